What follows belongs to an exercise in optimizing a design on an open flow for small area and a short achievable clock period; a production flow would make more cautious choices.
Where RTL was checked, it was by simulation tests only, not by an equivalence proof against the original.
Runs are listed by start time; runs that overlapped did not see each other's results, and the first one shown may already differ from the original design.
The series may have gaps, and a smaller design here may also do less where the tests do not look.
Only the layout flow was run in runs 2 to 7, 13, 14 and 21; the RTL was not checked for function there.
Power and IR drop assume default switching activity.

**flow/run.sh**
```bash
#!/bin/bash
# synth_recipe.tcl (not shown) runs the flow's synth.tcl, then flattens the netlist and writes it again
# the make line also repeats each setting of config.mk as NAME=value (left out here)
make -C /OpenROAD-flow-scripts/flow DESIGN_CONFIG=/design/flow/config.mk WORK_HOME=/design/flow/orfs CLKGATE_MAP_FILE= SYNTH_SCRIPT=/design/flow/synth_recipe.tcl finish
```
**flow/config.mk**
```make
export PLATFORM = sky130hd
export DESIGN_NAME = Multiplier
export DESIGN_NICKNAME = Multiplier
export VERILOG_FILES = /design/flow/design.v
export SDC_FILE = /design/flow/constraint.sdc
export NUM_CORES = 4
export LEC_CHECK = 0
export CAP_MARGIN = 20
export CORE_MARGIN = 2
export CORE_UTILIZATION = 40
export SLEW_MARGIN = 20
```
**flow/constraint.sdc**
```tcl
create_clock -name core_clock -period 5.6 [get_ports {clock}]
set_input_delay 1.1200 -clock core_clock [delete_from_list [all_inputs] [get_ports {clock}]]
set_output_delay 1.1200 -clock core_clock [all_outputs]
set_load 0.01 [all_outputs]
```
**flow/design.v**
```verilog
module C22(	 
  input  [1:0] io_in,	 
  output [1:0] io_out	 
);
  assign io_out = {1'h0, io_in[0]} + {1'h0, io_in[1]};	 
endmodule
module C32(	 
  input  [2:0] io_in,	 
  output [1:0] io_out	 
);
  assign io_out = {1'h0, io_in[0]} + {1'h0, io_in[1]} + {1'h0, io_in[2]};	 
endmodule
module MulCore(	 
  input         clock,	 
  input  [32:0] io_a,	 
                io_b,	 
  input         io_regEnables_0,	 
                io_regEnables_1,	 
  output [65:0] io_res	 
);
  wire [1:0]  _c22_168_io_out;	 
  wire [1:0]  _c22_167_io_out;	 
  wire [1:0]  _c22_166_io_out;	 
  wire [1:0]  _c22_165_io_out;	 
  wire [1:0]  _c22_164_io_out;	 
  wire [1:0]  _c22_163_io_out;	 
  wire [1:0]  _c22_162_io_out;	 
  wire [1:0]  _c22_161_io_out;	 
  wire [1:0]  _c22_160_io_out;	 
  wire [1:0]  _c22_159_io_out;	 
  wire [1:0]  _c22_158_io_out;	 
  wire [1:0]  _c22_157_io_out;	 
  wire [1:0]  _c22_156_io_out;	 
  wire [1:0]  _c22_155_io_out;	 
  wire [1:0]  _c22_154_io_out;	 
  wire [1:0]  _c22_153_io_out;	 
  wire [1:0]  _c22_152_io_out;	 
  wire [1:0]  _c22_151_io_out;	 
  wire [1:0]  _c22_150_io_out;	 
  wire [1:0]  _c22_149_io_out;	 
  wire [1:0]  _c22_148_io_out;	 
  wire [1:0]  _c22_147_io_out;	 
  wire [1:0]  _c32_510_io_out;	 
  wire [1:0]  _c32_509_io_out;	 
  wire [1:0]  _c32_508_io_out;	 
  wire [1:0]  _c32_507_io_out;	 
  wire [1:0]  _c32_506_io_out;	 
  wire [1:0]  _c32_505_io_out;	 
  wire [1:0]  _c32_504_io_out;	 
  wire [1:0]  _c32_503_io_out;	 
  wire [1:0]  _c32_502_io_out;	 
  wire [1:0]  _c32_501_io_out;	 
  wire [1:0]  _c32_500_io_out;	 
  wire [1:0]  _c32_499_io_out;	 
  wire [1:0]  _c32_498_io_out;	 
  wire [1:0]  _c32_497_io_out;	 
  wire [1:0]  _c32_496_io_out;	 
  wire [1:0]  _c32_495_io_out;	 
  wire [1:0]  _c32_494_io_out;	 
  wire [1:0]  _c32_493_io_out;	 
  wire [1:0]  _c22_146_io_out;	 
  wire [1:0]  _c22_145_io_out;	 
  wire [1:0]  _c22_144_io_out;	 
  wire [1:0]  _c22_143_io_out;	 
  wire [1:0]  _c22_142_io_out;	 
  wire [1:0]  _c22_141_io_out;	 
  wire [1:0]  _c22_140_io_out;	 
  wire [1:0]  _c22_139_io_out;	 
  wire [1:0]  _c22_138_io_out;	 
  wire [1:0]  _c22_137_io_out;	 
  wire [1:0]  _c22_136_io_out;	 
  wire [1:0]  _c22_135_io_out;	 
  wire [1:0]  _c22_134_io_out;	 
  wire [1:0]  _c22_133_io_out;	 
  wire [1:0]  _c22_132_io_out;	 
  wire [1:0]  _c22_131_io_out;	 
  wire [1:0]  _c22_130_io_out;	 
  wire [1:0]  _c22_129_io_out;	 
  wire [1:0]  _c22_128_io_out;	 
  wire [1:0]  _c22_127_io_out;	 
  wire [1:0]  _c22_126_io_out;	 
  wire [1:0]  _c22_125_io_out;	 
  wire [1:0]  _c22_124_io_out;	 
  wire [1:0]  _c22_123_io_out;	 
  wire [1:0]  _c22_122_io_out;	 
  wire [1:0]  _c22_121_io_out;	 
  wire [1:0]  _c22_120_io_out;	 
  wire [1:0]  _c22_119_io_out;	 
  wire [1:0]  _c22_118_io_out;	 
  wire [1:0]  _c22_117_io_out;	 
  wire [1:0]  _c22_116_io_out;	 
  wire [1:0]  _c22_115_io_out;	 
  wire [1:0]  _c22_114_io_out;	 
  wire [1:0]  _c22_113_io_out;	 
  wire [1:0]  _c22_112_io_out;	 
  wire [1:0]  _c22_111_io_out;	 
  wire [1:0]  _c32_492_io_out;	 
  wire [1:0]  _c32_491_io_out;	 
  wire [1:0]  _c32_490_io_out;	 
  wire [1:0]  _c32_489_io_out;	 
  wire [1:0]  _c32_488_io_out;	 
  wire [1:0]  _c32_487_io_out;	 
  wire [1:0]  _c32_486_io_out;	 
  wire [1:0]  _c32_485_io_out;	 
  wire [1:0]  _c32_484_io_out;	 
  wire [1:0]  _c32_483_io_out;	 
  wire [1:0]  _c32_482_io_out;	 
  wire [1:0]  _c32_481_io_out;	 
  wire [1:0]  _c32_480_io_out;	 
  wire [1:0]  _c32_479_io_out;	 
  wire [1:0]  _c32_478_io_out;	 
  wire [1:0]  _c32_477_io_out;	 
  wire [1:0]  _c32_476_io_out;	 
  wire [1:0]  _c32_475_io_out;	 
  wire [1:0]  _c32_474_io_out;	 
  wire [1:0]  _c32_473_io_out;	 
  wire [1:0]  _c32_472_io_out;	 
  wire [1:0]  _c32_471_io_out;	 
  wire [1:0]  _c32_470_io_out;	 
  wire [1:0]  _c32_469_io_out;	 
  wire [1:0]  _c32_468_io_out;	 
  wire [1:0]  _c32_467_io_out;	 
  wire [1:0]  _c32_466_io_out;	 
  wire [1:0]  _c32_465_io_out;	 
  wire [1:0]  _c32_464_io_out;	 
  wire [1:0]  _c32_463_io_out;	 
  wire [1:0]  _c32_462_io_out;	 
  wire [1:0]  _c32_461_io_out;	 
  wire [1:0]  _c32_460_io_out;	 
  wire [1:0]  _c32_459_io_out;	 
  wire [1:0]  _c22_110_io_out;	 
  wire [1:0]  _c22_109_io_out;	 
  wire [1:0]  _c22_108_io_out;	 
  wire [1:0]  _c22_107_io_out;	 
  wire [1:0]  _c22_106_io_out;	 
  wire [1:0]  _c22_105_io_out;	 
  wire [1:0]  _c22_104_io_out;	 
  wire [1:0]  _c22_103_io_out;	 
  wire [1:0]  _c22_102_io_out;	 
  wire [1:0]  _c22_101_io_out;	 
  wire [1:0]  _c22_100_io_out;	 
  wire [1:0]  _c22_99_io_out;	 
  wire [1:0]  _c22_98_io_out;	 
  wire [1:0]  _c22_97_io_out;	 
  wire [1:0]  _c22_96_io_out;	 
  wire [1:0]  _c22_95_io_out;	 
  wire [1:0]  _c22_94_io_out;	 
  wire [1:0]  _c22_93_io_out;	 
  wire [1:0]  _c22_92_io_out;	 
  wire [1:0]  _c22_91_io_out;	 
  wire [1:0]  _c22_90_io_out;	 
  wire [1:0]  _c22_89_io_out;	 
  wire [1:0]  _c32_458_io_out;	 
  wire [1:0]  _c32_457_io_out;	 
  wire [1:0]  _c32_456_io_out;	 
  wire [1:0]  _c32_455_io_out;	 
  wire [1:0]  _c32_454_io_out;	 
  wire [1:0]  _c32_453_io_out;	 
  wire [1:0]  _c32_452_io_out;	 
  wire [1:0]  _c32_451_io_out;	 
  wire [1:0]  _c32_450_io_out;	 
  wire [1:0]  _c32_449_io_out;	 
  wire [1:0]  _c32_448_io_out;	 
  wire [1:0]  _c32_447_io_out;	 
  wire [1:0]  _c32_446_io_out;	 
  wire [1:0]  _c32_445_io_out;	 
  wire [1:0]  _c22_88_io_out;	 
  wire [1:0]  _c32_444_io_out;	 
  wire [1:0]  _c22_87_io_out;	 
  wire [1:0]  _c32_443_io_out;	 
  wire [1:0]  _c22_86_io_out;	 
  wire [1:0]  _c32_442_io_out;	 
  wire [1:0]  _c32_441_io_out;	 
  wire [1:0]  _c32_440_io_out;	 
  wire [1:0]  _c32_439_io_out;	 
  wire [1:0]  _c32_438_io_out;	 
  wire [1:0]  _c32_437_io_out;	 
  wire [1:0]  _c32_436_io_out;	 
  wire [1:0]  _c32_435_io_out;	 
  wire [1:0]  _c32_434_io_out;	 
  wire [1:0]  _c32_433_io_out;	 
  wire [1:0]  _c32_432_io_out;	 
  wire [1:0]  _c32_431_io_out;	 
  wire [1:0]  _c32_430_io_out;	 
  wire [1:0]  _c32_429_io_out;	 
  wire [1:0]  _c32_428_io_out;	 
  wire [1:0]  _c32_427_io_out;	 
  wire [1:0]  _c32_426_io_out;	 
  wire [1:0]  _c32_425_io_out;	 
  wire [1:0]  _c32_424_io_out;	 
  wire [1:0]  _c32_423_io_out;	 
  wire [1:0]  _c32_422_io_out;	 
  wire [1:0]  _c22_85_io_out;	 
  wire [1:0]  _c32_421_io_out;	 
  wire [1:0]  _c22_84_io_out;	 
  wire [1:0]  _c32_420_io_out;	 
  wire [1:0]  _c22_83_io_out;	 
  wire [1:0]  _c32_419_io_out;	 
  wire [1:0]  _c22_82_io_out;	 
  wire [1:0]  _c32_418_io_out;	 
  wire [1:0]  _c22_81_io_out;	 
  wire [1:0]  _c32_417_io_out;	 
  wire [1:0]  _c32_416_io_out;	 
  wire [1:0]  _c32_415_io_out;	 
  wire [1:0]  _c32_414_io_out;	 
  wire [1:0]  _c32_413_io_out;	 
  wire [1:0]  _c32_412_io_out;	 
  wire [1:0]  _c32_411_io_out;	 
  wire [1:0]  _c32_410_io_out;	 
  wire [1:0]  _c32_409_io_out;	 
  wire [1:0]  _c32_408_io_out;	 
  wire [1:0]  _c32_407_io_out;	 
  wire [1:0]  _c32_406_io_out;	 
  wire [1:0]  _c32_405_io_out;	 
  wire [1:0]  _c32_404_io_out;	 
  wire [1:0]  _c32_403_io_out;	 
  wire [1:0]  _c22_80_io_out;	 
  wire [1:0]  _c22_79_io_out;	 
  wire [1:0]  _c22_78_io_out;	 
  wire [1:0]  _c22_77_io_out;	 
  wire [1:0]  _c22_76_io_out;	 
  wire [1:0]  _c22_75_io_out;	 
  wire [1:0]  _c22_74_io_out;	 
  wire [1:0]  _c22_73_io_out;	 
  wire [1:0]  _c22_72_io_out;	 
  wire [1:0]  _c22_71_io_out;	 
  wire [1:0]  _c22_70_io_out;	 
  wire [1:0]  _c22_69_io_out;	 
  wire [1:0]  _c22_68_io_out;	 
  wire [1:0]  _c32_402_io_out;	 
  wire [1:0]  _c32_401_io_out;	 
  wire [1:0]  _c32_400_io_out;	 
  wire [1:0]  _c32_399_io_out;	 
  wire [1:0]  _c32_398_io_out;	 
  wire [1:0]  _c32_397_io_out;	 
  wire [1:0]  _c32_396_io_out;	 
  wire [1:0]  _c32_395_io_out;	 
  wire [1:0]  _c32_394_io_out;	 
  wire [1:0]  _c32_393_io_out;	 
  wire [1:0]  _c32_392_io_out;	 
  wire [1:0]  _c32_391_io_out;	 
  wire [1:0]  _c32_390_io_out;	 
  wire [1:0]  _c32_389_io_out;	 
  wire [1:0]  _c32_388_io_out;	 
  wire [1:0]  _c32_387_io_out;	 
  wire [1:0]  _c32_386_io_out;	 
  wire [1:0]  _c32_385_io_out;	 
  wire [1:0]  _c32_384_io_out;	 
  wire [1:0]  _c32_383_io_out;	 
  wire [1:0]  _c32_382_io_out;	 
  wire [1:0]  _c32_381_io_out;	 
  wire [1:0]  _c32_380_io_out;	 
  wire [1:0]  _c32_379_io_out;	 
  wire [1:0]  _c32_378_io_out;	 
  wire [1:0]  _c32_377_io_out;	 
  wire [1:0]  _c32_376_io_out;	 
  wire [1:0]  _c32_375_io_out;	 
  wire [1:0]  _c32_374_io_out;	 
  wire [1:0]  _c32_373_io_out;	 
  wire [1:0]  _c32_372_io_out;	 
  wire [1:0]  _c32_371_io_out;	 
  wire [1:0]  _c32_370_io_out;	 
  wire [1:0]  _c22_67_io_out;	 
  wire [1:0]  _c32_369_io_out;	 
  wire [1:0]  _c32_368_io_out;	 
  wire [1:0]  _c22_66_io_out;	 
  wire [1:0]  _c32_367_io_out;	 
  wire [1:0]  _c32_366_io_out;	 
  wire [1:0]  _c22_65_io_out;	 
  wire [1:0]  _c32_365_io_out;	 
  wire [1:0]  _c32_364_io_out;	 
  wire [1:0]  _c22_64_io_out;	 
  wire [1:0]  _c32_363_io_out;	 
  wire [1:0]  _c32_362_io_out;	 
  wire [1:0]  _c22_63_io_out;	 
  wire [1:0]  _c32_361_io_out;	 
  wire [1:0]  _c32_360_io_out;	 
  wire [1:0]  _c22_62_io_out;	 
  wire [1:0]  _c32_359_io_out;	 
  wire [1:0]  _c32_358_io_out;	 
  wire [1:0]  _c22_61_io_out;	 
  wire [1:0]  _c32_357_io_out;	 
  wire [1:0]  _c32_356_io_out;	 
  wire [1:0]  _c22_60_io_out;	 
  wire [1:0]  _c32_355_io_out;	 
  wire [1:0]  _c32_354_io_out;	 
  wire [1:0]  _c22_59_io_out;	 
  wire [1:0]  _c32_353_io_out;	 
  wire [1:0]  _c32_352_io_out;	 
  wire [1:0]  _c22_58_io_out;	 
  wire [1:0]  _c32_351_io_out;	 
  wire [1:0]  _c32_350_io_out;	 
  wire [1:0]  _c32_349_io_out;	 
  wire [1:0]  _c32_348_io_out;	 
  wire [1:0]  _c32_347_io_out;	 
  wire [1:0]  _c32_346_io_out;	 
  wire [1:0]  _c32_345_io_out;	 
  wire [1:0]  _c32_344_io_out;	 
  wire [1:0]  _c32_343_io_out;	 
  wire [1:0]  _c32_342_io_out;	 
  wire [1:0]  _c32_341_io_out;	 
  wire [1:0]  _c32_340_io_out;	 
  wire [1:0]  _c32_339_io_out;	 
  wire [1:0]  _c32_338_io_out;	 
  wire [1:0]  _c32_337_io_out;	 
  wire [1:0]  _c32_336_io_out;	 
  wire [1:0]  _c32_335_io_out;	 
  wire [1:0]  _c32_334_io_out;	 
  wire [1:0]  _c32_333_io_out;	 
  wire [1:0]  _c32_332_io_out;	 
  wire [1:0]  _c22_57_io_out;	 
  wire [1:0]  _c32_331_io_out;	 
  wire [1:0]  _c22_56_io_out;	 
  wire [1:0]  _c32_330_io_out;	 
  wire [1:0]  _c22_55_io_out;	 
  wire [1:0]  _c32_329_io_out;	 
  wire [1:0]  _c22_54_io_out;	 
  wire [1:0]  _c32_328_io_out;	 
  wire [1:0]  _c32_327_io_out;	 
  wire [1:0]  _c32_326_io_out;	 
  wire [1:0]  _c32_325_io_out;	 
  wire [1:0]  _c32_324_io_out;	 
  wire [1:0]  _c32_323_io_out;	 
  wire [1:0]  _c32_322_io_out;	 
  wire [1:0]  _c32_321_io_out;	 
  wire [1:0]  _c32_320_io_out;	 
  wire [1:0]  _c32_319_io_out;	 
  wire [1:0]  _c22_53_io_out;	 
  wire [1:0]  _c22_52_io_out;	 
  wire [1:0]  _c22_51_io_out;	 
  wire [1:0]  _c22_50_io_out;	 
  wire [1:0]  _c22_49_io_out;	 
  wire [1:0]  _c22_48_io_out;	 
  wire [1:0]  _c22_47_io_out;	 
  wire [1:0]  _c22_46_io_out;	 
  wire [1:0]  _c22_45_io_out;	 
  wire [1:0]  _c32_318_io_out;	 
  wire [1:0]  _c32_317_io_out;	 
  wire [1:0]  _c32_316_io_out;	 
  wire [1:0]  _c32_315_io_out;	 
  wire [1:0]  _c32_314_io_out;	 
  wire [1:0]  _c32_313_io_out;	 
  wire [1:0]  _c22_44_io_out;	 
  wire [1:0]  _c32_312_io_out;	 
  wire [1:0]  _c32_311_io_out;	 
  wire [1:0]  _c32_310_io_out;	 
  wire [1:0]  _c32_309_io_out;	 
  wire [1:0]  _c32_308_io_out;	 
  wire [1:0]  _c32_307_io_out;	 
  wire [1:0]  _c32_306_io_out;	 
  wire [1:0]  _c32_305_io_out;	 
  wire [1:0]  _c32_304_io_out;	 
  wire [1:0]  _c32_303_io_out;	 
  wire [1:0]  _c32_302_io_out;	 
  wire [1:0]  _c32_301_io_out;	 
  wire [1:0]  _c32_300_io_out;	 
  wire [1:0]  _c22_43_io_out;	 
  wire [1:0]  _c32_299_io_out;	 
  wire [1:0]  _c32_298_io_out;	 
  wire [1:0]  _c22_42_io_out;	 
  wire [1:0]  _c32_297_io_out;	 
  wire [1:0]  _c32_296_io_out;	 
  wire [1:0]  _c22_41_io_out;	 
  wire [1:0]  _c32_295_io_out;	 
  wire [1:0]  _c32_294_io_out;	 
  wire [1:0]  _c22_40_io_out;	 
  wire [1:0]  _c32_293_io_out;	 
  wire [1:0]  _c32_292_io_out;	 
  wire [1:0]  _c22_39_io_out;	 
  wire [1:0]  _c32_291_io_out;	 
  wire [1:0]  _c32_290_io_out;	 
  wire [1:0]  _c32_289_io_out;	 
  wire [1:0]  _c32_288_io_out;	 
  wire [1:0]  _c32_287_io_out;	 
  wire [1:0]  _c32_286_io_out;	 
  wire [1:0]  _c32_285_io_out;	 
  wire [1:0]  _c32_284_io_out;	 
  wire [1:0]  _c32_283_io_out;	 
  wire [1:0]  _c32_282_io_out;	 
  wire [1:0]  _c32_281_io_out;	 
  wire [1:0]  _c32_280_io_out;	 
  wire [1:0]  _c32_279_io_out;	 
  wire [1:0]  _c32_278_io_out;	 
  wire [1:0]  _c32_277_io_out;	 
  wire [1:0]  _c32_276_io_out;	 
  wire [1:0]  _c32_275_io_out;	 
  wire [1:0]  _c32_274_io_out;	 
  wire [1:0]  _c32_273_io_out;	 
  wire [1:0]  _c32_272_io_out;	 
  wire [1:0]  _c32_271_io_out;	 
  wire [1:0]  _c32_270_io_out;	 
  wire [1:0]  _c32_269_io_out;	 
  wire [1:0]  _c32_268_io_out;	 
  wire [1:0]  _c32_267_io_out;	 
  wire [1:0]  _c32_266_io_out;	 
  wire [1:0]  _c32_265_io_out;	 
  wire [1:0]  _c32_264_io_out;	 
  wire [1:0]  _c32_263_io_out;	 
  wire [1:0]  _c32_262_io_out;	 
  wire [1:0]  _c32_261_io_out;	 
  wire [1:0]  _c32_260_io_out;	 
  wire [1:0]  _c32_259_io_out;	 
  wire [1:0]  _c32_258_io_out;	 
  wire [1:0]  _c32_257_io_out;	 
  wire [1:0]  _c32_256_io_out;	 
  wire [1:0]  _c32_255_io_out;	 
  wire [1:0]  _c32_254_io_out;	 
  wire [1:0]  _c32_253_io_out;	 
  wire [1:0]  _c32_252_io_out;	 
  wire [1:0]  _c32_251_io_out;	 
  wire [1:0]  _c32_250_io_out;	 
  wire [1:0]  _c32_249_io_out;	 
  wire [1:0]  _c32_248_io_out;	 
  wire [1:0]  _c32_247_io_out;	 
  wire [1:0]  _c32_246_io_out;	 
  wire [1:0]  _c32_245_io_out;	 
  wire [1:0]  _c32_244_io_out;	 
  wire [1:0]  _c22_38_io_out;	 
  wire [1:0]  _c32_243_io_out;	 
  wire [1:0]  _c32_242_io_out;	 
  wire [1:0]  _c32_241_io_out;	 
  wire [1:0]  _c22_37_io_out;	 
  wire [1:0]  _c32_240_io_out;	 
  wire [1:0]  _c32_239_io_out;	 
  wire [1:0]  _c32_238_io_out;	 
  wire [1:0]  _c22_36_io_out;	 
  wire [1:0]  _c32_237_io_out;	 
  wire [1:0]  _c32_236_io_out;	 
  wire [1:0]  _c32_235_io_out;	 
  wire [1:0]  _c32_234_io_out;	 
  wire [1:0]  _c32_233_io_out;	 
  wire [1:0]  _c32_232_io_out;	 
  wire [1:0]  _c32_231_io_out;	 
  wire [1:0]  _c32_230_io_out;	 
  wire [1:0]  _c32_229_io_out;	 
  wire [1:0]  _c32_228_io_out;	 
  wire [1:0]  _c32_227_io_out;	 
  wire [1:0]  _c32_226_io_out;	 
  wire [1:0]  _c32_225_io_out;	 
  wire [1:0]  _c32_224_io_out;	 
  wire [1:0]  _c32_223_io_out;	 
  wire [1:0]  _c32_222_io_out;	 
  wire [1:0]  _c32_221_io_out;	 
  wire [1:0]  _c32_220_io_out;	 
  wire [1:0]  _c32_219_io_out;	 
  wire [1:0]  _c32_218_io_out;	 
  wire [1:0]  _c32_217_io_out;	 
  wire [1:0]  _c22_35_io_out;	 
  wire [1:0]  _c32_216_io_out;	 
  wire [1:0]  _c32_215_io_out;	 
  wire [1:0]  _c22_34_io_out;	 
  wire [1:0]  _c32_214_io_out;	 
  wire [1:0]  _c32_213_io_out;	 
  wire [1:0]  _c22_33_io_out;	 
  wire [1:0]  _c32_212_io_out;	 
  wire [1:0]  _c32_211_io_out;	 
  wire [1:0]  _c32_210_io_out;	 
  wire [1:0]  _c32_209_io_out;	 
  wire [1:0]  _c32_208_io_out;	 
  wire [1:0]  _c32_207_io_out;	 
  wire [1:0]  _c32_206_io_out;	 
  wire [1:0]  _c32_205_io_out;	 
  wire [1:0]  _c32_204_io_out;	 
  wire [1:0]  _c32_203_io_out;	 
  wire [1:0]  _c32_202_io_out;	 
  wire [1:0]  _c32_201_io_out;	 
  wire [1:0]  _c32_200_io_out;	 
  wire [1:0]  _c32_199_io_out;	 
  wire [1:0]  _c22_32_io_out;	 
  wire [1:0]  _c32_198_io_out;	 
  wire [1:0]  _c22_31_io_out;	 
  wire [1:0]  _c32_197_io_out;	 
  wire [1:0]  _c22_30_io_out;	 
  wire [1:0]  _c32_196_io_out;	 
  wire [1:0]  _c32_195_io_out;	 
  wire [1:0]  _c32_194_io_out;	 
  wire [1:0]  _c32_193_io_out;	 
  wire [1:0]  _c32_192_io_out;	 
  wire [1:0]  _c32_191_io_out;	 
  wire [1:0]  _c32_190_io_out;	 
  wire [1:0]  _c22_29_io_out;	 
  wire [1:0]  _c22_28_io_out;	 
  wire [1:0]  _c22_27_io_out;	 
  wire [1:0]  _c22_26_io_out;	 
  wire [1:0]  _c22_25_io_out;	 
  wire [1:0]  _c32_189_io_out;	 
  wire [1:0]  _c32_188_io_out;	 
  wire [1:0]  _c32_187_io_out;	 
  wire [1:0]  _c32_186_io_out;	 
  wire [1:0]  _c22_24_io_out;	 
  wire [1:0]  _c32_185_io_out;	 
  wire [1:0]  _c22_23_io_out;	 
  wire [1:0]  _c32_184_io_out;	 
  wire [1:0]  _c32_183_io_out;	 
  wire [1:0]  _c32_182_io_out;	 
  wire [1:0]  _c32_181_io_out;	 
  wire [1:0]  _c32_180_io_out;	 
  wire [1:0]  _c32_179_io_out;	 
  wire [1:0]  _c32_178_io_out;	 
  wire [1:0]  _c32_177_io_out;	 
  wire [1:0]  _c32_176_io_out;	 
  wire [1:0]  _c22_22_io_out;	 
  wire [1:0]  _c32_175_io_out;	 
  wire [1:0]  _c32_174_io_out;	 
  wire [1:0]  _c22_21_io_out;	 
  wire [1:0]  _c32_173_io_out;	 
  wire [1:0]  _c32_172_io_out;	 
  wire [1:0]  _c32_171_io_out;	 
  wire [1:0]  _c32_170_io_out;	 
  wire [1:0]  _c32_169_io_out;	 
  wire [1:0]  _c32_168_io_out;	 
  wire [1:0]  _c32_167_io_out;	 
  wire [1:0]  _c32_166_io_out;	 
  wire [1:0]  _c32_165_io_out;	 
  wire [1:0]  _c32_164_io_out;	 
  wire [1:0]  _c32_163_io_out;	 
  wire [1:0]  _c32_162_io_out;	 
  wire [1:0]  _c32_161_io_out;	 
  wire [1:0]  _c32_160_io_out;	 
  wire [1:0]  _c22_20_io_out;	 
  wire [1:0]  _c32_159_io_out;	 
  wire [1:0]  _c32_158_io_out;	 
  wire [1:0]  _c32_157_io_out;	 
  wire [1:0]  _c22_19_io_out;	 
  wire [1:0]  _c32_156_io_out;	 
  wire [1:0]  _c32_155_io_out;	 
  wire [1:0]  _c32_154_io_out;	 
  wire [1:0]  _c32_153_io_out;	 
  wire [1:0]  _c32_152_io_out;	 
  wire [1:0]  _c32_151_io_out;	 
  wire [1:0]  _c32_150_io_out;	 
  wire [1:0]  _c32_149_io_out;	 
  wire [1:0]  _c32_148_io_out;	 
  wire [1:0]  _c32_147_io_out;	 
  wire [1:0]  _c32_146_io_out;	 
  wire [1:0]  _c32_145_io_out;	 
  wire [1:0]  _c32_144_io_out;	 
  wire [1:0]  _c32_143_io_out;	 
  wire [1:0]  _c32_142_io_out;	 
  wire [1:0]  _c32_141_io_out;	 
  wire [1:0]  _c32_140_io_out;	 
  wire [1:0]  _c32_139_io_out;	 
  wire [1:0]  _c32_138_io_out;	 
  wire [1:0]  _c22_18_io_out;	 
  wire [1:0]  _c32_137_io_out;	 
  wire [1:0]  _c32_136_io_out;	 
  wire [1:0]  _c32_135_io_out;	 
  wire [1:0]  _c32_134_io_out;	 
  wire [1:0]  _c22_17_io_out;	 
  wire [1:0]  _c32_133_io_out;	 
  wire [1:0]  _c32_132_io_out;	 
  wire [1:0]  _c32_131_io_out;	 
  wire [1:0]  _c32_130_io_out;	 
  wire [1:0]  _c32_129_io_out;	 
  wire [1:0]  _c32_128_io_out;	 
  wire [1:0]  _c32_127_io_out;	 
  wire [1:0]  _c32_126_io_out;	 
  wire [1:0]  _c32_125_io_out;	 
  wire [1:0]  _c32_124_io_out;	 
  wire [1:0]  _c32_123_io_out;	 
  wire [1:0]  _c32_122_io_out;	 
  wire [1:0]  _c32_121_io_out;	 
  wire [1:0]  _c32_120_io_out;	 
  wire [1:0]  _c32_119_io_out;	 
  wire [1:0]  _c32_118_io_out;	 
  wire [1:0]  _c32_117_io_out;	 
  wire [1:0]  _c32_116_io_out;	 
  wire [1:0]  _c32_115_io_out;	 
  wire [1:0]  _c22_16_io_out;	 
  wire [1:0]  _c32_114_io_out;	 
  wire [1:0]  _c32_113_io_out;	 
  wire [1:0]  _c32_112_io_out;	 
  wire [1:0]  _c32_111_io_out;	 
  wire [1:0]  _c32_110_io_out;	 
  wire [1:0]  _c22_15_io_out;	 
  wire [1:0]  _c32_109_io_out;	 
  wire [1:0]  _c32_108_io_out;	 
  wire [1:0]  _c32_107_io_out;	 
  wire [1:0]  _c32_106_io_out;	 
  wire [1:0]  _c32_105_io_out;	 
  wire [1:0]  _c22_14_io_out;	 
  wire [1:0]  _c32_104_io_out;	 
  wire [1:0]  _c32_103_io_out;	 
  wire [1:0]  _c32_102_io_out;	 
  wire [1:0]  _c32_101_io_out;	 
  wire [1:0]  _c32_100_io_out;	 
  wire [1:0]  _c22_13_io_out;	 
  wire [1:0]  _c32_99_io_out;	 
  wire [1:0]  _c32_98_io_out;	 
  wire [1:0]  _c32_97_io_out;	 
  wire [1:0]  _c32_96_io_out;	 
  wire [1:0]  _c32_95_io_out;	 
  wire [1:0]  _c22_12_io_out;	 
  wire [1:0]  _c32_94_io_out;	 
  wire [1:0]  _c32_93_io_out;	 
  wire [1:0]  _c32_92_io_out;	 
  wire [1:0]  _c32_91_io_out;	 
  wire [1:0]  _c32_90_io_out;	 
  wire [1:0]  _c22_11_io_out;	 
  wire [1:0]  _c32_89_io_out;	 
  wire [1:0]  _c32_88_io_out;	 
  wire [1:0]  _c32_87_io_out;	 
  wire [1:0]  _c32_86_io_out;	 
  wire [1:0]  _c32_85_io_out;	 
  wire [1:0]  _c22_10_io_out;	 
  wire [1:0]  _c32_84_io_out;	 
  wire [1:0]  _c32_83_io_out;	 
  wire [1:0]  _c32_82_io_out;	 
  wire [1:0]  _c32_81_io_out;	 
  wire [1:0]  _c32_80_io_out;	 
  wire [1:0]  _c32_79_io_out;	 
  wire [1:0]  _c32_78_io_out;	 
  wire [1:0]  _c32_77_io_out;	 
  wire [1:0]  _c32_76_io_out;	 
  wire [1:0]  _c32_75_io_out;	 
  wire [1:0]  _c32_74_io_out;	 
  wire [1:0]  _c32_73_io_out;	 
  wire [1:0]  _c32_72_io_out;	 
  wire [1:0]  _c32_71_io_out;	 
  wire [1:0]  _c32_70_io_out;	 
  wire [1:0]  _c32_69_io_out;	 
  wire [1:0]  _c32_68_io_out;	 
  wire [1:0]  _c32_67_io_out;	 
  wire [1:0]  _c32_66_io_out;	 
  wire [1:0]  _c32_65_io_out;	 
  wire [1:0]  _c32_64_io_out;	 
  wire [1:0]  _c32_63_io_out;	 
  wire [1:0]  _c32_62_io_out;	 
  wire [1:0]  _c32_61_io_out;	 
  wire [1:0]  _c32_60_io_out;	 
  wire [1:0]  _c22_9_io_out;	 
  wire [1:0]  _c32_59_io_out;	 
  wire [1:0]  _c32_58_io_out;	 
  wire [1:0]  _c32_57_io_out;	 
  wire [1:0]  _c32_56_io_out;	 
  wire [1:0]  _c22_8_io_out;	 
  wire [1:0]  _c32_55_io_out;	 
  wire [1:0]  _c32_54_io_out;	 
  wire [1:0]  _c32_53_io_out;	 
  wire [1:0]  _c32_52_io_out;	 
  wire [1:0]  _c32_51_io_out;	 
  wire [1:0]  _c32_50_io_out;	 
  wire [1:0]  _c32_49_io_out;	 
  wire [1:0]  _c32_48_io_out;	 
  wire [1:0]  _c32_47_io_out;	 
  wire [1:0]  _c32_46_io_out;	 
  wire [1:0]  _c32_45_io_out;	 
  wire [1:0]  _c32_44_io_out;	 
  wire [1:0]  _c32_43_io_out;	 
  wire [1:0]  _c32_42_io_out;	 
  wire [1:0]  _c32_41_io_out;	 
  wire [1:0]  _c32_40_io_out;	 
  wire [1:0]  _c32_39_io_out;	 
  wire [1:0]  _c32_38_io_out;	 
  wire [1:0]  _c32_37_io_out;	 
  wire [1:0]  _c32_36_io_out;	 
  wire [1:0]  _c22_7_io_out;	 
  wire [1:0]  _c32_35_io_out;	 
  wire [1:0]  _c32_34_io_out;	 
  wire [1:0]  _c32_33_io_out;	 
  wire [1:0]  _c22_6_io_out;	 
  wire [1:0]  _c32_32_io_out;	 
  wire [1:0]  _c32_31_io_out;	 
  wire [1:0]  _c32_30_io_out;	 
  wire [1:0]  _c32_29_io_out;	 
  wire [1:0]  _c32_28_io_out;	 
  wire [1:0]  _c32_27_io_out;	 
  wire [1:0]  _c32_26_io_out;	 
  wire [1:0]  _c32_25_io_out;	 
  wire [1:0]  _c32_24_io_out;	 
  wire [1:0]  _c32_23_io_out;	 
  wire [1:0]  _c32_22_io_out;	 
  wire [1:0]  _c32_21_io_out;	 
  wire [1:0]  _c32_20_io_out;	 
  wire [1:0]  _c32_19_io_out;	 
  wire [1:0]  _c32_18_io_out;	 
  wire [1:0]  _c22_5_io_out;	 
  wire [1:0]  _c32_17_io_out;	 
  wire [1:0]  _c32_16_io_out;	 
  wire [1:0]  _c22_4_io_out;	 
  wire [1:0]  _c32_15_io_out;	 
  wire [1:0]  _c32_14_io_out;	 
  wire [1:0]  _c32_13_io_out;	 
  wire [1:0]  _c32_12_io_out;	 
  wire [1:0]  _c32_11_io_out;	 
  wire [1:0]  _c32_10_io_out;	 
  wire [1:0]  _c32_9_io_out;	 
  wire [1:0]  _c32_8_io_out;	 
  wire [1:0]  _c32_7_io_out;	 
  wire [1:0]  _c32_6_io_out;	 
  wire [1:0]  _c22_3_io_out;	 
  wire [1:0]  _c32_5_io_out;	 
  wire [1:0]  _c22_2_io_out;	 
  wire [1:0]  _c32_4_io_out;	 
  wire [1:0]  _c32_3_io_out;	 
  wire [1:0]  _c32_2_io_out;	 
  wire [1:0]  _c32_1_io_out;	 
  wire [1:0]  _c32_io_out;	 
  wire [1:0]  _c22_1_io_out;	 
  wire [1:0]  _c22_io_out;	 
  wire [33:0] b_sext = {io_b[32], io_b};	 
  wire [33:0] neg_b = ~b_sext;	 
  wire [33:0] neg_bx2 = {neg_b[32:0], 1'h0};	 
  reg  [33:0] casez_tmp;	 
  always_comb begin	 
    casez (io_a[1:0])	 
      2'b00:
        casez_tmp = 34'h0;	 
      2'b01:
        casez_tmp = b_sext;	 
      2'b10:
        casez_tmp = neg_bx2;	 
      default:
        casez_tmp = neg_b;	 
    endcase	 
  end  
  reg         r;	 
  reg         r_1;	 
  reg         r_2;	 
  reg         r_3;	 
  reg         r_4;	 
  reg         r_5;	 
  reg         r_6;	 
  reg         r_7;	 
  reg         r_8;	 
  reg         r_9;	 
  reg         r_10;	 
  reg         r_11;	 
  reg         r_12;	 
  reg         r_13;	 
  reg         r_14;	 
  reg         r_15;	 
  reg         r_16;	 
  reg         r_17;	 
  reg         r_18;	 
  reg         r_19;	 
  reg         r_20;	 
  reg         r_21;	 
  reg         r_22;	 
  reg         r_23;	 
  reg         r_24;	 
  reg         r_25;	 
  reg         r_26;	 
  reg         r_27;	 
  reg         r_28;	 
  reg         r_29;	 
  reg         r_30;	 
  reg         r_31;	 
  reg         r_32;	 
  reg         r_33;	 
  reg         r_34;	 
  reg         r_35;	 
  reg         r_36;	 
  reg         r_37;	 
  reg         r_38;	 
  reg         r_39;	 
  reg         r_40;	 
  reg         r_41;	 
  reg         r_42;	 
  reg         r_43;	 
  reg         r_44;	 
  reg         r_45;	 
  reg         r_46;	 
  reg         r_47;	 
  reg         r_48;	 
  reg         r_49;	 
  reg         r_50;	 
  reg         r_51;	 
  reg         r_52;	 
  reg         r_53;	 
  reg         r_54;	 
  reg         r_55;	 
  reg         r_56;	 
  reg         r_57;	 
  reg         r_58;	 
  reg         r_59;	 
  reg         r_60;	 
  reg         r_61;	 
  reg         r_62;	 
  reg         r_63;	 
  reg         r_64;	 
  reg         r_65;	 
  reg         r_66;	 
  reg         r_67;	 
  reg         r_68;	 
  reg         r_69;	 
  reg         r_70;	 
  reg         r_71;	 
  reg         r_72;	 
  reg         r_73;	 
  reg         r_74;	 
  reg         r_75;	 
  reg         r_76;	 
  reg         r_77;	 
  reg         r_78;	 
  reg         r_79;	 
  reg         r_80;	 
  reg         r_81;	 
  reg         r_82;	 
  reg         r_83;	 
  reg         r_84;	 
  reg         r_85;	 
  reg         r_86;	 
  reg         r_87;	 
  reg         r_88;	 
  reg         r_89;	 
  reg         r_90;	 
  reg         r_91;	 
  reg         r_92;	 
  reg         r_93;	 
  reg         r_94;	 
  reg         r_95;	 
  reg         r_96;	 
  reg         r_97;	 
  reg         r_98;	 
  reg         r_99;	 
  reg         r_100;	 
  reg         r_101;	 
  reg         r_102;	 
  reg         r_103;	 
  reg         r_104;	 
  reg         r_105;	 
  reg         r_106;	 
  reg         r_107;	 
  reg         r_108;	 
  reg         r_109;	 
  reg         r_110;	 
  reg         r_111;	 
  reg         r_112;	 
  reg         r_113;	 
  reg         r_114;	 
  reg         r_115;	 
  reg         r_116;	 
  reg         r_117;	 
  reg         r_118;	 
  reg         r_119;	 
  reg         r_120;	 
  reg         r_121;	 
  reg         r_122;	 
  reg         r_123;	 
  reg         r_124;	 
  reg         r_125;	 
  reg         r_126;	 
  reg         r_127;	 
  reg         r_128;	 
  reg         r_129;	 
  reg         r_130;	 
  reg         r_131;	 
  reg         r_132;	 
  reg         r_133;	 
  reg         r_134;	 
  reg         r_135;	 
  reg         r_136;	 
  reg         r_137;	 
  reg         r_138;	 
  reg         r_139;	 
  reg         r_140;	 
  reg         r_141;	 
  reg         r_142;	 
  reg         r_143;	 
  reg         r_144;	 
  reg         r_145;	 
  reg         r_146;	 
  reg         r_147;	 
  reg         r_148;	 
  reg         r_149;	 
  reg         r_150;	 
  reg         r_151;	 
  reg         r_152;	 
  reg         r_153;	 
  reg         r_154;	 
  reg         r_155;	 
  reg         r_156;	 
  reg         r_157;	 
  reg         r_158;	 
  reg         r_159;	 
  reg         r_160;	 
  reg         r_161;	 
  reg         r_162;	 
  reg         r_163;	 
  reg         r_164;	 
  reg         r_165;	 
  reg         r_166;	 
  reg         r_167;	 
  reg         r_168;	 
  reg         r_169;	 
  reg         r_170;	 
  reg         r_171;	 
  reg         r_172;	 
  reg         r_173;	 
  reg         r_174;	 
  reg         r_175;	 
  reg         r_176;	 
  reg         r_177;	 
  reg         r_178;	 
  reg         r_179;	 
  reg         r_180;	 
  reg         r_181;	 
  reg         r_182;	 
  reg         r_183;	 
  reg         r_184;	 
  reg         r_185;	 
  reg         r_186;	 
  reg         r_187;	 
  reg         r_188;	 
  reg         r_189;	 
  reg         r_190;	 
  reg         r_191;	 
  reg         r_192;	 
  reg         r_193;	 
  reg         r_194;	 
  reg         r_195;	 
  reg         r_196;	 
  reg         r_197;	 
  reg         r_198;	 
  reg         r_199;	 
  reg         r_200;	 
  reg         r_201;	 
  reg         r_202;	 
  reg         r_203;	 
  reg         r_204;	 
  reg         r_205;	 
  reg         r_206;	 
  reg         r_207;	 
  reg         r_208;	 
  reg         r_209;	 
  reg         r_210;	 
  reg         r_211;	 
  reg         r_212;	 
  reg         r_213;	 
  reg         r_214;	 
  reg         r_215;	 
  reg         r_216;	 
  reg         r_217;	 
  reg         r_218;	 
  reg         r_219;	 
  reg         r_220;	 
  reg         r_221;	 
  reg         r_222;	 
  reg         r_223;	 
  reg         r_224;	 
  reg         r_225;	 
  reg         r_226;	 
  reg         r_227;	 
  reg         r_228;	 
  reg         r_229;	 
  reg         r_230;	 
  reg         r_231;	 
  reg         r_232;	 
  reg         r_233;	 
  reg         r_234;	 
  reg         r_235;	 
  reg         r_236;	 
  reg         r_237;	 
  reg         r_238;	 
  reg         r_239;	 
  reg         r_240;	 
  reg         r_241;	 
  reg         r_242;	 
  reg         r_243;	 
  reg         r_244;	 
  reg         r_245;	 
  reg         r_246;	 
  reg         r_247;	 
  reg         r_248;	 
  reg         r_249;	 
  reg         r_250;	 
  reg         r_251;	 
  reg         r_252;	 
  reg         r_253;	 
  reg         r_254;	 
  reg         r_255;	 
  reg         r_256;	 
  reg         r_257;	 
  reg         r_258;	 
  reg         r_259;	 
  reg         r_260;	 
  reg         r_261;	 
  reg         r_262;	 
  reg         r_263;	 
  reg         r_264;	 
  reg         r_265;	 
  reg         r_266;	 
  reg         r_267;	 
  reg         r_268;	 
  reg         r_269;	 
  reg         r_270;	 
  reg         r_271;	 
  reg         r_272;	 
  reg         r_273;	 
  reg         r_274;	 
  reg         r_275;	 
  reg         r_276;	 
  reg         r_277;	 
  reg         r_278;	 
  reg         r_279;	 
  reg         r_280;	 
  reg         r_281;	 
  reg         r_282;	 
  reg         r_283;	 
  reg         r_284;	 
  reg         r_285;	 
  reg         r_286;	 
  reg         r_287;	 
  reg         r_288;	 
  reg         r_289;	 
  reg         r_290;	 
  reg         r_291;	 
  reg         r_292;	 
  reg         r_293;	 
  reg         r_294;	 
  reg         r_295;	 
  reg         r_296;	 
  reg         r_297;	 
  reg         r_298;	 
  reg         r_299;	 
  reg         r_300;	 
  reg         r_301;	 
  reg         r_302;	 
  reg         r_303;	 
  reg         r_304;	 
  reg         r_305;	 
  reg         r_306;	 
  reg         r_307;	 
  reg         r_308;	 
  reg         r_309;	 
  reg         r_310;	 
  reg         r_311;	 
  reg         r_312;	 
  reg         r_313;	 
  reg         r_314;	 
  reg         r_315;	 
  reg         r_316;	 
  reg         r_317;	 
  reg         r_318;	 
  reg         r_319;	 
  reg         r_320;	 
  reg         r_321;	 
  reg         r_322;	 
  reg         r_323;	 
  reg         r_324;	 
  reg         r_325;	 
  reg         r_326;	 
  reg         r_327;	 
  reg         r_328;	 
  reg         r_329;	 
  reg         r_330;	 
  reg         r_331;	 
  reg         r_332;	 
  reg         r_333;	 
  reg         r_334;	 
  reg         r_335;	 
  reg         r_336;	 
  reg         r_337;	 
  reg         r_338;	 
  reg         r_339;	 
  reg         r_340;	 
  reg         r_341;	 
  reg         r_342;	 
  reg         r_343;	 
  reg         r_344;	 
  reg         r_345;	 
  reg         r_346;	 
  reg         r_347;	 
  reg         r_348;	 
  reg         r_349;	 
  reg         r_350;	 
  reg         r_351;	 
  reg         r_352;	 
  reg         r_353;	 
  reg         r_354;	 
  reg         r_355;	 
  reg         r_356;	 
  reg         r_357;	 
  reg         r_358;	 
  reg         r_359;	 
  reg         r_360;	 
  reg         r_361;	 
  reg         r_362;	 
  reg         r_363;	 
  reg         r_364;	 
  reg         r_365;	 
  reg         r_366;	 
  reg         r_367;	 
  reg         r_368;	 
  reg         r_369;	 
  reg         r_370;	 
  reg         r_371;	 
  reg         r_372;	 
  reg         r_373;	 
  reg         r_374;	 
  reg         r_375;	 
  reg         r_376;	 
  reg         r_377;	 
  reg         r_378;	 
  reg         r_379;	 
  reg         r_380;	 
  reg         r_381;	 
  reg         r_382;	 
  reg         r_383;	 
  reg         r_384;	 
  reg         r_385;	 
  reg         r_386;	 
  reg         r_387;	 
  reg         r_388;	 
  reg         r_389;	 
  reg         r_390;	 
  reg         r_391;	 
  reg         r_392;	 
  reg         r_393;	 
  reg         r_394;	 
  reg         r_395;	 
  reg         r_396;	 
  reg         r_397;	 
  reg         r_398;	 
  reg         r_399;	 
  reg         r_400;	 
  reg         r_401;	 
  reg         r_402;	 
  reg         r_403;	 
  reg         r_404;	 
  reg         r_405;	 
  reg         r_406;	 
  reg         r_407;	 
  reg         r_408;	 
  reg         r_409;	 
  reg         r_410;	 
  reg         r_411;	 
  reg         r_412;	 
  reg         r_413;	 
  reg         r_414;	 
  reg         r_415;	 
  reg         r_416;	 
  reg         r_417;	 
  reg         r_418;	 
  reg         r_419;	 
  reg         r_420;	 
  reg         r_421;	 
  reg         r_422;	 
  reg         r_423;	 
  reg         r_424;	 
  reg         r_425;	 
  reg         r_426;	 
  reg         r_427;	 
  reg         r_428;	 
  reg         r_429;	 
  reg         r_430;	 
  reg         r_431;	 
  reg         r_432;	 
  reg         r_433;	 
  reg         r_434;	 
  reg         r_435;	 
  reg         r_436;	 
  reg         r_437;	 
  reg         r_438;	 
  reg         r_439;	 
  reg         r_440;	 
  reg         r_441;	 
  reg         r_442;	 
  reg         r_443;	 
  reg         r_444;	 
  reg         r_445;	 
  reg         r_446;	 
  reg         r_447;	 
  reg         r_448;	 
  reg         r_449;	 
  reg         r_450;	 
  reg         r_451;	 
  reg         r_452;	 
  reg         r_453;	 
  reg         r_454;	 
  reg         r_455;	 
  reg         r_456;	 
  reg         r_457;	 
  reg         r_458;	 
  reg         r_459;	 
  reg         r_460;	 
  reg         r_461;	 
  reg         r_462;	 
  reg         r_463;	 
  reg         r_464;	 
  reg         r_465;	 
  reg         r_466;	 
  reg         r_467;	 
  reg         r_468;	 
  reg         r_469;	 
  reg         r_470;	 
  reg         r_471;	 
  reg         r_472;	 
  reg         r_473;	 
  reg         r_474;	 
  reg         r_475;	 
  reg         r_476;	 
  reg         r_477;	 
  reg         r_478;	 
  reg         r_479;	 
  reg         r_480;	 
  reg         r_481;	 
  reg         r_482;	 
  reg         r_483;	 
  reg         r_484;	 
  reg         r_485;	 
  reg         r_486;	 
  reg         r_487;	 
  reg         r_488;	 
  reg         r_489;	 
  reg         r_490;	 
  reg         r_491;	 
  reg         r_492;	 
  reg         r_493;	 
  reg         r_494;	 
  reg         r_495;	 
  reg         r_496;	 
  reg         r_497;	 
  reg         r_498;	 
  reg         r_499;	 
  reg         r_500;	 
  reg         r_501;	 
  reg         r_502;	 
  reg         r_503;	 
  reg         r_504;	 
  reg         r_505;	 
  reg         r_506;	 
  reg         r_507;	 
  reg         r_508;	 
  reg         r_509;	 
  reg         r_510;	 
  reg         r_511;	 
  reg         r_512;	 
  reg         r_513;	 
  reg         r_514;	 
  reg         r_515;	 
  reg         r_516;	 
  reg         r_517;	 
  reg         r_518;	 
  reg         r_519;	 
  reg         r_520;	 
  reg         r_521;	 
  reg         r_522;	 
  reg         r_523;	 
  reg         r_524;	 
  reg         r_525;	 
  reg         r_526;	 
  reg         r_527;	 
  reg         r_528;	 
  reg         r_529;	 
  reg         r_530;	 
  reg         r_531;	 
  reg         r_532;	 
  reg         r_533;	 
  reg         r_534;	 
  reg         r_535;	 
  reg         r_536;	 
  reg         r_537;	 
  reg         r_538;	 
  reg         r_539;	 
  reg         r_540;	 
  reg         r_541;	 
  reg         r_542;	 
  reg         r_543;	 
  reg         r_544;	 
  reg         r_545;	 
  reg         r_546;	 
  reg         r_547;	 
  reg         r_548;	 
  reg         r_549;	 
  reg         r_550;	 
  reg         r_551;	 
  reg         r_552;	 
  reg         r_553;	 
  reg         r_554;	 
  reg         r_555;	 
  reg         r_556;	 
  reg         r_557;	 
  reg         r_558;	 
  reg         r_559;	 
  reg         r_560;	 
  reg         r_561;	 
  reg         r_562;	 
  reg         r_563;	 
  reg         r_564;	 
  reg         r_565;	 
  reg         r_566;	 
  reg         r_567;	 
  reg         r_568;	 
  reg         r_569;	 
  reg         r_570;	 
  reg         r_571;	 
  reg         r_572;	 
  reg         r_573;	 
  reg         r_574;	 
  reg         r_575;	 
  reg         r_576;	 
  reg         r_577;	 
  reg         r_578;	 
  reg         r_579;	 
  reg         r_580;	 
  reg         r_581;	 
  reg         r_582;	 
  reg         r_583;	 
  reg         r_584;	 
  reg         r_585;	 
  reg         r_586;	 
  reg         r_587;	 
  reg         r_588;	 
  reg         r_589;	 
  reg         r_590;	 
  reg         r_591;	 
  reg         r_592;	 
  reg         r_593;	 
  reg         r_594;	 
  reg         r_595;	 
  reg         r_596;	 
  reg         r_597;	 
  reg         r_598;	 
  reg         r_599;	 
  reg         r_600;	 
  reg         r_601;	 
  reg         r_602;	 
  reg         r_603;	 
  reg         r_604;	 
  reg         r_605;	 
  reg         r_606;	 
  reg         r_607;	 
  reg         r_608;	 
  reg         r_609;	 
  reg         r_610;	 
  reg         r_611;	 
  reg         r_612;	 
  reg         r_613;	 
  reg         r_614;	 
  reg         r_615;	 
  reg         r_616;	 
  reg         r_617;	 
  reg         r_618;	 
  reg         r_619;	 
  reg         r_620;	 
  reg         r_621;	 
  reg         r_622;	 
  reg         r_623;	 
  reg         r_624;	 
  reg         r_625;	 
  reg         r_626;	 
  reg         r_627;	 
  reg         r_628;	 
  reg         r_629;	 
  reg         r_630;	 
  reg         r_631;	 
  reg         r_632;	 
  reg         r_633;	 
  reg         r_634;	 
  reg         r_635;	 
  reg         r_636;	 
  reg         r_637;	 
  reg         r_638;	 
  reg         r_639;	 
  reg         r_640;	 
  reg         r_641;	 
  reg         r_642;	 
  reg         r_643;	 
  reg         r_644;	 
  reg         r_645;	 
  reg         r_646;	 
  reg         r_647;	 
  reg         r_648;	 
  reg         r_649;	 
  reg         r_650;	 
  reg         r_651;	 
  reg         r_652;	 
  reg         r_653;	 
  reg         r_654;	 
  reg         r_655;	 
  reg         r_656;	 
  reg         r_657;	 
  reg         r_658;	 
  reg         r_659;	 
  reg         r_660;	 
  reg         r_661;	 
  reg         r_662;	 
  reg         r_663;	 
  reg         r_664;	 
  reg         r_665;	 
  reg         r_666;	 
  reg         r_667;	 
  reg         r_668;	 
  reg         r_669;	 
  reg         r_670;	 
  reg         r_671;	 
  reg         r_672;	 
  reg         r_673;	 
  reg         r_674;	 
  reg         r_675;	 
  reg         r_676;	 
  reg         r_677;	 
  reg         r_678;	 
  reg         r_679;	 
  reg         r_680;	 
  reg         r_681;	 
  reg         r_682;	 
  reg         r_683;	 
  reg         r_684;	 
  reg         r_685;	 
  reg         r_686;	 
  reg         r_687;	 
  reg         r_688;	 
  reg         r_689;	 
  reg         r_690;	 
  reg         r_691;	 
  reg         r_692;	 
  reg         r_693;	 
  reg         r_694;	 
  reg         r_695;	 
  reg         r_696;	 
  reg         r_697;	 
  reg         r_698;	 
  reg         r_699;	 
  reg         r_700;	 
  reg         r_701;	 
  reg         r_702;	 
  reg         r_703;	 
  reg         r_704;	 
  reg         r_705;	 
  reg         r_706;	 
  reg         r_707;	 
  reg         r_708;	 
  reg         r_709;	 
  reg         r_710;	 
  reg         r_711;	 
  reg         r_712;	 
  reg         r_713;	 
  reg         r_714;	 
  reg         r_715;	 
  reg         r_716;	 
  reg         r_717;	 
  reg         r_718;	 
  reg         r_719;	 
  reg         r_720;	 
  reg         r_721;	 
  reg         r_722;	 
  reg         r_723;	 
  reg         r_724;	 
  reg         r_725;	 
  reg         r_726;	 
  reg         r_727;	 
  reg         r_728;	 
  reg         r_729;	 
  reg         r_730;	 
  reg         r_731;	 
  reg         r_732;	 
  reg         r_733;	 
  reg         r_734;	 
  reg         r_735;	 
  reg         r_736;	 
  reg         r_737;	 
  reg         r_738;	 
  reg         r_739;	 
  reg         r_740;	 
  reg         r_741;	 
  reg         r_742;	 
  reg         r_743;	 
  reg         r_744;	 
  reg         r_745;	 
  reg         r_746;	 
  reg         r_747;	 
  reg         r_748;	 
  reg         r_749;	 
  reg         r_750;	 
  reg         r_751;	 
  reg         r_752;	 
  reg         r_753;	 
  reg         r_754;	 
  reg         r_755;	 
  reg         r_756;	 
  reg         r_757;	 
  reg         r_758;	 
  reg         r_759;	 
  reg         r_760;	 
  reg         r_761;	 
  reg         r_762;	 
  reg         r_763;	 
  reg         r_764;	 
  reg         r_765;	 
  reg         r_766;	 
  reg         r_767;	 
  reg         r_768;	 
  reg         r_769;	 
  reg         r_770;	 
  reg         r_771;	 
  reg         r_772;	 
  reg         r_773;	 
  reg         r_774;	 
  reg         r_775;	 
  reg         r_776;	 
  reg         r_777;	 
  reg         r_778;	 
  reg         r_779;	 
  reg         r_780;	 
  reg         r_781;	 
  reg         r_782;	 
  reg         r_783;	 
  reg         r_784;	 
  reg         r_785;	 
  reg         r_786;	 
  reg         r_787;	 
  wire [33:0] bx2 = {io_b, 1'h0};	 
  wire        _t_T_10 = io_a[3:1] == 3'h4;	 
  wire        _GEN = io_a[3:1] == 3'h6 | io_a[3:1] == 3'h5;	 
  wire [33:0] pp_tmp_1 =
    _GEN
      ? neg_b
      : _t_T_10
          ? neg_bx2
          : io_a[3:1] == 3'h3
              ? bx2
              : io_a[3:1] == 3'h2 | io_a[3:1] == 3'h1 ? b_sext : 34'h0;	 
  wire [1:0]  t_1 = (&(io_a[1:0])) ? 2'h1 : {io_a[1:0] == 2'h2, 1'h0};	 
  wire        _t_T_15 = io_a[5:3] == 3'h4;	 
  wire        _GEN_0 = io_a[5:3] == 3'h6 | io_a[5:3] == 3'h5;	 
  wire [33:0] pp_tmp_2 =
    _GEN_0
      ? neg_b
      : _t_T_15
          ? neg_bx2
          : io_a[5:3] == 3'h3
              ? bx2
              : io_a[5:3] == 3'h2 | io_a[5:3] == 3'h1 ? b_sext : 34'h0;	 
  wire [1:0]  t_2 = _GEN ? 2'h1 : {_t_T_10, 1'h0};	 
  wire        _t_T_20 = io_a[7:5] == 3'h4;	 
  wire        _GEN_1 = io_a[7:5] == 3'h6 | io_a[7:5] == 3'h5;	 
  wire [33:0] pp_tmp_3 =
    _GEN_1
      ? neg_b
      : _t_T_20
          ? neg_bx2
          : io_a[7:5] == 3'h3
              ? bx2
              : io_a[7:5] == 3'h2 | io_a[7:5] == 3'h1 ? b_sext : 34'h0;	 
  wire [1:0]  t_3 = _GEN_0 ? 2'h1 : {_t_T_15, 1'h0};	 
  wire        _t_T_25 = io_a[9:7] == 3'h4;	 
  wire        _GEN_2 = io_a[9:7] == 3'h6 | io_a[9:7] == 3'h5;	 
  wire [33:0] pp_tmp_4 =
    _GEN_2
      ? neg_b
      : _t_T_25
          ? neg_bx2
          : io_a[9:7] == 3'h3
              ? bx2
              : io_a[9:7] == 3'h2 | io_a[9:7] == 3'h1 ? b_sext : 34'h0;	 
  wire [1:0]  t_4 = _GEN_1 ? 2'h1 : {_t_T_20, 1'h0};	 
  wire        _t_T_30 = io_a[11:9] == 3'h4;	 
  wire        _GEN_3 = io_a[11:9] == 3'h6 | io_a[11:9] == 3'h5;	 
  wire [33:0] pp_tmp_5 =
    _GEN_3
      ? neg_b
      : _t_T_30
          ? neg_bx2
          : io_a[11:9] == 3'h3
              ? bx2
              : io_a[11:9] == 3'h2 | io_a[11:9] == 3'h1 ? b_sext : 34'h0;	 
  wire [1:0]  t_5 = _GEN_2 ? 2'h1 : {_t_T_25, 1'h0};	 
  wire        _t_T_35 = io_a[13:11] == 3'h4;	 
  wire        _GEN_4 = io_a[13:11] == 3'h6 | io_a[13:11] == 3'h5;	 
  wire [33:0] pp_tmp_6 =
    _GEN_4
      ? neg_b
      : _t_T_35
          ? neg_bx2
          : io_a[13:11] == 3'h3
              ? bx2
              : io_a[13:11] == 3'h2 | io_a[13:11] == 3'h1 ? b_sext : 34'h0;	 
  wire [1:0]  t_6 = _GEN_3 ? 2'h1 : {_t_T_30, 1'h0};	 
  wire        _t_T_40 = io_a[15:13] == 3'h4;	 
  wire        _GEN_5 = io_a[15:13] == 3'h6 | io_a[15:13] == 3'h5;	 
  wire [33:0] pp_tmp_7 =
    _GEN_5
      ? neg_b
      : _t_T_40
          ? neg_bx2
          : io_a[15:13] == 3'h3
              ? bx2
              : io_a[15:13] == 3'h2 | io_a[15:13] == 3'h1 ? b_sext : 34'h0;	 
  wire [1:0]  t_7 = _GEN_4 ? 2'h1 : {_t_T_35, 1'h0};	 
  wire        _t_T_45 = io_a[17:15] == 3'h4;	 
  wire        _GEN_6 = io_a[17:15] == 3'h6 | io_a[17:15] == 3'h5;	 
  wire [33:0] pp_tmp_8 =
    _GEN_6
      ? neg_b
      : _t_T_45
          ? neg_bx2
          : io_a[17:15] == 3'h3
              ? bx2
              : io_a[17:15] == 3'h2 | io_a[17:15] == 3'h1 ? b_sext : 34'h0;	 
  wire [1:0]  t_8 = _GEN_5 ? 2'h1 : {_t_T_40, 1'h0};	 
  wire        _t_T_50 = io_a[19:17] == 3'h4;	 
  wire        _GEN_7 = io_a[19:17] == 3'h6 | io_a[19:17] == 3'h5;	 
  wire [33:0] pp_tmp_9 =
    _GEN_7
      ? neg_b
      : _t_T_50
          ? neg_bx2
          : io_a[19:17] == 3'h3
              ? bx2
              : io_a[19:17] == 3'h2 | io_a[19:17] == 3'h1 ? b_sext : 34'h0;	 
  wire [1:0]  t_9 = _GEN_6 ? 2'h1 : {_t_T_45, 1'h0};	 
  wire        _t_T_55 = io_a[21:19] == 3'h4;	 
  wire        _GEN_8 = io_a[21:19] == 3'h6 | io_a[21:19] == 3'h5;	 
  wire [33:0] pp_tmp_10 =
    _GEN_8
      ? neg_b
      : _t_T_55
          ? neg_bx2
          : io_a[21:19] == 3'h3
              ? bx2
              : io_a[21:19] == 3'h2 | io_a[21:19] == 3'h1 ? b_sext : 34'h0;	 
  wire [1:0]  t_10 = _GEN_7 ? 2'h1 : {_t_T_50, 1'h0};	 
  wire        _t_T_60 = io_a[23:21] == 3'h4;	 
  wire        _GEN_9 = io_a[23:21] == 3'h6 | io_a[23:21] == 3'h5;	 
  wire [33:0] pp_tmp_11 =
    _GEN_9
      ? neg_b
      : _t_T_60
          ? neg_bx2
          : io_a[23:21] == 3'h3
              ? bx2
              : io_a[23:21] == 3'h2 | io_a[23:21] == 3'h1 ? b_sext : 34'h0;	 
  wire [1:0]  t_11 = _GEN_8 ? 2'h1 : {_t_T_55, 1'h0};	 
  wire        _t_T_65 = io_a[25:23] == 3'h4;	 
  wire        _GEN_10 = io_a[25:23] == 3'h6 | io_a[25:23] == 3'h5;	 
  wire [33:0] pp_tmp_12 =
    _GEN_10
      ? neg_b
      : _t_T_65
          ? neg_bx2
          : io_a[25:23] == 3'h3
              ? bx2
              : io_a[25:23] == 3'h2 | io_a[25:23] == 3'h1 ? b_sext : 34'h0;	 
  wire [1:0]  t_12 = _GEN_9 ? 2'h1 : {_t_T_60, 1'h0};	 
  wire        _t_T_70 = io_a[27:25] == 3'h4;	 
  wire        _GEN_11 = io_a[27:25] == 3'h6 | io_a[27:25] == 3'h5;	 
  wire [33:0] pp_tmp_13 =
    _GEN_11
      ? neg_b
      : _t_T_70
          ? neg_bx2
          : io_a[27:25] == 3'h3
              ? bx2
              : io_a[27:25] == 3'h2 | io_a[27:25] == 3'h1 ? b_sext : 34'h0;	 
  wire [1:0]  t_13 = _GEN_10 ? 2'h1 : {_t_T_65, 1'h0};	 
  wire        _t_T_75 = io_a[29:27] == 3'h4;	 
  wire        _GEN_12 = io_a[29:27] == 3'h6 | io_a[29:27] == 3'h5;	 
  wire [33:0] pp_tmp_14 =
    _GEN_12
      ? neg_b
      : _t_T_75
          ? neg_bx2
          : io_a[29:27] == 3'h3
              ? bx2
              : io_a[29:27] == 3'h2 | io_a[29:27] == 3'h1 ? b_sext : 34'h0;	 
  wire [1:0]  t_14 = _GEN_11 ? 2'h1 : {_t_T_70, 1'h0};	 
  wire        _t_T_80 = io_a[31:29] == 3'h4;	 
  wire        _GEN_13 = io_a[31:29] == 3'h6 | io_a[31:29] == 3'h5;	 
  wire [33:0] pp_tmp_15 =
    _GEN_13
      ? neg_b
      : _t_T_80
          ? neg_bx2
          : io_a[31:29] == 3'h3
              ? bx2
              : io_a[31:29] == 3'h2 | io_a[31:29] == 3'h1 ? b_sext : 34'h0;	 
  wire [1:0]  t_15 = _GEN_12 ? 2'h1 : {_t_T_75, 1'h0};	 
  wire [2:0]  x_16 = {io_a[32], io_a[32:31]};	 
  wire [33:0] pp_tmp_16 =
    x_16 == 3'h6 | x_16 == 3'h5
      ? neg_b
      : x_16 == 3'h4
          ? neg_bx2
          : x_16 == 3'h3 ? bx2 : x_16 == 3'h2 | x_16 == 3'h1 ? b_sext : 34'h0;	 
  wire [1:0]  t_16 = _GEN_13 ? 2'h1 : {_t_T_80, 1'h0};	 
  always @(posedge clock) begin	 
    if (io_regEnables_0) begin	 
      r <= casez_tmp[0];	 
      r_1 <= t_1[0];	 
      r_2 <= casez_tmp[1];	 
      r_3 <= t_1[1];	 
      r_4 <= casez_tmp[2];	 
      r_5 <= pp_tmp_1[0];	 
      r_6 <= t_2[0];	 
      r_7 <= casez_tmp[3];	 
      r_8 <= pp_tmp_1[1];	 
      r_9 <= t_2[1];	 
      r_10 <= casez_tmp[4];	 
      r_11 <= pp_tmp_1[2];	 
      r_12 <= pp_tmp_2[0];	 
      r_13 <= t_3[0];	 
      r_14 <= casez_tmp[5];	 
      r_15 <= pp_tmp_1[3];	 
      r_16 <= pp_tmp_2[1];	 
      r_17 <= t_3[1];	 
      r_18 <= casez_tmp[6];	 
      r_19 <= pp_tmp_1[4];	 
      r_20 <= pp_tmp_2[2];	 
      r_21 <= pp_tmp_3[0];	 
      r_22 <= t_4[0];	 
      r_23 <= casez_tmp[7];	 
      r_24 <= pp_tmp_1[5];	 
      r_25 <= pp_tmp_2[3];	 
      r_26 <= pp_tmp_3[1];	 
      r_27 <= t_4[1];	 
      r_28 <= casez_tmp[8];	 
      r_29 <= pp_tmp_1[6];	 
      r_30 <= pp_tmp_2[4];	 
      r_31 <= pp_tmp_3[2];	 
      r_32 <= pp_tmp_4[0];	 
      r_33 <= t_5[0];	 
      r_34 <= casez_tmp[9];	 
      r_35 <= pp_tmp_1[7];	 
      r_36 <= pp_tmp_2[5];	 
      r_37 <= pp_tmp_3[3];	 
      r_38 <= pp_tmp_4[1];	 
      r_39 <= t_5[1];	 
      r_40 <= casez_tmp[10];	 
      r_41 <= pp_tmp_1[8];	 
      r_42 <= pp_tmp_2[6];	 
      r_43 <= pp_tmp_3[4];	 
      r_44 <= pp_tmp_4[2];	 
      r_45 <= pp_tmp_5[0];	 
      r_46 <= t_6[0];	 
      r_47 <= casez_tmp[11];	 
      r_48 <= pp_tmp_1[9];	 
      r_49 <= pp_tmp_2[7];	 
      r_50 <= pp_tmp_3[5];	 
      r_51 <= pp_tmp_4[3];	 
      r_52 <= pp_tmp_5[1];	 
      r_53 <= t_6[1];	 
      r_54 <= casez_tmp[12];	 
      r_55 <= pp_tmp_1[10];	 
      r_56 <= pp_tmp_2[8];	 
      r_57 <= pp_tmp_3[6];	 
      r_58 <= pp_tmp_4[4];	 
      r_59 <= pp_tmp_5[2];	 
      r_60 <= pp_tmp_6[0];	 
      r_61 <= t_7[0];	 
      r_62 <= casez_tmp[13];	 
      r_63 <= pp_tmp_1[11];	 
      r_64 <= pp_tmp_2[9];	 
      r_65 <= pp_tmp_3[7];	 
      r_66 <= pp_tmp_4[5];	 
      r_67 <= pp_tmp_5[3];	 
      r_68 <= pp_tmp_6[1];	 
      r_69 <= t_7[1];	 
      r_70 <= casez_tmp[14];	 
      r_71 <= pp_tmp_1[12];	 
      r_72 <= pp_tmp_2[10];	 
      r_73 <= pp_tmp_3[8];	 
      r_74 <= pp_tmp_4[6];	 
      r_75 <= pp_tmp_5[4];	 
      r_76 <= pp_tmp_6[2];	 
      r_77 <= pp_tmp_7[0];	 
      r_78 <= t_8[0];	 
      r_79 <= casez_tmp[15];	 
      r_80 <= pp_tmp_1[13];	 
      r_81 <= pp_tmp_2[11];	 
      r_82 <= pp_tmp_3[9];	 
      r_83 <= pp_tmp_4[7];	 
      r_84 <= pp_tmp_5[5];	 
      r_85 <= pp_tmp_6[3];	 
      r_86 <= pp_tmp_7[1];	 
      r_87 <= t_8[1];	 
      r_88 <= casez_tmp[16];	 
      r_89 <= pp_tmp_1[14];	 
      r_90 <= pp_tmp_2[12];	 
      r_91 <= pp_tmp_3[10];	 
      r_92 <= pp_tmp_4[8];	 
      r_93 <= pp_tmp_5[6];	 
      r_94 <= pp_tmp_6[4];	 
      r_95 <= pp_tmp_7[2];	 
      r_96 <= pp_tmp_8[0];	 
      r_97 <= t_9[0];	 
      r_98 <= casez_tmp[17];	 
      r_99 <= pp_tmp_1[15];	 
      r_100 <= pp_tmp_2[13];	 
      r_101 <= pp_tmp_3[11];	 
      r_102 <= pp_tmp_4[9];	 
      r_103 <= pp_tmp_5[7];	 
      r_104 <= pp_tmp_6[5];	 
      r_105 <= pp_tmp_7[3];	 
      r_106 <= pp_tmp_8[1];	 
      r_107 <= t_9[1];	 
      r_108 <= casez_tmp[18];	 
      r_109 <= pp_tmp_1[16];	 
      r_110 <= pp_tmp_2[14];	 
      r_111 <= pp_tmp_3[12];	 
      r_112 <= pp_tmp_4[10];	 
      r_113 <= pp_tmp_5[8];	 
      r_114 <= pp_tmp_6[6];	 
      r_115 <= pp_tmp_7[4];	 
      r_116 <= pp_tmp_8[2];	 
      r_117 <= pp_tmp_9[0];	 
      r_118 <= t_10[0];	 
      r_119 <= casez_tmp[19];	 
      r_120 <= pp_tmp_1[17];	 
      r_121 <= pp_tmp_2[15];	 
      r_122 <= pp_tmp_3[13];	 
      r_123 <= pp_tmp_4[11];	 
      r_124 <= pp_tmp_5[9];	 
      r_125 <= pp_tmp_6[7];	 
      r_126 <= pp_tmp_7[5];	 
      r_127 <= pp_tmp_8[3];	 
      r_128 <= pp_tmp_9[1];	 
      r_129 <= t_10[1];	 
      r_130 <= casez_tmp[20];	 
      r_131 <= pp_tmp_1[18];	 
      r_132 <= pp_tmp_2[16];	 
      r_133 <= pp_tmp_3[14];	 
      r_134 <= pp_tmp_4[12];	 
      r_135 <= pp_tmp_5[10];	 
      r_136 <= pp_tmp_6[8];	 
      r_137 <= pp_tmp_7[6];	 
      r_138 <= pp_tmp_8[4];	 
      r_139 <= pp_tmp_9[2];	 
      r_140 <= pp_tmp_10[0];	 
      r_141 <= t_11[0];	 
      r_142 <= casez_tmp[21];	 
      r_143 <= pp_tmp_1[19];	 
      r_144 <= pp_tmp_2[17];	 
      r_145 <= pp_tmp_3[15];	 
      r_146 <= pp_tmp_4[13];	 
      r_147 <= pp_tmp_5[11];	 
      r_148 <= pp_tmp_6[9];	 
      r_149 <= pp_tmp_7[7];	 
      r_150 <= pp_tmp_8[5];	 
      r_151 <= pp_tmp_9[3];	 
      r_152 <= pp_tmp_10[1];	 
      r_153 <= t_11[1];	 
      r_154 <= casez_tmp[22];	 
      r_155 <= pp_tmp_1[20];	 
      r_156 <= pp_tmp_2[18];	 
      r_157 <= pp_tmp_3[16];	 
      r_158 <= pp_tmp_4[14];	 
      r_159 <= pp_tmp_5[12];	 
      r_160 <= pp_tmp_6[10];	 
      r_161 <= pp_tmp_7[8];	 
      r_162 <= pp_tmp_8[6];	 
      r_163 <= pp_tmp_9[4];	 
      r_164 <= pp_tmp_10[2];	 
      r_165 <= pp_tmp_11[0];	 
      r_166 <= t_12[0];	 
      r_167 <= casez_tmp[23];	 
      r_168 <= pp_tmp_1[21];	 
      r_169 <= pp_tmp_2[19];	 
      r_170 <= pp_tmp_3[17];	 
      r_171 <= pp_tmp_4[15];	 
      r_172 <= pp_tmp_5[13];	 
      r_173 <= pp_tmp_6[11];	 
      r_174 <= pp_tmp_7[9];	 
      r_175 <= pp_tmp_8[7];	 
      r_176 <= pp_tmp_9[5];	 
      r_177 <= pp_tmp_10[3];	 
      r_178 <= pp_tmp_11[1];	 
      r_179 <= t_12[1];	 
      r_180 <= casez_tmp[24];	 
      r_181 <= pp_tmp_1[22];	 
      r_182 <= pp_tmp_2[20];	 
      r_183 <= pp_tmp_3[18];	 
      r_184 <= pp_tmp_4[16];	 
      r_185 <= pp_tmp_5[14];	 
      r_186 <= pp_tmp_6[12];	 
      r_187 <= pp_tmp_7[10];	 
      r_188 <= pp_tmp_8[8];	 
      r_189 <= pp_tmp_9[6];	 
      r_190 <= pp_tmp_10[4];	 
      r_191 <= pp_tmp_11[2];	 
      r_192 <= pp_tmp_12[0];	 
      r_193 <= t_13[0];	 
      r_194 <= casez_tmp[25];	 
      r_195 <= pp_tmp_1[23];	 
      r_196 <= pp_tmp_2[21];	 
      r_197 <= pp_tmp_3[19];	 
      r_198 <= pp_tmp_4[17];	 
      r_199 <= pp_tmp_5[15];	 
      r_200 <= pp_tmp_6[13];	 
      r_201 <= pp_tmp_7[11];	 
      r_202 <= pp_tmp_8[9];	 
      r_203 <= pp_tmp_9[7];	 
      r_204 <= pp_tmp_10[5];	 
      r_205 <= pp_tmp_11[3];	 
      r_206 <= pp_tmp_12[1];	 
      r_207 <= t_13[1];	 
      r_208 <= casez_tmp[26];	 
      r_209 <= pp_tmp_1[24];	 
      r_210 <= pp_tmp_2[22];	 
      r_211 <= pp_tmp_3[20];	 
      r_212 <= pp_tmp_4[18];	 
      r_213 <= pp_tmp_5[16];	 
      r_214 <= pp_tmp_6[14];	 
      r_215 <= pp_tmp_7[12];	 
      r_216 <= pp_tmp_8[10];	 
      r_217 <= pp_tmp_9[8];	 
      r_218 <= pp_tmp_10[6];	 
      r_219 <= pp_tmp_11[4];	 
      r_220 <= pp_tmp_12[2];	 
      r_221 <= pp_tmp_13[0];	 
      r_222 <= t_14[0];	 
      r_223 <= casez_tmp[27];	 
      r_224 <= pp_tmp_1[25];	 
      r_225 <= pp_tmp_2[23];	 
      r_226 <= pp_tmp_3[21];	 
      r_227 <= pp_tmp_4[19];	 
      r_228 <= pp_tmp_5[17];	 
      r_229 <= pp_tmp_6[15];	 
      r_230 <= pp_tmp_7[13];	 
      r_231 <= pp_tmp_8[11];	 
      r_232 <= pp_tmp_9[9];	 
      r_233 <= pp_tmp_10[7];	 
      r_234 <= pp_tmp_11[5];	 
      r_235 <= pp_tmp_12[3];	 
      r_236 <= pp_tmp_13[1];	 
      r_237 <= t_14[1];	 
      r_238 <= casez_tmp[28];	 
      r_239 <= pp_tmp_1[26];	 
      r_240 <= pp_tmp_2[24];	 
      r_241 <= pp_tmp_3[22];	 
      r_242 <= pp_tmp_4[20];	 
      r_243 <= pp_tmp_5[18];	 
      r_244 <= pp_tmp_6[16];	 
      r_245 <= pp_tmp_7[14];	 
      r_246 <= pp_tmp_8[12];	 
      r_247 <= pp_tmp_9[10];	 
      r_248 <= pp_tmp_10[8];	 
      r_249 <= pp_tmp_11[6];	 
      r_250 <= pp_tmp_12[4];	 
      r_251 <= pp_tmp_13[2];	 
      r_252 <= pp_tmp_14[0];	 
      r_253 <= t_15[0];	 
      r_254 <= casez_tmp[29];	 
      r_255 <= pp_tmp_1[27];	 
      r_256 <= pp_tmp_2[25];	 
      r_257 <= pp_tmp_3[23];	 
      r_258 <= pp_tmp_4[21];	 
      r_259 <= pp_tmp_5[19];	 
      r_260 <= pp_tmp_6[17];	 
      r_261 <= pp_tmp_7[15];	 
      r_262 <= pp_tmp_8[13];	 
      r_263 <= pp_tmp_9[11];	 
      r_264 <= pp_tmp_10[9];	 
      r_265 <= pp_tmp_11[7];	 
      r_266 <= pp_tmp_12[5];	 
      r_267 <= pp_tmp_13[3];	 
      r_268 <= pp_tmp_14[1];	 
      r_269 <= t_15[1];	 
      r_270 <= casez_tmp[30];	 
      r_271 <= pp_tmp_1[28];	 
      r_272 <= pp_tmp_2[26];	 
      r_273 <= pp_tmp_3[24];	 
      r_274 <= pp_tmp_4[22];	 
      r_275 <= pp_tmp_5[20];	 
      r_276 <= pp_tmp_6[18];	 
      r_277 <= pp_tmp_7[16];	 
      r_278 <= pp_tmp_8[14];	 
      r_279 <= pp_tmp_9[12];	 
      r_280 <= pp_tmp_10[10];	 
      r_281 <= pp_tmp_11[8];	 
      r_282 <= pp_tmp_12[6];	 
      r_283 <= pp_tmp_13[4];	 
      r_284 <= pp_tmp_14[2];	 
      r_285 <= pp_tmp_15[0];	 
      r_286 <= t_16[0];	 
      r_287 <= casez_tmp[31];	 
      r_288 <= pp_tmp_1[29];	 
      r_289 <= pp_tmp_2[27];	 
      r_290 <= pp_tmp_3[25];	 
      r_291 <= pp_tmp_4[23];	 
      r_292 <= pp_tmp_5[21];	 
      r_293 <= pp_tmp_6[19];	 
      r_294 <= pp_tmp_7[17];	 
      r_295 <= pp_tmp_8[15];	 
      r_296 <= pp_tmp_9[13];	 
      r_297 <= pp_tmp_10[11];	 
      r_298 <= pp_tmp_11[9];	 
      r_299 <= pp_tmp_12[7];	 
      r_300 <= pp_tmp_13[5];	 
      r_301 <= pp_tmp_14[3];	 
      r_302 <= pp_tmp_15[1];	 
      r_303 <= t_16[1];	 
      r_304 <= casez_tmp[32];	 
      r_305 <= pp_tmp_1[30];	 
      r_306 <= pp_tmp_2[28];	 
      r_307 <= pp_tmp_3[26];	 
      r_308 <= pp_tmp_4[24];	 
      r_309 <= pp_tmp_5[22];	 
      r_310 <= pp_tmp_6[20];	 
      r_311 <= pp_tmp_7[18];	 
      r_312 <= pp_tmp_8[16];	 
      r_313 <= pp_tmp_9[14];	 
      r_314 <= pp_tmp_10[12];	 
      r_315 <= pp_tmp_11[10];	 
      r_316 <= pp_tmp_12[8];	 
      r_317 <= pp_tmp_13[6];	 
      r_318 <= pp_tmp_14[4];	 
      r_319 <= pp_tmp_15[2];	 
      r_320 <= pp_tmp_16[0];	 
      r_321 <= casez_tmp[33];	 
      r_322 <= pp_tmp_1[31];	 
      r_323 <= pp_tmp_2[29];	 
      r_324 <= pp_tmp_3[27];	 
      r_325 <= pp_tmp_4[25];	 
      r_326 <= pp_tmp_5[23];	 
      r_327 <= pp_tmp_6[21];	 
      r_328 <= pp_tmp_7[19];	 
      r_329 <= pp_tmp_8[17];	 
      r_330 <= pp_tmp_9[15];	 
      r_331 <= pp_tmp_10[13];	 
      r_332 <= pp_tmp_11[11];	 
      r_333 <= pp_tmp_12[9];	 
      r_334 <= pp_tmp_13[7];	 
      r_335 <= pp_tmp_14[5];	 
      r_336 <= pp_tmp_15[3];	 
      r_337 <= pp_tmp_16[1];	 
      r_338 <= casez_tmp[33];	 
      r_339 <= pp_tmp_1[32];	 
      r_340 <= pp_tmp_2[30];	 
      r_341 <= pp_tmp_3[28];	 
      r_342 <= pp_tmp_4[26];	 
      r_343 <= pp_tmp_5[24];	 
      r_344 <= pp_tmp_6[22];	 
      r_345 <= pp_tmp_7[20];	 
      r_346 <= pp_tmp_8[18];	 
      r_347 <= pp_tmp_9[16];	 
      r_348 <= pp_tmp_10[14];	 
      r_349 <= pp_tmp_11[12];	 
      r_350 <= pp_tmp_12[10];	 
      r_351 <= pp_tmp_13[8];	 
      r_352 <= pp_tmp_14[6];	 
      r_353 <= pp_tmp_15[4];	 
      r_354 <= pp_tmp_16[2];	 
      r_355 <= casez_tmp[33];	 
      r_356 <= pp_tmp_1[33];	 
      r_357 <= pp_tmp_2[31];	 
      r_358 <= pp_tmp_3[29];	 
      r_359 <= pp_tmp_4[27];	 
      r_360 <= pp_tmp_5[25];	 
      r_361 <= pp_tmp_6[23];	 
      r_362 <= pp_tmp_7[21];	 
      r_363 <= pp_tmp_8[19];	 
      r_364 <= pp_tmp_9[17];	 
      r_365 <= pp_tmp_10[15];	 
      r_366 <= pp_tmp_11[13];	 
      r_367 <= pp_tmp_12[11];	 
      r_368 <= pp_tmp_13[9];	 
      r_369 <= pp_tmp_14[7];	 
      r_370 <= pp_tmp_15[5];	 
      r_371 <= pp_tmp_16[3];	 
      r_372 <= ~(casez_tmp[33]);	 
      r_373 <= ~(pp_tmp_1[33]);	 
      r_374 <= pp_tmp_2[32];	 
      r_375 <= pp_tmp_3[30];	 
      r_376 <= pp_tmp_4[28];	 
      r_377 <= pp_tmp_5[26];	 
      r_378 <= pp_tmp_6[24];	 
      r_379 <= pp_tmp_7[22];	 
      r_380 <= pp_tmp_8[20];	 
      r_381 <= pp_tmp_9[18];	 
      r_382 <= pp_tmp_10[16];	 
      r_383 <= pp_tmp_11[14];	 
      r_384 <= pp_tmp_12[12];	 
      r_385 <= pp_tmp_13[10];	 
      r_386 <= pp_tmp_14[8];	 
      r_387 <= pp_tmp_15[6];	 
      r_388 <= pp_tmp_16[4];	 
      r_390 <= pp_tmp_2[33];	 
      r_391 <= pp_tmp_3[31];	 
      r_392 <= pp_tmp_4[29];	 
      r_393 <= pp_tmp_5[27];	 
      r_394 <= pp_tmp_6[25];	 
      r_395 <= pp_tmp_7[23];	 
      r_396 <= pp_tmp_8[21];	 
      r_397 <= pp_tmp_9[19];	 
      r_398 <= pp_tmp_10[17];	 
      r_399 <= pp_tmp_11[15];	 
      r_400 <= pp_tmp_12[13];	 
      r_401 <= pp_tmp_13[11];	 
      r_402 <= pp_tmp_14[9];	 
      r_403 <= pp_tmp_15[7];	 
      r_404 <= pp_tmp_16[5];	 
      r_405 <= ~(pp_tmp_2[33]);	 
      r_406 <= pp_tmp_3[32];	 
      r_407 <= pp_tmp_4[30];	 
      r_408 <= pp_tmp_5[28];	 
      r_409 <= pp_tmp_6[26];	 
      r_410 <= pp_tmp_7[24];	 
      r_411 <= pp_tmp_8[22];	 
      r_412 <= pp_tmp_9[20];	 
      r_413 <= pp_tmp_10[18];	 
      r_414 <= pp_tmp_11[16];	 
      r_415 <= pp_tmp_12[14];	 
      r_416 <= pp_tmp_13[12];	 
      r_417 <= pp_tmp_14[10];	 
      r_418 <= pp_tmp_15[8];	 
      r_419 <= pp_tmp_16[6];	 
      r_421 <= pp_tmp_3[33];	 
      r_422 <= pp_tmp_4[31];	 
      r_423 <= pp_tmp_5[29];	 
      r_424 <= pp_tmp_6[27];	 
      r_425 <= pp_tmp_7[25];	 
      r_426 <= pp_tmp_8[23];	 
      r_427 <= pp_tmp_9[21];	 
      r_428 <= pp_tmp_10[19];	 
      r_429 <= pp_tmp_11[17];	 
      r_430 <= pp_tmp_12[15];	 
      r_431 <= pp_tmp_13[13];	 
      r_432 <= pp_tmp_14[11];	 
      r_433 <= pp_tmp_15[9];	 
      r_434 <= pp_tmp_16[7];	 
      r_435 <= ~(pp_tmp_3[33]);	 
      r_436 <= pp_tmp_4[32];	 
      r_437 <= pp_tmp_5[30];	 
      r_438 <= pp_tmp_6[28];	 
      r_439 <= pp_tmp_7[26];	 
      r_440 <= pp_tmp_8[24];	 
      r_441 <= pp_tmp_9[22];	 
      r_442 <= pp_tmp_10[20];	 
      r_443 <= pp_tmp_11[18];	 
      r_444 <= pp_tmp_12[16];	 
      r_445 <= pp_tmp_13[14];	 
      r_446 <= pp_tmp_14[12];	 
      r_447 <= pp_tmp_15[10];	 
      r_448 <= pp_tmp_16[8];	 
      r_450 <= pp_tmp_4[33];	 
      r_451 <= pp_tmp_5[31];	 
      r_452 <= pp_tmp_6[29];	 
      r_453 <= pp_tmp_7[27];	 
      r_454 <= pp_tmp_8[25];	 
      r_455 <= pp_tmp_9[23];	 
      r_456 <= pp_tmp_10[21];	 
      r_457 <= pp_tmp_11[19];	 
      r_458 <= pp_tmp_12[17];	 
      r_459 <= pp_tmp_13[15];	 
      r_460 <= pp_tmp_14[13];	 
      r_461 <= pp_tmp_15[11];	 
      r_462 <= pp_tmp_16[9];	 
      r_463 <= ~(pp_tmp_4[33]);	 
      r_464 <= pp_tmp_5[32];	 
      r_465 <= pp_tmp_6[30];	 
      r_466 <= pp_tmp_7[28];	 
      r_467 <= pp_tmp_8[26];	 
      r_468 <= pp_tmp_9[24];	 
      r_469 <= pp_tmp_10[22];	 
      r_470 <= pp_tmp_11[20];	 
      r_471 <= pp_tmp_12[18];	 
      r_472 <= pp_tmp_13[16];	 
      r_473 <= pp_tmp_14[14];	 
      r_474 <= pp_tmp_15[12];	 
      r_475 <= pp_tmp_16[10];	 
      r_477 <= pp_tmp_5[33];	 
      r_478 <= pp_tmp_6[31];	 
      r_479 <= pp_tmp_7[29];	 
      r_480 <= pp_tmp_8[27];	 
      r_481 <= pp_tmp_9[25];	 
      r_482 <= pp_tmp_10[23];	 
      r_483 <= pp_tmp_11[21];	 
      r_484 <= pp_tmp_12[19];	 
      r_485 <= pp_tmp_13[17];	 
      r_486 <= pp_tmp_14[15];	 
      r_487 <= pp_tmp_15[13];	 
      r_488 <= pp_tmp_16[11];	 
      r_489 <= ~(pp_tmp_5[33]);	 
      r_490 <= pp_tmp_6[32];	 
      r_491 <= pp_tmp_7[30];	 
      r_492 <= pp_tmp_8[28];	 
      r_493 <= pp_tmp_9[26];	 
      r_494 <= pp_tmp_10[24];	 
      r_495 <= pp_tmp_11[22];	 
      r_496 <= pp_tmp_12[20];	 
      r_497 <= pp_tmp_13[18];	 
      r_498 <= pp_tmp_14[16];	 
      r_499 <= pp_tmp_15[14];	 
      r_500 <= pp_tmp_16[12];	 
      r_502 <= pp_tmp_6[33];	 
      r_503 <= pp_tmp_7[31];	 
      r_504 <= pp_tmp_8[29];	 
      r_505 <= pp_tmp_9[27];	 
      r_506 <= pp_tmp_10[25];	 
      r_507 <= pp_tmp_11[23];	 
      r_508 <= pp_tmp_12[21];	 
      r_509 <= pp_tmp_13[19];	 
      r_510 <= pp_tmp_14[17];	 
      r_511 <= pp_tmp_15[15];	 
      r_512 <= pp_tmp_16[13];	 
      r_513 <= ~(pp_tmp_6[33]);	 
      r_514 <= pp_tmp_7[32];	 
      r_515 <= pp_tmp_8[30];	 
      r_516 <= pp_tmp_9[28];	 
      r_517 <= pp_tmp_10[26];	 
      r_518 <= pp_tmp_11[24];	 
      r_519 <= pp_tmp_12[22];	 
      r_520 <= pp_tmp_13[20];	 
      r_521 <= pp_tmp_14[18];	 
      r_522 <= pp_tmp_15[16];	 
      r_523 <= pp_tmp_16[14];	 
      r_525 <= pp_tmp_7[33];	 
      r_526 <= pp_tmp_8[31];	 
      r_527 <= pp_tmp_9[29];	 
      r_528 <= pp_tmp_10[27];	 
      r_529 <= pp_tmp_11[25];	 
      r_530 <= pp_tmp_12[23];	 
      r_531 <= pp_tmp_13[21];	 
      r_532 <= pp_tmp_14[19];	 
      r_533 <= pp_tmp_15[17];	 
      r_534 <= pp_tmp_16[15];	 
      r_535 <= ~(pp_tmp_7[33]);	 
      r_536 <= pp_tmp_8[32];	 
      r_537 <= pp_tmp_9[30];	 
      r_538 <= pp_tmp_10[28];	 
      r_539 <= pp_tmp_11[26];	 
      r_540 <= pp_tmp_12[24];	 
      r_541 <= pp_tmp_13[22];	 
      r_542 <= pp_tmp_14[20];	 
      r_543 <= pp_tmp_15[18];	 
      r_544 <= pp_tmp_16[16];	 
      r_546 <= pp_tmp_8[33];	 
      r_547 <= pp_tmp_9[31];	 
      r_548 <= pp_tmp_10[29];	 
      r_549 <= pp_tmp_11[27];	 
      r_550 <= pp_tmp_12[25];	 
      r_551 <= pp_tmp_13[23];	 
      r_552 <= pp_tmp_14[21];	 
      r_553 <= pp_tmp_15[19];	 
      r_554 <= pp_tmp_16[17];	 
      r_555 <= ~(pp_tmp_8[33]);	 
      r_556 <= pp_tmp_9[32];	 
      r_557 <= pp_tmp_10[30];	 
      r_558 <= pp_tmp_11[28];	 
      r_559 <= pp_tmp_12[26];	 
      r_560 <= pp_tmp_13[24];	 
      r_561 <= pp_tmp_14[22];	 
      r_562 <= pp_tmp_15[20];	 
      r_563 <= pp_tmp_16[18];	 
      r_565 <= pp_tmp_9[33];	 
      r_566 <= pp_tmp_10[31];	 
      r_567 <= pp_tmp_11[29];	 
      r_568 <= pp_tmp_12[27];	 
      r_569 <= pp_tmp_13[25];	 
      r_570 <= pp_tmp_14[23];	 
      r_571 <= pp_tmp_15[21];	 
      r_572 <= pp_tmp_16[19];	 
      r_573 <= ~(pp_tmp_9[33]);	 
      r_574 <= pp_tmp_10[32];	 
      r_575 <= pp_tmp_11[30];	 
      r_576 <= pp_tmp_12[28];	 
      r_577 <= pp_tmp_13[26];	 
      r_578 <= pp_tmp_14[24];	 
      r_579 <= pp_tmp_15[22];	 
      r_580 <= pp_tmp_16[20];	 
      r_582 <= pp_tmp_10[33];	 
      r_583 <= pp_tmp_11[31];	 
      r_584 <= pp_tmp_12[29];	 
      r_585 <= pp_tmp_13[27];	 
      r_586 <= pp_tmp_14[25];	 
      r_587 <= pp_tmp_15[23];	 
      r_588 <= pp_tmp_16[21];	 
      r_589 <= ~(pp_tmp_10[33]);	 
      r_590 <= pp_tmp_11[32];	 
      r_591 <= pp_tmp_12[30];	 
      r_592 <= pp_tmp_13[28];	 
      r_593 <= pp_tmp_14[26];	 
      r_594 <= pp_tmp_15[24];	 
      r_595 <= pp_tmp_16[22];	 
      r_597 <= pp_tmp_11[33];	 
      r_598 <= pp_tmp_12[31];	 
      r_599 <= pp_tmp_13[29];	 
      r_600 <= pp_tmp_14[27];	 
      r_601 <= pp_tmp_15[25];	 
      r_602 <= pp_tmp_16[23];	 
      r_603 <= ~(pp_tmp_11[33]);	 
      r_604 <= pp_tmp_12[32];	 
      r_605 <= pp_tmp_13[30];	 
      r_606 <= pp_tmp_14[28];	 
      r_607 <= pp_tmp_15[26];	 
      r_608 <= pp_tmp_16[24];	 
      r_610 <= pp_tmp_12[33];	 
      r_611 <= pp_tmp_13[31];	 
      r_612 <= pp_tmp_14[29];	 
      r_613 <= pp_tmp_15[27];	 
      r_614 <= pp_tmp_16[25];	 
      r_615 <= ~(pp_tmp_12[33]);	 
      r_616 <= pp_tmp_13[32];	 
      r_617 <= pp_tmp_14[30];	 
      r_618 <= pp_tmp_15[28];	 
      r_619 <= pp_tmp_16[26];	 
      r_621 <= pp_tmp_13[33];	 
      r_622 <= pp_tmp_14[31];	 
      r_623 <= pp_tmp_15[29];	 
      r_624 <= pp_tmp_16[27];	 
      r_625 <= ~(pp_tmp_13[33]);	 
      r_626 <= pp_tmp_14[32];	 
      r_627 <= pp_tmp_15[30];	 
      r_628 <= pp_tmp_16[28];	 
      r_630 <= pp_tmp_14[33];	 
      r_631 <= pp_tmp_15[31];	 
      r_632 <= pp_tmp_16[29];	 
      r_633 <= ~(pp_tmp_14[33]);	 
      r_634 <= pp_tmp_15[32];	 
      r_635 <= pp_tmp_16[30];	 
      r_637 <= pp_tmp_15[33];	 
      r_638 <= pp_tmp_16[31];	 
      r_639 <= ~(pp_tmp_15[33]);	 
      r_640 <= pp_tmp_16[32];	 
      r_642 <= pp_tmp_16[33];	 
    end
    r_389 <= io_regEnables_0 | r_389;	 
    r_420 <= io_regEnables_0 | r_420;	 
    r_449 <= io_regEnables_0 | r_449;	 
    r_476 <= io_regEnables_0 | r_476;	 
    r_501 <= io_regEnables_0 | r_501;	 
    r_524 <= io_regEnables_0 | r_524;	 
    r_545 <= io_regEnables_0 | r_545;	 
    r_564 <= io_regEnables_0 | r_564;	 
    r_581 <= io_regEnables_0 | r_581;	 
    r_596 <= io_regEnables_0 | r_596;	 
    r_609 <= io_regEnables_0 | r_609;	 
    r_620 <= io_regEnables_0 | r_620;	 
    r_629 <= io_regEnables_0 | r_629;	 
    r_636 <= io_regEnables_0 | r_636;	 
    r_641 <= io_regEnables_0 | r_641;	 
    if (io_regEnables_1) begin	 
      r_643 <= _c22_io_out[0];	 
      r_644 <= _c22_27_io_out[0];	 
      r_645 <= _c22_49_io_out[0];	 
      r_646 <= _c22_73_io_out[0];	 
      r_647 <= _c22_98_io_out[0];	 
      r_648 <= _c22_99_io_out[0];	 
      r_649 <= _c22_98_io_out[1];	 
      r_650 <= _c22_100_io_out[0];	 
      r_651 <= _c22_99_io_out[1];	 
      r_652 <= _c22_101_io_out[0];	 
      r_653 <= _c22_100_io_out[1];	 
      r_654 <= _c22_102_io_out[0];	 
      r_655 <= _c22_101_io_out[1];	 
      r_656 <= _c22_103_io_out[0];	 
      r_657 <= _c22_102_io_out[1];	 
      r_658 <= _c22_104_io_out[0];	 
      r_659 <= _c22_103_io_out[1];	 
      r_660 <= _c22_105_io_out[0];	 
      r_661 <= _c22_104_io_out[1];	 
      r_662 <= _c22_106_io_out[0];	 
      r_663 <= _c22_105_io_out[1];	 
      r_664 <= _c22_107_io_out[0];	 
      r_665 <= _c22_106_io_out[1];	 
      r_666 <= _c22_108_io_out[0];	 
      r_667 <= _c22_107_io_out[1];	 
      r_668 <= _c22_109_io_out[0];	 
      r_669 <= _c22_108_io_out[1];	 
      r_670 <= _c22_110_io_out[0];	 
      r_671 <= _c22_109_io_out[1];	 
      r_672 <= _c32_459_io_out[0];	 
      r_673 <= _c22_110_io_out[1];	 
      r_674 <= _c32_460_io_out[0];	 
      r_675 <= _c32_459_io_out[1];	 
      r_676 <= _c32_461_io_out[0];	 
      r_677 <= _c32_460_io_out[1];	 
      r_678 <= _c32_462_io_out[0];	 
      r_679 <= _c32_461_io_out[1];	 
      r_680 <= _c32_463_io_out[0];	 
      r_681 <= _c32_462_io_out[1];	 
      r_682 <= _c32_464_io_out[0];	 
      r_683 <= _c32_463_io_out[1];	 
      r_684 <= _c32_465_io_out[0];	 
      r_685 <= _c32_464_io_out[1];	 
      r_686 <= _c32_466_io_out[0];	 
      r_687 <= _c32_465_io_out[1];	 
      r_688 <= _c32_467_io_out[0];	 
      r_689 <= _c32_466_io_out[1];	 
      r_690 <= _c32_468_io_out[0];	 
      r_691 <= _c32_467_io_out[1];	 
      r_692 <= _c22_81_io_out[1];	 
      r_693 <= _c32_469_io_out[0];	 
      r_694 <= _c32_468_io_out[1];	 
      r_695 <= _c22_82_io_out[1];	 
      r_696 <= _c32_470_io_out[0];	 
      r_697 <= _c32_469_io_out[1];	 
      r_698 <= _c22_83_io_out[1];	 
      r_699 <= _c32_471_io_out[0];	 
      r_700 <= _c32_470_io_out[1];	 
      r_701 <= _c22_84_io_out[1];	 
      r_702 <= _c32_472_io_out[0];	 
      r_703 <= _c32_471_io_out[1];	 
      r_704 <= _c22_85_io_out[1];	 
      r_705 <= _c32_473_io_out[0];	 
      r_706 <= _c32_472_io_out[1];	 
      r_707 <= _c32_423_io_out[1];	 
      r_708 <= _c32_474_io_out[0];	 
      r_709 <= _c32_473_io_out[1];	 
      r_710 <= _c32_425_io_out[1];	 
      r_711 <= _c32_475_io_out[0];	 
      r_712 <= _c32_474_io_out[1];	 
      r_713 <= _c32_427_io_out[1];	 
      r_714 <= _c32_476_io_out[0];	 
      r_715 <= _c32_475_io_out[1];	 
      r_716 <= _c32_429_io_out[1];	 
      r_717 <= _c32_477_io_out[0];	 
      r_718 <= _c32_476_io_out[1];	 
      r_719 <= _c32_431_io_out[1];	 
      r_720 <= _c32_478_io_out[0];	 
      r_721 <= _c32_477_io_out[1];	 
      r_722 <= _c32_433_io_out[1];	 
      r_723 <= _c32_479_io_out[0];	 
      r_724 <= _c32_478_io_out[1];	 
      r_725 <= _c32_435_io_out[1];	 
      r_726 <= _c32_480_io_out[0];	 
      r_727 <= _c32_479_io_out[1];	 
      r_728 <= _c32_437_io_out[1];	 
      r_729 <= _c32_481_io_out[0];	 
      r_730 <= _c32_480_io_out[1];	 
      r_731 <= _c32_439_io_out[1];	 
      r_732 <= _c32_482_io_out[0];	 
      r_733 <= _c32_481_io_out[1];	 
      r_734 <= _c32_441_io_out[1];	 
      r_735 <= _c32_483_io_out[0];	 
      r_736 <= _c32_482_io_out[1];	 
      r_737 <= _c22_86_io_out[1];	 
      r_738 <= _c32_484_io_out[0];	 
      r_739 <= _c32_483_io_out[1];	 
      r_740 <= _c22_87_io_out[1];	 
      r_741 <= _c32_485_io_out[0];	 
      r_742 <= _c32_484_io_out[1];	 
      r_743 <= _c22_88_io_out[1];	 
      r_744 <= _c32_486_io_out[0];	 
      r_745 <= _c32_485_io_out[1];	 
      r_746 <= _c32_487_io_out[0];	 
      r_747 <= _c32_486_io_out[1];	 
      r_748 <= _c32_488_io_out[0];	 
      r_749 <= _c32_487_io_out[1];	 
      r_750 <= _c32_489_io_out[0];	 
      r_751 <= _c32_488_io_out[1];	 
      r_752 <= _c32_490_io_out[0];	 
      r_753 <= _c32_489_io_out[1];	 
      r_754 <= _c32_491_io_out[0];	 
      r_755 <= _c32_490_io_out[1];	 
      r_756 <= _c32_492_io_out[0];	 
      r_757 <= _c32_491_io_out[1];	 
      r_758 <= _c22_111_io_out[0];	 
      r_759 <= _c32_492_io_out[1];	 
      r_760 <= _c22_112_io_out[0];	 
      r_761 <= _c22_111_io_out[1];	 
      r_762 <= _c22_113_io_out[0];	 
      r_763 <= _c22_112_io_out[1];	 
      r_764 <= _c22_114_io_out[0];	 
      r_765 <= _c22_113_io_out[1];	 
      r_766 <= _c22_115_io_out[0];	 
      r_767 <= _c22_114_io_out[1];	 
      r_768 <= _c22_116_io_out[0];	 
      r_769 <= _c22_115_io_out[1];	 
      r_770 <= _c22_117_io_out[0];	 
      r_771 <= _c22_116_io_out[1];	 
      r_772 <= _c22_118_io_out[0];	 
      r_773 <= _c22_117_io_out[1];	 
      r_774 <= _c22_119_io_out[0];	 
      r_775 <= _c22_118_io_out[1];	 
      r_776 <= _c22_120_io_out[0];	 
      r_777 <= _c22_119_io_out[1];	 
      r_778 <= _c22_121_io_out[0];	 
      r_779 <= _c22_120_io_out[1];	 
      r_780 <= _c22_122_io_out[0];	 
      r_781 <= _c22_121_io_out[1];	 
      r_782 <= _c22_123_io_out[0];	 
      r_783 <= _c22_122_io_out[1];	 
      r_784 <= _c22_124_io_out[0];	 
      r_785 <= _c22_123_io_out[1];	 
      r_786 <= _c22_125_io_out[0];	 
      r_787 <= _c22_124_io_out[1];	 
    end
  end  
  C22 c22 (	 
    .io_in  ({r_1, r}),	 
    .io_out (_c22_io_out)
  );	 
  C22 c22_1 (	 
    .io_in  ({r_3, r_2}),	 
    .io_out (_c22_1_io_out)
  );	 
  C32 c32 (	 
    .io_in  ({r_6, r_5, r_4}),	 
    .io_out (_c32_io_out)
  );	 
  C32 c32_1 (	 
    .io_in  ({r_9, r_8, r_7}),	 
    .io_out (_c32_1_io_out)
  );	 
  C32 c32_2 (	 
    .io_in  ({r_12, r_11, r_10}),	 
    .io_out (_c32_2_io_out)
  );	 
  C32 c32_3 (	 
    .io_in  ({r_16, r_15, r_14}),	 
    .io_out (_c32_3_io_out)
  );	 
  C32 c32_4 (	 
    .io_in  ({r_20, r_19, r_18}),	 
    .io_out (_c32_4_io_out)
  );	 
  C22 c22_2 (	 
    .io_in  ({r_22, r_21}),	 
    .io_out (_c22_2_io_out)
  );	 
  C32 c32_5 (	 
    .io_in  ({r_25, r_24, r_23}),	 
    .io_out (_c32_5_io_out)
  );	 
  C22 c22_3 (	 
    .io_in  ({r_27, r_26}),	 
    .io_out (_c22_3_io_out)
  );	 
  C32 c32_6 (	 
    .io_in  ({r_30, r_29, r_28}),	 
    .io_out (_c32_6_io_out)
  );	 
  C32 c32_7 (	 
    .io_in  ({r_33, r_32, r_31}),	 
    .io_out (_c32_7_io_out)
  );	 
  C32 c32_8 (	 
    .io_in  ({r_36, r_35, r_34}),	 
    .io_out (_c32_8_io_out)
  );	 
  C32 c32_9 (	 
    .io_in  ({r_39, r_38, r_37}),	 
    .io_out (_c32_9_io_out)
  );	 
  C32 c32_10 (	 
    .io_in  ({r_42, r_41, r_40}),	 
    .io_out (_c32_10_io_out)
  );	 
  C32 c32_11 (	 
    .io_in  ({r_45, r_44, r_43}),	 
    .io_out (_c32_11_io_out)
  );	 
  C32 c32_12 (	 
    .io_in  ({r_49, r_48, r_47}),	 
    .io_out (_c32_12_io_out)
  );	 
  C32 c32_13 (	 
    .io_in  ({r_52, r_51, r_50}),	 
    .io_out (_c32_13_io_out)
  );	 
  C32 c32_14 (	 
    .io_in  ({r_56, r_55, r_54}),	 
    .io_out (_c32_14_io_out)
  );	 
  C32 c32_15 (	 
    .io_in  ({r_59, r_58, r_57}),	 
    .io_out (_c32_15_io_out)
  );	 
  C22 c22_4 (	 
    .io_in  ({r_61, r_60}),	 
    .io_out (_c22_4_io_out)
  );	 
  C32 c32_16 (	 
    .io_in  ({r_64, r_63, r_62}),	 
    .io_out (_c32_16_io_out)
  );	 
  C32 c32_17 (	 
    .io_in  ({r_67, r_66, r_65}),	 
    .io_out (_c32_17_io_out)
  );	 
  C22 c22_5 (	 
    .io_in  ({r_69, r_68}),	 
    .io_out (_c22_5_io_out)
  );	 
  C32 c32_18 (	 
    .io_in  ({r_72, r_71, r_70}),	 
    .io_out (_c32_18_io_out)
  );	 
  C32 c32_19 (	 
    .io_in  ({r_75, r_74, r_73}),	 
    .io_out (_c32_19_io_out)
  );	 
  C32 c32_20 (	 
    .io_in  ({r_78, r_77, r_76}),	 
    .io_out (_c32_20_io_out)
  );	 
  C32 c32_21 (	 
    .io_in  ({r_81, r_80, r_79}),	 
    .io_out (_c32_21_io_out)
  );	 
  C32 c32_22 (	 
    .io_in  ({r_84, r_83, r_82}),	 
    .io_out (_c32_22_io_out)
  );	 
  C32 c32_23 (	 
    .io_in  ({r_87, r_86, r_85}),	 
    .io_out (_c32_23_io_out)
  );	 
  C32 c32_24 (	 
    .io_in  ({r_90, r_89, r_88}),	 
    .io_out (_c32_24_io_out)
  );	 
  C32 c32_25 (	 
    .io_in  ({r_93, r_92, r_91}),	 
    .io_out (_c32_25_io_out)
  );	 
  C32 c32_26 (	 
    .io_in  ({r_96, r_95, r_94}),	 
    .io_out (_c32_26_io_out)
  );	 
  C32 c32_27 (	 
    .io_in  ({r_100, r_99, r_98}),	 
    .io_out (_c32_27_io_out)
  );	 
  C32 c32_28 (	 
    .io_in  ({r_103, r_102, r_101}),	 
    .io_out (_c32_28_io_out)
  );	 
  C32 c32_29 (	 
    .io_in  ({r_106, r_105, r_104}),	 
    .io_out (_c32_29_io_out)
  );	 
  C32 c32_30 (	 
    .io_in  ({r_110, r_109, r_108}),	 
    .io_out (_c32_30_io_out)
  );	 
  C32 c32_31 (	 
    .io_in  ({r_113, r_112, r_111}),	 
    .io_out (_c32_31_io_out)
  );	 
  C32 c32_32 (	 
    .io_in  ({r_116, r_115, r_114}),	 
    .io_out (_c32_32_io_out)
  );	 
  C22 c22_6 (	 
    .io_in  ({r_118, r_117}),	 
    .io_out (_c22_6_io_out)
  );	 
  C32 c32_33 (	 
    .io_in  ({r_121, r_120, r_119}),	 
    .io_out (_c32_33_io_out)
  );	 
  C32 c32_34 (	 
    .io_in  ({r_124, r_123, r_122}),	 
    .io_out (_c32_34_io_out)
  );	 
  C32 c32_35 (	 
    .io_in  ({r_127, r_126, r_125}),	 
    .io_out (_c32_35_io_out)
  );	 
  C22 c22_7 (	 
    .io_in  ({r_129, r_128}),	 
    .io_out (_c22_7_io_out)
  );	 
  C32 c32_36 (	 
    .io_in  ({r_132, r_131, r_130}),	 
    .io_out (_c32_36_io_out)
  );	 
  C32 c32_37 (	 
    .io_in  ({r_135, r_134, r_133}),	 
    .io_out (_c32_37_io_out)
  );	 
  C32 c32_38 (	 
    .io_in  ({r_138, r_137, r_136}),	 
    .io_out (_c32_38_io_out)
  );	 
  C32 c32_39 (	 
    .io_in  ({r_141, r_140, r_139}),	 
    .io_out (_c32_39_io_out)
  );	 
  C32 c32_40 (	 
    .io_in  ({r_144, r_143, r_142}),	 
    .io_out (_c32_40_io_out)
  );	 
  C32 c32_41 (	 
    .io_in  ({r_147, r_146, r_145}),	 
    .io_out (_c32_41_io_out)
  );	 
  C32 c32_42 (	 
    .io_in  ({r_150, r_149, r_148}),	 
    .io_out (_c32_42_io_out)
  );	 
  C32 c32_43 (	 
    .io_in  ({r_153, r_152, r_151}),	 
    .io_out (_c32_43_io_out)
  );	 
  C32 c32_44 (	 
    .io_in  ({r_156, r_155, r_154}),	 
    .io_out (_c32_44_io_out)
  );	 
  C32 c32_45 (	 
    .io_in  ({r_159, r_158, r_157}),	 
    .io_out (_c32_45_io_out)
  );	 
  C32 c32_46 (	 
    .io_in  ({r_162, r_161, r_160}),	 
    .io_out (_c32_46_io_out)
  );	 
  C32 c32_47 (	 
    .io_in  ({r_165, r_164, r_163}),	 
    .io_out (_c32_47_io_out)
  );	 
  C32 c32_48 (	 
    .io_in  ({r_169, r_168, r_167}),	 
    .io_out (_c32_48_io_out)
  );	 
  C32 c32_49 (	 
    .io_in  ({r_172, r_171, r_170}),	 
    .io_out (_c32_49_io_out)
  );	 
  C32 c32_50 (	 
    .io_in  ({r_175, r_174, r_173}),	 
    .io_out (_c32_50_io_out)
  );	 
  C32 c32_51 (	 
    .io_in  ({r_178, r_177, r_176}),	 
    .io_out (_c32_51_io_out)
  );	 
  C32 c32_52 (	 
    .io_in  ({r_182, r_181, r_180}),	 
    .io_out (_c32_52_io_out)
  );	 
  C32 c32_53 (	 
    .io_in  ({r_185, r_184, r_183}),	 
    .io_out (_c32_53_io_out)
  );	 
  C32 c32_54 (	 
    .io_in  ({r_188, r_187, r_186}),	 
    .io_out (_c32_54_io_out)
  );	 
  C32 c32_55 (	 
    .io_in  ({r_191, r_190, r_189}),	 
    .io_out (_c32_55_io_out)
  );	 
  C22 c22_8 (	 
    .io_in  ({r_193, r_192}),	 
    .io_out (_c22_8_io_out)
  );	 
  C32 c32_56 (	 
    .io_in  ({r_196, r_195, r_194}),	 
    .io_out (_c32_56_io_out)
  );	 
  C32 c32_57 (	 
    .io_in  ({r_199, r_198, r_197}),	 
    .io_out (_c32_57_io_out)
  );	 
  C32 c32_58 (	 
    .io_in  ({r_202, r_201, r_200}),	 
    .io_out (_c32_58_io_out)
  );	 
  C32 c32_59 (	 
    .io_in  ({r_205, r_204, r_203}),	 
    .io_out (_c32_59_io_out)
  );	 
  C22 c22_9 (	 
    .io_in  ({r_207, r_206}),	 
    .io_out (_c22_9_io_out)
  );	 
  C32 c32_60 (	 
    .io_in  ({r_210, r_209, r_208}),	 
    .io_out (_c32_60_io_out)
  );	 
  C32 c32_61 (	 
    .io_in  ({r_213, r_212, r_211}),	 
    .io_out (_c32_61_io_out)
  );	 
  C32 c32_62 (	 
    .io_in  ({r_216, r_215, r_214}),	 
    .io_out (_c32_62_io_out)
  );	 
  C32 c32_63 (	 
    .io_in  ({r_219, r_218, r_217}),	 
    .io_out (_c32_63_io_out)
  );	 
  C32 c32_64 (	 
    .io_in  ({r_222, r_221, r_220}),	 
    .io_out (_c32_64_io_out)
  );	 
  C32 c32_65 (	 
    .io_in  ({r_225, r_224, r_223}),	 
    .io_out (_c32_65_io_out)
  );	 
  C32 c32_66 (	 
    .io_in  ({r_228, r_227, r_226}),	 
    .io_out (_c32_66_io_out)
  );	 
  C32 c32_67 (	 
    .io_in  ({r_231, r_230, r_229}),	 
    .io_out (_c32_67_io_out)
  );	 
  C32 c32_68 (	 
    .io_in  ({r_234, r_233, r_232}),	 
    .io_out (_c32_68_io_out)
  );	 
  C32 c32_69 (	 
    .io_in  ({r_237, r_236, r_235}),	 
    .io_out (_c32_69_io_out)
  );	 
  C32 c32_70 (	 
    .io_in  ({r_240, r_239, r_238}),	 
    .io_out (_c32_70_io_out)
  );	 
  C32 c32_71 (	 
    .io_in  ({r_243, r_242, r_241}),	 
    .io_out (_c32_71_io_out)
  );	 
  C32 c32_72 (	 
    .io_in  ({r_246, r_245, r_244}),	 
    .io_out (_c32_72_io_out)
  );	 
  C32 c32_73 (	 
    .io_in  ({r_249, r_248, r_247}),	 
    .io_out (_c32_73_io_out)
  );	 
  C32 c32_74 (	 
    .io_in  ({r_252, r_251, r_250}),	 
    .io_out (_c32_74_io_out)
  );	 
  C32 c32_75 (	 
    .io_in  ({r_256, r_255, r_254}),	 
    .io_out (_c32_75_io_out)
  );	 
  C32 c32_76 (	 
    .io_in  ({r_259, r_258, r_257}),	 
    .io_out (_c32_76_io_out)
  );	 
  C32 c32_77 (	 
    .io_in  ({r_262, r_261, r_260}),	 
    .io_out (_c32_77_io_out)
  );	 
  C32 c32_78 (	 
    .io_in  ({r_265, r_264, r_263}),	 
    .io_out (_c32_78_io_out)
  );	 
  C32 c32_79 (	 
    .io_in  ({r_268, r_267, r_266}),	 
    .io_out (_c32_79_io_out)
  );	 
  C32 c32_80 (	 
    .io_in  ({r_272, r_271, r_270}),	 
    .io_out (_c32_80_io_out)
  );	 
  C32 c32_81 (	 
    .io_in  ({r_275, r_274, r_273}),	 
    .io_out (_c32_81_io_out)
  );	 
  C32 c32_82 (	 
    .io_in  ({r_278, r_277, r_276}),	 
    .io_out (_c32_82_io_out)
  );	 
  C32 c32_83 (	 
    .io_in  ({r_281, r_280, r_279}),	 
    .io_out (_c32_83_io_out)
  );	 
  C32 c32_84 (	 
    .io_in  ({r_284, r_283, r_282}),	 
    .io_out (_c32_84_io_out)
  );	 
  C22 c22_10 (	 
    .io_in  ({r_286, r_285}),	 
    .io_out (_c22_10_io_out)
  );	 
  C32 c32_85 (	 
    .io_in  ({r_289, r_288, r_287}),	 
    .io_out (_c32_85_io_out)
  );	 
  C32 c32_86 (	 
    .io_in  ({r_292, r_291, r_290}),	 
    .io_out (_c32_86_io_out)
  );	 
  C32 c32_87 (	 
    .io_in  ({r_295, r_294, r_293}),	 
    .io_out (_c32_87_io_out)
  );	 
  C32 c32_88 (	 
    .io_in  ({r_298, r_297, r_296}),	 
    .io_out (_c32_88_io_out)
  );	 
  C32 c32_89 (	 
    .io_in  ({r_301, r_300, r_299}),	 
    .io_out (_c32_89_io_out)
  );	 
  C22 c22_11 (	 
    .io_in  ({r_303, r_302}),	 
    .io_out (_c22_11_io_out)
  );	 
  C32 c32_90 (	 
    .io_in  ({r_306, r_305, r_304}),	 
    .io_out (_c32_90_io_out)
  );	 
  C32 c32_91 (	 
    .io_in  ({r_309, r_308, r_307}),	 
    .io_out (_c32_91_io_out)
  );	 
  C32 c32_92 (	 
    .io_in  ({r_312, r_311, r_310}),	 
    .io_out (_c32_92_io_out)
  );	 
  C32 c32_93 (	 
    .io_in  ({r_315, r_314, r_313}),	 
    .io_out (_c32_93_io_out)
  );	 
  C32 c32_94 (	 
    .io_in  ({r_318, r_317, r_316}),	 
    .io_out (_c32_94_io_out)
  );	 
  C22 c22_12 (	 
    .io_in  ({r_320, r_319}),	 
    .io_out (_c22_12_io_out)
  );	 
  C32 c32_95 (	 
    .io_in  ({r_323, r_322, r_321}),	 
    .io_out (_c32_95_io_out)
  );	 
  C32 c32_96 (	 
    .io_in  ({r_326, r_325, r_324}),	 
    .io_out (_c32_96_io_out)
  );	 
  C32 c32_97 (	 
    .io_in  ({r_329, r_328, r_327}),	 
    .io_out (_c32_97_io_out)
  );	 
  C32 c32_98 (	 
    .io_in  ({r_332, r_331, r_330}),	 
    .io_out (_c32_98_io_out)
  );	 
  C32 c32_99 (	 
    .io_in  ({r_335, r_334, r_333}),	 
    .io_out (_c32_99_io_out)
  );	 
  C22 c22_13 (	 
    .io_in  ({r_337, r_336}),	 
    .io_out (_c22_13_io_out)
  );	 
  C32 c32_100 (	 
    .io_in  ({r_340, r_339, r_338}),	 
    .io_out (_c32_100_io_out)
  );	 
  C32 c32_101 (	 
    .io_in  ({r_343, r_342, r_341}),	 
    .io_out (_c32_101_io_out)
  );	 
  C32 c32_102 (	 
    .io_in  ({r_346, r_345, r_344}),	 
    .io_out (_c32_102_io_out)
  );	 
  C32 c32_103 (	 
    .io_in  ({r_349, r_348, r_347}),	 
    .io_out (_c32_103_io_out)
  );	 
  C32 c32_104 (	 
    .io_in  ({r_352, r_351, r_350}),	 
    .io_out (_c32_104_io_out)
  );	 
  C22 c22_14 (	 
    .io_in  ({r_354, r_353}),	 
    .io_out (_c22_14_io_out)
  );	 
  C32 c32_105 (	 
    .io_in  ({r_357, r_356, r_355}),	 
    .io_out (_c32_105_io_out)
  );	 
  C32 c32_106 (	 
    .io_in  ({r_360, r_359, r_358}),	 
    .io_out (_c32_106_io_out)
  );	 
  C32 c32_107 (	 
    .io_in  ({r_363, r_362, r_361}),	 
    .io_out (_c32_107_io_out)
  );	 
  C32 c32_108 (	 
    .io_in  ({r_366, r_365, r_364}),	 
    .io_out (_c32_108_io_out)
  );	 
  C32 c32_109 (	 
    .io_in  ({r_369, r_368, r_367}),	 
    .io_out (_c32_109_io_out)
  );	 
  C22 c22_15 (	 
    .io_in  ({r_371, r_370}),	 
    .io_out (_c22_15_io_out)
  );	 
  C32 c32_110 (	 
    .io_in  ({r_374, r_373, r_372}),	 
    .io_out (_c32_110_io_out)
  );	 
  C32 c32_111 (	 
    .io_in  ({r_377, r_376, r_375}),	 
    .io_out (_c32_111_io_out)
  );	 
  C32 c32_112 (	 
    .io_in  ({r_380, r_379, r_378}),	 
    .io_out (_c32_112_io_out)
  );	 
  C32 c32_113 (	 
    .io_in  ({r_383, r_382, r_381}),	 
    .io_out (_c32_113_io_out)
  );	 
  C32 c32_114 (	 
    .io_in  ({r_386, r_385, r_384}),	 
    .io_out (_c32_114_io_out)
  );	 
  C22 c22_16 (	 
    .io_in  ({r_388, r_387}),	 
    .io_out (_c22_16_io_out)
  );	 
  C32 c32_115 (	 
    .io_in  ({r_391, r_390, r_389}),	 
    .io_out (_c32_115_io_out)
  );	 
  C32 c32_116 (	 
    .io_in  ({r_394, r_393, r_392}),	 
    .io_out (_c32_116_io_out)
  );	 
  C32 c32_117 (	 
    .io_in  ({r_397, r_396, r_395}),	 
    .io_out (_c32_117_io_out)
  );	 
  C32 c32_118 (	 
    .io_in  ({r_400, r_399, r_398}),	 
    .io_out (_c32_118_io_out)
  );	 
  C32 c32_119 (	 
    .io_in  ({r_403, r_402, r_401}),	 
    .io_out (_c32_119_io_out)
  );	 
  C32 c32_120 (	 
    .io_in  ({r_407, r_406, r_405}),	 
    .io_out (_c32_120_io_out)
  );	 
  C32 c32_121 (	 
    .io_in  ({r_410, r_409, r_408}),	 
    .io_out (_c32_121_io_out)
  );	 
  C32 c32_122 (	 
    .io_in  ({r_413, r_412, r_411}),	 
    .io_out (_c32_122_io_out)
  );	 
  C32 c32_123 (	 
    .io_in  ({r_416, r_415, r_414}),	 
    .io_out (_c32_123_io_out)
  );	 
  C32 c32_124 (	 
    .io_in  ({r_419, r_418, r_417}),	 
    .io_out (_c32_124_io_out)
  );	 
  C32 c32_125 (	 
    .io_in  ({r_422, r_421, r_420}),	 
    .io_out (_c32_125_io_out)
  );	 
  C32 c32_126 (	 
    .io_in  ({r_425, r_424, r_423}),	 
    .io_out (_c32_126_io_out)
  );	 
  C32 c32_127 (	 
    .io_in  ({r_428, r_427, r_426}),	 
    .io_out (_c32_127_io_out)
  );	 
  C32 c32_128 (	 
    .io_in  ({r_431, r_430, r_429}),	 
    .io_out (_c32_128_io_out)
  );	 
  C32 c32_129 (	 
    .io_in  ({r_434, r_433, r_432}),	 
    .io_out (_c32_129_io_out)
  );	 
  C32 c32_130 (	 
    .io_in  ({r_437, r_436, r_435}),	 
    .io_out (_c32_130_io_out)
  );	 
  C32 c32_131 (	 
    .io_in  ({r_440, r_439, r_438}),	 
    .io_out (_c32_131_io_out)
  );	 
  C32 c32_132 (	 
    .io_in  ({r_443, r_442, r_441}),	 
    .io_out (_c32_132_io_out)
  );	 
  C32 c32_133 (	 
    .io_in  ({r_446, r_445, r_444}),	 
    .io_out (_c32_133_io_out)
  );	 
  C22 c22_17 (	 
    .io_in  ({r_448, r_447}),	 
    .io_out (_c22_17_io_out)
  );	 
  C32 c32_134 (	 
    .io_in  ({r_451, r_450, r_449}),	 
    .io_out (_c32_134_io_out)
  );	 
  C32 c32_135 (	 
    .io_in  ({r_454, r_453, r_452}),	 
    .io_out (_c32_135_io_out)
  );	 
  C32 c32_136 (	 
    .io_in  ({r_457, r_456, r_455}),	 
    .io_out (_c32_136_io_out)
  );	 
  C32 c32_137 (	 
    .io_in  ({r_460, r_459, r_458}),	 
    .io_out (_c32_137_io_out)
  );	 
  C22 c22_18 (	 
    .io_in  ({r_462, r_461}),	 
    .io_out (_c22_18_io_out)
  );	 
  C32 c32_138 (	 
    .io_in  ({r_465, r_464, r_463}),	 
    .io_out (_c32_138_io_out)
  );	 
  C32 c32_139 (	 
    .io_in  ({r_468, r_467, r_466}),	 
    .io_out (_c32_139_io_out)
  );	 
  C32 c32_140 (	 
    .io_in  ({r_471, r_470, r_469}),	 
    .io_out (_c32_140_io_out)
  );	 
  C32 c32_141 (	 
    .io_in  ({r_474, r_473, r_472}),	 
    .io_out (_c32_141_io_out)
  );	 
  C32 c32_142 (	 
    .io_in  ({r_478, r_477, r_476}),	 
    .io_out (_c32_142_io_out)
  );	 
  C32 c32_143 (	 
    .io_in  ({r_481, r_480, r_479}),	 
    .io_out (_c32_143_io_out)
  );	 
  C32 c32_144 (	 
    .io_in  ({r_484, r_483, r_482}),	 
    .io_out (_c32_144_io_out)
  );	 
  C32 c32_145 (	 
    .io_in  ({r_487, r_486, r_485}),	 
    .io_out (_c32_145_io_out)
  );	 
  C32 c32_146 (	 
    .io_in  ({r_491, r_490, r_489}),	 
    .io_out (_c32_146_io_out)
  );	 
  C32 c32_147 (	 
    .io_in  ({r_494, r_493, r_492}),	 
    .io_out (_c32_147_io_out)
  );	 
  C32 c32_148 (	 
    .io_in  ({r_497, r_496, r_495}),	 
    .io_out (_c32_148_io_out)
  );	 
  C32 c32_149 (	 
    .io_in  ({r_500, r_499, r_498}),	 
    .io_out (_c32_149_io_out)
  );	 
  C32 c32_150 (	 
    .io_in  ({r_503, r_502, r_501}),	 
    .io_out (_c32_150_io_out)
  );	 
  C32 c32_151 (	 
    .io_in  ({r_506, r_505, r_504}),	 
    .io_out (_c32_151_io_out)
  );	 
  C32 c32_152 (	 
    .io_in  ({r_509, r_508, r_507}),	 
    .io_out (_c32_152_io_out)
  );	 
  C32 c32_153 (	 
    .io_in  ({r_512, r_511, r_510}),	 
    .io_out (_c32_153_io_out)
  );	 
  C32 c32_154 (	 
    .io_in  ({r_515, r_514, r_513}),	 
    .io_out (_c32_154_io_out)
  );	 
  C32 c32_155 (	 
    .io_in  ({r_518, r_517, r_516}),	 
    .io_out (_c32_155_io_out)
  );	 
  C32 c32_156 (	 
    .io_in  ({r_521, r_520, r_519}),	 
    .io_out (_c32_156_io_out)
  );	 
  C22 c22_19 (	 
    .io_in  ({r_523, r_522}),	 
    .io_out (_c22_19_io_out)
  );	 
  C32 c32_157 (	 
    .io_in  ({r_526, r_525, r_524}),	 
    .io_out (_c32_157_io_out)
  );	 
  C32 c32_158 (	 
    .io_in  ({r_529, r_528, r_527}),	 
    .io_out (_c32_158_io_out)
  );	 
  C32 c32_159 (	 
    .io_in  ({r_532, r_531, r_530}),	 
    .io_out (_c32_159_io_out)
  );	 
  C22 c22_20 (	 
    .io_in  ({r_534, r_533}),	 
    .io_out (_c22_20_io_out)
  );	 
  C32 c32_160 (	 
    .io_in  ({r_537, r_536, r_535}),	 
    .io_out (_c32_160_io_out)
  );	 
  C32 c32_161 (	 
    .io_in  ({r_540, r_539, r_538}),	 
    .io_out (_c32_161_io_out)
  );	 
  C32 c32_162 (	 
    .io_in  ({r_543, r_542, r_541}),	 
    .io_out (_c32_162_io_out)
  );	 
  C32 c32_163 (	 
    .io_in  ({r_547, r_546, r_545}),	 
    .io_out (_c32_163_io_out)
  );	 
  C32 c32_164 (	 
    .io_in  ({r_550, r_549, r_548}),	 
    .io_out (_c32_164_io_out)
  );	 
  C32 c32_165 (	 
    .io_in  ({r_553, r_552, r_551}),	 
    .io_out (_c32_165_io_out)
  );	 
  C32 c32_166 (	 
    .io_in  ({r_557, r_556, r_555}),	 
    .io_out (_c32_166_io_out)
  );	 
  C32 c32_167 (	 
    .io_in  ({r_560, r_559, r_558}),	 
    .io_out (_c32_167_io_out)
  );	 
  C32 c32_168 (	 
    .io_in  ({r_563, r_562, r_561}),	 
    .io_out (_c32_168_io_out)
  );	 
  C32 c32_169 (	 
    .io_in  ({r_566, r_565, r_564}),	 
    .io_out (_c32_169_io_out)
  );	 
  C32 c32_170 (	 
    .io_in  ({r_569, r_568, r_567}),	 
    .io_out (_c32_170_io_out)
  );	 
  C32 c32_171 (	 
    .io_in  ({r_572, r_571, r_570}),	 
    .io_out (_c32_171_io_out)
  );	 
  C32 c32_172 (	 
    .io_in  ({r_575, r_574, r_573}),	 
    .io_out (_c32_172_io_out)
  );	 
  C32 c32_173 (	 
    .io_in  ({r_578, r_577, r_576}),	 
    .io_out (_c32_173_io_out)
  );	 
  C22 c22_21 (	 
    .io_in  ({r_580, r_579}),	 
    .io_out (_c22_21_io_out)
  );	 
  C32 c32_174 (	 
    .io_in  ({r_583, r_582, r_581}),	 
    .io_out (_c32_174_io_out)
  );	 
  C32 c32_175 (	 
    .io_in  ({r_586, r_585, r_584}),	 
    .io_out (_c32_175_io_out)
  );	 
  C22 c22_22 (	 
    .io_in  ({r_588, r_587}),	 
    .io_out (_c22_22_io_out)
  );	 
  C32 c32_176 (	 
    .io_in  ({r_591, r_590, r_589}),	 
    .io_out (_c32_176_io_out)
  );	 
  C32 c32_177 (	 
    .io_in  ({r_594, r_593, r_592}),	 
    .io_out (_c32_177_io_out)
  );	 
  C32 c32_178 (	 
    .io_in  ({r_598, r_597, r_596}),	 
    .io_out (_c32_178_io_out)
  );	 
  C32 c32_179 (	 
    .io_in  ({r_601, r_600, r_599}),	 
    .io_out (_c32_179_io_out)
  );	 
  C32 c32_180 (	 
    .io_in  ({r_605, r_604, r_603}),	 
    .io_out (_c32_180_io_out)
  );	 
  C32 c32_181 (	 
    .io_in  ({r_608, r_607, r_606}),	 
    .io_out (_c32_181_io_out)
  );	 
  C32 c32_182 (	 
    .io_in  ({r_611, r_610, r_609}),	 
    .io_out (_c32_182_io_out)
  );	 
  C32 c32_183 (	 
    .io_in  ({r_614, r_613, r_612}),	 
    .io_out (_c32_183_io_out)
  );	 
  C32 c32_184 (	 
    .io_in  ({r_617, r_616, r_615}),	 
    .io_out (_c32_184_io_out)
  );	 
  C22 c22_23 (	 
    .io_in  ({r_619, r_618}),	 
    .io_out (_c22_23_io_out)
  );	 
  C32 c32_185 (	 
    .io_in  ({r_622, r_621, r_620}),	 
    .io_out (_c32_185_io_out)
  );	 
  C22 c22_24 (	 
    .io_in  ({r_624, r_623}),	 
    .io_out (_c22_24_io_out)
  );	 
  C32 c32_186 (	 
    .io_in  ({r_627, r_626, r_625}),	 
    .io_out (_c32_186_io_out)
  );	 
  C32 c32_187 (	 
    .io_in  ({r_631, r_630, r_629}),	 
    .io_out (_c32_187_io_out)
  );	 
  C32 c32_188 (	 
    .io_in  ({r_635, r_634, r_633}),	 
    .io_out (_c32_188_io_out)
  );	 
  C32 c32_189 (	 
    .io_in  ({r_638, r_637, r_636}),	 
    .io_out (_c32_189_io_out)
  );	 
  C22 c22_25 (	 
    .io_in  ({r_640, r_639}),	 
    .io_out (_c22_25_io_out)
  );	 
  C22 c22_26 (	 
    .io_in  ({r_642, r_641}),	 
    .io_out (_c22_26_io_out)
  );	 
  C22 c22_27 (	 
    .io_in  ({_c22_io_out[1], _c22_1_io_out[0]}),	 
    .io_out (_c22_27_io_out)
  );	 
  C22 c22_28 (	 
    .io_in  ({_c22_1_io_out[1], _c32_io_out[0]}),	 
    .io_out (_c22_28_io_out)
  );	 
  C22 c22_29 (	 
    .io_in  ({_c32_io_out[1], _c32_1_io_out[0]}),	 
    .io_out (_c22_29_io_out)
  );	 
  C32 c32_190 (	 
    .io_in  ({r_13, _c32_1_io_out[1], _c32_2_io_out[0]}),	 
    .io_out (_c32_190_io_out)
  );	 
  C32 c32_191 (	 
    .io_in  ({r_17, _c32_2_io_out[1], _c32_3_io_out[0]}),	 
    .io_out (_c32_191_io_out)
  );	 
  C32 c32_192 (	 
    .io_in  ({_c22_2_io_out[0], _c32_3_io_out[1], _c32_4_io_out[0]}),	 
    .io_out (_c32_192_io_out)
  );	 
  C32 c32_193 (	 
    .io_in  ({_c22_3_io_out[0], _c32_4_io_out[1], _c32_5_io_out[0]}),	 
    .io_out (_c32_193_io_out)
  );	 
  C32 c32_194 (	 
    .io_in  ({_c32_7_io_out[0], _c32_5_io_out[1], _c32_6_io_out[0]}),	 
    .io_out (_c32_194_io_out)
  );	 
  C32 c32_195 (	 
    .io_in  ({_c32_9_io_out[0], _c32_6_io_out[1], _c32_8_io_out[0]}),	 
    .io_out (_c32_195_io_out)
  );	 
  C32 c32_196 (	 
    .io_in  ({_c32_11_io_out[0], _c32_8_io_out[1], _c32_10_io_out[0]}),	 
    .io_out (_c32_196_io_out)
  );	 
  C22 c22_30 (	 
    .io_in  ({r_46, _c32_9_io_out[1]}),	 
    .io_out (_c22_30_io_out)
  );	 
  C32 c32_197 (	 
    .io_in  ({_c32_13_io_out[0], _c32_10_io_out[1], _c32_12_io_out[0]}),	 
    .io_out (_c32_197_io_out)
  );	 
  C22 c22_31 (	 
    .io_in  ({r_53, _c32_11_io_out[1]}),	 
    .io_out (_c22_31_io_out)
  );	 
  C32 c32_198 (	 
    .io_in  ({_c32_15_io_out[0], _c32_12_io_out[1], _c32_14_io_out[0]}),	 
    .io_out (_c32_198_io_out)
  );	 
  C22 c22_32 (	 
    .io_in  ({_c22_4_io_out[0], _c32_13_io_out[1]}),	 
    .io_out (_c22_32_io_out)
  );	 
  C32 c32_199 (	 
    .io_in  ({_c32_17_io_out[0], _c32_14_io_out[1], _c32_16_io_out[0]}),	 
    .io_out (_c32_199_io_out)
  );	 
  C32 c32_200 (	 
    .io_in  ({_c22_4_io_out[1], _c22_5_io_out[0], _c32_15_io_out[1]}),	 
    .io_out (_c32_200_io_out)
  );	 
  C32 c32_201 (	 
    .io_in  ({_c32_19_io_out[0], _c32_16_io_out[1], _c32_18_io_out[0]}),	 
    .io_out (_c32_201_io_out)
  );	 
  C32 c32_202 (	 
    .io_in  ({_c22_5_io_out[1], _c32_20_io_out[0], _c32_17_io_out[1]}),	 
    .io_out (_c32_202_io_out)
  );	 
  C32 c32_203 (	 
    .io_in  ({_c32_22_io_out[0], _c32_18_io_out[1], _c32_21_io_out[0]}),	 
    .io_out (_c32_203_io_out)
  );	 
  C32 c32_204 (	 
    .io_in  ({_c32_20_io_out[1], _c32_23_io_out[0], _c32_19_io_out[1]}),	 
    .io_out (_c32_204_io_out)
  );	 
  C32 c32_205 (	 
    .io_in  ({_c32_25_io_out[0], _c32_21_io_out[1], _c32_24_io_out[0]}),	 
    .io_out (_c32_205_io_out)
  );	 
  C32 c32_206 (	 
    .io_in  ({_c32_23_io_out[1], _c32_26_io_out[0], _c32_22_io_out[1]}),	 
    .io_out (_c32_206_io_out)
  );	 
  C32 c32_207 (	 
    .io_in  ({_c32_28_io_out[0], _c32_24_io_out[1], _c32_27_io_out[0]}),	 
    .io_out (_c32_207_io_out)
  );	 
  C32 c32_208 (	 
    .io_in  ({_c32_26_io_out[1], _c32_29_io_out[0], _c32_25_io_out[1]}),	 
    .io_out (_c32_208_io_out)
  );	 
  C32 c32_209 (	 
    .io_in  ({_c32_31_io_out[0], _c32_27_io_out[1], _c32_30_io_out[0]}),	 
    .io_out (_c32_209_io_out)
  );	 
  C32 c32_210 (	 
    .io_in  ({_c32_29_io_out[1], _c32_32_io_out[0], _c32_28_io_out[1]}),	 
    .io_out (_c32_210_io_out)
  );	 
  C32 c32_211 (	 
    .io_in  ({_c32_34_io_out[0], _c32_30_io_out[1], _c32_33_io_out[0]}),	 
    .io_out (_c32_211_io_out)
  );	 
  C32 c32_212 (	 
    .io_in  ({_c32_32_io_out[1], _c32_35_io_out[0], _c32_31_io_out[1]}),	 
    .io_out (_c32_212_io_out)
  );	 
  C22 c22_33 (	 
    .io_in  ({_c22_6_io_out[1], _c22_7_io_out[0]}),	 
    .io_out (_c22_33_io_out)
  );	 
  C32 c32_213 (	 
    .io_in  ({_c32_37_io_out[0], _c32_33_io_out[1], _c32_36_io_out[0]}),	 
    .io_out (_c32_213_io_out)
  );	 
  C32 c32_214 (	 
    .io_in  ({_c32_35_io_out[1], _c32_38_io_out[0], _c32_34_io_out[1]}),	 
    .io_out (_c32_214_io_out)
  );	 
  C22 c22_34 (	 
    .io_in  ({_c22_7_io_out[1], _c32_39_io_out[0]}),	 
    .io_out (_c22_34_io_out)
  );	 
  C32 c32_215 (	 
    .io_in  ({_c32_41_io_out[0], _c32_36_io_out[1], _c32_40_io_out[0]}),	 
    .io_out (_c32_215_io_out)
  );	 
  C32 c32_216 (	 
    .io_in  ({_c32_38_io_out[1], _c32_42_io_out[0], _c32_37_io_out[1]}),	 
    .io_out (_c32_216_io_out)
  );	 
  C22 c22_35 (	 
    .io_in  ({_c32_39_io_out[1], _c32_43_io_out[0]}),	 
    .io_out (_c22_35_io_out)
  );	 
  C32 c32_217 (	 
    .io_in  ({_c32_45_io_out[0], _c32_40_io_out[1], _c32_44_io_out[0]}),	 
    .io_out (_c32_217_io_out)
  );	 
  C32 c32_218 (	 
    .io_in  ({_c32_42_io_out[1], _c32_46_io_out[0], _c32_41_io_out[1]}),	 
    .io_out (_c32_218_io_out)
  );	 
  C32 c32_219 (	 
    .io_in  ({r_166, _c32_43_io_out[1], _c32_47_io_out[0]}),	 
    .io_out (_c32_219_io_out)
  );	 
  C32 c32_220 (	 
    .io_in  ({_c32_49_io_out[0], _c32_44_io_out[1], _c32_48_io_out[0]}),	 
    .io_out (_c32_220_io_out)
  );	 
  C32 c32_221 (	 
    .io_in  ({_c32_46_io_out[1], _c32_50_io_out[0], _c32_45_io_out[1]}),	 
    .io_out (_c32_221_io_out)
  );	 
  C32 c32_222 (	 
    .io_in  ({r_179, _c32_47_io_out[1], _c32_51_io_out[0]}),	 
    .io_out (_c32_222_io_out)
  );	 
  C32 c32_223 (	 
    .io_in  ({_c32_53_io_out[0], _c32_48_io_out[1], _c32_52_io_out[0]}),	 
    .io_out (_c32_223_io_out)
  );	 
  C32 c32_224 (	 
    .io_in  ({_c32_50_io_out[1], _c32_54_io_out[0], _c32_49_io_out[1]}),	 
    .io_out (_c32_224_io_out)
  );	 
  C32 c32_225 (	 
    .io_in  ({_c22_8_io_out[0], _c32_51_io_out[1], _c32_55_io_out[0]}),	 
    .io_out (_c32_225_io_out)
  );	 
  C32 c32_226 (	 
    .io_in  ({_c32_57_io_out[0], _c32_52_io_out[1], _c32_56_io_out[0]}),	 
    .io_out (_c32_226_io_out)
  );	 
  C32 c32_227 (	 
    .io_in  ({_c32_54_io_out[1], _c32_58_io_out[0], _c32_53_io_out[1]}),	 
    .io_out (_c32_227_io_out)
  );	 
  C32 c32_228 (	 
    .io_in  ({_c22_9_io_out[0], _c32_55_io_out[1], _c32_59_io_out[0]}),	 
    .io_out (_c32_228_io_out)
  );	 
  C32 c32_229 (	 
    .io_in  ({_c32_61_io_out[0], _c32_56_io_out[1], _c32_60_io_out[0]}),	 
    .io_out (_c32_229_io_out)
  );	 
  C32 c32_230 (	 
    .io_in  ({_c32_58_io_out[1], _c32_62_io_out[0], _c32_57_io_out[1]}),	 
    .io_out (_c32_230_io_out)
  );	 
  C32 c32_231 (	 
    .io_in  ({_c32_64_io_out[0], _c32_59_io_out[1], _c32_63_io_out[0]}),	 
    .io_out (_c32_231_io_out)
  );	 
  C32 c32_232 (	 
    .io_in  ({_c32_66_io_out[0], _c32_60_io_out[1], _c32_65_io_out[0]}),	 
    .io_out (_c32_232_io_out)
  );	 
  C32 c32_233 (	 
    .io_in  ({_c32_62_io_out[1], _c32_67_io_out[0], _c32_61_io_out[1]}),	 
    .io_out (_c32_233_io_out)
  );	 
  C32 c32_234 (	 
    .io_in  ({_c32_69_io_out[0], _c32_63_io_out[1], _c32_68_io_out[0]}),	 
    .io_out (_c32_234_io_out)
  );	 
  C32 c32_235 (	 
    .io_in  ({_c32_71_io_out[0], _c32_65_io_out[1], _c32_70_io_out[0]}),	 
    .io_out (_c32_235_io_out)
  );	 
  C32 c32_236 (	 
    .io_in  ({_c32_67_io_out[1], _c32_72_io_out[0], _c32_66_io_out[1]}),	 
    .io_out (_c32_236_io_out)
  );	 
  C32 c32_237 (	 
    .io_in  ({_c32_74_io_out[0], _c32_68_io_out[1], _c32_73_io_out[0]}),	 
    .io_out (_c32_237_io_out)
  );	 
  C22 c22_36 (	 
    .io_in  ({r_253, _c32_69_io_out[1]}),	 
    .io_out (_c22_36_io_out)
  );	 
  C32 c32_238 (	 
    .io_in  ({_c32_76_io_out[0], _c32_70_io_out[1], _c32_75_io_out[0]}),	 
    .io_out (_c32_238_io_out)
  );	 
  C32 c32_239 (	 
    .io_in  ({_c32_72_io_out[1], _c32_77_io_out[0], _c32_71_io_out[1]}),	 
    .io_out (_c32_239_io_out)
  );	 
  C32 c32_240 (	 
    .io_in  ({_c32_79_io_out[0], _c32_73_io_out[1], _c32_78_io_out[0]}),	 
    .io_out (_c32_240_io_out)
  );	 
  C22 c22_37 (	 
    .io_in  ({r_269, _c32_74_io_out[1]}),	 
    .io_out (_c22_37_io_out)
  );	 
  C32 c32_241 (	 
    .io_in  ({_c32_81_io_out[0], _c32_75_io_out[1], _c32_80_io_out[0]}),	 
    .io_out (_c32_241_io_out)
  );	 
  C32 c32_242 (	 
    .io_in  ({_c32_77_io_out[1], _c32_82_io_out[0], _c32_76_io_out[1]}),	 
    .io_out (_c32_242_io_out)
  );	 
  C32 c32_243 (	 
    .io_in  ({_c32_84_io_out[0], _c32_78_io_out[1], _c32_83_io_out[0]}),	 
    .io_out (_c32_243_io_out)
  );	 
  C22 c22_38 (	 
    .io_in  ({_c22_10_io_out[0], _c32_79_io_out[1]}),	 
    .io_out (_c22_38_io_out)
  );	 
  C32 c32_244 (	 
    .io_in  ({_c32_86_io_out[0], _c32_80_io_out[1], _c32_85_io_out[0]}),	 
    .io_out (_c32_244_io_out)
  );	 
  C32 c32_245 (	 
    .io_in  ({_c32_82_io_out[1], _c32_87_io_out[0], _c32_81_io_out[1]}),	 
    .io_out (_c32_245_io_out)
  );	 
  C32 c32_246 (	 
    .io_in  ({_c32_89_io_out[0], _c32_83_io_out[1], _c32_88_io_out[0]}),	 
    .io_out (_c32_246_io_out)
  );	 
  C32 c32_247 (	 
    .io_in  ({_c22_10_io_out[1], _c22_11_io_out[0], _c32_84_io_out[1]}),	 
    .io_out (_c32_247_io_out)
  );	 
  C32 c32_248 (	 
    .io_in  ({_c32_91_io_out[0], _c32_85_io_out[1], _c32_90_io_out[0]}),	 
    .io_out (_c32_248_io_out)
  );	 
  C32 c32_249 (	 
    .io_in  ({_c32_87_io_out[1], _c32_92_io_out[0], _c32_86_io_out[1]}),	 
    .io_out (_c32_249_io_out)
  );	 
  C32 c32_250 (	 
    .io_in  ({_c32_94_io_out[0], _c32_88_io_out[1], _c32_93_io_out[0]}),	 
    .io_out (_c32_250_io_out)
  );	 
  C32 c32_251 (	 
    .io_in  ({_c22_11_io_out[1], _c22_12_io_out[0], _c32_89_io_out[1]}),	 
    .io_out (_c32_251_io_out)
  );	 
  C32 c32_252 (	 
    .io_in  ({_c32_96_io_out[0], _c32_90_io_out[1], _c32_95_io_out[0]}),	 
    .io_out (_c32_252_io_out)
  );	 
  C32 c32_253 (	 
    .io_in  ({_c32_92_io_out[1], _c32_97_io_out[0], _c32_91_io_out[1]}),	 
    .io_out (_c32_253_io_out)
  );	 
  C32 c32_254 (	 
    .io_in  ({_c32_99_io_out[0], _c32_93_io_out[1], _c32_98_io_out[0]}),	 
    .io_out (_c32_254_io_out)
  );	 
  C32 c32_255 (	 
    .io_in  ({_c22_12_io_out[1], _c22_13_io_out[0], _c32_94_io_out[1]}),	 
    .io_out (_c32_255_io_out)
  );	 
  C32 c32_256 (	 
    .io_in  ({_c32_101_io_out[0], _c32_95_io_out[1], _c32_100_io_out[0]}),	 
    .io_out (_c32_256_io_out)
  );	 
  C32 c32_257 (	 
    .io_in  ({_c32_97_io_out[1], _c32_102_io_out[0], _c32_96_io_out[1]}),	 
    .io_out (_c32_257_io_out)
  );	 
  C32 c32_258 (	 
    .io_in  ({_c32_104_io_out[0], _c32_98_io_out[1], _c32_103_io_out[0]}),	 
    .io_out (_c32_258_io_out)
  );	 
  C32 c32_259 (	 
    .io_in  ({_c22_13_io_out[1], _c22_14_io_out[0], _c32_99_io_out[1]}),	 
    .io_out (_c32_259_io_out)
  );	 
  C32 c32_260 (	 
    .io_in  ({_c32_106_io_out[0], _c32_100_io_out[1], _c32_105_io_out[0]}),	 
    .io_out (_c32_260_io_out)
  );	 
  C32 c32_261 (	 
    .io_in  ({_c32_102_io_out[1], _c32_107_io_out[0], _c32_101_io_out[1]}),	 
    .io_out (_c32_261_io_out)
  );	 
  C32 c32_262 (	 
    .io_in  ({_c32_109_io_out[0], _c32_103_io_out[1], _c32_108_io_out[0]}),	 
    .io_out (_c32_262_io_out)
  );	 
  C32 c32_263 (	 
    .io_in  ({_c22_14_io_out[1], _c22_15_io_out[0], _c32_104_io_out[1]}),	 
    .io_out (_c32_263_io_out)
  );	 
  C32 c32_264 (	 
    .io_in  ({_c32_111_io_out[0], _c32_105_io_out[1], _c32_110_io_out[0]}),	 
    .io_out (_c32_264_io_out)
  );	 
  C32 c32_265 (	 
    .io_in  ({_c32_107_io_out[1], _c32_112_io_out[0], _c32_106_io_out[1]}),	 
    .io_out (_c32_265_io_out)
  );	 
  C32 c32_266 (	 
    .io_in  ({_c32_114_io_out[0], _c32_108_io_out[1], _c32_113_io_out[0]}),	 
    .io_out (_c32_266_io_out)
  );	 
  C32 c32_267 (	 
    .io_in  ({_c22_15_io_out[1], _c22_16_io_out[0], _c32_109_io_out[1]}),	 
    .io_out (_c32_267_io_out)
  );	 
  C32 c32_268 (	 
    .io_in  ({_c32_116_io_out[0], _c32_110_io_out[1], _c32_115_io_out[0]}),	 
    .io_out (_c32_268_io_out)
  );	 
  C32 c32_269 (	 
    .io_in  ({_c32_112_io_out[1], _c32_117_io_out[0], _c32_111_io_out[1]}),	 
    .io_out (_c32_269_io_out)
  );	 
  C32 c32_270 (	 
    .io_in  ({_c32_119_io_out[0], _c32_113_io_out[1], _c32_118_io_out[0]}),	 
    .io_out (_c32_270_io_out)
  );	 
  C32 c32_271 (	 
    .io_in  ({_c22_16_io_out[1], r_404, _c32_114_io_out[1]}),	 
    .io_out (_c32_271_io_out)
  );	 
  C32 c32_272 (	 
    .io_in  ({_c32_121_io_out[0], _c32_115_io_out[1], _c32_120_io_out[0]}),	 
    .io_out (_c32_272_io_out)
  );	 
  C32 c32_273 (	 
    .io_in  ({_c32_117_io_out[1], _c32_122_io_out[0], _c32_116_io_out[1]}),	 
    .io_out (_c32_273_io_out)
  );	 
  C32 c32_274 (	 
    .io_in  ({_c32_124_io_out[0], _c32_118_io_out[1], _c32_123_io_out[0]}),	 
    .io_out (_c32_274_io_out)
  );	 
  C32 c32_275 (	 
    .io_in  ({_c32_126_io_out[0], _c32_120_io_out[1], _c32_125_io_out[0]}),	 
    .io_out (_c32_275_io_out)
  );	 
  C32 c32_276 (	 
    .io_in  ({_c32_122_io_out[1], _c32_127_io_out[0], _c32_121_io_out[1]}),	 
    .io_out (_c32_276_io_out)
  );	 
  C32 c32_277 (	 
    .io_in  ({_c32_129_io_out[0], _c32_123_io_out[1], _c32_128_io_out[0]}),	 
    .io_out (_c32_277_io_out)
  );	 
  C32 c32_278 (	 
    .io_in  ({_c32_131_io_out[0], _c32_125_io_out[1], _c32_130_io_out[0]}),	 
    .io_out (_c32_278_io_out)
  );	 
  C32 c32_279 (	 
    .io_in  ({_c32_127_io_out[1], _c32_132_io_out[0], _c32_126_io_out[1]}),	 
    .io_out (_c32_279_io_out)
  );	 
  C32 c32_280 (	 
    .io_in  ({_c22_17_io_out[0], _c32_128_io_out[1], _c32_133_io_out[0]}),	 
    .io_out (_c32_280_io_out)
  );	 
  C32 c32_281 (	 
    .io_in  ({_c32_135_io_out[0], _c32_130_io_out[1], _c32_134_io_out[0]}),	 
    .io_out (_c32_281_io_out)
  );	 
  C32 c32_282 (	 
    .io_in  ({_c32_132_io_out[1], _c32_136_io_out[0], _c32_131_io_out[1]}),	 
    .io_out (_c32_282_io_out)
  );	 
  C32 c32_283 (	 
    .io_in  ({_c22_18_io_out[0], _c32_133_io_out[1], _c32_137_io_out[0]}),	 
    .io_out (_c32_283_io_out)
  );	 
  C32 c32_284 (	 
    .io_in  ({_c32_139_io_out[0], _c32_134_io_out[1], _c32_138_io_out[0]}),	 
    .io_out (_c32_284_io_out)
  );	 
  C32 c32_285 (	 
    .io_in  ({_c32_136_io_out[1], _c32_140_io_out[0], _c32_135_io_out[1]}),	 
    .io_out (_c32_285_io_out)
  );	 
  C32 c32_286 (	 
    .io_in  ({r_475, _c32_137_io_out[1], _c32_141_io_out[0]}),	 
    .io_out (_c32_286_io_out)
  );	 
  C32 c32_287 (	 
    .io_in  ({_c32_143_io_out[0], _c32_138_io_out[1], _c32_142_io_out[0]}),	 
    .io_out (_c32_287_io_out)
  );	 
  C32 c32_288 (	 
    .io_in  ({_c32_140_io_out[1], _c32_144_io_out[0], _c32_139_io_out[1]}),	 
    .io_out (_c32_288_io_out)
  );	 
  C32 c32_289 (	 
    .io_in  ({r_488, _c32_141_io_out[1], _c32_145_io_out[0]}),	 
    .io_out (_c32_289_io_out)
  );	 
  C32 c32_290 (	 
    .io_in  ({_c32_147_io_out[0], _c32_142_io_out[1], _c32_146_io_out[0]}),	 
    .io_out (_c32_290_io_out)
  );	 
  C32 c32_291 (	 
    .io_in  ({_c32_144_io_out[1], _c32_148_io_out[0], _c32_143_io_out[1]}),	 
    .io_out (_c32_291_io_out)
  );	 
  C22 c22_39 (	 
    .io_in  ({_c32_145_io_out[1], _c32_149_io_out[0]}),	 
    .io_out (_c22_39_io_out)
  );	 
  C32 c32_292 (	 
    .io_in  ({_c32_151_io_out[0], _c32_146_io_out[1], _c32_150_io_out[0]}),	 
    .io_out (_c32_292_io_out)
  );	 
  C32 c32_293 (	 
    .io_in  ({_c32_148_io_out[1], _c32_152_io_out[0], _c32_147_io_out[1]}),	 
    .io_out (_c32_293_io_out)
  );	 
  C22 c22_40 (	 
    .io_in  ({_c32_149_io_out[1], _c32_153_io_out[0]}),	 
    .io_out (_c22_40_io_out)
  );	 
  C32 c32_294 (	 
    .io_in  ({_c32_155_io_out[0], _c32_150_io_out[1], _c32_154_io_out[0]}),	 
    .io_out (_c32_294_io_out)
  );	 
  C32 c32_295 (	 
    .io_in  ({_c32_152_io_out[1], _c32_156_io_out[0], _c32_151_io_out[1]}),	 
    .io_out (_c32_295_io_out)
  );	 
  C22 c22_41 (	 
    .io_in  ({_c32_153_io_out[1], _c22_19_io_out[0]}),	 
    .io_out (_c22_41_io_out)
  );	 
  C32 c32_296 (	 
    .io_in  ({_c32_158_io_out[0], _c32_154_io_out[1], _c32_157_io_out[0]}),	 
    .io_out (_c32_296_io_out)
  );	 
  C32 c32_297 (	 
    .io_in  ({_c32_156_io_out[1], _c32_159_io_out[0], _c32_155_io_out[1]}),	 
    .io_out (_c32_297_io_out)
  );	 
  C22 c22_42 (	 
    .io_in  ({_c22_19_io_out[1], _c22_20_io_out[0]}),	 
    .io_out (_c22_42_io_out)
  );	 
  C32 c32_298 (	 
    .io_in  ({_c32_161_io_out[0], _c32_157_io_out[1], _c32_160_io_out[0]}),	 
    .io_out (_c32_298_io_out)
  );	 
  C32 c32_299 (	 
    .io_in  ({_c32_159_io_out[1], _c32_162_io_out[0], _c32_158_io_out[1]}),	 
    .io_out (_c32_299_io_out)
  );	 
  C22 c22_43 (	 
    .io_in  ({_c22_20_io_out[1], r_544}),	 
    .io_out (_c22_43_io_out)
  );	 
  C32 c32_300 (	 
    .io_in  ({_c32_164_io_out[0], _c32_160_io_out[1], _c32_163_io_out[0]}),	 
    .io_out (_c32_300_io_out)
  );	 
  C32 c32_301 (	 
    .io_in  ({_c32_162_io_out[1], _c32_165_io_out[0], _c32_161_io_out[1]}),	 
    .io_out (_c32_301_io_out)
  );	 
  C32 c32_302 (	 
    .io_in  ({_c32_167_io_out[0], _c32_163_io_out[1], _c32_166_io_out[0]}),	 
    .io_out (_c32_302_io_out)
  );	 
  C32 c32_303 (	 
    .io_in  ({_c32_165_io_out[1], _c32_168_io_out[0], _c32_164_io_out[1]}),	 
    .io_out (_c32_303_io_out)
  );	 
  C32 c32_304 (	 
    .io_in  ({_c32_170_io_out[0], _c32_166_io_out[1], _c32_169_io_out[0]}),	 
    .io_out (_c32_304_io_out)
  );	 
  C32 c32_305 (	 
    .io_in  ({_c32_168_io_out[1], _c32_171_io_out[0], _c32_167_io_out[1]}),	 
    .io_out (_c32_305_io_out)
  );	 
  C32 c32_306 (	 
    .io_in  ({_c32_173_io_out[0], _c32_169_io_out[1], _c32_172_io_out[0]}),	 
    .io_out (_c32_306_io_out)
  );	 
  C32 c32_307 (	 
    .io_in  ({_c32_171_io_out[1], _c22_21_io_out[0], _c32_170_io_out[1]}),	 
    .io_out (_c32_307_io_out)
  );	 
  C32 c32_308 (	 
    .io_in  ({_c32_175_io_out[0], _c32_172_io_out[1], _c32_174_io_out[0]}),	 
    .io_out (_c32_308_io_out)
  );	 
  C32 c32_309 (	 
    .io_in  ({_c22_21_io_out[1], _c22_22_io_out[0], _c32_173_io_out[1]}),	 
    .io_out (_c32_309_io_out)
  );	 
  C32 c32_310 (	 
    .io_in  ({_c32_177_io_out[0], _c32_174_io_out[1], _c32_176_io_out[0]}),	 
    .io_out (_c32_310_io_out)
  );	 
  C32 c32_311 (	 
    .io_in  ({_c22_22_io_out[1], r_595, _c32_175_io_out[1]}),	 
    .io_out (_c32_311_io_out)
  );	 
  C32 c32_312 (	 
    .io_in  ({_c32_179_io_out[0], _c32_176_io_out[1], _c32_178_io_out[0]}),	 
    .io_out (_c32_312_io_out)
  );	 
  C22 c22_44 (	 
    .io_in  ({r_602, _c32_177_io_out[1]}),	 
    .io_out (_c22_44_io_out)
  );	 
  C32 c32_313 (	 
    .io_in  ({_c32_181_io_out[0], _c32_178_io_out[1], _c32_180_io_out[0]}),	 
    .io_out (_c32_313_io_out)
  );	 
  C32 c32_314 (	 
    .io_in  ({_c32_183_io_out[0], _c32_180_io_out[1], _c32_182_io_out[0]}),	 
    .io_out (_c32_314_io_out)
  );	 
  C32 c32_315 (	 
    .io_in  ({_c22_23_io_out[0], _c32_182_io_out[1], _c32_184_io_out[0]}),	 
    .io_out (_c32_315_io_out)
  );	 
  C32 c32_316 (	 
    .io_in  ({_c22_24_io_out[0], _c32_184_io_out[1], _c32_185_io_out[0]}),	 
    .io_out (_c32_316_io_out)
  );	 
  C32 c32_317 (	 
    .io_in  ({r_628, _c32_185_io_out[1], _c32_186_io_out[0]}),	 
    .io_out (_c32_317_io_out)
  );	 
  C32 c32_318 (	 
    .io_in  ({r_632, _c32_186_io_out[1], _c32_187_io_out[0]}),	 
    .io_out (_c32_318_io_out)
  );	 
  C22 c22_45 (	 
    .io_in  ({_c32_187_io_out[1], _c32_188_io_out[0]}),	 
    .io_out (_c22_45_io_out)
  );	 
  C22 c22_46 (	 
    .io_in  ({_c32_188_io_out[1], _c32_189_io_out[0]}),	 
    .io_out (_c22_46_io_out)
  );	 
  C22 c22_47 (	 
    .io_in  ({_c32_189_io_out[1], _c22_25_io_out[0]}),	 
    .io_out (_c22_47_io_out)
  );	 
  C22 c22_48 (	 
    .io_in  ({_c22_25_io_out[1], _c22_26_io_out[0]}),	 
    .io_out (_c22_48_io_out)
  );	 
  C22 c22_49 (	 
    .io_in  ({_c22_27_io_out[1], _c22_28_io_out[0]}),	 
    .io_out (_c22_49_io_out)
  );	 
  C22 c22_50 (	 
    .io_in  ({_c22_28_io_out[1], _c22_29_io_out[0]}),	 
    .io_out (_c22_50_io_out)
  );	 
  C22 c22_51 (	 
    .io_in  ({_c22_29_io_out[1], _c32_190_io_out[0]}),	 
    .io_out (_c22_51_io_out)
  );	 
  C22 c22_52 (	 
    .io_in  ({_c32_190_io_out[1], _c32_191_io_out[0]}),	 
    .io_out (_c22_52_io_out)
  );	 
  C22 c22_53 (	 
    .io_in  ({_c32_191_io_out[1], _c32_192_io_out[0]}),	 
    .io_out (_c22_53_io_out)
  );	 
  C32 c32_319 (	 
    .io_in  ({_c22_2_io_out[1], _c32_192_io_out[1], _c32_193_io_out[0]}),	 
    .io_out (_c32_319_io_out)
  );	 
  C32 c32_320 (	 
    .io_in  ({_c22_3_io_out[1], _c32_193_io_out[1], _c32_194_io_out[0]}),	 
    .io_out (_c32_320_io_out)
  );	 
  C32 c32_321 (	 
    .io_in  ({_c32_7_io_out[1], _c32_194_io_out[1], _c32_195_io_out[0]}),	 
    .io_out (_c32_321_io_out)
  );	 
  C32 c32_322 (	 
    .io_in  ({_c22_30_io_out[0], _c32_195_io_out[1], _c32_196_io_out[0]}),	 
    .io_out (_c32_322_io_out)
  );	 
  C32 c32_323 (	 
    .io_in  ({_c22_31_io_out[0], _c32_196_io_out[1], _c32_197_io_out[0]}),	 
    .io_out (_c32_323_io_out)
  );	 
  C32 c32_324 (	 
    .io_in  ({_c22_32_io_out[0], _c32_197_io_out[1], _c32_198_io_out[0]}),	 
    .io_out (_c32_324_io_out)
  );	 
  C32 c32_325 (	 
    .io_in  ({_c32_200_io_out[0], _c32_198_io_out[1], _c32_199_io_out[0]}),	 
    .io_out (_c32_325_io_out)
  );	 
  C32 c32_326 (	 
    .io_in  ({_c32_202_io_out[0], _c32_199_io_out[1], _c32_201_io_out[0]}),	 
    .io_out (_c32_326_io_out)
  );	 
  C32 c32_327 (	 
    .io_in  ({_c32_204_io_out[0], _c32_201_io_out[1], _c32_203_io_out[0]}),	 
    .io_out (_c32_327_io_out)
  );	 
  C32 c32_328 (	 
    .io_in  ({_c32_206_io_out[0], _c32_203_io_out[1], _c32_205_io_out[0]}),	 
    .io_out (_c32_328_io_out)
  );	 
  C22 c22_54 (	 
    .io_in  ({r_97, _c32_204_io_out[1]}),	 
    .io_out (_c22_54_io_out)
  );	 
  C32 c32_329 (	 
    .io_in  ({_c32_208_io_out[0], _c32_205_io_out[1], _c32_207_io_out[0]}),	 
    .io_out (_c32_329_io_out)
  );	 
  C22 c22_55 (	 
    .io_in  ({r_107, _c32_206_io_out[1]}),	 
    .io_out (_c22_55_io_out)
  );	 
  C32 c32_330 (	 
    .io_in  ({_c32_210_io_out[0], _c32_207_io_out[1], _c32_209_io_out[0]}),	 
    .io_out (_c32_330_io_out)
  );	 
  C22 c22_56 (	 
    .io_in  ({_c22_6_io_out[0], _c32_208_io_out[1]}),	 
    .io_out (_c22_56_io_out)
  );	 
  C32 c32_331 (	 
    .io_in  ({_c32_212_io_out[0], _c32_209_io_out[1], _c32_211_io_out[0]}),	 
    .io_out (_c32_331_io_out)
  );	 
  C22 c22_57 (	 
    .io_in  ({_c22_33_io_out[0], _c32_210_io_out[1]}),	 
    .io_out (_c22_57_io_out)
  );	 
  C32 c32_332 (	 
    .io_in  ({_c32_214_io_out[0], _c32_211_io_out[1], _c32_213_io_out[0]}),	 
    .io_out (_c32_332_io_out)
  );	 
  C32 c32_333 (	 
    .io_in  ({_c22_33_io_out[1], _c22_34_io_out[0], _c32_212_io_out[1]}),	 
    .io_out (_c32_333_io_out)
  );	 
  C32 c32_334 (	 
    .io_in  ({_c32_216_io_out[0], _c32_213_io_out[1], _c32_215_io_out[0]}),	 
    .io_out (_c32_334_io_out)
  );	 
  C32 c32_335 (	 
    .io_in  ({_c22_34_io_out[1], _c22_35_io_out[0], _c32_214_io_out[1]}),	 
    .io_out (_c32_335_io_out)
  );	 
  C32 c32_336 (	 
    .io_in  ({_c32_218_io_out[0], _c32_215_io_out[1], _c32_217_io_out[0]}),	 
    .io_out (_c32_336_io_out)
  );	 
  C32 c32_337 (	 
    .io_in  ({_c22_35_io_out[1], _c32_219_io_out[0], _c32_216_io_out[1]}),	 
    .io_out (_c32_337_io_out)
  );	 
  C32 c32_338 (	 
    .io_in  ({_c32_221_io_out[0], _c32_217_io_out[1], _c32_220_io_out[0]}),	 
    .io_out (_c32_338_io_out)
  );	 
  C32 c32_339 (	 
    .io_in  ({_c32_219_io_out[1], _c32_222_io_out[0], _c32_218_io_out[1]}),	 
    .io_out (_c32_339_io_out)
  );	 
  C32 c32_340 (	 
    .io_in  ({_c32_224_io_out[0], _c32_220_io_out[1], _c32_223_io_out[0]}),	 
    .io_out (_c32_340_io_out)
  );	 
  C32 c32_341 (	 
    .io_in  ({_c32_222_io_out[1], _c32_225_io_out[0], _c32_221_io_out[1]}),	 
    .io_out (_c32_341_io_out)
  );	 
  C32 c32_342 (	 
    .io_in  ({_c32_227_io_out[0], _c32_223_io_out[1], _c32_226_io_out[0]}),	 
    .io_out (_c32_342_io_out)
  );	 
  C32 c32_343 (	 
    .io_in  ({_c32_225_io_out[1], _c32_228_io_out[0], _c32_224_io_out[1]}),	 
    .io_out (_c32_343_io_out)
  );	 
  C32 c32_344 (	 
    .io_in  ({_c32_230_io_out[0], _c32_226_io_out[1], _c32_229_io_out[0]}),	 
    .io_out (_c32_344_io_out)
  );	 
  C32 c32_345 (	 
    .io_in  ({_c32_228_io_out[1], _c32_231_io_out[0], _c32_227_io_out[1]}),	 
    .io_out (_c32_345_io_out)
  );	 
  C32 c32_346 (	 
    .io_in  ({_c32_233_io_out[0], _c32_229_io_out[1], _c32_232_io_out[0]}),	 
    .io_out (_c32_346_io_out)
  );	 
  C32 c32_347 (	 
    .io_in  ({_c32_231_io_out[1], _c32_234_io_out[0], _c32_230_io_out[1]}),	 
    .io_out (_c32_347_io_out)
  );	 
  C32 c32_348 (	 
    .io_in  ({_c32_236_io_out[0], _c32_232_io_out[1], _c32_235_io_out[0]}),	 
    .io_out (_c32_348_io_out)
  );	 
  C32 c32_349 (	 
    .io_in  ({_c32_234_io_out[1], _c32_237_io_out[0], _c32_233_io_out[1]}),	 
    .io_out (_c32_349_io_out)
  );	 
  C32 c32_350 (	 
    .io_in  ({_c32_239_io_out[0], _c32_235_io_out[1], _c32_238_io_out[0]}),	 
    .io_out (_c32_350_io_out)
  );	 
  C32 c32_351 (	 
    .io_in  ({_c32_237_io_out[1], _c32_240_io_out[0], _c32_236_io_out[1]}),	 
    .io_out (_c32_351_io_out)
  );	 
  C22 c22_58 (	 
    .io_in  ({_c22_36_io_out[1], _c22_37_io_out[0]}),	 
    .io_out (_c22_58_io_out)
  );	 
  C32 c32_352 (	 
    .io_in  ({_c32_242_io_out[0], _c32_238_io_out[1], _c32_241_io_out[0]}),	 
    .io_out (_c32_352_io_out)
  );	 
  C32 c32_353 (	 
    .io_in  ({_c32_240_io_out[1], _c32_243_io_out[0], _c32_239_io_out[1]}),	 
    .io_out (_c32_353_io_out)
  );	 
  C22 c22_59 (	 
    .io_in  ({_c22_37_io_out[1], _c22_38_io_out[0]}),	 
    .io_out (_c22_59_io_out)
  );	 
  C32 c32_354 (	 
    .io_in  ({_c32_245_io_out[0], _c32_241_io_out[1], _c32_244_io_out[0]}),	 
    .io_out (_c32_354_io_out)
  );	 
  C32 c32_355 (	 
    .io_in  ({_c32_243_io_out[1], _c32_246_io_out[0], _c32_242_io_out[1]}),	 
    .io_out (_c32_355_io_out)
  );	 
  C22 c22_60 (	 
    .io_in  ({_c22_38_io_out[1], _c32_247_io_out[0]}),	 
    .io_out (_c22_60_io_out)
  );	 
  C32 c32_356 (	 
    .io_in  ({_c32_249_io_out[0], _c32_244_io_out[1], _c32_248_io_out[0]}),	 
    .io_out (_c32_356_io_out)
  );	 
  C32 c32_357 (	 
    .io_in  ({_c32_246_io_out[1], _c32_250_io_out[0], _c32_245_io_out[1]}),	 
    .io_out (_c32_357_io_out)
  );	 
  C22 c22_61 (	 
    .io_in  ({_c32_247_io_out[1], _c32_251_io_out[0]}),	 
    .io_out (_c22_61_io_out)
  );	 
  C32 c32_358 (	 
    .io_in  ({_c32_253_io_out[0], _c32_248_io_out[1], _c32_252_io_out[0]}),	 
    .io_out (_c32_358_io_out)
  );	 
  C32 c32_359 (	 
    .io_in  ({_c32_250_io_out[1], _c32_254_io_out[0], _c32_249_io_out[1]}),	 
    .io_out (_c32_359_io_out)
  );	 
  C22 c22_62 (	 
    .io_in  ({_c32_251_io_out[1], _c32_255_io_out[0]}),	 
    .io_out (_c22_62_io_out)
  );	 
  C32 c32_360 (	 
    .io_in  ({_c32_257_io_out[0], _c32_252_io_out[1], _c32_256_io_out[0]}),	 
    .io_out (_c32_360_io_out)
  );	 
  C32 c32_361 (	 
    .io_in  ({_c32_254_io_out[1], _c32_258_io_out[0], _c32_253_io_out[1]}),	 
    .io_out (_c32_361_io_out)
  );	 
  C22 c22_63 (	 
    .io_in  ({_c32_255_io_out[1], _c32_259_io_out[0]}),	 
    .io_out (_c22_63_io_out)
  );	 
  C32 c32_362 (	 
    .io_in  ({_c32_261_io_out[0], _c32_256_io_out[1], _c32_260_io_out[0]}),	 
    .io_out (_c32_362_io_out)
  );	 
  C32 c32_363 (	 
    .io_in  ({_c32_258_io_out[1], _c32_262_io_out[0], _c32_257_io_out[1]}),	 
    .io_out (_c32_363_io_out)
  );	 
  C22 c22_64 (	 
    .io_in  ({_c32_259_io_out[1], _c32_263_io_out[0]}),	 
    .io_out (_c22_64_io_out)
  );	 
  C32 c32_364 (	 
    .io_in  ({_c32_265_io_out[0], _c32_260_io_out[1], _c32_264_io_out[0]}),	 
    .io_out (_c32_364_io_out)
  );	 
  C32 c32_365 (	 
    .io_in  ({_c32_262_io_out[1], _c32_266_io_out[0], _c32_261_io_out[1]}),	 
    .io_out (_c32_365_io_out)
  );	 
  C22 c22_65 (	 
    .io_in  ({_c32_263_io_out[1], _c32_267_io_out[0]}),	 
    .io_out (_c22_65_io_out)
  );	 
  C32 c32_366 (	 
    .io_in  ({_c32_269_io_out[0], _c32_264_io_out[1], _c32_268_io_out[0]}),	 
    .io_out (_c32_366_io_out)
  );	 
  C32 c32_367 (	 
    .io_in  ({_c32_266_io_out[1], _c32_270_io_out[0], _c32_265_io_out[1]}),	 
    .io_out (_c32_367_io_out)
  );	 
  C22 c22_66 (	 
    .io_in  ({_c32_267_io_out[1], _c32_271_io_out[0]}),	 
    .io_out (_c22_66_io_out)
  );	 
  C32 c32_368 (	 
    .io_in  ({_c32_273_io_out[0], _c32_268_io_out[1], _c32_272_io_out[0]}),	 
    .io_out (_c32_368_io_out)
  );	 
  C32 c32_369 (	 
    .io_in  ({_c32_270_io_out[1], _c32_274_io_out[0], _c32_269_io_out[1]}),	 
    .io_out (_c32_369_io_out)
  );	 
  C22 c22_67 (	 
    .io_in  ({_c32_271_io_out[1], _c32_119_io_out[1]}),	 
    .io_out (_c22_67_io_out)
  );	 
  C32 c32_370 (	 
    .io_in  ({_c32_276_io_out[0], _c32_272_io_out[1], _c32_275_io_out[0]}),	 
    .io_out (_c32_370_io_out)
  );	 
  C32 c32_371 (	 
    .io_in  ({_c32_274_io_out[1], _c32_277_io_out[0], _c32_273_io_out[1]}),	 
    .io_out (_c32_371_io_out)
  );	 
  C32 c32_372 (	 
    .io_in  ({_c32_279_io_out[0], _c32_275_io_out[1], _c32_278_io_out[0]}),	 
    .io_out (_c32_372_io_out)
  );	 
  C32 c32_373 (	 
    .io_in  ({_c32_277_io_out[1], _c32_280_io_out[0], _c32_276_io_out[1]}),	 
    .io_out (_c32_373_io_out)
  );	 
  C32 c32_374 (	 
    .io_in  ({_c32_282_io_out[0], _c32_278_io_out[1], _c32_281_io_out[0]}),	 
    .io_out (_c32_374_io_out)
  );	 
  C32 c32_375 (	 
    .io_in  ({_c32_280_io_out[1], _c32_283_io_out[0], _c32_279_io_out[1]}),	 
    .io_out (_c32_375_io_out)
  );	 
  C32 c32_376 (	 
    .io_in  ({_c32_285_io_out[0], _c32_281_io_out[1], _c32_284_io_out[0]}),	 
    .io_out (_c32_376_io_out)
  );	 
  C32 c32_377 (	 
    .io_in  ({_c32_283_io_out[1], _c32_286_io_out[0], _c32_282_io_out[1]}),	 
    .io_out (_c32_377_io_out)
  );	 
  C32 c32_378 (	 
    .io_in  ({_c32_288_io_out[0], _c32_284_io_out[1], _c32_287_io_out[0]}),	 
    .io_out (_c32_378_io_out)
  );	 
  C32 c32_379 (	 
    .io_in  ({_c32_286_io_out[1], _c32_289_io_out[0], _c32_285_io_out[1]}),	 
    .io_out (_c32_379_io_out)
  );	 
  C32 c32_380 (	 
    .io_in  ({_c32_291_io_out[0], _c32_287_io_out[1], _c32_290_io_out[0]}),	 
    .io_out (_c32_380_io_out)
  );	 
  C32 c32_381 (	 
    .io_in  ({_c32_289_io_out[1], _c22_39_io_out[0], _c32_288_io_out[1]}),	 
    .io_out (_c32_381_io_out)
  );	 
  C32 c32_382 (	 
    .io_in  ({_c32_293_io_out[0], _c32_290_io_out[1], _c32_292_io_out[0]}),	 
    .io_out (_c32_382_io_out)
  );	 
  C32 c32_383 (	 
    .io_in  ({_c22_39_io_out[1], _c22_40_io_out[0], _c32_291_io_out[1]}),	 
    .io_out (_c32_383_io_out)
  );	 
  C32 c32_384 (	 
    .io_in  ({_c32_295_io_out[0], _c32_292_io_out[1], _c32_294_io_out[0]}),	 
    .io_out (_c32_384_io_out)
  );	 
  C32 c32_385 (	 
    .io_in  ({_c22_40_io_out[1], _c22_41_io_out[0], _c32_293_io_out[1]}),	 
    .io_out (_c32_385_io_out)
  );	 
  C32 c32_386 (	 
    .io_in  ({_c32_297_io_out[0], _c32_294_io_out[1], _c32_296_io_out[0]}),	 
    .io_out (_c32_386_io_out)
  );	 
  C32 c32_387 (	 
    .io_in  ({_c22_41_io_out[1], _c22_42_io_out[0], _c32_295_io_out[1]}),	 
    .io_out (_c32_387_io_out)
  );	 
  C32 c32_388 (	 
    .io_in  ({_c32_299_io_out[0], _c32_296_io_out[1], _c32_298_io_out[0]}),	 
    .io_out (_c32_388_io_out)
  );	 
  C32 c32_389 (	 
    .io_in  ({_c22_42_io_out[1], _c22_43_io_out[0], _c32_297_io_out[1]}),	 
    .io_out (_c32_389_io_out)
  );	 
  C32 c32_390 (	 
    .io_in  ({_c32_301_io_out[0], _c32_298_io_out[1], _c32_300_io_out[0]}),	 
    .io_out (_c32_390_io_out)
  );	 
  C32 c32_391 (	 
    .io_in  ({_c22_43_io_out[1], r_554, _c32_299_io_out[1]}),	 
    .io_out (_c32_391_io_out)
  );	 
  C32 c32_392 (	 
    .io_in  ({_c32_303_io_out[0], _c32_300_io_out[1], _c32_302_io_out[0]}),	 
    .io_out (_c32_392_io_out)
  );	 
  C32 c32_393 (	 
    .io_in  ({_c32_305_io_out[0], _c32_302_io_out[1], _c32_304_io_out[0]}),	 
    .io_out (_c32_393_io_out)
  );	 
  C32 c32_394 (	 
    .io_in  ({_c32_307_io_out[0], _c32_304_io_out[1], _c32_306_io_out[0]}),	 
    .io_out (_c32_394_io_out)
  );	 
  C32 c32_395 (	 
    .io_in  ({_c32_309_io_out[0], _c32_306_io_out[1], _c32_308_io_out[0]}),	 
    .io_out (_c32_395_io_out)
  );	 
  C32 c32_396 (	 
    .io_in  ({_c32_311_io_out[0], _c32_308_io_out[1], _c32_310_io_out[0]}),	 
    .io_out (_c32_396_io_out)
  );	 
  C32 c32_397 (	 
    .io_in  ({_c22_44_io_out[0], _c32_310_io_out[1], _c32_312_io_out[0]}),	 
    .io_out (_c32_397_io_out)
  );	 
  C32 c32_398 (	 
    .io_in  ({_c32_179_io_out[1], _c32_312_io_out[1], _c32_313_io_out[0]}),	 
    .io_out (_c32_398_io_out)
  );	 
  C32 c32_399 (	 
    .io_in  ({_c32_181_io_out[1], _c32_313_io_out[1], _c32_314_io_out[0]}),	 
    .io_out (_c32_399_io_out)
  );	 
  C32 c32_400 (	 
    .io_in  ({_c32_183_io_out[1], _c32_314_io_out[1], _c32_315_io_out[0]}),	 
    .io_out (_c32_400_io_out)
  );	 
  C32 c32_401 (	 
    .io_in  ({_c22_23_io_out[1], _c32_315_io_out[1], _c32_316_io_out[0]}),	 
    .io_out (_c32_401_io_out)
  );	 
  C32 c32_402 (	 
    .io_in  ({_c22_24_io_out[1], _c32_316_io_out[1], _c32_317_io_out[0]}),	 
    .io_out (_c32_402_io_out)
  );	 
  C22 c22_68 (	 
    .io_in  ({_c32_317_io_out[1], _c32_318_io_out[0]}),	 
    .io_out (_c22_68_io_out)
  );	 
  C22 c22_69 (	 
    .io_in  ({_c32_318_io_out[1], _c22_45_io_out[0]}),	 
    .io_out (_c22_69_io_out)
  );	 
  C22 c22_70 (	 
    .io_in  ({_c22_45_io_out[1], _c22_46_io_out[0]}),	 
    .io_out (_c22_70_io_out)
  );	 
  C22 c22_71 (	 
    .io_in  ({_c22_46_io_out[1], _c22_47_io_out[0]}),	 
    .io_out (_c22_71_io_out)
  );	 
  C22 c22_72 (	 
    .io_in  ({_c22_47_io_out[1], _c22_48_io_out[0]}),	 
    .io_out (_c22_72_io_out)
  );	 
  C22 c22_73 (	 
    .io_in  ({_c22_49_io_out[1], _c22_50_io_out[0]}),	 
    .io_out (_c22_73_io_out)
  );	 
  C22 c22_74 (	 
    .io_in  ({_c22_50_io_out[1], _c22_51_io_out[0]}),	 
    .io_out (_c22_74_io_out)
  );	 
  C22 c22_75 (	 
    .io_in  ({_c22_51_io_out[1], _c22_52_io_out[0]}),	 
    .io_out (_c22_75_io_out)
  );	 
  C22 c22_76 (	 
    .io_in  ({_c22_52_io_out[1], _c22_53_io_out[0]}),	 
    .io_out (_c22_76_io_out)
  );	 
  C22 c22_77 (	 
    .io_in  ({_c22_53_io_out[1], _c32_319_io_out[0]}),	 
    .io_out (_c22_77_io_out)
  );	 
  C22 c22_78 (	 
    .io_in  ({_c32_319_io_out[1], _c32_320_io_out[0]}),	 
    .io_out (_c22_78_io_out)
  );	 
  C22 c22_79 (	 
    .io_in  ({_c32_320_io_out[1], _c32_321_io_out[0]}),	 
    .io_out (_c22_79_io_out)
  );	 
  C22 c22_80 (	 
    .io_in  ({_c32_321_io_out[1], _c32_322_io_out[0]}),	 
    .io_out (_c22_80_io_out)
  );	 
  C32 c32_403 (	 
    .io_in  ({_c22_30_io_out[1], _c32_322_io_out[1], _c32_323_io_out[0]}),	 
    .io_out (_c32_403_io_out)
  );	 
  C32 c32_404 (	 
    .io_in  ({_c22_31_io_out[1], _c32_323_io_out[1], _c32_324_io_out[0]}),	 
    .io_out (_c32_404_io_out)
  );	 
  C32 c32_405 (	 
    .io_in  ({_c22_32_io_out[1], _c32_324_io_out[1], _c32_325_io_out[0]}),	 
    .io_out (_c32_405_io_out)
  );	 
  C32 c32_406 (	 
    .io_in  ({_c32_200_io_out[1], _c32_325_io_out[1], _c32_326_io_out[0]}),	 
    .io_out (_c32_406_io_out)
  );	 
  C32 c32_407 (	 
    .io_in  ({_c32_202_io_out[1], _c32_326_io_out[1], _c32_327_io_out[0]}),	 
    .io_out (_c32_407_io_out)
  );	 
  C32 c32_408 (	 
    .io_in  ({_c22_54_io_out[0], _c32_327_io_out[1], _c32_328_io_out[0]}),	 
    .io_out (_c32_408_io_out)
  );	 
  C32 c32_409 (	 
    .io_in  ({_c22_55_io_out[0], _c32_328_io_out[1], _c32_329_io_out[0]}),	 
    .io_out (_c32_409_io_out)
  );	 
  C32 c32_410 (	 
    .io_in  ({_c22_56_io_out[0], _c32_329_io_out[1], _c32_330_io_out[0]}),	 
    .io_out (_c32_410_io_out)
  );	 
  C32 c32_411 (	 
    .io_in  ({_c22_57_io_out[0], _c32_330_io_out[1], _c32_331_io_out[0]}),	 
    .io_out (_c32_411_io_out)
  );	 
  C32 c32_412 (	 
    .io_in  ({_c32_333_io_out[0], _c32_331_io_out[1], _c32_332_io_out[0]}),	 
    .io_out (_c32_412_io_out)
  );	 
  C32 c32_413 (	 
    .io_in  ({_c32_335_io_out[0], _c32_332_io_out[1], _c32_334_io_out[0]}),	 
    .io_out (_c32_413_io_out)
  );	 
  C32 c32_414 (	 
    .io_in  ({_c32_337_io_out[0], _c32_334_io_out[1], _c32_336_io_out[0]}),	 
    .io_out (_c32_414_io_out)
  );	 
  C32 c32_415 (	 
    .io_in  ({_c32_339_io_out[0], _c32_336_io_out[1], _c32_338_io_out[0]}),	 
    .io_out (_c32_415_io_out)
  );	 
  C32 c32_416 (	 
    .io_in  ({_c32_341_io_out[0], _c32_338_io_out[1], _c32_340_io_out[0]}),	 
    .io_out (_c32_416_io_out)
  );	 
  C32 c32_417 (	 
    .io_in  ({_c32_343_io_out[0], _c32_340_io_out[1], _c32_342_io_out[0]}),	 
    .io_out (_c32_417_io_out)
  );	 
  C22 c22_81 (	 
    .io_in  ({_c22_8_io_out[1], _c32_341_io_out[1]}),	 
    .io_out (_c22_81_io_out)
  );	 
  C32 c32_418 (	 
    .io_in  ({_c32_345_io_out[0], _c32_342_io_out[1], _c32_344_io_out[0]}),	 
    .io_out (_c32_418_io_out)
  );	 
  C22 c22_82 (	 
    .io_in  ({_c22_9_io_out[1], _c32_343_io_out[1]}),	 
    .io_out (_c22_82_io_out)
  );	 
  C32 c32_419 (	 
    .io_in  ({_c32_347_io_out[0], _c32_344_io_out[1], _c32_346_io_out[0]}),	 
    .io_out (_c32_419_io_out)
  );	 
  C22 c22_83 (	 
    .io_in  ({_c32_64_io_out[1], _c32_345_io_out[1]}),	 
    .io_out (_c22_83_io_out)
  );	 
  C32 c32_420 (	 
    .io_in  ({_c32_349_io_out[0], _c32_346_io_out[1], _c32_348_io_out[0]}),	 
    .io_out (_c32_420_io_out)
  );	 
  C22 c22_84 (	 
    .io_in  ({_c22_36_io_out[0], _c32_347_io_out[1]}),	 
    .io_out (_c22_84_io_out)
  );	 
  C32 c32_421 (	 
    .io_in  ({_c32_351_io_out[0], _c32_348_io_out[1], _c32_350_io_out[0]}),	 
    .io_out (_c32_421_io_out)
  );	 
  C22 c22_85 (	 
    .io_in  ({_c22_58_io_out[0], _c32_349_io_out[1]}),	 
    .io_out (_c22_85_io_out)
  );	 
  C32 c32_422 (	 
    .io_in  ({_c32_353_io_out[0], _c32_350_io_out[1], _c32_352_io_out[0]}),	 
    .io_out (_c32_422_io_out)
  );	 
  C32 c32_423 (	 
    .io_in  ({_c22_58_io_out[1], _c22_59_io_out[0], _c32_351_io_out[1]}),	 
    .io_out (_c32_423_io_out)
  );	 
  C32 c32_424 (	 
    .io_in  ({_c32_355_io_out[0], _c32_352_io_out[1], _c32_354_io_out[0]}),	 
    .io_out (_c32_424_io_out)
  );	 
  C32 c32_425 (	 
    .io_in  ({_c22_59_io_out[1], _c22_60_io_out[0], _c32_353_io_out[1]}),	 
    .io_out (_c32_425_io_out)
  );	 
  C32 c32_426 (	 
    .io_in  ({_c32_357_io_out[0], _c32_354_io_out[1], _c32_356_io_out[0]}),	 
    .io_out (_c32_426_io_out)
  );	 
  C32 c32_427 (	 
    .io_in  ({_c22_60_io_out[1], _c22_61_io_out[0], _c32_355_io_out[1]}),	 
    .io_out (_c32_427_io_out)
  );	 
  C32 c32_428 (	 
    .io_in  ({_c32_359_io_out[0], _c32_356_io_out[1], _c32_358_io_out[0]}),	 
    .io_out (_c32_428_io_out)
  );	 
  C32 c32_429 (	 
    .io_in  ({_c22_61_io_out[1], _c22_62_io_out[0], _c32_357_io_out[1]}),	 
    .io_out (_c32_429_io_out)
  );	 
  C32 c32_430 (	 
    .io_in  ({_c32_361_io_out[0], _c32_358_io_out[1], _c32_360_io_out[0]}),	 
    .io_out (_c32_430_io_out)
  );	 
  C32 c32_431 (	 
    .io_in  ({_c22_62_io_out[1], _c22_63_io_out[0], _c32_359_io_out[1]}),	 
    .io_out (_c32_431_io_out)
  );	 
  C32 c32_432 (	 
    .io_in  ({_c32_363_io_out[0], _c32_360_io_out[1], _c32_362_io_out[0]}),	 
    .io_out (_c32_432_io_out)
  );	 
  C32 c32_433 (	 
    .io_in  ({_c22_63_io_out[1], _c22_64_io_out[0], _c32_361_io_out[1]}),	 
    .io_out (_c32_433_io_out)
  );	 
  C32 c32_434 (	 
    .io_in  ({_c32_365_io_out[0], _c32_362_io_out[1], _c32_364_io_out[0]}),	 
    .io_out (_c32_434_io_out)
  );	 
  C32 c32_435 (	 
    .io_in  ({_c22_64_io_out[1], _c22_65_io_out[0], _c32_363_io_out[1]}),	 
    .io_out (_c32_435_io_out)
  );	 
  C32 c32_436 (	 
    .io_in  ({_c32_367_io_out[0], _c32_364_io_out[1], _c32_366_io_out[0]}),	 
    .io_out (_c32_436_io_out)
  );	 
  C32 c32_437 (	 
    .io_in  ({_c22_65_io_out[1], _c22_66_io_out[0], _c32_365_io_out[1]}),	 
    .io_out (_c32_437_io_out)
  );	 
  C32 c32_438 (	 
    .io_in  ({_c32_369_io_out[0], _c32_366_io_out[1], _c32_368_io_out[0]}),	 
    .io_out (_c32_438_io_out)
  );	 
  C32 c32_439 (	 
    .io_in  ({_c22_66_io_out[1], _c22_67_io_out[0], _c32_367_io_out[1]}),	 
    .io_out (_c32_439_io_out)
  );	 
  C32 c32_440 (	 
    .io_in  ({_c32_371_io_out[0], _c32_368_io_out[1], _c32_370_io_out[0]}),	 
    .io_out (_c32_440_io_out)
  );	 
  C32 c32_441 (	 
    .io_in  ({_c22_67_io_out[1], _c32_124_io_out[1], _c32_369_io_out[1]}),	 
    .io_out (_c32_441_io_out)
  );	 
  C32 c32_442 (	 
    .io_in  ({_c32_373_io_out[0], _c32_370_io_out[1], _c32_372_io_out[0]}),	 
    .io_out (_c32_442_io_out)
  );	 
  C22 c22_86 (	 
    .io_in  ({_c32_129_io_out[1], _c32_371_io_out[1]}),	 
    .io_out (_c22_86_io_out)
  );	 
  C32 c32_443 (	 
    .io_in  ({_c32_375_io_out[0], _c32_372_io_out[1], _c32_374_io_out[0]}),	 
    .io_out (_c32_443_io_out)
  );	 
  C22 c22_87 (	 
    .io_in  ({_c22_17_io_out[1], _c32_373_io_out[1]}),	 
    .io_out (_c22_87_io_out)
  );	 
  C32 c32_444 (	 
    .io_in  ({_c32_377_io_out[0], _c32_374_io_out[1], _c32_376_io_out[0]}),	 
    .io_out (_c32_444_io_out)
  );	 
  C22 c22_88 (	 
    .io_in  ({_c22_18_io_out[1], _c32_375_io_out[1]}),	 
    .io_out (_c22_88_io_out)
  );	 
  C32 c32_445 (	 
    .io_in  ({_c32_379_io_out[0], _c32_376_io_out[1], _c32_378_io_out[0]}),	 
    .io_out (_c32_445_io_out)
  );	 
  C32 c32_446 (	 
    .io_in  ({_c32_381_io_out[0], _c32_378_io_out[1], _c32_380_io_out[0]}),	 
    .io_out (_c32_446_io_out)
  );	 
  C32 c32_447 (	 
    .io_in  ({_c32_383_io_out[0], _c32_380_io_out[1], _c32_382_io_out[0]}),	 
    .io_out (_c32_447_io_out)
  );	 
  C32 c32_448 (	 
    .io_in  ({_c32_385_io_out[0], _c32_382_io_out[1], _c32_384_io_out[0]}),	 
    .io_out (_c32_448_io_out)
  );	 
  C32 c32_449 (	 
    .io_in  ({_c32_387_io_out[0], _c32_384_io_out[1], _c32_386_io_out[0]}),	 
    .io_out (_c32_449_io_out)
  );	 
  C32 c32_450 (	 
    .io_in  ({_c32_389_io_out[0], _c32_386_io_out[1], _c32_388_io_out[0]}),	 
    .io_out (_c32_450_io_out)
  );	 
  C32 c32_451 (	 
    .io_in  ({_c32_391_io_out[0], _c32_388_io_out[1], _c32_390_io_out[0]}),	 
    .io_out (_c32_451_io_out)
  );	 
  C32 c32_452 (	 
    .io_in  ({_c32_301_io_out[1], _c32_390_io_out[1], _c32_392_io_out[0]}),	 
    .io_out (_c32_452_io_out)
  );	 
  C32 c32_453 (	 
    .io_in  ({_c32_303_io_out[1], _c32_392_io_out[1], _c32_393_io_out[0]}),	 
    .io_out (_c32_453_io_out)
  );	 
  C32 c32_454 (	 
    .io_in  ({_c32_305_io_out[1], _c32_393_io_out[1], _c32_394_io_out[0]}),	 
    .io_out (_c32_454_io_out)
  );	 
  C32 c32_455 (	 
    .io_in  ({_c32_307_io_out[1], _c32_394_io_out[1], _c32_395_io_out[0]}),	 
    .io_out (_c32_455_io_out)
  );	 
  C32 c32_456 (	 
    .io_in  ({_c32_309_io_out[1], _c32_395_io_out[1], _c32_396_io_out[0]}),	 
    .io_out (_c32_456_io_out)
  );	 
  C32 c32_457 (	 
    .io_in  ({_c32_311_io_out[1], _c32_396_io_out[1], _c32_397_io_out[0]}),	 
    .io_out (_c32_457_io_out)
  );	 
  C32 c32_458 (	 
    .io_in  ({_c22_44_io_out[1], _c32_397_io_out[1], _c32_398_io_out[0]}),	 
    .io_out (_c32_458_io_out)
  );	 
  C22 c22_89 (	 
    .io_in  ({_c32_398_io_out[1], _c32_399_io_out[0]}),	 
    .io_out (_c22_89_io_out)
  );	 
  C22 c22_90 (	 
    .io_in  ({_c32_399_io_out[1], _c32_400_io_out[0]}),	 
    .io_out (_c22_90_io_out)
  );	 
  C22 c22_91 (	 
    .io_in  ({_c32_400_io_out[1], _c32_401_io_out[0]}),	 
    .io_out (_c22_91_io_out)
  );	 
  C22 c22_92 (	 
    .io_in  ({_c32_401_io_out[1], _c32_402_io_out[0]}),	 
    .io_out (_c22_92_io_out)
  );	 
  C22 c22_93 (	 
    .io_in  ({_c32_402_io_out[1], _c22_68_io_out[0]}),	 
    .io_out (_c22_93_io_out)
  );	 
  C22 c22_94 (	 
    .io_in  ({_c22_68_io_out[1], _c22_69_io_out[0]}),	 
    .io_out (_c22_94_io_out)
  );	 
  C22 c22_95 (	 
    .io_in  ({_c22_69_io_out[1], _c22_70_io_out[0]}),	 
    .io_out (_c22_95_io_out)
  );	 
  C22 c22_96 (	 
    .io_in  ({_c22_70_io_out[1], _c22_71_io_out[0]}),	 
    .io_out (_c22_96_io_out)
  );	 
  C22 c22_97 (	 
    .io_in  ({_c22_71_io_out[1], _c22_72_io_out[0]}),	 
    .io_out (_c22_97_io_out)
  );	 
  C22 c22_98 (	 
    .io_in  ({_c22_73_io_out[1], _c22_74_io_out[0]}),	 
    .io_out (_c22_98_io_out)
  );	 
  C22 c22_99 (	 
    .io_in  ({_c22_74_io_out[1], _c22_75_io_out[0]}),	 
    .io_out (_c22_99_io_out)
  );	 
  C22 c22_100 (	 
    .io_in  ({_c22_75_io_out[1], _c22_76_io_out[0]}),	 
    .io_out (_c22_100_io_out)
  );	 
  C22 c22_101 (	 
    .io_in  ({_c22_76_io_out[1], _c22_77_io_out[0]}),	 
    .io_out (_c22_101_io_out)
  );	 
  C22 c22_102 (	 
    .io_in  ({_c22_77_io_out[1], _c22_78_io_out[0]}),	 
    .io_out (_c22_102_io_out)
  );	 
  C22 c22_103 (	 
    .io_in  ({_c22_78_io_out[1], _c22_79_io_out[0]}),	 
    .io_out (_c22_103_io_out)
  );	 
  C22 c22_104 (	 
    .io_in  ({_c22_79_io_out[1], _c22_80_io_out[0]}),	 
    .io_out (_c22_104_io_out)
  );	 
  C22 c22_105 (	 
    .io_in  ({_c22_80_io_out[1], _c32_403_io_out[0]}),	 
    .io_out (_c22_105_io_out)
  );	 
  C22 c22_106 (	 
    .io_in  ({_c32_403_io_out[1], _c32_404_io_out[0]}),	 
    .io_out (_c22_106_io_out)
  );	 
  C22 c22_107 (	 
    .io_in  ({_c32_404_io_out[1], _c32_405_io_out[0]}),	 
    .io_out (_c22_107_io_out)
  );	 
  C22 c22_108 (	 
    .io_in  ({_c32_405_io_out[1], _c32_406_io_out[0]}),	 
    .io_out (_c22_108_io_out)
  );	 
  C22 c22_109 (	 
    .io_in  ({_c32_406_io_out[1], _c32_407_io_out[0]}),	 
    .io_out (_c22_109_io_out)
  );	 
  C22 c22_110 (	 
    .io_in  ({_c32_407_io_out[1], _c32_408_io_out[0]}),	 
    .io_out (_c22_110_io_out)
  );	 
  C32 c32_459 (	 
    .io_in  ({_c22_54_io_out[1], _c32_408_io_out[1], _c32_409_io_out[0]}),	 
    .io_out (_c32_459_io_out)
  );	 
  C32 c32_460 (	 
    .io_in  ({_c22_55_io_out[1], _c32_409_io_out[1], _c32_410_io_out[0]}),	 
    .io_out (_c32_460_io_out)
  );	 
  C32 c32_461 (	 
    .io_in  ({_c22_56_io_out[1], _c32_410_io_out[1], _c32_411_io_out[0]}),	 
    .io_out (_c32_461_io_out)
  );	 
  C32 c32_462 (	 
    .io_in  ({_c22_57_io_out[1], _c32_411_io_out[1], _c32_412_io_out[0]}),	 
    .io_out (_c32_462_io_out)
  );	 
  C32 c32_463 (	 
    .io_in  ({_c32_333_io_out[1], _c32_412_io_out[1], _c32_413_io_out[0]}),	 
    .io_out (_c32_463_io_out)
  );	 
  C32 c32_464 (	 
    .io_in  ({_c32_335_io_out[1], _c32_413_io_out[1], _c32_414_io_out[0]}),	 
    .io_out (_c32_464_io_out)
  );	 
  C32 c32_465 (	 
    .io_in  ({_c32_337_io_out[1], _c32_414_io_out[1], _c32_415_io_out[0]}),	 
    .io_out (_c32_465_io_out)
  );	 
  C32 c32_466 (	 
    .io_in  ({_c32_339_io_out[1], _c32_415_io_out[1], _c32_416_io_out[0]}),	 
    .io_out (_c32_466_io_out)
  );	 
  C32 c32_467 (	 
    .io_in  ({_c22_81_io_out[0], _c32_416_io_out[1], _c32_417_io_out[0]}),	 
    .io_out (_c32_467_io_out)
  );	 
  C32 c32_468 (	 
    .io_in  ({_c22_82_io_out[0], _c32_417_io_out[1], _c32_418_io_out[0]}),	 
    .io_out (_c32_468_io_out)
  );	 
  C32 c32_469 (	 
    .io_in  ({_c22_83_io_out[0], _c32_418_io_out[1], _c32_419_io_out[0]}),	 
    .io_out (_c32_469_io_out)
  );	 
  C32 c32_470 (	 
    .io_in  ({_c22_84_io_out[0], _c32_419_io_out[1], _c32_420_io_out[0]}),	 
    .io_out (_c32_470_io_out)
  );	 
  C32 c32_471 (	 
    .io_in  ({_c22_85_io_out[0], _c32_420_io_out[1], _c32_421_io_out[0]}),	 
    .io_out (_c32_471_io_out)
  );	 
  C32 c32_472 (	 
    .io_in  ({_c32_423_io_out[0], _c32_421_io_out[1], _c32_422_io_out[0]}),	 
    .io_out (_c32_472_io_out)
  );	 
  C32 c32_473 (	 
    .io_in  ({_c32_425_io_out[0], _c32_422_io_out[1], _c32_424_io_out[0]}),	 
    .io_out (_c32_473_io_out)
  );	 
  C32 c32_474 (	 
    .io_in  ({_c32_427_io_out[0], _c32_424_io_out[1], _c32_426_io_out[0]}),	 
    .io_out (_c32_474_io_out)
  );	 
  C32 c32_475 (	 
    .io_in  ({_c32_429_io_out[0], _c32_426_io_out[1], _c32_428_io_out[0]}),	 
    .io_out (_c32_475_io_out)
  );	 
  C32 c32_476 (	 
    .io_in  ({_c32_431_io_out[0], _c32_428_io_out[1], _c32_430_io_out[0]}),	 
    .io_out (_c32_476_io_out)
  );	 
  C32 c32_477 (	 
    .io_in  ({_c32_433_io_out[0], _c32_430_io_out[1], _c32_432_io_out[0]}),	 
    .io_out (_c32_477_io_out)
  );	 
  C32 c32_478 (	 
    .io_in  ({_c32_435_io_out[0], _c32_432_io_out[1], _c32_434_io_out[0]}),	 
    .io_out (_c32_478_io_out)
  );	 
  C32 c32_479 (	 
    .io_in  ({_c32_437_io_out[0], _c32_434_io_out[1], _c32_436_io_out[0]}),	 
    .io_out (_c32_479_io_out)
  );	 
  C32 c32_480 (	 
    .io_in  ({_c32_439_io_out[0], _c32_436_io_out[1], _c32_438_io_out[0]}),	 
    .io_out (_c32_480_io_out)
  );	 
  C32 c32_481 (	 
    .io_in  ({_c32_441_io_out[0], _c32_438_io_out[1], _c32_440_io_out[0]}),	 
    .io_out (_c32_481_io_out)
  );	 
  C32 c32_482 (	 
    .io_in  ({_c22_86_io_out[0], _c32_440_io_out[1], _c32_442_io_out[0]}),	 
    .io_out (_c32_482_io_out)
  );	 
  C32 c32_483 (	 
    .io_in  ({_c22_87_io_out[0], _c32_442_io_out[1], _c32_443_io_out[0]}),	 
    .io_out (_c32_483_io_out)
  );	 
  C32 c32_484 (	 
    .io_in  ({_c22_88_io_out[0], _c32_443_io_out[1], _c32_444_io_out[0]}),	 
    .io_out (_c32_484_io_out)
  );	 
  C32 c32_485 (	 
    .io_in  ({_c32_377_io_out[1], _c32_444_io_out[1], _c32_445_io_out[0]}),	 
    .io_out (_c32_485_io_out)
  );	 
  C32 c32_486 (	 
    .io_in  ({_c32_379_io_out[1], _c32_445_io_out[1], _c32_446_io_out[0]}),	 
    .io_out (_c32_486_io_out)
  );	 
  C32 c32_487 (	 
    .io_in  ({_c32_381_io_out[1], _c32_446_io_out[1], _c32_447_io_out[0]}),	 
    .io_out (_c32_487_io_out)
  );	 
  C32 c32_488 (	 
    .io_in  ({_c32_383_io_out[1], _c32_447_io_out[1], _c32_448_io_out[0]}),	 
    .io_out (_c32_488_io_out)
  );	 
  C32 c32_489 (	 
    .io_in  ({_c32_385_io_out[1], _c32_448_io_out[1], _c32_449_io_out[0]}),	 
    .io_out (_c32_489_io_out)
  );	 
  C32 c32_490 (	 
    .io_in  ({_c32_387_io_out[1], _c32_449_io_out[1], _c32_450_io_out[0]}),	 
    .io_out (_c32_490_io_out)
  );	 
  C32 c32_491 (	 
    .io_in  ({_c32_389_io_out[1], _c32_450_io_out[1], _c32_451_io_out[0]}),	 
    .io_out (_c32_491_io_out)
  );	 
  C32 c32_492 (	 
    .io_in  ({_c32_391_io_out[1], _c32_451_io_out[1], _c32_452_io_out[0]}),	 
    .io_out (_c32_492_io_out)
  );	 
  C22 c22_111 (	 
    .io_in  ({_c32_452_io_out[1], _c32_453_io_out[0]}),	 
    .io_out (_c22_111_io_out)
  );	 
  C22 c22_112 (	 
    .io_in  ({_c32_453_io_out[1], _c32_454_io_out[0]}),	 
    .io_out (_c22_112_io_out)
  );	 
  C22 c22_113 (	 
    .io_in  ({_c32_454_io_out[1], _c32_455_io_out[0]}),	 
    .io_out (_c22_113_io_out)
  );	 
  C22 c22_114 (	 
    .io_in  ({_c32_455_io_out[1], _c32_456_io_out[0]}),	 
    .io_out (_c22_114_io_out)
  );	 
  C22 c22_115 (	 
    .io_in  ({_c32_456_io_out[1], _c32_457_io_out[0]}),	 
    .io_out (_c22_115_io_out)
  );	 
  C22 c22_116 (	 
    .io_in  ({_c32_457_io_out[1], _c32_458_io_out[0]}),	 
    .io_out (_c22_116_io_out)
  );	 
  C22 c22_117 (	 
    .io_in  ({_c32_458_io_out[1], _c22_89_io_out[0]}),	 
    .io_out (_c22_117_io_out)
  );	 
  C22 c22_118 (	 
    .io_in  ({_c22_89_io_out[1], _c22_90_io_out[0]}),	 
    .io_out (_c22_118_io_out)
  );	 
  C22 c22_119 (	 
    .io_in  ({_c22_90_io_out[1], _c22_91_io_out[0]}),	 
    .io_out (_c22_119_io_out)
  );	 
  C22 c22_120 (	 
    .io_in  ({_c22_91_io_out[1], _c22_92_io_out[0]}),	 
    .io_out (_c22_120_io_out)
  );	 
  C22 c22_121 (	 
    .io_in  ({_c22_92_io_out[1], _c22_93_io_out[0]}),	 
    .io_out (_c22_121_io_out)
  );	 
  C22 c22_122 (	 
    .io_in  ({_c22_93_io_out[1], _c22_94_io_out[0]}),	 
    .io_out (_c22_122_io_out)
  );	 
  C22 c22_123 (	 
    .io_in  ({_c22_94_io_out[1], _c22_95_io_out[0]}),	 
    .io_out (_c22_123_io_out)
  );	 
  C22 c22_124 (	 
    .io_in  ({_c22_95_io_out[1], _c22_96_io_out[0]}),	 
    .io_out (_c22_124_io_out)
  );	 
  C22 c22_125 (	 
    .io_in  ({_c22_96_io_out[1], _c22_97_io_out[0]}),	 
    .io_out (_c22_125_io_out)
  );	 
  C22 c22_126 (	 
    .io_in  ({r_649, r_648}),	 
    .io_out (_c22_126_io_out)
  );	 
  C22 c22_127 (	 
    .io_in  ({r_651, r_650}),	 
    .io_out (_c22_127_io_out)
  );	 
  C22 c22_128 (	 
    .io_in  ({r_653, r_652}),	 
    .io_out (_c22_128_io_out)
  );	 
  C22 c22_129 (	 
    .io_in  ({r_655, r_654}),	 
    .io_out (_c22_129_io_out)
  );	 
  C22 c22_130 (	 
    .io_in  ({r_657, r_656}),	 
    .io_out (_c22_130_io_out)
  );	 
  C22 c22_131 (	 
    .io_in  ({r_659, r_658}),	 
    .io_out (_c22_131_io_out)
  );	 
  C22 c22_132 (	 
    .io_in  ({r_661, r_660}),	 
    .io_out (_c22_132_io_out)
  );	 
  C22 c22_133 (	 
    .io_in  ({r_663, r_662}),	 
    .io_out (_c22_133_io_out)
  );	 
  C22 c22_134 (	 
    .io_in  ({r_665, r_664}),	 
    .io_out (_c22_134_io_out)
  );	 
  C22 c22_135 (	 
    .io_in  ({r_667, r_666}),	 
    .io_out (_c22_135_io_out)
  );	 
  C22 c22_136 (	 
    .io_in  ({r_669, r_668}),	 
    .io_out (_c22_136_io_out)
  );	 
  C22 c22_137 (	 
    .io_in  ({r_671, r_670}),	 
    .io_out (_c22_137_io_out)
  );	 
  C22 c22_138 (	 
    .io_in  ({r_673, r_672}),	 
    .io_out (_c22_138_io_out)
  );	 
  C22 c22_139 (	 
    .io_in  ({r_675, r_674}),	 
    .io_out (_c22_139_io_out)
  );	 
  C22 c22_140 (	 
    .io_in  ({r_677, r_676}),	 
    .io_out (_c22_140_io_out)
  );	 
  C22 c22_141 (	 
    .io_in  ({r_679, r_678}),	 
    .io_out (_c22_141_io_out)
  );	 
  C22 c22_142 (	 
    .io_in  ({r_681, r_680}),	 
    .io_out (_c22_142_io_out)
  );	 
  C22 c22_143 (	 
    .io_in  ({r_683, r_682}),	 
    .io_out (_c22_143_io_out)
  );	 
  C22 c22_144 (	 
    .io_in  ({r_685, r_684}),	 
    .io_out (_c22_144_io_out)
  );	 
  C22 c22_145 (	 
    .io_in  ({r_687, r_686}),	 
    .io_out (_c22_145_io_out)
  );	 
  C22 c22_146 (	 
    .io_in  ({r_689, r_688}),	 
    .io_out (_c22_146_io_out)
  );	 
  C32 c32_493 (	 
    .io_in  ({r_692, r_691, r_690}),	 
    .io_out (_c32_493_io_out)
  );	 
  C32 c32_494 (	 
    .io_in  ({r_695, r_694, r_693}),	 
    .io_out (_c32_494_io_out)
  );	 
  C32 c32_495 (	 
    .io_in  ({r_698, r_697, r_696}),	 
    .io_out (_c32_495_io_out)
  );	 
  C32 c32_496 (	 
    .io_in  ({r_701, r_700, r_699}),	 
    .io_out (_c32_496_io_out)
  );	 
  C32 c32_497 (	 
    .io_in  ({r_704, r_703, r_702}),	 
    .io_out (_c32_497_io_out)
  );	 
  C32 c32_498 (	 
    .io_in  ({r_707, r_706, r_705}),	 
    .io_out (_c32_498_io_out)
  );	 
  C32 c32_499 (	 
    .io_in  ({r_710, r_709, r_708}),	 
    .io_out (_c32_499_io_out)
  );	 
  C32 c32_500 (	 
    .io_in  ({r_713, r_712, r_711}),	 
    .io_out (_c32_500_io_out)
  );	 
  C32 c32_501 (	 
    .io_in  ({r_716, r_715, r_714}),	 
    .io_out (_c32_501_io_out)
  );	 
  C32 c32_502 (	 
    .io_in  ({r_719, r_718, r_717}),	 
    .io_out (_c32_502_io_out)
  );	 
  C32 c32_503 (	 
    .io_in  ({r_722, r_721, r_720}),	 
    .io_out (_c32_503_io_out)
  );	 
  C32 c32_504 (	 
    .io_in  ({r_725, r_724, r_723}),	 
    .io_out (_c32_504_io_out)
  );	 
  C32 c32_505 (	 
    .io_in  ({r_728, r_727, r_726}),	 
    .io_out (_c32_505_io_out)
  );	 
  C32 c32_506 (	 
    .io_in  ({r_731, r_730, r_729}),	 
    .io_out (_c32_506_io_out)
  );	 
  C32 c32_507 (	 
    .io_in  ({r_734, r_733, r_732}),	 
    .io_out (_c32_507_io_out)
  );	 
  C32 c32_508 (	 
    .io_in  ({r_737, r_736, r_735}),	 
    .io_out (_c32_508_io_out)
  );	 
  C32 c32_509 (	 
    .io_in  ({r_740, r_739, r_738}),	 
    .io_out (_c32_509_io_out)
  );	 
  C32 c32_510 (	 
    .io_in  ({r_743, r_742, r_741}),	 
    .io_out (_c32_510_io_out)
  );	 
  C22 c22_147 (	 
    .io_in  ({r_745, r_744}),	 
    .io_out (_c22_147_io_out)
  );	 
  C22 c22_148 (	 
    .io_in  ({r_747, r_746}),	 
    .io_out (_c22_148_io_out)
  );	 
  C22 c22_149 (	 
    .io_in  ({r_749, r_748}),	 
    .io_out (_c22_149_io_out)
  );	 
  C22 c22_150 (	 
    .io_in  ({r_751, r_750}),	 
    .io_out (_c22_150_io_out)
  );	 
  C22 c22_151 (	 
    .io_in  ({r_753, r_752}),	 
    .io_out (_c22_151_io_out)
  );	 
  C22 c22_152 (	 
    .io_in  ({r_755, r_754}),	 
    .io_out (_c22_152_io_out)
  );	 
  C22 c22_153 (	 
    .io_in  ({r_757, r_756}),	 
    .io_out (_c22_153_io_out)
  );	 
  C22 c22_154 (	 
    .io_in  ({r_759, r_758}),	 
    .io_out (_c22_154_io_out)
  );	 
  C22 c22_155 (	 
    .io_in  ({r_761, r_760}),	 
    .io_out (_c22_155_io_out)
  );	 
  C22 c22_156 (	 
    .io_in  ({r_763, r_762}),	 
    .io_out (_c22_156_io_out)
  );	 
  C22 c22_157 (	 
    .io_in  ({r_765, r_764}),	 
    .io_out (_c22_157_io_out)
  );	 
  C22 c22_158 (	 
    .io_in  ({r_767, r_766}),	 
    .io_out (_c22_158_io_out)
  );	 
  C22 c22_159 (	 
    .io_in  ({r_769, r_768}),	 
    .io_out (_c22_159_io_out)
  );	 
  C22 c22_160 (	 
    .io_in  ({r_771, r_770}),	 
    .io_out (_c22_160_io_out)
  );	 
  C22 c22_161 (	 
    .io_in  ({r_773, r_772}),	 
    .io_out (_c22_161_io_out)
  );	 
  C22 c22_162 (	 
    .io_in  ({r_775, r_774}),	 
    .io_out (_c22_162_io_out)
  );	 
  C22 c22_163 (	 
    .io_in  ({r_777, r_776}),	 
    .io_out (_c22_163_io_out)
  );	 
  C22 c22_164 (	 
    .io_in  ({r_779, r_778}),	 
    .io_out (_c22_164_io_out)
  );	 
  C22 c22_165 (	 
    .io_in  ({r_781, r_780}),	 
    .io_out (_c22_165_io_out)
  );	 
  C22 c22_166 (	 
    .io_in  ({r_783, r_782}),	 
    .io_out (_c22_166_io_out)
  );	 
  C22 c22_167 (	 
    .io_in  ({r_785, r_784}),	 
    .io_out (_c22_167_io_out)
  );	 
  C22 c22_168 (	 
    .io_in  ({r_787, r_786}),	 
    .io_out (_c22_168_io_out)
  );	 
  assign io_res =
    {_c22_168_io_out[0],
     _c22_167_io_out[0],
     _c22_166_io_out[0],
     _c22_165_io_out[0],
     _c22_164_io_out[0],
     _c22_163_io_out[0],
     _c22_162_io_out[0],
     _c22_161_io_out[0],
     _c22_160_io_out[0],
     _c22_159_io_out[0],
     _c22_158_io_out[0],
     _c22_157_io_out[0],
     _c22_156_io_out[0],
     _c22_155_io_out[0],
     _c22_154_io_out[0],
     _c22_153_io_out[0],
     _c22_152_io_out[0],
     _c22_151_io_out[0],
     _c22_150_io_out[0],
     _c22_149_io_out[0],
     _c22_148_io_out[0],
     _c22_147_io_out[0],
     _c32_510_io_out[0],
     _c32_509_io_out[0],
     _c32_508_io_out[0],
     _c32_507_io_out[0],
     _c32_506_io_out[0],
     _c32_505_io_out[0],
     _c32_504_io_out[0],
     _c32_503_io_out[0],
     _c32_502_io_out[0],
     _c32_501_io_out[0],
     _c32_500_io_out[0],
     _c32_499_io_out[0],
     _c32_498_io_out[0],
     _c32_497_io_out[0],
     _c32_496_io_out[0],
     _c32_495_io_out[0],
     _c32_494_io_out[0],
     _c32_493_io_out[0],
     _c22_146_io_out[0],
     _c22_145_io_out[0],
     _c22_144_io_out[0],
     _c22_143_io_out[0],
     _c22_142_io_out[0],
     _c22_141_io_out[0],
     _c22_140_io_out[0],
     _c22_139_io_out[0],
     _c22_138_io_out[0],
     _c22_137_io_out[0],
     _c22_136_io_out[0],
     _c22_135_io_out[0],
     _c22_134_io_out[0],
     _c22_133_io_out[0],
     _c22_132_io_out[0],
     _c22_131_io_out[0],
     _c22_130_io_out[0],
     _c22_129_io_out[0],
     _c22_128_io_out[0],
     _c22_127_io_out[0],
     _c22_126_io_out[0],
     r_647,
     r_646,
     r_645,
     r_644,
     r_643}
    + {_c22_167_io_out[1],
       _c22_166_io_out[1],
       _c22_165_io_out[1],
       _c22_164_io_out[1],
       _c22_163_io_out[1],
       _c22_162_io_out[1],
       _c22_161_io_out[1],
       _c22_160_io_out[1],
       _c22_159_io_out[1],
       _c22_158_io_out[1],
       _c22_157_io_out[1],
       _c22_156_io_out[1],
       _c22_155_io_out[1],
       _c22_154_io_out[1],
       _c22_153_io_out[1],
       _c22_152_io_out[1],
       _c22_151_io_out[1],
       _c22_150_io_out[1],
       _c22_149_io_out[1],
       _c22_148_io_out[1],
       _c22_147_io_out[1],
       _c32_510_io_out[1],
       _c32_509_io_out[1],
       _c32_508_io_out[1],
       _c32_507_io_out[1],
       _c32_506_io_out[1],
       _c32_505_io_out[1],
       _c32_504_io_out[1],
       _c32_503_io_out[1],
       _c32_502_io_out[1],
       _c32_501_io_out[1],
       _c32_500_io_out[1],
       _c32_499_io_out[1],
       _c32_498_io_out[1],
       _c32_497_io_out[1],
       _c32_496_io_out[1],
       _c32_495_io_out[1],
       _c32_494_io_out[1],
       _c32_493_io_out[1],
       _c22_146_io_out[1],
       _c22_145_io_out[1],
       _c22_144_io_out[1],
       _c22_143_io_out[1],
       _c22_142_io_out[1],
       _c22_141_io_out[1],
       _c22_140_io_out[1],
       _c22_139_io_out[1],
       _c22_138_io_out[1],
       _c22_137_io_out[1],
       _c22_136_io_out[1],
       _c22_135_io_out[1],
       _c22_134_io_out[1],
       _c22_133_io_out[1],
       _c22_132_io_out[1],
       _c22_131_io_out[1],
       _c22_130_io_out[1],
       _c22_129_io_out[1],
       _c22_128_io_out[1],
       _c22_127_io_out[1],
       _c22_126_io_out[1],
       6'h0};	 
endmodule
module Multiplier(
  input         clock,
                reset,
                io_in_valid,
  input  [31:0] io_a,
                io_b,
  input  [1:0]  io_op,
  output [31:0] io_res,
  output        io_res_valid
);
  wire [65:0] _mulcore_inst_io_res;
  reg         valid_1;
  reg         valid_2;
  reg  [1:0]  op_1;
  reg  [1:0]  op_2;
  always @(posedge clock) begin
    if (reset) begin
      valid_1 <= 1'h0;
      valid_2 <= 1'h0;
    end
    else begin
      valid_1 <= io_in_valid;
      valid_2 <= valid_1;
    end
    if (io_in_valid)
      op_1 <= io_op;
    if (valid_1)
      op_2 <= op_1;
  end
  MulCore mulcore_inst (
    .clock           (clock),
    .io_a            ({io_op != 2'h3 & io_a[31], io_a}),
    .io_b            ({~(io_op[1]) & io_b[31], io_b}),
    .io_regEnables_0 (io_in_valid),
    .io_regEnables_1 (valid_1),
    .io_res          (_mulcore_inst_io_res)
  );
  assign io_res = (|op_2) ? _mulcore_inst_io_res[63:32] : _mulcore_inst_io_res[31:0];
  assign io_res_valid = valid_2;
endmodule
```
==> results of run 1 <==
[cells by family (layout without fill, tap and decap cells)]
group           Yosys count  in the layout
compound gates          982            982
simple gates            694            694
xor+xnor                583            583
flops                   784            784
fa+ha+maj               720            720
mux                       3              3
other cells               0              2
buf+inv                1027            972
[worst max-delay path, delay by kind of cell, from the launching register on]
family	cells	cell delay, ps
DFF	1	410
adders and majority gates	3	810
buffers and inverters	3	550
AOI/OAI and AO/OA	8	1840
and+or+nand+nor	1	100
[worst min path at each step]
| stage | startpoint | endpoint | slack, ps |
|---|---|---|---|
| global route | op_1[1]$_DFFE_PP_ | op_2[1]$_DFFE_PP_ | 440 |
| CTS | op_1[1]$_DFFE_PP_ | op_2[1]$_DFFE_PP_ | 420 |
| detailed placement | op_1[1]$_DFFE_PP_ | op_2[1]$_DFFE_PP_ | 410 |
| floorplan | op_1[0]$_DFFE_PP_ | op_2[0]$_DFFE_PP_ | 400 |
| finish | op_1[1]$_DFFE_PP_ | op_2[1]$_DFFE_PP_ | 420 |
| global placement | op_1[1]$_DFFE_PP_ | op_2[1]$_DFFE_PP_ | 410 |
[metal layers]
layer | global-route usage (%) | up-vias | share of wire [%]
met2 | 36.6 | 1920 | 44
met4 | 7.81 | 8 | 3.1
met3 | 3.83 | 263 | 9.4
met5 | 0 | - | 0.025
li1 | - | 16200 | -
met1 | 34.9 | 19100 | 43
[area by class of cell]
type	count	area (um2)
Antenna cell	2	5.00
Clock buffer	104	2270
Clock inverter	48	363
Fill cell	12500	76300
Inverter	599	2250
Multi-Input combinational cell	2982	29000
Sequential cell	784	23400
Tap cell	1794	2240
Timing Repair Buffer	221	1790
[cell usage after synthesis (16+ instances only)]
| master | number | area share (%) |
|---|---|---|
| edfxtp_1 | 768 | 42 |
| inv_1 | 599 | 4.0 |
| xor2_1 | 554 | 8.7 |
| fa_1 | 511 | 18 |
| nor2_1 | 366 | 2.5 |
| clkbuf_1 | 357 | 2.4 |
| a221o_1 | 287 | 5.2 |
| o21ai_0 | 235 | 2.1 |
| ha_1 | 209 | 4.7 |
| a22oi_1 | 180 | 2.4 |
| nand2_1 | 138 | 0.93 |
| a21oi_1 | 110 | 0.99 |
| and2_1 | 69 | 0.78 |
| buf_1 | 56 | 0.38 |
| a21o_1 | 43 | 0.58 |
| nand3_1 | 30 | 0.27 |
| xnor2_1 | 29 | 0.46 |
| and3_1 | 23 | 0.26 |
| o21ai_1 | 21 | 0.19 |
| dfxtp_1 | 16 | 0.58 |
| nand4_1 | 16 | 0.18 |
| or2_2 | 16 | 0.18 |
[timing repair]
item / in CTS / in global routing
pin swaps: 9 / 15
setup buffers: 4 / 4
endpoints found under the setup margin: 22 / 17
resized for setup: 41 / 57
[layout by cell type (no fill, tap or decap), types with 43 or more instances in the layout]
cell type / instances
nand2_1: 125
edfxtp_1: 768
o21ai_0: 234
a21o_1: 43
xor2_1: 539
a22oi_1: 180
a221o_1: 287
buf_4: 111
a21oi_1: 103
clkbuf_16: 87
inv_1: 599
nor2_1: 349
buf_2: 50
ha_1: 188
and2_1: 69
fa_1: 510
[through the flow]
stage / hold slack, ps / std cells / utilization (%) / area [um2] / setup slack [ps]
after global placement: 410 / 6367 / 42.2 / 58000 / 210
after detailed placement: 412 / 6370 / 42.2 / 58100 / 224
after CTS: 423 / 6526 / 44.3 / 60900 / -37.1
after global routing: 436 / 6533 / 44.5 / 61300 / -35.2
after floorplan: 400 / 4793 / - / 55500 / 1290
final: 421 / 6534 / 44.5 / 61300 / 99.1
==> flow_metrics.py, run 1 <==
metrics = {
    "outcome": {
        "status": "complete, no violations",
    },
    "timing": {
        "tightest_slew_ps": 1190,
        "drv_slew": 0,
        "setup_tns_ps": 0,
        "rsz0062_at_grt": "yes",
        "clock_skew_ps": 28.3,
        "finalSetupViolations": 0,
        "maxSlewHeadroom_pct": 20.4,
        "finalHoldViolations": 0,
        "period_share_pct": 98.2,
        "fmax_mhz": 182,
        "min_period_ps": 5500,
    },
    "finish": {
        "reg.largest.list": "op_1: 2 flops, op_2: 2 flops",
        "syn_to_final_growth_pct": 10.4,
        "drive_gt1_share_pct": 8.82,
        "nets": 5461,
    },
    "critical_path": {
        "cp_cell_sequence": "ha_4 > ha_4 > fa_2 > a21o_1 > a221o_1 > a221oi_4 > a211oi_4 > a221oi_2 > buf_4 > o31ai_1 > buf_4 > o21bai_4 > nand3_1 > a31o_1 > clkdlybuf4s15_1",
        "crit_fanout": 3,
        "critPathMaxStageDelay_ps": 410,
        "arrival_ps": 4380,
        "startpoint": "mulcore_inst.r_651$_DFFE_PP_",
        "worst_r2r_endpoint": "mulcore_inst.r_678$_DFFE_PP_",
        "worstSetupPathType": "reg2out",
        "crit_path_end_kind": "primary output",
        "cp.required_ps": 4480,
        "crit_path_start_kind": "flop",
        "reg2reg_from": "mulcore_inst.r_135$_DFFE_PP_",
        "r2r_cells": 9,
        "rrSetupSlack_ps": 1860,
        "cp_slowest_cell": "edfxtp_1",
        "endpoint": "io_res[24]",
    },
    "synthesis": {
        "synthCells": 4793,
        "synth_edf_count": 768,
        "yosys.area_share.simple_pct": 5.48,
        "synth_xor_area_share_pct": 9.19,
        "synth_nets": 5582,
        "synth_top_family_by_area": "adder cells",
        "synthAdderAreaFrac_pct": 23.1,
        "yosysSeqAreaShare_pct": 42.1,
        "synth.distinct_cells": 69,
        "ys.warnings.count": 2,
        "yosys_register_bits": 784,
        "synth_compound_area_share_pct": 13.1,
        "async_flop_share_pct": 0,
        "ys.flop_type": "edfxtp_1",
        "avgSynthCellArea_um2": 11.6,
        "netlist_area_mm2": 0.0555,
        "synth.area.mux_share_pct": 0.0563,
    },
    "route": {
        "drcViolationCount": 0,
        "via_per_inst": 5.74,
        "finalWirelength_um": 171000,
        "drtIter0Drc": 4277,
        "wl_per_cell_um": 26.2,
        "first_pass_iters": 6,
        "via_count": 37500,
        "antenna_left": 0,
    },
    "clock_tree": {
        "clock_path_buffers": 3,
        "h-tree-depth": 3,
        "cts_tree": "yes",
        "path_clk_slew_ps": 60,
        "cts_root_buffer": "clkbuf_16",
        "holdBufCountCts": 0,
        "cts_sinks": 784,
        "cts_buffers": 84,
        "clock_latency_ps": 660,
    },
    "die": {
        "die_area_mm2": 0.142,
        "core_mm2": 0.138,
        "die_h_um": 377,
        "num_io_pins": 102,
        "core.rowCount": 136,
        "die_w_um": 377,
        "initial_core_util_pct": 40.4,
    },
    "global_route": {
        "antenna_found_initial": 12,
        "grt_pass1_vias": 37300,
        "track_usage_pct": 24.0,
        "grt_max_degree": 104,
        "overflow": 0,
        "grt_pass1_wl_um": 252000,
    },
    "placement": {
        "place_hpwl_um": 116000,
        "numPortBuffers": 101,
        "place.gp.congestion": 0.877,
    },
    "hold_path": {
        "min_delay_path_depth": 0,
        "min_path_type": "reg2reg",
    },
    "flow_run": {
        "cap_violations": 0,
    },
}
Power of run 1 is not shown: the default activity estimate is doubtful for this run.
## Run 2: large edit since run 1, in outline
flow/design.v: 5361 -> 2756 lines; modules unchanged: 0
  MulCore: edited, 5309 -> 2725 lines, shown in part
  Multiplier: edited, 40 -> 31 lines
  removed: C22, C32
==> module MulCore, changes in run 2, first 56 of 8033 lines <==
@@ -1,5309 +1,2725 @@
-module MulCore(	 
-  input         clock,	 
-  input  [32:0] io_a,	 
-                io_b,	 
-  input         io_regEnables_0,	 
-                io_regEnables_1,	 
-  output [65:0] io_res	 
+module MulCore(
+  input         clock,
+  input  [31:0] io_a,
+  input  [31:0] io_b,
+  input  [1:0]  io_op,
+  output [31:0] io_res
 );
-  wire [1:0]  _c22_168_io_out;	 
-  wire [1:0]  _c22_167_io_out;	 
-  wire [1:0]  _c22_166_io_out;	 
-  wire [1:0]  _c22_165_io_out;	 
-  wire [1:0]  _c22_164_io_out;	 
-  wire [1:0]  _c22_163_io_out;	 
-  wire [1:0]  _c22_162_io_out;	 
-  wire [1:0]  _c22_161_io_out;	 
-  wire [1:0]  _c22_160_io_out;	 
-  wire [1:0]  _c22_159_io_out;	 
-  wire [1:0]  _c22_158_io_out;	 
-  wire [1:0]  _c22_157_io_out;	 
-  wire [1:0]  _c22_156_io_out;	 
-  wire [1:0]  _c22_155_io_out;	 
-  wire [1:0]  _c22_154_io_out;	 
-  wire [1:0]  _c22_153_io_out;	 
-  wire [1:0]  _c22_152_io_out;	 
-  wire [1:0]  _c22_151_io_out;	 
-  wire [1:0]  _c22_150_io_out;	 
-  wire [1:0]  _c22_149_io_out;	 
-  wire [1:0]  _c22_148_io_out;	 
-  wire [1:0]  _c22_147_io_out;	 
-  wire [1:0]  _c32_510_io_out;	 
-  wire [1:0]  _c32_509_io_out;	 
-  wire [1:0]  _c32_508_io_out;	 
-  wire [1:0]  _c32_507_io_out;	 
-  wire [1:0]  _c32_506_io_out;	 
-  wire [1:0]  _c32_505_io_out;	 
-  wire [1:0]  _c32_504_io_out;	 
-  wire [1:0]  _c32_503_io_out;	 
-  wire [1:0]  _c32_502_io_out;	 
-  wire [1:0]  _c32_501_io_out;	 
-  wire [1:0]  _c32_500_io_out;	 
-  wire [1:0]  _c32_499_io_out;	 
-  wire [1:0]  _c32_498_io_out;	 
-  wire [1:0]  _c32_497_io_out;	 
-  wire [1:0]  _c32_496_io_out;	 
-  wire [1:0]  _c32_495_io_out;	 
-  wire [1:0]  _c32_494_io_out;	 
-  wire [1:0]  _c32_493_io_out;	 
-  wire [1:0]  _c22_146_io_out;	 
==> module Multiplier as of run 2 <==
module Multiplier(
  input         clock,
                reset,
                io_in_valid,
  input  [31:0] io_a,
                io_b,
  input  [1:0]  io_op,
  output [31:0] io_res,
  output        io_res_valid
);
  reg valid_1;
  reg valid_2;
  always @(posedge clock) begin
    if (reset) begin
      valid_1 <= 1'h0;
      valid_2 <= 1'h0;
    end
    else begin
      valid_1 <= io_in_valid;
      valid_2 <= valid_1;
    end
  end
  MulCore mulcore_inst (
    .clock  (clock),
    .io_a   (io_a),
    .io_b   (io_b),
    .io_op  (io_op),
    .io_res (io_res)
  );
  assign io_res_valid = valid_2;
endmodule
==> run 2 against run 1 <==
  * Setup slack better by 290 ps
  * Routed wire length is 2.9% lower
  * Global-route usage is 7.5 points higher
  * Register-to-register slack lost 390 ps
  * Largest cell class unchanged
  * Maximum frequency grew 5.7%
  * Core utilization shrank 1.1 points
  * Synthesized cell count up 11%
  * Non-clock buffer count rose by 93
  * Cell area shrank 29%
  * Area after synthesis shrank 27%
  * Via count increased by 4.6%
  * First-iteration DRC count is 42% higher
==> flow_metrics.py, run 2 <==
metrics = {
    "outcome": {
        "status": "complete, no violations",
    },
    "synthesis": {
        "yosys.cell_count.top_type": "inv_1",
        "yosys_register_bits": 317,
        "synth.distinct_cells": 81,
        "avgSynthCellArea_um2": 7.65,
        "synth_nets": 5927,
        "async_flop_share_pct": 0,
        "synth_common_cells": "584 x inv_1, 530 x clkbuf_1, 493 x fa_1",
        "yosysTopAreaCell": "fa_1",
        "netlist_area_mm2": 0.0406,
        "synth_edf_count": 0,
        "yosys.area.top_type_share_pct": 24.3,
        "synth_area_leaders": "fa_1 24%, dfxtp_1 16%, a22oi_1 6.1%",
        "yosysSeqAreaShare_pct": 15.6,
        "ys.flop_type": "dfxtp_1",
        "synthCells": 5299,
        "ys.warnings.count": 2,
    },
    "global_route": {
        "antenna_found_initial": 11,
        "overflow": 0,
        "grt_max_degree": 121,
        "track_usage_pct": 31.5,
        "grt_pass1_wl_um": 245000,
        "grt_pass1_vias": 35800,
    },
    "finish": {
        "fin_util_pct": 43.4,
        "mostFrequentLayoutCell": "inv_1",
        "seqCellArea_mm2": 0.00635,
        "drive_gt1_share_pct": 7.42,
        "fillCellCount": 10100,
        "final_cell_mix": "584 x inv_1, 493 x fa_1, 458 x nand2_1",
        "final_cells": 6369,
        "syn_to_final_growth_pct": 7.34,
        "multiInputGateArea_mm2": 0.0295,
        "nets": 5613,
        "reg.largest.list": "mulcore_inst.rl: 32 flops, mulcore_inst.rxh: 32 flops, mulcore_inst.ryh: 22 flops",
    },
    "timing": {
        "drv_slew": 0,
        "holdWs_ps": 322,
        "rsz0062_at_grt": "no",
        "clock_skew_ps": 32.9,
        "period_share_pct": 93.0,
        "finalHoldViolations": 0,
        "finalSetupViolations": 0,
        "setup_tns_ps": 0,
        "maxSlewHeadroom_pct": 25.3,
        "min_period_ps": 5210,
        "tightest_slew_ps": 1120,
        "fmax_mhz": 192,
    },
    "die": {
        "num_io_pins": 102,
        "die_h_um": 322,
        "initial_core_util_pct": 40.4,
        "die_area_mm2": 0.104,
        "core.rowCount": 116,
        "die_w_um": 322,
        "core_mm2": 0.100,
    },
    "clock_tree": {
        "clock_path_buffers": 3,
        "holdBufCountCts": 0,
        "path_clk_slew_ps": 60,
        "cts_tree": "yes",
        "clock_latency_ps": 590,
        "cts_sinks": 317,
        "cts_root_buffer": "clkbuf_16",
        "post_cts_buffers": 0,
        "post_cts_resized": 0,
        "h-tree-depth": 2,
        "cts_buffers": 36,
    },
    "route": {
        "antenna_left": 0,
        "via_count": 39200,
        "via_per_inst": 6.16,
        "wl_per_cell_um": 26.1,
        "drtIter0Drc": 6082,
        "drcViolationCount": 0,
        "first_pass_iters": 7,
        "finalWirelength_um": 166000,
    },
    "placement": {
        "place.gp.congestion": 0.965,
        "numPlacedInstances": 6304,
        "numPortBuffers": 101,
        "place_hpwl_um": 123000,
    },
    "critical_path": {
        "rrSetupSlack_ps": 1470,
        "arrival_ps": 4090,
        "r2r_cells": 12,
        "critPathMaxStageDelay_ps": 530,
        "path_buf_inv": 4,
        "cp_cell_sequence": "inv_1 > fa_1 > inv_1 > fa_1 > a21oi_1 > o2111ai_1 > a21oi_1 > buf_4 > o41ai_1 > xor2_1 > mux2_2 > clkdlybuf4s50_1",
        "startpoint": "mulcore_inst.ryh[0]$_DFF_P_",
        "crit_fanout": 5,
        "crit_path_start_kind": "flop",
        "worst_r2r_endpoint": "mulcore_inst.rl[31]$_DFF_P_",
        "path_depth": 12,
        "reg2reg_from": "mulcore_inst.q840$_DFF_P_",
        "crit_path_end_kind": "primary output",
        "cpLargestDelayFamily": "compound AO/OA/AOI/OAI gates",
        "cp.required_ps": 4480,
        "cp_slowest_cell": "clkdlybuf4s50_1",
        "endpoint": "io_res[24]",
        "worstSetupPathType": "reg2out",
    },
    "hold_path": {
        "min_path_type": "reg2reg",
        "hp-start": "mulcore_inst.q984$_DFF_P_",
    },
    "pwr": {
        "ir_worst_vdd_v": 0.000881,
        "power.leakage_nw": 17.6,
        "power_mw": 26.8,
        "pwr_density_cell_mw_per_mm2": 616,
    },
    "flow_run": {
        "cap_violations": 0,
    },
}
[run 2: final cells by class]
class | count | share of cell area (%)
Clock buffer | 51 | 2.34
Sequential cell | 317 | 14.6
Inverter | 589 | 5.08
Antenna cell | 1 | 0.00575
Timing Repair Buffer | 314 | 5.99
Tap cell | 1357 | 3.90
Clock inverter | 13 | 0.241
Multi-Input combinational cell | 3727 | 67.9
[run 2: layer usage]
metal / share of wire (%) / GRT usage [%] / vias up
li1: - / - / 17500
met4: 4.6 / 12.7 / 10
met1: 40 / 43.8 / 18800
met5: 0.042 / 0 / -
met3: 14 / 9.53 / 389
met2: 41 / 45.3 / 2585
[run 2: kinds of logic (layout without fill, tap and decap cells)]
family	Yosys count	count (layout)	share of synthesized area [%]
compound gates	1845	1845	29.1
xor+xnor	106	106	2.29
fa+ha+maj	659	659	28.8
buf+inv	1255	967	11.7
flops	317	317	15.6
mux	28	28	0.731
other cells	0	1	0
simple gates	1089	1089	11.7
[run 2: worst register-to-register path, cell delays in order (launching register included)]
cell and delay (ps):
dfxtp_1 320, fa_1 600, inv_1 80, fa_1 410, fa_1 550, inv_1 60, fa_1 430, ha_1 400
nand2_1 140, o21bai_1 300, nor4b_1 90, a2111oi_0 450, o211ai_1 150
[run 2: worst min path at each step]
stage | end | cells after the start | slack [ps]
after floorplan | mulcore_inst.rhi$_DFF_P_ | 0 | 310
after global placement | mulcore_inst.rxh[31]$_DFF_P_ | 0 | 310
after detailed placement | mulcore_inst.rxh[31]$_DFF_P_ | 0 | 310
after CTS | mulcore_inst.rxh[29]$_DFF_P_ | 0 | 320
after global routing | mulcore_inst.rxh[31]$_DFF_P_ | 0 | 330
final | mulcore_inst.rxh[29]$_DFF_P_ | 0 | 320
[run 2: power breakdown]
group	internal, mW	leakage (nW)	switching, mW	total (mW)
Clock	1.28	0.555	1.04	2.32
Combinational	7.92	14.4	12.2	20.1
Sequential	3.72	2.67	0.679	4.39
[run 2: per-stage QoR]
stage / setup WS, ps / cell area (um2)
global route: 213 / 43500
detailed placement: 773 / 42400
global placement: 799 / 42400
floorplan: 1370 / 40600
CTS: 404 / 43500
finish: 394 / 43500
--- run 3: outline of the changes from run 2 ---
flow/design.v: 2756 -> 2916 lines; modules unchanged: 1
  MulCore: edited, 2725 -> 2885 lines, shown in part
==> module MulCore as of run 3, first 40 of 2885 lines <==
module MulCore(
  input         clock,
  input  [31:0] io_a,
  input  [31:0] io_b,
  input  [1:0]  io_op,
  output [31:0] io_res
);
  wire sa = (io_op != 2'h3);
  wire sb = ~io_op[1];
  wire hi = (io_op != 2'h0);
  wire bx = sb & io_b[31];
  wire [33:0] B = {bx, bx, io_b};
  wire [32:0] A = {io_a, 1'b0};
  wire corr = io_a[31] & ~sa;
  wire one0 = A[1] ^ A[0];
  wire two0 = (A[2] & ~A[1] & ~A[0]) | (~A[2] & A[1] & A[0]);
  wire neg0 = A[2];
  wire [33:0] pp0;
  assign pp0[0] = (one0 & B[0]) ^ neg0;
  assign pp0[1] = ((one0 & B[1]) | (two0 & B[0])) ^ neg0;
  assign pp0[2] = ((one0 & B[2]) | (two0 & B[1])) ^ neg0;
  assign pp0[3] = ((one0 & B[3]) | (two0 & B[2])) ^ neg0;
  assign pp0[4] = ((one0 & B[4]) | (two0 & B[3])) ^ neg0;
  assign pp0[5] = ((one0 & B[5]) | (two0 & B[4])) ^ neg0;
  assign pp0[6] = ((one0 & B[6]) | (two0 & B[5])) ^ neg0;
  assign pp0[7] = ((one0 & B[7]) | (two0 & B[6])) ^ neg0;
  assign pp0[8] = ((one0 & B[8]) | (two0 & B[7])) ^ neg0;
  assign pp0[9] = ((one0 & B[9]) | (two0 & B[8])) ^ neg0;
  assign pp0[10] = ((one0 & B[10]) | (two0 & B[9])) ^ neg0;
  assign pp0[11] = ((one0 & B[11]) | (two0 & B[10])) ^ neg0;
  assign pp0[12] = ((one0 & B[12]) | (two0 & B[11])) ^ neg0;
  assign pp0[13] = ((one0 & B[13]) | (two0 & B[12])) ^ neg0;
  assign pp0[14] = ((one0 & B[14]) | (two0 & B[13])) ^ neg0;
  assign pp0[15] = ((one0 & B[15]) | (two0 & B[14])) ^ neg0;
  assign pp0[16] = ((one0 & B[16]) | (two0 & B[15])) ^ neg0;
  assign pp0[17] = ((one0 & B[17]) | (two0 & B[16])) ^ neg0;
  assign pp0[18] = ((one0 & B[18]) | (two0 & B[17])) ^ neg0;
  assign pp0[19] = ((one0 & B[19]) | (two0 & B[18])) ^ neg0;
  assign pp0[20] = ((one0 & B[20]) | (two0 & B[19])) ^ neg0;
  assign pp0[21] = ((one0 & B[21]) | (two0 & B[20])) ^ neg0;
==> run 3 against run 2 <==
  * Clock-buffer cell count grew 11
  * Routed wire length grew 0.63%
  * Worst hold slack gained 16 ps
  * Core utilization shrank 0.15 points
  * Largest cell class unchanged
  * Sequential share of layout area grew 3.2 points
  * Maximum frequency grew 5.8%
  * Cell count grew 1.7%
  * Register-to-register slack lost 240 ps
  * Highest routed layer unchanged
  * Synthesized cell count grew 1.9%
  * Still clean on timing, DRC and antenna
==> flow_metrics.py, run 3 <==
metrics = {
    "timing": {
        "drv_slew": 0,
        "tightest_slew_ps": 1240,
        "period_share_pct": 87.9,
        "fmax_mhz": 203,
        "maxSlewHeadroom_pct": 17.2,
        "clock_skew_ps": 19.7,
        "finalSetupViolations": 0,
        "finalHoldViolations": 0,
        "setup_tns_ps": 0,
        "finalWorstSetupSlack_ps": 680,
        "rsz0062_at_grt": "no",
        "min_period_ps": 4920,
    },
    "placement": {
        "place.gp.congestion": 0.949,
        "numPortBuffers": 101,
        "post-place-ws_ps": 874,
        "dpl-instance-area_mm2": 0.0433,
        "place_hpwl_um": 121000,
    },
    "clock_tree": {
        "post_cts_resized": 0,
        "cts_buffers": 46,
        "h-tree-depth": 2,
        "clock_latency_ps": 620,
        "holdBufCountCts": 0,
        "path_clk_slew_ps": 60,
        "cts_root_buffer": "clkbuf_16",
        "clock_path_buffers": 3,
        "cts_tree": "yes",
        "cts_sinks": 397,
        "post_cts_buffers": 0,
    },
    "route": {
        "via_count": 39800,
        "drcViolationCount": 0,
        "drtIter0Drc": 6111,
        "antenna_left": 0,
        "first_pass_iters": 7,
        "via_per_inst": 6.14,
        "finalWirelength_um": 167000,
        "wl_per_cell_um": 25.9,
    },
    "die": {
        "die_h_um": 327,
        "num_io_pins": 102,
        "core_mm2": 0.104,
        "core.rowCount": 118,
        "initial_core_util_pct": 40.3,
        "die_area_mm2": 0.107,
        "die_w_um": 327,
    },
    "critical_path": {
        "rrSetupSlack_ps": 1230,
        "reg2reg_from": "mulcore_inst.q631$_DFF_P_",
        "crit_path_end_kind": "primary output",
        "arrival_ps": 3800,
        "cp_cell_sequence": "inv_1 > fa_1 > inv_1 > fa_1 > a21oi_1 > nor2_2 > o2111ai_2 > nand2_1 > o31ai_1 > nand2_1 > xnor2_1 > a21oi_1 > clkdlybuf4s50_1",
        "cp_slowest_cell": "clkdlybuf4s50_1",
        "crit_path_start_kind": "flop",
        "critPathMaxStageDelay_ps": 620,
        "crit_fanout": 4,
        "cp.required_ps": 4480,
        "path_buf_inv": 3,
        "worst_r2r_endpoint": "mulcore_inst.rl[25]$_DFF_P_",
        "worstSetupPathType": "reg2out",
        "cpLargestDelayFamily": "compound AO/OA/AOI/OAI gates",
        "r2r_cells": 18,
    },
    "global_route": {
        "track_usage_pct": 30.5,
        "grt_max_degree": 70,
        "grt_pass1_wl_um": 245000,
        "antenna_found_initial": 6,
        "grt_pass1_vias": 35700,
        "overflow": 0,
    },
    "finish": {
        "seqCellArea_mm2": 0.00795,
        "fillCellCount": 10300,
        "final_area_mm2": 0.0448,
        "reg.largest.list": "mulcore_inst.rl: 32 flops, mulcore_inst.rxh: 32 flops, mulcore_inst.ryh: 22 flops",
        "fin_util_pct": 43.2,
        "syn_to_final_growth_pct": 7.24,
        "mostFrequentLayoutCell": "inv_1",
        "drive_gt1_share_pct": 7.48,
        "final_cell_mix": "600 x inv_1, 554 x a21oi_1, 499 x nor2_1",
        "nets": 5687,
        "multiInputGateArea_mm2": 0.0291,
    },
    "hold_path": {
        "min_path_type": "reg2reg",
        "worstHoldEndpoint": "mulcore_inst.rxh[31]$_DFF_P_",
        "min_delay_path_depth": 0,
        "hp-start": "mulcore_inst.q908$_DFF_P_",
    },
    "synthesis": {
        "yosys.area.top_type_share_pct": 23.6,
        "yosys.cell_count.top_type": "inv_1",
        "synth_common_cells": "601 x inv_1, 554 x a21oi_1, 531 x clkbuf_1",
        "synth_nets": 6026,
        "netlist_area_mm2": 0.0418,
        "synth_edf_count": 0,
        "yosysSeqAreaShare_pct": 19.0,
        "async_flop_share_pct": 0,
        "ys.flop_type": "dfxtp_1",
        "ys.warnings.count": 2,
        "yosys_register_bits": 397,
        "avgSynthCellArea_um2": 7.74,
        "yosysTopAreaCell": "fa_1",
        "synth_area_leaders": "fa_1 24%, dfxtp_1 19%, a21oi_1 6.6%",
        "synth.distinct_cells": 73,
        "synthCells": 5398,
    },
    "flow_run": {
        "cap_violations": 0,
    },
    "outcome": {
        "status": "complete, no violations",
    },
}
==> run 3: changes by cell type after synthesis, sizes merged, moves of 21 or more <==
cell and delta:
a211oi -136, a21oi +158, a221oi +147, a22oi -101
dfxtp +80, nor2 +130, nor2b -40, o211ai -21
o21ai -162, o22ai +92, o311a -32
==> run 3: worst max-delay path by stage <==
| stage | from | endpoint | slack (ps) | cells past startpoint |
|---|---|---|---|---|
| final | mulcore_inst.ryh[0]$_DFF_P_ | io_res[16] | 680 | 13 |
| after global placement | io_a[6] | mulcore_inst.q631$_DFF_P_ | 860 | 11 |
| after floorplan | mulcore_inst.q683$_DFF_P_ | mulcore_inst.rl[31]$_DFF_P_ | 1760 | 18 |
| after CTS | mulcore_inst.ryh[0]$_DFF_P_ | io_res[16] | 610 | 13 |
| after detailed placement | io_a[6] | mulcore_inst.q725$_DFF_P_ | 870 | 9 |
| after global routing | mulcore_inst.ryh[0]$_DFF_P_ | io_res[30] | 460 | 13 |
==> run 3: cell type report <==
| class | instances | area share (%) |
|---|---|---|
| multi-input combinational | 3722 | 64.9 |
| timing repair buffer | 286 | 5.05 |
| clock inverter | 22 | 0.458 |
| sequential | 397 | 17.7 |
| inverter | 606 | 5.07 |
| clock buffer | 62 | 2.90 |
| antenna | 2 | 0.0112 |
| tap | 1380 | 3.85 |
==> run 3: worst reg2reg max path, cell delays in order (launching register included) <==
cell	delay, ps
dfxtp_1	310
fa_1	410
inv_1	70
fa_1	400
inv_1	70
ha_1	140
inv_1	50
fa_1	460
fa_1	430
inv_1	60
ha_1	140
nor3b_1	310
and3_1	240
nor2b_1	240
a21oi_2	140
nor2_2	160
nor2_1	60
nor2_1	110
xor2_1	410
==> run 3: cells by family (layout without fill, tap and decap cells) <==
logic type	Yosys count	in the layout	share of synthesized area, %
xor gates and xnor gates	117	117	2.45
adders and majority gates	646	646	27.7
and+or+nand+nor	1140	1140	11.2
buffers and inverters	1279	976	11.5
other	0	2	0
DFF	397	397	19.0
AOI/OAI and AO/OA	1789	1789	27.4
muxes	30	30	0.763
==> run 3: routing by layer <==
metal	track usage (%)	up-vias	wire, um
met3	7.88	322	22200
met1	43.4	19200	67900
li1	-	17600	-
met2	44.9	2665	71000
met4	9.93	4	6330
met5	0	-	23
==> run 3: through the flow <==
stage	hold slack (ps)	std cells
finish	338	6477
global route	354	6476
CTS	339	6475
detailed placement	321	6391
global placement	312	6391
floorplan	310	5398
Power of run 3 is not shown: the default activity estimate is doubtful for this run.
==> inputs of run 4 (changes only) <==
==> flow/design.v: back to that of run 2 <==
--- a/flow/config.mk
+++ b/flow/config.mk
@@ -8,4 +8,5 @@
 export CAP_MARGIN = 20
 export CORE_MARGIN = 2
 export CORE_UTILIZATION = 40
+export SETUP_SLACK_MARGIN = 1.8
 export SLEW_MARGIN = 20
==> run 4 against run 3 <==
  * First-iteration DRC count fell by 1.3%
  * Critical path depth fell by 1
  * Area after synthesis fell by 3.0%
  * Critical endpoint is now io_res[24]
  * Highest routed layer unchanged
==> flow_metrics.py, run 4 <==
metrics = {
    "critical_path": {
        "rrSetupSlack_ps": 1890,
        "r2r_cells": 12,
        "critPathMaxStageDelay_ps": 390,
        "cp.required_ps": 4480,
        "reg2reg_from": "mulcore_inst.q843$_DFF_P_",
        "cp_slowest_cell": "fa_2",
        "cp_cell_sequence": "inv_2 > fa_2 > inv_2 > fa_2 > a21oi_4 > o2111ai_4 > a21oi_1 > buf_4 > o41ai_4 > xor2_2 > mux2_4 > clkdlybuf4s15_2",
        "crit_path_start_kind": "flop",
        "arrival_ps": 3200,
        "worstSetupPathType": "reg2out",
        "crit_fanout": 4,
        "crit_path_end_kind": "primary output",
        "worst_r2r_endpoint": "mulcore_inst.rl[30]$_DFF_P_",
    },
    "placement": {
        "dpl-instance-area_mm2": 0.0423,
        "place.gp.congestion": 0.974,
        "post-place-ws_ps": 616,
        "place_hpwl_um": 123000,
        "numPortBuffers": 101,
    },
    "flow_run": {
        "cap_violations": 0,
    },
    "die": {
        "die_h_um": 322,
        "core_mm2": 0.100,
        "core.rowCount": 116,
        "num_io_pins": 102,
        "die_area_mm2": 0.104,
        "die_w_um": 322,
        "initial_core_util_pct": 40.4,
    },
    "clock_tree": {
        "clock_path_buffers": 3,
        "cts_buffers": 37,
        "cts_root_buffer": "clkbuf_16",
        "cts_sinks": 317,
        "clock_latency_ps": 600,
        "h-tree-depth": 2,
        "cts_tree": "yes",
        "path_clk_slew_ps": 60,
    },
    "timing": {
        "setup_tns_ps": 0,
        "maxSlewHeadroom_pct": 22.3,
        "rsz0062_at_grt": "yes",
        "finalWorstSetupSlack_ps": 1280,
        "holdWs_ps": 327,
        "tightest_slew_ps": 1160,
        "clock_skew_ps": 30.4,
        "drv_slew": 0,
        "fmax_mhz": 232,
        "min_period_ps": 4320,
        "finalSetupViolations": 0,
        "finalHoldViolations": 0,
        "period_share_pct": 77.1,
    },
    "finish": {
        "mostFrequentLayoutCell": "inv_1",
        "nets": 5656,
        "final_area_mm2": 0.0450,
        "syn_to_final_growth_pct": 11.0,
        "drive_gt1_share_pct": 11.7,
        "final_cell_mix": "573 x inv_1, 485 x fa_1, 451 x nand2_1",
        "reg.largest.list": "mulcore_inst.rl: 32 flops, mulcore_inst.rxh: 32 flops, mulcore_inst.ryh: 22 flops",
        "fillCellCount": 9883,
    },
    "hold_path": {
        "min_delay_path_depth": 0,
        "min_path_type": "reg2reg",
        "hp-start": "mulcore_inst.hi1$_DFF_P_",
        "worstHoldEndpoint": "mulcore_inst.rhi$_DFF_P_",
    },
    "synthesis": {
        "netlist_area_mm2": 0.0406,
        "ys.flop_type": "dfxtp_1",
        "yosysTopAreaCell": "fa_1",
        "synth_common_cells": "584 x inv_1, 530 x clkbuf_1, 493 x fa_1",
        "synth_area_leaders": "fa_1 24%, dfxtp_1 16%, a22oi_1 6.1%",
        "yosysSeqAreaShare_pct": 15.6,
        "yosys.cell_count.top_type": "inv_1",
        "yosys_register_bits": 317,
        "async_flop_share_pct": 0,
        "synth_nets": 5927,
        "yosys.area.top_type_share_pct": 24.3,
        "synth_edf_count": 0,
        "ys.warnings.count": 2,
        "synthCells": 5299,
        "avgSynthCellArea_um2": 7.65,
        "synth.distinct_cells": 81,
    },
    "route": {
        "finalWirelength_um": 169000,
        "wl_met2_um": 70300,
        "dr.max_layer_used": "met5",
        "via_per_inst": 6.18,
        "via_count": 39700,
        "met3_length_um": 22200,
        "drtIter0Drc": 6029,
        "drcViolationCount": 0,
        "drt-met1-wl_um": 67700,
        "first_pass_iters": 7,
        "antenna_left": 0,
        "wl_per_cell_um": 26.3,
    },
    "global_route": {
        "antenna_found_initial": 10,
        "overflow": 0,
        "grt_pass1_vias": 36400,
        "grt_pass1_wl_um": 247000,
        "track_usage_pct": 31.8,
        "grt_max_degree": 123,
    },
    "pwr": {
        "ir_worst_vdd_v": 0.00129,
        "power.leakage_nw": 18.1,
        "pwr_density_cell_mw_per_mm2": 654,
        "power_mw": 29.4,
    },
    "outcome": {
        "status": "complete, no violations",
    },
}
run 4: timing repair:
action,4_1_cts,5_1_grt
resized for setup,251,175
setup buffers,29,14
cloned,2,4
pin swaps,49,35
hold buffers,0,0
endpoints found under the setup margin,158,112
run 4: routing by layer:
metal | global-route usage, % | vias to the layer above
met5 | 0.694 | -
met4 | 13.0 | 16
met3 | 9.51 | 414
met2 | 46.3 | 2580
met1 | 43.7 | 19100
li1 | - | 17500
run 4: cells by family (layout without fill, tap and decap cells):
| family | Yosys count | count (layout) | synth area share [%] |
|---|---|---|---|
| buffers and inverters | 1255 | 1006 | 11.7 |
| xor gates and xnor gates | 106 | 106 | 2.29 |
| other | 0 | 4 | 0 |
| muxes | 28 | 28 | 0.731 |
| AOI/OAI and AO/OA | 1845 | 1845 | 29.1 |
| adders and majority gates | 659 | 659 | 28.8 |
| DFF | 317 | 317 | 15.6 |
| and+or+nand+nor | 1089 | 1093 | 11.7 |
run 4: layout make-up:
cell class	instances	area [um2]	share of cell area (%)
Clock inverter	22	307	0.681
Timing Repair inverter	1	5.00	0.0111
Clock buffer	43	1010	2.24
Antenna cell	4	10.0	0.0222
Multi-Input combinational cell	3731	30300	67.4
Tap cell	1357	1700	3.77
Sequential cell	317	6350	14.1
Timing Repair Buffer	351	3070	6.81
Inverter	589	2240	4.98
run 4: metrics by stage:
| step | std cells | utilization (%) |
|---|---|---|
| finish | 6415 | 44.9 |
| global route | 6411 | 44.9 |
| CTS | 6393 | 44.2 |
| detailed placement | 6297 | 42.2 |
| global placement | 6297 | 42.2 |
| floorplan | 5299 | - |
run 4: worst max-delay path: cells and delay by family, from the launching register on:
family / cells / cell delay, ps
flip-flops: 1 / 330
adder cells (fa/ha/maj): 2 / 620
XOR/XNOR: 1 / 300
multiplexers: 1 / 210
AO/OA/AOI/OAI: 4 / 680
buffers and inverters: 4 / 490
run 4: where the power goes:
group	leakage (nW)	internal [mW]	total (mW)	switching, mW
Combinational	14.8	9.24	22.4	13.1
Sequential	2.67	3.72	4.41	0.693
Clock	0.633	1.55	2.65	1.10
run 4: worst max path at each step:
stage | endpoint | startpoint | cells past startpoint
global route | io_res[26] | mulcore_inst.rc$_DFF_P_ | 12
detailed placement | mulcore_inst.q931$_DFF_P_ | io_a[18] | 10
floorplan | mulcore_inst.q897$_DFF_P_ | io_a[7] | 11
global placement | mulcore_inst.q931$_DFF_P_ | io_a[18] | 10
finish | io_res[24] | mulcore_inst.rc$_DFF_P_ | 12
CTS | io_res[24] | mulcore_inst.rc$_DFF_P_ | 12
==> inputs of run 5 (changes only) <==
--- a/flow/config.mk
+++ b/flow/config.mk
@@ -8,5 +8,5 @@
 export CAP_MARGIN = 20
 export CORE_MARGIN = 2
 export CORE_UTILIZATION = 40
-export SETUP_SLACK_MARGIN = 1.8
+export SETUP_SLACK_MARGIN = 2.4
 export SLEW_MARGIN = 20
==> run 5 against run 4 <==
  * Total power is 17% higher
  * Setup slack better by 50 ps
  * Global-route usage is 3.8 points higher
  * Critical path depth stayed put
  * Critical path type unchanged
  * Largest power group unchanged
  * Highest routed layer unchanged
==> flow_metrics.py, run 5 <==
metrics = {
    "outcome": {
        "status": "complete, no violations",
    },
    "timing": {
        "fmax_mhz": 234,
        "drv_slew": 0,
        "rsz0062_at_grt": "yes",
        "finalHoldViolations": 0,
        "tightest_slew_ps": 999,
        "clock_skew_ps": 40.9,
        "holdWs_ps": 326,
        "setup_tns_ps": 0,
        "maxSlewHeadroom_pct": 33.4,
        "finalWorstSetupSlack_ps": 1330,
        "min_period_ps": 4270,
        "period_share_pct": 76.2,
        "finalSetupViolations": 0,
    },
    "placement": {
        "place_hpwl_um": 122000,
        "dpl-instance-area_mm2": 0.0431,
        "numPlacedInstances": 6288,
        "numPortBuffers": 101,
        "place.gp.congestion": 0.947,
        "post-place-ws_ps": 704,
    },
    "route": {
        "drcViolationCount": 0,
        "finalWirelength_um": 192000,
        "drtIter0Drc": 7466,
        "antenna_left": 0,
        "via_per_inst": 6.43,
        "wl_per_cell_um": 28.7,
        "via_count": 43200,
        "first_pass_iters": 8,
    },
    "clock_tree": {
        "cts_tree": "yes",
        "path_clk_slew_ps": 60,
        "h-tree-depth": 2,
        "cts_buffers": 38,
        "clock_path_buffers": 3,
        "cts_sinks": 317,
        "cts_root_buffer": "clkbuf_16",
        "clock_latency_ps": 620,
        "holdBufCountCts": 0,
    },
    "synthesis": {
        "netlist_area_mm2": 0.0406,
        "synth_area_leaders": "fa_1 24%, dfxtp_1 16%, a22oi_1 6.1%",
        "avgSynthCellArea_um2": 7.65,
        "yosys_register_bits": 317,
        "synth.distinct_cells": 81,
        "yosysTopAreaCell": "fa_1",
        "async_flop_share_pct": 0,
        "synthCells": 5299,
        "synth_edf_count": 0,
        "synth_nets": 5927,
        "ys.warnings.count": 2,
        "ys.flop_type": "dfxtp_1",
        "yosys.cell_count.top_type": "inv_1",
        "yosys.area.top_type_share_pct": 24.3,
        "yosysSeqAreaShare_pct": 15.6,
        "synth_common_cells": "584 x inv_1, 530 x clkbuf_1, 493 x fa_1",
    },
    "finish": {
        "final_cells": 6715,
        "syn_to_final_growth_pct": 31.0,
        "fin_util_pct": 53.0,
        "final_area_mm2": 0.0531,
        "final_cell_mix": "453 x inv_1, 428 x nand2_1, 366 x a21oi_1",
        "nets": 5952,
        "reg.largest.list": "mulcore_inst.rl: 32 flops, mulcore_inst.rxh: 32 flops, mulcore_inst.ryh: 22 flops",
        "drive_gt1_share_pct": 30.2,
        "mostFrequentLayoutCell": "inv_1",
    },
    "die": {
        "die_area_mm2": 0.104,
        "die_h_um": 322,
        "initial_core_util_pct": 40.4,
        "core.rowCount": 116,
        "num_io_pins": 102,
        "core_mm2": 0.100,
        "die_w_um": 322,
    },
    "critical_path": {
        "cp_slowest_cell": "fa_2",
        "cp.required_ps": 4480,
        "startpoint": "mulcore_inst.ryh[0]$_DFF_P_",
        "crit_path_start_kind": "flop",
        "worstSetupPathType": "reg2out",
        "reg2reg_from": "mulcore_inst.q841$_DFF_P_",
        "cpLargestDelayFamily": "compound AO/OA/AOI/OAI gates",
        "crit_fanout": 4,
        "crit_path_end_kind": "primary output",
        "worst_r2r_endpoint": "mulcore_inst.rl[30]$_DFF_P_",
        "r2r_cells": 12,
        "cp_cell_sequence": "inv_2 > fa_2 > inv_2 > fa_2 > a21oi_4 > o2111ai_4 > a21oi_4 > buf_6 > o41ai_4 > xor2_2 > mux2_4 > buf_6",
        "arrival_ps": 3150,
        "critPathMaxStageDelay_ps": 390,
        "path_buf_inv": 4,
        "rrSetupSlack_ps": 2100,
    },
    "global_route": {
        "grt_pass1_vias": 39800,
        "grt_pass1_wl_um": 274000,
        "track_usage_pct": 35.6,
        "antenna_found_initial": 6,
        "grt_max_degree": 57,
        "overflow": 0,
    },
    "hold_path": {
        "worstHoldEndpoint": "mulcore_inst.rhi$_DFF_P_",
        "min_path_type": "reg2reg",
        "hp-start": "mulcore_inst.hi1$_DFF_P_",
        "min_delay_path_depth": 0,
    },
    "pwr": {
        "internal_power_mw": 17.3,
        "pwr_density_cell_mw_per_mm2": 648,
        "ir_worst_vdd_v": 0.00122,
        "power.share.clock_pct": 7.5,
        "power_mw": 34.4,
        "sequentialPowerShare_pct": 12.9,
        "swShare_pct": 49.8,
        "power.leakage_nw": 21.2,
        "switchingPower_mw": 17.1,
        "combPwrFrac_pct": 79.6,
    },
    "flow_run": {
        "cap_violations": 0,
    },
}
[run 5: metal layers]
| metal | track usage [%] | part of all wire (%) |
|---|---|---|
| met5 | 0 | 0.085 |
| met4 | 18.5 | 6.9 |
| met3 | 12.7 | 15 |
| met2 | 51.6 | 41 |
| met1 | 46.4 | 37 |
[run 5: what timing repair did]
action | 4_1_cts | 5_1_grt
pin swaps | 259 | 246
cloned | 55 | 7
gates resized for setup | 1066 | 410
endpoints found under the setup margin | 250 | 146
setup buffers | 231 | 60
[run 5: cell families after synthesis]
logic type | share of synthesized area (%)
AOI/OAI and AO/OA | 29.1
xor gates and xnor gates | 2.29
adders and majority gates | 28.8
buffers and inverters | 11.7
DFF | 15.6
muxes | 0.731
and+or+nand+nor | 11.7
[run 5: worst max path at each step]
stage | endpoint | slack (ps) | cells past startpoint
2_1_floorplan | mulcore_inst.q918$_DFF_P_ | 1840 | 13
3_5_place_dp | mulcore_inst.q973$_DFF_P_ | 700 | 11
6_report | io_res[24] | 1330 | 12
3_3_place_gp | mulcore_inst.q973$_DFF_P_ | 710 | 11
4_1_cts | io_res[24] | 1290 | 12
5_1_grt | io_res[26] | 1220 | 12
[run 5: area by class of cell]
type / instances / area, um2
diodes: 5 / 12.5
flip-flops and latches: 317 / 6360
fillers: 8997 / 47200
clock inverters: 22 / 264
repair buffers: 642 / 8290
repair inverters: 1 / 7.51
inverters: 589 / 2300
clock buffers: 47 / 1020
multi-input cells: 3735 / 33200
well taps: 1357 / 1700
[run 5: power groups by stage]
stage	clock, mW	sequential, mW	combinational, mW
final	2.59	4.43	27.4
after floorplan	0	4.17	14.0
after CTS	2.64	4.43	24.3
after global placement	0	4.44	21.0
after global routing	2.72	4.53	29.4
after detailed placement	0	4.46	21.3
## Run 6: large edit since run 5, in outline
flow/design.v: 2756 -> 2891 lines; modules unchanged: 1
  MulCore: edited, 2725 -> 2860 lines, shown in part
==> module MulCore as of run 6, first 38 of 2860 lines <==
module MulCore(
  input         clock,
  input  [31:0] io_a,
  input  [31:0] io_b,
  input  [1:0]  io_op,
  output [31:0] io_res
);
  wire sa = (io_op != 2'h3);
  wire sb = ~io_op[1];
  wire hi = (io_op != 2'h0);
  wire bx = sb & io_b[31];
  wire [33:0] B = {bx, bx, io_b};
  wire [32:0] A = {io_a, 1'b0};
  wire corr = io_a[31] & ~sa;
  wire one0 = A[1] ^ A[0];
  wire two0 = (A[2] & ~A[1] & ~A[0]) | (~A[2] & A[1] & A[0]);
  wire neg0 = A[2];
  wire [33:0] pp0;
  wire po0 = one0 & ~neg0;
  wire no0 = one0 & neg0;
  wire pt0 = two0 & ~neg0;
  wire nt0 = two0 & neg0;
  wire ng0 = neg0 & (one0 | two0);
  assign pp0[0] = (po0 & B[0]) | (no0 & ~B[0]) | nt0;
  assign pp0[1] = (po0 & B[1]) | (no0 & ~B[1]) | (pt0 & B[0]) | (nt0 & ~B[0]);
  assign pp0[2] = (po0 & B[2]) | (no0 & ~B[2]) | (pt0 & B[1]) | (nt0 & ~B[1]);
  assign pp0[3] = (po0 & B[3]) | (no0 & ~B[3]) | (pt0 & B[2]) | (nt0 & ~B[2]);
  assign pp0[4] = (po0 & B[4]) | (no0 & ~B[4]) | (pt0 & B[3]) | (nt0 & ~B[3]);
  assign pp0[5] = (po0 & B[5]) | (no0 & ~B[5]) | (pt0 & B[4]) | (nt0 & ~B[4]);
  assign pp0[6] = (po0 & B[6]) | (no0 & ~B[6]) | (pt0 & B[5]) | (nt0 & ~B[5]);
  assign pp0[7] = (po0 & B[7]) | (no0 & ~B[7]) | (pt0 & B[6]) | (nt0 & ~B[6]);
  assign pp0[8] = (po0 & B[8]) | (no0 & ~B[8]) | (pt0 & B[7]) | (nt0 & ~B[7]);
  assign pp0[9] = (po0 & B[9]) | (no0 & ~B[9]) | (pt0 & B[8]) | (nt0 & ~B[8]);
  assign pp0[10] = (po0 & B[10]) | (no0 & ~B[10]) | (pt0 & B[9]) | (nt0 & ~B[9]);
  assign pp0[11] = (po0 & B[11]) | (no0 & ~B[11]) | (pt0 & B[10]) | (nt0 & ~B[10]);
  assign pp0[12] = (po0 & B[12]) | (no0 & ~B[12]) | (pt0 & B[11]) | (nt0 & ~B[11]);
  assign pp0[13] = (po0 & B[13]) | (no0 & ~B[13]) | (pt0 & B[12]) | (nt0 & ~B[12]);
  assign pp0[14] = (po0 & B[14]) | (no0 & ~B[14]) | (pt0 & B[13]) | (nt0 & ~B[13]);
==> run 6 against run 5 <==
  * Still clean
  * Sequential share of layout area fell by 0.20 points
  * Core utilization is 1.6 points higher
  * Synthesized cell count is 14% lower
  * Cell count down 10%
  * Flip-flop and latch count is 23 lower
  * Via count decreased by 21%
  * First-iteration DRC count decreased by 46%
  * Global-route usage shrank 3.9 points
  * Critical path type is now reg2reg
  * Critical endpoint is now mulcore_inst.r0[30]$_DFF_P_
==> flow_metrics.py, run 6 <==
metrics = {
    "clock_tree": {
        "h-tree-depth": 2,
        "cts_sinks": 294,
        "clock_path_buffers": 3,
        "clock_latency_ps": 600,
        "cts_root_buffer": "clkbuf_16",
        "cts_tree": "yes",
        "holdBufCountCts": 0,
        "path_clk_slew_ps": 60,
        "cts_buffers": 37,
    },
    "global_route": {
        "grt_pass1_vias": 32700,
        "met3_usage_pct": 7.81,
        "track_usage_pct": 31.7,
        "antenna_found_initial": 2,
        "grt_max_degree": 59,
        "grt_use_met2_pct": 47.9,
        "grt_pass1_wl_um": 223000,
        "use_met1_pct": 42.8,
        "overflow": 0,
        "grt.busiest_layer": "met2",
    },
    "route": {
        "drtIter0Drc": 4032,
        "antenna_left": 0,
        "via_per_inst": 5.64,
        "drcViolationCount": 0,
        "via_count": 34100,
        "finalWirelength_um": 155000,
        "wl_per_cell_um": 25.6,
        "first_pass_iters": 6,
    },
    "synthesis": {
        "yosys.area.top_type_share_pct": 26.6,
        "synthCells": 4574,
        "yosysSeqAreaShare_pct": 15.9,
        "synth_edf_count": 0,
        "async_flop_share_pct": 0,
        "avgSynthCellArea_um2": 8.10,
        "yosys_register_bits": 294,
        "synth_common_cells": "969 x nor2_1, 552 x inv_1, 546 x xnor2_1",
        "ys.flop_type": "dfxtp_1",
        "ys.warnings.count": 2,
        "synth.distinct_cells": 86,
        "netlist_area_mm2": 0.0371,
        "yosysTopAreaCell": "fa_1",
        "yosys.cell_count.top_type": "nor2_1",
        "synth_area_leaders": "fa_1 27%, dfxtp_1 16%, xnor2_1 13%",
        "synth_nets": 5204,
    },
    "critical_path": {
        "worstSetupPathType": "reg2reg",
        "cp_slowest_cell": "fa_1",
        "crit_fanout": 6,
        "r2r_cells": 15,
        "startpoint": "mulcore_inst.q909$_DFF_P_",
        "critPathMaxStageDelay_ps": 560,
        "worst_r2r_endpoint": "mulcore_inst.r0[30]$_DFF_P_",
        "crit_path_start_kind": "flop",
        "endpoint": "mulcore_inst.r0[30]$_DFF_P_",
        "rrSetupSlack_ps": 1340,
        "reg2reg_from": "mulcore_inst.q909$_DFF_P_",
        "arrival_ps": 4750,
        "cp_cell_sequence": "fa_1 > inv_1 > fa_2 > fa_2 > fa_1 > inv_2 > ha_4 > nand4_1 > nor4_4 > a21bo_4 > nand4b_1 > a21o_1 > a31oi_2 > xnor2_1 > mux2_2",
        "cp.required_ps": 6090,
        "crit_path_end_kind": "flop",
    },
    "placement": {
        "numPortBuffers": 101,
        "place.gp.congestion": 0.917,
        "place_hpwl_um": 106000,
        "dpl-instance-area_mm2": 0.0414,
        "numPlacedInstances": 5640,
    },
    "timing": {
        "period_share_pct": 76.1,
        "min_period_ps": 4260,
        "drv_slew": 0,
        "clock_skew_ps": 44.5,
        "setup_tns_ps": 0,
        "fmax_mhz": 235,
        "finalHoldViolations": 0,
        "finalSetupViolations": 0,
        "tightest_slew_ps": 813,
        "rsz0062_at_grt": "yes",
        "maxSlewHeadroom_pct": 45.3,
    },
    "die": {
        "core.rowCount": 111,
        "num_io_pins": 102,
        "die_h_um": 308,
        "initial_core_util_pct": 40.4,
        "core_mm2": 0.0918,
        "die_area_mm2": 0.0951,
        "die_w_um": 308,
    },
    "finish": {
        "mostFrequentLayoutCell": "nor2_1",
        "nets": 5400,
        "drive_gt1_share_pct": 35.5,
        "final_cells": 6041,
        "fin_util_pct": 54.6,
        "reg.largest.list": "mulcore_inst.r0: 32 flops, mulcore_inst.r1: 32 flops",
        "final_cell_mix": "834 x nor2_1, 519 x xnor2_1, 436 x inv_1",
        "n_antenna_cell": 0,
        "final_area_mm2": 0.0501,
        "syn_to_final_growth_pct": 35.1,
    },
    "flow_run": {
        "cap_violations": 0,
    },
    "outcome": {
        "status": "complete, no violations",
    },
    "hold_path": {
        "min_path_type": "reg2reg",
    },
}
## run 6: cell types whose count changed in the layout (fill, tap and decap cells not counted), moves of 77 or more
cell / delta
a21oi_1: -305
xnor2_1: +484
o21ai_1: -141
maj3_1: -90
o21ai_0: -177
nor2_4: +77
nor2_1: +487
o22ai_1: -137
a211oi_2: +163
a22oi_1: -267
nand2_1: -286
## run 6: timing repair
action                     in CTS  in global routing
setup endpoints to repair     304                144
pin swaps                     219                236
resized for setup             709                361
gates cloned                   21                 10
setup buffers                 198                105
## run 6: stage by stage
stage	setup WS, ps	hold slack (ps)
6_report	1340	434
3_3_place_gp	518	419
2_1_floorplan	1540	414
4_1_cts	1390	431
3_5_place_dp	698	431
5_1_grt	1240	457
## run 6: final cells by class
class	count	area [um2]
clock buffer	49	1050
clock inverter	18	354
fill	7947	41700
inverter	552	2100
multi-input combinational	3278	32100
sequential	294	5900
tap	1243	1560
timing repair buffer	607	7000
## run 6: cells by family after synthesis
group	Yosys count	synth area share, %
AO/OA/AOI/OAI	792	15.2
buffers and inverters	1013	10.5
flip-flops	294	15.9
adder cells (fa/ha/maj)	561	28.9
multiplexers	69	1.98
AND/OR/NAND/NOR	1264	13.8
XOR/XNOR	581	13.7
## run 6: metal layers
metal | part of all wire [%] | routed length, um | up-vias
li1 | - | - | 14900
met1 | 39 | 60700 | 16600
met2 | 43 | 65900 | 2179
met3 | 12 | 18500 | 445
met4 | 6.3 | 9690 | 0
met5 | 0 | 0 | -
## run 6: worst max-delay path: cells and delay by family, from the launching register on
family          cells  cell delay, ps
mux                 1             280
compound gates      3             610
xor+xnor            1             170
flops               1             340
buf+inv             2             110
fa+ha+maj           5            2060
simple gates        3             560
## run 6: worst min-delay path by stage
stage / end / start / slack [ps] / cells after the start
after detailed placement: valid_2$_SDFF_PP0_ / valid_1$_SDFF_PP0_ / 430 / 1
after global placement: valid_2$_SDFF_PP0_ / valid_1$_SDFF_PP0_ / 420 / 1
after CTS: valid_2$_SDFF_PP0_ / valid_1$_SDFF_PP0_ / 430 / 1
after floorplan: valid_2$_SDFF_PP0_ / valid_1$_SDFF_PP0_ / 410 / 1
after global routing: valid_2$_SDFF_PP0_ / valid_1$_SDFF_PP0_ / 460 / 1
final: valid_2$_SDFF_PP0_ / valid_1$_SDFF_PP0_ / 430 / 1
Power of run 6 is left out: the tool's default activity adds up to more than one toggle a clock period on the data nets, which glitch-free logic cannot reach.
--- run 7: outline of the changes from run 6 ---
flow/design.v: 2891 -> 3051 lines; modules unchanged: 1
  MulCore: edited, 2860 -> 3020 lines, shown in part
==> module MulCore, changes in run 7, first 50 of 3610 lines <==
@@ -755,762 +755,762 @@
   wire s5, k6;
   assign {k6, s5} = ng2 + pp0[4] + pp1[2];
   wire s7, k8;
-  assign {k8, s7} = pp2[0] + s5 + k4;
+  assign {k8, s7} = pp0[5] + pp1[3] + pp2[1];
   wire s9, k10;
-  assign {k10, s9} = pp0[5] + pp1[3] + pp2[1];
+  assign {k10, s9} = ng3 + pp0[6] + pp1[4];
   wire s11, k12;
-  assign {k12, s11} = ng3 + pp0[6] + pp1[4];
+  assign {k12, s11} = pp2[2] + pp3[0] + k8;
   wire s13, k14;
-  assign {k14, s13} = pp2[2] + pp3[0] + k10;
+  assign {k14, s13} = pp0[7] + pp1[5] + pp2[3];
   wire s15, k16;
-  assign {k16, s15} = pp0[7] + pp1[5] + pp2[3];
+  assign {k16, s15} = pp3[1] + k10 + s13;
   wire s17, k18;
-  assign {k18, s17} = pp3[1] + k12 + s15;
+  assign {k18, s17} = ng4 + pp0[8] + pp1[6];
   wire s19, k20;
-  assign {k20, s19} = ng4 + pp0[8] + pp1[6];
+  assign {k20, s19} = pp2[4] + pp3[2] + pp4[0];
   wire s21, k22;
-  assign {k22, s21} = pp2[4] + pp3[2] + pp4[0];
+  assign {k22, s21} = k14 + s17 + s19;
   wire s23, k24;
-  assign {k24, s23} = k16 + s19 + s21;
+  assign {k24, s23} = pp0[9] + pp1[7] + pp2[5];
   wire s25, k26;
-  assign {k26, s25} = pp0[9] + pp1[7] + pp2[5];
+  assign {k26, s25} = pp3[3] + pp4[1] + k18;
   wire s27, k28;
-  assign {k28, s27} = pp3[3] + pp4[1] + k20;
+  assign {k28, s27} = ng5 + pp0[10] + pp1[8];
   wire s29, k30;
-  assign {k30, s29} = k22 + s25 + k24;
+  assign {k30, s29} = pp2[6] + pp3[4] + pp4[2];
   wire s31, k32;
-  assign {k32, s31} = ng5 + pp0[10] + pp1[8];
+  assign {k32, s31} = pp5[0] + k24 + s27;
   wire s33, k34;
-  assign {k34, s33} = pp2[6] + pp3[4] + pp4[2];
+  assign {k34, s33} = pp0[11] + pp1[9] + pp2[7];
   wire s35, k36;
-  assign {k36, s35} = pp5[0] + k26 + s31;
+  assign {k36, s35} = pp3[5] + pp4[3] + pp5[1];
   wire s37, k38;
-  assign {k38, s37} = s33 + k28 + s35;
--- a/flow/config.mk
+++ b/flow/config.mk
@@ -5,8 +5,9 @@
 export SDC_FILE = /design/flow/constraint.sdc
 export NUM_CORES = 4
 export LEC_CHECK = 0
+export ABC_AREA = 1
 export CAP_MARGIN = 20
 export CORE_MARGIN = 2
 export CORE_UTILIZATION = 40
-export SETUP_SLACK_MARGIN = 2.4
+export SETUP_SLACK_MARGIN = 1.8
 export SLEW_MARGIN = 20
==> run 7 against run 6 <==
  * Register-to-register slack better by 310 ps
  * Still clean on timing, DRC and antenna
  * Setup slack better by 310 ps
  * Cell area down 13%
  * Critical path type unchanged
==> flow_metrics.py, run 7 <==
metrics = {
    "outcome": {
        "status": "complete, no violations",
    },
    "finish": {
        "reg.largest.list": "mulcore_inst.r0: 32 flops, mulcore_inst.r1: 32 flops",
        "mostFrequentLayoutCell": "inv_1",
        "seqCellArea_mm2": 0.00752,
        "nets": 5496,
        "multiInputGateArea_mm2": 0.0264,
        "drive_gt1_share_pct": 15.5,
        "fillCellCount": 9051,
        "fin_util_pct": 46.9,
        "syn_to_final_growth_pct": 16.8,
        "final_cell_mix": "819 x inv_1, 784 x nand2_1, 430 x fa_1",
    },
    "global_route": {
        "grt_max_degree": 54,
        "overflow": 0,
        "antenna_found_initial": 9,
        "track_usage_pct": 33.5,
        "grt_pass1_vias": 34900,
        "grt_pass1_wl_um": 235000,
    },
    "critical_path": {
        "arrival_ps": 4490,
        "crit_path_end_kind": "flop",
        "crit_fanout": 5,
        "cp.required_ps": 6140,
        "crit_path_start_kind": "flop",
        "worstSetupPathType": "reg2reg",
    },
    "synthesis": {
        "ys.flop_type": "dfxtp_1",
        "yosys_register_bits": 374,
        "synth.distinct_cells": 51,
        "yosysSeqAreaShare_pct": 20.1,
        "netlist_area_mm2": 0.0373,
        "synthCells": 4862,
        "synth_nets": 5519,
        "yosysTopAreaCell": "fa_1",
        "yosys.area.top_type_share_pct": 25.0,
        "synth_common_cells": "864 x inv_1, 864 x nand2_1, 466 x fa_1",
        "synth_edf_count": 0,
        "avgSynthCellArea_um2": 7.67,
        "async_flop_share_pct": 0,
        "ys.warnings.count": 2,
        "synth_area_leaders": "fa_1 25%, dfxtp_1 20%, inv_1 8.7%",
    },
    "timing": {
        "rsz0062_at_grt": "yes",
        "min_period_ps": 3950,
        "finalHoldViolations": 0,
        "tightest_slew_ps": 1210,
        "setup_tns_ps": 0,
        "finalSetupViolations": 0,
        "fmax_mhz": 253,
        "period_share_pct": 70.6,
        "drv_slew": 0,
        "maxSlewHeadroom_pct": 18.9,
        "clock_skew_ps": 28.0,
    },
    "placement": {
        "place_hpwl_um": 115000,
        "numPortBuffers": 101,
        "place.gp.congestion": 0.983,
    },
    "die": {
        "initial_core_util_pct": 40.2,
        "die_area_mm2": 0.0957,
        "die_w_um": 309,
        "die_h_um": 309,
        "core.rowCount": 112,
        "core_mm2": 0.0929,
        "num_io_pins": 102,
    },
    "clock_tree": {
        "clock_path_buffers": 3,
        "clock_latency_ps": 620,
        "path_clk_slew_ps": 60,
        "cts_buffers": 45,
        "h-tree-depth": 2,
        "cts_sinks": 374,
        "cts_root_buffer": "clkbuf_16",
        "cts_tree": "yes",
    },
    "route": {
        "wl_per_cell_um": 26.6,
        "via_per_inst": 6.02,
        "via_count": 36900,
        "drtIter0Drc": 5516,
        "first_pass_iters": 9,
        "finalWirelength_um": 163000,
        "drcViolationCount": 0,
        "antenna_left": 0,
    },
    "hold_path": {
        "min_path_type": "reg2reg",
    },
    "flow_run": {
        "cap_violations": 0,
    },
}
run 7: layout make-up:
type / instances / share of cell area, %
multi-input cells: 3181 / 60.6
flip-flops and latches: 374 / 17.3
inverters: 889 / 7.82
repair buffers: 346 / 6.95
well taps: 1254 / 3.60
clock buffers: 55 / 2.83
clock inverters: 27 / 0.904
repair inverters: 2 / 0.0344
diodes: 1 / 0.00574
run 7: metal layers:
| metal | routed length [um] | up-vias | share of wire (%) | track usage (%) |
|---|---|---|---|---|
| met3 | 24900 | 680 | 15 | 12.4 |
| met5 | 47 | - | 0.029 | 0 |
| met1 | 61000 | 17200 | 37 | 43.5 |
| li1 | - | 16000 | - | - |
| met4 | 12200 | 6 | 7.5 | 17.9 |
| met2 | 65000 | 2984 | 40 | 48.1 |
run 7: logic make-up (layout without fill, tap and decap cells):
family,count (synthesis),after routing,synth area share [%]
buffers and inverters,1307,1319,13.4
adder cells (fa/ha/maj),588,588,29.1
other,0,1,0
flip-flops,374,374,20.1
XOR/XNOR,8,8,0.188
AND/OR/NAND/NOR,1250,1250,13.9
multiplexers,32,32,0.966
AO/OA/AOI/OAI,1303,1303,22.3
run 7: stage by stage:
step           cell area [um2]  cells  hold slack, ps  setup slack [ps]
5_1_grt                  43600   6128             441              1510
3_5_place_dp             39700   5974             406               822
2_1_floorplan            37300   4862             388              1820
6_report                 43600   6129             410              1650
4_1_cts                  42400   6086             416              1670
3_3_place_gp             39700   5974             395               802
run 7: final timing paths:
kind,start,endpoint,slack (ps),depth (start not counted)
max,mulcore_inst.q655$_DFF_P_,mulcore_inst.r0[20]$_DFF_P_,1650,14
min,valid_1$_SDFF_PP0_,valid_2$_SDFF_PP0_,410,2
min reg2reg,valid_1$_SDFF_PP0_,valid_2$_SDFF_PP0_,410,2
max reg2reg,mulcore_inst.q655$_DFF_P_,mulcore_inst.r0[20]$_DFF_P_,1650,14
run 7: worst max-delay path, cell delays in order, from the launching register on:
cell and delay [ps]:
dfxtp_1 310, fa_1 440, fa_1 510, inv_1 50
fa_1 620, inv_1 60, ha_1 440, nand2_1 200
o21ai_0 310, inv_1 70, nand2_1 110, inv_1 60
nand3b_1 90, nand3_1 370, o21ai_1 230
run 7: repair_timing:
item	4_1_cts	5_1_grt
cloned	1	1
resized for setup	221	256
hold buffers	0	0
pin swaps	88	138
endpoints found under the setup margin	126	171
setup buffers	29	40
Power of run 7 is left out for the same reason.
==> run 8: too many edits to list; what changed since run 7 <==
flow/design.v: 3051 -> 3007 lines; modules unchanged: 1
  MulCore: edited, 3020 -> 2976 lines, shown in part
==> module MulCore, changes in run 8, first 50 of 3351 lines <==
@@ -749,137 +749,137 @@
   wire cr30 = corr & B[30];
   wire cr31 = corr & B[31];
   wire s1, k2;
-  assign {k2, s1} = ng1 + pp0[2] + pp1[0];
+  assign {k2, s1} = ng12 + pp0[24];
   wire s3, k4;
-  assign {k4, s3} = pp0[3] + pp1[1] + k2;
+  assign {k4, s3} = pp0[25] + pp1[23];
   wire s5, k6;
-  assign {k6, s5} = ng2 + pp0[4] + pp1[2];
+  assign {k6, s5} = ng13 + pp0[26] + pp1[24];
   wire s7, k8;
-  assign {k8, s7} = pp0[5] + pp1[3] + pp2[1];
+  assign {k8, s7} = pp2[22] + pp3[20];
   wire s9, k10;
-  assign {k10, s9} = ng3 + pp0[6] + pp1[4];
+  assign {k10, s9} = pp0[27] + pp1[25] + pp2[23];
   wire s11, k12;
-  assign {k12, s11} = pp2[2] + pp3[0] + k8;
+  assign {k12, s11} = pp3[21] + pp4[19];
   wire s13, k14;
-  assign {k14, s13} = pp0[7] + pp1[5] + pp2[3];
+  assign {k14, s13} = ng14 + pp0[28] + pp1[26];
   wire s15, k16;
-  assign {k16, s15} = pp3[1] + k10 + s13;
+  assign {k16, s15} = pp2[24] + pp3[22] + pp4[20];
   wire s17, k18;
-  assign {k18, s17} = ng4 + pp0[8] + pp1[6];
+  assign {k18, s17} = pp5[18] + pp6[16];
   wire s19, k20;
-  assign {k20, s19} = pp2[4] + pp3[2] + pp4[0];
+  assign {k20, s19} = pp0[29] + pp1[27] + pp2[25];
   wire s21, k22;
-  assign {k22, s21} = k14 + s17 + s19;
+  assign {k22, s21} = pp3[23] + pp4[21] + pp5[19];
   wire s23, k24;
-  assign {k24, s23} = pp0[9] + pp1[7] + pp2[5];
+  assign {k24, s23} = pp6[17] + pp7[15];
   wire s25, k26;
-  assign {k26, s25} = pp3[3] + pp4[1] + k18;
+  assign {k26, s25} = ng15 + pp0[30] + pp1[28];
   wire s27, k28;
-  assign {k28, s27} = ng5 + pp0[10] + pp1[8];
+  assign {k28, s27} = pp2[26] + pp3[24] + pp4[22];
   wire s29, k30;
-  assign {k30, s29} = pp2[6] + pp3[4] + pp4[2];
+  assign {k30, s29} = pp5[20] + pp6[18] + pp7[16];
   wire s31, k32;
-  assign {k32, s31} = pp5[0] + k24 + s27;
--- a/flow/config.mk
+++ b/flow/config.mk
@@ -9,5 +9,5 @@
 export CAP_MARGIN = 20
 export CORE_MARGIN = 2
 export CORE_UTILIZATION = 40
-export SETUP_SLACK_MARGIN = 1.8
+export SETUP_SLACK_MARGIN = 2.0
 export SLEW_MARGIN = 20
==> run 8 against run 7 <==
  * Highest routed layer unchanged
  * Area after synthesis fell by 2.4%
  * Routed wire length rose by 2.2%
  * Non-clock buffer count rose by 132
  * Worst hold slack got worse by 6.0 ps
  * Register-to-register slack improved by 330 ps
  * First-iteration DRC count fell by 3.8%
  * Still clean on timing, DRC and antenna
  * Sequential share of layout area fell by 1.5 points
  * Via count barely moved
  * Die area fell by 2.3%
  * Critical path depth fell by 5
  * Synthesized cell count fell by 4.7%
==> flow_metrics.py, run 8 <==
metrics = {
    "die": {
        "num_io_pins": 102,
        "die_w_um": 306,
        "core.rowCount": 110,
        "die_area_mm2": 0.0935,
        "core_mm2": 0.0901,
        "die_h_um": 306,
        "initial_core_util_pct": 40.4,
    },
    "critical_path": {
        "crit_fanout": 31,
        "critPathMaxStageDelay_ps": 550,
        "arrival_ps": 4170,
        "cp.required_ps": 6140,
        "cpLargestDelayFamily": "adder cells",
        "r2r_cells": 14,
        "crit_path_start_kind": "input pin",
        "worstSetupPathType": "in2reg",
        "cp_slowest_cell": "fa_1",
        "path_depth": 9,
        "path_buf_inv": 4,
        "cp_cell_sequence": "clkdlybuf4s50_1 > inv_1 > buf_12 > o22ai_1 > a221oi_2 > fa_1 > fa_2 > fa_1 > inv_1",
        "crit_path_end_kind": "flop",
    },
    "timing": {
        "tightest_slew_ps": 898,
        "finalSetupViolations": 0,
        "period_share_pct": 64.9,
        "holdWs_ps": 404,
        "clock_skew_ps": 37.2,
        "drv_slew": 0,
        "rsz0062_at_grt": "yes",
        "fmax_mhz": 275,
        "finalHoldViolations": 0,
        "min_period_ps": 3630,
        "setup_tns_ps": 0,
        "maxSlewHeadroom_pct": 40.0,
    },
    "route": {
        "via_per_inst": 6.20,
        "finalWirelength_um": 167000,
        "first_pass_iters": 8,
        "wl_per_cell_um": 28.0,
        "drtIter0Drc": 5304,
        "antenna_left": 0,
        "via_count": 36900,
        "drcViolationCount": 0,
    },
    "hold_path": {
        "min_path_type": "reg2reg",
        "min_delay_path_depth": 2,
    },
    "synthesis": {
        "netlist_area_mm2": 0.0364,
        "synth.distinct_cells": 55,
        "yosysSeqAreaShare_pct": 19.3,
        "synthAdderAreaFrac_pct": 29.7,
        "yosys.area.top_type_share_pct": 25.8,
        "synth_nets": 5286,
        "yosys.cell_count.top_type": "inv_1",
        "synth_top_family_by_area": "adder cells",
        "ys.warnings.count": 2,
        "synth_xor_area_share_pct": 0.168,
        "async_flop_share_pct": 0,
        "synth_area_leaders": "fa_1 26%, dfxtp_1 19%, inv_1 8.3%",
        "synth.area.mux_share_pct": 0.989,
        "yosys.area_share.simple_pct": 12.8,
        "synth_compound_area_share_pct": 23.7,
        "synth_edf_count": 0,
        "ys.flop_type": "dfxtp_1",
        "yosysTopAreaCell": "fa_1",
        "synthCells": 4633,
        "yosys_register_bits": 352,
        "avgSynthCellArea_um2": 7.86,
        "synth_common_cells": "807 x inv_1, 702 x nand2_1, 470 x fa_1",
    },
    "global_route": {
        "grt_use_met2_pct": 50.7,
        "track_usage_pct": 34.8,
        "grt_pass1_wl_um": 239000,
        "overflow": 0,
        "use_met1_pct": 45.9,
        "grt_max_degree": 63,
        "antenna_found_initial": 4,
        "met3_usage_pct": 11.3,
        "grt_pass1_vias": 34600,
        "grt.busiest_layer": "met2",
    },
    "finish": {
        "drive_gt1_share_pct": 21.6,
        "reg.largest.list": "mulcore_inst.r0: 32 flops, mulcore_inst.r1: 32 flops",
        "mostFrequentLayoutCell": "inv_1",
        "fillCellCount": 8583,
        "seqCellArea_mm2": 0.00705,
        "nets": 5397,
        "syn_to_final_growth_pct": 22.7,
        "final_cell_mix": "753 x inv_1, 615 x nand2_1, 445 x fa_1",
        "multiInputGateArea_mm2": 0.0269,
        "n_antenna_cell": 0,
    },
    "flow_run": {
        "cap_violations": 0,
    },
    "outcome": {
        "status": "complete, no violations",
    },
    "clock_tree": {
        "h-tree-depth": 2,
        "clock_latency_ps": 630,
        "cts_buffers": 42,
        "cts_root_buffer": "clkbuf_16",
        "path_clk_slew_ps": 70,
        "holdBufCountCts": 0,
        "clock_path_buffers": 3,
        "cts_tree": "yes",
        "cts_sinks": 352,
    },
    "placement": {
        "numPortBuffers": 101,
        "place_hpwl_um": 122000,
        "place.gp.congestion": 1.02,
    },
}
-- run 8: changes by cell type after synthesis, moves of 40 or more --
cell       before  now
a221oi_1      190  301
a21oi_1       306  234
inv_1         864  807
o22ai_1       237  340
nand2_1       864  702
o21ai_0       338  255
o2111ai_1      54   14
-- run 8: repair_timing --
action / 4_1_cts / 5_1_grt
setup endpoints to repair: 245 / 138
resized for setup: 379 / 370
cloned: 8 / 2
pin swaps: 52 / 112
endpoints found under the hold margin: 0 / 0
setup buffers: 109 / 61
-- run 8: area by class of cell --
class	count	area share, %
Multi-Input combinational cell	3028	60.3
Sequential cell	352	15.8
Timing Repair Buffer	478	9.91
Inverter	836	7.35
Tap cell	1176	3.29
Clock buffer	59	2.79
Clock inverter	17	0.501
Timing Repair inverter	6	0.0952
-- run 8: worst min-delay path, cell delays in order (launching register included) --
cell and delay (ps):
dfxtp_1 290, inv_1 40, nor2_1 30
-- run 8: cell families (layout without fill, tap and decap cells) --
group | count (synthesis) | count (layout)
buffers and inverters | 1254 | 1396
DFF | 352 | 352
adders and majority gates | 584 | 584
xor gates and xnor gates | 7 | 7
muxes | 32 | 32
and+or+nand+nor | 1102 | 1103
AOI/OAI and AO/OA | 1302 | 1302
-- run 8: metrics by stage --
stage	cells	area [um2]	utilization, %	setup WS [ps]
2_1_floorplan	4633	37100	-	1950
3_3_place_gp	5696	39300	43.6	638
3_5_place_dp	5696	39300	43.6	632
4_1_cts	5889	43100	47.8	1970
5_1_grt	5952	44700	49.6	1890
6_report	5952	44700	49.6	1970
-- run 8: worst paths after layout --
| kind | from | end | slack (ps) |
|---|---|---|---|
| worst max-delay path | io_b[24] | mulcore_inst.q897$_DFF_P_ | 1970 |
| worst min-delay path | valid_1$_SDFF_PP0_ | valid_2$_SDFF_PP0_ | 400 |
| worst max register to register | mulcore_inst.q804$_DFF_P_ | mulcore_inst.r1[27]$_DFF_P_ | 1980 |
| worst min register to register | valid_1$_SDFF_PP0_ | valid_2$_SDFF_PP0_ | 400 |
-- run 8: per-layer routing --
layer | share of wire [%] | wire (um)
met1 | 38 | 63500
met2 | 41 | 67900
met3 | 14 | 23300
met4 | 7.2 | 12000
met5 | 0.024 | 40
Power of run 8 is left out for the same reason.
==> run 9: too many edits to list; what changed since run 8 <==
flow/design.v: 3007 -> 2991 lines; modules unchanged: 1
  MulCore: edited, 2976 -> 2960 lines, not shown
new, not shown: flow/flow/polfix.py
removed: flow/run.sh
==> flow/flow/run.sh (new file) <==
#!/bin/bash
# Own layout flow: the standard flow (standard.sh), with one extra step
# between synthesis and floorplan: flow/polfix.py removes the needless
# inverters that Yosys's full-adder extraction leaves around full-adder cells
# (a full adder is self-dual, so each may be built in either polarity).
# Registers, ports and all other cells are kept as synthesis made them.
# Each tool's output goes to a log file of its own in the work folder.
set -euo pipefail
cd "$(dirname "$0")/.."
R=orfs/results/${FLOW_PLATFORM:-sky130hd}/Multiplier/base
bash standard.sh synth > flow_synth.log 2>&1
cp "$R/1_2_yosys.v" 1_2_yosys.std.v
python3 flow/polfix.py 1_2_yosys.std.v 1_2_yosys.pol.v > flow_polfix.log 2>&1
cp 1_2_yosys.pol.v "$R/1_2_yosys.v"
rm -f "$R/1_synth.odb" "$R/1_synth.sdc"
bash standard.sh > flow_finish.log 2>&1
==> flow/standard.sh (new file) <==
#!/bin/bash
# synth_recipe.tcl (not shown) runs the flow's synth.tcl, then flattens the netlist and writes it again
# the make line also repeats each setting of config.mk as NAME=value (left out here)
make -C /OpenROAD-flow-scripts/flow DESIGN_CONFIG=/design/flow/config.mk WORK_HOME=/design/flow/orfs CLKGATE_MAP_FILE= SYNTH_SCRIPT=/design/flow/synth_recipe.tcl "${@:-finish}"
==> run 9 against run 8 <==
  * Non-clock buffer count decreased by 195
  * Via count decreased by 26%
  * Sequential share of layout area increased by 2.6 points
  * Clock-buffer cell count decreased by 9
  * Cell count decreased by 19%
  * Die area decreased by 8.8%
  * Core utilization decreased by 2.8 points
  * Critical path depth decreased by 3
  * Register-to-register slack improved by 40 ps
  * Area after synthesis decreased by 8.9%
  * Synthesized cell count decreased by 21%
  * Setup slack improved by 38 ps
==> flow_metrics.py, run 9 <==
metrics = {
    "timing": {
        "drv_slew": 0,
        "rsz0062_at_grt": "yes",
        "clock_skew_ps": 20.2,
        "finalHoldViolations": 0,
        "tightest_slew_ps": 1070,
        "period_share_pct": 64.2,
        "finalSetupViolations": 0,
        "min_period_ps": 3600,
        "setup_tns_ps": 0,
        "fmax_mhz": 278,
        "finalWorstSetupSlack_ps": 2000,
        "maxSlewHeadroom_pct": 28.7,
    },
    "clock_tree": {
        "holdBufCountCts": 0,
        "cts_root_buffer": "clkbuf_16",
        "path_clk_slew_ps": 60,
        "h-tree-depth": 2,
        "clock_latency_ps": 580,
        "cts_tree": "yes",
        "cts_sinks": 352,
        "cts_buffers": 42,
        "clock_path_buffers": 3,
    },
    "global_route": {
        "overflow": 0,
        "grt_pass1_vias": 26700,
        "grt.busiest_layer": "met2",
        "antenna_found_initial": 3,
        "track_usage_pct": 27.1,
        "use_met1_pct": 37.1,
        "met3_usage_pct": 6.61,
        "grt_use_met2_pct": 41.2,
        "grt_max_degree": 54,
        "grt_pass1_wl_um": 173000,
    },
    "route": {
        "via_count": 27300,
        "finalWirelength_um": 118000,
        "drtIter0Drc": 2830,
        "via_per_inst": 5.64,
        "wl_per_cell_um": 24.5,
        "first_pass_iters": 5,
        "drcViolationCount": 0,
        "antenna_left": 0,
    },
    "synthesis": {
        "netlist_area_mm2": 0.0332,
        "synth_nets": 4292,
        "synthCells": 3639,
        "avgSynthCellArea_um2": 9.11,
        "ys.warnings.count": 2,
    },
    "die": {
        "core_mm2": 0.0821,
        "num_io_pins": 102,
        "die_h_um": 292,
        "die_area_mm2": 0.0852,
        "die_w_um": 292,
        "core.rowCount": 105,
        "initial_core_util_pct": 40.4,
    },
    "critical_path": {
        "worstSetupPathType": "in2reg",
        "crit_path_start_kind": "input pin",
        "crit_fanout": 12,
        "cp.required_ps": 6050,
        "crit_path_end_kind": "flop",
        "cp_cell_sequence": "dlygate4sd2_1 > xnor2_1 > o22ai_1 > fa_1 > fa_1 > fa_1",
        "path_buf_inv": 1,
        "cp_slowest_cell": "dlygate4sd2_1",
        "crit_top_cell": "fa_1",
        "critPathMaxStageDelay_ps": 910,
        "arrival_ps": 4040,
        "cpLargestDelayFamily": "adder cells",
    },
    "finish": {
        "nets": 4389,
        "final_cell_mix": "503 x xnor2_1, 499 x nand2_1, 476 x o22ai_1",
        "mostFrequentLayoutCell": "xnor2_1",
        "seqCellArea_mm2": 0.00705,
        "syn_to_final_growth_pct": 15.8,
        "drive_gt1_share_pct": 15.3,
        "fillCellCount": 7813,
        "n_antenna_cell": 0,
        "final_area_mm2": 0.0384,
        "multiInputGateArea_mm2": 0.0248,
        "reg.largest.list": "mulcore_inst.r0: 32 flops, mulcore_inst.r1: 32 flops",
    },
    "placement": {
        "place_hpwl_um": 92900,
        "post-place-ws_ps": 937,
        "place.gp.congestion": 0.978,
        "numPortBuffers": 101,
        "dpl-instance-area_mm2": 0.0351,
    },
    "flow_run": {
        "cap_violations": 0,
    },
    "outcome": {
        "status": "complete, no violations",
    },
    "hold_path": {
        "min_path_type": "reg2reg",
    },
}
==> run 9: cell count changes in the layout (fill, tap and decap cells not counted), moves of 39 or more <==
cell	previous run	this run
nor2_4	57	17
a221oi_2	58	0
nand2_2	75	28
a221o_1	39	0
xnor2_1	2	503
a21oi_1	197	81
inv_1	753	300
o21ai_0	239	70
buf_4	299	175
o22ai_1	325	476
a221oi_1	239	0
nand2_1	615	499
==> run 9: layer usage <==
layer,vias up,share of wire [%]
li1,12300,-
met1,13300,42
met2,1405,43
met3,292,10
met4,6,4.8
met5,-,0.035
==> run 9: worst min-delay path, delay by kind of cell (launching register included) <==
| family | cells | cell delay [ps] |
|---|---|---|
| buf+inv | 1 | 40 |
| flops | 1 | 300 |
| simple gates | 1 | 30 |
==> run 9: cell type report <==
cell class | count | area share [%]
flip-flops and latches | 352 | 18.4
inverters | 333 | 3.44
well taps | 1070 | 3.49
repair buffers | 283 | 6.10
repair inverters | 16 | 0.300
clock inverters | 26 | 0.899
multi-input cells | 2708 | 64.5
clock buffers | 50 | 2.95
==> run 9: stage by stage <==
step                hold WS (ps)  cells  util, %
floorplan                    388   3639        -
global placement             393   4672     42.8
detailed placement           407   4672     42.8
CTS                          415   4789     45.4
global route                 434   4838     46.8
finish                       409   4838     46.8
==> run 9: final timing paths <==
kind / slack (ps) / from / endpoint / cells after the start
setup / recovery: 2000 / io_b[21] / mulcore_inst.q873$_DFF_P_ / 6
hold / removal: 410 / valid_1$_SDFF_PP0_ / valid_2$_SDFF_PP0_ / 2
setup reg to reg: 2020 / mulcore_inst.q821$_DFF_P_ / mulcore_inst.r1[26]$_DFF_P_ / 13
hold reg to reg: 410 / valid_1$_SDFF_PP0_ / valid_2$_SDFF_PP0_ / 2
==> run 9: repair_timing <==
action                                 in CTS  in global routing
buffers inserted                           31                 43
setup endpoints to repair                 163                128
pin swaps                                   2                 26
cloned                                     10                  6
gates resized for setup                   131                209
endpoints found under the hold margin       0                  0
Power of run 9 is left out for the same reason.
==> inputs of run 10 (changes only) <==
--- a/flow/flow/run.sh
+++ b/flow/flow/run.sh
@@ -8,9 +8,12 @@
 set -euo pipefail
 cd "$(dirname "$0")/.."
 R=orfs/results/${FLOW_PLATFORM:-sky130hd}/Multiplier/base
-bash standard.sh synth > flow_synth.log 2>&1
+# Port buffers: buf_4 instead of the delay cell buffer_ports picks by default
+# (every port still gets its own buffer).
+PORTBUF="BUFFER_PORTS_ARGS=-buffer_cell sky130_fd_sc_hd__buf_4"
+bash standard.sh "$PORTBUF" synth > flow_synth.log 2>&1
 cp "$R/1_2_yosys.v" 1_2_yosys.std.v
 python3 flow/polfix.py 1_2_yosys.std.v 1_2_yosys.pol.v > flow_polfix.log 2>&1
 cp 1_2_yosys.pol.v "$R/1_2_yosys.v"
 rm -f "$R/1_synth.odb" "$R/1_synth.sdc"
-bash standard.sh > flow_finish.log 2>&1
+bash standard.sh "$PORTBUF" finish > flow_finish.log 2>&1
--- a/flow/config.mk
+++ b/flow/config.mk
@@ -9,5 +9,5 @@
 export CAP_MARGIN = 20
 export CORE_MARGIN = 2
 export CORE_UTILIZATION = 40
-export SETUP_SLACK_MARGIN = 2.0
+export SETUP_SLACK_MARGIN = 2.4
 export SLEW_MARGIN = 20
==> run 10 against run 9 <==
  * Cell count is 1.4% lower
  * Synthesized cell count stayed put
  * Die area stayed put
  * Flip-flop and latch count stayed put
  * Worst hold slack worse by 6.2 ps
  * Core utilization is 3.2 points higher
  * Clock skew is 11 ps higher
  * Critical path depth is 5 higher
  * Via count is 0.67% lower
  * Setup slack better by 130 ps
  * Area after synthesis stayed put
  * Critical path type is now reg2reg
  * Critical endpoint is now mulcore_inst.r1[19]$_DFF_P_
==> flow_metrics.py, run 10 <==
metrics = {
    "critical_path": {
        "arrival_ps": 3970,
        "crit_path_end_kind": "flop",
        "crit_path_start_kind": "flop",
        "worstSetupPathType": "reg2reg",
        "cp.required_ps": 6110,
        "crit_fanout": 4,
    },
    "route": {
        "dr.max_layer_used": "met4",
        "via_count": 27100,
        "finalWirelength_um": 121000,
        "first_pass_iters": 5,
        "antenna_left": 0,
        "met3_length_um": 11200,
        "drcViolationCount": 0,
        "wl_per_cell_um": 25.3,
        "via_per_inst": 5.68,
        "drt-met1-wl_um": 51400,
        "wl_met2_um": 53300,
        "drtIter0Drc": 2599,
    },
    "synthesis": {
        "avgSynthCellArea_um2": 9.11,
        "synth_nets": 4292,
        "synthCells": 3639,
        "ys.warnings.count": 2,
        "netlist_area_mm2": 0.0332,
    },
    "clock_tree": {
        "cts_sinks": 352,
        "cts_tree": "yes",
        "h-tree-depth": 2,
        "holdBufCountCts": 0,
        "clock_latency_ps": 570,
        "cts_root_buffer": "clkbuf_16",
        "clock_path_buffers": 3,
        "cts_buffers": 41,
        "path_clk_slew_ps": 60,
    },
    "placement": {
        "numPlacedInstances": 4607,
        "place_hpwl_um": 91100,
        "place.gp.congestion": 0.946,
        "numPortBuffers": 101,
    },
    "finish": {
        "drive_gt1_share_pct": 27.6,
        "n_antenna_cell": 0,
        "nets": 4323,
        "reg.largest.list": "mulcore_inst.r0: 32 flops, mulcore_inst.r1: 32 flops",
        "syn_to_final_growth_pct": 23.8,
        "fin_util_pct": 50.0,
        "final_cell_mix": "433 x xnor2_1, 413 x o22ai_1, 396 x nand2_1",
        "mostFrequentLayoutCell": "xnor2_1",
        "final_cells": 4769,
        "fillCellCount": 7440,
    },
    "die": {
        "num_io_pins": 102,
        "die_w_um": 292,
        "die_area_mm2": 0.0852,
        "core_mm2": 0.0821,
        "die_h_um": 292,
        "core.rowCount": 105,
        "initial_core_util_pct": 40.4,
    },
    "global_route": {
        "track_usage_pct": 27.8,
        "grt_pass1_wl_um": 177000,
        "overflow": 0,
        "grt_pass1_vias": 26900,
        "grt_max_degree": 54,
        "antenna_found_initial": 1,
    },
    "timing": {
        "finalHoldViolations": 0,
        "drv_slew": 0,
        "period_share_pct": 61.9,
        "rsz0062_at_grt": "yes",
        "fmax_mhz": 289,
        "maxSlewHeadroom_pct": 41.9,
        "clock_skew_ps": 31.2,
        "min_period_ps": 3460,
        "setup_tns_ps": 0,
        "tightest_slew_ps": 863,
        "finalSetupViolations": 0,
    },
    "outcome": {
        "status": "complete, no violations",
    },
    "hold_path": {
        "min_path_type": "reg2reg",
    },
    "flow_run": {
        "cap_violations": 0,
    },
}
run 10: cell count changes in the layout (fill, tap and decap cells not counted), moves of 28 or more:
cell | previous run | this run
clkdlybuf4s50_1 | 60 | 0
clkinvlp_4 | 32 | 4
fa_2 | 18 | 94
o22ai_2 | 23 | 65
xnor2_1 | 503 | 433
xnor2_2 | 1 | 53
nand2_1 | 499 | 396
fa_1 | 452 | 376
nand2_4 | 2 | 37
nand2_2 | 28 | 97
o22ai_1 | 476 | 413
run 10: final timing paths:
path | endpoint | depth (start not counted) | slack (ps) | start
worst min-delay path | valid_2$_SDFF_PP0_ | 2 | 400 | valid_1$_SDFF_PP0_
worst min register to register | valid_2$_SDFF_PP0_ | 2 | 400 | valid_1$_SDFF_PP0_
worst max register to register | mulcore_inst.r1[19]$_DFF_P_ | 11 | 2140 | mulcore_inst.q790$_DFF_P_
worst max-delay path | mulcore_inst.r1[19]$_DFF_P_ | 11 | 2140 | mulcore_inst.q790$_DFF_P_
run 10: timing repair:
item / 4_1_cts / 5_1_grt
hold endpoints to repair: 0 / 0
pin swaps: 65 / 144
endpoints found under the setup margin: 203 / 92
resized for setup: 396 / 279
gates cloned: 0 / 7
setup buffers: 42 / 41
run 10: metal layers:
| layer | GRT usage (%) | up-vias |
|---|---|---|
| li1 | - | 12200 |
| met1 | 38.7 | 13400 |
| met2 | 43.5 | 1305 |
| met3 | 5.52 | 230 |
| met4 | 8.60 | 0 |
| met5 | 0 | - |
run 10: through the flow:
step	hold slack, ps	worst slack [ps]	area [um2]
2_1_floorplan	388	2210	36100
3_5_place_dp	399	1280	36200
4_1_cts	406	2180	39600
6_report	403	2140	41100
3_3_place_gp	392	1350	36200
5_1_grt	424	2060	41100
run 10: final cells by class:
cell class | instances | area [um2] | share of cell area, %
timing repair inverter | 4 | 22.5 | 0.0548
timing repair buffer | 229 | 2090 | 5.10
multi-input combinational | 2709 | 27500 | 67.0
clock buffer | 57 | 1230 | 2.99
tap | 1070 | 1340 | 3.26
inverter | 333 | 1550 | 3.78
clock inverter | 15 | 239 | 0.582
sequential | 352 | 7070 | 17.2
run 10: worst max-delay path, stage by stage, from the launching register on:
cell and delay [ps]:
dfxtp_2 320, fa_1 560, fa_1 460, fa_2 700, ha_4 270, a21oi_4 180, nand2_2 100, o21bai_4 190
a21oi_2 130, or2_1 160, nand3_4 160, nand2_4 140
Power of run 10 is left out for the same reason.
==> inputs of run 11 (changes only) <==
--- a/flow/config.mk
+++ b/flow/config.mk
@@ -9,5 +9,5 @@
 export CAP_MARGIN = 20
 export CORE_MARGIN = 2
 export CORE_UTILIZATION = 40
-export SETUP_SLACK_MARGIN = 2.4
+export SETUP_SLACK_MARGIN = 2.0
 export SLEW_MARGIN = 20
==> run 11 against run 10 <==
  * Maximum frequency is 2.8% lower
  * Clock skew is 9.9 ps higher
  * Clock-buffer cell count is 2 lower
  * Cell count is 0.82% lower
  * Via count is 1.2% lower
  * Cell area is 9.6% lower
  * Routed wire length is 4.7% lower
  * Setup slack worse by 100 ps
  * Worst hold slack better by 1.5 ps
  * Critical endpoint is now mulcore_inst.q873$_DFF_P_
==> flow_metrics.py, run 11 <==
metrics = {
    "outcome": {
        "status": "complete, no violations",
    },
    "route": {
        "drcViolationCount": 0,
        "finalWirelength_um": 115000,
        "via_count": 26800,
        "first_pass_iters": 8,
        "wl_per_cell_um": 24.3,
        "antenna_left": 0,
        "via_per_inst": 5.66,
        "drtIter0Drc": 2474,
    },
    "die": {
        "die_w_um": 292,
        "core.rowCount": 105,
        "die_area_mm2": 0.0852,
        "die_h_um": 292,
        "core_mm2": 0.0821,
        "num_io_pins": 102,
        "initial_core_util_pct": 40.4,
    },
    "clock_tree": {
        "clock_path_buffers": 3,
        "cts_root_buffer": "clkbuf_16",
        "cts_sinks": 352,
        "cts_buffers": 42,
        "cts_tree": "yes",
        "holdBufCountCts": 0,
        "h-tree-depth": 2,
        "path_clk_slew_ps": 70,
        "clock_latency_ps": 590,
    },
    "global_route": {
        "grt_use_met2_pct": 40.5,
        "grt_max_degree": 54,
        "antenna_found_initial": 1,
        "grt_pass1_vias": 26500,
        "grt_pass1_wl_um": 170000,
        "use_met1_pct": 36.5,
        "track_usage_pct": 26.6,
        "met3_usage_pct": 6.46,
        "overflow": 0,
        "grt.busiest_layer": "met2",
    },
    "synthesis": {
        "synthCells": 3639,
        "netlist_area_mm2": 0.0332,
        "ys.warnings.count": 2,
        "synth_nets": 4292,
        "avgSynthCellArea_um2": 9.11,
    },
    "timing": {
        "fmax_mhz": 281,
        "drv_slew": 0,
        "period_share_pct": 63.7,
        "maxSlewHeadroom_pct": 43.5,
        "finalSetupViolations": 0,
        "finalWorstSetupSlack_ps": 2040,
        "finalHoldViolations": 0,
        "rsz0062_at_grt": "yes",
        "tightest_slew_ps": 846,
        "min_period_ps": 3560,
        "setup_tns_ps": 0,
        "clock_skew_ps": 41.1,
    },
    "placement": {
        "dpl-instance-area_mm2": 0.0346,
        "post-place-ws_ps": 1090,
        "place.gp.congestion": 0.946,
        "numPortBuffers": 101,
        "place_hpwl_um": 88400,
    },
    "critical_path": {
        "crit_fanout": 16,
        "cp.required_ps": 6030,
        "crit_path_end_kind": "flop",
        "rrSetupSlack_ps": 2080,
        "reg2reg_from": "mulcore_inst.q840$_DFF_P_",
        "worst_r2r_endpoint": "mulcore_inst.r1[28]$_DFF_P_",
        "arrival_ps": 4000,
        "worstSetupPathType": "in2reg",
        "r2r_cells": 11,
        "crit_path_start_kind": "input pin",
    },
    "finish": {
        "final_cell_mix": "504 x nand2_1, 504 x xnor2_1, 498 x o22ai_1",
        "drive_gt1_share_pct": 13.2,
        "n_antenna_cell": 0,
        "fin_util_pct": 45.2,
        "nets": 4281,
        "final_area_mm2": 0.0371,
        "reg.largest.list": "mulcore_inst.r0: 32 flops, mulcore_inst.r1: 32 flops",
        "syn_to_final_growth_pct": 11.9,
    },
    "hold_path": {
        "hp-start": "valid_1$_SDFF_PP0_",
        "worstHoldEndpoint": "valid_2$_SDFF_PP0_",
        "min_delay_path_depth": 2,
        "min_path_type": "reg2reg",
    },
    "flow_run": {
        "cap_violations": 0,
    },
}
[run 11: cell type report]
cell class / count / area, um2
clock inverter: 21 / 297
clock buffer: 55 / 1180
inverter: 333 / 1290
tap: 1070 / 1340
multi-input combinational: 2708 / 24500
timing repair inverter: 9 / 60.1
timing repair buffer: 182 / 1450
sequential: 352 / 7050
fill: 7730 / 45000
[run 11: worst max path at each step]
stage | start | to | slack [ps] | cells past startpoint
2_1_floorplan | io_a[13] | mulcore_inst.q879$_DFF_P_ | 1970 | 9
3_3_place_gp | io_a[21] | mulcore_inst.q951$_DFF_P_ | 870 | 8
3_5_place_dp | io_a[19] | mulcore_inst.q951$_DFF_P_ | 1090 | 9
4_1_cts | mulcore_inst.q786$_DFF_P_ | mulcore_inst.r1[30]$_DFF_P_ | 1990 | 12
5_1_grt | io_a[13] | mulcore_inst.q879$_DFF_P_ | 1930 | 9
6_report | io_a[9] | mulcore_inst.q873$_DFF_P_ | 2040 | 9
[run 11: layer usage]
metal / vias to the layer above / routed length (um)
met3: 253 / 12400
met1: 13100 / 47600
met2: 1404 / 49700
met5: - / 13
met4: 2 / 5260
li1: 12000 / -
[run 11: metrics by stage]
stage | hold slack [ps] | instances
after floorplan | 388 | 3639
after global placement | 389 | 4615
after detailed placement | 398 | 4616
after CTS | 408 | 4705
after global routing | 430 | 4730
final | 405 | 4730
[run 11: critical path: stages]
cell	delay, ps
buf_4	180
nor2_1	80
nand2_1	70
o21ai_0	80
inv_1	580
o22ai_1	280
fa_1	590
fa_1	520
fa_1	480
[run 11: what timing repair did]
item,in CTS,in global routing
setup endpoints to repair,118,121
pin swaps,2,19
resized for setup,89,115
gates cloned,4,5
setup buffers,9,20
Power of run 11 is left out for the same reason.
--- run 12: outline of the changes from run 11 ---
flow/design.v: 2991 -> 2801 lines; modules unchanged: 1
  MulCore: edited, 2960 -> 2770 lines, shown in part
==> module MulCore, changes in run 12, first 42 of 992 lines <==
@@ -2361,600 +2361,410 @@
   wire [31:0] L_p = L_x ^ L_y;
   wire [31:0] L_g0 = L_x & L_y;
   wire L_G1337 = L_g0[1] | (L_p[1] & L_g0[0]);
-  wire L_G1338 = L_g0[2] | (L_p[2] & L_g0[1]);
-  wire L_P1339 = L_p[2] & L_p[1];
-  wire L_G1340 = L_g0[3] | (L_p[3] & L_g0[2]);
-  wire L_P1341 = L_p[3] & L_p[2];
-  wire L_G1342 = L_g0[4] | (L_p[4] & L_g0[3]);
-  wire L_P1343 = L_p[4] & L_p[3];
-  wire L_G1344 = L_g0[5] | (L_p[5] & L_g0[4]);
-  wire L_P1345 = L_p[5] & L_p[4];
-  wire L_G1346 = L_g0[6] | (L_p[6] & L_g0[5]);
-  wire L_P1347 = L_p[6] & L_p[5];
-  wire L_G1348 = L_g0[7] | (L_p[7] & L_g0[6]);
-  wire L_P1349 = L_p[7] & L_p[6];
-  wire L_G1350 = L_g0[8] | (L_p[8] & L_g0[7]);
-  wire L_P1351 = L_p[8] & L_p[7];
-  wire L_G1352 = L_g0[9] | (L_p[9] & L_g0[8]);
-  wire L_P1353 = L_p[9] & L_p[8];
-  wire L_G1354 = L_g0[10] | (L_p[10] & L_g0[9]);
-  wire L_P1355 = L_p[10] & L_p[9];
-  wire L_G1356 = L_g0[11] | (L_p[11] & L_g0[10]);
-  wire L_P1357 = L_p[11] & L_p[10];
-  wire L_G1358 = L_g0[12] | (L_p[12] & L_g0[11]);
-  wire L_P1359 = L_p[12] & L_p[11];
-  wire L_G1360 = L_g0[13] | (L_p[13] & L_g0[12]);
-  wire L_P1361 = L_p[13] & L_p[12];
-  wire L_G1362 = L_g0[14] | (L_p[14] & L_g0[13]);
-  wire L_P1363 = L_p[14] & L_p[13];
-  wire L_G1364 = L_g0[15] | (L_p[15] & L_g0[14]);
-  wire L_P1365 = L_p[15] & L_p[14];
-  wire L_G1366 = L_g0[16] | (L_p[16] & L_g0[15]);
-  wire L_P1367 = L_p[16] & L_p[15];
-  wire L_G1368 = L_g0[17] | (L_p[17] & L_g0[16]);
-  wire L_P1369 = L_p[17] & L_p[16];
-  wire L_G1370 = L_g0[18] | (L_p[18] & L_g0[17]);
-  wire L_P1371 = L_p[18] & L_p[17];
-  wire L_G1372 = L_g0[19] | (L_p[19] & L_g0[18]);
-  wire L_P1373 = L_p[19] & L_p[18];
-  wire L_G1374 = L_g0[20] | (L_p[20] & L_g0[19]);
-  wire L_P1375 = L_p[20] & L_p[19];
--- a/flow/config.mk
+++ b/flow/config.mk
@@ -9,5 +9,5 @@
 export CAP_MARGIN = 20
 export CORE_MARGIN = 2
 export CORE_UTILIZATION = 40
-export SETUP_SLACK_MARGIN = 2.0
+export SETUP_SLACK_MARGIN = 2.2
 export SLEW_MARGIN = 20
==> run 12 against run 11 <==
  * Still clean
  * Core utilization increased by 1.6 points
  * First-iteration DRC count is 6.0% lower
  * Cell count shrank 6.1%
  * Flip-flop and latch count up 34
==> flow_metrics.py, run 12 <==
metrics = {
    "global_route": {
        "antenna_found_initial": 1,
        "grt_use_met2_pct": 39.4,
        "grt_pass1_wl_um": 158000,
        "track_usage_pct": 25.9,
        "overflow": 0,
        "met3_usage_pct": 5.93,
        "grt.busiest_layer": "met2",
        "grt_max_degree": 39,
        "grt_pass1_vias": 24100,
        "use_met1_pct": 36.5,
    },
    "hold_path": {
        "worstHoldEndpoint": "valid_2$_SDFF_PP0_",
        "min_delay_path_depth": 2,
        "hp-start": "valid_1$_SDFF_PP0_",
        "min_path_type": "reg2reg",
    },
    "critical_path": {
        "r2r_cells": 9,
        "crit_fanout": 4,
        "rrSetupSlack_ps": 2070,
        "reg2reg_from": "mulcore_inst.q772$_DFF_P_",
        "crit_path_end_kind": "flop",
        "cp.required_ps": 6080,
        "crit_path_start_kind": "flop",
        "arrival_ps": 4010,
        "worst_r2r_endpoint": "mulcore_inst.rlo[17]$_DFF_P_",
        "worstSetupPathType": "reg2reg",
    },
    "flow_run": {
        "cap_violations": 0,
    },
    "die": {
        "die_h_um": 288,
        "die_area_mm2": 0.0829,
        "core_mm2": 0.0802,
        "core.rowCount": 104,
        "initial_core_util_pct": 40.2,
        "num_io_pins": 102,
        "die_w_um": 288,
    },
    "finish": {
        "n_antenna_cell": 0,
        "reg.largest.list": "mulcore_inst.rh0: 32 flops, mulcore_inst.rh1: 32 flops, mulcore_inst.rlo: 32 flops",
        "final_cells": 4440,
        "final_cell_mix": "497 x xnor2_1, 436 x o22ai_1, 435 x fa_1",
        "syn_to_final_growth_pct": 16.4,
        "nets": 4007,
        "mostFrequentLayoutCell": "xnor2_1",
        "drive_gt1_share_pct": 18.4,
    },
    "clock_tree": {
        "h-tree-depth": 2,
        "holdBufCountCts": 0,
        "cts_sinks": 386,
        "clock_path_buffers": 3,
        "cts_root_buffer": "clkbuf_16",
        "cts_tree": "yes",
        "clock_latency_ps": 590,
        "path_clk_slew_ps": 60,
        "cts_buffers": 44,
    },
    "timing": {
        "fmax_mhz": 283,
        "holdWs_ps": 404,
        "finalHoldViolations": 0,
        "finalSetupViolations": 0,
        "tightest_slew_ps": 751,
        "maxSlewHeadroom_pct": 49.4,
        "period_share_pct": 63.1,
        "setup_tns_ps": 0,
        "drv_slew": 0,
        "rsz0062_at_grt": "yes",
        "clock_skew_ps": 25.4,
        "min_period_ps": 3530,
    },
    "synthesis": {
        "synth_nets": 3987,
        "synthCells": 3326,
        "ys.warnings.count": 2,
        "netlist_area_mm2": 0.0323,
        "avgSynthCellArea_um2": 9.70,
    },
    "route": {
        "via_per_inst": 5.54,
        "drcViolationCount": 0,
        "finalWirelength_um": 109000,
        "drtIter0Drc": 2326,
        "via_count": 24600,
        "wl_per_cell_um": 24.5,
        "first_pass_iters": 6,
        "antenna_left": 0,
    },
    "placement": {
        "place.gp.congestion": 0.887,
        "numPortBuffers": 101,
        "numPlacedInstances": 4290,
        "place_hpwl_um": 81100,
    },
    "outcome": {
        "status": "complete, no violations",
    },
}
-- run 12: repair_timing --
item                       CTS  global route
setup endpoints to repair  190           142
setup buffers               36            23
gates cloned                 8             3
resized for setup          134           189
pin swaps                   33            72
-- run 12: area by class of cell --
type,count,area (um2)
Fill cell,7485,42600
Multi-Input combinational cell,2449,24100
Sequential cell,386,7740
Timing Repair Buffer,205,1790
Tap cell,1060,1330
Clock buffer,64,1310
Inverter,252,1010
Clock inverter,16,239
Timing Repair inverter,8,57.6
-- run 12: worst max-delay path by stage --
stage	slack, ps	cells past startpoint	endpoint	from
after floorplan	1980	17	mulcore_inst.rh1[17]$_DFF_P_	mulcore_inst.q874$_DFF_P_
after global placement	950	9	mulcore_inst.q935$_DFF_P_	io_a[27]
after detailed placement	1200	10	mulcore_inst.q935$_DFF_P_	io_a[27]
after CTS	1980	16	mulcore_inst.rh1[17]$_DFF_P_	mulcore_inst.q876$_DFF_P_
after global routing	1980	15	mulcore_inst.rh1[17]$_DFF_P_	mulcore_inst.q916$_DFF_P_
final	2070	9	mulcore_inst.rlo[17]$_DFF_P_	mulcore_inst.q772$_DFF_P_
-- run 12: per-stage QoR --
stage	util (%)	cell area, um2	worst slack [ps]
detailed placement	42.6	34200	1200
floorplan	-	33400	1980
finish	46.9	37600	2070
CTS	45.7	36600	1980
global route	46.9	37600	1980
global placement	42.6	34100	947
-- run 12: routing by layer --
layer / up-vias / wire (um)
met5: - / 12
met4: 2 / 3720
met3: 204 / 10400
met2: 1193 / 48100
met1: 12200 / 46300
li1: 11000 / -
-- run 12: worst max-delay path, stage by stage, from the launching register on --
cell,delay (ps)
dfxtp_2,330
fa_1,550
fa_1,440
fa_1,630
ha_4,260
a21oi_4,160
a21boi_4,230
nand3_4,170
fa_2,410
xor2_2,250
Power of run 12 is left out for the same reason.
==> run 13: too many edits to list; what changed since run 12 <==
flow/design.v: 2801 -> 2832 lines; modules unchanged: 1
  MulCore: edited, 2770 -> 2801 lines, shown in part
==> module MulCore, changes in run 13, first 33 of 856 lines <==
@@ -2356,415 +2356,446 @@
   assign {k1334, s1333} = q994 + q995;
   wire s1335, k1336;
   assign {k1336, s1335} = q997 + q998;
-  wire [31:0] L_x = {k1274, k1272, k1270, k1268, k1266, k1264, k1262, k1260, k1258, k1256, k1254, k1252, k1250, k1248, k1246, k1244, k1242, k1240, k1238, k1236, k1234, k1232, k1230, k1228, k1226, k1224, q725, q722, q721, q720, q719, q717};
-  wire [31:0] L_y = {s1275, s1273, s1271, s1269, s1267, s1265, s1263, s1261, s1259, s1257, s1255, s1253, s1251, s1249, s1247, s1245, s1243, s1241, s1239, s1237, s1235, s1233, s1231, s1229, s1227, s1225, s1223, 1'b0, 1'b0, 1'b0, 1'b0, q718};
-  wire [31:0] L_p = L_x ^ L_y;
-  wire [31:0] L_g0 = L_x & L_y;
-  wire L_G1337 = L_g0[1] | (L_p[1] & L_g0[0]);
-  wire L_G1338 = L_g0[3] | (L_p[3] & L_g0[2]);
-  wire L_P1339 = L_p[3] & L_p[2];
-  wire L_G1340 = L_g0[5] | (L_p[5] & L_g0[4]);
-  wire L_P1341 = L_p[5] & L_p[4];
-  wire L_G1342 = L_g0[7] | (L_p[7] & L_g0[6]);
-  wire L_P1343 = L_p[7] & L_p[6];
-  wire L_G1344 = L_g0[9] | (L_p[9] & L_g0[8]);
-  wire L_P1345 = L_p[9] & L_p[8];
-  wire L_G1346 = L_g0[11] | (L_p[11] & L_g0[10]);
-  wire L_P1347 = L_p[11] & L_p[10];
-  wire L_G1348 = L_g0[13] | (L_p[13] & L_g0[12]);
-  wire L_P1349 = L_p[13] & L_p[12];
-  wire L_G1350 = L_g0[15] | (L_p[15] & L_g0[14]);
-  wire L_P1351 = L_p[15] & L_p[14];
-  wire L_G1352 = L_g0[17] | (L_p[17] & L_g0[16]);
-  wire L_P1353 = L_p[17] & L_p[16];
-  wire L_G1354 = L_g0[19] | (L_p[19] & L_g0[18]);
-  wire L_P1355 = L_p[19] & L_p[18];
-  wire L_G1356 = L_g0[21] | (L_p[21] & L_g0[20]);
-  wire L_P1357 = L_p[21] & L_p[20];
-  wire L_G1358 = L_g0[23] | (L_p[23] & L_g0[22]);
-  wire L_P1359 = L_p[23] & L_p[22];
-  wire L_G1360 = L_g0[25] | (L_p[25] & L_g0[24]);
-  wire L_P1361 = L_p[25] & L_p[24];
==> run 13 against run 12 <==
  * Still clean on timing, DRC and antenna
  * Via count is 0.32% lower
  * Flip-flop and latch count is 19 higher
  * Die area is 3.2% higher
  * Non-clock buffer count is 21 higher
  * Setup slack worse by 28 ps
  * Cell count is 0.20% higher
  * Critical path type unchanged
==> flow_metrics.py, run 13 <==
metrics = {
    "outcome": {
        "status": "complete, no violations",
    },
    "route": {
        "via_per_inst": 5.51,
        "via_count": 24500,
        "drtIter0Drc": 2267,
        "finalWirelength_um": 110000,
        "drcViolationCount": 0,
        "antenna_left": 0,
        "first_pass_iters": 5,
        "wl_per_cell_um": 24.8,
    },
    "timing": {
        "period_share_pct": 63.6,
        "min_period_ps": 3560,
        "tightest_slew_ps": 1030,
        "finalSetupViolations": 0,
        "rsz0062_at_grt": "yes",
        "finalHoldViolations": 0,
        "setup_tns_ps": 0,
        "holdWs_ps": 326,
        "clock_skew_ps": 22.1,
        "maxSlewHeadroom_pct": 30.4,
        "drv_slew": 0,
        "fmax_mhz": 281,
        "finalWorstSetupSlack_ps": 2040,
    },
    "placement": {
        "post-place-ws_ps": 1090,
        "place.gp.congestion": 0.920,
        "numPortBuffers": 101,
        "place_hpwl_um": 84000,
        "dpl-instance-area_mm2": 0.0350,
    },
    "synthesis": {
        "synthCells": 3305,
        "avgSynthCellArea_um2": 10.1,
        "ys.warnings.count": 2,
        "synth_nets": 3974,
        "netlist_area_mm2": 0.0333,
    },
    "clock_tree": {
        "clock_path_buffers": 3,
        "cts_tree": "yes",
        "path_clk_slew_ps": 60,
        "h-tree-depth": 2,
        "cts_buffers": 44,
        "cts_sinks": 405,
        "cts_root_buffer": "clkbuf_16",
        "clock_latency_ps": 600,
    },
    "critical_path": {
        "crit_path_end_kind": "flop",
        "arrival_ps": 4030,
        "r2r_cells": 11,
        "worstSetupPathType": "reg2reg",
        "cp.required_ps": 6070,
        "crit_fanout": 3,
        "crit_path_start_kind": "flop",
    },
    "die": {
        "die_h_um": 293,
        "die_w_um": 293,
        "core_mm2": 0.0822,
        "die_area_mm2": 0.0856,
        "core.rowCount": 105,
        "num_io_pins": 102,
        "initial_core_util_pct": 40.5,
    },
    "finish": {
        "fillCellCount": 7655,
        "syn_to_final_growth_pct": 14.2,
        "drive_gt1_share_pct": 17.6,
        "final_area_mm2": 0.0380,
        "final_cell_mix": "496 x xnor2_1, 449 x o22ai_1, 447 x fa_1",
        "mostFrequentLayoutCell": "xnor2_1",
        "nets": 4014,
    },
    "global_route": {
        "track_usage_pct": 25.7,
        "antenna_found_initial": 3,
        "overflow": 0,
        "grt_max_degree": 39,
        "grt_pass1_wl_um": 163000,
        "grt_pass1_vias": 24900,
    },
    "hold_path": {
        "min_delay_path_depth": 0,
        "min_path_type": "reg2reg",
    },
    "flow_run": {
        "cap_violations": 0,
    },
}
-- run 13: worst paths after layout --
path,slack [ps],endpoint,start
max,2040,mulcore_inst.rb1s1[9]$_DFF_P_,mulcore_inst.q820$_DFF_P_
min,330,mulcore_inst.rhi$_DFF_P_,mulcore_inst.hi1$_DFF_P_
max reg2reg,2040,mulcore_inst.rb1s1[9]$_DFF_P_,mulcore_inst.q820$_DFF_P_
min reg2reg,330,mulcore_inst.rhi$_DFF_P_,mulcore_inst.hi1$_DFF_P_
-- run 13: cell type report --
class | instances | area (um2) | area share, %
repair buffers | 226 | 1940 | 5.11
clock inverters | 19 | 293 | 0.770
clock buffers | 60 | 1260 | 3.32
multi-input cells | 2404 | 24000 | 63.1
flip-flops and latches | 405 | 8110 | 21.3
repair inverters | 9 | 62.6 | 0.165
well taps | 1070 | 1340 | 3.52
diodes | 1 | 2.50 | 0.00658
inverters | 255 | 1010 | 2.67
-- run 13: metal layers --
| layer | part of all wire [%] | routed length (um) | vias up | global-route usage (%) |
|---|---|---|---|---|
| met2 | 43 | 47800 | 1159 | 38.9 |
| met1 | 42 | 46600 | 12100 | 35.6 |
| met4 | 4.4 | 4860 | 4 | 10.1 |
| met3 | 9.8 | 10800 | 208 | 5.94 |
| met5 | 0.025 | 27 | - | 0 |
| li1 | - | - | 11100 | - |
-- run 13: timing repair --
item                                    4_1_cts  5_1_grt
resized for setup                           111      106
buffers inserted                             43       24
endpoints found under the setup margin      162      124
cloned                                       10        1
hold buffers                                  0        0
pin swaps                                    19       31
endpoints found under the hold margin         0        0
-- run 13: through the flow --
step | instances | utilization, %
finish | 4449 | 46.2
global route | 4448 | 46.2
CTS | 4423 | 45.4
detailed placement | 4291 | 42.5
global placement | 4290 | 42.5
floorplan | 3305 | -
-- run 13: critical path: stages (launching register included) --
cell	delay (ps)
dfxtp_1	310
fa_1	500
fa_1	550
fa_2	690
ha_4	250
nand2_2	100
inv_2	70
a21oi_4	230
nand2_8	60
fa_2	360
a21o_1	170
xor2_1	140
Power of run 13 is left out for the same reason.
==> inputs of run 14 (changes only) <==
--- a/flow/design.v
+++ b/flow/design.v
@@ -2356,10 +2356,10 @@
   assign {k1334, s1333} = q994 + q995;
   wire s1335, k1336;
   assign {k1336, s1335} = q997 + q998;
-  wire [15:0] B0_x = {k1242, k1240, k1238, k1236, k1234, k1232, k1230, k1228, k1226, k1224, q725, q722, q721, q720, q719, q717};
-  wire [15:0] B0_y = {s1243, s1241, s1239, s1237, s1235, s1233, s1231, s1229, s1227, s1225, s1223, 1'b0, 1'b0, 1'b0, 1'b0, q718};
-  wire [15:0] B0_p = B0_x ^ B0_y;
-  wire [15:0] B0_g0 = B0_x & B0_y;
+  wire [7:0] B0_x = {k1226, k1224, q725, q722, q721, q720, q719, q717};
+  wire [7:0] B0_y = {s1227, s1225, s1223, 1'b0, 1'b0, 1'b0, 1'b0, q718};
+  wire [7:0] B0_p = B0_x ^ B0_y;
+  wire [7:0] B0_g0 = B0_x & B0_y;
   wire B0_G1337 = B0_g0[1] | (B0_p[1] & B0_g0[0]);
   wire B0_P1338 = B0_p[1] & B0_p[0];
   wire B0_G1339 = B0_g0[3] | (B0_p[3] & B0_g0[2]);
@@ -2368,436 +2368,432 @@
   wire B0_P1342 = B0_p[5] & B0_p[4];
   wire B0_G1343 = B0_g0[7] | (B0_p[7] & B0_g0[6]);
   wire B0_P1344 = B0_p[7] & B0_p[6];
-  wire B0_G1345 = B0_g0[9] | (B0_p[9] & B0_g0[8]);
-  wire B0_P1346 = B0_p[9] & B0_p[8];
-  wire B0_G1347 = B0_g0[11] | (B0_p[11] & B0_g0[10]);
-  wire B0_P1348 = B0_p[11] & B0_p[10];
-  wire B0_G1349 = B0_g0[13] | (B0_p[13] & B0_g0[12]);
-  wire B0_P1350 = B0_p[13] & B0_p[12];
-  wire B0_G1351 = B0_g0[15] | (B0_p[15] & B0_g0[14]);
-  wire B0_P1352 = B0_p[15] & B0_p[14];
-  wire B0_G1353 = B0_g0[2] | (B0_p[2] & B0_G1337);
-  wire B0_P1354 = B0_p[2] & B0_P1338;
-  wire B0_G1355 = B0_G1339 | (B0_P1340 & B0_G1337);
-  wire B0_P1356 = B0_P1340 & B0_P1338;
-  wire B0_G1357 = B0_g0[6] | (B0_p[6] & B0_G1341);
-  wire B0_P1358 = B0_p[6] & B0_P1342;
-  wire B0_G1359 = B0_G1343 | (B0_P1344 & B0_G1341);
-  wire B0_P1360 = B0_P1344 & B0_P1342;
-  wire B0_G1361 = B0_g0[10] | (B0_p[10] & B0_G1345);
-  wire B0_P1362 = B0_p[10] & B0_P1346;
-  wire B0_G1363 = B0_G1347 | (B0_P1348 & B0_G1345);
-  wire B0_P1364 = B0_P1348 & B0_P1346;
-  wire B0_G1365 = B0_g0[14] | (B0_p[14] & B0_G1349);
-  wire B0_P1366 = B0_p[14] & B0_P1350;
-  wire B0_G1367 = B0_G1351 | (B0_P1352 & B0_G1349);
-  wire B0_P1368 = B0_P1352 & B0_P1350;
-  wire B0_G1369 = B0_g0[4] | (B0_p[4] & B0_G1355);
-  wire B0_P1370 = B0_p[4] & B0_P1356;
-  wire B0_G1371 = B0_G1341 | (B0_P1342 & B0_G1355);
-  wire B0_P1372 = B0_P1342 & B0_P1356;
-  wire B0_G1373 = B0_G1357 | (B0_P1358 & B0_G1355);
-  wire B0_P1374 = B0_P1358 & B0_P1356;
-  wire B0_G1375 = B0_G1359 | (B0_P1360 & B0_G1355);
-  wire B0_P1376 = B0_P1360 & B0_P1356;
-  wire B0_G1377 = B0_g0[12] | (B0_p[12] & B0_G1363);
-  wire B0_P1378 = B0_p[12] & B0_P1364;
-  wire B0_G1379 = B0_G1349 | (B0_P1350 & B0_G1363);
-  wire B0_P1380 = B0_P1350 & B0_P1364;
-  wire B0_G1381 = B0_G1365 | (B0_P1366 & B0_G1363);
-  wire B0_P1382 = B0_P1366 & B0_P1364;
-  wire B0_G1383 = B0_G1367 | (B0_P1368 & B0_G1363);
-  wire B0_P1384 = B0_P1368 & B0_P1364;
-  wire B0_G1385 = B0_g0[8] | (B0_p[8] & B0_G1375);
-  wire B0_P1386 = B0_p[8] & B0_P1376;
-  wire B0_G1387 = B0_G1345 | (B0_P1346 & B0_G1375);
-  wire B0_P1388 = B0_P1346 & B0_P1376;
-  wire B0_G1389 = B0_G1361 | (B0_P1362 & B0_G1375);
-  wire B0_P1390 = B0_P1362 & B0_P1376;
-  wire B0_G1391 = B0_G1363 | (B0_P1364 & B0_G1375);
-  wire B0_P1392 = B0_P1364 & B0_P1376;
-  wire B0_G1393 = B0_G1377 | (B0_P1378 & B0_G1375);
-  wire B0_P1394 = B0_P1378 & B0_P1376;
-  wire B0_G1395 = B0_G1379 | (B0_P1380 & B0_G1375);
-  wire B0_P1396 = B0_P1380 & B0_P1376;
-  wire B0_G1397 = B0_G1381 | (B0_P1382 & B0_G1375);
-  wire B0_P1398 = B0_P1382 & B0_P1376;
-  wire B0_G1399 = B0_G1383 | (B0_P1384 & B0_G1375);
-  wire B0_P1400 = B0_P1384 & B0_P1376;
-  wire [15:0] b0s0, b0s1;
+  wire B0_G1345 = B0_g0[2] | (B0_p[2] & B0_G1337);
+  wire B0_P1346 = B0_p[2] & B0_P1338;
+  wire B0_G1347 = B0_G1339 | (B0_P1340 & B0_G1337);
+  wire B0_P1348 = B0_P1340 & B0_P1338;
+  wire B0_G1349 = B0_g0[6] | (B0_p[6] & B0_G1341);
+  wire B0_P1350 = B0_p[6] & B0_P1342;
+  wire B0_G1351 = B0_G1343 | (B0_P1344 & B0_G1341);
+  wire B0_P1352 = B0_P1344 & B0_P1342;
+  wire B0_G1353 = B0_g0[4] | (B0_p[4] & B0_G1347);
+  wire B0_P1354 = B0_p[4] & B0_P1348;
+  wire B0_G1355 = B0_G1341 | (B0_P1342 & B0_G1347);
+  wire B0_P1356 = B0_P1342 & B0_P1348;
+  wire B0_G1357 = B0_G1349 | (B0_P1350 & B0_G1347);
+  wire B0_P1358 = B0_P1350 & B0_P1348;
+  wire B0_G1359 = B0_G1351 | (B0_P1352 & B0_G1347);
+  wire B0_P1360 = B0_P1352 & B0_P1348;
+  wire [7:0] b0s0, b0s1;
   assign b0s0[0] = B0_p[0];
   assign b0s1[0] = ~B0_p[0];
   assign b0s0[1] = B0_p[1] ^ B0_g0[0];
   assign b0s1[1] = B0_p[1] ^ (B0_g0[0] | B0_p[0]);
   assign b0s0[2] = B0_p[2] ^ B0_G1337;
   assign b0s1[2] = B0_p[2] ^ (B0_G1337 | B0_P1338);
-  assign b0s0[3] = B0_p[3] ^ B0_G1353;
-  assign b0s1[3] = B0_p[3] ^ (B0_G1353 | B0_P1354);
-  assign b0s0[4] = B0_p[4] ^ B0_G1355;
-  assign b0s1[4] = B0_p[4] ^ (B0_G1355 | B0_P1356);
-  assign b0s0[5] = B0_p[5] ^ B0_G1369;
-  assign b0s1[5] = B0_p[5] ^ (B0_G1369 | B0_P1370);
-  assign b0s0[6] = B0_p[6] ^ B0_G1371;
-  assign b0s1[6] = B0_p[6] ^ (B0_G1371 | B0_P1372);
-  assign b0s0[7] = B0_p[7] ^ B0_G1373;
-  assign b0s1[7] = B0_p[7] ^ (B0_G1373 | B0_P1374);
-  assign b0s0[8] = B0_p[8] ^ B0_G1375;
-  assign b0s1[8] = B0_p[8] ^ (B0_G1375 | B0_P1376);
-  assign b0s0[9] = B0_p[9] ^ B0_G1385;
-  assign b0s1[9] = B0_p[9] ^ (B0_G1385 | B0_P1386);
-  assign b0s0[10] = B0_p[10] ^ B0_G1387;
-  assign b0s1[10] = B0_p[10] ^ (B0_G1387 | B0_P1388);
-  assign b0s0[11] = B0_p[11] ^ B0_G1389;
-  assign b0s1[11] = B0_p[11] ^ (B0_G1389 | B0_P1390);
-  assign b0s0[12] = B0_p[12] ^ B0_G1391;
-  assign b0s1[12] = B0_p[12] ^ (B0_G1391 | B0_P1392);
-  assign b0s0[13] = B0_p[13] ^ B0_G1393;
-  assign b0s1[13] = B0_p[13] ^ (B0_G1393 | B0_P1394);
-  assign b0s0[14] = B0_p[14] ^ B0_G1395;
-  assign b0s1[14] = B0_p[14] ^ (B0_G1395 | B0_P1396);
-  assign b0s0[15] = B0_p[15] ^ B0_G1397;
-  assign b0s1[15] = B0_p[15] ^ (B0_G1397 | B0_P1398);
-  wire [15:0] B1_x = {k1274, k1272, k1270, k1268, k1266, k1264, k1262, k1260, k1258, k1256, k1254, k1252, k1250, k1248, k1246, k1244};
-  wire [15:0] B1_y = {s1275, s1273, s1271, s1269, s1267, s1265, s1263, s1261, s1259, s1257, s1255, s1253, s1251, s1249, s1247, s1245};
-  wire [15:0] B1_p = B1_x ^ B1_y;
-  wire [15:0] B1_g0 = B1_x & B1_y;
-  wire B1_G1401 = B1_g0[1] | (B1_p[1] & B1_g0[0]);
-  wire B1_P1402 = B1_p[1] & B1_p[0];
-  wire B1_G1403 = B1_g0[3] | (B1_p[3] & B1_g0[2]);
-  wire B1_P1404 = B1_p[3] & B1_p[2];
-  wire B1_G1405 = B1_g0[5] | (B1_p[5] & B1_g0[4]);
-  wire B1_P1406 = B1_p[5] & B1_p[4];
-  wire B1_G1407 = B1_g0[7] | (B1_p[7] & B1_g0[6]);
-  wire B1_P1408 = B1_p[7] & B1_p[6];
-  wire B1_G1409 = B1_g0[9] | (B1_p[9] & B1_g0[8]);
-  wire B1_P1410 = B1_p[9] & B1_p[8];
-  wire B1_G1411 = B1_g0[11] | (B1_p[11] & B1_g0[10]);
-  wire B1_P1412 = B1_p[11] & B1_p[10];
-  wire B1_G1413 = B1_g0[13] | (B1_p[13] & B1_g0[12]);
-  wire B1_P1414 = B1_p[13] & B1_p[12];
-  wire B1_G1415 = B1_g0[15] | (B1_p[15] & B1_g0[14]);
-  wire B1_P1416 = B1_p[15] & B1_p[14];
-  wire B1_G1417 = B1_g0[2] | (B1_p[2] & B1_G1401);
-  wire B1_P1418 = B1_p[2] & B1_P1402;
-  wire B1_G1419 = B1_G1403 | (B1_P1404 & B1_G1401);
-  wire B1_P1420 = B1_P1404 & B1_P1402;
-  wire B1_G1421 = B1_g0[6] | (B1_p[6] & B1_G1405);
-  wire B1_P1422 = B1_p[6] & B1_P1406;
-  wire B1_G1423 = B1_G1407 | (B1_P1408 & B1_G1405);
-  wire B1_P1424 = B1_P1408 & B1_P1406;
-  wire B1_G1425 = B1_g0[10] | (B1_p[10] & B1_G1409);
-  wire B1_P1426 = B1_p[10] & B1_P1410;
-  wire B1_G1427 = B1_G1411 | (B1_P1412 & B1_G1409);
-  wire B1_P1428 = B1_P1412 & B1_P1410;
-  wire B1_G1429 = B1_g0[14] | (B1_p[14] & B1_G1413);
-  wire B1_P1430 = B1_p[14] & B1_P1414;
-  wire B1_G1431 = B1_G1415 | (B1_P1416 & B1_G1413);
-  wire B1_P1432 = B1_P1416 & B1_P1414;
-  wire B1_G1433 = B1_g0[4] | (B1_p[4] & B1_G1419);
-  wire B1_P1434 = B1_p[4] & B1_P1420;
-  wire B1_G1435 = B1_G1405 | (B1_P1406 & B1_G1419);
-  wire B1_P1436 = B1_P1406 & B1_P1420;
-  wire B1_G1437 = B1_G1421 | (B1_P1422 & B1_G1419);
-  wire B1_P1438 = B1_P1422 & B1_P1420;
-  wire B1_G1439 = B1_G1423 | (B1_P1424 & B1_G1419);
-  wire B1_P1440 = B1_P1424 & B1_P1420;
-  wire B1_G1441 = B1_g0[12] | (B1_p[12] & B1_G1427);
-  wire B1_P1442 = B1_p[12] & B1_P1428;
-  wire B1_G1443 = B1_G1413 | (B1_P1414 & B1_G1427);
-  wire B1_P1444 = B1_P1414 & B1_P1428;
-  wire B1_G1445 = B1_G1429 | (B1_P1430 & B1_G1427);
-  wire B1_P1446 = B1_P1430 & B1_P1428;
-  wire B1_G1447 = B1_G1431 | (B1_P1432 & B1_G1427);
-  wire B1_P1448 = B1_P1432 & B1_P1428;
-  wire B1_G1449 = B1_g0[8] | (B1_p[8] & B1_G1439);
-  wire B1_P1450 = B1_p[8] & B1_P1440;
-  wire B1_G1451 = B1_G1409 | (B1_P1410 & B1_G1439);
-  wire B1_P1452 = B1_P1410 & B1_P1440;
-  wire B1_G1453 = B1_G1425 | (B1_P1426 & B1_G1439);
-  wire B1_P1454 = B1_P1426 & B1_P1440;
-  wire B1_G1455 = B1_G1427 | (B1_P1428 & B1_G1439);
-  wire B1_P1456 = B1_P1428 & B1_P1440;
-  wire B1_G1457 = B1_G1441 | (B1_P1442 & B1_G1439);
-  wire B1_P1458 = B1_P1442 & B1_P1440;
-  wire B1_G1459 = B1_G1443 | (B1_P1444 & B1_G1439);
-  wire B1_P1460 = B1_P1444 & B1_P1440;
-  wire B1_G1461 = B1_G1445 | (B1_P1446 & B1_G1439);
-  wire B1_P1462 = B1_P1446 & B1_P1440;
-  wire B1_G1463 = B1_G1447 | (B1_P1448 & B1_G1439);
-  wire B1_P1464 = B1_P1448 & B1_P1440;
-  wire [15:0] b1s0, b1s1;
+  assign b0s0[3] = B0_p[3] ^ B0_G1345;
+  assign b0s1[3] = B0_p[3] ^ (B0_G1345 | B0_P1346);
+  assign b0s0[4] = B0_p[4] ^ B0_G1347;
+  assign b0s1[4] = B0_p[4] ^ (B0_G1347 | B0_P1348);
+  assign b0s0[5] = B0_p[5] ^ B0_G1353;
+  assign b0s1[5] = B0_p[5] ^ (B0_G1353 | B0_P1354);
+  assign b0s0[6] = B0_p[6] ^ B0_G1355;
+  assign b0s1[6] = B0_p[6] ^ (B0_G1355 | B0_P1356);
+  assign b0s0[7] = B0_p[7] ^ B0_G1357;
+  assign b0s1[7] = B0_p[7] ^ (B0_G1357 | B0_P1358);
+  wire [7:0] B1_x = {k1242, k1240, k1238, k1236, k1234, k1232, k1230, k1228};
+  wire [7:0] B1_y = {s1243, s1241, s1239, s1237, s1235, s1233, s1231, s1229};
+  wire [7:0] B1_p = B1_x ^ B1_y;
+  wire [7:0] B1_g0 = B1_x & B1_y;
+  wire B1_G1361 = B1_g0[1] | (B1_p[1] & B1_g0[0]);
+  wire B1_P1362 = B1_p[1] & B1_p[0];
+  wire B1_G1363 = B1_g0[3] | (B1_p[3] & B1_g0[2]);
+  wire B1_P1364 = B1_p[3] & B1_p[2];
+  wire B1_G1365 = B1_g0[5] | (B1_p[5] & B1_g0[4]);
+  wire B1_P1366 = B1_p[5] & B1_p[4];
+  wire B1_G1367 = B1_g0[7] | (B1_p[7] & B1_g0[6]);
+  wire B1_P1368 = B1_p[7] & B1_p[6];
+  wire B1_G1369 = B1_g0[2] | (B1_p[2] & B1_G1361);
+  wire B1_P1370 = B1_p[2] & B1_P1362;
+  wire B1_G1371 = B1_G1363 | (B1_P1364 & B1_G1361);
+  wire B1_P1372 = B1_P1364 & B1_P1362;
+  wire B1_G1373 = B1_g0[6] | (B1_p[6] & B1_G1365);
+  wire B1_P1374 = B1_p[6] & B1_P1366;
+  wire B1_G1375 = B1_G1367 | (B1_P1368 & B1_G1365);
+  wire B1_P1376 = B1_P1368 & B1_P1366;
+  wire B1_G1377 = B1_g0[4] | (B1_p[4] & B1_G1371);
+  wire B1_P1378 = B1_p[4] & B1_P1372;
+  wire B1_G1379 = B1_G1365 | (B1_P1366 & B1_G1371);
+  wire B1_P1380 = B1_P1366 & B1_P1372;
+  wire B1_G1381 = B1_G1373 | (B1_P1374 & B1_G1371);
+  wire B1_P1382 = B1_P1374 & B1_P1372;
+  wire B1_G1383 = B1_G1375 | (B1_P1376 & B1_G1371);
+  wire B1_P1384 = B1_P1376 & B1_P1372;
+  wire [7:0] b1s0, b1s1;
   assign b1s0[0] = B1_p[0];
   assign b1s1[0] = ~B1_p[0];
   assign b1s0[1] = B1_p[1] ^ B1_g0[0];
   assign b1s1[1] = B1_p[1] ^ (B1_g0[0] | B1_p[0]);
-  assign b1s0[2] = B1_p[2] ^ B1_G1401;
-  assign b1s1[2] = B1_p[2] ^ (B1_G1401 | B1_P1402);
-  assign b1s0[3] = B1_p[3] ^ B1_G1417;
-  assign b1s1[3] = B1_p[3] ^ (B1_G1417 | B1_P1418);
-  assign b1s0[4] = B1_p[4] ^ B1_G1419;
-  assign b1s1[4] = B1_p[4] ^ (B1_G1419 | B1_P1420);
-  assign b1s0[5] = B1_p[5] ^ B1_G1433;
-  assign b1s1[5] = B1_p[5] ^ (B1_G1433 | B1_P1434);
-  assign b1s0[6] = B1_p[6] ^ B1_G1435;
-  assign b1s1[6] = B1_p[6] ^ (B1_G1435 | B1_P1436);
-  assign b1s0[7] = B1_p[7] ^ B1_G1437;
-  assign b1s1[7] = B1_p[7] ^ (B1_G1437 | B1_P1438);
-  assign b1s0[8] = B1_p[8] ^ B1_G1439;
-  assign b1s1[8] = B1_p[8] ^ (B1_G1439 | B1_P1440);
-  assign b1s0[9] = B1_p[9] ^ B1_G1449;
-  assign b1s1[9] = B1_p[9] ^ (B1_G1449 | B1_P1450);
-  assign b1s0[10] = B1_p[10] ^ B1_G1451;
-  assign b1s1[10] = B1_p[10] ^ (B1_G1451 | B1_P1452);
-  assign b1s0[11] = B1_p[11] ^ B1_G1453;
-  assign b1s1[11] = B1_p[11] ^ (B1_G1453 | B1_P1454);
-  assign b1s0[12] = B1_p[12] ^ B1_G1455;
-  assign b1s1[12] = B1_p[12] ^ (B1_G1455 | B1_P1456);
-  assign b1s0[13] = B1_p[13] ^ B1_G1457;
-  assign b1s1[13] = B1_p[13] ^ (B1_G1457 | B1_P1458);
-  assign b1s0[14] = B1_p[14] ^ B1_G1459;
-  assign b1s1[14] = B1_p[14] ^ (B1_G1459 | B1_P1460);
-  assign b1s0[15] = B1_p[15] ^ B1_G1461;
-  assign b1s1[15] = B1_p[15] ^ (B1_G1461 | B1_P1462);
-  wire [15:0] B2_x = {k1306, k1304, s1303, k1300, k1298, k1296, k1294, k1292, k1290, k1288, k1286, k1284, k1282, k1280, k1278, k1276};
-  wire [15:0] B2_y = {s1307, s1305, k1302, s1301, s1299, s1297, s1295, s1293, s1291, s1289, s1287, s1285, s1283, s1281, s1279, s1277};
-  wire [15:0] B2_p = B2_x ^ B2_y;
-  wire [15:0] B2_g0 = B2_x & B2_y;
-  wire B2_G1465 = B2_g0[1] | (B2_p[1] & B2_g0[0]);
-  wire B2_P1466 = B2_p[1] & B2_p[0];
-  wire B2_G1467 = B2_g0[3] | (B2_p[3] & B2_g0[2]);
-  wire B2_P1468 = B2_p[3] & B2_p[2];
-  wire B2_G1469 = B2_g0[5] | (B2_p[5] & B2_g0[4]);
-  wire B2_P1470 = B2_p[5] & B2_p[4];
-  wire B2_G1471 = B2_g0[7] | (B2_p[7] & B2_g0[6]);
-  wire B2_P1472 = B2_p[7] & B2_p[6];
-  wire B2_G1473 = B2_g0[9] | (B2_p[9] & B2_g0[8]);
-  wire B2_P1474 = B2_p[9] & B2_p[8];
-  wire B2_G1475 = B2_g0[11] | (B2_p[11] & B2_g0[10]);
-  wire B2_P1476 = B2_p[11] & B2_p[10];
-  wire B2_G1477 = B2_g0[13] | (B2_p[13] & B2_g0[12]);
-  wire B2_P1478 = B2_p[13] & B2_p[12];
-  wire B2_G1479 = B2_g0[15] | (B2_p[15] & B2_g0[14]);
-  wire B2_P1480 = B2_p[15] & B2_p[14];
-  wire B2_G1481 = B2_g0[2] | (B2_p[2] & B2_G1465);
-  wire B2_P1482 = B2_p[2] & B2_P1466;
-  wire B2_G1483 = B2_G1467 | (B2_P1468 & B2_G1465);
-  wire B2_P1484 = B2_P1468 & B2_P1466;
-  wire B2_G1485 = B2_g0[6] | (B2_p[6] & B2_G1469);
-  wire B2_P1486 = B2_p[6] & B2_P1470;
-  wire B2_G1487 = B2_G1471 | (B2_P1472 & B2_G1469);
-  wire B2_P1488 = B2_P1472 & B2_P1470;
-  wire B2_G1489 = B2_g0[10] | (B2_p[10] & B2_G1473);
-  wire B2_P1490 = B2_p[10] & B2_P1474;
-  wire B2_G1491 = B2_G1475 | (B2_P1476 & B2_G1473);
-  wire B2_P1492 = B2_P1476 & B2_P1474;
-  wire B2_G1493 = B2_g0[14] | (B2_p[14] & B2_G1477);
-  wire B2_P1494 = B2_p[14] & B2_P1478;
-  wire B2_G1495 = B2_G1479 | (B2_P1480 & B2_G1477);
-  wire B2_P1496 = B2_P1480 & B2_P1478;
-  wire B2_G1497 = B2_g0[4] | (B2_p[4] & B2_G1483);
-  wire B2_P1498 = B2_p[4] & B2_P1484;
-  wire B2_G1499 = B2_G1469 | (B2_P1470 & B2_G1483);
-  wire B2_P1500 = B2_P1470 & B2_P1484;
-  wire B2_G1501 = B2_G1485 | (B2_P1486 & B2_G1483);
-  wire B2_P1502 = B2_P1486 & B2_P1484;
-  wire B2_G1503 = B2_G1487 | (B2_P1488 & B2_G1483);
-  wire B2_P1504 = B2_P1488 & B2_P1484;
-  wire B2_G1505 = B2_g0[12] | (B2_p[12] & B2_G1491);
-  wire B2_P1506 = B2_p[12] & B2_P1492;
-  wire B2_G1507 = B2_G1477 | (B2_P1478 & B2_G1491);
-  wire B2_P1508 = B2_P1478 & B2_P1492;
-  wire B2_G1509 = B2_G1493 | (B2_P1494 & B2_G1491);
-  wire B2_P1510 = B2_P1494 & B2_P1492;
-  wire B2_G1511 = B2_G1495 | (B2_P1496 & B2_G1491);
-  wire B2_P1512 = B2_P1496 & B2_P1492;
-  wire B2_G1513 = B2_g0[8] | (B2_p[8] & B2_G1503);
-  wire B2_P1514 = B2_p[8] & B2_P1504;
-  wire B2_G1515 = B2_G1473 | (B2_P1474 & B2_G1503);
-  wire B2_P1516 = B2_P1474 & B2_P1504;
-  wire B2_G1517 = B2_G1489 | (B2_P1490 & B2_G1503);
-  wire B2_P1518 = B2_P1490 & B2_P1504;
-  wire B2_G1519 = B2_G1491 | (B2_P1492 & B2_G1503);
-  wire B2_P1520 = B2_P1492 & B2_P1504;
-  wire B2_G1521 = B2_G1505 | (B2_P1506 & B2_G1503);
-  wire B2_P1522 = B2_P1506 & B2_P1504;
-  wire B2_G1523 = B2_G1507 | (B2_P1508 & B2_G1503);
-  wire B2_P1524 = B2_P1508 & B2_P1504;
-  wire B2_G1525 = B2_G1509 | (B2_P1510 & B2_G1503);
-  wire B2_P1526 = B2_P1510 & B2_P1504;
-  wire B2_G1527 = B2_G1511 | (B2_P1512 & B2_G1503);
-  wire B2_P1528 = B2_P1512 & B2_P1504;
-  wire [15:0] b2s0, b2s1;
+  assign b1s0[2] = B1_p[2] ^ B1_G1361;
+  assign b1s1[2] = B1_p[2] ^ (B1_G1361 | B1_P1362);
+  assign b1s0[3] = B1_p[3] ^ B1_G1369;
+  assign b1s1[3] = B1_p[3] ^ (B1_G1369 | B1_P1370);
+  assign b1s0[4] = B1_p[4] ^ B1_G1371;
+  assign b1s1[4] = B1_p[4] ^ (B1_G1371 | B1_P1372);
+  assign b1s0[5] = B1_p[5] ^ B1_G1377;
+  assign b1s1[5] = B1_p[5] ^ (B1_G1377 | B1_P1378);
+  assign b1s0[6] = B1_p[6] ^ B1_G1379;
+  assign b1s1[6] = B1_p[6] ^ (B1_G1379 | B1_P1380);
+  assign b1s0[7] = B1_p[7] ^ B1_G1381;
+  assign b1s1[7] = B1_p[7] ^ (B1_G1381 | B1_P1382);
+  wire [7:0] B2_x = {k1258, k1256, k1254, k1252, k1250, k1248, k1246, k1244};
+  wire [7:0] B2_y = {s1259, s1257, s1255, s1253, s1251, s1249, s1247, s1245};
+  wire [7:0] B2_p = B2_x ^ B2_y;
+  wire [7:0] B2_g0 = B2_x & B2_y;
+  wire B2_G1385 = B2_g0[1] | (B2_p[1] & B2_g0[0]);
+  wire B2_P1386 = B2_p[1] & B2_p[0];
+  wire B2_G1387 = B2_g0[3] | (B2_p[3] & B2_g0[2]);
+  wire B2_P1388 = B2_p[3] & B2_p[2];
+  wire B2_G1389 = B2_g0[5] | (B2_p[5] & B2_g0[4]);
+  wire B2_P1390 = B2_p[5] & B2_p[4];
+  wire B2_G1391 = B2_g0[7] | (B2_p[7] & B2_g0[6]);
+  wire B2_P1392 = B2_p[7] & B2_p[6];
+  wire B2_G1393 = B2_g0[2] | (B2_p[2] & B2_G1385);
+  wire B2_P1394 = B2_p[2] & B2_P1386;
+  wire B2_G1395 = B2_G1387 | (B2_P1388 & B2_G1385);
+  wire B2_P1396 = B2_P1388 & B2_P1386;
+  wire B2_G1397 = B2_g0[6] | (B2_p[6] & B2_G1389);
+  wire B2_P1398 = B2_p[6] & B2_P1390;
+  wire B2_G1399 = B2_G1391 | (B2_P1392 & B2_G1389);
+  wire B2_P1400 = B2_P1392 & B2_P1390;
+  wire B2_G1401 = B2_g0[4] | (B2_p[4] & B2_G1395);
+  wire B2_P1402 = B2_p[4] & B2_P1396;
+  wire B2_G1403 = B2_G1389 | (B2_P1390 & B2_G1395);
+  wire B2_P1404 = B2_P1390 & B2_P1396;
+  wire B2_G1405 = B2_G1397 | (B2_P1398 & B2_G1395);
+  wire B2_P1406 = B2_P1398 & B2_P1396;
+  wire B2_G1407 = B2_G1399 | (B2_P1400 & B2_G1395);
+  wire B2_P1408 = B2_P1400 & B2_P1396;
+  wire [7:0] b2s0, b2s1;
   assign b2s0[0] = B2_p[0];
   assign b2s1[0] = ~B2_p[0];
   assign b2s0[1] = B2_p[1] ^ B2_g0[0];
   assign b2s1[1] = B2_p[1] ^ (B2_g0[0] | B2_p[0]);
-  assign b2s0[2] = B2_p[2] ^ B2_G1465;
-  assign b2s1[2] = B2_p[2] ^ (B2_G1465 | B2_P1466);
-  assign b2s0[3] = B2_p[3] ^ B2_G1481;
-  assign b2s1[3] = B2_p[3] ^ (B2_G1481 | B2_P1482);
-  assign b2s0[4] = B2_p[4] ^ B2_G1483;
-  assign b2s1[4] = B2_p[4] ^ (B2_G1483 | B2_P1484);
-  assign b2s0[5] = B2_p[5] ^ B2_G1497;
-  assign b2s1[5] = B2_p[5] ^ (B2_G1497 | B2_P1498);
-  assign b2s0[6] = B2_p[6] ^ B2_G1499;
-  assign b2s1[6] = B2_p[6] ^ (B2_G1499 | B2_P1500);
-  assign b2s0[7] = B2_p[7] ^ B2_G1501;
-  assign b2s1[7] = B2_p[7] ^ (B2_G1501 | B2_P1502);
-  assign b2s0[8] = B2_p[8] ^ B2_G1503;
-  assign b2s1[8] = B2_p[8] ^ (B2_G1503 | B2_P1504);
-  assign b2s0[9] = B2_p[9] ^ B2_G1513;
-  assign b2s1[9] = B2_p[9] ^ (B2_G1513 | B2_P1514);
-  assign b2s0[10] = B2_p[10] ^ B2_G1515;
-  assign b2s1[10] = B2_p[10] ^ (B2_G1515 | B2_P1516);
-  assign b2s0[11] = B2_p[11] ^ B2_G1517;
-  assign b2s1[11] = B2_p[11] ^ (B2_G1517 | B2_P1518);
-  assign b2s0[12] = B2_p[12] ^ B2_G1519;
-  assign b2s1[12] = B2_p[12] ^ (B2_G1519 | B2_P1520);
-  assign b2s0[13] = B2_p[13] ^ B2_G1521;
-  assign b2s1[13] = B2_p[13] ^ (B2_G1521 | B2_P1522);
-  assign b2s0[14] = B2_p[14] ^ B2_G1523;
-  assign b2s1[14] = B2_p[14] ^ (B2_G1523 | B2_P1524);
-  assign b2s0[15] = B2_p[15] ^ B2_G1525;
-  assign b2s1[15] = B2_p[15] ^ (B2_G1525 | B2_P1526);
-  wire [15:0] B3_x = {q1000, q999, q996, s1333, k1330, s1329, k1326, k1324, k1322, k1320, s1319, k1316, k1314, k1312, k1310, k1308};
-  wire [15:0] B3_y = {k1336, s1335, k1334, k1332, s1331, k1328, s1327, s1325, s1323, s1321, k1318, s1317, s1315, s1313, s1311, s1309};
-  wire [15:0] B3_p = B3_x ^ B3_y;
-  wire [15:0] B3_g0 = B3_x & B3_y;
-  wire B3_G1529 = B3_g0[1] | (B3_p[1] & B3_g0[0]);
-  wire B3_P1530 = B3_p[1] & B3_p[0];
-  wire B3_G1531 = B3_g0[3] | (B3_p[3] & B3_g0[2]);
-  wire B3_P1532 = B3_p[3] & B3_p[2];
-  wire B3_G1533 = B3_g0[5] | (B3_p[5] & B3_g0[4]);
-  wire B3_P1534 = B3_p[5] & B3_p[4];
-  wire B3_G1535 = B3_g0[7] | (B3_p[7] & B3_g0[6]);
-  wire B3_P1536 = B3_p[7] & B3_p[6];
-  wire B3_G1537 = B3_g0[9] | (B3_p[9] & B3_g0[8]);
-  wire B3_P1538 = B3_p[9] & B3_p[8];
-  wire B3_G1539 = B3_g0[11] | (B3_p[11] & B3_g0[10]);
-  wire B3_P1540 = B3_p[11] & B3_p[10];
-  wire B3_G1541 = B3_g0[13] | (B3_p[13] & B3_g0[12]);
-  wire B3_P1542 = B3_p[13] & B3_p[12];
-  wire B3_G1543 = B3_g0[15] | (B3_p[15] & B3_g0[14]);
-  wire B3_P1544 = B3_p[15] & B3_p[14];
-  wire B3_G1545 = B3_g0[2] | (B3_p[2] & B3_G1529);
-  wire B3_P1546 = B3_p[2] & B3_P1530;
-  wire B3_G1547 = B3_G1531 | (B3_P1532 & B3_G1529);
-  wire B3_P1548 = B3_P1532 & B3_P1530;
-  wire B3_G1549 = B3_g0[6] | (B3_p[6] & B3_G1533);
-  wire B3_P1550 = B3_p[6] & B3_P1534;
-  wire B3_G1551 = B3_G1535 | (B3_P1536 & B3_G1533);
-  wire B3_P1552 = B3_P1536 & B3_P1534;
-  wire B3_G1553 = B3_g0[10] | (B3_p[10] & B3_G1537);
-  wire B3_P1554 = B3_p[10] & B3_P1538;
-  wire B3_G1555 = B3_G1539 | (B3_P1540 & B3_G1537);
-  wire B3_P1556 = B3_P1540 & B3_P1538;
-  wire B3_G1557 = B3_g0[14] | (B3_p[14] & B3_G1541);
-  wire B3_P1558 = B3_p[14] & B3_P1542;
-  wire B3_G1559 = B3_G1543 | (B3_P1544 & B3_G1541);
-  wire B3_P1560 = B3_P1544 & B3_P1542;
-  wire B3_G1561 = B3_g0[4] | (B3_p[4] & B3_G1547);
-  wire B3_P1562 = B3_p[4] & B3_P1548;
-  wire B3_G1563 = B3_G1533 | (B3_P1534 & B3_G1547);
-  wire B3_P1564 = B3_P1534 & B3_P1548;
-  wire B3_G1565 = B3_G1549 | (B3_P1550 & B3_G1547);
-  wire B3_P1566 = B3_P1550 & B3_P1548;
-  wire B3_G1567 = B3_G1551 | (B3_P1552 & B3_G1547);
-  wire B3_P1568 = B3_P1552 & B3_P1548;
-  wire B3_G1569 = B3_g0[12] | (B3_p[12] & B3_G1555);
-  wire B3_P1570 = B3_p[12] & B3_P1556;
-  wire B3_G1571 = B3_G1541 | (B3_P1542 & B3_G1555);
-  wire B3_P1572 = B3_P1542 & B3_P1556;
-  wire B3_G1573 = B3_G1557 | (B3_P1558 & B3_G1555);
-  wire B3_P1574 = B3_P1558 & B3_P1556;
-  wire B3_G1575 = B3_G1559 | (B3_P1560 & B3_G1555);
-  wire B3_P1576 = B3_P1560 & B3_P1556;
-  wire B3_G1577 = B3_g0[8] | (B3_p[8] & B3_G1567);
-  wire B3_P1578 = B3_p[8] & B3_P1568;
-  wire B3_G1579 = B3_G1537 | (B3_P1538 & B3_G1567);
-  wire B3_P1580 = B3_P1538 & B3_P1568;
-  wire B3_G1581 = B3_G1553 | (B3_P1554 & B3_G1567);
-  wire B3_P1582 = B3_P1554 & B3_P1568;
-  wire B3_G1583 = B3_G1555 | (B3_P1556 & B3_G1567);
-  wire B3_P1584 = B3_P1556 & B3_P1568;
-  wire B3_G1585 = B3_G1569 | (B3_P1570 & B3_G1567);
-  wire B3_P1586 = B3_P1570 & B3_P1568;
-  wire B3_G1587 = B3_G1571 | (B3_P1572 & B3_G1567);
-  wire B3_P1588 = B3_P1572 & B3_P1568;
-  wire B3_G1589 = B3_G1573 | (B3_P1574 & B3_G1567);
-  wire B3_P1590 = B3_P1574 & B3_P1568;
-  wire B3_G1591 = B3_G1575 | (B3_P1576 & B3_G1567);
-  wire B3_P1592 = B3_P1576 & B3_P1568;
-  wire [15:0] b3s0, b3s1;
+  assign b2s0[2] = B2_p[2] ^ B2_G1385;
+  assign b2s1[2] = B2_p[2] ^ (B2_G1385 | B2_P1386);
+  assign b2s0[3] = B2_p[3] ^ B2_G1393;
+  assign b2s1[3] = B2_p[3] ^ (B2_G1393 | B2_P1394);
+  assign b2s0[4] = B2_p[4] ^ B2_G1395;
+  assign b2s1[4] = B2_p[4] ^ (B2_G1395 | B2_P1396);
+  assign b2s0[5] = B2_p[5] ^ B2_G1401;
+  assign b2s1[5] = B2_p[5] ^ (B2_G1401 | B2_P1402);
+  assign b2s0[6] = B2_p[6] ^ B2_G1403;
+  assign b2s1[6] = B2_p[6] ^ (B2_G1403 | B2_P1404);
+  assign b2s0[7] = B2_p[7] ^ B2_G1405;
+  assign b2s1[7] = B2_p[7] ^ (B2_G1405 | B2_P1406);
+  wire [7:0] B3_x = {k1274, k1272, k1270, k1268, k1266, k1264, k1262, k1260};
+  wire [7:0] B3_y = {s1275, s1273, s1271, s1269, s1267, s1265, s1263, s1261};
+  wire [7:0] B3_p = B3_x ^ B3_y;
+  wire [7:0] B3_g0 = B3_x & B3_y;
+  wire B3_G1409 = B3_g0[1] | (B3_p[1] & B3_g0[0]);
+  wire B3_P1410 = B3_p[1] & B3_p[0];
+  wire B3_G1411 = B3_g0[3] | (B3_p[3] & B3_g0[2]);
+  wire B3_P1412 = B3_p[3] & B3_p[2];
+  wire B3_G1413 = B3_g0[5] | (B3_p[5] & B3_g0[4]);
+  wire B3_P1414 = B3_p[5] & B3_p[4];
+  wire B3_G1415 = B3_g0[7] | (B3_p[7] & B3_g0[6]);
+  wire B3_P1416 = B3_p[7] & B3_p[6];
+  wire B3_G1417 = B3_g0[2] | (B3_p[2] & B3_G1409);
+  wire B3_P1418 = B3_p[2] & B3_P1410;
+  wire B3_G1419 = B3_G1411 | (B3_P1412 & B3_G1409);
+  wire B3_P1420 = B3_P1412 & B3_P1410;
+  wire B3_G1421 = B3_g0[6] | (B3_p[6] & B3_G1413);
+  wire B3_P1422 = B3_p[6] & B3_P1414;
+  wire B3_G1423 = B3_G1415 | (B3_P1416 & B3_G1413);
+  wire B3_P1424 = B3_P1416 & B3_P1414;
+  wire B3_G1425 = B3_g0[4] | (B3_p[4] & B3_G1419);
+  wire B3_P1426 = B3_p[4] & B3_P1420;
+  wire B3_G1427 = B3_G1413 | (B3_P1414 & B3_G1419);
+  wire B3_P1428 = B3_P1414 & B3_P1420;
+  wire B3_G1429 = B3_G1421 | (B3_P1422 & B3_G1419);
+  wire B3_P1430 = B3_P1422 & B3_P1420;
+  wire B3_G1431 = B3_G1423 | (B3_P1424 & B3_G1419);
+  wire B3_P1432 = B3_P1424 & B3_P1420;
+  wire [7:0] b3s0, b3s1;
   assign b3s0[0] = B3_p[0];
   assign b3s1[0] = ~B3_p[0];
   assign b3s0[1] = B3_p[1] ^ B3_g0[0];
   assign b3s1[1] = B3_p[1] ^ (B3_g0[0] | B3_p[0]);
-  assign b3s0[2] = B3_p[2] ^ B3_G1529;
-  assign b3s1[2] = B3_p[2] ^ (B3_G1529 | B3_P1530);
-  assign b3s0[3] = B3_p[3] ^ B3_G1545;
-  assign b3s1[3] = B3_p[3] ^ (B3_G1545 | B3_P1546);
-  assign b3s0[4] = B3_p[4] ^ B3_G1547;
-  assign b3s1[4] = B3_p[4] ^ (B3_G1547 | B3_P1548);
-  assign b3s0[5] = B3_p[5] ^ B3_G1561;
-  assign b3s1[5] = B3_p[5] ^ (B3_G1561 | B3_P1562);
-  assign b3s0[6] = B3_p[6] ^ B3_G1563;
-  assign b3s1[6] = B3_p[6] ^ (B3_G1563 | B3_P1564);
-  assign b3s0[7] = B3_p[7] ^ B3_G1565;
-  assign b3s1[7] = B3_p[7] ^ (B3_G1565 | B3_P1566);
-  assign b3s0[8] = B3_p[8] ^ B3_G1567;
-  assign b3s1[8] = B3_p[8] ^ (B3_G1567 | B3_P1568);
-  assign b3s0[9] = B3_p[9] ^ B3_G1577;
-  assign b3s1[9] = B3_p[9] ^ (B3_G1577 | B3_P1578);
-  assign b3s0[10] = B3_p[10] ^ B3_G1579;
-  assign b3s1[10] = B3_p[10] ^ (B3_G1579 | B3_P1580);
-  assign b3s0[11] = B3_p[11] ^ B3_G1581;
-  assign b3s1[11] = B3_p[11] ^ (B3_G1581 | B3_P1582);
-  assign b3s0[12] = B3_p[12] ^ B3_G1583;
-  assign b3s1[12] = B3_p[12] ^ (B3_G1583 | B3_P1584);
-  assign b3s0[13] = B3_p[13] ^ B3_G1585;
-  assign b3s1[13] = B3_p[13] ^ (B3_G1585 | B3_P1586);
-  assign b3s0[14] = B3_p[14] ^ B3_G1587;
-  assign b3s1[14] = B3_p[14] ^ (B3_G1587 | B3_P1588);
-  assign b3s0[15] = B3_p[15] ^ B3_G1589;
-  assign b3s1[15] = B3_p[15] ^ (B3_G1589 | B3_P1590);
-  reg [15:0] rb0s0;
+  assign b3s0[2] = B3_p[2] ^ B3_G1409;
+  assign b3s1[2] = B3_p[2] ^ (B3_G1409 | B3_P1410);
+  assign b3s0[3] = B3_p[3] ^ B3_G1417;
+  assign b3s1[3] = B3_p[3] ^ (B3_G1417 | B3_P1418);
+  assign b3s0[4] = B3_p[4] ^ B3_G1419;
+  assign b3s1[4] = B3_p[4] ^ (B3_G1419 | B3_P1420);
+  assign b3s0[5] = B3_p[5] ^ B3_G1425;
+  assign b3s1[5] = B3_p[5] ^ (B3_G1425 | B3_P1426);
+  assign b3s0[6] = B3_p[6] ^ B3_G1427;
+  assign b3s1[6] = B3_p[6] ^ (B3_G1427 | B3_P1428);
+  assign b3s0[7] = B3_p[7] ^ B3_G1429;
+  assign b3s1[7] = B3_p[7] ^ (B3_G1429 | B3_P1430);
+  wire [7:0] B4_x = {k1290, k1288, k1286, k1284, k1282, k1280, k1278, k1276};
+  wire [7:0] B4_y = {s1291, s1289, s1287, s1285, s1283, s1281, s1279, s1277};
+  wire [7:0] B4_p = B4_x ^ B4_y;
+  wire [7:0] B4_g0 = B4_x & B4_y;
+  wire B4_G1433 = B4_g0[1] | (B4_p[1] & B4_g0[0]);
+  wire B4_P1434 = B4_p[1] & B4_p[0];
+  wire B4_G1435 = B4_g0[3] | (B4_p[3] & B4_g0[2]);
+  wire B4_P1436 = B4_p[3] & B4_p[2];
+  wire B4_G1437 = B4_g0[5] | (B4_p[5] & B4_g0[4]);
+  wire B4_P1438 = B4_p[5] & B4_p[4];
+  wire B4_G1439 = B4_g0[7] | (B4_p[7] & B4_g0[6]);
+  wire B4_P1440 = B4_p[7] & B4_p[6];
+  wire B4_G1441 = B4_g0[2] | (B4_p[2] & B4_G1433);
+  wire B4_P1442 = B4_p[2] & B4_P1434;
+  wire B4_G1443 = B4_G1435 | (B4_P1436 & B4_G1433);
+  wire B4_P1444 = B4_P1436 & B4_P1434;
+  wire B4_G1445 = B4_g0[6] | (B4_p[6] & B4_G1437);
+  wire B4_P1446 = B4_p[6] & B4_P1438;
+  wire B4_G1447 = B4_G1439 | (B4_P1440 & B4_G1437);
+  wire B4_P1448 = B4_P1440 & B4_P1438;
+  wire B4_G1449 = B4_g0[4] | (B4_p[4] & B4_G1443);
+  wire B4_P1450 = B4_p[4] & B4_P1444;
+  wire B4_G1451 = B4_G1437 | (B4_P1438 & B4_G1443);
+  wire B4_P1452 = B4_P1438 & B4_P1444;
+  wire B4_G1453 = B4_G1445 | (B4_P1446 & B4_G1443);
+  wire B4_P1454 = B4_P1446 & B4_P1444;
+  wire B4_G1455 = B4_G1447 | (B4_P1448 & B4_G1443);
+  wire B4_P1456 = B4_P1448 & B4_P1444;
+  wire [7:0] b4s0, b4s1;
+  assign b4s0[0] = B4_p[0];
+  assign b4s1[0] = ~B4_p[0];
+  assign b4s0[1] = B4_p[1] ^ B4_g0[0];
+  assign b4s1[1] = B4_p[1] ^ (B4_g0[0] | B4_p[0]);
+  assign b4s0[2] = B4_p[2] ^ B4_G1433;
+  assign b4s1[2] = B4_p[2] ^ (B4_G1433 | B4_P1434);
+  assign b4s0[3] = B4_p[3] ^ B4_G1441;
+  assign b4s1[3] = B4_p[3] ^ (B4_G1441 | B4_P1442);
+  assign b4s0[4] = B4_p[4] ^ B4_G1443;
+  assign b4s1[4] = B4_p[4] ^ (B4_G1443 | B4_P1444);
+  assign b4s0[5] = B4_p[5] ^ B4_G1449;
+  assign b4s1[5] = B4_p[5] ^ (B4_G1449 | B4_P1450);
+  assign b4s0[6] = B4_p[6] ^ B4_G1451;
+  assign b4s1[6] = B4_p[6] ^ (B4_G1451 | B4_P1452);
+  assign b4s0[7] = B4_p[7] ^ B4_G1453;
+  assign b4s1[7] = B4_p[7] ^ (B4_G1453 | B4_P1454);
+  wire [7:0] B5_x = {k1306, k1304, s1303, k1300, k1298, k1296, k1294, k1292};
+  wire [7:0] B5_y = {s1307, s1305, k1302, s1301, s1299, s1297, s1295, s1293};
+  wire [7:0] B5_p = B5_x ^ B5_y;
+  wire [7:0] B5_g0 = B5_x & B5_y;
+  wire B5_G1457 = B5_g0[1] | (B5_p[1] & B5_g0[0]);
+  wire B5_P1458 = B5_p[1] & B5_p[0];
+  wire B5_G1459 = B5_g0[3] | (B5_p[3] & B5_g0[2]);
+  wire B5_P1460 = B5_p[3] & B5_p[2];
+  wire B5_G1461 = B5_g0[5] | (B5_p[5] & B5_g0[4]);
+  wire B5_P1462 = B5_p[5] & B5_p[4];
+  wire B5_G1463 = B5_g0[7] | (B5_p[7] & B5_g0[6]);
+  wire B5_P1464 = B5_p[7] & B5_p[6];
+  wire B5_G1465 = B5_g0[2] | (B5_p[2] & B5_G1457);
+  wire B5_P1466 = B5_p[2] & B5_P1458;
+  wire B5_G1467 = B5_G1459 | (B5_P1460 & B5_G1457);
+  wire B5_P1468 = B5_P1460 & B5_P1458;
+  wire B5_G1469 = B5_g0[6] | (B5_p[6] & B5_G1461);
+  wire B5_P1470 = B5_p[6] & B5_P1462;
+  wire B5_G1471 = B5_G1463 | (B5_P1464 & B5_G1461);
+  wire B5_P1472 = B5_P1464 & B5_P1462;
+  wire B5_G1473 = B5_g0[4] | (B5_p[4] & B5_G1467);
+  wire B5_P1474 = B5_p[4] & B5_P1468;
+  wire B5_G1475 = B5_G1461 | (B5_P1462 & B5_G1467);
+  wire B5_P1476 = B5_P1462 & B5_P1468;
+  wire B5_G1477 = B5_G1469 | (B5_P1470 & B5_G1467);
+  wire B5_P1478 = B5_P1470 & B5_P1468;
+  wire B5_G1479 = B5_G1471 | (B5_P1472 & B5_G1467);
+  wire B5_P1480 = B5_P1472 & B5_P1468;
+  wire [7:0] b5s0, b5s1;
+  assign b5s0[0] = B5_p[0];
+  assign b5s1[0] = ~B5_p[0];
+  assign b5s0[1] = B5_p[1] ^ B5_g0[0];
+  assign b5s1[1] = B5_p[1] ^ (B5_g0[0] | B5_p[0]);
+  assign b5s0[2] = B5_p[2] ^ B5_G1457;
+  assign b5s1[2] = B5_p[2] ^ (B5_G1457 | B5_P1458);
+  assign b5s0[3] = B5_p[3] ^ B5_G1465;
+  assign b5s1[3] = B5_p[3] ^ (B5_G1465 | B5_P1466);
+  assign b5s0[4] = B5_p[4] ^ B5_G1467;
+  assign b5s1[4] = B5_p[4] ^ (B5_G1467 | B5_P1468);
+  assign b5s0[5] = B5_p[5] ^ B5_G1473;
+  assign b5s1[5] = B5_p[5] ^ (B5_G1473 | B5_P1474);
+  assign b5s0[6] = B5_p[6] ^ B5_G1475;
+  assign b5s1[6] = B5_p[6] ^ (B5_G1475 | B5_P1476);
+  assign b5s0[7] = B5_p[7] ^ B5_G1477;
+  assign b5s1[7] = B5_p[7] ^ (B5_G1477 | B5_P1478);
+  wire [7:0] B6_x = {k1322, k1320, s1319, k1316, k1314, k1312, k1310, k1308};
+  wire [7:0] B6_y = {s1323, s1321, k1318, s1317, s1315, s1313, s1311, s1309};
+  wire [7:0] B6_p = B6_x ^ B6_y;
+  wire [7:0] B6_g0 = B6_x & B6_y;
+  wire B6_G1481 = B6_g0[1] | (B6_p[1] & B6_g0[0]);
+  wire B6_P1482 = B6_p[1] & B6_p[0];
+  wire B6_G1483 = B6_g0[3] | (B6_p[3] & B6_g0[2]);
+  wire B6_P1484 = B6_p[3] & B6_p[2];
+  wire B6_G1485 = B6_g0[5] | (B6_p[5] & B6_g0[4]);
+  wire B6_P1486 = B6_p[5] & B6_p[4];
+  wire B6_G1487 = B6_g0[7] | (B6_p[7] & B6_g0[6]);
+  wire B6_P1488 = B6_p[7] & B6_p[6];
+  wire B6_G1489 = B6_g0[2] | (B6_p[2] & B6_G1481);
+  wire B6_P1490 = B6_p[2] & B6_P1482;
+  wire B6_G1491 = B6_G1483 | (B6_P1484 & B6_G1481);
+  wire B6_P1492 = B6_P1484 & B6_P1482;
+  wire B6_G1493 = B6_g0[6] | (B6_p[6] & B6_G1485);
+  wire B6_P1494 = B6_p[6] & B6_P1486;
+  wire B6_G1495 = B6_G1487 | (B6_P1488 & B6_G1485);
+  wire B6_P1496 = B6_P1488 & B6_P1486;
+  wire B6_G1497 = B6_g0[4] | (B6_p[4] & B6_G1491);
+  wire B6_P1498 = B6_p[4] & B6_P1492;
+  wire B6_G1499 = B6_G1485 | (B6_P1486 & B6_G1491);
+  wire B6_P1500 = B6_P1486 & B6_P1492;
+  wire B6_G1501 = B6_G1493 | (B6_P1494 & B6_G1491);
+  wire B6_P1502 = B6_P1494 & B6_P1492;
+  wire B6_G1503 = B6_G1495 | (B6_P1496 & B6_G1491);
+  wire B6_P1504 = B6_P1496 & B6_P1492;
+  wire [7:0] b6s0, b6s1;
+  assign b6s0[0] = B6_p[0];
+  assign b6s1[0] = ~B6_p[0];
+  assign b6s0[1] = B6_p[1] ^ B6_g0[0];
+  assign b6s1[1] = B6_p[1] ^ (B6_g0[0] | B6_p[0]);
+  assign b6s0[2] = B6_p[2] ^ B6_G1481;
+  assign b6s1[2] = B6_p[2] ^ (B6_G1481 | B6_P1482);
+  assign b6s0[3] = B6_p[3] ^ B6_G1489;
+  assign b6s1[3] = B6_p[3] ^ (B6_G1489 | B6_P1490);
+  assign b6s0[4] = B6_p[4] ^ B6_G1491;
+  assign b6s1[4] = B6_p[4] ^ (B6_G1491 | B6_P1492);
+  assign b6s0[5] = B6_p[5] ^ B6_G1497;
+  assign b6s1[5] = B6_p[5] ^ (B6_G1497 | B6_P1498);
+  assign b6s0[6] = B6_p[6] ^ B6_G1499;
+  assign b6s1[6] = B6_p[6] ^ (B6_G1499 | B6_P1500);
+  assign b6s0[7] = B6_p[7] ^ B6_G1501;
+  assign b6s1[7] = B6_p[7] ^ (B6_G1501 | B6_P1502);
+  wire [7:0] B7_x = {q1000, q999, q996, s1333, k1330, s1329, k1326, k1324};
+  wire [7:0] B7_y = {k1336, s1335, k1334, k1332, s1331, k1328, s1327, s1325};
+  wire [7:0] B7_p = B7_x ^ B7_y;
+  wire [7:0] B7_g0 = B7_x & B7_y;
+  wire B7_G1505 = B7_g0[1] | (B7_p[1] & B7_g0[0]);
+  wire B7_P1506 = B7_p[1] & B7_p[0];
+  wire B7_G1507 = B7_g0[3] | (B7_p[3] & B7_g0[2]);
+  wire B7_P1508 = B7_p[3] & B7_p[2];
+  wire B7_G1509 = B7_g0[5] | (B7_p[5] & B7_g0[4]);
+  wire B7_P1510 = B7_p[5] & B7_p[4];
+  wire B7_G1511 = B7_g0[7] | (B7_p[7] & B7_g0[6]);
+  wire B7_P1512 = B7_p[7] & B7_p[6];
+  wire B7_G1513 = B7_g0[2] | (B7_p[2] & B7_G1505);
+  wire B7_P1514 = B7_p[2] & B7_P1506;
+  wire B7_G1515 = B7_G1507 | (B7_P1508 & B7_G1505);
+  wire B7_P1516 = B7_P1508 & B7_P1506;
+  wire B7_G1517 = B7_g0[6] | (B7_p[6] & B7_G1509);
+  wire B7_P1518 = B7_p[6] & B7_P1510;
+  wire B7_G1519 = B7_G1511 | (B7_P1512 & B7_G1509);
+  wire B7_P1520 = B7_P1512 & B7_P1510;
+  wire B7_G1521 = B7_g0[4] | (B7_p[4] & B7_G1515);
+  wire B7_P1522 = B7_p[4] & B7_P1516;
+  wire B7_G1523 = B7_G1509 | (B7_P1510 & B7_G1515);
+  wire B7_P1524 = B7_P1510 & B7_P1516;
+  wire B7_G1525 = B7_G1517 | (B7_P1518 & B7_G1515);
+  wire B7_P1526 = B7_P1518 & B7_P1516;
+  wire B7_G1527 = B7_G1519 | (B7_P1520 & B7_G1515);
+  wire B7_P1528 = B7_P1520 & B7_P1516;
+  wire [7:0] b7s0, b7s1;
+  assign b7s0[0] = B7_p[0];
+  assign b7s1[0] = ~B7_p[0];
+  assign b7s0[1] = B7_p[1] ^ B7_g0[0];
+  assign b7s1[1] = B7_p[1] ^ (B7_g0[0] | B7_p[0]);
+  assign b7s0[2] = B7_p[2] ^ B7_G1505;
+  assign b7s1[2] = B7_p[2] ^ (B7_G1505 | B7_P1506);
+  assign b7s0[3] = B7_p[3] ^ B7_G1513;
+  assign b7s1[3] = B7_p[3] ^ (B7_G1513 | B7_P1514);
+  assign b7s0[4] = B7_p[4] ^ B7_G1515;
+  assign b7s1[4] = B7_p[4] ^ (B7_G1515 | B7_P1516);
+  assign b7s0[5] = B7_p[5] ^ B7_G1521;
+  assign b7s1[5] = B7_p[5] ^ (B7_G1521 | B7_P1522);
+  assign b7s0[6] = B7_p[6] ^ B7_G1523;
+  assign b7s1[6] = B7_p[6] ^ (B7_G1523 | B7_P1524);
+  assign b7s0[7] = B7_p[7] ^ B7_G1525;
+  assign b7s1[7] = B7_p[7] ^ (B7_G1525 | B7_P1526);
+  reg [7:0] rb0s0;
   reg rg0;
-  reg [15:0] rb1s0;
-  reg [15:0] rb1s1;
+  reg [7:0] rb1s0;
+  reg [7:0] rb1s1;
   reg rg1;
   reg rp1;
-  reg [15:0] rb2s0;
-  reg [15:0] rb2s1;
+  reg [7:0] rb2s0;
+  reg [7:0] rb2s1;
   reg rg2;
   reg rp2;
-  reg [15:0] rb3s0;
-  reg [15:0] rb3s1;
+  reg [7:0] rb3s0;
+  reg [7:0] rb3s1;
+  reg rg3;
+  reg rp3;
+  reg [7:0] rb4s0;
+  reg [7:0] rb4s1;
+  reg rg4;
+  reg rp4;
+  reg [7:0] rb5s0;
+  reg [7:0] rb5s1;
+  reg rg5;
+  reg rp5;
+  reg [7:0] rb6s0;
+  reg [7:0] rb6s1;
+  reg rg6;
+  reg rp6;
+  reg [7:0] rb7s0;
+  reg [7:0] rb7s1;
   reg rhi;
   always @(posedge clock) begin
     rb0s0 <= b0s0;
-    rg0 <= B0_G1399;
+    rg0 <= B0_G1359;
     rb1s0 <= b1s0;
     rb1s1 <= b1s1;
-    rg1 <= B1_G1463;
-    rp1 <= B1_P1464;
+    rg1 <= B1_G1383;
+    rp1 <= B1_P1384;
     rb2s0 <= b2s0;
     rb2s1 <= b2s1;
-    rg2 <= B2_G1527;
-    rp2 <= B2_P1528;
+    rg2 <= B2_G1407;
+    rp2 <= B2_P1408;
     rb3s0 <= b3s0;
     rb3s1 <= b3s1;
+    rg3 <= B3_G1431;
+    rp3 <= B3_P1432;
+    rb4s0 <= b4s0;
+    rb4s1 <= b4s1;
+    rg4 <= B4_G1455;
+    rp4 <= B4_P1456;
+    rb5s0 <= b5s0;
+    rb5s1 <= b5s1;
+    rg5 <= B5_G1479;
+    rp5 <= B5_P1480;
+    rb6s0 <= b6s0;
+    rb6s1 <= b6s1;
+    rg6 <= B6_G1503;
+    rp6 <= B6_P1504;
+    rb7s0 <= b7s0;
+    rb7s1 <= b7s1;
     rhi <= hi1;
   end
-  wire [4:0] bc;
+  wire [8:0] bc;
   assign bc[0] = 1'b0;
-  wire [15:0] sum0 = rb0s0;
+  wire [7:0] sum0 = rb0s0;
   assign bc[1] = rg0;
-  wire [15:0] sum1 = bc[1] ? rb1s1 : rb1s0;
+  wire [7:0] sum1 = bc[1] ? rb1s1 : rb1s0;
   assign bc[2] = rg1 | (rp1 & bc[1]);
-  wire [15:0] sum2 = bc[2] ? rb2s1 : rb2s0;
+  wire [7:0] sum2 = bc[2] ? rb2s1 : rb2s0;
   assign bc[3] = rg2 | (rp2 & bc[2]);
-  wire [15:0] sum3 = bc[3] ? rb3s1 : rb3s0;
-  assign io_res = rhi ? {sum3, sum2} : {sum1, sum0};
+  wire [7:0] sum3 = bc[3] ? rb3s1 : rb3s0;
+  assign bc[4] = rg3 | (rp3 & bc[3]);
+  wire [7:0] sum4 = bc[4] ? rb4s1 : rb4s0;
+  assign bc[5] = rg4 | (rp4 & bc[4]);
+  wire [7:0] sum5 = bc[5] ? rb5s1 : rb5s0;
+  assign bc[6] = rg5 | (rp5 & bc[5]);
+  wire [7:0] sum6 = bc[6] ? rb6s1 : rb6s0;
+  assign bc[7] = rg6 | (rp6 & bc[6]);
+  wire [7:0] sum7 = bc[7] ? rb7s1 : rb7s0;
+  assign io_res = rhi ? {sum7, sum6, sum5, sum4} : {sum3, sum2, sum1, sum0};
 endmodule
 module Multiplier(
   input         clock,
==> run 14 against run 13 <==
  * Still clean on timing, DRC and antenna
  * Cell count decreased by 4.7%
  * Routed wire length about the same
  * Core utilization up 0.52 points
  * Maximum frequency shrank 1.5%
  * Cell area fell by 0.96%
  * Non-clock buffer count decreased by 18
  * Synthesized cell count fell by 5.8%
  * Critical endpoint is now io_res[10]
  * Largest cell class unchanged
==> flow_metrics.py, run 14 <==
metrics = {
    "outcome": {
        "status": "complete, no violations",
    },
    "synthesis": {
        "synthCells": 3113,
        "ys.warnings.count": 2,
        "avgSynthCellArea_um2": 10.4,
        "netlist_area_mm2": 0.0325,
        "synth_nets": 3794,
    },
    "clock_tree": {
        "holdBufCountCts": 0,
        "cts_tree": "yes",
        "cts_buffers": 48,
        "path_clk_slew_ps": 60,
        "cts_root_buffer": "clkbuf_16",
        "cts_sinks": 421,
        "clock_latency_ps": 620,
        "clock_path_buffers": 3,
        "h-tree-depth": 2,
    },
    "die": {
        "die_w_um": 289,
        "core_mm2": 0.0805,
        "die_area_mm2": 0.0836,
        "num_io_pins": 102,
        "initial_core_util_pct": 40.4,
        "core.rowCount": 104,
        "die_h_um": 289,
    },
    "critical_path": {
        "crit_fanout": 8,
        "worstSetupPathType": "reg2out",
        "cp.required_ps": 4480,
        "crit_path_start_kind": "flop",
        "crit_path_end_kind": "primary output",
        "arrival_ps": 2500,
        "r2r_cells": 13,
    },
    "placement": {
        "numPortBuffers": 101,
        "numPlacedInstances": 4091,
        "place_hpwl_um": 82200,
        "place.gp.congestion": 0.934,
    },
    "hold_path": {
        "min_path_type": "reg2reg",
        "min_delay_path_depth": 0,
    },
    "global_route": {
        "grt_pass1_vias": 24500,
        "track_usage_pct": 26.4,
        "grt_max_degree": 39,
        "grt_pass1_wl_um": 162000,
        "overflow": 0,
        "antenna_found_initial": 4,
    },
    "finish": {
        "seqCellArea_mm2": 0.00844,
        "syn_to_final_growth_pct": 15.8,
        "nets": 3824,
        "final_cell_mix": "509 x xnor2_1, 459 x fa_1, 431 x o22ai_1",
        "fin_util_pct": 46.7,
        "final_cells": 4241,
        "mostFrequentLayoutCell": "xnor2_1",
        "fillCellCount": 7375,
        "drive_gt1_share_pct": 18.9,
        "multiInputGateArea_mm2": 0.0236,
    },
    "flow_run": {
        "cap_violations": 0,
    },
    "timing": {
        "fmax_mhz": 277,
        "rsz0062_at_grt": "yes",
        "maxSlewHeadroom_pct": 48.0,
        "drv_slew": 0,
        "finalHoldViolations": 0,
        "period_share_pct": 64.6,
        "setup_tns_ps": 0,
        "min_period_ps": 3620,
        "tightest_slew_ps": 779,
        "finalSetupViolations": 0,
        "clock_skew_ps": 29.6,
    },
    "route": {
        "drtIter0Drc": 2164,
        "via_count": 24000,
        "antenna_left": 0,
        "drcViolationCount": 0,
        "first_pass_iters": 6,
        "wl_per_cell_um": 26.0,
        "via_per_inst": 5.65,
        "finalWirelength_um": 110000,
    },
}
==> run 14: cell types whose count changed in the layout (fill, tap and decap cells not counted), sizes merged, moves of 11 or more <==
cell    delta
nand2    -201
o21ai     +39
a21oi     -26
nand3     -24
o21bai    +21
buf       -17
dfxtp     +16
mux2i     -16
inv       -15
xnor2     +15
a31oi     +11
nand4     -11
o22ai     -11
==> run 14: timing repair <==
action	4_1_cts	5_1_grt
gates resized for setup	125	136
gates cloned	4	2
pin swaps	27	63
buffers inserted	36	20
setup endpoints to repair	205	113
==> run 14: routing by layer <==
| metal | part of all wire (%) | GRT usage [%] | routed length [um] | vias to the layer above |
|---|---|---|---|---|
| li1 | - | - | - | 10500 |
| met1 | 41 | 35.3 | 45300 | 11900 |
| met4 | 5.4 | 12.5 | 5950 | 6 |
| met3 | 9.5 | 6.65 | 10400 | 298 |
| met2 | 44 | 40.3 | 48500 | 1251 |
| met5 | 0.042 | 0 | 46 | - |
==> run 14: area by class of cell <==
type	count	area share, %
Clock buffer	60	3.52
Antenna cell	1	0.00665
Multi-Input combinational cell	2224	62.6
Inverter	235	2.51
Sequential cell	421	22.4
Timing Repair Buffer	208	4.60
Tap cell	1060	3.52
Timing Repair inverter	5	0.0931
Clock inverter	27	0.721
==> run 14: critical path, cell delays in order (launching register included) <==
cell,delay [ps]
dfxtp_4,360
nand2_4,60
nand2_8,110
nand2_8,70
nand2_8,110
nand2_4,80
nand2_8,60
nand2_4,60
nand2_8,70
buf_4,130
clkinvlp_4,170
buf_4,190
o21ai_2,110
o22ai_1,120
buf_4,170
==> run 14: metrics by stage <==
| step | hold slack, ps | cell area (um2) | setup slack, ps |
|---|---|---|---|
| final | 331 | 37600 | 1980 |
| after global routing | 347 | 37600 | 1860 |
| after CTS | 333 | 37000 | 1910 |
| after detailed placement | 318 | 34700 | 1020 |
| after global placement | 311 | 34700 | 1050 |
| after floorplan | 310 | 34000 | 2170 |
==> run 14: final timing paths <==
check	startpoint	to	slack, ps
worst max register to register	mulcore_inst.q828$_DFF_P_	mulcore_inst.rb3s0[7]$_DFF_P_	2030
worst max-delay path	mulcore_inst.rg0$_DFF_P_	io_res[10]	1980
worst min register to register	mulcore_inst.hi1$_DFF_P_	mulcore_inst.rhi$_DFF_P_	330
worst min-delay path	mulcore_inst.hi1$_DFF_P_	mulcore_inst.rhi$_DFF_P_	330
Power of run 14 is left out for the same reason.
==> inputs of run 15 (changes only) <==
==> flow/design.v: back to that of run 12 <==
--- a/flow/config.mk
+++ b/flow/config.mk
@@ -8,6 +8,7 @@
 export ABC_AREA = 1
 export CAP_MARGIN = 20
 export CORE_MARGIN = 2
-export CORE_UTILIZATION = 40
+export CORE_UTILIZATION = 50
+export PLACE_DENSITY = 0.75
 export SETUP_SLACK_MARGIN = 2.2
 export SLEW_MARGIN = 20
==> run 15 against run 14 <==
  * Global-route usage up 4.3 points
  * Still clean on timing, DRC and antenna
  * Maximum frequency down 2.3%
  * Setup slack worse by 87 ps
==> flow_metrics.py, run 15 <==
metrics = {
    "timing": {
        "setup_tns_ps": 0,
        "clock_skew_ps": 19.1,
        "period_share_pct": 66.1,
        "fmax_mhz": 270,
        "finalHoldViolations": 0,
        "maxSlewHeadroom_pct": 46.0,
        "drv_slew": 0,
        "tightest_slew_ps": 801,
        "min_period_ps": 3700,
        "rsz0062_at_grt": "yes",
        "finalSetupViolations": 0,
    },
    "clock_tree": {
        "holdBufCountCts": 0,
        "cts_tree": "yes",
        "cts_sinks": 386,
        "cts_root_buffer": "clkbuf_16",
        "cts_buffers": 42,
        "h-tree-depth": 2,
        "clock_path_buffers": 3,
        "path_clk_slew_ps": 60,
        "clock_latency_ps": 580,
    },
    "finish": {
        "syn_to_final_growth_pct": 14.7,
        "final_area_mm2": 0.0370,
        "final_cell_mix": "497 x xnor2_1, 445 x fa_1, 441 x o22ai_1",
        "nets": 4005,
        "drive_gt1_share_pct": 17.6,
        "mostFrequentLayoutCell": "xnor2_1",
        "reg.largest.list": "mulcore_inst.rh0: 32 flops, mulcore_inst.rh1: 32 flops, mulcore_inst.rlo: 32 flops",
        "fillCellCount": 5144,
    },
    "global_route": {
        "use_met1_pct": 39.7,
        "grt.busiest_layer": "met2",
        "grt_pass1_vias": 25200,
        "grt_use_met2_pct": 45.7,
        "overflow": 0,
        "grt_pass1_wl_um": 154000,
        "grt_max_degree": 39,
        "track_usage_pct": 30.7,
        "antenna_found_initial": 1,
        "met3_usage_pct": 10.0,
    },
    "critical_path": {
        "critPathMaxStageDelay_ps": 570,
        "cpLargestDelayFamily": "adder cells",
        "cp_cell_sequence": "fa_1 > fa_1 > fa_1 > ha_2 > fa_2 > nand3_2 > nand2_4 > nand2_4 > nand2_4 > nand2_4 > nand2_8 > buf_4 > buf_6 > buf_12 > nand2_8 > nand3_2 > nand2_1 > nand2_1",
        "cp.required_ps": 6050,
        "crit_fanout": 7,
        "crit_path_start_kind": "flop",
        "worstSetupPathType": "reg2reg",
        "cp_slowest_cell": "fa_1",
        "crit_path_end_kind": "flop",
        "r2r_cells": 18,
        "path_buf_inv": 3,
        "crit_top_cell": "nand2_4",
        "arrival_ps": 4160,
        "rrSetupSlack_ps": 1900,
        "path_depth": 18,
    },
    "route": {
        "via_per_inst": 6.06,
        "wl_per_cell_um": 24.8,
        "antenna_left": 0,
        "finalWirelength_um": 105000,
        "via_count": 25600,
        "drtIter0Drc": 3140,
        "drcViolationCount": 0,
        "first_pass_iters": 9,
    },
    "die": {
        "die_area_mm2": 0.0665,
        "initial_core_util_pct": 50.3,
        "core.rowCount": 93,
        "die_h_um": 258,
        "num_io_pins": 102,
        "die_w_um": 258,
        "core_mm2": 0.0641,
    },
    "synthesis": {
        "avgSynthCellArea_um2": 9.70,
        "synth_nets": 3987,
        "ys.warnings.count": 2,
        "synthCells": 3326,
        "netlist_area_mm2": 0.0323,
    },
    "placement": {
        "dpl-instance-area_mm2": 0.0339,
        "place_hpwl_um": 75900,
        "numPortBuffers": 101,
        "place.gp.congestion": 0.947,
    },
    "outcome": {
        "status": "complete, no violations",
    },
    "hold_path": {
        "min_path_type": "reg2reg",
        "min_delay_path_depth": 2,
    },
    "flow_run": {
        "cap_violations": 0,
    },
}
## run 15: area by class of cell
cell class,count,area (um2),area share [%]
antenna,1,2.50,0.00677
clock buffer,56,1190,3.23
clock inverter,16,149,0.403
inverter,252,1020,2.76
multi-input combinational,2449,24000,64.8
sequential,386,7740,20.9
tap,855,1070,2.89
timing repair buffer,206,1780,4.80
timing repair inverter,7,50.0,0.135
## run 15: per-layer routing
layer  part of all wire (%)  wire length, um
met1                     38            39400
met2                     43            44700
met3                     13            13500
met4                    6.7             7040
met5                      0                0
## run 15: worst paths after layout
path	start	to
min reg2reg	valid_1$_SDFF_PP0_	valid_2$_SDFF_PP0_
max	mulcore_inst.q875$_DFF_P_	mulcore_inst.rh1[19]$_DFF_P_
min	valid_1$_SDFF_PP0_	valid_2$_SDFF_PP0_
max reg2reg	mulcore_inst.q875$_DFF_P_	mulcore_inst.rh1[19]$_DFF_P_
## run 15: stage by stage
stage	setup slack, ps	cells	util (%)	hold WS, ps
after global routing	1820	4227	57.7	462
after CTS	1920	4191	56.2	407
after floorplan	1980	3326	-	375
final	1900	4228	57.7	405
after global placement	959	4082	52.8	389
after detailed placement	953	4082	52.8	398
## run 15: worst min-delay path, cell delays in order (launching register included)
cell	delay [ps]
dfxtp_1	300
inv_1	40
nor2_1	30
## run 15: repair_timing
action                                  in CTS  in global routing
resized for setup                          120                167
cloned                                       7                  2
endpoints found under the setup margin     209                156
buffers inserted                            30                 34
pin swaps                                   23                 62
Power of run 15 is left out for the same reason.
==> inputs of run 16 (changes only) <==
--- a/flow/config.mk
+++ b/flow/config.mk
@@ -8,7 +8,6 @@
 export ABC_AREA = 1
 export CAP_MARGIN = 20
 export CORE_MARGIN = 2
-export CORE_UTILIZATION = 50
-export PLACE_DENSITY = 0.75
-export SETUP_SLACK_MARGIN = 2.2
+export CORE_UTILIZATION = 40
+export SETUP_SLACK_MARGIN = 1.8
 export SLEW_MARGIN = 20
==> run 16 against run 15 <==
  * Sequential share of layout area grew 0.81 points
  * Cell count up 4.1%
  * Global-route usage is 5.1 points lower
  * Via count fell by 4.5%
  * Maximum frequency is 3.3% lower
  * Non-clock buffer count is 36 lower
  * Clock-buffer cell count up 3
  * Worst hold slack better by 1.7 ps
  * Area after synthesis unchanged
  * Clock skew grew 6.2 ps
  * Synthesized cell count stayed put
  * Register-to-register slack lost 130 ps
  * Critical path type unchanged
  * Critical endpoint is now mulcore_inst.rh1[17]$_DFF_P_
  * Largest cell class unchanged
==> flow_metrics.py, run 16 <==
metrics = {
    "critical_path": {
        "cp_cell_sequence": "fa_1 > fa_1 > fa_1 > ha_2 > nand2_2 > inv_1 > a21oi_2 > nand2_4 > nand2_4 > nand2_8 > fa_1 > inv_1 > xnor2_1 > a21oi_1 > a21oi_1",
        "crit_path_start_kind": "flop",
        "worstSetupPathType": "reg2reg",
        "arrival_ps": 4340,
        "crit_fanout": 15,
        "cp_slowest_cell": "fa_1",
        "crit_path_end_kind": "flop",
        "cp.required_ps": 6110,
        "critPathMaxStageDelay_ps": 570,
        "crit_top_cell": "fa_1",
    },
    "global_route": {
        "grt_pass1_vias": 23900,
        "grt_use_met2_pct": 38.3,
        "grt_pass1_wl_um": 157000,
        "met3_usage_pct": 5.45,
        "overflow": 0,
        "track_usage_pct": 25.6,
        "antenna_found_initial": 0,
        "grt_max_degree": 39,
        "use_met1_pct": 36.2,
        "grt.busiest_layer": "met2",
    },
    "placement": {
        "place_hpwl_um": 81100,
        "numPortBuffers": 101,
        "place.gp.congestion": 0.910,
    },
    "die": {
        "core_mm2": 0.0802,
        "die_h_um": 288,
        "num_io_pins": 102,
        "die_area_mm2": 0.0829,
        "die_w_um": 288,
        "core.rowCount": 104,
        "initial_core_util_pct": 40.2,
    },
    "finish": {
        "final_cell_mix": "512 x xnor2_1, 500 x o22ai_1, 467 x fa_1",
        "drive_gt1_share_pct": 9.46,
        "reg.largest.list": "mulcore_inst.rh0: 32 flops, mulcore_inst.rh1: 32 flops, mulcore_inst.rlo: 32 flops",
        "syn_to_final_growth_pct": 10.3,
        "mostFrequentLayoutCell": "xnor2_1",
        "n_antenna_cell": 0,
        "nets": 3973,
    },
    "clock_tree": {
        "cts_sinks": 386,
        "clock_latency_ps": 590,
        "h-tree-depth": 2,
        "cts_tree": "yes",
        "path_clk_slew_ps": 60,
        "cts_root_buffer": "clkbuf_16",
        "holdBufCountCts": 0,
        "cts_buffers": 43,
        "clock_path_buffers": 3,
    },
    "route": {
        "finalWirelength_um": 107000,
        "via_count": 24500,
        "via_per_inst": 5.55,
        "wl_per_cell_um": 24.3,
        "antenna_left": 0,
        "drcViolationCount": 0,
        "drtIter0Drc": 2628,
        "first_pass_iters": 8,
    },
    "timing": {
        "setup_tns_ps": 0,
        "tightest_slew_ps": 1010,
        "finalSetupViolations": 0,
        "fmax_mhz": 261,
        "period_share_pct": 68.4,
        "min_period_ps": 3830,
        "rsz0062_at_grt": "yes",
        "finalHoldViolations": 0,
        "drv_slew": 0,
        "clock_skew_ps": 25.3,
        "maxSlewHeadroom_pct": 32.7,
    },
    "synthesis": {
        "netlist_area_mm2": 0.0323,
        "synth_nets": 3987,
        "avgSynthCellArea_um2": 9.70,
        "ys.warnings.count": 2,
        "synthCells": 3326,
    },
    "hold_path": {
        "min_path_type": "reg2reg",
    },
    "flow_run": {
        "cap_violations": 0,
    },
    "outcome": {
        "status": "complete, no violations",
    },
}
## run 16: repair_timing
| action | 4_1_cts | 5_1_grt |
|---|---|---|
| pin swaps | 2 | 9 |
| hold endpoints to repair | 0 | 0 |
| gates cloned | 5 | 6 |
| resized for setup | 30 | 42 |
| setup endpoints to repair | 65 | 82 |
| buffers inserted | 12 | 14 |
## run 16: worst paths after layout
check | end | slack, ps | cells past startpoint | startpoint
setup / recovery | mulcore_inst.rh1[17]$_DFF_P_ | 1770 | 15 | mulcore_inst.q918$_DFF_P_
hold / removal | valid_2$_SDFF_PP0_ | 410 | 2 | valid_1$_SDFF_PP0_
setup reg to reg | mulcore_inst.rh1[17]$_DFF_P_ | 1770 | 15 | mulcore_inst.q918$_DFF_P_
hold reg to reg | valid_2$_SDFF_PP0_ | 410 | 2 | valid_1$_SDFF_PP0_
## run 16: through the flow
step                      instance area [um2]  instances  hold WS, ps  util (%)  setup WS, ps
after floorplan                         32300       3326          375         -          1810
after global placement                  33500       4289          389      41.8           819
after detailed placement                33600       4290          402      41.9           883
after CTS                               35300       4382          412      44.0          1720
after global routing                    35600       4402          451      44.4          1600
final                                   35600       4402          406      44.4          1770
## run 16: area by class of cell
type                            instances  area, um2
Multi-Input combinational cell       2448      22600
Clock buffer                           59       1270
Fill cell                            7776      44600
Timing Repair inverter                 11       77.6
Clock inverter                         16        199
Sequential cell                       386       7730
Tap cell                             1060       1330
Timing Repair Buffer                  170       1360
Inverter                              252        993
## run 16: worst max-delay path, delay by kind of cell, from the launching register on
family | cells | cell delay, ps
buffers and inverters | 2 | 130
xor gates and xnor gates | 1 | 140
and+or+nand+nor | 4 | 460
AOI/OAI and AO/OA | 3 | 350
DFF | 1 | 340
adders and majority gates | 5 | 2320
## run 16: per-layer routing
layer  vias up  part of all wire, %
met5         -                    0
met4         0                  4.1
met3       200                   10
met2      1273                   43
met1     12000                   42
li1      11000                    -
Power of run 16 is left out for the same reason.
==> inputs of run 17 (changes only) <==
--- a/flow/config.mk
+++ b/flow/config.mk
@@ -5,9 +5,8 @@
 export SDC_FILE = /design/flow/constraint.sdc
 export NUM_CORES = 4
 export LEC_CHECK = 0
-export ABC_AREA = 1
 export CAP_MARGIN = 20
 export CORE_MARGIN = 2
 export CORE_UTILIZATION = 40
-export SETUP_SLACK_MARGIN = 1.8
+export SETUP_SLACK_MARGIN = 2.0
 export SLEW_MARGIN = 20
==> run 17 against run 16 <==
  * Still clean
  * Cell area is 20% higher
  * Worst hold slack better by 12 ps
  * Via count is 26% higher
  * Sequential share of layout area is 3.5 points lower
  * Critical path type unchanged
  * Highest routed layer is now met5
==> flow_metrics.py, run 17 <==
metrics = {
    "outcome": {
        "status": "complete, no violations",
    },
    "hold_path": {
        "hp-start": "mulcore_inst.hi1$_DFF_P_",
        "min_path_type": "reg2reg",
        "worstHoldEndpoint": "mulcore_inst.rsl$_DFF_P_",
        "min_delay_path_depth": 1,
    },
    "clock_tree": {
        "h-tree-depth": 2,
        "clock_path_buffers": 3,
        "cts_tree": "yes",
        "cts_buffers": 46,
        "cts_root_buffer": "clkbuf_16",
        "path_clk_slew_ps": 60,
        "clock_latency_ps": 610,
        "holdBufCountCts": 0,
        "cts_sinks": 386,
    },
    "die": {
        "core.rowCount": 111,
        "num_io_pins": 102,
        "initial_core_util_pct": 40.2,
        "core_mm2": 0.0912,
        "die_w_um": 307,
        "die_h_um": 307,
        "die_area_mm2": 0.0940,
    },
    "timing": {
        "maxSlewHeadroom_pct": 28.7,
        "finalSetupViolations": 0,
        "fmax_mhz": 259,
        "drv_slew": 0,
        "clock_skew_ps": 31.1,
        "min_period_ps": 3870,
        "rsz0062_at_grt": "yes",
        "period_share_pct": 69.1,
        "finalHoldViolations": 0,
        "setup_tns_ps": 0,
        "tightest_slew_ps": 1060,
    },
    "placement": {
        "place_hpwl_um": 99800,
        "numPortBuffers": 101,
        "place.gp.congestion": 0.930,
    },
    "global_route": {
        "grt_pass1_wl_um": 201000,
        "grt_max_degree": 50,
        "grt_pass1_vias": 28700,
        "overflow": 0,
        "antenna_found_initial": 7,
        "grt_use_met2_pct": 41.6,
        "track_usage_pct": 28.7,
        "met3_usage_pct": 6.77,
        "grt.busiest_layer": "met2",
        "use_met1_pct": 40.1,
    },
    "critical_path": {
        "crit_path_start_kind": "flop",
        "worstSetupPathType": "reg2reg",
        "cp_slowest_cell": "fa_1",
        "critPathMaxStageDelay_ps": 550,
        "r2r_cells": 11,
        "cp_cell_sequence": "fa_1 > fa_1 > fa_1 > ha_4 > a21o_1 > o21bai_4 > a221oi_4 > nand2_2 > fa_2 > xor2_1 > buf_4",
        "startpoint": "mulcore_inst.q749$_DFF_P_",
        "arrival_ps": 4350,
        "rrSetupSlack_ps": 1730,
        "path_buf_inv": 1,
        "cpLargestDelayFamily": "adder cells",
        "worst_r2r_endpoint": "mulcore_inst.rlo[17]$_DFF_P_",
        "crit_fanout": 3,
        "cp.required_ps": 6080,
        "crit_top_cell": "fa_1",
        "crit_path_end_kind": "flop",
        "reg2reg_from": "mulcore_inst.q749$_DFF_P_",
    },
    "synthesis": {
        "avgSynthCellArea_um2": 9.16,
        "synth_nets": 4660,
        "synthCells": 3999,
        "netlist_area_mm2": 0.0366,
        "ys.warnings.count": 2,
    },
    "flow_run": {
        "cap_violations": 0,
    },
    "finish": {
        "final_cell_mix": "430 x fa_1, 425 x nor2_1, 377 x dfxtp_1",
        "syn_to_final_growth_pct": 16.1,
        "seqCellArea_mm2": 0.00774,
        "drive_gt1_share_pct": 18.2,
        "multiInputGateArea_mm2": 0.0282,
        "mostFrequentLayoutCell": "fa_1",
        "reg.largest.list": "mulcore_inst.rh0: 32 flops, mulcore_inst.rh1: 32 flops, mulcore_inst.rlo: 32 flops",
        "nets": 4551,
        "fillCellCount": 8407,
    },
    "route": {
        "drtIter0Drc": 3722,
        "via_per_inst": 6.01,
        "drcViolationCount": 0,
        "wl_per_cell_um": 27.1,
        "first_pass_iters": 6,
        "antenna_left": 0,
        "via_count": 30700,
        "finalWirelength_um": 139000,
    },
}
[run 17: what timing repair did]
item	CTS	global route
resized for setup	198	151
buffers inserted	41	37
setup endpoints to repair	177	93
gates cloned	0	3
pin swaps	92	95
[run 17: stage by stage]
step	utilization (%)	instance area, um2	hold slack, ps	worst slack [ps]	std cells
2_1_floorplan	-	37700	367	1920	3999
5_1_grt	46.6	42500	430	1640	5113
4_1_cts	45.5	41500	404	1740	5070
3_3_place_gp	42.4	38700	382	931	4947
6_report	46.6	42500	418	1730	5114
3_5_place_dp	42.4	38700	388	868	4947
[run 17: layout make-up]
type	instances	share of cell area (%)
diodes	4	0.0235
clock buffers	58	3.05
clock inverters	24	0.768
inverters	280	2.48
multi-input cells	2885	66.4
flip-flops and latches	386	18.2
well taps	1186	3.49
repair buffers	291	5.61
[run 17: worst max path at each step]
| stage | to | slack, ps | cells after the start |
|---|---|---|---|
| finish | mulcore_inst.rlo[17]$_DFF_P_ | 1730 | 11 |
| global route | mulcore_inst.rh1[25]$_DFF_P_ | 1640 | 13 |
| floorplan | mulcore_inst.q897$_DFF_P_ | 1920 | 11 |
| detailed placement | mulcore_inst.q903$_DFF_P_ | 870 | 10 |
| global placement | mulcore_inst.q867$_DFF_P_ | 930 | 10 |
| CTS | mulcore_inst.rlo[27]$_DFF_P_ | 1740 | 10 |
[run 17: layer usage]
metal  routed length (um)  part of all wire (%)
met1                56600                    41
met2                58700                    42
met3                15300                    11
met4                 7930                   5.7
met5                   63                 0.045
Power of run 17 is left out for the same reason.
==> inputs of run 18 (changes only) <==
--- a/flow/config.mk
+++ b/flow/config.mk
@@ -5,6 +5,7 @@
 export SDC_FILE = /design/flow/constraint.sdc
 export NUM_CORES = 4
 export LEC_CHECK = 0
+export ABC_AREA = 1
 export CAP_MARGIN = 20
 export CORE_MARGIN = 2
 export CORE_UTILIZATION = 40
==> run 18 against run 17 <==
  * Core utilization fell by 1.7 points
  * Still clean
  * Die area fell by 12%
  * Clock skew shrank 13 ps
  * Critical path depth grew 4
  * Via count decreased by 20%
  * Setup slack improved by 300 ps
  * Routed wire length decreased by 23%
  * Critical endpoint is now mulcore_inst.rh1[17]$_DFF_P_
  * Register-to-register slack gained 300 ps
  * Flip-flop and latch count unchanged
==> flow_metrics.py, run 18 <==
metrics = {
    "outcome": {
        "status": "complete, no violations",
    },
    "hold_path": {
        "min_delay_path_depth": 2,
        "min_path_type": "reg2reg",
        "worstHoldEndpoint": "valid_2$_SDFF_PP0_",
        "hp-start": "valid_1$_SDFF_PP0_",
    },
    "timing": {
        "drv_slew": 0,
        "min_period_ps": 3570,
        "period_share_pct": 63.8,
        "tightest_slew_ps": 937,
        "setup_tns_ps": 0,
        "clock_skew_ps": 18.1,
        "rsz0062_at_grt": "yes",
        "finalSetupViolations": 0,
        "maxSlewHeadroom_pct": 37.4,
        "finalHoldViolations": 0,
        "fmax_mhz": 280,
    },
    "route": {
        "drtIter0Drc": 2512,
        "finalWirelength_um": 106000,
        "first_pass_iters": 5,
        "antenna_left": 0,
        "via_per_inst": 5.52,
        "drcViolationCount": 0,
        "via_count": 24500,
        "wl_per_cell_um": 24.0,
    },
    "finish": {
        "fillCellCount": 7734,
        "syn_to_final_growth_pct": 11.5,
        "seqCellArea_mm2": 0.00773,
        "nets": 3999,
        "multiInputGateArea_mm2": 0.0228,
        "final_cell_mix": "511 x xnor2_1, 500 x o22ai_1, 457 x fa_1",
        "mostFrequentLayoutCell": "xnor2_1",
        "drive_gt1_share_pct": 11.7,
        "reg.largest.list": "mulcore_inst.rh0: 32 flops, mulcore_inst.rh1: 32 flops, mulcore_inst.rlo: 32 flops",
    },
    "synthesis": {
        "netlist_area_mm2": 0.0323,
        "ys.warnings.count": 2,
        "synthCells": 3326,
        "avgSynthCellArea_um2": 9.70,
        "synth_nets": 3987,
    },
    "clock_tree": {
        "cts_sinks": 386,
        "clock_path_buffers": 3,
        "cts_buffers": 43,
        "cts_tree": "yes",
        "clock_latency_ps": 590,
        "path_clk_slew_ps": 70,
        "cts_root_buffer": "clkbuf_16",
        "h-tree-depth": 2,
    },
    "die": {
        "die_area_mm2": 0.0829,
        "num_io_pins": 102,
        "die_w_um": 288,
        "initial_core_util_pct": 40.2,
        "core_mm2": 0.0802,
        "core.rowCount": 104,
        "die_h_um": 288,
    },
    "global_route": {
        "grt_pass1_wl_um": 155000,
        "grt_pass1_vias": 24000,
        "grt_max_degree": 39,
        "overflow": 0,
        "track_usage_pct": 25.3,
        "antenna_found_initial": 1,
    },
    "placement": {
        "place_hpwl_um": 80800,
        "numPortBuffers": 101,
        "place.gp.congestion": 0.916,
    },
    "critical_path": {
        "arrival_ps": 4080,
        "crit_path_end_kind": "flop",
        "worstSetupPathType": "reg2reg",
        "reg2reg_from": "mulcore_inst.q917$_DFF_P_",
        "r2r_cells": 15,
        "crit_path_start_kind": "flop",
        "crit_fanout": 4,
        "rrSetupSlack_ps": 2030,
        "worst_r2r_endpoint": "mulcore_inst.rh1[17]$_DFF_P_",
        "cp.required_ps": 6110,
    },
    "flow_run": {
        "cap_violations": 0,
    },
}
run 18: routing by layer:
metal  GRT usage [%]  routed length (um)
met5               0                   0
met1            34.7               44600
met2            38.8               46600
met4            8.90                4510
met3            6.09               10800
run 18: layout make-up:
cell class              count  area share (%)
flip-flops and latches    386            21.5
well taps                1060            3.69
clock inverters            18           0.619
inverters                 252            2.76
diodes                      1         0.00696
repair buffers            192            4.24
multi-input cells        2449            63.5
clock buffers              60            3.45
repair inverters           14           0.237
run 18: critical path, cell delays in order, from the launching register on:
cell and delay, ps:
dfxtp_1 320, fa_1 570, fa_2 450, fa_2 600, ha_4 230, nand2_1 130, inv_1 70, a21oi_2 160
nand2_4 90, nand2_4 100, nand2_8 60, fa_2 330, inv_2 70, xnor2_2 110, a21oi_1 60, a21oi_1 130
run 18: stage by stage:
step / utilization, % / worst slack, ps / hold WS, ps / cells / area [um2]
after floorplan: - / 1970 / 375 / 3326 / 32300
after detailed placement: 42.0 / 1120 / 397 / 4297 / 33600
after global routing: 44.9 / 1880 / 446 / 4431 / 36000
final: 44.9 / 2030 / 404 / 4432 / 36000
after CTS: 44.2 / 1870 / 405 / 4396 / 35400
after global placement: 41.9 / 1130 / 390 / 4296 / 33600
run 18: repair_timing:
action,4_1_cts,5_1_grt
pin swaps,10,26
hold buffers,0,0
gates resized for setup,39,91
cloned,4,11
buffers inserted,17,24
endpoints found under the setup margin,116,138
run 18: how the worst max path moves through the flow:
| stage | startpoint | endpoint | slack (ps) |
|---|---|---|---|
| finish | mulcore_inst.q917$_DFF_P_ | mulcore_inst.rh1[17]$_DFF_P_ | 2030 |
| global route | mulcore_inst.q921$_DFF_P_ | mulcore_inst.rh1[17]$_DFF_P_ | 1880 |
| CTS | mulcore_inst.q875$_DFF_P_ | mulcore_inst.rh1[17]$_DFF_P_ | 1870 |
| detailed placement | io_a[27] | mulcore_inst.q947$_DFF_P_ | 1120 |
| global placement | io_a[19] | mulcore_inst.q951$_DFF_P_ | 1130 |
| floorplan | mulcore_inst.q876$_DFF_P_ | mulcore_inst.rh1[17]$_DFF_P_ | 1970 |
Power of run 18 is left out for the same reason.
==> inputs of run 19 (changes only) <==
--- a/flow/config.mk
+++ b/flow/config.mk
@@ -6,8 +6,8 @@
 export NUM_CORES = 4
 export LEC_CHECK = 0
 export ABC_AREA = 1
-export CAP_MARGIN = 20
+export CAP_MARGIN = 5
 export CORE_MARGIN = 2
 export CORE_UTILIZATION = 40
 export SETUP_SLACK_MARGIN = 2.0
-export SLEW_MARGIN = 20
+export SLEW_MARGIN = 5
==> run 19 against run 18 <==
  * Setup slack lost 100 ps
  * Sequential share of layout area about the same
  * Via count hardly changed
  * Flip-flop and latch count is the same
  * Non-clock buffer count grew 2
==> flow_metrics.py, run 19 <==
metrics = {
    "hold_path": {
        "min_delay_path_depth": 2,
        "min_path_type": "reg2reg",
    },
    "timing": {
        "finalSetupViolations": 0,
        "rsz0062_at_grt": "yes",
        "tightest_slew_ps": 942,
        "drv_slew": 0,
        "finalHoldViolations": 0,
        "fmax_mhz": 272,
        "maxSlewHeadroom_pct": 37.1,
        "clock_skew_ps": 20.8,
        "period_share_pct": 65.6,
        "min_period_ps": 3670,
        "setup_tns_ps": 0,
    },
    "synthesis": {
        "synth_nets": 3987,
        "netlist_area_mm2": 0.0323,
        "avgSynthCellArea_um2": 9.70,
        "synthCells": 3326,
        "ys.warnings.count": 2,
    },
    "route": {
        "drcViolationCount": 0,
        "via_count": 24500,
        "antenna_left": 0,
        "wl_per_cell_um": 24.0,
        "first_pass_iters": 5,
        "finalWirelength_um": 106000,
        "via_per_inst": 5.52,
        "drtIter0Drc": 2480,
    },
    "finish": {
        "drive_gt1_share_pct": 11.9,
        "fillCellCount": 7735,
        "reg.largest.list": "mulcore_inst.rh0: 32 flops, mulcore_inst.rh1: 32 flops, mulcore_inst.rlo: 32 flops",
        "mostFrequentLayoutCell": "xnor2_1",
        "final_area_mm2": 0.0359,
        "final_cells": 4438,
        "nets": 4002,
        "final_cell_mix": "509 x xnor2_1, 499 x o22ai_1, 462 x fa_1",
        "syn_to_final_growth_pct": 11.4,
    },
    "critical_path": {
        "arrival_ps": 4190,
        "worst_r2r_endpoint": "mulcore_inst.rh1[17]$_DFF_P_",
        "crit_fanout": 4,
        "critPathMaxStageDelay_ps": 650,
        "r2r_cells": 15,
        "endpoint": "mulcore_inst.rh1[17]$_DFF_P_",
        "reg2reg_from": "mulcore_inst.q918$_DFF_P_",
        "cp_cell_sequence": "fa_1 > fa_2 > fa_2 > ha_4 > nand2_1 > inv_1 > a21oi_2 > nand2_4 > nand2_4 > nand2_8 > fa_2 > inv_2 > xnor2_2 > a21oi_1 > a21oi_1",
        "crit_path_end_kind": "flop",
        "worstSetupPathType": "reg2reg",
        "rrSetupSlack_ps": 1930,
        "cp.required_ps": 6120,
        "startpoint": "mulcore_inst.q918$_DFF_P_",
        "crit_path_start_kind": "flop",
        "crit_top_cell": "fa_2",
        "cp_slowest_cell": "fa_2",
    },
    "global_route": {
        "grt_use_met2_pct": 38.4,
        "met3_usage_pct": 6.00,
        "grt_pass1_vias": 24100,
        "grt_pass1_wl_um": 155000,
        "grt.busiest_layer": "met2",
        "use_met1_pct": 34.8,
        "grt_max_degree": 39,
        "track_usage_pct": 25.3,
        "antenna_found_initial": 2,
        "overflow": 0,
    },
    "clock_tree": {
        "cts_tree": "yes",
        "h-tree-depth": 2,
        "holdBufCountCts": 0,
        "path_clk_slew_ps": 60,
        "cts_sinks": 386,
        "clock_path_buffers": 3,
        "clock_latency_ps": 590,
        "cts_buffers": 45,
        "cts_root_buffer": "clkbuf_16",
    },
    "die": {
        "die_h_um": 288,
        "die_area_mm2": 0.0829,
        "num_io_pins": 102,
        "core.rowCount": 104,
        "die_w_um": 288,
        "core_mm2": 0.0802,
        "initial_core_util_pct": 40.2,
    },
    "placement": {
        "dpl-instance-area_mm2": 0.0336,
        "numPortBuffers": 101,
        "place.gp.congestion": 0.916,
        "place_hpwl_um": 80800,
        "numPlacedInstances": 4296,
    },
    "outcome": {
        "status": "complete, no violations",
    },
    "flow_run": {
        "cap_violations": 0,
    },
}
-- run 19: worst min-delay path by stage --
| stage | endpoint | start |
|---|---|---|
| 5_1_grt | valid_2$_SDFF_PP0_ | valid_1$_SDFF_PP0_ |
| 6_report | valid_2$_SDFF_PP0_ | valid_1$_SDFF_PP0_ |
| 4_1_cts | valid_2$_SDFF_PP0_ | valid_1$_SDFF_PP0_ |
| 2_1_floorplan | mulcore_inst.rsl$_DFF_P_ | mulcore_inst.hi1$_DFF_P_ |
| 3_5_place_dp | valid_2$_SDFF_PP0_ | valid_1$_SDFF_PP0_ |
| 3_3_place_gp | valid_2$_SDFF_PP0_ | valid_1$_SDFF_PP0_ |
-- run 19: what timing repair did --
item | 4_1_cts | 5_1_grt
buffers inserted | 23 | 21
gates resized for setup | 35 | 92
setup endpoints to repair | 119 | 149
pin swaps | 10 | 13
gates cloned | 6 | 8
-- run 19: worst max-delay path, delay by kind of cell (launching register included) --
kind | cells | cell delay [ps]
buffers and inverters | 2 | 150
AOI/OAI and AO/OA | 3 | 360
DFF | 1 | 320
adders and majority gates | 5 | 2280
and+or+nand+nor | 4 | 380
xor gates and xnor gates | 1 | 120
-- run 19: per-stage QoR --
stage	util, %	setup WS (ps)	hold slack [ps]
CTS	44.2	1850	405
global route	44.8	1790	448
detailed placement	41.9	1100	397
global placement	41.9	1130	390
floorplan	-	1970	375
finish	44.8	1930	404
-- run 19: area by class of cell --
cell class	instances	area [um2]	share of cell area, %
multi-input combinational	2448	22800	63.4
sequential	386	7730	21.5
timing repair buffer	194	1520	4.24
tap	1060	1330	3.69
clock buffer	57	1220	3.40
inverter	252	995	2.77
clock inverter	25	260	0.724
timing repair inverter	14	87.6	0.244
antenna	2	5.00	0.0139
-- run 19: per-layer routing --
layer  up-vias  part of all wire [%]
li1      11000                     -
met1     11900                    42
met2      1261                    43
met3       256                   9.8
met4         2                   4.8
met5         -                 0.081
Power of run 19 is left out for the same reason.
==> inputs of run 20 (changes only) <==
--- a/flow/config.mk
+++ b/flow/config.mk
@@ -6,8 +6,8 @@
 export NUM_CORES = 4
 export LEC_CHECK = 0
 export ABC_AREA = 1
-export CAP_MARGIN = 5
+export CAP_MARGIN = 20
 export CORE_MARGIN = 2
 export CORE_UTILIZATION = 40
-export SETUP_SLACK_MARGIN = 2.0
-export SLEW_MARGIN = 5
+export SETUP_SLACK_MARGIN = 2.1
+export SLEW_MARGIN = 20
==> run 20 against run 19 <==
  * Critical path depth unchanged
  * Clock skew decreased by 2.9 ps
  * Flip-flop and latch count unchanged
  * Cell count increased by 0.27%
  * Register-to-register slack got worse by 20 ps
  * First-iteration DRC count decreased by 7.1%
  * Global-route usage increased by 0.47 points
  * Routed wire length increased by 0.95%
  * Via count increased by 0.44%
  * Critical path type unchanged
  * Critical endpoint unchanged
==> flow_metrics.py, run 20 <==
metrics = {
    "outcome": {
        "status": "complete, no violations",
    },
    "critical_path": {
        "crit_path_end_kind": "flop",
        "arrival_ps": 4180,
        "critPathMaxStageDelay_ps": 630,
        "cp_slowest_cell": "fa_1",
        "worstSetupPathType": "reg2reg",
        "cp.required_ps": 6080,
        "crit_path_start_kind": "flop",
        "cp_cell_sequence": "fa_1 > fa_1 > fa_1 > ha_4 > nand2_1 > nand2_1 > a21oi_2 > nand2_4 > nand2_8 > nand2_8 > fa_2 > inv_2 > xnor2_2 > a21oi_2 > a21oi_2",
        "crit_fanout": 3,
    },
    "global_route": {
        "grt_pass1_wl_um": 158000,
        "antenna_found_initial": 1,
        "grt_max_degree": 39,
        "overflow": 0,
        "track_usage_pct": 25.8,
        "grt_pass1_vias": 24700,
    },
    "route": {
        "via_per_inst": 5.53,
        "drcViolationCount": 0,
        "antenna_left": 0,
        "first_pass_iters": 6,
        "drtIter0Drc": 2305,
        "wl_per_cell_um": 24.1,
        "via_count": 24600,
        "finalWirelength_um": 107000,
    },
    "finish": {
        "drive_gt1_share_pct": 14.5,
        "final_cell_mix": "509 x xnor2_1, 461 x o22ai_1, 450 x fa_1",
        "mostFrequentLayoutCell": "xnor2_1",
        "reg.largest.list": "mulcore_inst.rh0: 32 flops, mulcore_inst.rh1: 32 flops, mulcore_inst.rlo: 32 flops",
        "nets": 4015,
        "fin_util_pct": 45.8,
        "fillCellCount": 7635,
        "syn_to_final_growth_pct": 13.7,
    },
    "timing": {
        "holdWs_ps": 402,
        "finalSetupViolations": 0,
        "drv_slew": 0,
        "min_period_ps": 3690,
        "finalHoldViolations": 0,
        "clock_skew_ps": 18.0,
        "fmax_mhz": 271,
        "tightest_slew_ps": 1040,
        "period_share_pct": 66.0,
        "maxSlewHeadroom_pct": 30.3,
        "rsz0062_at_grt": "yes",
        "setup_tns_ps": 0,
    },
    "clock_tree": {
        "cts_tree": "yes",
        "cts_buffers": 45,
        "h-tree-depth": 2,
        "clock_path_buffers": 3,
        "cts_root_buffer": "clkbuf_16",
        "clock_latency_ps": 600,
        "cts_sinks": 386,
        "path_clk_slew_ps": 60,
    },
    "die": {
        "die_area_mm2": 0.0829,
        "die_w_um": 288,
        "num_io_pins": 102,
        "core.rowCount": 104,
        "die_h_um": 288,
        "initial_core_util_pct": 40.2,
        "core_mm2": 0.0802,
    },
    "synthesis": {
        "netlist_area_mm2": 0.0323,
        "synth_nets": 3987,
        "synthCells": 3326,
        "avgSynthCellArea_um2": 9.70,
        "ys.warnings.count": 2,
    },
    "flow_run": {
        "cap_violations": 0,
    },
    "placement": {
        "place.gp.congestion": 0.888,
        "place_hpwl_um": 81900,
        "numPortBuffers": 101,
    },
    "hold_path": {
        "min_path_type": "reg2reg",
    },
}
==> run 20: changes by cell type in the layout (fill, tap and decap cells not counted), sizes merged <==
| cell | previous run | this run |
|---|---|---|
| nand3 | 87 | 88 |
| inv | 244 | 243 |
| buf | 192 | 213 |
| bufinv | 3 | 6 |
| clkbuf | 59 | 60 |
| clkinvlp | 33 | 21 |
| diode | 2 | 1 |
==> run 20: what timing repair did <==
action / in CTS / in global routing
hold endpoints to repair: 0 / 0
buffers inserted: 23 / 29
hold buffers: 0 / 0
gates resized for setup: 63 / 98
cloned: 5 / 3
endpoints found under the setup margin: 142 / 131
pin swaps: 17 / 33
==> run 20: through the flow <==
stage	instances	area, um2	setup slack, ps
after CTS	4417	36000	1920
final	4450	36700	1910
after floorplan	3326	32800	1980
after global routing	4449	36700	1810
after detailed placement	4307	34000	1210
after global placement	4307	34000	1250
==> run 20: worst paths after layout <==
check | slack, ps | startpoint | cells after the start | endpoint
setup / recovery | 1910 | mulcore_inst.q905$_DFF_P_ | 15 | mulcore_inst.rh1[17]$_DFF_P_
hold / removal | 400 | valid_1$_SDFF_PP0_ | 2 | valid_2$_SDFF_PP0_
setup reg to reg | 1910 | mulcore_inst.q905$_DFF_P_ | 15 | mulcore_inst.rh1[17]$_DFF_P_
hold reg to reg | 400 | valid_1$_SDFF_PP0_ | 2 | valid_2$_SDFF_PP0_
==> run 20: per-layer routing <==
metal  wire [um]  GRT usage, %
met1       45500          35.3
met2       47300          39.7
met3       10000          6.25
met4        4490          9.38
met5           0             0
==> run 20: cell type report <==
type,count,area (um2),area share (%)
repair inverters,7,45.0,0.123
flip-flops and latches,386,7730,21.1
inverters,252,993,2.71
repair buffers,213,1730,4.71
diodes,1,2.50,0.00682
clock buffers,60,1270,3.47
multi-input cells,2449,23300,63.5
well taps,1060,1330,3.62
clock inverters,22,307,0.836
==> run 20: critical path, delay by kind of cell, from the launching register on <==
family | cells | cell delay (ps)
adder cells (fa/ha/maj) | 5 | 2230
AO/OA/AOI/OAI | 3 | 370
flip-flops | 1 | 380
XOR/XNOR | 1 | 70
AND/OR/NAND/NOR | 5 | 470
buffers and inverters | 1 | 70
Power of run 20 is left out for the same reason.
## Run 21: large edit since run 20, in outline
flow/design.v: 2801 -> 2997 lines; modules unchanged: 1
  MulCore: edited, 2770 -> 2966 lines, shown in part
==> module MulCore, changes in run 21, first 42 of 972 lines <==
@@ -2361,397 +2361,593 @@
   wire [31:0] L_p = L_x ^ L_y;
   wire [31:0] L_g0 = L_x & L_y;
   wire L_G1337 = L_g0[1] | (L_p[1] & L_g0[0]);
-  wire L_G1338 = L_g0[3] | (L_p[3] & L_g0[2]);
-  wire L_P1339 = L_p[3] & L_p[2];
-  wire L_G1340 = L_g0[5] | (L_p[5] & L_g0[4]);
-  wire L_P1341 = L_p[5] & L_p[4];
-  wire L_G1342 = L_g0[7] | (L_p[7] & L_g0[6]);
-  wire L_P1343 = L_p[7] & L_p[6];
-  wire L_G1344 = L_g0[9] | (L_p[9] & L_g0[8]);
-  wire L_P1345 = L_p[9] & L_p[8];
-  wire L_G1346 = L_g0[11] | (L_p[11] & L_g0[10]);
-  wire L_P1347 = L_p[11] & L_p[10];
-  wire L_G1348 = L_g0[13] | (L_p[13] & L_g0[12]);
-  wire L_P1349 = L_p[13] & L_p[12];
-  wire L_G1350 = L_g0[15] | (L_p[15] & L_g0[14]);
-  wire L_P1351 = L_p[15] & L_p[14];
-  wire L_G1352 = L_g0[17] | (L_p[17] & L_g0[16]);
-  wire L_P1353 = L_p[17] & L_p[16];
-  wire L_G1354 = L_g0[19] | (L_p[19] & L_g0[18]);
-  wire L_P1355 = L_p[19] & L_p[18];
-  wire L_G1356 = L_g0[21] | (L_p[21] & L_g0[20]);
-  wire L_P1357 = L_p[21] & L_p[20];
-  wire L_G1358 = L_g0[23] | (L_p[23] & L_g0[22]);
-  wire L_P1359 = L_p[23] & L_p[22];
-  wire L_G1360 = L_g0[25] | (L_p[25] & L_g0[24]);
-  wire L_P1361 = L_p[25] & L_p[24];
-  wire L_G1362 = L_g0[27] | (L_p[27] & L_g0[26]);
-  wire L_P1363 = L_p[27] & L_p[26];
-  wire L_G1364 = L_g0[29] | (L_p[29] & L_g0[28]);
-  wire L_P1365 = L_p[29] & L_p[28];
-  wire L_G1366 = L_g0[31] | (L_p[31] & L_g0[30]);
-  wire L_P1367 = L_p[31] & L_p[30];
-  wire L_G1368 = L_g0[2] | (L_p[2] & L_G1337);
-  wire L_G1369 = L_G1338 | (L_P1339 & L_G1337);
-  wire L_G1370 = L_g0[6] | (L_p[6] & L_G1340);
-  wire L_P1371 = L_p[6] & L_P1341;
-  wire L_G1372 = L_G1342 | (L_P1343 & L_G1340);
-  wire L_P1373 = L_P1343 & L_P1341;
-  wire L_G1374 = L_g0[10] | (L_p[10] & L_G1344);
-  wire L_P1375 = L_p[10] & L_P1345;
--- a/flow/config.mk
+++ b/flow/config.mk
@@ -9,5 +9,5 @@
 export CAP_MARGIN = 20
 export CORE_MARGIN = 2
 export CORE_UTILIZATION = 40
-export SETUP_SLACK_MARGIN = 2.1
+export SETUP_SLACK_MARGIN = 2.0
 export SLEW_MARGIN = 20
==> run 21 against run 20 <==
  * First-iteration DRC count rose by 11%
  * Critical endpoint is now mulcore_inst.q831$_DFF_P_
  * Clock skew up 13 ps
  * Setup slack better by 150 ps
  * Global-route usage rose by 0.15 points
==> flow_metrics.py, run 21 <==
metrics = {
    "synthesis": {
        "ys.warnings.count": 2,
        "avgSynthCellArea_um2": 9.28,
        "synth_nets": 4257,
        "synthCells": 3604,
        "netlist_area_mm2": 0.0334,
    },
    "clock_tree": {
        "clock_latency_ps": 610,
        "clock_path_buffers": 3,
        "cts_buffers": 47,
        "path_clk_slew_ps": 60,
        "cts_tree": "yes",
        "cts_sinks": 386,
        "h-tree-depth": 2,
        "cts_root_buffer": "clkbuf_16",
        "holdBufCountCts": 0,
    },
    "placement": {
        "place_hpwl_um": 88200,
        "numPortBuffers": 101,
        "dpl-instance-area_mm2": 0.0349,
        "place.gp.congestion": 0.922,
    },
    "route": {
        "wl_per_cell_um": 24.1,
        "first_pass_iters": 6,
        "antenna_left": 0,
        "via_per_inst": 5.53,
        "via_count": 26100,
        "drcViolationCount": 0,
        "finalWirelength_um": 113000,
        "drtIter0Drc": 2557,
    },
    "finish": {
        "nets": 4251,
        "final_cell_mix": "545 x nand2_1, 516 x xnor2_1, 497 x o22ai_1",
        "reg.largest.list": "mulcore_inst.rh0: 32 flops, mulcore_inst.rh1: 32 flops, mulcore_inst.rlo: 32 flops",
        "final_area_mm2": 0.0369,
        "syn_to_final_growth_pct": 10.2,
        "mostFrequentLayoutCell": "nand2_1",
        "fillCellCount": 8023,
        "n_antenna_cell": 0,
        "drive_gt1_share_pct": 9.69,
    },
    "global_route": {
        "grt_pass1_vias": 26000,
        "track_usage_pct": 26.0,
        "grt_max_degree": 40,
        "grt_pass1_wl_um": 165000,
        "antenna_found_initial": 1,
        "overflow": 0,
    },
    "timing": {
        "finalSetupViolations": 0,
        "min_period_ps": 3550,
        "clock_skew_ps": 30.9,
        "tightest_slew_ps": 929,
        "period_share_pct": 63.4,
        "rsz0062_at_grt": "yes",
        "maxSlewHeadroom_pct": 38.0,
        "setup_tns_ps": 0,
        "fmax_mhz": 282,
        "finalHoldViolations": 0,
        "drv_slew": 0,
    },
    "die": {
        "die_area_mm2": 0.0859,
        "initial_core_util_pct": 40.2,
        "core_mm2": 0.0832,
        "die_w_um": 293,
        "die_h_um": 293,
        "num_io_pins": 102,
        "core.rowCount": 106,
    },
    "hold_path": {
        "min_delay_path_depth": 1,
        "worstHoldEndpoint": "mulcore_inst.rsl$_DFF_P_",
        "min_path_type": "reg2reg",
        "hp-start": "mulcore_inst.hi1$_DFF_P_",
    },
    "critical_path": {
        "rrSetupSlack_ps": 2090,
        "crit_path_start_kind": "input pin",
        "reg2reg_from": "mulcore_inst.q810$_DFF_P_",
        "worst_r2r_endpoint": "mulcore_inst.rlo[26]$_DFF_P_",
        "startpoint": "io_a[17]",
        "crit_path_end_kind": "flop",
        "cp.required_ps": 6050,
        "arrival_ps": 3990,
        "r2r_cells": 10,
        "worstSetupPathType": "in2reg",
        "crit_fanout": 12,
    },
    "flow_run": {
        "cap_violations": 0,
    },
    "outcome": {
        "status": "complete, no violations",
    },
}
[run 21: repair_timing]
item | in CTS | in global routing
pin swaps | 0 | 3
gates cloned | 1 | 5
gates resized for setup | 8 | 76
setup endpoints to repair | 14 | 114
setup buffers | 4 | 12
[run 21: routing by layer]
layer,part of all wire (%),up-vias,GRT usage (%)
met1,41,12600,34.0
met3,11,266,8.52
met5,0.011,-,0
li1,-,11800,-
met4,4.8,2,10.7
met2,43,1333,39.4
[run 21: worst max path at each step]
stage	slack, ps	to	cells after the start
after floorplan	2020	mulcore_inst.q925$_DFF_P_	11
after global placement	1330	mulcore_inst.q979$_DFF_P_	12
after detailed placement	1260	mulcore_inst.q942$_DFF_P_	12
after CTS	1980	mulcore_inst.q943$_DFF_P_	9
after global routing	1950	mulcore_inst.rlo[29]$_DFF_P_	12
final	2050	mulcore_inst.q831$_DFF_P_	9
[run 21: cell type report]
cell class	count	area [um2]	area share (%)
Multi-Input combinational cell	2660	23500	63.9
Sequential cell	386	7730	21.0
Timing Repair Buffer	177	1390	3.77
Tap cell	1080	1350	3.67
Clock buffer	63	1340	3.63
Inverter	320	1230	3.34
Clock inverter	21	240	0.652
Timing Repair inverter	6	42.5	0.115
[run 21: critical path: stages]
cell and delay, ps:
buf_4 120, nand2_1 120, inv_1 50, nor2_1 430, clkinvlp_4 480, buf_4 310
o22ai_1 310, fa_1 530, fa_1 500
[run 21: stage by stage]
step | worst slack, ps | instances | util [%] | hold WS, ps
floorplan | 2020 | 3604 | - | 375
CTS | 1980 | 4696 | 43.9 | 398
finish | 2050 | 4713 | 44.3 | 397
global placement | 1330 | 4607 | 41.9 | 385
global route | 1950 | 4713 | 44.3 | 420
detailed placement | 1260 | 4607 | 41.9 | 384
Power of run 21 is left out for the same reason.
==> inputs of run 22 (changes only) <==
==> flow/design.v: back to that of run 12 <==
--- a/flow/config.mk
+++ b/flow/config.mk
@@ -9,5 +9,5 @@
 export CAP_MARGIN = 20
 export CORE_MARGIN = 2
 export CORE_UTILIZATION = 40
-export SETUP_SLACK_MARGIN = 2.0
+export SETUP_SLACK_MARGIN = 1.9
 export SLEW_MARGIN = 20
==> run 22 against run 21 <==
  * Still clean on timing, DRC and antenna
  * Routed wire length is 6.1% lower
  * First-iteration DRC count is 3.2% lower
  * Maximum frequency is 5.1% lower
  * Setup slack worse by 190 ps
  * Flip-flop and latch count stayed put
  * Clock skew is 8.0 ps lower
  * Synthesized cell count is 7.7% lower
  * Via count is 6.7% lower
  * Core utilization is 0.20 points higher
  * Cell count is 6.3% lower
  * Critical path type is now reg2reg
  * Largest cell class unchanged
==> flow_metrics.py, run 22 <==
metrics = {
    "outcome": {
        "status": "complete, no violations",
    },
    "global_route": {
        "overflow": 0,
        "track_usage_pct": 25.4,
        "grt_max_degree": 39,
        "antenna_found_initial": 2,
        "grt_pass1_wl_um": 156000,
        "grt_pass1_vias": 24300,
    },
    "timing": {
        "fmax_mhz": 267,
        "rsz0062_at_grt": "yes",
        "finalWorstSetupSlack_ps": 1860,
        "tightest_slew_ps": 1060,
        "min_period_ps": 3740,
        "finalSetupViolations": 0,
        "finalHoldViolations": 0,
        "setup_tns_ps": 0,
        "clock_skew_ps": 22.9,
        "drv_slew": 0,
        "period_share_pct": 66.8,
        "maxSlewHeadroom_pct": 29.3,
    },
    "critical_path": {
        "rrSetupSlack_ps": 1860,
        "critPathMaxStageDelay_ps": 570,
        "cp_slowest_cell": "fa_1",
        "crit_fanout": 7,
        "cp.required_ps": 6110,
        "startpoint": "mulcore_inst.q875$_DFF_P_",
        "crit_top_cell": "fa_1",
        "crit_path_end_kind": "flop",
        "r2r_cells": 16,
        "reg2reg_from": "mulcore_inst.q875$_DFF_P_",
        "crit_path_start_kind": "flop",
        "arrival_ps": 4250,
        "worst_r2r_endpoint": "mulcore_inst.rh1[17]$_DFF_P_",
        "cp_cell_sequence": "fa_1 > fa_1 > fa_1 > ha_2 > fa_2 > nand3_1 > nand2_2 > nand2_2 > nand2_4 > nand2_8 > nand2_8 > fa_2 > inv_2 > xnor2_2 > a21oi_1 > a21oi_1",
        "worstSetupPathType": "reg2reg",
    },
    "route": {
        "antenna_left": 0,
        "via_per_inst": 5.51,
        "first_pass_iters": 6,
        "finalWirelength_um": 106000,
        "drcViolationCount": 0,
        "via_count": 24300,
        "drtIter0Drc": 2474,
        "wl_per_cell_um": 24.1,
    },
    "die": {
        "core.rowCount": 104,
        "num_io_pins": 102,
        "die_area_mm2": 0.0829,
        "die_h_um": 288,
        "initial_core_util_pct": 40.2,
        "core_mm2": 0.0802,
        "die_w_um": 288,
    },
    "hold_path": {
        "min_delay_path_depth": 2,
        "worstHoldEndpoint": "valid_2$_SDFF_PP0_",
        "min_path_type": "reg2reg",
        "hp-start": "valid_1$_SDFF_PP0_",
    },
    "clock_tree": {
        "clock_path_buffers": 3,
        "cts_buffers": 45,
        "path_clk_slew_ps": 60,
        "clock_latency_ps": 590,
        "h-tree-depth": 2,
        "cts_tree": "yes",
        "holdBufCountCts": 0,
        "cts_sinks": 386,
        "cts_root_buffer": "clkbuf_16",
    },
    "placement": {
        "numPortBuffers": 101,
        "post-place-ws_ps": 1070,
        "place_hpwl_um": 81300,
        "place.gp.congestion": 0.894,
    },
    "finish": {
        "mostFrequentLayoutCell": "xnor2_1",
        "nets": 3984,
        "drive_gt1_share_pct": 10.3,
        "final_cell_mix": "511 x xnor2_1, 499 x o22ai_1, 463 x fa_1",
        "reg.largest.list": "mulcore_inst.rh0: 32 flops, mulcore_inst.rh1: 32 flops, mulcore_inst.rlo: 32 flops",
        "syn_to_final_growth_pct": 10.6,
    },
    "synthesis": {
        "avgSynthCellArea_um2": 9.70,
        "netlist_area_mm2": 0.0323,
        "ys.warnings.count": 2,
        "synth_nets": 3987,
        "synthCells": 3326,
    },
    "flow_run": {
        "cap_violations": 0,
    },
}
-- run 22: final cells by class --
cell class	instances	area (um2)
tap	1060	1330
timing repair buffer	182	1410
clock buffer	65	1290
inverter	252	980
fill	7701	44500
antenna	2	5.00
multi-input combinational	2449	22700
sequential	386	7730
timing repair inverter	7	50.0
clock inverter	15	198
-- run 22: through the flow --
| stage | cells | cell area (um2) | hold slack, ps | utilization [%] |
|---|---|---|---|---|
| floorplan | 3326 | 32300 | 375 | - |
| global placement | 4295 | 33600 | 389 | 41.9 |
| detailed placement | 4295 | 33600 | 398 | 41.9 |
| CTS | 4391 | 35300 | 406 | 44.0 |
| global route | 4416 | 35700 | 438 | 44.5 |
| finish | 4418 | 35700 | 404 | 44.5 |
-- run 22: critical path, delay by kind of cell, from the launching register on --
| kind | cells | cell delay, ps |
|---|---|---|
| buffers and inverters | 1 | 70 |
| AO/OA/AOI/OAI | 2 | 180 |
| adder cells (fa/ha/maj) | 6 | 2420 |
| AND/OR/NAND/NOR | 6 | 560 |
| flip-flops | 1 | 320 |
| XOR/XNOR | 1 | 120 |
-- run 22: worst max-delay path by stage --
| stage | endpoint | slack (ps) |
|---|---|---|
| floorplan | mulcore_inst.rh1[17]$_DFF_P_ | 1890 |
| global placement | mulcore_inst.q943$_DFF_P_ | 1100 |
| detailed placement | mulcore_inst.q943$_DFF_P_ | 1070 |
| CTS | mulcore_inst.rh1[17]$_DFF_P_ | 1790 |
| global route | mulcore_inst.rh1[17]$_DFF_P_ | 1730 |
| finish | mulcore_inst.rh1[17]$_DFF_P_ | 1860 |
-- run 22: routing by layer --
layer	GRT usage, %	part of all wire, %
met1	34.5	42
met2	38.1	43
met3	7.13	11
met4	10.5	4.8
met5	0	0
-- run 22: what timing repair did --
action	4_1_cts	5_1_grt
gates cloned	4	4
setup endpoints to repair	73	130
pin swaps	6	11
setup buffers	12	21
gates resized for setup	29	66
Power of run 22 is left out for the same reason.
==> inputs of run 23 (changes only) <==
--- a/flow/config.mk
+++ b/flow/config.mk
@@ -9,5 +9,6 @@
 export CAP_MARGIN = 20
 export CORE_MARGIN = 2
 export CORE_UTILIZATION = 40
-export SETUP_SLACK_MARGIN = 1.9
+export CTS_BUF_LIST = sky130_fd_sc_hd__clkbuf_4 sky130_fd_sc_hd__clkbuf_8
+export SETUP_SLACK_MARGIN = 2.0
 export SLEW_MARGIN = 20
==> run 23 against run 22 <==
  * Largest cell class unchanged
  * Setup slack gained 160 ps
  * First-iteration DRC count is 3.0% higher
  * Critical path type unchanged
  * Non-clock buffer count rose by 9
  * Clock-buffer cell count is 30 higher
  * Via count increased by 1.1%
  * Synthesized cell count unchanged
  * Worst hold slack improved by 0.78 ps
==> flow_metrics.py, run 23 <==
metrics = {
    "timing": {
        "drv_slew": 0,
        "min_period_ps": 3580,
        "fmax_mhz": 279,
        "finalSetupViolations": 0,
        "clock_skew_ps": 41.5,
        "maxSlewHeadroom_pct": 38.7,
        "finalHoldViolations": 0,
        "rsz0062_at_grt": "yes",
        "period_share_pct": 63.9,
        "setup_tns_ps": 0,
        "tightest_slew_ps": 917,
    },
    "route": {
        "drcViolationCount": 0,
        "wl_per_cell_um": 23.8,
        "antenna_left": 0,
        "drtIter0Drc": 2548,
        "first_pass_iters": 6,
        "via_count": 24600,
        "finalWirelength_um": 106000,
        "via_per_inst": 5.50,
    },
    "die": {
        "die_area_mm2": 0.0829,
        "die_h_um": 288,
        "initial_core_util_pct": 40.2,
        "die_w_um": 288,
        "core_mm2": 0.0802,
        "core.rowCount": 104,
        "num_io_pins": 102,
    },
    "critical_path": {
        "worstSetupPathType": "reg2reg",
        "cp_slowest_cell": "fa_1",
        "critPathMaxStageDelay_ps": 640,
        "r2r_cells": 15,
        "crit_top_cell": "fa_1",
        "rrSetupSlack_ps": 2020,
        "crit_path_end_kind": "flop",
        "startpoint": "mulcore_inst.q900$_DFF_P_",
        "crit_fanout": 3,
        "cp.required_ps": 6160,
        "worst_r2r_endpoint": "mulcore_inst.rh1[17]$_DFF_P_",
        "crit_path_start_kind": "flop",
        "cp_cell_sequence": "fa_1 > fa_1 > fa_1 > ha_1 > nand2_1 > nor2_4 > nand2_2 > nand2_4 > nand2_4 > nand2_8 > fa_2 > inv_2 > xnor2_2 > a21oi_1 > a21oi_1",
        "arrival_ps": 4140,
        "reg2reg_from": "mulcore_inst.q900$_DFF_P_",
    },
    "placement": {
        "place.gp.congestion": 0.916,
        "place_hpwl_um": 80800,
        "numPortBuffers": 101,
        "numPlacedInstances": 4297,
    },
    "clock_tree": {
        "h-tree-depth": 3,
        "cts_tree": "yes",
        "cts_sinks": 386,
        "clock_path_buffers": 3,
        "path_clk_slew_ps": 60,
        "clock_latency_ps": 660,
        "holdBufCountCts": 0,
        "cts_buffers": 69,
        "cts_root_buffer": "clkbuf_8",
    },
    "outcome": {
        "status": "complete, no violations",
    },
    "synthesis": {
        "synth_nets": 3987,
        "synthCells": 3326,
        "ys.warnings.count": 2,
        "avgSynthCellArea_um2": 9.70,
        "netlist_area_mm2": 0.0323,
    },
    "finish": {
        "nets": 4022,
        "final_cell_mix": "510 x xnor2_1, 499 x o22ai_1, 456 x fa_1",
        "multiInputGateArea_mm2": 0.0229,
        "fin_util_pct": 45.0,
        "mostFrequentLayoutCell": "xnor2_1",
        "seqCellArea_mm2": 0.00773,
        "fillCellCount": 7704,
        "syn_to_final_growth_pct": 11.8,
        "drive_gt1_share_pct": 13.4,
        "final_cells": 4469,
        "reg.largest.list": "mulcore_inst.rh0: 32 flops, mulcore_inst.rh1: 32 flops, mulcore_inst.rlo: 32 flops",
    },
    "flow_run": {
        "cap_violations": 0,
    },
    "hold_path": {
        "min_path_type": "reg2reg",
        "hp-start": "valid_1$_SDFF_PP0_",
        "min_delay_path_depth": 2,
        "worstHoldEndpoint": "valid_2$_SDFF_PP0_",
    },
    "global_route": {
        "overflow": 0,
        "antenna_found_initial": 2,
        "track_usage_pct": 25.3,
        "grt_pass1_vias": 24200,
        "grt_pass1_wl_um": 155000,
        "grt_max_degree": 39,
    },
}
[run 23: layout make-up]
class / instances / area share [%]
diodes: 2 / 0.0139
clock buffers: 95 / 3.45
clock inverters: 22 / 0.642
inverters: 252 / 2.75
multi-input cells: 2449 / 63.6
flip-flops and latches: 386 / 21.4
well taps: 1060 / 3.68
repair buffers: 191 / 4.16
repair inverters: 12 / 0.208
[run 23: per-stage QoR]
step	area, um2	hold slack [ps]	setup slack, ps
final	36100	404	2020
after global routing	36000	442	1890
after CTS	35400	406	1890
after detailed placement	33600	397	1120
after global placement	33600	390	1130
after floorplan	32300	375	1970
[run 23: worst max-delay path: cells and delay by family, from the launching register on]
| family | cells | cell delay [ps] |
|---|---|---|
| xor+xnor | 1 | 120 |
| simple gates | 6 | 520 |
| fa+ha+maj | 5 | 2300 |
| buf+inv | 1 | 70 |
| flops | 1 | 320 |
| compound gates | 2 | 190 |
[run 23: routing by layer]
layer,global-route usage (%),share of wire [%],up-vias
met1,35.0,42,12100
met5,0,0,-
met3,5.70,9.8,224
met4,10.5,4.4,0
li1,-,-,11100
met2,38.4,44,1176
[run 23: worst max-delay path by stage]
stage,end,slack (ps)
2_1_floorplan,mulcore_inst.rh1[17]$_DFF_P_,1970
3_3_place_gp,mulcore_inst.q951$_DFF_P_,1130
3_5_place_dp,mulcore_inst.q947$_DFF_P_,1120
4_1_cts,mulcore_inst.rh1[17]$_DFF_P_,1890
5_1_grt,mulcore_inst.rh1[17]$_DFF_P_,1890
6_report,mulcore_inst.rh1[17]$_DFF_P_,2020
[run 23: what timing repair did]
item | 4_1_cts | 5_1_grt
pin swaps | 11 | 34
buffers inserted | 17 | 23
resized for setup | 35 | 108
setup endpoints to repair | 85 | 158
gates cloned | 4 | 9
Power of run 23 is left out for the same reason.
--- run 24: outline of the changes from run 23 ---
flow/design.v: 2801 -> 2723 lines; modules unchanged: 1
  MulCore: edited, 2770 -> 2692 lines, shown in part
==> module MulCore, changes in run 24, first 49 of 3121 lines <==
@@ -733,766 +733,766 @@
   wire cr30 = corr & B[30];
   wire cr31 = corr & B[31];
   wire s1, k2;
-  assign {k2, s1} = ng12 + pp0[24];
+  assign {k2, s1} = ng1 + pp0[2] + pp1[0];
   wire s3, k4;
-  assign {k4, s3} = pp0[25] + pp1[23];
+  assign {k4, s3} = ng2 + pp0[4] + pp1[2];
   wire s5, k6;
-  assign {k6, s5} = ng13 + pp0[26] + pp1[24];
+  assign {k6, s5} = pp0[5] + pp1[3] + pp2[1];
   wire s7, k8;
-  assign {k8, s7} = pp2[22] + pp3[20];
+  assign {k8, s7} = ng3 + pp0[6] + pp1[4];
   wire s9, k10;
-  assign {k10, s9} = pp0[27] + pp1[25] + pp2[23];
+  assign {k10, s9} = pp0[7] + pp1[5] + pp2[3];
   wire s11, k12;
-  assign {k12, s11} = pp3[21] + pp4[19];
+  assign {k12, s11} = ng4 + pp0[8] + pp1[6];
   wire s13, k14;
-  assign {k14, s13} = ng14 + pp0[28] + pp1[26];
+  assign {k14, s13} = pp2[4] + pp3[2] + pp4[0];
   wire s15, k16;
-  assign {k16, s15} = pp2[24] + pp3[22] + pp4[20];
+  assign {k16, s15} = pp0[9] + pp1[7] + pp2[5];
   wire s17, k18;
-  assign {k18, s17} = pp5[18] + pp6[16];
+  assign {k18, s17} = ng5 + pp0[10] + pp1[8];
   wire s19, k20;
-  assign {k20, s19} = pp0[29] + pp1[27] + pp2[25];
+  assign {k20, s19} = pp2[6] + pp3[4] + pp4[2];
   wire s21, k22;
-  assign {k22, s21} = pp3[23] + pp4[21] + pp5[19];
+  assign {k22, s21} = pp0[11] + pp1[9] + pp2[7];
   wire s23, k24;
-  assign {k24, s23} = pp6[17] + pp7[15];
+  assign {k24, s23} = pp3[5] + pp4[3] + pp5[1];
   wire s25, k26;
-  assign {k26, s25} = ng15 + pp0[30] + pp1[28];
+  assign {k26, s25} = ng6 + pp0[12] + pp1[10];
   wire s27, k28;
-  assign {k28, s27} = pp2[26] + pp3[24] + pp4[22];
+  assign {k28, s27} = pp2[8] + pp3[6] + pp4[4];
   wire s29, k30;
-  assign {k30, s29} = pp5[20] + pp6[18] + pp7[16];
+  assign {k30, s29} = pp0[13] + pp1[11] + pp2[9];
   wire s31, k32;
==> run 24 against run 23 <==
  * Still clean
  * Via count fell by 0.46%
  * First-iteration DRC count fell by 12%
  * Clock-buffer cell count fell by 14
  * Setup slack got worse by 16 ps
  * Routed wire length fell by 0.39%
  * Flip-flop and latch count fell by 39
  * Cell area fell by 1.7%
  * Sequential share of layout area fell by 1.8 points
  * Largest cell class unchanged
==> flow_metrics.py, run 24 <==
metrics = {
    "outcome": {
        "status": "complete, no violations",
    },
    "placement": {
        "place_hpwl_um": 78700,
        "place.gp.congestion": 0.912,
        "numPortBuffers": 101,
    },
    "route": {
        "drtIter0Drc": 2254,
        "finalWirelength_um": 106000,
        "wl_per_cell_um": 23.8,
        "first_pass_iters": 6,
        "drcViolationCount": 0,
        "via_per_inst": 5.49,
        "via_count": 24500,
        "antenna_left": 0,
    },
    "synthesis": {
        "synth_nets": 3983,
        "netlist_area_mm2": 0.0317,
        "avgSynthCellArea_um2": 9.54,
        "synthCells": 3319,
        "ys.warnings.count": 2,
    },
    "global_route": {
        "overflow": 0,
        "grt_pass1_wl_um": 156000,
        "grt_max_degree": 39,
        "grt_pass1_vias": 24200,
        "track_usage_pct": 25.7,
        "antenna_found_initial": 1,
    },
    "critical_path": {
        "cp_cell_sequence": "fa_1 > fa_1 > fa_2 > ha_4 > nand2_2 > inv_1 > a21oi_2 > nand2_4 > nand2_4 > nand2_8 > fa_2 > inv_2 > xnor2_1 > o21ai_1 > inv_1",
        "cpLargestDelayFamily": "adder cells",
        "critPathMaxStageDelay_ps": 660,
        "worstSetupPathType": "reg2reg",
        "path_buf_inv": 3,
        "crit_path_start_kind": "flop",
        "crit_path_end_kind": "flop",
        "arrival_ps": 4190,
        "crit_fanout": 4,
        "cp.required_ps": 6200,
        "path_depth": 15,
        "r2r_cells": 15,
        "cp_slowest_cell": "fa_2",
    },
    "clock_tree": {
        "cts_tree": "yes",
        "h-tree-depth": 2,
        "path_clk_slew_ps": 70,
        "cts_root_buffer": "clkbuf_8",
        "cts_sinks": 347,
        "cts_buffers": 60,
        "clock_latency_ps": 700,
        "clock_path_buffers": 3,
    },
    "timing": {
        "finalHoldViolations": 0,
        "rsz0062_at_grt": "yes",
        "clock_skew_ps": 26.4,
        "period_share_pct": 64.2,
        "maxSlewHeadroom_pct": 36.3,
        "tightest_slew_ps": 945,
        "setup_tns_ps": 0,
        "finalSetupViolations": 0,
        "holdWs_ps": 400,
        "min_period_ps": 3600,
        "fmax_mhz": 278,
        "drv_slew": 0,
    },
    "finish": {
        "nets": 4026,
        "fin_util_pct": 45.1,
        "drive_gt1_share_pct": 13.0,
        "final_cell_mix": "510 x xnor2_1, 494 x o22ai_1, 457 x fa_1",
        "mostFrequentLayoutCell": "xnor2_1",
        "reg.largest.list": "mulcore_inst.rh0: 32 flops, mulcore_inst.rh1: 32 flops, mulcore_inst.rlo: 32 flops",
        "fillCellCount": 7571,
        "syn_to_final_growth_pct": 12.0,
    },
    "die": {
        "num_io_pins": 102,
        "initial_core_util_pct": 40.3,
        "core.rowCount": 103,
        "die_w_um": 285,
        "die_area_mm2": 0.0814,
        "die_h_um": 285,
        "core_mm2": 0.0786,
    },
    "hold_path": {
        "min_delay_path_depth": 2,
        "min_path_type": "reg2reg",
    },
    "flow_run": {
        "cap_violations": 0,
    },
}
## run 24: worst register-to-register path, stage by stage (launching register included)
cell and delay [ps]:
dfxtp_1 320, fa_1 520, fa_1 540, fa_2 660, ha_4 240, nand2_2 90
inv_1 60, a21oi_2 170, nand2_4 110, nand2_4 110, nand2_8 60, fa_2 340
inv_2 60, xnor2_1 70, o21ai_1 120, inv_1 40
## run 24: area by class of cell
type                    instances  area (um2)  area share [%]
well taps                    1050        1310            3.71
flip-flops and latches        347        6950            19.6
clock inverters                28         418            1.18
multi-input cells            2462       22900            64.6
repair inverters               13        92.6           0.261
diodes                          1        2.50         0.00706
clock buffers                  81        1080            3.04
repair buffers                208        1620            4.58
inverters                     270        1070            3.01
## run 24: path summary, 6_finish.rpt
check,startpoint,end,slack [ps]
max,mulcore_inst.q916$_DFF_P_,mulcore_inst.rh1[17]$_DFF_P_,2000
min,valid_1$_SDFF_PP0_,valid_2$_SDFF_PP0_,400
max reg2reg,mulcore_inst.q916$_DFF_P_,mulcore_inst.rh1[17]$_DFF_P_,2000
min reg2reg,valid_1$_SDFF_PP0_,valid_2$_SDFF_PP0_,400
## run 24: per-layer routing
| metal | share of wire [%] | track usage, % |
|---|---|---|
| met4 | 4.7 | 10.7 |
| met2 | 43 | 38.1 |
| met1 | 41 | 34.6 |
| met5 | 0 | 0 |
| met3 | 11 | 7.94 |
## run 24: timing repair
item | 4_1_cts | 5_1_grt
setup buffers | 35 | 25
cloned | 11 | 3
pin swaps | 13 | 17
endpoints found under the setup margin | 148 | 142
gates resized for setup | 47 | 63
hold buffers | 0 | 0
## run 24: stage by stage
step | setup WS (ps) | instance area, um2 | std cells
after floorplan | 1960 | 31700 | 3319
after global placement | 895 | 33000 | 4276
after detailed placement | 869 | 33000 | 4276
after CTS | 1970 | 35000 | 4431
after global routing | 1880 | 35500 | 4460
final | 2000 | 35500 | 4460
Power of run 24 is left out for the same reason.
==> inputs of run 25 (changes only) <==
--- a/flow/config.mk
+++ b/flow/config.mk
@@ -9,6 +9,5 @@
 export CAP_MARGIN = 20
 export CORE_MARGIN = 2
 export CORE_UTILIZATION = 40
-export CTS_BUF_LIST = sky130_fd_sc_hd__clkbuf_4 sky130_fd_sc_hd__clkbuf_8
 export SETUP_SLACK_MARGIN = 2.0
 export SLEW_MARGIN = 20
==> run 25 against run 24 <==
  * Still clean
  * Flip-flop and latch count unchanged
  * Synthesized cell count did not move
  * Clock-buffer cell count fell by 26
  * Critical path depth up 2
  * Maximum frequency shrank 0.56%
  * Register-to-register slack worse by 20 ps
  * Critical path type unchanged
  * Critical endpoint unchanged
  * Largest cell class unchanged
==> flow_metrics.py, run 25 <==
metrics = {
    "timing": {
        "tightest_slew_ps": 947,
        "finalHoldViolations": 0,
        "drv_slew": 0,
        "clock_skew_ps": 16.4,
        "finalSetupViolations": 0,
        "maxSlewHeadroom_pct": 36.2,
        "fmax_mhz": 277,
        "period_share_pct": 64.6,
        "min_period_ps": 3620,
        "rsz0062_at_grt": "yes",
        "setup_tns_ps": 0,
    },
    "finish": {
        "final_cells": 4417,
        "reg.largest.list": "mulcore_inst.rh0: 32 flops, mulcore_inst.rh1: 32 flops, mulcore_inst.rlo: 32 flops",
        "fin_util_pct": 44.9,
        "syn_to_final_growth_pct": 11.5,
        "multiInputGateArea_mm2": 0.0229,
        "fillCellCount": 7553,
        "seqCellArea_mm2": 0.00695,
        "drive_gt1_share_pct": 11.9,
        "nets": 4005,
        "n_antenna_cell": 0,
        "final_area_mm2": 0.0353,
        "mostFrequentLayoutCell": "xnor2_1",
        "final_cell_mix": "509 x xnor2_1, 493 x o22ai_1, 455 x fa_1",
    },
    "clock_tree": {
        "cts_tree": "yes",
        "holdBufCountCts": 0,
        "path_clk_slew_ps": 60,
        "cts_sinks": 347,
        "cts_buffers": 41,
        "h-tree-depth": 2,
        "cts_root_buffer": "clkbuf_16",
        "clock_path_buffers": 3,
        "clock_latency_ps": 580,
    },
    "route": {
        "via_count": 24500,
        "met3_length_um": 11300,
        "drt-met1-wl_um": 44000,
        "wl_met2_um": 45600,
        "dr.max_layer_used": "met5",
        "finalWirelength_um": 106000,
        "drtIter0Drc": 2345,
        "via_per_inst": 5.54,
        "wl_per_cell_um": 24.0,
        "first_pass_iters": 5,
        "drcViolationCount": 0,
        "antenna_left": 0,
    },
    "placement": {
        "place_hpwl_um": 78700,
        "dpl-instance-area_mm2": 0.0330,
        "numPortBuffers": 101,
        "numPlacedInstances": 4276,
        "place.gp.congestion": 0.912,
    },
    "outcome": {
        "status": "complete, no violations",
    },
    "die": {
        "core.rowCount": 103,
        "die_area_mm2": 0.0814,
        "core_mm2": 0.0786,
        "die_h_um": 285,
        "num_io_pins": 102,
        "initial_core_util_pct": 40.3,
        "die_w_um": 285,
    },
    "synthesis": {
        "synthCells": 3319,
        "synth_nets": 3983,
        "ys.warnings.count": 2,
        "netlist_area_mm2": 0.0317,
        "avgSynthCellArea_um2": 9.54,
    },
    "critical_path": {
        "worstSetupPathType": "reg2reg",
        "crit_path_end_kind": "flop",
        "crit_path_start_kind": "flop",
        "crit_fanout": 4,
        "arrival_ps": 4100,
        "cp.required_ps": 6080,
    },
    "global_route": {
        "antenna_found_initial": 0,
        "grt_max_degree": 39,
        "track_usage_pct": 25.7,
        "grt_pass1_wl_um": 156000,
        "grt_pass1_vias": 24100,
        "overflow": 0,
    },
    "flow_run": {
        "cap_violations": 0,
    },
    "hold_path": {
        "min_path_type": "reg2reg",
    },
}
run 25: final cells by class:
type / instances / area share [%]
multi-input cells: 2462 / 64.9
flip-flops and latches: 347 / 19.7
repair buffers: 206 / 4.62
well taps: 1050 / 3.72
clock buffers: 55 / 3.26
inverters: 270 / 3.01
clock inverters: 14 / 0.493
repair inverters: 13 / 0.269
run 25: path summary, 6_finish.rpt:
kind | start | endpoint | slack (ps) | depth (start not counted)
setup / recovery | mulcore_inst.q928$_DFF_P_ | mulcore_inst.rh1[17]$_DFF_P_ | 1980 | 17
hold / removal | valid_1$_SDFF_PP0_ | valid_2$_SDFF_PP0_ | 400 | 2
setup reg to reg | mulcore_inst.q928$_DFF_P_ | mulcore_inst.rh1[17]$_DFF_P_ | 1980 | 17
hold reg to reg | valid_1$_SDFF_PP0_ | valid_2$_SDFF_PP0_ | 400 | 2
run 25: stage by stage:
step | setup WS [ps] | hold WS (ps)
2_1_floorplan | 1960 | 375
3_3_place_gp | 895 | 385
3_5_place_dp | 869 | 393
4_1_cts | 1970 | 401
5_1_grt | 1870 | 421
6_report | 1980 | 400
run 25: timing repair:
action / 4_1_cts / 5_1_grt
endpoints found under the hold margin: 0 / 0
pin swaps: 17 / 17
resized for setup: 60 / 68
setup endpoints to repair: 174 / 163
gates cloned: 11 / 3
setup buffers: 49 / 9
run 25: metal layers:
metal | vias to the layer above | global-route usage, %
met2 | 1258 | 38.1
met1 | 11900 | 34.9
li1 | 11000 | -
met5 | - | 1.10
met3 | 238 | 7.63
met4 | 2 | 11.1
run 25: worst max-delay path, stage by stage (launching register included):
cell     delay [ps]
dfxtp_2         330
fa_2            570
fa_1            460
fa_2            710
ha_4            240
nand2_1          70
inv_2            60
nand2_4          80
inv_2            50
nand2_2          90
inv_2            50
nand2_4          80
nand2_4          70
fa_2            340
inv_2            60
xnor2_1          70
o21ai_1         140
inv_1            50
Power of run 25 is left out for the same reason.

## port drivers added, routing unchanged
The flow's constraints put no driver on any port. The routed layouts listed below were extracted and timed again, unchanged, in two steps. Step 1: set_driving_cell puts a clkbuf_16 on clock and a buf_2 on each other input, an assumption about the parent block. Step 2 also shifts input and output timing later by t, the mid clock arrival at the registers, as if the neighbouring blocks saw the same clock. a / b / c = no drivers / after step 1 / after step 2; a / b = the first two.
run	t, ns	setup slack, ns	worst setup path after step 2	slew at the worst register clock pin (ns)	pins driven straight from the clock port
run 1	0.718	0.099 / 0.028 / 0.746	register to output	0.07 / 0.07	1
run 2	0.645	0.394 / 0.325 / 0.630	input to register	0.07 / 0.07	1
run 3	0.681	0.680 / 0.609 / 0.774	input to register	0.07 / 0.07	1
run 4	0.651	1.282 / 1.212 / 1.008	input to register	0.07 / 0.07	1
run 5	0.670	1.332 / 1.258 / 1.376	input to register	0.07 / 0.07	1
run 6	0.645	1.340 / 1.340 / 1.340	register to register	0.07 / 0.07	1
run 7	0.684	1.647 / 1.647 / 1.153	input to register	0.08 / 0.08	1
run 8	0.679	1.965 / 1.982 / 1.326	input to register	0.07 / 0.07	1
run 9	0.643	2.003 / 2.016 / 1.415	input to register	0.07 / 0.07	1
run 10	0.631	2.135 / 2.135 / 1.755	input to register	0.08 / 0.08	1
run 11	0.635	2.035 / 2.074 / 1.439	input to register	0.07 / 0.07	1
run 12	0.643	2.066 / 2.066 / 1.601	input to register	0.07 / 0.07	1
run 13	0.654	2.038 / 2.038 / 1.606	input to register	0.07 / 0.07	1
run 14	0.669	1.984 / 1.924 / 1.613	input to register	0.07 / 0.07	1
run 15	0.627	1.897 / 1.897 / 1.581	input to register	0.07 / 0.07	1
run 16	0.643	1.770 / 1.770 / 1.205	input to register	0.07 / 0.07	1
run 17	0.659	1.733 / 1.733 / 1.353	input to register	0.07 / 0.07	1
run 18	0.637	2.028 / 2.028 / 1.413	input to register	0.07 / 0.07	1
run 19	0.653	1.928 / 1.928 / 1.346	input to register	0.07 / 0.07	1
run 20	0.652	1.905 / 1.905 / 1.580	input to register	0.06 / 0.06	1
run 21	0.661	2.051 / 2.087 / 1.425	input to register	0.07 / 0.07	1
run 22	0.637	1.859 / 1.859 / 1.279	input to register	0.07 / 0.07	1
run 23	0.694	2.021 / 2.021 / 1.381	input to register	0.07 / 0.07	1
run 24	0.745	2.005 / 2.005 / 1.313	input to register	0.07 / 0.07	1
run 25	0.647	1.985 / 1.985 / 1.429	input to register	0.06 / 0.06	1
After both steps every run listed still meets setup and hold. The setup slack of run 24, which loses most, moves by 0.000 ns with the drivers and by -0.692 ns with both steps.
